This is an optimization exercise on Yosys and OpenROAD, whose aim is small area and a short achievable clock period, not a production implementation.
RTL that was checked went through simulation tests only; none was proved equivalent to the original.
Runs are listed by start time; runs that overlapped did not see each other's results, and the first one shown may already differ from the original design.
The series may have gaps, and a smaller design here may also do less where the tests do not look.
The RTL of runs 6 to 15, 19, 22 to 25, 28, 29, 35 to 37, 39 and 59 was laid out without a check of its function.
In runs 47 to 62 the design's own scripts or RTL, not TritonCTS, make the clock network.
No driver is modelled on the clock port, so clock power and skew are understated where the tree is cut down; a real chip needs a root buffer or a tree.
Power figures rest on the tool's default switching activity, not on a simulated workload.

### design.v
module cordic (
    input clk,
    input rst_n,
    input start,
    input [15:0] angle,
    output reg [15:0] cos,
    output reg [15:0] sin
);
    reg [16:0] r;
    reg [3:0] cnt;
    wire d = ~r[16];
    wire idle = cnt[3] & cnt[2] & cnt[1];
    reg [14:0] e;
    always @(*) begin
        case (cnt)
            4'd0:  e = 15'h6487;
            4'd1:  e = 15'h3B58;
            4'd2:  e = 15'h1F5B;
            4'd3:  e = 15'h0FEA;
            4'd4:  e = 15'h07FD;
            4'd5:  e = 15'h03FF;
            4'd6:  e = 15'h01FF;
            4'd7:  e = 15'h00FF;
            4'd8:  e = 15'h007F;
            4'd9:  e = 15'h003F;
            4'd10: e = 15'h001F;
            4'd11: e = 15'h000F;
            4'd12: e = 15'h0007;
            4'd13: e = 15'h0003;
            default: e = 15'h0000;
        endcase
    end
    wire [15:0] tc_sh = sin >> cnt;
    wire [15:0] ts_sh = cos >> cnt;
    wire [15:0] tc = {tc_sh[15:2], tc_sh[1:0] & {2{~idle}}};
    wire [15:0] ts = {ts_sh[15:2], ts_sh[1:0] & {2{~idle}}};
    wire [15:0] new_cos = cos + (tc ^ {16{d}}) + {15'd0, d};
    wire [15:0] new_sin = sin + (ts ^ {16{~d}}) + {15'd0, ~d};
    wire [16:0] new_r = r + ({2'b00, e} ^ {17{d}}) + {16'd0, d};
    wire lo = (cnt == 4'd0) && (r[15:0] < 16'd2516);
    always @(posedge clk) begin
        if (start) begin
            cos <= 16'h4DBA;
            sin <= 16'h0000;
            r <= {1'b0, angle};
        end else begin
            cos <= new_cos;
            sin <= new_sin;
            r <= {new_r[16], new_r[15] & ~lo, new_r[14:0]};
        end
    end
    always @(posedge clk or negedge rst_n) begin
        if (!rst_n)
            cnt <= 4'hF;
        else if (start)
            cnt <= 4'h0;
        else if (cnt != 4'hF)
            cnt <= cnt + 4'h1;
    end
endmodule
### config.mk
export PLATFORM = sky130hd
export DESIGN_NAME = cordic
export DESIGN_NICKNAME = cordic
export VERILOG_FILES = /design/flow/design.v
export SDC_FILE = /design/flow/constraint.sdc
export NUM_CORES = 4
export LEC_CHECK = 0
export CAP_MARGIN = 20
export CORE_MARGIN = 2
export CORE_UTILIZATION = 40
export SLEW_MARGIN = 20
### run.sh
#!/bin/bash
# synth_recipe.tcl (not shown) runs the flow's synth.tcl, then flattens the netlist and writes it again
# the make line also repeats each setting of config.mk as NAME=value (left out here)
make -C /OpenROAD-flow-scripts/flow DESIGN_CONFIG=/design/flow/config.mk WORK_HOME=/design/flow/orfs CLKGATE_MAP_FILE= SYNTH_SCRIPT=/design/flow/synth_recipe.tcl finish
### constraint.sdc
create_clock -name core_clock -period 16.0 [get_ports {clk}]
set_input_delay 3.2000 -clock core_clock [delete_from_list [all_inputs] [get_ports {clk}]]
set_output_delay 3.2000 -clock core_clock [all_outputs]
set_load 0.01 [all_outputs]
==> results.cfg, run 1 <==
[cts]
cts_tree = built
cts-htree-levels = 2
clkTransAtPathRegs_ps = 80
insertion_delay_ps = 310
post_cts_resized = 0
cts_hold_buffers = 0
cts_setup_buffers = 0
cts-root-buf = clkbuf_16
cts_max_path_buffers = 2
clock_sinks = 53
numCtsBuffers = 5

[sta]
finalCriticalPeriod_ps = 5870
hold_viol = 0
relSlewSlack = 0.443
worst_clock_skew_ps = 9.63
finalCritPeriodShare = 0.367
maxSlewViolCount = 0
whs_ps = 577
rsz0062_at_grt = no
tightest_slew_ps = 835
finalSetupViolCount = 0
fmax_mhz = 170
setup_tns_ps = 0

[floorplanning]
dieArea_um2 = 14600
io_pins = 51
die_x_um = 121
die_h_um = 121
row_count = 42
initial_utilization = 0.410
design.core.area_um2 = 13300

[cells_and_area]
stdcell_area_um2 = 6180
drive_gt1_frac = 0.0830
syn2layout_area_growth_pct = 13.5
layout.nets = 757
diodes = 0

[route]
wire_per_inst_um = 16.9
dr.pass1.iters = 5
drcViolationCount = 0
initialDrtViolationCount = 315
vias = 4872
ant_nets = 0
wirelength_um = 14600
viasPerCell = 5.65

[yosys]
synthArstFlopShare = 0.0755
ys.flop_type = dfxtp_1
yosysSeqAreaShare = 0.199
netlist_instances = 663
yosysWarnings = 1
synthesis.area_um2 = 5450
synth_edf_count = 0
syn_nets = 734
ys_ff_latch = 53
syn_avg_cell_area_um2 = 8.22
ys_types = 62

[min_path]
whs_endpoint = r[0]
hold_class = flip-flop to flip-flop
min_path_cells = 2
hold_start = r[0]

[job]
maxCapViolCount = 0

[grt]
first_global_vias = 4782
grt_overflow = 0
grt_start_max_net_pins = 72
grtUsageTotal = 0.207
antenna_found_initial = 0
grt_first_pass_wirelength_um = 24400

[critical_path]
end_kind = flip-flop
startpoint_type = flip-flop
reg2reg_depth = 19
worstPathMaxFanout = 40
r2r_start = cnt[1]
cp.arrival_ps = 6070
worst-endpoint-required_ps = 16190
r2r_slack_ps = 10130
critical_path_class = flip-flop to flip-flop
r2r-end = cos[14]

[placed_design]
dp_hpwl_um = 10900
place_area_um2 = 6020
port_buffers = 50
gp_congestion = 0.943

[outcome]
status = timing/DRC/antenna clean
==> cells in the mapped netlist, types with 3 or more instances <==
library cell,n,area (um2)
or3_1,4,25.0
o21ai_0,39,195
nand3_1,12,60.1
dfxtp_1,49,981
mux2i_1,31,310
fa_1,3,60.1
nor3_1,13,65.1
mux4_2,12,270
dfstp_2,4,105
and3_1,4,25.0
buf_2,3,15.0
a221oi_1,3,26.3
or2_2,8,50.1
o21bai_1,4,30.0
a21o_1,11,82.6
xnor2_1,70,613
nand2b_1,14,87.6
a211oi_1,14,105
o2111ai_1,3,26.3
nor2b_1,15,93.8
and2_1,5,31.3
inv_1,22,82.6
ha_1,49,613
nand2_1,53,199
a31oi_1,5,31.3
a21oi_1,48,240
mux2_2,8,90.1
nor2_1,55,206
o22ai_1,9,56.3
a31o_2,4,35.0
buf_1,13,48.8
a22oi_1,4,30.0
clkbuf_1,19,71.3
o31ai_1,5,37.5
xor2_1,14,123
==> worst max-delay path by stage <==
| stage | depth (start not counted) | end | startpoint |
|---|---|---|---|
| 3_3_place_gp | 19 | cos[14] | cnt[1] |
| 6_report | 19 | cos[14] | cnt[1] |
| 5_1_grt | 19 | cos[14] | cnt[1] |
| 2_1_floorplan | 19 | sin[14] | cnt[0] |
| 3_5_place_dp | 19 | cos[14] | cnt[1] |
| 4_1_cts | 19 | cos[14] | cnt[1] |
==> placed cells by master (no fill, tap or decap), types with 3 or more instances in the layout <==
cell / n
a211oi_1: 14
a21o_1: 11
a21oi_1: 48
a221oi_1: 3
a22oi_1: 4
a31o_2: 4
a31oi_1: 5
and2_1: 5
and3_1: 4
buf_4: 3
clkbuf_16: 5
clkdlybuf4s50_1: 49
dfstp_2: 4
dfxtp_1: 49
fa_1: 3
ha_1: 49
inv_1: 22
mux2_2: 8
mux2i_1: 31
mux4_2: 12
nand2_1: 53
nand2b_1: 14
nand3_1: 12
nor2_1: 55
nor2b_1: 15
nor3_1: 13
o2111ai_1: 3
o21ai_0: 39
o21bai_1: 4
o22ai_1: 9
o31ai_1: 5
or2_2: 8
or3_1: 4
xnor2_1: 70
xor2_1: 14
==> cells by family after synthesis <==
logic type / Yosys count / synth area share
simple gates: 189 / 0.163
compound gates: 171 / 0.204
xor+xnor: 84 / 0.135
buf+inv: 61 / 0.0462
mux: 53 / 0.129
flops: 53 / 0.199
fa+ha+maj: 52 / 0.124
==> metrics by stage <==
step                 util  worst slack, ps  instances
floorplan               -            11290        663
global placement    0.453            10390        855
detailed placement  0.453            10250        855
CTS                 0.465            10210        863
global route        0.465             9730        863
finish              0.465            10130        863
==> worst max-delay path, cell delays in order (launching register included) <==
cell	delay, ps
dfstp_2	1010
clkinv_1	870
nor2_1	300
a21oi_1	100
mux2i_1	240
o32ai_1	170
a31o_2	260
a222oi_1	320
xnor2_1	180
fa_1	470
a21o_1	170
a21oi_1	220
o21ai_0	120
a21oi_1	220
nor2b_1	90
o2111ai_1	250
a311oi_1	180
a31oi_1	230
xnor2_1	80
or2_2	260
==> layer usage <==
metal | track usage | vias to the layer above | part of all wire
li1 | - | 2424 | -
met1 | 0.294 | 2324 | 0.50
met2 | 0.328 | 110 | 0.45
met3 | 0.0283 | 14 | 0.038
met4 | 0.0538 | 0 | 0.014
met5 | 0 | - | 0
==> final cells by class <==
class | count | area, um2
sequential | 53 | 1090
timing repair buffer | 53 | 518
tap | 176 | 220
inverter | 24 | 90.1
fill | 1315 | 7110
clock inverter | 1 | 5.00
multi-input combinational | 549 | 4110
clock buffer | 7 | 153
==> sequential cells by signal (all words and copies together), names as in the netlist <==
name  count
r        17
cos      16
cnt       4
sin      16
Power of run 1 is not shown: the default activity estimate is doubtful for this run.
==> run 2, diff against run 1 <==
==> flow/run.sh (new file) <==
#!/bin/bash
# Standard layout, with repair_timing aiming for extra setup slack so that the
# achieved period, not just the 16 ns clock, is optimised.
set -euo pipefail
bash standard.sh SETUP_SLACK_MARGIN=11.5 finish > standard_flow.log 2>&1
==> standard.sh (new file) <==
#!/bin/bash
# synth_recipe.tcl (not shown) runs the flow's synth.tcl, then flattens the netlist and writes it again
# the make line also repeats each setting of config.mk as NAME=value (left out here)
make -C /OpenROAD-flow-scripts/flow DESIGN_CONFIG=/design/flow/config.mk WORK_HOME=/design/flow/orfs CLKGATE_MAP_FILE= SYNTH_SCRIPT=/design/flow/synth_recipe.tcl "${@:-finish}"
removed: run.sh
==> results.cfg, run 2 <==
[critical_path]
r2r-end = cos[14]
cp_common_cell = a21oi_2
startpoint_type = flip-flop
end_kind = flip-flop
critPathSlowestCell = dfstp_2
reg2reg_depth = 20
critPathMaxStageDelay_ps = 560
critical_path_class = flip-flop to flip-flop
crit_chain = buf_12 -> mux2_4 -> nor2_4 -> a21oi_2 -> mux2i_2 -> o32ai_2 -> a31o_2 -> a222oi_1 -> xnor2_1 -> fa_2 -> a21o_1 -> a21oi_2 -> o21ai_2 -> a21oi_2 -> nor2b_2 -> o2111ai_2 -> a311oi_2 -> a31oi_1 -> xnor2_1 -> or2_4
r2r_slack_ps = 11510
cp.arrival_ps = 4680
r2r_start = cnt[0]
worstPathMaxFanout = 6
worst-endpoint-required_ps = 16200

[sta]
fmax_mhz = 223
finalCritPeriodShare = 0.280
hold_viol = 0
relSlewSlack = 0.539
setup_tns_ps = 0
finalSetupViolCount = 0
finalCriticalPeriod_ps = 4490
maxSlewViolCount = 0
rsz0062_at_grt = yes
worst_clock_skew_ps = 10.6
tightest_slew_ps = 692

[cells_and_area]
layout.cells.most_common = xnor2_1
num-fill-cells = 1269
largest_reg_flops = 17
layout_common_cells = xnor2_1, nor2_1, nand2_1, ha_1, clkdlybuf4s50_1
multi_input_area_um2 = 4240
drive_gt1_frac = 0.186
layout.nets = 776
diodes = 0
seq_area_um2 = 1140
syn2layout_area_growth_pct = 22.0
largest_registers = r x17, cos x16, sin x16
top_register = r

[floorplanning]
initial_utilization = 0.410
dieArea_um2 = 14600
io_pins = 51
design.core.area_um2 = 13300
die_x_um = 121
row_count = 42
die_h_um = 121

[grt]
grt_first_pass_wirelength_um = 25400
grtUsageTotal = 0.218
first_global_vias = 4771
grt_start_max_net_pins = 72
grt_overflow = 0
antenna_found_initial = 0

[yosys]
yosys.area.top_type = dfxtp_1
yosysWarnings = 1
synth_edf_count = 0
yosysSeqAreaShare = 0.199
synth_most_common_cell = xnor2_1
netlist_instances = 663
ys_ff_latch = 53
syn_nets = 734
ys_types = 62
synth_commonest_cells = xnor2_1, nor2_1, nand2_1
syn_avg_cell_area_um2 = 8.22
synthesis.area_um2 = 5450
synth_top_area_frac = 0.180
ys.flop_type = dfxtp_1
synthTopCellsByArea = dfxtp_1, ha_1, xnor2_1, mux2i_1, mux4_2
synthArstFlopShare = 0.0755

[placed_design]
dp_hpwl_um = 11100
port_buffers = 50
gp_congestion = 0.879

[min_path]
min_path_cells = 2
hold_class = flip-flop to flip-flop
whs_endpoint = sin[0]
hold_start = sin[0]

[route]
vias = 5084
drcViolationCount = 0
wirelength_um = 16100
dr.pass1.iters = 5
initialDrtViolationCount = 403
wire_per_inst_um = 18.3
ant_nets = 0
viasPerCell = 5.76

[cts]
clock_sinks = 53
cts_max_path_buffers = 2
numCtsBuffers = 5
cts_hold_buffers = 0
insertion_delay_ps = 310
cts_tree = built
cts-htree-levels = 2
cts-root-buf = clkbuf_16
clkTransAtPathRegs_ps = 80

[job]
maxCapViolCount = 0

[outcome]
status = timing/DRC/antenna clean
run 2: cell counts after synthesis:
No cell type changed its count.
run 2: metal layers:
layer	global-route usage	vias to the layer above	share of wire
li1	-	2467	-
met1	0.307	2464	0.47
met2	0.354	138	0.46
met3	0.0316	15	0.054
met4	0.0443	0	0.013
met5	0	-	0
run 2: worst max path at each step:
stage	startpoint	to	slack, ps	cells past startpoint
finish	cnt[0]	cos[14]	11510	20
global route	cnt[0]	cos[14]	11310	20
CTS	cnt[0]	cos[14]	11310	20
detailed placement	cnt[1]	cos[14]	10290	19
global placement	cnt[1]	cos[14]	10360	19
floorplan	cnt[0]	cos[14]	11540	21
run 2: cell type report:
type	instances	share of cell area
clock inverter	3	0.00697
inverter	24	0.0153
timing repair buffer	71	0.116
multi-input combinational	549	0.638
clock buffer	5	0.0188
timing repair inverter	1	0.000753
tap	176	0.0331
sequential	53	0.171
run 2: kinds of logic after synthesis:
logic type               after synthesis  share of synthesized area
adder cells (fa/ha/maj)               52                      0.124
multiplexers                          53                      0.129
flip-flops                            53                      0.199
buffers and inverters                 61                     0.0462
XOR/XNOR                              84                      0.135
AO/OA/AOI/OAI                        171                      0.204
AND/OR/NAND/NOR                      189                      0.163
run 2: timing repair:
action | in CTS | in global routing
cloned | 3 | 0
setup buffers | 6 | 10
gates resized for setup | 36 | 42
pin swaps | 6 | 24
setup endpoints to repair | 57 | 26
run 2: critical path: cells and delay by family (launching register included):
family | cells | cell delay (ps)
XOR/XNOR | 2 | 290
flip-flops | 1 | 560
buffers and inverters | 1 | 130
AO/OA/AOI/OAI | 11 | 1980
AND/OR/NAND/NOR | 3 | 400
adder cells (fa/ha/maj) | 1 | 430
multiplexers | 2 | 560
run 2: per-stage QoR:
step	cells	hold slack [ps]	utilization	setup slack [ps]	cell area (um2)
after global routing	882	594	0.500	11310	6640
after global placement	855	558	0.453	10360	6020
after detailed placement	855	572	0.453	10290	6020
after floorplan	663	521	-	11540	5460
final	882	559	0.500	11510	6640
after CTS	872	566	0.480	11310	6380
Power of run 2 is not shown: the default activity estimate is doubtful for this run.
==> run 3, diff against run 2 <==
--- a/config.mk
+++ b/config.mk
@@ -5,6 +5,7 @@
 export SDC_FILE = /design/flow/constraint.sdc
 export NUM_CORES = 4
 export LEC_CHECK = 0
+export ABC_AREA = 1
 export CAP_MARGIN = 20
 export CORE_MARGIN = 2
 export CORE_UTILIZATION = 40
==> results.cfg, run 3 <==
[outcome]
status = timing/DRC/antenna clean

[route]
initialDrtViolationCount = 460
drcViolationCount = 0
ant_nets = 0
vias = 5712
wire_per_inst_um = 14.4
viasPerCell = 5.27
dr.pass1.iters = 5
wirelength_um = 15600

[yosys]
yosysWarnings = 1
synth_top_family_by_area = simple AND/OR/NAND/NOR gates
ys_types = 40
synth_commonest_cells = nand2_1, nand3_1, a21oi_1
ys.flop_type = dfxtp_1
synth_top_area_frac = 0.181
synth_edf_count = 0
yosysSeqAreaShare = 0.201
synthArstFlopShare = 0.0755
synthesis.area_um2 = 5420
synth_adder_area_share = 0.124
syn_avg_cell_area_um2 = 6.22
synthSimpleGateAreaFrac = 0.333
muxShareOfSynthArea = 0.00739
synth_most_common_cell = nand2_1
netlist_instances = 871
syn_nets = 942
ys_ff_latch = 53
synthTopCellsByArea = dfxtp_1, nand2_1, ha_1, nand3_1, a21oi_1
synth_compound_area_frac = 0.182
yosys.area.top_type = dfxtp_1
yosys.area_share.xor_xnor = 0.0728

[sta]
rsz0062_at_grt = no
maxSlewViolCount = 0
relSlewSlack = 0.402
hold_viol = 0
fmax_mhz = 224
tightest_slew_ps = 893
finalCriticalPeriod_ps = 4460
worst_clock_skew_ps = 10.7
finalCritPeriodShare = 0.279
setup_tns_ps = 0
finalSetupViolCount = 0

[floorplanning]
row_count = 42
die_x_um = 120
io_pins = 51
die_h_um = 120
dieArea_um2 = 14500
initial_utilization = 0.409
design.core.area_um2 = 13200

[min_path]
whs_endpoint = r[0]
hold_start = r[0]
hold_class = flip-flop to flip-flop
min_path_cells = 2

[grt]
first_global_vias = 5333
grtUsageTotal = 0.219
antenna_found_initial = 0
grt_overflow = 0
grt_start_max_net_pins = 37
grt_first_pass_wirelength_um = 25600

[critical_path]
cp.arrival_ps = 1260
critPathMaxStageDelay_ps = 560
critical_path_class = flip-flop to primary output
startpoint = cos[3]
r2r-end = sin[12]
reg2reg_depth = 15
path_buf_inv = 1
r2r_slack_ps = 11800
worst-endpoint-required_ps = 12800
worstPathMaxFanout = 4
r2r_start = cnt[1]
end_kind = primary output
critPathSlowestCell = clkdlybuf4s50_1
startpoint_type = flip-flop
crit_chain = clkdlybuf4s50_1
cp_top_family = buffers and inverters

[cts]
numCtsBuffers = 5
cts-htree-levels = 2
cts_max_path_buffers = 2
cts_tree = built
cts_hold_buffers = 0
insertion_delay_ps = 310
clock_sinks = 53
cts-root-buf = clkbuf_16
clkTransAtPathRegs_ps = 70

[cells_and_area]
layout_common_cells = nand2_1, nand3_1, a21oi_1, inv_1, nor2_1
top_register = r
diodes = 0
multi_input_area_um2 = 3890
largest_reg_flops = 17
seq_area_um2 = 1120
largest_registers = r x17, cos x16, sin x16
layout.nets = 978
layout.cells.most_common = nand2_1
num-fill-cells = 1463
drive_gt1_frac = 0.0705
syn2layout_area_growth_pct = 15.6

[placed_design]
dp_hpwl_um = 11700
port_buffers = 50
gp_congestion = 0.964

[job]
maxCapViolCount = 0
-- run 3: routing by layer --
layer / track usage / routed length [um] / up-vias
met5: 0 / 0 / -
met4: 0.0574 / 222 / 0
met3: 0.0335 / 752 / 13
met2: 0.386 / 7510 / 137
met1: 0.279 / 7090 / 2580
li1: - / - / 2982
-- run 3: logic make-up (layout without fill, tap and decap cells) --
group | after synthesis | count (layout)
buffers and inverters | 109 | 146
AOI/OAI and AO/OA | 180 | 180
muxes | 4 | 4
and+or+nand+nor | 428 | 428
xor gates and xnor gates | 45 | 45
DFF | 53 | 53
adders and majority gates | 52 | 52
-- run 3: timing repair --
action | in CTS | in global routing
gates resized for setup | 8 | 25
pin swaps | 0 | 0
buffers inserted | 0 | 3
cloned | 0 | 1
endpoints found under the setup margin | 9 | 41
-- run 3: area by class of cell --
type                       instances  area share
timing repair buffer              57      0.0923
multi-input combinational        709       0.622
clock buffer                       6      0.0206
timing repair inverter             1    0.000799
inverter                          80      0.0490
sequential                        53       0.179
tap                              176      0.0352
clock inverter                     2     0.00160
-- run 3: metrics by stage --
step,hold slack (ps),cells,worst slack (ps),cell area [um2],utilization
global placement,463,1072,11180,6030,0.455
global route,497,1084,11500,6260,0.473
floorplan,442,871,11910,5420,-
detailed placement,464,1072,11170,6030,0.455
finish,472,1084,11540,6260,0.473
CTS,476,1080,11470,6180,0.467
-- run 3: worst max-delay path by stage --
stage | endpoint | slack, ps | depth (start not counted)
floorplan | r[10] | 11910 | 5
global placement | cnt[1] | 11180 | 6
detailed placement | cnt[1] | 11170 | 6
CTS | cos[12] | 11470 | 20
global route | cos[3] | 11500 | 1
finish | cos[3] | 11540 | 1
Power of run 3 is not shown: the default activity estimate is doubtful for this run.
==> run 4, diff against run 3 <==
==> flow/run.sh (replaced) <==
#!/bin/bash
# Standard layout, with repair_timing aiming for extra setup slack so that the
# achieved period, not just the 16 ns clock, is optimised.
set -euo pipefail
bash standard.sh SETUP_SLACK_MARGIN=12.0 finish > standard_flow.log 2>&1
==> results.cfg, run 4 <==
[route]
maxUsedRoutingLayer = met4
dr_wl_met3_um = 810
dr.pass1.iters = 5
wl_met1_um = 7450
viasPerCell = 5.22
wirelength_um = 16600
wire_per_inst_um = 14.8
drcViolationCount = 0
ant_nets = 0
vias = 5886
initialDrtViolationCount = 485
route.met2.wl_um = 8020

[grt]
grt_first_pass_wirelength_um = 27000
grtUsageTotal = 0.233
antenna_found_initial = 0
first_global_vias = 5626
grt_start_max_net_pins = 37
grt_overflow = 0

[sta]
finalCriticalPeriod_ps = 3980
tightest_slew_ps = 533
worst_clock_skew_ps = 5.01
maxSlewViolCount = 0
finalSetupViolCount = 0
finalWorstSetupSlack_ps = 12020
setup_tns_ps = 0
relSlewSlack = 0.641
rsz0062_at_grt = no
fmax_mhz = 251
finalCritPeriodShare = 0.249
hold_viol = 0

[yosys]
ys.flop_type = dfxtp_1
synth_commonest_cells = nand2_1, nand3_1, a21oi_1
synthesis.area_um2 = 5420
syn_nets = 942
ys_ff_latch = 53
synth_most_common_cell = nand2_1
yosysWarnings = 1
netlist_instances = 871
synth_edf_count = 0
yosys.area.top_type = dfxtp_1
synthArstFlopShare = 0.0755
ys_types = 40
synthTopCellsByArea = dfxtp_1, nand2_1, ha_1, nand3_1, a21oi_1
yosysSeqAreaShare = 0.201
syn_avg_cell_area_um2 = 6.22
synth_top_area_frac = 0.181

[critical_path]
cp.arrival_ps = 780
critPathSlowestCell = dfxtp_4
startpoint_type = flip-flop
cp_top_family = flip-flops
end_kind = primary output
path_buf_inv = 1
critical_path_class = flip-flop to primary output
crit_cells = 1
critPathMaxStageDelay_ps = 360
reg2reg_depth = 17
worst-endpoint-required_ps = 12800
worstPathMaxFanout = 2
crit_chain = buf_6

[cts]
cts_max_path_buffers = 2
clock_sinks = 53
cts_tree = built
insertion_delay_ps = 310
cts-htree-levels = 2
cts-root-buf = clkbuf_16
numCtsBuffers = 5
cts_hold_buffers = 0
clkTransAtPathRegs_ps = 70

[floorplanning]
dieArea_um2 = 14500
row_count = 42
design.core.area_um2 = 13200
io_pins = 51
initial_utilization = 0.409
die_h_um = 120
die_x_um = 120

[outcome]
status = timing/DRC/antenna clean

[cells_and_area]
syn2layout_area_growth_pct = 22.1
drive_gt1_frac = 0.164
layout.cells.most_common = nand2_1
finalNonFillerCells = 1128
diodes = 0
seq_area_um2 = 1170
top_register = r
layout_common_cells = nand2_1, nand3_1, a21oi_1, inv_1, nor2_1
layout.nets = 1022
multi_input_area_um2 = 3910
num-fill-cells = 1432
largest_registers = r x17, cos x16, sin x16
fin_util = 0.499
largest_reg_flops = 17

[min_path]
hold_class = flip-flop to flip-flop
min_path_cells = 2

[placed_design]
pre_cts_ws_ps = 10770
dp_hpwl_um = 11800
numPlacedInstances = 1071
port_buffers = 50
gp_congestion = 0.968

[job]
maxCapViolCount = 0
-- run 4: cell count changes in the layout (fill, tap and decap cells not counted), moves of 2 or more --
cell	delta
buf_4	+43
clkdlybuf4s50_1	-29
buf_2	+22
dfxtp_4	+15
buf_6	+10
dfxtp_1	-10
dfxtp_2	-5
o21ai_0	-5
o21ai_1	+5
dlymetal6s2s_1	-4
clkinvlp_4	+2
nor2_1	-2
nor2_2	+2
-- run 4: final cells by class --
cell class	count	area share
flip-flops and latches	53	0.177
well taps	176	0.0333
clock buffers	6	0.0195
inverters	80	0.0509
multi-input cells	709	0.591
repair buffers	101	0.125
clock inverters	2	0.00151
repair inverters	1	0.00114
-- run 4: through the flow --
| stage | instance area (um2) | hold slack, ps |
|---|---|---|
| floorplan | 5420 | 442 |
| global placement | 6020 | 462 |
| detailed placement | 6020 | 463 |
| CTS | 6470 | 474 |
| global route | 6610 | 498 |
| finish | 6610 | 468 |
-- run 4: cell families after synthesis --
logic type | Yosys count | synth area share
muxes | 4 | 0.00739
and+or+nand+nor | 428 | 0.333
buffers and inverters | 109 | 0.0806
AOI/OAI and AO/OA | 180 | 0.182
adders and majority gates | 52 | 0.124
xor gates and xnor gates | 45 | 0.0728
DFF | 53 | 0.201
-- run 4: path summary, 6_finish.rpt --
kind / slack [ps] / endpoint / start
max: 12020 / sin[11] / sin[11]
min: 470 / r[0] / r[0]
max reg2reg: 12250 / sin[12] / cnt[0]
min reg2reg: 470 / r[0] / r[0]
max in group asynchronous: 12660 / cnt[3] / rst_n
min in group asynchronous: 3320 / cnt[2] / rst_n
-- run 4: per-layer routing --
metal  vias to the layer above  global-route usage
met1                      2634               0.298
met4                         0              0.0705
li1                       3064                   -
met5                         -                   0
met2                       159               0.405
met3                        29              0.0349
-- run 4: timing repair --
action,CTS,global route
endpoints found under the setup margin,76,18
gates resized for setup,189,18
gates cloned,2,0
setup buffers,39,8
Power of run 4 is not shown: the default activity estimate is doubtful for this run.
==> run 5, diff against run 4 <==
==> flow/run.sh (replaced) <==
#!/bin/bash
# Standard layout, with repair_timing aiming for extra setup slack so that the
# achieved period, not just the 16 ns clock, is optimised.
set -euo pipefail
bash standard.sh SETUP_SLACK_MARGIN=12.5 finish > standard_flow.log 2>&1
==> results.cfg, run 5 <==
[outcome]
status = timing/DRC/antenna clean

[grt]
first_global_vias = 5569
antenna_found_initial = 0
grt_first_pass_wirelength_um = 27500
grtUsageTotal = 0.237
grt_start_max_net_pins = 36
grt_overflow = 0

[yosys]
yosysWarnings = 1
yosysSeqAreaShare = 0.201
synth_most_common_cell = nand2_1
synth_top_area_frac = 0.181
synth_edf_count = 0
syn_nets = 942
ys_types = 40
ys_ff_latch = 53
yosys.area.top_type = dfxtp_1
syn_avg_cell_area_um2 = 6.22
synthesis.area_um2 = 5420
synthArstFlopShare = 0.0755
ys.flop_type = dfxtp_1
synthTopCellsByArea = dfxtp_1, nand2_1, ha_1, nand3_1, a21oi_1
synth_commonest_cells = nand2_1, nand3_1, a21oi_1
netlist_instances = 871

[critical_path]
worstPathMaxFanout = 2
critical_path_class = flip-flop to primary output
r2r_start = cnt[0]
cp_top_family = flip-flops
startpoint_type = flip-flop
reg2reg_depth = 21
crit_cells = 1
r2r-end = cos[12]
worst-endpoint-required_ps = 12800
critical_path.endpoint = cos[1]
critPathMaxStageDelay_ps = 350
path_buf_inv = 1
critPathSlowestCell = dfxtp_4
crit_chain = buf_6
startpoint = cos[1]
end_kind = primary output
r2r_slack_ps = 12560
cp.arrival_ps = 780

[cts]
cts-root-buf = clkbuf_16
clock_sinks = 53
cts_max_path_buffers = 2
cts-htree-levels = 2
clkTransAtPathRegs_ps = 80
insertion_delay_ps = 310
numCtsBuffers = 5
cts_tree = built
cts_hold_buffers = 0

[route]
vias = 6150
viasPerCell = 5.32
drcViolationCount = 0
dr_wl_met3_um = 927
wirelength_um = 17600
initialDrtViolationCount = 488
dr.pass1.iters = 5
wl_met1_um = 8590
route.met2.wl_um = 7720
maxUsedRoutingLayer = met4
wire_per_inst_um = 15.2
ant_nets = 0

[sta]
worst_clock_skew_ps = 4.65
finalCriticalPeriod_ps = 3980
finalCritPeriodShare = 0.249
hold_viol = 0
tightest_slew_ps = 483
rsz0062_at_grt = yes
relSlewSlack = 0.678
setup_tns_ps = 0
finalSetupViolCount = 0
fmax_mhz = 251
maxSlewViolCount = 0

[cells_and_area]
layout.nets = 1049
layout.cells.most_common = nand2_1
drive_gt1_frac = 0.240
top_register = r
largest_reg_flops = 17
syn2layout_area_growth_pct = 34.8
layout_common_cells = nand2_1, inv_1, nand3_1, a21oi_1, buf_4
diodes = 0
num-fill-cells = 1363
largest_registers = r x17, cos x16, sin x16

[floorplanning]
die_x_um = 120
initial_utilization = 0.409
io_pins = 51
dieArea_um2 = 14500
row_count = 42
design.core.area_um2 = 13200
die_h_um = 120

[min_path]
hold_class = flip-flop to flip-flop
min_path_cells = 2

[placed_design]
gp_congestion = 0.995
port_buffers = 50
dp_hpwl_um = 11900

[job]
maxCapViolCount = 0
[run 5: cell types whose count changed in the layout (fill, tap and decap cells not counted), sizes merged]
cell           change
dlymetal6s2s       +9
clkinv             +2
clkdlybuf4s50     -16
inv                +2
buf               +25
dlygate4sd2        +6
clkbuf             -1
[run 5: tightest hold or removal path: stages, from the launching register on]
cell and delay, ps:
dfxtp_1 320, nand2_1 60, a31oi_1 70
[run 5: worst min-delay path by stage]
| stage | start | to |
|---|---|---|
| 2_1_floorplan | r[0] | r[0] |
| 3_3_place_gp | r[0] | r[0] |
| 3_5_place_dp | r[0] | r[0] |
| 4_1_cts | r[0] | r[0] |
| 5_1_grt | r[0] | r[0] |
| 6_report | r[0] | r[0] |
[run 5: timing repair]
item                                    4_1_cts  5_1_grt
endpoints found under the setup margin       85       59
cloned                                        3        2
resized for setup                           212       62
buffers inserted                             45       27
pin swaps                                     2       28
[run 5: metal layers]
metal	track usage	up-vias
met2	0.374	189
met4	0.0676	0
li1	-	3135
met3	0.0368	31
met5	0	-
met1	0.334	2795
[run 5: cells by family after synthesis]
group           synth area share
xor+xnor                  0.0728
fa+ha+maj                  0.124
simple gates               0.333
buf+inv                   0.0806
mux                      0.00739
flops                      0.201
compound gates             0.182
[run 5: per-stage QoR]
step | setup slack, ps | area, um2 | instances | hold WS (ps) | util
final | 12020 | 7300 | 1155 | 498 | 0.551
after global routing | 12000 | 7300 | 1155 | 530 | 0.551
after CTS | 12010 | 6820 | 1126 | 494 | 0.515
after detailed placement | 11270 | 6110 | 1070 | 482 | 0.462
after global placement | 11310 | 6110 | 1070 | 471 | 0.462
after floorplan | 12230 | 5580 | 871 | 453 | -
[run 5: layout make-up]
class | instances | area, um2 | share of cell area
multi-input cells | 709 | 4160 | 0.569
flip-flops and latches | 53 | 1170 | 0.160
inverters | 80 | 347 | 0.0475
well taps | 176 | 220 | 0.0302
repair inverters | 4 | 41.3 | 0.00566
clock buffers | 5 | 125 | 0.0171
clock inverters | 3 | 22.5 | 0.00309
repair buffers | 125 | 1220 | 0.167
Power of run 5 is not shown: the default activity estimate is doubtful for this run.
==> run 6, diff against run 5 <==
--- a/design.v
+++ b/design.v
@@ -1,3 +1,44 @@
+module add_bk #(parameter N = 16) (
+    input  [N-1:0] a,
+    input  [N-1:0] b,
+    input          ci,
+    output [N-1:0] s
+);
+    localparam L = $clog2(N);
+    wire [N-1:0] p0 = a ^ b;
+    wire [N-1:0] g0 = a & b;
+    wire [N*2*L-1:0] G;
+    wire [N*2*L-1:0] P;
+    assign G[N-1:0] = {g0[N-1:1], g0[0] | (p0[0] & ci)};
+    assign P[N-1:0] = p0;
+    genvar l, i;
+    generate
+        for (l = 0; l < L; l = l + 1) begin : up
+            for (i = 0; i < N; i = i + 1) begin : bt
+                if (((i + 1) % (2 << l)) == 0) begin : node
+                    assign G[(l+1)*N+i] = G[l*N+i] | (P[l*N+i] & G[l*N+i-(1<<l)]);
+                    assign P[(l+1)*N+i] = P[l*N+i] & P[l*N+i-(1<<l)];
+                end else begin : pass
+                    assign G[(l+1)*N+i] = G[l*N+i];
+                    assign P[(l+1)*N+i] = P[l*N+i];
+                end
+            end
+        end
+        for (l = L - 2; l >= 0; l = l - 1) begin : down
+            for (i = 0; i < N; i = i + 1) begin : bt
+                if (((i + 1) % (2 << l)) == (1 << l) && i >= (2 << l)) begin : node
+                    assign G[(2*L-1-l)*N+i] = G[(2*L-2-l)*N+i] | (P[(2*L-2-l)*N+i] & G[(2*L-2-l)*N+i-(1<<l)]);
+                    assign P[(2*L-1-l)*N+i] = P[(2*L-2-l)*N+i] & P[(2*L-2-l)*N+i-(1<<l)];
+                end else begin : pass
+                    assign G[(2*L-1-l)*N+i] = G[(2*L-2-l)*N+i];
+                    assign P[(2*L-1-l)*N+i] = P[(2*L-2-l)*N+i];
+                end
+            end
+        end
+    endgenerate
+    wire [N-1:0] gf = G[(2*L-1)*N +: N];
+    assign s = p0 ^ {gf[N-2:0], ci};
+endmodule
 module cordic (
     input clk,
     input rst_n,
@@ -34,9 +75,12 @@
     wire [15:0] ts_sh = cos >> cnt;
     wire [15:0] tc = {tc_sh[15:2], tc_sh[1:0] & {2{~idle}}};
     wire [15:0] ts = {ts_sh[15:2], ts_sh[1:0] & {2{~idle}}};
-    wire [15:0] new_cos = cos + (tc ^ {16{d}}) + {15'd0, d};
-    wire [15:0] new_sin = sin + (ts ^ {16{~d}}) + {15'd0, ~d};
-    wire [16:0] new_r = r + ({2'b00, e} ^ {17{d}}) + {16'd0, d};
+    wire [15:0] new_cos;
+    wire [15:0] new_sin;
+    wire [16:0] new_r;
+    add_bk #(16) i_add_c (.a(cos), .b(tc ^ {16{d}}), .ci(d), .s(new_cos));
+    add_bk #(16) i_add_s (.a(sin), .b(ts ^ {16{~d}}), .ci(~d), .s(new_sin));
+    assign new_r = r + ({2'b00, e} ^ {17{d}}) + {16'd0, d};
     wire lo = (cnt == 4'd0) && (r[15:0] < 16'd2516);
     always @(posedge clk) begin
         if (start) begin
==> flow/run.sh (replaced) <==
#!/bin/bash
# Standard layout, with repair_timing aiming for extra setup slack so that the
# achieved period, not just the 16 ns clock, is optimised.
set -euo pipefail
bash standard.sh SETUP_SLACK_MARGIN=12.0 finish > standard_flow.log 2>&1
==> results.cfg, run 6 <==
[grt]
grt_first_pass_wirelength_um = 26400
grtUsageTotal = 0.230
antenna_found_initial = 0
grt_overflow = 0
first_global_vias = 5355
grt_start_max_net_pins = 48

[yosys]
synthesis.area_um2 = 5390
yosys.area.top_type = dfxtp_1
yosysWarnings = 1
synth_top_area_frac = 0.182
ys_types = 51
ys_ff_latch = 53
yosysSeqAreaShare = 0.201
synth_commonest_cells = nand2_1, inv_1, o21ai_0
syn_nets = 852
synth_most_common_cell = nand2_1
netlist_instances = 772
syn_avg_cell_area_um2 = 6.98
synthArstFlopShare = 0.0755
ys.flop_type = dfxtp_1
synth_edf_count = 0
synthTopCellsByArea = dfxtp_1, nand2_1, ha_1, xor2_1, fa_1

[sta]
finalCriticalPeriod_ps = 3980
rsz0062_at_grt = yes
finalCritPeriodShare = 0.249
tightest_slew_ps = 705
relSlewSlack = 0.529
maxSlewViolCount = 0
worst_clock_skew_ps = 7.99
hold_viol = 0
finalSetupViolCount = 0
setup_tns_ps = 0
fmax_mhz = 251

[floorplanning]
design.core.area_um2 = 13200
die_h_um = 120
die_x_um = 120
io_pins = 51
dieArea_um2 = 14400
row_count = 42
initial_utilization = 0.409

[cells_and_area]
largest_registers = r x17, cos x16, sin x16
layout_common_cells = nand2_1, inv_1, buf_4, nand3_1, nor2_1
syn2layout_area_growth_pct = 22.7
layout.cells.most_common = nand2_1
layout.nets = 935
largest_reg_flops = 17
top_register = r
finalNonFillerCells = 1032
num-fill-cells = 1337
drive_gt1_frac = 0.230
diodes = 0

[critical_path]
crit_chain = buf_2
critPathMaxStageDelay_ps = 350
path_buf_inv = 1
cp_top_family = flip-flops
worstPathMaxFanout = 2
cp.arrival_ps = 780
startpoint_type = flip-flop
end_kind = primary output
critPathSlowestCell = dfxtp_4
critical_path_class = flip-flop to primary output
worst-endpoint-required_ps = 12800

[route]
viasPerCell = 5.17
initialDrtViolationCount = 246
vias = 5340
wire_per_inst_um = 15.6
ant_nets = 0
drcViolationCount = 0
dr.pass1.iters = 5
wirelength_um = 16100

[cts]
insertion_delay_ps = 310
cts_tree = built
cts-htree-levels = 2
cts-root-buf = clkbuf_16
clock_sinks = 53
clkTransAtPathRegs_ps = 70
cts_max_path_buffers = 2
numCtsBuffers = 5

[placed_design]
numPlacedInstances = 969
dp_hpwl_um = 11200
gp_congestion = 0.910
port_buffers = 50

[min_path]
hold_class = flip-flop to flip-flop

[job]
maxCapViolCount = 0

[outcome]
status = timing/DRC/antenna clean
## run 6: final cells by class
type                    instances  area (um2)  share of cell area
repair buffers                105         851               0.129
well taps                     176         220              0.0333
multi-input cells             605        3870               0.585
clock buffers                   8         146              0.0221
inverters                      83         334              0.0505
flip-flops and latches         53        1180               0.178
repair inverters                2        12.5             0.00189
## run 6: logic make-up after synthesis
kind of cell	Yosys count	share of synthesized area
compound gates	152	0.167
xor+xnor	55	0.0907
fa+ha+maj	61	0.165
buf+inv	114	0.0993
flops	53	0.201
mux	4	0.00975
simple gates	333	0.266
## run 6: timing repair
item	in CTS	in global routing
endpoints found under the hold margin	0	0
gates resized for setup	192	45
hold buffers	0	0
cloned	2	1
pin swaps	0	3
buffers inserted	42	10
endpoints found under the setup margin	72	13
## run 6: metal layers
layer,share of wire,GRT usage,up-vias
met5,0,0,-
met4,0.023,0.0809,0
met3,0.048,0.0295,24
met2,0.50,0.408,143
met1,0.43,0.286,2489
li1,-,-,2684
## run 6: metrics by stage
stage	instance area [um2]	hold WS [ps]	worst slack, ps	utilization
2_1_floorplan	5390	447	12030	-
3_3_place_gp	5910	457	10860	0.448
3_5_place_dp	5910	476	10770	0.448
4_1_cts	6370	488	11890	0.483
5_1_grt	6620	518	11780	0.502
6_report	6620	488	12020	0.502
## run 6: worst paths after layout
check	slack, ps	end	start	depth (start not counted)
worst max-delay path	12020	cos[15]	cos[15]	1
worst min-delay path	490	r[0]	r[0]	2
worst max register to register	12040	cos[15]	cnt[0]	20
worst min register to register	490	r[0]	r[0]	2
max in group asynchronous	12660	cnt[2]	rst_n	1
min in group asynchronous	3320	cnt[0]	rst_n	1
Power of run 6 is not shown: the default activity estimate is doubtful for this run.
==> run 7, diff against run 6 <==
--- a/design.v
+++ b/design.v
@@ -38,6 +38,52 @@
     endgenerate
     wire [N-1:0] gf = G[(2*L-1)*N +: N];
     assign s = p0 ^ {gf[N-2:0], ci};
+endmodule
+module add_sk #(parameter N = 16) (
+    input  [N-1:0] a,
+    input  [N-1:0] b,
+    input          ci,
+    output [N-1:0] s
+);
+    localparam L = $clog2(N);
+    wire [N-1:0] p0 = a ^ b;
+    wire [N-1:0] g0 = a & b;
+    wire [N*(L+1)-1:0] G;
+    wire [N*(L+1)-1:0] P;
+    assign G[N-1:0] = {g0[N-1:1], g0[0] | (p0[0] & ci)};
+    assign P[N-1:0] = p0;
+    genvar l, i;
+    generate
+        for (l = 0; l < L; l = l + 1) begin : lv
+            for (i = 0; i < N; i = i + 1) begin : bt
+                if ((i >> l) % 2 == 1) begin : node
+                    assign G[(l+1)*N+i] = G[l*N+i] | (P[l*N+i] & G[l*N+((i>>l)<<l)-1]);
+                    assign P[(l+1)*N+i] = P[l*N+i] & P[l*N+((i>>l)<<l)-1];
+                end else begin : pass
+                    assign G[(l+1)*N+i] = G[l*N+i];
+                    assign P[(l+1)*N+i] = P[l*N+i];
+                end
+            end
+        end
+    endgenerate
+    wire [N-1:0] gf = G[L*N +: N];
+    assign s = p0 ^ {gf[N-2:0], ci};
+endmodule
+module add_rc #(parameter N = 16) (
+    input  [N-1:0] a,
+    input  [N-1:0] b,
+    input          ci,
+    output [N-1:0] s
+);
+    wire [N:0] c;
+    assign c[0] = ci;
+    genvar i;
+    generate
+        for (i = 0; i < N; i = i + 1) begin : bt
+            assign c[i+1] = (a[i] & b[i]) | (c[i] & (a[i] ^ b[i]));
+        end
+    endgenerate
+    assign s = a ^ b ^ c[N-1:0];
 endmodule
 module cordic (
     input clk,
@@ -80,7 +126,7 @@
     wire [16:0] new_r;
     add_bk #(16) i_add_c (.a(cos), .b(tc ^ {16{d}}), .ci(d), .s(new_cos));
     add_bk #(16) i_add_s (.a(sin), .b(ts ^ {16{~d}}), .ci(~d), .s(new_sin));
-    assign new_r = r + ({2'b00, e} ^ {17{d}}) + {16'd0, d};
+    add_bk #(17) i_add_r (.a(r), .b({2'b00, e} ^ {17{d}}), .ci(d), .s(new_r));
     wire lo = (cnt == 4'd0) && (r[15:0] < 16'd2516);
     always @(posedge clk) begin
         if (start) begin
==> flow/run.sh (replaced) <==
#!/bin/bash
# Standard layout, with repair_timing aiming for extra setup slack so that the
# achieved period, not just the 16 ns clock, is optimised, and plain buffers
# (instead of delay cells) on the ports.
set -euo pipefail
bash standard.sh SETUP_SLACK_MARGIN=12.0 'BUFFER_PORTS_ARGS=-buffer_cell sky130_fd_sc_hd__buf_2' finish > standard_flow.log 2>&1
==> results.cfg, run 7 <==
[grt]
grt_first_pass_wirelength_um = 24400
grt_overflow = 0
grtUsageTotal = 0.213
antenna_found_initial = 0
first_global_vias = 5137
grt_start_max_net_pins = 55

[yosys]
yosysWarnings = 1
ys_ff_latch = 53
syn_nets = 867
synth_top_area_frac = 0.186
ys.flop_type = dfxtp_1
ys_types = 38
yosys.area.top_type = dfxtp_1
netlist_instances = 781
synth_edf_count = 0
yosysSeqAreaShare = 0.206
synth_commonest_cells = nand2_1, nand3_1, inv_1
synthArstFlopShare = 0.0755
synth_most_common_cell = nand2_1
synthTopCellsByArea = dfxtp_1, nand2_1, ha_1, fa_1, nand3_1
syn_avg_cell_area_um2 = 6.74
synthesis.area_um2 = 5260

[power]
p_total_mw = 1.38
irDropWorstVdd_uv = 119
leakage_nw = 3.17
p_per_area_nw_per_um2 = 223

[sta]
rsz0062_at_grt = yes
maxSlewViolCount = 0
setup_tns_ps = 0
finalWorstSetupSlack_ps = 12010
hold_viol = 0
worst_clock_skew_ps = 2.81
finalCritPeriodShare = 0.249
relSlewSlack = 0.695
finalCriticalPeriod_ps = 3990
fmax_mhz = 251
tightest_slew_ps = 456
finalSetupViolCount = 0

[critical_path]
end_kind = primary output
path_buf_inv = 1
cp.arrival_ps = 790
cp_top_family = flip-flops
worstPathMaxFanout = 2
critical_path.endpoint = sin[14]
critical_path_class = flip-flop to primary output
startpoint_type = flip-flop
r2r-end = sin[15]
crit_cells = 1
crit_chain = buf_2
reg2reg_depth = 19
worst-endpoint-required_ps = 12800
critPathSlowestCell = dfxtp_4
startpoint = sin[14]
r2r_slack_ps = 12220
r2r_start = cnt[3]
critPathMaxStageDelay_ps = 350

[floorplanning]
dieArea_um2 = 14100
row_count = 41
io_pins = 51
die_x_um = 119
die_h_um = 119
initial_utilization = 0.414
design.core.area_um2 = 12700

[job]
maxCapViolCount = 0

[cells_and_area]
largest_reg_flops = 17
diodes = 0
layout.nets = 928
multi_input_area_um2 = 3670
finalNonFillerCells = 1015
layout.cells.most_common = nand2_1
seq_area_um2 = 1170
syn2layout_area_growth_pct = 17.1
largest_registers = r x17, cos x16, sin x16
drive_gt1_frac = 0.180
top_register = r
layout_common_cells = nand2_1, nand3_1, inv_1, nor2_1
num-fill-cells = 1332

[min_path]
hold_class = flip-flop to flip-flop

[cts]
numCtsBuffers = 5
clkTransAtPathRegs_ps = 70
cts_hold_buffers = 0
cts-htree-levels = 2
cts_max_path_buffers = 2
clock_sinks = 53
insertion_delay_ps = 310
cts_tree = built
cts-root-buf = clkbuf_16

[placed_design]
pre_cts_ws_ps = 11000
port_buffers = 50
numPlacedInstances = 971
gp_congestion = 0.902
dp_hpwl_um = 10600

[route]
drcViolationCount = 0
viasPerCell = 5.09
ant_nets = 0
vias = 5168
initialDrtViolationCount = 307
wirelength_um = 14600
dr.pass1.iters = 4
wire_per_inst_um = 14.4

[outcome]
status = timing/DRC/antenna clean
## run 7: layer usage
layer / wire length [um] / part of all wire / vias up / track usage
met5: 0 / 0 / - / 0
met4: 297 / 0.020 / 0 / 0.0714
met3: 616 / 0.042 / 24 / 0.0309
met2: 7060 / 0.48 / 120 / 0.372
met1: 6630 / 0.45 / 2404 / 0.268
li1: - / - / 2620 / -
## run 7: repair_timing
item,in CTS,in global routing
gates resized for setup,56,17
setup endpoints to repair,65,22
buffers inserted,24,12
pin swaps,0,1
## run 7: per-stage QoR
stage               utilization  hold WS, ps  instance area [um2]
global route              0.484          523                 6160
CTS                       0.471          492                 6000
global placement          0.434          465                 5530
floorplan                     -          454                 5270
finish                    0.484          489                 6160
detailed placement        0.434          480                 5530
## run 7: power breakdown
group / leakage, nW / total (mW) / switching (mW) / internal [mW]
Combinational: 2.62 / 1.00 / 0.575 / 0.426
Sequential: 0.463 / 0.243 / 0.0366 / 0.206
Clock: 0.0841 / 0.132 / 0.0535 / 0.0784
Total: 3.17 / 1.38 / 0.665 / 0.711
## run 7: final cells by class
| class | instances | share of cell area |
|---|---|---|
| multi-input cells | 606 | 0.595 |
| flip-flops and latches | 53 | 0.191 |
| repair buffers | 88 | 0.0952 |
| inverters | 88 | 0.0564 |
| well taps | 172 | 0.0349 |
| clock buffers | 7 | 0.0231 |
| clock inverters | 1 | 0.00487 |
## run 7: cells by family (layout without fill, tap and decap cells)
logic type,count (synthesis),after routing,synth area share
AO/OA/AOI/OAI,97,97,0.103
AND/OR/NAND/NOR,394,394,0.311
buffers and inverters,122,184,0.106
XOR/XNOR,48,48,0.0799
flip-flops,53,53,0.206
adder cells (fa/ha/maj),67,67,0.193
## run 7: worst min path at each step
stage                start     end  slack [ps]  cells after the start
floorplan             r[0]    r[0]         450                      2
global placement      r[0]    r[0]         470                      2
detailed placement    r[0]    r[0]         480                      2
CTS                   r[0]    r[0]         490                      2
global route        sin[0]  sin[0]         520                      2
finish                r[0]    r[0]         490                      2
==> run 8, diff against run 7 <==
==> flow/run.sh (replaced) <==
#!/bin/bash
# Standard layout, with repair_timing aiming for extra setup slack so that the
# achieved period, not just the 16 ns clock, is optimised, and plain buffers
# (instead of delay cells) on the ports.
set -euo pipefail
bash standard.sh SETUP_SLACK_MARGIN=11.8 'BUFFER_PORTS_ARGS=-buffer_cell sky130_fd_sc_hd__buf_2' finish > standard_flow.log 2>&1
==> results.cfg, run 8 <==
[outcome]
status = timing/DRC/antenna clean

[sta]
maxSlewViolCount = 0
rsz0062_at_grt = yes
finalWorstSetupSlack_ps = 11880
finalCritPeriodShare = 0.258
hold_viol = 0
relSlewSlack = 0.629
worst_clock_skew_ps = 8.38
finalCriticalPeriod_ps = 4120
setup_tns_ps = 0
fmax_mhz = 243
tightest_slew_ps = 556
finalSetupViolCount = 0

[cts]
cts_tree = built
clock_sinks = 53
numCtsBuffers = 5
cts_hold_buffers = 0
cts_max_path_buffers = 2
cts-root-buf = clkbuf_16
cts-htree-levels = 2
clkTransAtPathRegs_ps = 70
insertion_delay_ps = 310

[floorplanning]
die_h_um = 119
die_x_um = 119
design.core.area_um2 = 12700
row_count = 41
dieArea_um2 = 14100
io_pins = 51
initial_utilization = 0.414

[yosys]
yosys.area.top_type = dfxtp_1
synthesis.area_um2 = 5260
synthTopCellsByArea = dfxtp_1, nand2_1, ha_1, fa_1, nand3_1
ys_ff_latch = 53
ys.flop_type = dfxtp_1
synth_most_common_cell = nand2_1
ys_types = 38
netlist_instances = 781
yosysWarnings = 1
syn_avg_cell_area_um2 = 6.74
syn_nets = 867
synthArstFlopShare = 0.0755
synth_edf_count = 0
synth_commonest_cells = nand2_1, nand3_1, inv_1
synth_top_area_frac = 0.186
yosysSeqAreaShare = 0.206

[cells_and_area]
drive_gt1_frac = 0.106
seq_area_um2 = 1100
syn2layout_area_growth_pct = 9.15
finalNonFillerCells = 983
layout.nets = 896
largest_reg_flops = 17
top_register = r
multi_input_area_um2 = 3630
num-fill-cells = 1399
diodes = 0
layout_common_cells = nand2_1, nand3_1, inv_1, buf_2, nor2_1
layout.cells.most_common = nand2_1
largest_registers = r x17, cos x16, sin x16
fin_util = 0.452

[job]
maxCapViolCount = 0

[grt]
first_global_vias = 4967
use_met2 = 0.369
grt_first_pass_wirelength_um = 24000
top_usage_layer = met2
antenna_found_initial = 0
grt_start_max_net_pins = 55
grtUsageTotal = 0.211
grt_overflow = 0
grt_use_met1 = 0.270
gr-usage-met3 = 0.0275

[placed_design]
port_buffers = 50
numPlacedInstances = 971
dp_hpwl_um = 10700
pre_cts_ws_ps = 10690
gp_congestion = 0.907

[route]
drcViolationCount = 0
vias = 5046
initialDrtViolationCount = 229
viasPerCell = 5.13
dr.pass1.iters = 5
wirelength_um = 14500
ant_nets = 0
wire_per_inst_um = 14.8

[critical_path]
cp.arrival_ps = 920
critical_path_class = flip-flop to primary output
critPathSlowestCell = dfxtp_1
crit_cells = 1
worst-endpoint-required_ps = 12800
reg2reg_depth = 19
r2r-end = cos[15]
critPathMaxStageDelay_ps = 440
startpoint_type = flip-flop
cp_top_family = flip-flops
crit_chain = buf_2
path_buf_inv = 1
r2r_start = cnt[3]
r2r_slack_ps = 12090
end_kind = primary output
worstPathMaxFanout = 5

[min_path]
whs_endpoint = r[0]
hold_start = r[0]
min_path_cells = 2
hold_class = flip-flop to flip-flop
[run 8: changes by cell type in the layout (fill, tap and decap cells not counted), moves of 6 or more]
cell     change
buf_2        +6
buf_4       -32
buf_6        -6
dfxtp_1     +29
dfxtp_2     -15
dfxtp_4     -14
[run 8: through the flow]
| step | hold slack, ps | instance area (um2) |
|---|---|---|
| after floorplan | 454 | 5260 |
| after global placement | 465 | 5520 |
| after detailed placement | 482 | 5520 |
| after CTS | 498 | 5680 |
| after global routing | 530 | 5750 |
| final | 498 | 5750 |
[run 8: layer usage]
metal,part of all wire,vias up
met3,0.045,24
met1,0.44,2345
met5,0,-
li1,-,2559
met2,0.49,118
met4,0.020,0
[run 8: kinds of logic (layout without fill, tap and decap cells)]
logic type	count (synthesis)	count (layout)	synth area share
xor gates and xnor gates	48	48	0.0799
DFF	53	53	0.206
adders and majority gates	67	67	0.193
AOI/OAI and AO/OA	97	97	0.103
buffers and inverters	122	152	0.106
and+or+nand+nor	394	394	0.311
[run 8: worst max-delay path by stage]
stage	endpoint	from
after floorplan	r[10]	start
after global placement	cnt[3]	start
after detailed placement	cnt[3]	start
after CTS	cos[8]	cos[8]
after global routing	cos[15]	cnt[3]
final	sin[8]	sin[8]
[run 8: area by class of cell]
class | count | area share
tap | 172 | 0.0375
clock inverter | 2 | 0.00174
multi-input combinational | 606 | 0.632
inverter | 88 | 0.0603
sequential | 53 | 0.192
clock buffer | 6 | 0.0224
timing repair buffer | 56 | 0.0538
[run 8: repair_timing]
| item | CTS | global route |
|---|---|---|
| gates resized for setup | 5 | 14 |
| setup buffers | 0 | 4 |
| endpoints found under the setup margin | 23 | 18 |
Power of run 8 is not shown: the default activity estimate is doubtful for this run.
==> run 9, diff against run 8 <==
==> flow/run.sh (replaced) <==
#!/bin/bash
# Standard layout, with repair_timing aiming for extra setup slack so that the
# achieved period, not just the 16 ns clock, is optimised, and plain buffers
# (instead of delay cells) on the ports.
set -euo pipefail
bash standard.sh SETUP_SLACK_MARGIN=11.6 'BUFFER_PORTS_ARGS=-buffer_cell sky130_fd_sc_hd__buf_2' finish > standard_flow.log 2>&1
==> results.cfg, run 9 <==
[outcome]
status = timing/DRC/antenna clean

[cts]
cts_max_path_buffers = 2
insertion_delay_ps = 310
cts_tree = built
cts-htree-levels = 2
clkTransAtPathRegs_ps = 70
cts-root-buf = clkbuf_16
clock_sinks = 53
numCtsBuffers = 5

[grt]
grt_first_pass_wirelength_um = 24100
gr-usage-met3 = 0.0270
grt_overflow = 0
antenna_found_initial = 0
grtUsageTotal = 0.211
grt_start_max_net_pins = 55
top_usage_layer = met2
use_met2 = 0.369
first_global_vias = 4974
grt_use_met1 = 0.271

[sta]
setup_tns_ps = 0
worst_clock_skew_ps = 8.32
finalSetupViolCount = 0
fmax_mhz = 239
hold_viol = 0
maxSlewViolCount = 0
finalCritPeriodShare = 0.262
tightest_slew_ps = 551
rsz0062_at_grt = yes
relSlewSlack = 0.632
finalCriticalPeriod_ps = 4190

[cells_and_area]
seq_area_um2 = 1100
largest_registers = r x17, cos x16, sin x16
layout.cells.most_common = nand2_1
largest_reg_flops = 17
drive_gt1_frac = 0.0991
layout_common_cells = nand2_1, nand3_1, inv_1, dfxtp_1, buf_2
top_register = r
syn2layout_area_growth_pct = 8.15
layout.nets = 892
multi_input_area_um2 = 3630
diodes = 0
num-fill-cells = 1405

[route]
viasPerCell = 5.13
wire_per_inst_um = 14.5
drcViolationCount = 0
wirelength_um = 14200
vias = 5018
initialDrtViolationCount = 248
ant_nets = 0
dr.pass1.iters = 5

[yosys]
syn_nets = 867
synthesis.area_um2 = 5260
ys.flop_type = dfxtp_1
syn_avg_cell_area_um2 = 6.74
yosys.area.top_type = dfxtp_1
synthArstFlopShare = 0.0755
synth_edf_count = 0
synth_top_area_frac = 0.186
synthTopCellsByArea = dfxtp_1, nand2_1, ha_1, fa_1, nand3_1
synth_most_common_cell = nand2_1
netlist_instances = 781
yosysWarnings = 1
synth_commonest_cells = nand2_1, nand3_1, inv_1
ys_ff_latch = 53
yosysSeqAreaShare = 0.206
ys_types = 38

[critical_path]
critical_path.endpoint = cos[8]
crit_chain = buf_2
cp.arrival_ps = 990
crit_cells = 1
path_buf_inv = 1
critPathMaxStageDelay_ps = 480
critPathSlowestCell = dfxtp_1
r2r_start = cnt[0]
worstPathMaxFanout = 5
r2r-end = cos[15]
critical_path_class = flip-flop to primary output
worst-endpoint-required_ps = 12800
r2r_slack_ps = 11960
end_kind = primary output
startpoint = cos[8]
reg2reg_depth = 23
startpoint_type = flip-flop
cp_top_family = flip-flops

[job]
maxCapViolCount = 0

[floorplanning]
io_pins = 51
die_h_um = 119
dieArea_um2 = 14100
initial_utilization = 0.414
die_x_um = 119
row_count = 41
design.core.area_um2 = 12700

[min_path]
hold_class = flip-flop to flip-flop

[placed_design]
port_buffers = 50
gp_congestion = 0.907
dp_hpwl_um = 10700
[run 9: cell counts after synthesis]
Identical to the previous run, type by type.
[run 9: kinds of logic (layout without fill, tap and decap cells)]
family          Yosys count  count (layout)  share of synthesized area
compound gates           97              97                      0.103
xor+xnor                 48              48                     0.0799
fa+ha+maj                67              67                      0.193
buf+inv                 122             148                      0.106
flops                    53              53                      0.206
simple gates            394             394                      0.311
[run 9: final cells by class]
class,instances,area share
multi-input cells,606,0.638
flip-flops and latches,53,0.193
inverters,88,0.0600
repair buffers,52,0.0470
well taps,172,0.0378
clock buffers,6,0.0226
clock inverters,2,0.00176
[run 9: worst min path at each step]
stage / startpoint / end / slack, ps / cells past startpoint
after detailed placement: r[0] / r[0] / 480 / 2
final: sin[0] / sin[0] / 500 / 2
after floorplan: r[0] / r[0] / 450 / 2
after global placement: r[0] / r[0] / 470 / 2
after CTS: r[0] / r[0] / 500 / 2
after global routing: sin[0] / sin[0] / 530 / 2
[run 9: metal layers]
layer | up-vias | part of all wire
met5 | - | 0
met4 | 0 | 0.019
met3 | 22 | 0.042
met2 | 116 | 0.49
met1 | 2332 | 0.45
li1 | 2548 | -
[run 9: timing repair]
item	in CTS	in global routing
hold buffers	0	0
endpoints found under the setup margin	16	5
buffers inserted	0	0
resized for setup	3	7
[run 9: per-stage QoR]
| step | hold slack (ps) | area [um2] | worst slack, ps | utilization | cells |
|---|---|---|---|---|---|
| 2_1_floorplan | 454 | 5260 | 11920 | - | 781 |
| 3_3_place_gp | 465 | 5520 | 10800 | 0.434 | 971 |
| 3_5_place_dp | 482 | 5520 | 10690 | 0.434 | 971 |
| 4_1_cts | 498 | 5670 | 11740 | 0.446 | 979 |
| 5_1_grt | 530 | 5690 | 11530 | 0.447 | 979 |
| 6_report | 498 | 5690 | 11810 | 0.447 | 979 |
Power of run 9 is not shown: the default activity estimate is doubtful for this run.
==> run 10, diff against run 9 <==
==> flow/run.sh (replaced) <==
#!/bin/bash
# Standard layout, with repair_timing aiming for extra setup slack so that the
# achieved period, not just the 16 ns clock, is optimised, and plain buffers
# (instead of delay cells) on the ports.
set -euo pipefail
bash standard.sh SETUP_SLACK_MARGIN=11.4 'BUFFER_PORTS_ARGS=-buffer_cell sky130_fd_sc_hd__buf_2' finish > standard_flow.log 2>&1
==> results.cfg, run 10 <==
[outcome]
status = timing/DRC/antenna clean

[yosys]
synth_top_area_frac = 0.186
yosysSeqAreaShare = 0.206
synth_edf_count = 0
synthTopCellsByArea = dfxtp_1, nand2_1, ha_1, fa_1, nand3_1
ys.flop_type = dfxtp_1
ys_types = 38
synth_commonest_cells = nand2_1, nand3_1, inv_1
yosys.area.top_type = dfxtp_1
synth_most_common_cell = nand2_1
ys_ff_latch = 53
syn_nets = 867
synthesis.area_um2 = 5260
synthArstFlopShare = 0.0755
yosysWarnings = 1
netlist_instances = 781
syn_avg_cell_area_um2 = 6.74

[cells_and_area]
layout_common_cells = nand2_1, nand3_1, inv_1, nor2_1
largest_registers = r x17, cos x16, sin x16
seq_area_um2 = 1090
largest_reg_flops = 17
top_register = r
diodes = 0
layout.cells.most_common = nand2_1
finalNonFillerCells = 979
multi_input_area_um2 = 3620
num-fill-cells = 1409
drive_gt1_frac = 0.0954
syn2layout_area_growth_pct = 7.87
layout.nets = 892

[cts]
cts_hold_buffers = 0
cts_setup_buffers = 0
cts-root-buf = clkbuf_16
numCtsBuffers = 5
cts_max_path_buffers = 2
clock_sinks = 53
cts_tree = built
clkTransAtPathRegs_ps = 70
insertion_delay_ps = 310
cts-htree-levels = 2

[floorplanning]
design.core.area_um2 = 12700
row_count = 41
dieArea_um2 = 14100
die_x_um = 119
die_h_um = 119
initial_utilization = 0.414
io_pins = 51

[sta]
finalCritPeriodShare = 0.262
maxSlewViolCount = 0
setup_tns_ps = 0
finalCriticalPeriod_ps = 4200
rsz0062_at_grt = no
tightest_slew_ps = 909
fmax_mhz = 238
finalSetupViolCount = 0
whs_ps = 498
worst_clock_skew_ps = 7.42
hold_viol = 0
finalWorstSetupSlack_ps = 11800
relSlewSlack = 0.392

[grt]
first_global_vias = 4974
grt_first_pass_wirelength_um = 24100
antenna_found_initial = 0
grtUsageTotal = 0.211
grt_start_max_net_pins = 55
grt_overflow = 0

[placed_design]
port_buffers = 50
numPlacedInstances = 971
pre_cts_ws_ps = 10690
dp_hpwl_um = 10700
gp_congestion = 0.907

[critical_path]
critPathSlowestCell = dfxtp_1
startpoint_type = flip-flop
path_buf_inv = 1
cp.arrival_ps = 1000
worst-endpoint-required_ps = 12800
reg2reg_depth = 19
r2r_start = cnt[3]
critPathMaxStageDelay_ps = 490
end_kind = primary output
r2r_slack_ps = 11840
worstPathMaxFanout = 5
critical_path_class = flip-flop to primary output
crit_chain = buf_2
r2r-end = cos[15]
cp_top_family = flip-flops

[route]
drcViolationCount = 0
dr.pass1.iters = 5
vias = 4987
ant_nets = 0
wire_per_inst_um = 14.6
wirelength_um = 14300
initialDrtViolationCount = 252
viasPerCell = 5.09

[job]
maxCapViolCount = 0

[min_path]
hold_class = flip-flop to flip-flop
whs_endpoint = sin[0]
min_path_cells = 2
hold_start = sin[0]
[run 10: cell count changes in the layout (fill, tap and decap cells not counted)]
cell / delta
nor2_2: -3
dfstp_2: +2
nor2_1: +3
dfstp_4: -2
[run 10: worst max-delay path by stage]
stage / from / to / slack [ps] / cells past startpoint
final: cos[8] / cos[8] / 11800 / 1
after floorplan: start / r[10] / 11920 / 5
after global routing: cnt[3] / cos[15] / 11450 / 18
after CTS: cnt[2] / cos[15] / 11480 / 21
after detailed placement: start / cnt[3] / 10690 / 4
after global placement: start / cnt[3] / 10800 / 4
[run 10: per-layer routing]
metal | share of wire | wire length [um] | track usage | up-vias
met3 | 0.039 | 551 | 0.0270 | 23
met2 | 0.49 | 6970 | 0.369 | 107
li1 | - | - | - | 2548
met1 | 0.45 | 6460 | 0.271 | 2309
met4 | 0.020 | 281 | 0.0625 | 0
met5 | 0 | 0 | 0 | -
[run 10: repair_timing]
action                     CTS  global route
setup endpoints to repair   16             5
pin swaps                    0             0
gates resized for setup      2             3
[run 10: through the flow]
step | area [um2] | utilization
after floorplan | 5260 | -
after global routing | 5680 | 0.446
after global placement | 5520 | 0.434
after CTS | 5670 | 0.445
after detailed placement | 5520 | 0.434
final | 5680 | 0.446
[run 10: cells by family after synthesis]
family | after synthesis | share of synthesized area
AOI/OAI and AO/OA | 97 | 0.103
xor gates and xnor gates | 48 | 0.0799
buffers and inverters | 122 | 0.106
adders and majority gates | 67 | 0.193
DFF | 53 | 0.206
and+or+nand+nor | 394 | 0.311
[run 10: final cells by class]
| class | instances | share of cell area |
|---|---|---|
| clock inverter | 2 | 0.00176 |
| clock buffer | 6 | 0.0227 |
| tap | 172 | 0.0379 |
| timing repair buffer | 52 | 0.0472 |
| inverter | 88 | 0.0602 |
| multi-input combinational | 606 | 0.638 |
| sequential | 53 | 0.192 |
Power of run 10 is not shown: the default activity estimate is doubtful for this run.
==> run 11, diff against run 10 <==
--- a/design.v
+++ b/design.v
@@ -124,8 +124,8 @@
     wire [15:0] new_cos;
     wire [15:0] new_sin;
     wire [16:0] new_r;
-    add_bk #(16) i_add_c (.a(cos), .b(tc ^ {16{d}}), .ci(d), .s(new_cos));
-    add_bk #(16) i_add_s (.a(sin), .b(ts ^ {16{~d}}), .ci(~d), .s(new_sin));
+    add_sk #(16) i_add_c (.a(cos), .b(tc ^ {16{d}}), .ci(d), .s(new_cos));
+    add_sk #(16) i_add_s (.a(sin), .b(ts ^ {16{~d}}), .ci(~d), .s(new_sin));
     add_bk #(17) i_add_r (.a(r), .b({2'b00, e} ^ {17{d}}), .ci(d), .s(new_r));
     wire lo = (cnt == 4'd0) && (r[15:0] < 16'd2516);
     always @(posedge clk) begin
==> flow/run.sh (replaced) <==
#!/bin/bash
# Standard layout, with repair_timing aiming for extra setup slack so that the
# achieved period, not just the 16 ns clock, is optimised, and plain buffers
# (instead of delay cells) on the ports.
set -euo pipefail
bash standard.sh SETUP_SLACK_MARGIN=11.8 'BUFFER_PORTS_ARGS=-buffer_cell sky130_fd_sc_hd__buf_2' finish > standard_flow.log 2>&1
==> results.cfg, run 11 <==
[critical_path]
critical_path_class = flip-flop to primary output
crit_chain = buf_2
worst-endpoint-required_ps = 12800
cp_top_family = flip-flops
path_buf_inv = 1
crit_cells = 1
cp.arrival_ps = 950
startpoint_type = flip-flop
reg2reg_depth = 19
critPathMaxStageDelay_ps = 460
critPathSlowestCell = dfxtp_1
end_kind = primary output
worstPathMaxFanout = 4

[yosys]
synth_top_area_frac = 0.199
syn_avg_cell_area_um2 = 6.38
syn_nets = 939
ys.flop_type = dfxtp_1
netlist_instances = 859
yosysWarnings = 1
synth_most_common_cell = nand2_1
synthesis.area_um2 = 5480
synthArstFlopShare = 0.0755
ys_types = 44
synthTopCellsByArea = nand2_1, dfxtp_1, ha_1, nand3_1, fa_1
yosysSeqAreaShare = 0.198
synth_edf_count = 0
yosys.area.top_type = nand2_1
synth_commonest_cells = nand2_1, nand3_1, inv_1
ys_ff_latch = 53

[cts]
cts_tree = built
cts-root-buf = clkbuf_16
clkTransAtPathRegs_ps = 70
clock_sinks = 53
cts_max_path_buffers = 2
insertion_delay_ps = 310
cts_hold_buffers = 0
cts-htree-levels = 2
numCtsBuffers = 5

[route]
wirelength_um = 15000
wire_per_inst_um = 14.0
dr.pass1.iters = 5
initialDrtViolationCount = 328
ant_nets = 0
viasPerCell = 5.05
drcViolationCount = 0
vias = 5388

[floorplanning]
row_count = 42
die_x_um = 121
io_pins = 51
die_h_um = 121
dieArea_um2 = 14700
initial_utilization = 0.412
design.core.area_um2 = 13300

[sta]
maxSlewViolCount = 0
finalCriticalPeriod_ps = 4150
tightest_slew_ps = 651
finalWorstSetupSlack_ps = 11850
hold_viol = 0
setup_tns_ps = 0
relSlewSlack = 0.565
rsz0062_at_grt = no
finalCritPeriodShare = 0.259
finalSetupViolCount = 0
worst_clock_skew_ps = 9.07
whs_ps = 484
fmax_mhz = 241

[job]
maxCapViolCount = 0

[cells_and_area]
fin_util = 0.449
drive_gt1_frac = 0.114
layout_common_cells = nand2_1, nand3_1, inv_1, nor2_1, buf_2
largest_reg_flops = 17
layout.nets = 970
syn2layout_area_growth_pct = 8.92
layout.cells.most_common = nand2_1
top_register = r
largest_registers = r x17, cos x16, sin x16
diodes = 0

[min_path]
min_path_cells = 2
hold_class = flip-flop to flip-flop

[placed_design]
port_buffers = 50
pre_cts_ws_ps = 11260
dp_hpwl_um = 11300
gp_congestion = 0.897

[grt]
antenna_found_initial = 0
first_global_vias = 4978
grt_overflow = 0
grt_start_max_net_pins = 42
grtUsageTotal = 0.209
grt_first_pass_wirelength_um = 24500

[outcome]
status = timing/DRC/antenna clean
## run 11: cell count changes after synthesis, sizes merged, moves of 5 or more
cell	previous run	this run
nand2	233	298
nor2	53	66
fa	24	16
a21oi	28	33
buf	24	29
## run 11: layer usage
metal	global-route usage	share of wire
met1	0.284	0.47
met2	0.341	0.45
met3	0.0324	0.057
met4	0.0647	0.020
met5	0	0
## run 11: timing repair
action | in CTS | in global routing
setup endpoints to repair | 18 | 7
setup buffers | 1 | 4
resized for setup | 3 | 4
pin swaps | 0 | 1
## run 11: path summary, 6_finish.rpt
check,startpoint,to,slack (ps)
hold reg to reg,r[0],r[0],480
setup reg to reg,cnt[0],sin[9],12090
max in group asynchronous,rst_n,cnt[3],13110
min in group asynchronous,rst_n,cnt[0],2870
hold / removal,r[0],r[0],480
setup / recovery,sin[7],sin[7],11850
## run 11: area by class of cell
type,count,area [um2]
fillers,1483,7320
multi-input cells,683,3840
flip-flops and latches,53,1100
repair buffers,59,337
inverters,88,337
well taps,176,220
clock buffers,6,129
clock inverters,2,10.0
## run 11: per-stage QoR
step / instances / area (um2)
2_1_floorplan: 859 / 5480
5_1_grt: 1067 / 5970
3_5_place_dp: 1054 / 5760
3_3_place_gp: 1053 / 5740
6_report: 1067 / 5970
4_1_cts: 1063 / 5920
## run 11: worst reg2reg max path, stage by stage (launching register included)
cell and delay, ps:
dfstp_2 540, buf_4 380, or2_1 190, o21ai_0 110
nand2_1 130, nand2_1 70, nand2_1 130, nand3_1 160
nand3_1 100, nand2_1 100, fa_1 490, inv_1 80
nand3_1 60, nand2_1 130, nand2_1 60, nand2_1 270
inv_1 130, fa_1 450, xor2_1 170, nor2_1 50
## run 11: logic make-up (layout without fill, tap and decap cells)
kind of cell / after synthesis / after routing / synth area share
flops: 53 / 53 / 0.198
simple gates: 482 / 482 / 0.371
fa+ha+maj: 61 / 61 / 0.161
compound gates: 100 / 100 / 0.103
xor+xnor: 40 / 40 / 0.0639
buf+inv: 123 / 155 / 0.103
Power of run 11 is not shown: the default activity estimate is doubtful for this run.
==> run 12, diff against run 11 <==
--- a/design.v
+++ b/design.v
@@ -124,9 +124,9 @@
     wire [15:0] new_cos;
     wire [15:0] new_sin;
     wire [16:0] new_r;
-    add_sk #(16) i_add_c (.a(cos), .b(tc ^ {16{d}}), .ci(d), .s(new_cos));
-    add_sk #(16) i_add_s (.a(sin), .b(ts ^ {16{~d}}), .ci(~d), .s(new_sin));
-    add_bk #(17) i_add_r (.a(r), .b({2'b00, e} ^ {17{d}}), .ci(d), .s(new_r));
+    add_bk #(16) i_add_c (.a(cos), .b(tc ^ {16{d}}), .ci(d), .s(new_cos));
+    add_bk #(16) i_add_s (.a(sin), .b(ts ^ {16{~d}}), .ci(~d), .s(new_sin));
+    add_rc #(17) i_add_r (.a(r), .b({2'b00, e} ^ {17{d}}), .ci(d), .s(new_r));
     wire lo = (cnt == 4'd0) && (r[15:0] < 16'd2516);
     always @(posedge clk) begin
         if (start) begin
==> results.cfg, run 12 <==
[outcome]
status = timing/DRC/antenna clean

[cells_and_area]
top_register = r
diodes = 0
layout.nets = 882
fin_util = 0.481
largest_reg_flops = 17
largest_registers = r x17, cos x16, sin x16
layout.cells.most_common = nand2_1
syn2layout_area_growth_pct = 17.6
drive_gt1_frac = 0.210
stdcell_area_um2 = 6070
finalNonFillerCells = 976
layout_common_cells = nand2_1, nand3_1, inv_1, buf_2, dfxtp_1

[critical_path]
worst-endpoint-required_ps = 16210
cp_top_family = adder cells
r2r_slack_ps = 9140
cp.arrival_ps = 7070
critPathSlowestCell = dfstp_2
startpoint_type = flip-flop
critical_path_class = flip-flop to flip-flop
worstPathMaxFanout = 4
cp_common_cell = fa_2
critPathMaxStageDelay_ps = 570
end_kind = flip-flop
path_buf_inv = 3

[floorplanning]
design.core.area_um2 = 12600
initial_utilization = 0.409
dieArea_um2 = 13800
die_x_um = 118
io_pins = 51
row_count = 41
die_h_um = 118

[yosys]
synth_edf_count = 0
yosysWarnings = 1
syn_avg_cell_area_um2 = 6.91
synthArstFlopShare = 0.0755
synthTopCellsByArea = dfxtp_1, nand2_1, fa_1, nand3_1, ha_1
netlist_instances = 746
synthesis.area_um2 = 5160
synth_commonest_cells = nand2_1, nand3_1, inv_1
yosysSeqAreaShare = 0.211
yosys.area.top_type = dfxtp_1
ys_ff_latch = 53
ys.flop_type = dfxtp_1
syn_nets = 825
ys_types = 44
synth_most_common_cell = nand2_1
synth_top_area_frac = 0.190

[power]
irDropWorstVdd_uv = 89.9
leakage_nw = 3.02
p_total_mw = 1.23
p_per_area_nw_per_um2 = 203

[placed_design]
pre_cts_ws_ps = 8430
numPlacedInstances = 938
port_buffers = 50
place_area_um2 = 5470
gp_congestion = 0.891
dp_hpwl_um = 11700

[cts]
cts_tree = built
cts_max_path_buffers = 2
clkTransAtPathRegs_ps = 80
cts-htree-levels = 2
insertion_delay_ps = 320
cts_hold_buffers = 0
cts-root-buf = clkbuf_16
clock_sinks = 53
numCtsBuffers = 5

[sta]
fmax_mhz = 146
worst_clock_skew_ps = 13.4
whs_ps = 505
finalCriticalPeriod_ps = 6860
relSlewSlack = 0.634
finalCritPeriodShare = 0.429
rsz0062_at_grt = yes
maxSlewViolCount = 0
hold_viol = 0
setup_tns_ps = 0
tightest_slew_ps = 547
finalSetupViolCount = 0
finalWorstSetupSlack_ps = 9140

[min_path]
hold_class = flip-flop to flip-flop

[route]
viasPerCell = 5.20
wirelength_um = 16600
maxUsedRoutingLayer = met4
initialDrtViolationCount = 322
route.met2.wl_um = 7980
drcViolationCount = 0
vias = 5072
dr.pass1.iters = 5
ant_nets = 0
wl_met1_um = 7510
dr_wl_met3_um = 824
wire_per_inst_um = 17.0

[grt]
grtUsageTotal = 0.245
grt_first_pass_wirelength_um = 26500
grt_overflow = 0
grt_start_max_net_pins = 56
antenna_found_initial = 0
first_global_vias = 5019

[job]
maxCapViolCount = 0
==> run 12: layout make-up <==
| type | instances | area (um2) |
|---|---|---|
| inverters | 88 | 375 |
| repair inverters | 2 | 17.5 |
| repair buffers | 82 | 564 |
| clock buffers | 5 | 125 |
| multi-input cells | 571 | 3620 |
| fillers | 1348 | 6550 |
| flip-flops and latches | 53 | 1100 |
| well taps | 172 | 215 |
| clock inverters | 3 | 46.3 |
==> run 12: cells by family (layout without fill, tap and decap cells) <==
family,after synthesis,in the layout,share of synthesized area
adder cells (fa/ha/maj),60,60,0.191
buffers and inverters,122,180,0.111
flip-flops,53,53,0.211
AND/OR/NAND/NOR,378,378,0.318
XOR/XNOR,36,36,0.0641
AO/OA/AOI/OAI,97,97,0.105
==> run 12: layer usage <==
layer  global-route usage  vias to the layer above
li1                     -                     2488
met5                    0                        -
met3               0.0368                       18
met1                0.328                     2434
met2                0.417                      132
met4               0.0550                        0
==> run 12: worst min-delay path, delay by kind of cell, from the launching register on <==
| family | cells | cell delay [ps] |
|---|---|---|
| AOI/OAI and AO/OA | 1 | 80 |
| DFF | 1 | 310 |
| and+or+nand+nor | 1 | 60 |
==> run 12: where the power goes <==
group	internal, mW	total, mW	switching (mW)
registers	0.195	0.253	0.0581
logic	0.344	0.850	0.506
clock network	0.0743	0.131	0.0571
==> run 12: path summary, 6_finish.rpt <==
path                       startpoint  endpoint  cells past startpoint
max                            cnt[0]     r[15]                     26
min                              r[0]      r[0]                      2
max reg2reg                    cnt[0]     r[15]                     26
min reg2reg                      r[0]      r[0]                      2
max in group asynchronous       rst_n    cnt[2]                      1
min in group asynchronous       rst_n    cnt[0]                      1
==> run 12: timing repair <==
| item | CTS | global route |
|---|---|---|
| endpoints found under the setup margin | 20 | 12 |
| pin swaps | 2 | 2 |
| setup buffers | 25 | 1 |
| gates cloned | 4 | 0 |
| resized for setup | 35 | 7 |
==> run 13, diff against run 12 <==
--- a/design.v
+++ b/design.v
@@ -126,7 +126,7 @@
     wire [16:0] new_r;
     add_bk #(16) i_add_c (.a(cos), .b(tc ^ {16{d}}), .ci(d), .s(new_cos));
     add_bk #(16) i_add_s (.a(sin), .b(ts ^ {16{~d}}), .ci(~d), .s(new_sin));
-    add_rc #(17) i_add_r (.a(r), .b({2'b00, e} ^ {17{d}}), .ci(d), .s(new_r));
+    add_bk #(17) i_add_r (.a(r), .b({2'b00, e} ^ {17{d}}), .ci(d), .s(new_r));
     wire lo = (cnt == 4'd0) && (r[15:0] < 16'd2516);
     always @(posedge clk) begin
         if (start) begin
==> flow/run.sh (replaced) <==
#!/bin/bash
# The standard layout with three changes:
#  - Yosys's ABC step maps with an area-oriented script (flow/abc_area.script)
#    instead of ORFS's; everything else in the synthesis, including the
#    flip-flop mapping, is the standard synthesis script unchanged;
#  - repair_timing aims for extra setup slack (SETUP_SLACK_MARGIN) so that
#    the achieved period, not just the 16 ns clock, is optimised;
#  - the ports get plain buffers (buf_2) instead of delay cells.
set -euo pipefail
here=$(pwd)
{
  head -n 1 synth_recipe.tcl
  cat <<EOT
proc abc {args} {
  set i [lsearch -exact \$args -script]
  if {\$i >= 0} { set args [lreplace \$args [expr {\$i + 1}] [expr {\$i + 1}] $here/flow/abc_area.script] }
  yosys abc {*}\$args
}
EOT
  tail -n +2 synth_recipe.tcl
} > synth_area.tcl
bash standard.sh SYNTH_SCRIPT="$here/synth_area.tcl" SETUP_SLACK_MARGIN=11.8 \
  'BUFFER_PORTS_ARGS=-buffer_cell sky130_fd_sc_hd__buf_2' finish > standard_flow.log 2>&1
==> flow/abc_area.script (new file) <==
strash
ifraig
dc2
strash
&get -n
&dch -f
&nf -a
&put
==> results.cfg, run 13 <==
[route]
dr.pass1.iters = 6
dr_wl_met3_um = 595
ant_nets = 0
viasPerCell = 5.48
route.met2.wl_um = 6260
wl_met1_um = 6440
initialDrtViolationCount = 295
vias = 4294
wire_per_inst_um = 17.5
wirelength_um = 13700
drcViolationCount = 0
maxUsedRoutingLayer = met4

[sta]
finalSetupViolCount = 0
tightest_slew_ps = 706
worst_clock_skew_ps = 4.22
finalCritPeriodShare = 0.295
setup_tns_ps = 0
fmax_mhz = 212
maxSlewViolCount = 0
finalCriticalPeriod_ps = 4720
rsz0062_at_grt = yes
relSlewSlack = 0.529
hold_viol = 0

[yosys]
synth_most_common_cell = nor2_1
ys_types = 36
synthTopCellsByArea = dfxtp_1, ha_1, fa_1, xnor2_1, nor2_1
synthSimpleGateAreaFrac = 0.130
synthesis.area_um2 = 4590
synth_commonest_cells = nor2_1, nand2_1, xnor2_1
ys_ff_latch = 53
synth_top_family_by_area = adder cells
synth_adder_area_share = 0.222
synth_edf_count = 0
synth_top_area_frac = 0.214
ys.flop_type = dfxtp_1
netlist_instances = 540
syn_nets = 626
yosysWarnings = 1
synth_compound_area_frac = 0.194
synthArstFlopShare = 0.0755
yosys.area.top_type = dfxtp_1
yosysSeqAreaShare = 0.237
syn_avg_cell_area_um2 = 8.49
yosys.area_share.xor_xnor = 0.115
muxShareOfSynthArea = 0.0723

[placed_design]
numPlacedInstances = 734
gp_congestion = 0.907
dp_hpwl_um = 9250
port_buffers = 50

[cells_and_area]
syn2layout_area_growth_pct = 27.9
finalNonFillerCells = 784
drive_gt1_frac = 0.246
largest_registers = r x17, cos x16, sin x16
num-fill-cells = 1074
layout.cells.most_common = nor2_1
layout_common_cells = nor2_1, nand2_1, xnor2_1, buf_2, dfxtp_1
layout.nets = 726
largest_reg_flops = 17
diodes = 0
top_register = r

[cts]
cts-root-buf = clkbuf_16
cts-htree-levels = 2
clock_sinks = 53
cts_tree = built
numCtsBuffers = 5
insertion_delay_ps = 300
clkTransAtPathRegs_ps = 70
cts_hold_buffers = 0
cts_max_path_buffers = 2

[floorplanning]
io_pins = 51
row_count = 39
initial_utilization = 0.405
die_x_um = 111
dieArea_um2 = 12300
design.core.area_um2 = 11300
die_h_um = 111

[critical_path]
worst-endpoint-required_ps = 16200
r2r_slack_ps = 11280
cp.arrival_ps = 4920
worstPathMaxFanout = 8
critical_path_class = flip-flop to flip-flop
end_kind = flip-flop
startpoint_type = flip-flop

[grt]
use_met2 = 0.358
grt_overflow = 0
grt_use_met1 = 0.312
grt_first_pass_wirelength_um = 22600
gr-usage-met3 = 0.0273
grtUsageTotal = 0.225
top_usage_layer = met2
antenna_found_initial = 0
first_global_vias = 4336
grt_start_max_net_pins = 66

[outcome]
status = timing/DRC/antenna clean

[job]
maxCapViolCount = 0

[min_path]
hold_class = flip-flop to flip-flop
run 13: layout make-up:
| class | count | area [um2] | area share |
|---|---|---|---|
| multi-input combinational | 450 | 3610 | 0.615 |
| sequential | 53 | 1110 | 0.189 |
| timing repair buffer | 93 | 637 | 0.109 |
| tap | 143 | 179 | 0.0305 |
| inverter | 37 | 173 | 0.0294 |
| clock buffer | 7 | 153 | 0.0260 |
| clock inverter | 1 | 5.00 | 0.000854 |
run 13: metrics by stage:
stage | instance area [um2] | worst slack (ps) | hold WS (ps) | util
floorplan | 4640 | 11500 | 525 | -
global placement | 5080 | 10560 | 546 | 0.449
detailed placement | 5080 | 10470 | 563 | 0.449
CTS | 5710 | 11270 | 577 | 0.504
global route | 5860 | 11030 | 588 | 0.518
finish | 5860 | 11280 | 571 | 0.518
run 13: final timing paths:
kind / from / to / depth (start not counted)
setup / recovery: cnt[0] / cos[15] / 26
hold / removal: r[0] / r[0] / 2
setup reg to reg: cnt[0] / cos[15] / 26
hold reg to reg: r[0] / r[0] / 2
max in group asynchronous: rst_n / cnt[1] / 1
min in group asynchronous: rst_n / cnt[3] / 1
run 13: worst max-delay path, cell delays in order, from the launching register on:
cell,delay (ps)
dfstp_4,720
mux2_4,340
nand2_4,70
o21ai_4,60
nand2_1,80
o21ai_2,90
a22oi_2,190
nor2_1,50
a21oi_1,140
o31ai_2,110
mux2i_1,150
fa_2,380
nor2b_1,120
o21a_1,150
o21a_1,130
o21ai_2,50
nand2b_1,120
a21o_1,140
a21o_1,180
a31oi_4,110
o21bai_1,180
a21oi_2,90
o21a_1,200
fa_2,360
xnor2_2,180
a21oi_1,90
o21a_1,130
run 13: what timing repair did:
action	in CTS	in global routing
pin swaps	19	17
gates cloned	1	0
resized for setup	55	17
buffers inserted	30	11
endpoints found under the setup margin	29	26
Power of run 13 is not shown: the default activity estimate is doubtful for this run.
==> run 14, diff against run 13 <==
==> flow/abc_area.script (replaced) <==
&get -n
&st
&dch
&nf
&put
==> results.cfg, run 14 <==
[grt]
first_global_vias = 3989
grtUsageTotal = 0.194
grt_first_pass_wirelength_um = 20100
grt_start_max_net_pins = 66
antenna_found_initial = 0
grt_overflow = 0

[critical_path]
crit_chain = buf_2
worstPathMaxFanout = 6
worst-endpoint-required_ps = 12800
critPathSlowestCell = dfxtp_1
critPathMaxStageDelay_ps = 510
startpoint_type = flip-flop
path_buf_inv = 1
cp.arrival_ps = 1000
end_kind = primary output
cp_top_family = flip-flops
critical_path_class = flip-flop to primary output

[yosys]
ys_ff_latch = 53
yosysSeqAreaShare = 0.230
synth_commonest_cells = xnor2_1, nand2_1, dfxtp_1
synthesis.area_um2 = 4730
syn_nets = 599
synth_edf_count = 0
yosys.area.top_type = dfxtp_1
ys_types = 39
synth_top_area_frac = 0.207
syn_avg_cell_area_um2 = 9.22
yosysWarnings = 1
synthTopCellsByArea = dfxtp_1, ha_1, xnor2_1, fa_1, mux2i_1
netlist_instances = 513
ys.flop_type = dfxtp_1
synth_most_common_cell = xnor2_1
synthArstFlopShare = 0.0755

[floorplanning]
row_count = 39
initial_utilization = 0.413
die_x_um = 113
design.core.area_um2 = 11500
dieArea_um2 = 12700
io_pins = 51
die_h_um = 113

[cts]
insertion_delay_ps = 300
cts_max_path_buffers = 2
clock_sinks = 53
cts-htree-levels = 2
cts-root-buf = clkbuf_16
clkTransAtPathRegs_ps = 70
numCtsBuffers = 5
cts_tree = built

[sta]
fmax_mhz = 238
maxSlewViolCount = 0
worst_clock_skew_ps = 7.05
hold_viol = 0
finalCritPeriodShare = 0.262
setup_tns_ps = 0
tightest_slew_ps = 814
relSlewSlack = 0.458
finalCriticalPeriod_ps = 4200
finalSetupViolCount = 0
finalWorstSetupSlack_ps = 11800
rsz0062_at_grt = yes

[cells_and_area]
seq_area_um2 = 1100
largest_registers = r x17, cos x16, sin x16
fin_util = 0.500
stdcell_area_um2 = 5730
diodes = 0
layout_common_cells = xnor2_1, nand2_1, buf_2, dfxtp_1, ha_1
drive_gt1_frac = 0.214
multi_input_area_um2 = 3700
layout.cells.most_common = xnor2_1
num-fill-cells = 1070
syn2layout_area_growth_pct = 21.2
top_register = r
layout.nets = 679
largest_reg_flops = 17

[placed_design]
gp_congestion = 0.870
dp_hpwl_um = 8630
pre_cts_ws_ps = 10920
place_area_um2 = 5190
port_buffers = 50

[job]
maxCapViolCount = 0

[route]
initialDrtViolationCount = 264
dr.pass1.iters = 5
viasPerCell = 5.58
drcViolationCount = 0
wire_per_inst_um = 16.9
ant_nets = 0
vias = 4109
wirelength_um = 12500

[min_path]
hold_class = flip-flop to flip-flop

[outcome]
status = timing/DRC/antenna clean
## run 14: cell families after synthesis
kind of cell    after synthesis  share of synthesized area
simple gates                116                      0.104
xor+xnor                     65                      0.120
mux                          55                      0.146
flops                        53                      0.230
compound gates              122                      0.157
buf+inv                      35                     0.0278
fa+ha+maj                    67                      0.215
## run 14: area by class of cell
cell class | count | area share
clock buffer | 6 | 0.0225
clock inverter | 2 | 0.00611
inverter | 35 | 0.0238
multi-input combinational | 425 | 0.645
sequential | 53 | 0.192
tap | 143 | 0.0312
timing repair buffer | 73 | 0.0794
## run 14: final timing paths
kind | startpoint | endpoint | slack, ps | cells past startpoint
worst max-delay path | cos[8] | cos[8] | 11800 | 1
max in group asynchronous | rst_n | cnt[3] | 13100 | 1
worst min register to register | cos[0] | cos[0] | 570 | 2
worst max register to register | cnt[0] | sin[15] | 11880 | 15
min in group asynchronous | rst_n | cnt[3] | 2880 | 1
worst min-delay path | cos[0] | cos[0] | 570 | 2
## run 14: worst reg2reg max path, cell delays in order (launching register included)
cell,delay [ps]
dfstp_4,700
buf_4,200
mux4_2,550
nand2_1,90
o21ai_0,90
a21oi_1,310
xnor2_1,190
ha_1,320
nand2_1,100
o31ai_4,350
a21oi_2,110
o21a_1,210
fa_1,400
xnor2_1,190
xnor2_1,130
nor2_1,50
## run 14: metal layers
layer,GRT usage,vias up,routed length [um]
li1,-,1997,-
met1,0.276,1990,5930
met2,0.305,107,5740
met3,0.0343,15,606
met4,0.0561,0,199
met5,0,-,0
## run 14: timing repair
| action | in CTS | in global routing |
|---|---|---|
| resized for setup | 23 | 28 |
| hold buffers | 0 | 0 |
| buffers inserted | 10 | 11 |
| pin swaps | 4 | 18 |
| setup endpoints to repair | 33 | 11 |
| cloned | 0 | 0 |
## run 14: per-stage QoR
| step | cells | hold WS [ps] |
|---|---|---|
| final | 737 | 565 |
| after CTS | 726 | 570 |
| after floorplan | 513 | 525 |
| after global routing | 737 | 592 |
| after global placement | 708 | 553 |
| after detailed placement | 708 | 561 |
Power of run 14 is not shown: the default activity estimate is doubtful for this run.
==> run 15, diff against run 14 <==
==> flow/abc_area.script (replaced) <==
strash
dch
map -B 0.9
topo
==> results.cfg, run 15 <==
[route]
wirelength_um = 14800
ant_nets = 0
dr.pass1.iters = 5
viasPerCell = 5.22
wire_per_inst_um = 15.0
vias = 5137
initialDrtViolationCount = 262
drcViolationCount = 0

[cells_and_area]
layout.nets = 902
layout_common_cells = nand2_1, nand3_1, clkinv_1, buf_2, nor2_1
layout.cells.most_common = nand2_1
diodes = 0
top_register = r
drive_gt1_frac = 0.125
largest_reg_flops = 17
syn2layout_area_growth_pct = 16.7
largest_registers = r x17, cos x16, sin x16

[floorplanning]
die_x_um = 116
die_h_um = 116
initial_utilization = 0.414
io_pins = 51
design.core.area_um2 = 12200
row_count = 40
dieArea_um2 = 13500

[grt]
grt_overflow = 0
grt_first_pass_wirelength_um = 24200
first_global_vias = 5077
grt_start_max_net_pins = 55
antenna_found_initial = 0
grtUsageTotal = 0.229

[sta]
worst_clock_skew_ps = 7.73
setup_tns_ps = 0
finalSetupViolCount = 0
relSlewSlack = 0.698
finalCritPeriodShare = 0.258
maxSlewViolCount = 0
fmax_mhz = 242
rsz0062_at_grt = yes
tightest_slew_ps = 448
hold_viol = 0
finalCriticalPeriod_ps = 4130

[critical_path]
critPathSlowestCell = dfxtp_1
crit_chain = buf_2
critPathMaxStageDelay_ps = 440
reg2reg_depth = 23
critical_path_class = flip-flop to primary output
startpoint = cos[7]
worst-endpoint-required_ps = 12800
end_kind = primary output
worstPathMaxFanout = 4
path_buf_inv = 1
critical_path.endpoint = cos[7]
r2r_slack_ps = 12120
crit_cells = 1
r2r_start = cnt[0]
cp.arrival_ps = 930
r2r-end = cos[15]
startpoint_type = flip-flop
cp_top_family = flip-flops

[yosys]
synthTopCellsByArea = dfxtp_1, nand2_1, ha_1, fa_1, nand3_1
yosysSeqAreaShare = 0.216
synth_top_family_by_area = simple AND/OR/NAND/NOR gates
yosys.area_share.xor_xnor = 0.0835
ys.flop_type = dfxtp_1
yosys.area.top_type = dfxtp_1
netlist_instances = 747
synthSimpleGateAreaFrac = 0.324
synth_compound_area_frac = 0.109
syn_avg_cell_area_um2 = 6.74
synth_most_common_cell = nand2_1
syn_nets = 833
yosysWarnings = 1
ys_types = 28
synth_adder_area_share = 0.202
synth_top_area_frac = 0.195
synth_edf_count = 0
synthArstFlopShare = 0.0755
ys_ff_latch = 53
synth_commonest_cells = nand2_1, nand3_1, clkinv_1
synthesis.area_um2 = 5030
muxShareOfSynthArea = 0

[cts]
numCtsBuffers = 5
cts_hold_buffers = 0
insertion_delay_ps = 310
clkTransAtPathRegs_ps = 80
cts_max_path_buffers = 2
cts_tree = built
clock_sinks = 53
cts-root-buf = clkbuf_16
cts-htree-levels = 2

[placed_design]
dp_hpwl_um = 11200
port_buffers = 50
gp_congestion = 0.999

[job]
maxCapViolCount = 0

[outcome]
status = timing/DRC/antenna clean

[min_path]
hold_class = flip-flop to flip-flop
-- run 15: area by class of cell --
class | count | area [um2]
Fill cell | 1287 | 6290
Clock inverter | 2 | 38.8
Multi-Input combinational cell | 606 | 3670
Sequential cell | 53 | 1100
Clock buffer | 6 | 129
Inverter | 88 | 362
Timing Repair Buffer | 62 | 359
Tap cell | 168 | 210
-- run 15: kinds of logic after synthesis --
logic type,after synthesis
AND/OR/NAND/NOR,394
AO/OA/AOI/OAI,97
buffers and inverters,88
adder cells (fa/ha/maj),67
flip-flops,53
XOR/XNOR,48
-- run 15: per-stage QoR --
stage | instance area, um2 | cells | hold WS [ps] | utilization | worst slack (ps)
3_3_place_gp | 5530 | 970 | 470 | 0.455 | 10970
5_1_grt | 5870 | 985 | 496 | 0.483 | 11780
4_1_cts | 5760 | 979 | 486 | 0.474 | 11820
3_5_place_dp | 5530 | 970 | 470 | 0.455 | 10920
2_1_floorplan | 5030 | 747 | 455 | - | 11810
6_report | 5870 | 985 | 482 | 0.483 | 11870
-- run 15: what timing repair did --
item                                    in CTS  in global routing
buffers inserted                             1                  6
resized for setup                           16                 20
hold endpoints to repair                     0                  0
endpoints found under the setup margin      44                 21
pin swaps                                    0                  1
-- run 15: tightest hold or removal path, stage by stage (launching register included) --
cell	delay [ps]
dfxtp_1	310
nand2_1	60
a31oi_1	70
-- run 15: metal layers --
metal,track usage,vias up,share of wire
met5,0,-,0
li1,-,2569,-
met2,0.409,126,0.50
met1,0.287,2422,0.44
met3,0.0311,20,0.042
met4,0.0706,0,0.019
-- run 15: how the worst min path moves through the flow --
stage / from / end / cells past startpoint / slack [ps]
after floorplan: r[0] / r[0] / 2 / 460
after global placement: r[0] / r[0] / 2 / 470
after detailed placement: r[0] / r[0] / 2 / 470
after CTS: r[0] / r[0] / 2 / 490
after global routing: r[0] / r[0] / 2 / 500
final: r[0] / r[0] / 2 / 480
Power of run 15 is not shown: the default activity estimate is doubtful for this run.
==> run 16, diff against run 15 <==
--- a/design.v
+++ b/design.v
@@ -4,7 +4,7 @@
     input          ci,
     output [N-1:0] s
 );
-    localparam L = $clog2(N);
+    localparam L = (N <= 2) ? 1 : (N <= 4) ? 2 : (N <= 8) ? 3 : (N <= 16) ? 4 : (N <= 32) ? 5 : 6;
     wire [N-1:0] p0 = a ^ b;
     wire [N-1:0] g0 = a & b;
     wire [N*2*L-1:0] G;
@@ -45,7 +45,7 @@
     input          ci,
     output [N-1:0] s
 );
-    localparam L = $clog2(N);
+    localparam L = (N <= 2) ? 1 : (N <= 4) ? 2 : (N <= 8) ? 3 : (N <= 16) ? 4 : (N <= 32) ? 5 : 6;
     wire [N-1:0] p0 = a ^ b;
     wire [N-1:0] g0 = a & b;
     wire [N*(L+1)-1:0] G;
==> flow/run.sh (replaced) <==
#!/bin/bash
# Standard layout, with repair_timing aiming for extra setup slack so that the
# achieved period, not just the 16 ns clock, is optimised, and plain buffers
# (instead of delay cells) on the ports.
set -euo pipefail
bash standard.sh SETUP_SLACK_MARGIN=11.8 'BUFFER_PORTS_ARGS=-buffer_cell sky130_fd_sc_hd__buf_2' finish > standard_flow.log 2>&1
removed: flow/abc_area.script
==> results.cfg, run 16 <==
[outcome]
status = timing/DRC/antenna clean

[sta]
maxSlewViolCount = 0
worst_clock_skew_ps = 8.38
hold_viol = 0
relSlewSlack = 0.629
tightest_slew_ps = 556
rsz0062_at_grt = yes
finalCritPeriodShare = 0.258
fmax_mhz = 243
finalCriticalPeriod_ps = 4120
setup_tns_ps = 0
finalWorstSetupSlack_ps = 11880
finalSetupViolCount = 0

[cells_and_area]
num-fill-cells = 1399
drive_gt1_frac = 0.106
diodes = 0
layout.nets = 896
top_register = r
largest_reg_flops = 17
layout.cells.most_common = nand2_1
layout_common_cells = nand2_1, nand3_1, inv_1, buf_2, nor2_1
largest_registers = r x17, cos x16, sin x16
syn2layout_area_growth_pct = 9.15

[cts]
cts-htree-levels = 2
clock_sinks = 53
cts_max_path_buffers = 2
cts_hold_buffers = 0
numCtsBuffers = 5
cts-root-buf = clkbuf_16
insertion_delay_ps = 310
clkTransAtPathRegs_ps = 70
cts_tree = built

[grt]
grt_overflow = 0
antenna_found_initial = 0
grtUsageTotal = 0.211
grt_start_max_net_pins = 55
first_global_vias = 4967
grt_first_pass_wirelength_um = 24000

[job]
maxCapViolCount = 0

[route]
wirelength_um = 14500
vias = 5046
dr.pass1.iters = 5
initialDrtViolationCount = 229
viasPerCell = 5.13
wire_per_inst_um = 14.8
ant_nets = 0
drcViolationCount = 0

[placed_design]
gp_congestion = 0.907
port_buffers = 50
dp_hpwl_um = 10700
pre_cts_ws_ps = 10690

[critical_path]
cp_top_family = flip-flops
worst-endpoint-required_ps = 12800
reg2reg_depth = 19
crit_chain = buf_2
end_kind = primary output
crit_cells = 1
critical_path_class = flip-flop to primary output
critPathMaxStageDelay_ps = 440
path_buf_inv = 1
worstPathMaxFanout = 5
cp.arrival_ps = 920
critPathSlowestCell = dfxtp_1
startpoint_type = flip-flop

[floorplanning]
row_count = 41
die_h_um = 119
dieArea_um2 = 14100
io_pins = 51
die_x_um = 119
initial_utilization = 0.414
design.core.area_um2 = 12700

[yosys]
ys_types = 38
synthTopCellsByArea = dfxtp_1, nand2_1, ha_1, fa_1, nand3_1
synth_commonest_cells = nand2_1, nand3_1, inv_1
synth_most_common_cell = nand2_1
syn_avg_cell_area_um2 = 6.74
synthArstFlopShare = 0.0755
netlist_instances = 781
ys_ff_latch = 53
syn_nets = 867
synthesis.area_um2 = 5260
yosysWarnings = 1
ys.flop_type = dfxtp_1
synth_top_area_frac = 0.186
synth_edf_count = 0
yosysSeqAreaShare = 0.206
yosys.area.top_type = dfxtp_1

[min_path]
hold_class = flip-flop to flip-flop
min_path_cells = 2
## run 16: changes by cell type in the layout (fill, tap and decap cells not counted), sizes merged
cell / before / now
bufinv: 1 / 0
clkinvlp: 1 / 0
clkinv: 88 / 3
inv: 0 / 87
buf: 62 / 56
## run 16: cell families after synthesis
family / count (synthesis) / share of synthesized area
buf+inv: 122 / 0.106
xor+xnor: 48 / 0.0799
fa+ha+maj: 67 / 0.193
compound gates: 97 / 0.103
simple gates: 394 / 0.311
flops: 53 / 0.206
## run 16: final cells by class
| cell class | count | area, um2 | area share |
|---|---|---|---|
| clock buffer | 6 | 129 | 0.0224 |
| clock inverter | 2 | 10.0 | 0.00174 |
| inverter | 88 | 347 | 0.0603 |
| multi-input combinational | 606 | 3630 | 0.632 |
| sequential | 53 | 1100 | 0.192 |
| tap | 172 | 215 | 0.0375 |
| timing repair buffer | 56 | 309 | 0.0538 |
## run 16: what timing repair did
action | in CTS | in global routing
setup buffers | 0 | 4
setup endpoints to repair | 23 | 18
gates resized for setup | 5 | 14
## run 16: metal layers
layer	part of all wire	GRT usage	vias up
li1	-	-	2559
met1	0.44	0.270	2345
met2	0.49	0.369	118
met3	0.045	0.0275	24
met4	0.020	0.0632	0
met5	0	0	-
## run 16: stage by stage
stage,utilization,instances,hold WS [ps],area [um2]
final,0.452,983,498,5750
after global routing,0.452,983,530,5750
after CTS,0.446,979,498,5680
after detailed placement,0.434,971,482,5520
after global placement,0.434,971,465,5520
after floorplan,-,781,454,5260
## run 16: final timing paths
check,start,to,slack (ps)
setup / recovery,sin[8],sin[8],11880
hold / removal,r[0],r[0],500
setup reg to reg,cnt[3],cos[15],12090
hold reg to reg,r[0],r[0],500
max in group asynchronous,rst_n,cnt[3],13110
min in group asynchronous,rst_n,cnt[0],2870
Power of run 16 is not shown: the default activity estimate is doubtful for this run.
==> run 17, diff against run 16 <==
--- a/config.mk
+++ b/config.mk
@@ -8,5 +8,5 @@
 export ABC_AREA = 1
 export CAP_MARGIN = 20
 export CORE_MARGIN = 2
-export CORE_UTILIZATION = 40
+export CORE_UTILIZATION = 60
 export SLEW_MARGIN = 20
==> results.cfg, run 17 <==
[cts]
cts-root-buf = clkbuf_8
cts_hold_buffers = 0
clock_sinks = 53
numCtsBuffers = 5
insertion_delay_ps = 330
cts_max_path_buffers = 2
cts_tree = built
clkTransAtPathRegs_ps = 110
cts-htree-levels = 2

[grt]
grt_start_max_net_pins = 55
first_global_vias = 5150
grt_first_pass_wirelength_um = 23500
antenna_found_initial = 0
grtUsageTotal = 0.300
grt_overflow = 0

[yosys]
synthesis.area_um2 = 5260
synth_edf_count = 0
synth_compound_area_frac = 0.103
synthSimpleGateAreaFrac = 0.311
synth_adder_area_share = 0.193
ys_types = 38
netlist_instances = 781
synthArstFlopShare = 0.0755
syn_nets = 867
synthTopCellsByArea = dfxtp_1, nand2_1, ha_1, fa_1, nand3_1
syn_avg_cell_area_um2 = 6.74
synth_commonest_cells = nand2_1, nand3_1, inv_1
yosys.area.top_type = dfxtp_1
synth_top_area_frac = 0.186
synth_most_common_cell = nand2_1
yosysWarnings = 1
ys.flop_type = dfxtp_1
yosysSeqAreaShare = 0.206
yosys.area_share.xor_xnor = 0.0799
synth_top_family_by_area = simple AND/OR/NAND/NOR gates
ys_ff_latch = 53
muxShareOfSynthArea = 0

[floorplanning]
design.core.area_um2 = 8590
row_count = 34
io_pins = 51
die_x_um = 97.7
die_h_um = 97.7
dieArea_um2 = 9540
initial_utilization = 0.613

[cells_and_area]
stdcell_area_um2 = 5650
finalNonFillerCells = 924
drive_gt1_frac = 0.113
layout.nets = 901
layout_common_cells = nand2_1, nand3_1, inv_1, buf_2, nor2_1
syn2layout_area_growth_pct = 7.32
largest_registers = r x17, cos x16, sin x16
layout.cells.most_common = nand2_1
largest_reg_flops = 17
num-fill-cells = 839
top_register = r
diodes = 0

[critical_path]
r2r-end = sin[15]
startpoint_type = flip-flop
worst-endpoint-required_ps = 12800
reg2reg_depth = 24
path_buf_inv = 1
r2r_start = cnt[0]
critPathSlowestCell = dfxtp_1
cp.arrival_ps = 930
end_kind = primary output
critPathMaxStageDelay_ps = 440
critical_path_class = flip-flop to primary output
cp_top_family = flip-flops
r2r_slack_ps = 12040
worstPathMaxFanout = 4
crit_chain = buf_2

[sta]
finalSetupViolCount = 0
hold_viol = 0
worst_clock_skew_ps = 12.5
tightest_slew_ps = 595
relSlewSlack = 0.603
setup_tns_ps = 0
finalCritPeriodShare = 0.258
maxSlewViolCount = 0
fmax_mhz = 242
finalCriticalPeriod_ps = 4130
whs_ps = 502
rsz0062_at_grt = yes

[route]
vias = 5196
dr.pass1.iters = 6
drcViolationCount = 0
wire_per_inst_um = 15.3
ant_nets = 0
viasPerCell = 5.62
initialDrtViolationCount = 312
wirelength_um = 14200

[placed_design]
gp_congestion = 0.925
place_area_um2 = 5440
port_buffers = 50
numPlacedInstances = 907
dp_hpwl_um = 10400

[min_path]
hold_start = r[0]
hold_class = flip-flop to flip-flop
whs_endpoint = r[0]
min_path_cells = 2

[job]
maxCapViolCount = 0

[outcome]
status = timing/DRC/antenna clean
run 17: cell types whose count changed in the layout (fill, tap and decap cells not counted), sizes merged:
cell | previous run | this run
buf | 56 | 61
clkinv | 3 | 1
clkinvlp | 0 | 2
run 17: worst max-delay path by stage:
stage                 start      end  cells past startpoint
finish              cos[11]  cos[11]                      1
global route         cnt[1]    r[14]                     19
CTS                  cos[8]   cos[8]                      1
detailed placement    start   cnt[3]                      4
global placement      start   cnt[3]                      4
floorplan             start    r[10]                      5
run 17: stage by stage:
step           worst slack [ps]   util
3_5_place_dp              10720  0.634
2_1_floorplan             11920      -
5_1_grt                   11740  0.657
6_report                  11870  0.657
4_1_cts                   11810  0.646
3_3_place_gp              10800  0.634
run 17: metal layers:
metal  vias up  global-route usage  wire length [um]
li1       2566                   -                 -
met1      2399               0.366              5790
met2       190               0.541              7110
met3        41              0.0273               725
met4         0               0.119               551
met5         -                   0                 0
run 17: kinds of logic (layout without fill, tap and decap cells):
logic type,count (synthesis),after routing
fa+ha+maj,67,67
simple gates,394,394
buf+inv,122,157
xor+xnor,48,48
flops,53,53
compound gates,97,97
run 17: layout make-up:
type / instances / area (um2) / area share
Inverter: 88 / 342 / 0.0605
Clock inverter: 2 / 15.0 / 0.00266
Timing Repair Buffer: 61 / 348 / 0.0616
Sequential cell: 53 / 1100 / 0.196
Clock buffer: 6 / 72.6 / 0.0128
Tap cell: 108 / 135 / 0.0239
Multi-Input combinational cell: 606 / 3630 / 0.643
run 17: repair_timing:
item                                    4_1_cts  5_1_grt
buffers inserted                              0        9
resized for setup                             6        9
endpoints found under the setup margin       21       18
endpoints found under the hold margin         0        0
Power of run 17 is not shown: the default activity estimate is doubtful for this run.
==> run 18, diff against run 17 <==
--- a/config.mk
+++ b/config.mk
@@ -8,5 +8,7 @@
 export ABC_AREA = 1
 export CAP_MARGIN = 20
 export CORE_MARGIN = 2
-export CORE_UTILIZATION = 60
+export CORE_UTILIZATION = 40
+export CTS_CLUSTER_DIAMETER = 300
+export CTS_CLUSTER_SIZE = 60
 export SLEW_MARGIN = 20
==> results.cfg, run 18 <==
[cts]
cts_tree = built
cts_hold_buffers = 0
cts-root-buf = clkbuf_16
numCtsBuffers = 5
clkTransAtPathRegs_ps = 70
cts_max_path_buffers = 2
cts-htree-levels = 2
clock_sinks = 53
insertion_delay_ps = 310

[cells_and_area]
diodes = 0
num-fill-cells = 1399
multi_input_comb_cells = 606
top_register = r
layout_common_cells = nand2_1, nand3_1, inv_1, buf_2, nor2_1
multi_input_area_um2 = 3630
seq_cells = 53
syn2layout_area_growth_pct = 9.15
layout.cells.most_common = nand2_1
bufAreaShareNonClock = 0.0538
sh_seq_area = 0.192
largest_class = multi-input combinational cells
clock_area_frac = 0.0242
drive_gt1_frac = 0.106
layout.nets = 896
nNonClkBuffers = 56
largest_registers = r x17, cos x16, sin x16
n_clock_buffer = 6
multi_input_area_share = 0.632
seq_area_um2 = 1100
inv_count = 88
largest_reg_flops = 17

[critical_path]
end_kind = primary output
r2r-end = cos[15]
r2r_slack_ps = 12090
startpoint_type = flip-flop
startpoint = sin[8]
r2r_start = cnt[3]
crit_cells = 1
critPathSlowestCell = dfxtp_1
critical_path.endpoint = sin[8]
cp_top_family = flip-flops
path_buf_inv = 1
reg2reg_depth = 19
critPathMaxStageDelay_ps = 440
crit_chain = buf_2
worst-endpoint-required_ps = 12800
critical_path_class = flip-flop to primary output
cp.arrival_ps = 920
worstPathMaxFanout = 5

[floorplanning]
design.core.area_um2 = 12700
row_count = 41
initial_utilization = 0.414
io_pins = 51
die_x_um = 119
taps = 172
die_h_um = 119
dieArea_um2 = 14100

[grt]
grt_start_max_net_pins = 55
grt_overflow = 0
first_global_vias = 4967
grtUsageTotal = 0.211
antenna_found_initial = 0
grt_first_pass_wirelength_um = 24000

[yosys]
synth_edf_count = 0
ys_types = 38
ys.flop_type = dfxtp_1
synth_commonest_cells = nand2_1, nand3_1, inv_1
ys_ff_latch = 53
synthArstFlopShare = 0.0755
synthTopCellsByArea = dfxtp_1, nand2_1, ha_1, fa_1, nand3_1
yosysSeqAreaShare = 0.206
netlist_instances = 781
syn_avg_cell_area_um2 = 6.74
synth_most_common_cell = nand2_1
synthesis.area_um2 = 5260
syn_nets = 867
synth_top_area_frac = 0.186
yosys.area.top_type = dfxtp_1
yosysWarnings = 1

[route]
drcViolationCount = 0
vias = 5046
initialDrtViolationCount = 229
wirelength_um = 14500
viasPerCell = 5.13
dr.pass1.iters = 5
wire_per_inst_um = 14.8
ant_nets = 0

[sta]
rsz0062_at_grt = yes
finalSetupViolCount = 0
setup_tns_ps = 0
fmax_mhz = 243
relSlewSlack = 0.629
hold_viol = 0
whs_ps = 498
finalCritPeriodShare = 0.258
finalCriticalPeriod_ps = 4120
maxSlewViolCount = 0
tightest_slew_ps = 556
worst_clock_skew_ps = 8.38

[job]
maxCapViolCount = 0

[placed_design]
gp_congestion = 0.907
port_buffers = 50
dp_hpwl_um = 10700

[min_path]
hold_class = flip-flop to flip-flop

[outcome]
status = timing/DRC/antenna clean
-- run 18: cell counts after synthesis --
Identical to the previous run, type by type.
-- run 18: per-layer routing --
layer	track usage	routed length [um]	vias up
li1	-	-	2559
met2	0.369	7120	118
met5	0	0	-
met4	0.0632	296	0
met3	0.0275	657	24
met1	0.270	6470	2345
-- run 18: cells by family (layout without fill, tap and decap cells) --
logic type / after synthesis / after routing / share of synthesized area
buffers and inverters: 122 / 152 / 0.106
DFF: 53 / 53 / 0.206
adders and majority gates: 67 / 67 / 0.193
AOI/OAI and AO/OA: 97 / 97 / 0.103
and+or+nand+nor: 394 / 394 / 0.311
xor gates and xnor gates: 48 / 48 / 0.0799
-- run 18: how the worst min path moves through the flow --
| stage | start | end | slack [ps] | depth (start not counted) |
|---|---|---|---|---|
| 5_1_grt | sin[0] | sin[0] | 530 | 2 |
| 2_1_floorplan | r[0] | r[0] | 450 | 2 |
| 3_3_place_gp | r[0] | r[0] | 470 | 2 |
| 4_1_cts | r[0] | r[0] | 500 | 2 |
| 6_report | r[0] | r[0] | 500 | 2 |
| 3_5_place_dp | r[0] | r[0] | 480 | 2 |
-- run 18: what timing repair did --
action	4_1_cts	5_1_grt
hold endpoints to repair	0	0
endpoints found under the setup margin	23	18
gates resized for setup	5	14
buffers inserted	0	4
-- run 18: metrics by stage --
step	cell area, um2	util	cells	setup slack (ps)
after global routing	5750	0.452	983	11760
after floorplan	5260	-	781	11920
final	5750	0.452	983	11880
after global placement	5520	0.434	971	10800
after CTS	5680	0.446	979	11800
after detailed placement	5520	0.434	971	10690
-- run 18: worst reg2reg max path: stages, from the launching register on --
cell,delay (ps)
dfstp_4,770
inv_2,230
nor2_2,340
nand3_1,210
nand3_1,130
nand2_1,80
fa_1,400
inv_1,110
nand3_1,80
o211ai_1,130
nand2_1,90
nand2_1,180
nand2_1,80
nand2_1,90
a21boi_0,130
fa_1,390
xor2_1,180
nand2_1,90
nand2_1,60
nor2_1,40
Power of run 18 is not shown: the default activity estimate is doubtful for this run.
==> run 19, diff against run 18 <==
--- a/design.v
+++ b/design.v
@@ -97,6 +97,7 @@
     reg [3:0] cnt;
     wire d = ~r[16];
     wire idle = cnt[3] & cnt[2] & cnt[1];
+    wire first = (cnt == 4'd0);
     reg [14:0] e;
     always @(*) begin
         case (cnt)
@@ -127,17 +128,21 @@
     add_bk #(16) i_add_c (.a(cos), .b(tc ^ {16{d}}), .ci(d), .s(new_cos));
     add_bk #(16) i_add_s (.a(sin), .b(ts ^ {16{~d}}), .ci(~d), .s(new_sin));
     add_bk #(17) i_add_r (.a(r), .b({2'b00, e} ^ {17{d}}), .ci(d), .s(new_r));
-    wire lo = (cnt == 4'd0) && (r[15:0] < 16'd2516);
+    wire lo = first && (r[15:0] < 16'd2516);
     always @(posedge clk) begin
-        if (start) begin
+        if (first) begin
             cos <= 16'h4DBA;
-            sin <= 16'h0000;
-            r <= {1'b0, angle};
+            sin <= 16'h4DBA;
         end else begin
             cos <= new_cos;
             sin <= new_sin;
+        end
+    end
+    always @(posedge clk) begin
+        if (start)
+            r <= {1'b0, angle};
+        else
             r <= {new_r[16], new_r[15] & ~lo, new_r[14:0]};
-        end
     end
     always @(posedge clk or negedge rst_n) begin
         if (!rst_n)
--- a/config.mk
+++ b/config.mk
@@ -9,6 +9,4 @@
 export CAP_MARGIN = 20
 export CORE_MARGIN = 2
 export CORE_UTILIZATION = 40
-export CTS_CLUSTER_DIAMETER = 300
-export CTS_CLUSTER_SIZE = 60
 export SLEW_MARGIN = 20
==> results.cfg, run 19 <==
[outcome]
status = timing/DRC/antenna clean

[yosys]
synthTopCellsByArea = dfxtp_1, nand2_1, ha_1, fa_1, nand3_1
yosysSeqAreaShare = 0.196
ys.flop_type = dfxtp_1
netlist_instances = 773
synth_most_common_cell = nand2_1
yosys.area.top_type = dfxtp_1
synth_edf_count = 0
ys_ff_latch = 53
yosysWarnings = 1
ys_types = 47
synth_commonest_cells = nand2_1, nand3_1, inv_1
synth_top_area_frac = 0.177
syn_avg_cell_area_um2 = 7.17
syn_nets = 859
synthesis.area_um2 = 5540
synthArstFlopShare = 0.0755

[cells_and_area]
finalNonFillerCells = 985
layout.nets = 894
diodes = 0
drive_gt1_frac = 0.182
layout_common_cells = nand2_1, nand3_1, inv_1, buf_2, dfxtp_1
top_register = r
seq_area_um2 = 1110
largest_registers = r x17, cos x16, sin x16
layout.cells.most_common = nand2_1
largest_reg_flops = 17
syn2layout_area_growth_pct = 8.52
multi_input_area_um2 = 3870
fin_util = 0.449
num-fill-cells = 1432

[job]
maxCapViolCount = 0

[sta]
rsz0062_at_grt = no
finalCritPeriodShare = 0.259
hold_viol = 0
finalCriticalPeriod_ps = 4150
whs_ps = 484
setup_tns_ps = 0
relSlewSlack = 0.550
tightest_slew_ps = 675
finalSetupViolCount = 0
fmax_mhz = 241
worst_clock_skew_ps = 7.77
maxSlewViolCount = 0

[grt]
grtUsageTotal = 0.197
grt_first_pass_wirelength_um = 23000
grt_overflow = 0
first_global_vias = 4584
grt_start_max_net_pins = 38
antenna_found_initial = 0

[cts]
cts-htree-levels = 2
numCtsBuffers = 5
cts_max_path_buffers = 2
insertion_delay_ps = 310
cts_tree = built
clkTransAtPathRegs_ps = 70
cts-root-buf = clkbuf_16
clock_sinks = 53

[floorplanning]
die_x_um = 122
die_h_um = 122
dieArea_um2 = 14800
io_pins = 51
design.core.area_um2 = 13400
row_count = 42
initial_utilization = 0.413

[route]
drcViolationCount = 0
dr.pass1.iters = 5
wire_per_inst_um = 14.0
viasPerCell = 5.00
wirelength_um = 13800
vias = 4927
initialDrtViolationCount = 284
ant_nets = 0

[critical_path]
r2r-end = sin[15]
cp_top_family = flip-flops
critPathMaxStageDelay_ps = 460
worst-endpoint-required_ps = 12800
reg2reg_depth = 21
startpoint_type = flip-flop
cp.arrival_ps = 950
r2r_slack_ps = 12150
end_kind = primary output
r2r_start = cnt[2]
worstPathMaxFanout = 5
critical_path_class = flip-flop to primary output
crit_cells = 1
critPathSlowestCell = dfxtp_1
critical_path.endpoint = cos[6]
startpoint = cos[6]
path_buf_inv = 1
crit_chain = buf_2

[min_path]
hold_class = flip-flop to flip-flop

[placed_design]
gp_congestion = 0.934
dp_hpwl_um = 10500
numPlacedInstances = 969
port_buffers = 50
==> run 19: cell types whose count changed after synthesis, moves of 10 or more <==
cell,before,now
nand2_1,233,218
nand3_1,94,84
o21ai_0,39,23
nand2_2,0,20
inv_1,80,68
==> run 19: final cells by class <==
class,instances,share of cell area
clock buffer,6,0.0231
multi-input combinational,606,0.644
timing repair buffer,59,0.0541
inverter,83,0.0554
sequential,53,0.184
tap,176,0.0366
clock inverter,2,0.00291
==> run 19: worst min path at each step <==
stage                     start   end  cells past startpoint
after floorplan            r[0]  r[0]                      2
after global placement     r[0]  r[0]                      2
after detailed placement   r[0]  r[0]                      2
after CTS                  r[0]  r[0]                      2
after global routing       r[0]  r[0]                      2
final                      r[0]  r[0]                      2
==> run 19: kinds of logic (layout without fill, tap and decap cells) <==
family,after synthesis,count (layout),share of synthesized area
and+or+nand+nor,399,399,0.331
buffers and inverters,114,150,0.106
AOI/OAI and AO/OA,88,88,0.0960
adders and majority gates,67,67,0.184
DFF,53,53,0.196
xor gates and xnor gates,52,52,0.0876
==> run 19: stage by stage <==
| stage | instance area, um2 | worst slack [ps] |
|---|---|---|
| floorplan | 5540 | 12050 |
| global placement | 5760 | 11620 |
| detailed placement | 5760 | 11610 |
| CTS | 5920 | 11810 |
| global route | 6010 | 11790 |
| finish | 6010 | 11850 |
==> run 19: layer usage <==
metal / track usage / part of all wire
met1: 0.268 / 0.48
met2: 0.322 / 0.46
met3: 0.0257 / 0.041
met4: 0.0647 / 0.022
met5: 0 / 0
==> run 19: what timing repair did <==
item                       CTS  global route
hold buffers                 0             0
pin swaps                    0             1
setup buffers                0             8
gates resized for setup      3            10
setup endpoints to repair    7            17
Power of run 19 is not shown: the default activity estimate is doubtful for this run.
==> run 20, diff against run 19 <==
--- a/design.v
+++ b/design.v
@@ -97,7 +97,6 @@
     reg [3:0] cnt;
     wire d = ~r[16];
     wire idle = cnt[3] & cnt[2] & cnt[1];
-    wire first = (cnt == 4'd0);
     reg [14:0] e;
     always @(*) begin
         case (cnt)
@@ -128,21 +127,17 @@
     add_bk #(16) i_add_c (.a(cos), .b(tc ^ {16{d}}), .ci(d), .s(new_cos));
     add_bk #(16) i_add_s (.a(sin), .b(ts ^ {16{~d}}), .ci(~d), .s(new_sin));
     add_bk #(17) i_add_r (.a(r), .b({2'b00, e} ^ {17{d}}), .ci(d), .s(new_r));
-    wire lo = first && (r[15:0] < 16'd2516);
+    wire lo = (cnt == 4'd0) && (r[15:0] < 16'd2516);
     always @(posedge clk) begin
-        if (first) begin
+        if (start) begin
             cos <= 16'h4DBA;
-            sin <= 16'h4DBA;
+            sin <= 16'h0000;
+            r <= {1'b0, angle};
         end else begin
             cos <= new_cos;
             sin <= new_sin;
+            r <= {new_r[16], new_r[15] & ~lo, new_r[14:0]};
         end
-    end
-    always @(posedge clk) begin
-        if (start)
-            r <= {1'b0, angle};
-        else
-            r <= {new_r[16], new_r[15] & ~lo, new_r[14:0]};
     end
     always @(posedge clk or negedge rst_n) begin
         if (!rst_n)
==> flow/run.sh (replaced) <==
#!/bin/bash
# Standard layout, with repair_timing aiming for extra setup slack so that the
# achieved period, not just the 16 ns clock, is optimised, and plain buffers
# (instead of delay cells) on the ports.
set -euo pipefail
bash standard.sh SETUP_SLACK_MARGIN=11.9 'BUFFER_PORTS_ARGS=-buffer_cell sky130_fd_sc_hd__buf_2' finish > standard_flow.log 2>&1
==> results.cfg, run 20 <==
[sta]
finalSetupViolCount = 0
finalCriticalPeriod_ps = 4080
tightest_slew_ps = 472
fmax_mhz = 245
worst_clock_skew_ps = 8.58
finalCritPeriodShare = 0.255
setup_tns_ps = 0
maxSlewViolCount = 0
relSlewSlack = 0.682
hold_viol = 0
rsz0062_at_grt = yes

[critical_path]
path_buf_inv = 1
critical_path_class = flip-flop to primary output
worstPathMaxFanout = 5
cp_top_family = flip-flops
critPathMaxStageDelay_ps = 410
worst-endpoint-required_ps = 12800
critPathSlowestCell = dfxtp_2
cp.arrival_ps = 880
crit_chain = buf_2
end_kind = primary output
startpoint_type = flip-flop

[placed_design]
port_buffers = 50
gp_congestion = 0.907
dp_hpwl_um = 10700

[cells_and_area]
top_register = r
layout_common_cells = nand2_1, nand3_1, inv_1, buf_2, nor2_1
diodes = 0
layout.nets = 900
largest_reg_flops = 17
multi_input_area_um2 = 3660
layout.cells.most_common = nand2_1
largest_registers = r x17, cos x16, sin x16
syn2layout_area_growth_pct = 10.5
drive_gt1_frac = 0.133
seq_area_um2 = 1120
num-fill-cells = 1393

[floorplanning]
die_x_um = 119
io_pins = 51
dieArea_um2 = 14100
row_count = 41
die_h_um = 119
design.core.area_um2 = 12700
initial_utilization = 0.414

[cts]
cts-root-buf = clkbuf_16
clock_sinks = 53
numCtsBuffers = 5
clkTransAtPathRegs_ps = 70
cts_max_path_buffers = 2
cts_tree = built
cts_hold_buffers = 0
cts-htree-levels = 2
insertion_delay_ps = 310

[yosys]
syn_avg_cell_area_um2 = 6.74
synth_compound_area_frac = 0.103
yosysSeqAreaShare = 0.206
synth_edf_count = 0
synthTopCellsByArea = dfxtp_1, nand2_1, ha_1, fa_1, nand3_1
synth_commonest_cells = nand2_1, nand3_1, inv_1
synthArstFlopShare = 0.0755
muxShareOfSynthArea = 0
yosys.area.top_type = dfxtp_1
synth_top_family_by_area = simple AND/OR/NAND/NOR gates
synthesis.area_um2 = 5260
synthSimpleGateAreaFrac = 0.311
synth_adder_area_share = 0.193
ys_types = 38
syn_nets = 867
ys_ff_latch = 53
netlist_instances = 781
synth_top_area_frac = 0.186
ys.flop_type = dfxtp_1
yosys.area_share.xor_xnor = 0.0799
yosysWarnings = 1
synth_most_common_cell = nand2_1

[grt]
grt_first_pass_wirelength_um = 24100
grtUsageTotal = 0.211
first_global_vias = 4968
grt_overflow = 0
antenna_found_initial = 0
grt_start_max_net_pins = 55

[route]
wire_per_inst_um = 14.7
initialDrtViolationCount = 315
ant_nets = 0
wirelength_um = 14500
dr.pass1.iters = 5
drcViolationCount = 0
vias = 5069
viasPerCell = 5.14

[outcome]
status = timing/DRC/antenna clean

[job]
maxCapViolCount = 0

[min_path]
hold_class = flip-flop to flip-flop
[run 20: changes by cell type after synthesis, sizes merged, moves of 3 or more]
cell,delta
buf,-4
xor2,-3
a21oi,+5
nand3,+5
or2,-3
nand2,-9
clkbuf,+7
nor2,+3
inv,+5
o21ai,+3
[run 20: final cells by class]
cell class                      count  share of cell area
Multi-Input combinational cell    606               0.628
Inverter                           88              0.0596
Timing Repair Buffer               60              0.0583
Tap cell                          172              0.0370
Sequential cell                    53               0.193
Clock buffer                        6              0.0222
Clock inverter                      2             0.00172
[run 20: per-stage QoR]
step | cells | hold WS (ps) | setup slack [ps] | util | instance area, um2
finish | 987 | 498 | 11920 | 0.457 | 5820
CTS | 979 | 498 | 11900 | 0.448 | 5700
floorplan | 781 | 454 | 11920 | - | 5260
global placement | 971 | 465 | 10800 | 0.434 | 5520
detailed placement | 971 | 482 | 10690 | 0.434 | 5520
global route | 987 | 530 | 11840 | 0.457 | 5820
[run 20: metal layers]
| layer | vias to the layer above | share of wire | global-route usage |
|---|---|---|---|
| li1 | 2567 | - | - |
| met1 | 2364 | 0.45 | 0.270 |
| met2 | 116 | 0.49 | 0.369 |
| met3 | 22 | 0.039 | 0.0275 |
| met4 | 0 | 0.020 | 0.0632 |
| met5 | - | 0 | 0 |
[run 20: final timing paths]
kind / cells past startpoint / end / slack (ps) / startpoint
worst min-delay path: 2 / sin[0] / 500 / sin[0]
min in group asynchronous: 1 / cnt[0] / 2870 / rst_n
worst min register to register: 2 / sin[0] / 500 / sin[0]
worst max-delay path: 1 / cos[8] / 11920 / cos[8]
worst max register to register: 22 / cos[15] / 12180 / cnt[0]
max in group asynchronous: 1 / cnt[3] / 13110 / rst_n
[run 20: what timing repair did]
item,CTS,global route
hold endpoints to repair,0,0
gates resized for setup,20,20
setup buffers,0,8
cloned,0,0
pin swaps,0,0
setup endpoints to repair,38,18
Power of run 20 is not shown: the default activity estimate is doubtful for this run.
==> run 21, diff against run 20 <==
==> flow/run.sh (replaced) <==
#!/bin/bash
# Standard layout, with repair_timing aiming for extra setup slack so that the
# achieved period, not just the 16 ns clock, is optimised, and plain buffers
# (instead of delay cells) on the ports.
set -euo pipefail
bash standard.sh SETUP_SLACK_MARGIN=11.7 'BUFFER_PORTS_ARGS=-buffer_cell sky130_fd_sc_hd__buf_2' finish > standard_flow.log 2>&1
==> results.cfg, run 21 <==
[route]
viasPerCell = 5.12
initialDrtViolationCount = 238
drcViolationCount = 0
wire_per_inst_um = 14.6
wirelength_um = 14300
vias = 5021
dr.pass1.iters = 5
ant_nets = 0

[critical_path]
crit_chain = buf_2
startpoint_type = flip-flop
path_buf_inv = 1
worst-endpoint-required_ps = 12800
cp.arrival_ps = 990
critPathMaxStageDelay_ps = 480
critical_path_class = flip-flop to primary output
cp_top_family = flip-flops
end_kind = primary output
critPathSlowestCell = dfxtp_1
worstPathMaxFanout = 5

[yosys]
ys_ff_latch = 53
synthArstFlopShare = 0.0755
synth_commonest_cells = nand2_1, nand3_1, inv_1
yosysSeqAreaShare = 0.206
synthTopCellsByArea = dfxtp_1, nand2_1, ha_1, fa_1, nand3_1
netlist_instances = 781
synth_top_area_frac = 0.186
synth_most_common_cell = nand2_1
synthesis.area_um2 = 5260
yosysWarnings = 1
yosys.area.top_type = dfxtp_1
syn_nets = 867
synth_edf_count = 0
ys_types = 38
syn_avg_cell_area_um2 = 6.74
ys.flop_type = dfxtp_1

[cts]
clkTransAtPathRegs_ps = 70
cts-htree-levels = 2
cts_tree = built
numCtsBuffers = 5
insertion_delay_ps = 310
cts-root-buf = clkbuf_16
cts_max_path_buffers = 2
clock_sinks = 53

[cells_and_area]
largest_registers = r x17, cos x16, sin x16
layout_common_cells = nand2_1, nand3_1, inv_1, dfxtp_1, buf_2
seq_area_um2 = 1100
diodes = 0
layout.nets = 893
num-fill-cells = 1399
top_register = r
largest_reg_flops = 17
drive_gt1_frac = 0.100
multi_input_area_um2 = 3630
layout.cells.most_common = nand2_1
syn2layout_area_growth_pct = 8.56

[placed_design]
dp_hpwl_um = 10700
gp_congestion = 0.907
port_buffers = 50

[floorplanning]
row_count = 41
design.core.area_um2 = 12700
initial_utilization = 0.414
die_x_um = 119
io_pins = 51
die_h_um = 119
dieArea_um2 = 14100

[sta]
maxSlewViolCount = 0
worst_clock_skew_ps = 8.39
relSlewSlack = 0.622
tightest_slew_ps = 566
finalCritPeriodShare = 0.262
finalSetupViolCount = 0
setup_tns_ps = 0
rsz0062_at_grt = no
hold_viol = 0
fmax_mhz = 239
finalCriticalPeriod_ps = 4190

[grt]
grt_overflow = 0
grtUsageTotal = 0.211
grt_first_pass_wirelength_um = 24100
grt_start_max_net_pins = 55
antenna_found_initial = 0
first_global_vias = 4974

[job]
maxCapViolCount = 0

[min_path]
hold_class = flip-flop to flip-flop

[outcome]
status = timing/DRC/antenna clean
==> run 21: cell counts after synthesis <==
Identical to the previous run, type by type.
==> run 21: kinds of logic (layout without fill, tap and decap cells) <==
| family | count (synthesis) | count (layout) | share of synthesized area |
|---|---|---|---|
| fa+ha+maj | 67 | 67 | 0.193 |
| flops | 53 | 53 | 0.206 |
| compound gates | 97 | 97 | 0.103 |
| xor+xnor | 48 | 48 | 0.0799 |
| simple gates | 394 | 394 | 0.311 |
| buf+inv | 122 | 149 | 0.106 |
==> run 21: path summary, 6_finish.rpt <==
path | start | end | slack, ps | depth (start not counted)
max | cos[8] | cos[8] | 11810 | 1
min | r[0] | r[0] | 490 | 2
max reg2reg | cnt[0] | cos[15] | 12080 | 23
min reg2reg | r[0] | r[0] | 490 | 2
max in group asynchronous | rst_n | cnt[3] | 13110 | 1
min in group asynchronous | rst_n | cnt[0] | 2870 | 1
==> run 21: tightest hold or removal path, delay by kind of cell (launching register included) <==
family,cells,cell delay (ps)
DFF,1,310
and+or+nand+nor,1,60
AOI/OAI and AO/OA,1,80
==> run 21: area by class of cell <==
type	instances	area share
Clock buffer	6	0.0226
Clock inverter	2	0.00175
Inverter	88	0.0602
Multi-Input combinational cell	606	0.636
Sequential cell	53	0.193
Tap cell	172	0.0377
Timing Repair Buffer	53	0.0495
==> run 21: routing by layer <==
layer / wire length [um] / global-route usage / vias up
met3: 589 / 0.0270 / 22
met4: 272 / 0.0625 / 0
met2: 7050 / 0.369 / 116
met5: 0 / 0 / -
li1: - / - / 2548
met1: 6420 / 0.271 / 2335
==> run 21: per-stage QoR <==
stage	util	cells	hold WS (ps)	instance area [um2]	setup WS, ps
after CTS	0.446	979	498	5670	11740
after floorplan	-	781	454	5260	11920
final	0.449	980	494	5710	11810
after detailed placement	0.434	971	482	5520	10690
after global placement	0.434	971	465	5520	10800
after global routing	0.449	980	530	5710	11710
==> run 21: repair_timing <==
action	in CTS	in global routing
hold buffers	0	0
buffers inserted	0	1
setup endpoints to repair	17	12
resized for setup	3	12
Power of run 21 is not shown: the default activity estimate is doubtful for this run.
==> run 22, diff against run 21 <==
--- a/design.v
+++ b/design.v
@@ -126,7 +126,7 @@
     wire [16:0] new_r;
     add_bk #(16) i_add_c (.a(cos), .b(tc ^ {16{d}}), .ci(d), .s(new_cos));
     add_bk #(16) i_add_s (.a(sin), .b(ts ^ {16{~d}}), .ci(~d), .s(new_sin));
-    add_bk #(17) i_add_r (.a(r), .b({2'b00, e} ^ {17{d}}), .ci(d), .s(new_r));
+    add_sk #(17) i_add_r (.a(r), .b({2'b00, e} ^ {17{d}}), .ci(d), .s(new_r));
     wire lo = (cnt == 4'd0) && (r[15:0] < 16'd2516);
     always @(posedge clk) begin
         if (start) begin
==> flow/run.sh (replaced) <==
#!/bin/bash
# Standard layout, with repair_timing aiming for extra setup slack so that the
# achieved period, not just the 16 ns clock, is optimised, and plain buffers
# (instead of delay cells) on the ports.
set -euo pipefail
bash standard.sh SETUP_SLACK_MARGIN=11.8 'BUFFER_PORTS_ARGS=-buffer_cell sky130_fd_sc_hd__buf_2' finish > standard_flow.log 2>&1
==> results.cfg, run 22 <==
[critical_path]
critical_path_class = flip-flop to primary output
cp_top_family = flip-flops
startpoint_type = flip-flop
critPathMaxStageDelay_ps = 450
r2r-end = cos[15]
worst-endpoint-required_ps = 12800
path_buf_inv = 1
critPathSlowestCell = dfxtp_1
crit_chain = buf_2
r2r_start = cnt[2]
reg2reg_depth = 21
r2r_slack_ps = 12110
end_kind = primary output
cp.arrival_ps = 940
worstPathMaxFanout = 4

[sta]
finalCritPeriodShare = 0.259
hold_viol = 0
maxSlewViolCount = 0
finalCriticalPeriod_ps = 4140
whs_ps = 481
finalWorstSetupSlack_ps = 11860
tightest_slew_ps = 625
fmax_mhz = 242
relSlewSlack = 0.583
finalSetupViolCount = 0
worst_clock_skew_ps = 8.82
setup_tns_ps = 0
rsz0062_at_grt = no

[grt]
grt_first_pass_wirelength_um = 23400
grt_start_max_net_pins = 53
use_met2 = 0.322
antenna_found_initial = 0
grtUsageTotal = 0.203
grt_use_met1 = 0.291
first_global_vias = 4665
grt_overflow = 0
top_usage_layer = met2
gr-usage-met3 = 0.0347

[route]
initialDrtViolationCount = 317
dr.pass1.iters = 5
wirelength_um = 14500
viasPerCell = 5.03
wire_per_inst_um = 14.2
drcViolationCount = 0
vias = 5120
ant_nets = 0

[min_path]
min_path_cells = 2
hold_class = flip-flop to flip-flop
whs_endpoint = r[0]
hold_start = r[0]

[floorplanning]
design.core.area_um2 = 13200
dieArea_um2 = 14400
io_pins = 51
die_x_um = 120
initial_utilization = 0.407
row_count = 42
die_h_um = 120

[cells_and_area]
layout.nets = 923
top_register = r
diodes = 0
layout.cells.most_common = nand2_1
stdcell_area_um2 = 5990
syn2layout_area_growth_pct = 11.5
fin_util = 0.454
largest_registers = r x17, cos x16, sin x16
drive_gt1_frac = 0.152
num-fill-cells = 1419
finalNonFillerCells = 1018
layout_common_cells = nand2_1, nand3_1, inv_1, buf_2, nor2_1
largest_reg_flops = 17

[placed_design]
dp_hpwl_um = 10200
pre_cts_ws_ps = 11260
numPlacedInstances = 995
port_buffers = 50
place_area_um2 = 5650
gp_congestion = 0.914

[yosys]
yosys.area.top_type = dfxtp_1
synth_most_common_cell = nand2_1
ys_types = 52
syn_avg_cell_area_um2 = 6.71
yosysWarnings = 1
syn_nets = 882
ys.flop_type = dfxtp_1
yosysSeqAreaShare = 0.202
netlist_instances = 800
synthArstFlopShare = 0.0755
synth_commonest_cells = nand2_1, inv_1, nand3_1
synth_edf_count = 0
synthTopCellsByArea = dfxtp_1, nand2_1, ha_1, nand3_1, fa_1
synthesis.area_um2 = 5370
synth_top_area_frac = 0.183
ys_ff_latch = 53

[outcome]
status = timing/DRC/antenna clean

[job]
maxCapViolCount = 0

[power]
p_per_area_nw_per_um2 = 220
leakage_nw = 3.11
p_total_mw = 1.32
irDropWorstVdd_uv = 86.6

[cts]
cts-root-buf = clkbuf_16
insertion_delay_ps = 310
clkTransAtPathRegs_ps = 80
cts-htree-levels = 2
cts_max_path_buffers = 2
numCtsBuffers = 5
cts_tree = built
clock_sinks = 53
==> run 22: logic make-up after synthesis <==
| kind of cell | share of synthesized area |
|---|---|
| buf+inv | 0.107 |
| mux | 0.00186 |
| xor+xnor | 0.0795 |
| compound gates | 0.107 |
| fa+ha+maj | 0.175 |
| flops | 0.202 |
| simple gates | 0.328 |
==> run 22: what timing repair did <==
action,4_1_cts,5_1_grt
resized for setup,7,12
cloned,1,0
hold buffers,0,0
buffers inserted,0,14
pin swaps,0,1
endpoints found under the setup margin,20,12
==> run 22: how the worst max path moves through the flow <==
stage	from	slack (ps)	depth (start not counted)	end
2_1_floorplan	start	11890	4	sin[11]
3_3_place_gp	start	11280	5	cnt[1]
3_5_place_dp	start	11260	5	cnt[1]
4_1_cts	cos[15]	11820	1	cos[15]
5_1_grt	cos[4]	11810	1	cos[4]
6_report	cos[14]	11860	1	cos[14]
==> run 22: area by class of cell <==
| type | instances | area (um2) | area share |
|---|---|---|---|
| Tap cell | 176 | 220 | 0.0368 |
| Clock buffer | 5 | 125 | 0.0209 |
| Sequential cell | 53 | 1110 | 0.185 |
| Clock inverter | 3 | 25.0 | 0.00418 |
| Multi-Input combinational cell | 618 | 3720 | 0.621 |
| Timing Repair inverter | 1 | 7.51 | 0.00125 |
| Timing Repair Buffer | 66 | 400 | 0.0669 |
| Inverter | 96 | 380 | 0.0635 |
==> run 22: power by group <==
group,leakage (nW),total [mW],internal (mW),switching (mW)
Sequential,0.455,0.257,0.196,0.0604
Combinational,2.58,0.944,0.387,0.557
Clock,0.0704,0.116,0.0591,0.0567
==> run 22: per-layer routing <==
metal	routed length, um	share of wire
met3	870	0.060
met4	264	0.018
met5	0	0
met1	6990	0.48
met2	6330	0.44
==> run 23, diff against run 22 <==
--- a/design.v
+++ b/design.v
@@ -117,8 +117,14 @@
             default: e = 15'h0000;
         endcase
     end
-    wire [15:0] tc_sh = sin >> cnt;
-    wire [15:0] ts_sh = cos >> cnt;
+    wire [15:0] tc_8 = cnt[3] ? {8'd0, sin[15:8]} : sin;
+    wire [15:0] ts_8 = cnt[3] ? {8'd0, cos[15:8]} : cos;
+    wire [15:0] tc_4 = cnt[2] ? {4'd0, tc_8[15:4]} : tc_8;
+    wire [15:0] ts_4 = cnt[2] ? {4'd0, ts_8[15:4]} : ts_8;
+    wire [15:0] tc_2 = cnt[1] ? {2'd0, tc_4[15:2]} : tc_4;
+    wire [15:0] ts_2 = cnt[1] ? {2'd0, ts_4[15:2]} : ts_4;
+    wire [15:0] tc_sh = cnt[0] ? {1'd0, tc_2[15:1]} : tc_2;
+    wire [15:0] ts_sh = cnt[0] ? {1'd0, ts_2[15:1]} : ts_2;
     wire [15:0] tc = {tc_sh[15:2], tc_sh[1:0] & {2{~idle}}};
     wire [15:0] ts = {ts_sh[15:2], ts_sh[1:0] & {2{~idle}}};
     wire [15:0] new_cos;
@@ -126,7 +132,7 @@
     wire [16:0] new_r;
     add_bk #(16) i_add_c (.a(cos), .b(tc ^ {16{d}}), .ci(d), .s(new_cos));
     add_bk #(16) i_add_s (.a(sin), .b(ts ^ {16{~d}}), .ci(~d), .s(new_sin));
-    add_sk #(17) i_add_r (.a(r), .b({2'b00, e} ^ {17{d}}), .ci(d), .s(new_r));
+    add_bk #(17) i_add_r (.a(r), .b({2'b00, e} ^ {17{d}}), .ci(d), .s(new_r));
     wire lo = (cnt == 4'd0) && (r[15:0] < 16'd2516);
     always @(posedge clk) begin
         if (start) begin
==> results.cfg, run 23 <==
[critical_path]
worstPathMaxFanout = 4
end_kind = primary output
critical_path_class = flip-flop to primary output
cp_top_family = flip-flops
r2r_slack_ps = 11970
crit_chain = buf_2
path_buf_inv = 1
cp.arrival_ps = 970
startpoint_type = flip-flop
worst-endpoint-required_ps = 12800
critPathMaxStageDelay_ps = 460
critPathSlowestCell = dfxtp_1

[cts]
cts_hold_buffers = 0
cts_tree = built
numCtsBuffers = 5
insertion_delay_ps = 310
clock_sinks = 53
cts_max_path_buffers = 2
cts-htree-levels = 2
clkTransAtPathRegs_ps = 70
cts-root-buf = clkbuf_16

[yosys]
netlist_instances = 784
synth_top_area_frac = 0.177
syn_nets = 870
synth_commonest_cells = nand2_1, nand3_1, inv_1
synthTopCellsByArea = dfxtp_1, nand2_1, ha_1, fa_1, nand3_1
yosysWarnings = 1
synth_top_family_by_area = simple AND/OR/NAND/NOR gates
synth_most_common_cell = nand2_1
ys_types = 46
yosys.area_share.xor_xnor = 0.0726
yosysSeqAreaShare = 0.196
synthSimpleGateAreaFrac = 0.324
ys.flop_type = dfxtp_1
synth_adder_area_share = 0.184
synth_compound_area_frac = 0.120
yosys.area.top_type = dfxtp_1
synthArstFlopShare = 0.0755
synth_edf_count = 0
syn_avg_cell_area_um2 = 7.05
synthesis.area_um2 = 5530
muxShareOfSynthArea = 0.00362
ys_ff_latch = 53

[placed_design]
port_buffers = 50
dp_hpwl_um = 10600
gp_congestion = 0.919

[sta]
rsz0062_at_grt = yes
relSlewSlack = 0.445
finalCriticalPeriod_ps = 4170
worst_clock_skew_ps = 7.16
finalSetupViolCount = 0
maxSlewViolCount = 0
fmax_mhz = 240
hold_viol = 0
finalCritPeriodShare = 0.260
tightest_slew_ps = 832
setup_tns_ps = 0

[floorplanning]
die_h_um = 122
io_pins = 51
die_x_um = 122
row_count = 42
dieArea_um2 = 14800
design.core.area_um2 = 13300
initial_utilization = 0.414

[grt]
first_global_vias = 4564
grt_overflow = 0
grt_start_max_net_pins = 55
grtUsageTotal = 0.205
grt_first_pass_wirelength_um = 23800
antenna_found_initial = 0

[cells_and_area]
syn2layout_area_growth_pct = 11.3
largest_registers = r x17, cos x16, sin x16
drive_gt1_frac = 0.175
top_register = r
layout_common_cells = nand2_1, nand3_1, inv_1, buf_2, nor2_1
num-fill-cells = 1416
diodes = 0
layout.cells.most_common = nand2_1
multi_input_area_um2 = 3910
fin_util = 0.461
seq_area_um2 = 1110
layout.nets = 908
largest_reg_flops = 17

[min_path]
hold_class = flip-flop to flip-flop

[route]
viasPerCell = 5.10
wirelength_um = 14900
ant_nets = 0
wire_per_inst_um = 14.9
drcViolationCount = 0
dr.pass1.iters = 5
initialDrtViolationCount = 393
vias = 5096

[power]
irDropWorstVdd_uv = 92.9
p_total_mw = 1.32
p_per_area_nw_per_um2 = 215
leakage_nw = 3.07

[job]
maxCapViolCount = 0

[outcome]
status = timing/DRC/antenna clean
[run 23: cell count changes in the layout (fill, tap and decap cells not counted), moves of 9 or more]
| cell | change |
|---|---|
| nand2_4 | +9 |
| o21ai_0 | +9 |
| nand2_1 | -24 |
| inv_1 | -17 |
| o211ai_1 | +13 |
[run 23: final timing paths]
kind	to	depth (start not counted)	startpoint
min in group asynchronous	cnt[0]	1	rst_n
max in group asynchronous	cnt[3]	1	rst_n
worst max-delay path	sin[15]	1	sin[15]
worst min-delay path	r[0]	2	r[0]
worst min register to register	r[0]	2	r[0]
worst max register to register	sin[15]	23	cnt[3]
[run 23: area by class of cell]
cell class,count,area share
inverters,77,0.0518
repair buffers,68,0.0681
well taps,176,0.0358
clock buffers,6,0.0209
repair inverters,1,0.00122
multi-input cells,616,0.636
clock inverters,2,0.00630
flip-flops and latches,53,0.180
[run 23: per-stage QoR]
stage               std cells  hold slack (ps)  worst slack (ps)  instance area, um2
floorplan                 784              453             11920                5530
global placement          974              466             10490                5760
detailed placement        974              468             10410                5760
CTS                       987              482             11800                6000
global route              999              507             11610                6160
finish                    999              486             11830                6160
[run 23: cell families (layout without fill, tap and decap cells)]
kind of cell / count (synthesis) / count (layout)
multiplexers: 2 / 2
buffers and inverters: 115 / 154
adder cells (fa/ha/maj): 67 / 67
AO/OA/AOI/OAI: 107 / 107
AND/OR/NAND/NOR: 395 / 395
flip-flops: 53 / 53
XOR/XNOR: 45 / 45
[run 23: repair_timing]
| item | CTS | global route |
|---|---|---|
| setup buffers | 4 | 12 |
| gates resized for setup | 14 | 12 |
| cloned | 1 | 0 |
| endpoints found under the setup margin | 29 | 10 |
[run 23: routing by layer]
layer  track usage  vias up  share of wire
li1              -     2611              -
met3        0.0431       19          0.068
met5             0        -              0
met1         0.294     2289           0.47
met2         0.317      177           0.45
met4        0.0445        0          0.019
[run 23: power breakdown]
part,internal [mW],switching (mW),total (mW)
sequential,0.196,0.0641,0.260
combinational,0.390,0.542,0.932
clock,0.0744,0.0551,0.130
total,0.661,0.661,1.32
==> run 24, diff against run 23 <==
--- a/design.v
+++ b/design.v
@@ -3,6 +3,16 @@
     input  [N-1:0] b,
     input          ci,
     output [N-1:0] s
+);
+    wire [N-1:0] c;
+    bk_carry #(N) i_carry (.a(a), .b(b), .ci(ci), .c(c));
+    assign s = a ^ b ^ c;
+endmodule
+module bk_carry #(parameter N = 16) (
+    input  [N-1:0] a,
+    input  [N-1:0] b,
+    input          ci,
+    output [N-1:0] c
 );
     localparam L = (N <= 2) ? 1 : (N <= 4) ? 2 : (N <= 8) ? 3 : (N <= 16) ? 4 : (N <= 32) ? 5 : 6;
     wire [N-1:0] p0 = a ^ b;
@@ -37,53 +47,7 @@
         end
     endgenerate
     wire [N-1:0] gf = G[(2*L-1)*N +: N];
-    assign s = p0 ^ {gf[N-2:0], ci};
-endmodule
-module add_sk #(parameter N = 16) (
-    input  [N-1:0] a,
-    input  [N-1:0] b,
-    input          ci,
-    output [N-1:0] s
-);
-    localparam L = (N <= 2) ? 1 : (N <= 4) ? 2 : (N <= 8) ? 3 : (N <= 16) ? 4 : (N <= 32) ? 5 : 6;
-    wire [N-1:0] p0 = a ^ b;
-    wire [N-1:0] g0 = a & b;
-    wire [N*(L+1)-1:0] G;
-    wire [N*(L+1)-1:0] P;
-    assign G[N-1:0] = {g0[N-1:1], g0[0] | (p0[0] & ci)};
-    assign P[N-1:0] = p0;
-    genvar l, i;
-    generate
-        for (l = 0; l < L; l = l + 1) begin : lv
-            for (i = 0; i < N; i = i + 1) begin : bt
-                if ((i >> l) % 2 == 1) begin : node
-                    assign G[(l+1)*N+i] = G[l*N+i] | (P[l*N+i] & G[l*N+((i>>l)<<l)-1]);
-                    assign P[(l+1)*N+i] = P[l*N+i] & P[l*N+((i>>l)<<l)-1];
-                end else begin : pass
-                    assign G[(l+1)*N+i] = G[l*N+i];
-                    assign P[(l+1)*N+i] = P[l*N+i];
-                end
-            end
-        end
-    endgenerate
-    wire [N-1:0] gf = G[L*N +: N];
-    assign s = p0 ^ {gf[N-2:0], ci};
-endmodule
-module add_rc #(parameter N = 16) (
-    input  [N-1:0] a,
-    input  [N-1:0] b,
-    input          ci,
-    output [N-1:0] s
-);
-    wire [N:0] c;
-    assign c[0] = ci;
-    genvar i;
-    generate
-        for (i = 0; i < N; i = i + 1) begin : bt
-            assign c[i+1] = (a[i] & b[i]) | (c[i] & (a[i] ^ b[i]));
-        end
-    endgenerate
-    assign s = a ^ b ^ c[N-1:0];
+    assign c = {gf[N-2:0], ci};
 endmodule
 module cordic (
     input clk,
@@ -117,21 +81,19 @@
             default: e = 15'h0000;
         endcase
     end
-    wire [15:0] tc_8 = cnt[3] ? {8'd0, sin[15:8]} : sin;
-    wire [15:0] ts_8 = cnt[3] ? {8'd0, cos[15:8]} : cos;
-    wire [15:0] tc_4 = cnt[2] ? {4'd0, tc_8[15:4]} : tc_8;
-    wire [15:0] ts_4 = cnt[2] ? {4'd0, ts_8[15:4]} : ts_8;
-    wire [15:0] tc_2 = cnt[1] ? {2'd0, tc_4[15:2]} : tc_4;
-    wire [15:0] ts_2 = cnt[1] ? {2'd0, ts_4[15:2]} : ts_4;
-    wire [15:0] tc_sh = cnt[0] ? {1'd0, tc_2[15:1]} : tc_2;
-    wire [15:0] ts_sh = cnt[0] ? {1'd0, ts_2[15:1]} : ts_2;
+    wire [15:0] tc_sh = sin >> cnt;
+    wire [15:0] ts_sh = cos >> cnt;
     wire [15:0] tc = {tc_sh[15:2], tc_sh[1:0] & {2{~idle}}};
     wire [15:0] ts = {ts_sh[15:2], ts_sh[1:0] & {2{~idle}}};
     wire [15:0] new_cos;
     wire [15:0] new_sin;
     wire [16:0] new_r;
-    add_bk #(16) i_add_c (.a(cos), .b(tc ^ {16{d}}), .ci(d), .s(new_cos));
-    add_bk #(16) i_add_s (.a(sin), .b(ts ^ {16{~d}}), .ci(~d), .s(new_sin));
+    wire [15:0] cy_c;
+    wire [15:0] cy_s;
+    bk_carry #(16) i_cy_c (.a(cos ^ {16{d}}), .b(tc), .ci(1'b0), .c(cy_c));
+    bk_carry #(16) i_cy_s (.a(sin ^ {16{~d}}), .b(ts), .ci(1'b0), .c(cy_s));
+    assign new_cos = cos ^ tc ^ cy_c;
+    assign new_sin = sin ^ ts ^ cy_s;
     add_bk #(17) i_add_r (.a(r), .b({2'b00, e} ^ {17{d}}), .ci(d), .s(new_r));
     wire lo = (cnt == 4'd0) && (r[15:0] < 16'd2516);
     always @(posedge clk) begin
==> results.cfg, run 24 <==
[cts]
insertion_delay_ps = 310
clock_sinks = 53
numCtsBuffers = 5
cts_setup_buffers = 11
cts_hold_buffers = 0
post_cts_resized = 10
cts-root-buf = clkbuf_16
cts_tree = built
clkTransAtPathRegs_ps = 70
cts_max_path_buffers = 2
cts-htree-levels = 2

[cells_and_area]
stdcell_area_um2 = 5980
largest_reg_flops = 17
syn2layout_area_growth_pct = 13.4
layout_common_cells = nand2_1, inv_1, xor2_1, a21oi_1, o21ai_0
drive_gt1_frac = 0.169
diodes = 0
top_register = r
layout.cells.most_common = nand2_1
largest_registers = r x17, cos x16, sin x16
finalNonFillerCells = 985
fin_util = 0.468
layout.nets = 886

[yosys]
yosysSeqAreaShare = 0.206
yosysWarnings = 1
synth_edf_count = 0
ys_ff_latch = 53
ys_types = 45
synth_most_common_cell = nand2_1
synth_commonest_cells = nand2_1, inv_1, xor2_1
synthArstFlopShare = 0.0755
synth_top_area_frac = 0.186
ys.flop_type = dfxtp_1
syn_nets = 835
synthTopCellsByArea = dfxtp_1, nand2_1, ha_1, xor2_1, a21oi_1
syn_avg_cell_area_um2 = 6.93
synthesis.area_um2 = 5280
netlist_instances = 761
yosys.area.top_type = dfxtp_1

[critical_path]
worst-endpoint-required_ps = 12800
reg2reg_depth = 20
cp.arrival_ps = 960
critPathSlowestCell = dfxtp_1
crit_cells = 1
critical_path_class = flip-flop to primary output
crit_chain = buf_2
path_buf_inv = 1
cp_top_family = flip-flops
end_kind = primary output
startpoint_type = flip-flop
worstPathMaxFanout = 5
critPathMaxStageDelay_ps = 470

[sta]
maxSlewViolCount = 0
relSlewSlack = 0.560
finalCritPeriodShare = 0.260
tightest_slew_ps = 660
finalWorstSetupSlack_ps = 11840
worst_clock_skew_ps = 8.27
whs_ps = 503
setup_tns_ps = 0
finalSetupViolCount = 0
fmax_mhz = 240
hold_viol = 0
finalCriticalPeriod_ps = 4160
rsz0062_at_grt = yes

[floorplanning]
io_pins = 51
initial_utilization = 0.413
design.core.area_um2 = 12800
die_x_um = 119
row_count = 41
dieArea_um2 = 14100
die_h_um = 119

[route]
vias = 5222
viasPerCell = 5.30
wirelength_um = 14900
dr.pass1.iters = 5
initialDrtViolationCount = 420
ant_nets = 0
wire_per_inst_um = 15.1
drcViolationCount = 0

[placed_design]
numPlacedInstances = 957
place_area_um2 = 5600
port_buffers = 50
dp_hpwl_um = 10700
gp_congestion = 1.01
pre_cts_ws_ps = 10730

[min_path]
hold_class = flip-flop to flip-flop
min_path_cells = 2

[grt]
grtUsageTotal = 0.212
first_global_vias = 4833
antenna_found_initial = 0
grt_start_max_net_pins = 40
grt_overflow = 0
grt_first_pass_wirelength_um = 24200

[job]
maxCapViolCount = 0

[power]
p_per_area_nw_per_um2 = 219
leakage_nw = 2.97
p_total_mw = 1.31
p_sw_uw = 673
combPwrFrac = 0.713
power_switching_share = 0.514
irDropWorstVdd_uv = 80.6
p_int_uw = 635
power.share.clock = 0.087
power_frac_seq = 0.200

[outcome]
status = timing/DRC/antenna clean
run 24: area by class of cell:
cell class	count	area, um2
Fill cell	1296	6790
Multi-Input combinational cell	610	3810
Sequential cell	53	1110
Timing Repair Buffer	70	410
Inverter	71	285
Tap cell	172	215
Clock buffer	6	129
Clock inverter	2	15.0
Timing Repair inverter	1	7.51
run 24: power by group through the flow:
| stage | registers [mW] | logic, mW | clock network, mW |
|---|---|---|---|
| detailed placement | 0.266 | 0.902 | 0 |
| finish | 0.261 | 0.933 | 0.114 |
| global placement | 0.264 | 0.867 | 0 |
| floorplan | 0.260 | 0.705 | 0 |
| CTS | 0.262 | 0.919 | 0.117 |
| global route | 0.272 | 1.06 | 0.122 |
run 24: worst paths after layout:
check	start	slack, ps	to
worst max-delay path	sin[6]	11840	sin[6]
worst min-delay path	r[0]	500	r[0]
worst max register to register	cnt[0]	12050	r[15]
worst min register to register	r[0]	500	r[0]
max in group asynchronous	rst_n	13100	cnt[1]
min in group asynchronous	rst_n	2880	cnt[2]
run 24: logic make-up (layout without fill, tap and decap cells):
| kind of cell | count (synthesis) | count (layout) | share of synthesized area |
|---|---|---|---|
| multiplexers | 6 | 6 | 0.0114 |
| AO/OA/AOI/OAI | 154 | 154 | 0.164 |
| flip-flops | 53 | 53 | 0.206 |
| AND/OR/NAND/NOR | 314 | 314 | 0.264 |
| adder cells (fa/ha/maj) | 55 | 55 | 0.142 |
| buffers and inverters | 98 | 150 | 0.0790 |
| XOR/XNOR | 81 | 81 | 0.134 |
run 24: per-layer routing:
| metal | global-route usage | part of all wire | vias to the layer above |
|---|---|---|---|
| met3 | 0.0378 | 0.058 | 28 |
| met5 | 0 | 0 | - |
| met2 | 0.347 | 0.46 | 161 |
| met4 | 0.0536 | 0.020 | 0 |
| met1 | 0.289 | 0.46 | 2427 |
| li1 | - | - | 2606 |
==> run 25, diff against run 24 <==
--- a/design.v
+++ b/design.v
@@ -94,7 +94,9 @@
     bk_carry #(16) i_cy_s (.a(sin ^ {16{~d}}), .b(ts), .ci(1'b0), .c(cy_s));
     assign new_cos = cos ^ tc ^ cy_c;
     assign new_sin = sin ^ ts ^ cy_s;
-    add_bk #(17) i_add_r (.a(r), .b({2'b00, e} ^ {17{d}}), .ci(d), .s(new_r));
+    wire [16:0] cy_r;
+    bk_carry #(17) i_cy_r (.a(r ^ {17{d}}), .b({2'b00, e}), .ci(1'b0), .c(cy_r));
+    assign new_r = r ^ {2'b00, e} ^ cy_r;
     wire lo = (cnt == 4'd0) && (r[15:0] < 16'd2516);
     always @(posedge clk) begin
         if (start) begin
==> results.cfg, run 25 <==
[outcome]
status = timing/DRC/antenna clean

[critical_path]
crit_cells = 1
critical_path.endpoint = cos[10]
startpoint = cos[10]
crit_chain = buf_2
end_kind = primary output
r2r_start = cnt[1]
critPathMaxStageDelay_ps = 470
critical_path_class = flip-flop to primary output
r2r_slack_ps = 12240
path_buf_inv = 1
startpoint_type = flip-flop
cp_top_family = flip-flops
worstPathMaxFanout = 5
critPathSlowestCell = dfxtp_1
worst-endpoint-required_ps = 12800
cp.arrival_ps = 960
reg2reg_depth = 19
r2r-end = cos[15]

[placed_design]
port_buffers = 50
pre_cts_ws_ps = 11310
gp_congestion = 0.928
dp_hpwl_um = 10600

[floorplanning]
die_h_um = 120
dieArea_um2 = 14500
row_count = 42
initial_utilization = 0.408
die_x_um = 120
design.core.area_um2 = 13200
io_pins = 51

[power]
power_frac_seq = 0.211
powerSeq_uw = 271
p_per_area_nw_per_um2 = 217
power_switching_share = 0.508
p_int_uw = 633
p_comb_uw = 882
power.share.clock = 0.103
power_leader = combinational logic
clock_net_power_uw = 132
irDropWorstVdd_uv = 75.9
combPwrFrac = 0.686
leakage_nw = 2.97
p_sw_uw = 653

[cells_and_area]
top_register = r
multi_input_area_um2 = 3850
layout.nets = 912
largest_reg_flops = 17
drive_gt1_frac = 0.130
layout.cells.most_common = nand2_1
syn2layout_area_growth_pct = 9.81
largest_registers = r x17, cos x16, sin x16
fin_util = 0.448
seq_area_um2 = 1090
diodes = 0
layout_common_cells = nand2_1, inv_1, a21oi_1, o21ai_0, xor2_1
num-fill-cells = 1491

[route]
maxUsedRoutingLayer = met4
drcViolationCount = 0
vias = 5178
dr_wl_met3_um = 613
wl_met1_um = 7080
dr.pass1.iters = 5
ant_nets = 0
viasPerCell = 5.06
wire_per_inst_um = 13.9
initialDrtViolationCount = 318
route.met2.wl_um = 6350
wirelength_um = 14200

[sta]
finalSetupViolCount = 0
finalWorstSetupSlack_ps = 11840
rsz0062_at_grt = no
maxSlewViolCount = 0
fmax_mhz = 240
finalCriticalPeriod_ps = 4160
relSlewSlack = 0.619
hold_viol = 0
tightest_slew_ps = 572
setup_tns_ps = 0
worst_clock_skew_ps = 7.06
finalCritPeriodShare = 0.260

[grt]
grt_overflow = 0
grtUsageTotal = 0.203
antenna_found_initial = 0
top_usage_layer = met2
grt_start_max_net_pins = 43
first_global_vias = 4922
grt_use_met1 = 0.279
grt_first_pass_wirelength_um = 23800
gr-usage-met3 = 0.0288
use_met2 = 0.336

[cts]
insertion_delay_ps = 310
clkTransAtPathRegs_ps = 80
cts_tree = built
cts-htree-levels = 2
cts_max_path_buffers = 2
clock_sinks = 53
cts-root-buf = clkbuf_16
numCtsBuffers = 5
cts_hold_buffers = 0

[yosys]
yosysWarnings = 1
synthesis.area_um2 = 5410
syn_avg_cell_area_um2 = 6.63
yosys.area.top_type = dfxtp_1
syn_nets = 882
synth_edf_count = 0
synthTopCellsByArea = dfxtp_1, nand2_1, ha_1, xor2_1, xnor2_1
synth_commonest_cells = nand2_1, inv_1, a21oi_1
synth_most_common_cell = nand2_1
yosysSeqAreaShare = 0.201
synth_top_area_frac = 0.181
ys_ff_latch = 53
netlist_instances = 816
synthArstFlopShare = 0.0755
ys.flop_type = dfxtp_1
ys_types = 45

[min_path]
hold_class = flip-flop to flip-flop

[job]
maxCapViolCount = 0
## run 25: cell count changes in the layout (fill, tap and decap cells not counted), sizes merged, moves of 4 or more
| cell | before | now |
|---|---|---|
| buf | 70 | 53 |
| xnor2 | 25 | 42 |
| a21oi | 54 | 69 |
| inv | 70 | 84 |
| nand2 | 199 | 211 |
| nand3 | 44 | 53 |
| fa | 8 | 0 |
| o21ai | 63 | 69 |
| o211ai | 11 | 6 |
| nor2 | 51 | 47 |
## run 25: worst min-delay path by stage
stage | startpoint | end | slack (ps) | depth (start not counted)
2_1_floorplan | r[15] | r[16] | 510 | 3
3_5_place_dp | r[15] | r[16] | 540 | 3
4_1_cts | r[15] | r[16] | 560 | 3
6_report | r[15] | r[16] | 570 | 3
5_1_grt | r[15] | r[16] | 610 | 3
3_3_place_gp | r[15] | r[16] | 550 | 3
## run 25: cells by family after synthesis
| logic type | after synthesis | share of synthesized area |
|---|---|---|
| simple gates | 328 | 0.262 |
| compound gates | 172 | 0.178 |
| buf+inv | 116 | 0.0875 |
| xor+xnor | 96 | 0.155 |
| flops | 53 | 0.201 |
| fa+ha+maj | 47 | 0.109 |
| mux | 4 | 0.00740 |
## run 25: area by class of cell
cell class,instances,area share
clock buffer,6,0.0217
clock inverter,2,0.00653
inverter,85,0.0544
multi-input combinational,647,0.649
sequential,53,0.184
tap,176,0.0371
timing repair buffer,53,0.0470
timing repair inverter,1,0.000843
## run 25: metrics by stage
step	area (um2)	instances	power [mW]	hold slack (ps)
6_report	5940	1023	1.29	565
2_1_floorplan	5410	816	0.966	508
4_1_cts	5920	1022	1.29	562
5_1_grt	5940	1023	1.45	615
3_3_place_gp	5750	1014	1.14	547
3_5_place_dp	5750	1014	1.15	537
## run 25: what timing repair did
action	in CTS	in global routing
setup endpoints to repair	6	15
cloned	0	1
buffers inserted	0	0
resized for setup	1	5
## run 25: tightest hold or removal path: cells and delay by family (launching register included)
family / cells / cell delay, ps
flip-flops: 1 / 370
AND/OR/NAND/NOR: 2 / 130
AO/OA/AOI/OAI: 1 / 40
==> run 26, diff against run 25 <==
==> design.v: back to that of run 16 <==
--- a/config.mk
+++ b/config.mk
@@ -5,7 +5,7 @@
 export SDC_FILE = /design/flow/constraint.sdc
 export NUM_CORES = 4
 export LEC_CHECK = 0
-export ABC_AREA = 1
+export ABC_AREA = 0
 export CAP_MARGIN = 20
 export CORE_MARGIN = 2
 export CORE_UTILIZATION = 40
==> results.cfg, run 26 <==
[yosys]
muxShareOfSynthArea = 0.150
yosys.area.top_type = dfxtp_1
ys.flop_type = dfxtp_1
synth_edf_count = 0
ys_types = 53
synth_commonest_cells = xnor2_1, nand2_1, nor2_1
synthSimpleGateAreaFrac = 0.148
syn_avg_cell_area_um2 = 8.78
yosysWarnings = 1
synth_adder_area_share = 0.186
netlist_instances = 624
synthArstFlopShare = 0.0755
synthTopCellsByArea = dfxtp_1, xnor2_1, ha_1, fa_1, mux2i_1
synth_compound_area_frac = 0.132
synth_top_family_by_area = adder cells
yosysSeqAreaShare = 0.198
ys_ff_latch = 53
synth_most_common_cell = xnor2_1
syn_nets = 710
synth_top_area_frac = 0.179
yosys.area_share.xor_xnor = 0.121
synthesis.area_um2 = 5480

[route]
viasPerCell = 5.71
dr.pass1.iters = 5
initialDrtViolationCount = 472
wire_per_inst_um = 18.9
ant_nets = 0
drcViolationCount = 0
wirelength_um = 16100
vias = 4850

[cts]
insertion_delay_ps = 310
clock_sinks = 53
numCtsBuffers = 5
cts_max_path_buffers = 2
cts_tree = built
cts-root-buf = clkbuf_16
clkTransAtPathRegs_ps = 80
cts-htree-levels = 2

[critical_path]
cp_common_cell = xnor2_1
startpoint_type = flip-flop
critical_path_class = flip-flop to flip-flop
critPathSlowestCell = dfstp_2
end_kind = flip-flop
r2r_slack_ps = 11710
worst-endpoint-required_ps = 16180
critPathMaxStageDelay_ps = 620
crit_chain = bufbuf_16 -> mux2_2 -> mux2i_2 -> a2bb2oi_2 -> a21oi_1 -> xnor2_2 -> ha_1 -> nor2b_2 -> o211ai_1 -> a31o_2 -> nor3_4 -> o41ai_2 -> fa_1 -> xnor2_1 -> xnor2_1 -> xnor2_1 -> nor2_1
cp_top_family = compound AO/OA/AOI/OAI gates
cp.arrival_ps = 4470
startpoint = cnt[0]
path_buf_inv = 1
worstPathMaxFanout = 6
r2r-end = sin[15]
r2r_start = cnt[0]
reg2reg_depth = 17

[sta]
worst_clock_skew_ps = 8.93
tightest_slew_ps = 758
finalSetupViolCount = 0
finalCriticalPeriod_ps = 4290
maxSlewViolCount = 0
finalCritPeriodShare = 0.268
hold_viol = 0
rsz0062_at_grt = yes
setup_tns_ps = 0
relSlewSlack = 0.494
fmax_mhz = 233

[cells_and_area]
largest_registers = r x17, cos x16, sin x16
syn2layout_area_growth_pct = 17.6
stdcell_area_um2 = 6440
drive_gt1_frac = 0.245
finalNonFillerCells = 849
largest_reg_flops = 17
num-fill-cells = 1282
fin_util = 0.485
diodes = 0
top_register = r
layout_common_cells = xnor2_1, nand2_1, nor2_1, buf_2, ha_1
layout.nets = 758

[placed_design]
numPlacedInstances = 817
place_area_um2 = 5760
gp_congestion = 0.954
dp_hpwl_um = 10800
port_buffers = 50

[min_path]
min_path_cells = 2
whs_endpoint = r[15]
hold_start = r[11]
hold_class = flip-flop to flip-flop

[floorplanning]
io_pins = 51
initial_utilization = 0.412
die_h_um = 121
die_x_um = 121
design.core.area_um2 = 13300
dieArea_um2 = 14700
row_count = 42

[grt]
grtUsageTotal = 0.225
grt_start_max_net_pins = 67
grt_first_pass_wirelength_um = 25800
grt_overflow = 0
first_global_vias = 4796
antenna_found_initial = 0

[outcome]
status = timing/DRC/antenna clean

[job]
maxCapViolCount = 0
[run 26: repair_timing]
| item | CTS | global route |
|---|---|---|
| gates resized for setup | 39 | 30 |
| hold buffers | 0 | 0 |
| pin swaps | 5 | 16 |
| setup endpoints to repair | 42 | 18 |
| cloned | 3 | 0 |
| endpoints found under the hold margin | 0 | 0 |
| setup buffers | 13 | 8 |
[run 26: through the flow]
step | hold WS [ps] | worst slack, ps
floorplan | 447 | 11960
finish | 512 | 11710
detailed placement | 486 | 10970
global placement | 485 | 11130
global route | 532 | 11550
CTS | 501 | 11720
[run 26: layout make-up]
class,instances,area [um2],share of cell area
repair buffers,77,573,0.0889
flip-flops and latches,53,1110,0.173
well taps,176,220,0.0342
multi-input cells,499,4230,0.656
inverters,36,140,0.0217
clock buffers,7,143,0.0221
clock inverters,1,30.0,0.00466
[run 26: how the worst max path moves through the flow]
stage / endpoint / slack, ps / cells past startpoint
finish: sin[15] / 11710 / 17
global route: sin[15] / 11550 / 17
CTS: sin[15] / 11720 / 15
detailed placement: sin[15] / 10970 / 16
global placement: r[15] / 11130 / 16
floorplan: sin[15] / 11960 / 15
[run 26: metal layers]
| metal | vias to the layer above | part of all wire | global-route usage |
|---|---|---|---|
| met3 | 31 | 0.066 | 0.0338 |
| li1 | 2267 | - | - |
| met5 | - | 0 | 0 |
| met4 | 0 | 0.020 | 0.0632 |
| met1 | 2333 | 0.45 | 0.308 |
| met2 | 219 | 0.47 | 0.367 |
[run 26: worst register-to-register path: stages, from the launching register on]
cell	delay (ps)
dfstp_2	620
bufbuf_16	310
mux2_2	370
mux2i_2	200
a2bb2oi_2	230
a21oi_1	140
xnor2_2	180
ha_1	310
nor2b_2	160
o211ai_1	250
a31o_2	260
nor3_4	50
o41ai_2	350
fa_1	250
xnor2_1	130
xnor2_1	150
xnor2_1	130
nor2_1	50
Power of run 26 is not shown: the default activity estimate is doubtful for this run.
==> run 27, diff against run 26 <==
--- a/config.mk
+++ b/config.mk
@@ -5,8 +5,9 @@
 export SDC_FILE = /design/flow/constraint.sdc
 export NUM_CORES = 4
 export LEC_CHECK = 0
-export ABC_AREA = 0
+export ABC_AREA = 1
 export CAP_MARGIN = 20
 export CORE_MARGIN = 2
 export CORE_UTILIZATION = 40
+export GPL_TIMING_DRIVEN = 1
 export SLEW_MARGIN = 20
==> results.cfg, run 27 <==
[floorplanning]
design.core.area_um2 = 12700
die_h_um = 119
initial_utilization = 0.414
dieArea_um2 = 14100
io_pins = 51
die_x_um = 119
row_count = 41

[yosys]
syn_avg_cell_area_um2 = 6.74
synth_edf_count = 0
synthTopCellsByArea = dfxtp_1, nand2_1, ha_1, fa_1, nand3_1
synthesis.area_um2 = 5260
yosys.area.top_type = dfxtp_1
synth_commonest_cells = nand2_1, nand3_1, inv_1
yosysSeqAreaShare = 0.206
ys.flop_type = dfxtp_1
ys_types = 38
syn_nets = 867
yosysWarnings = 1
synth_most_common_cell = nand2_1
netlist_instances = 781
synth_top_area_frac = 0.186
synthArstFlopShare = 0.0755
ys_ff_latch = 53

[critical_path]
worst-endpoint-required_ps = 12800
startpoint_type = flip-flop
path_buf_inv = 1
cp_top_family = flip-flops
critPathSlowestCell = dfxtp_1
critPathMaxStageDelay_ps = 440
end_kind = primary output
worstPathMaxFanout = 5
crit_chain = buf_2
crit_cells = 1
critical_path_class = flip-flop to primary output
reg2reg_depth = 19
cp.arrival_ps = 920

[grt]
antenna_found_initial = 0
grt_first_pass_wirelength_um = 24000
grt_overflow = 0
grt_start_max_net_pins = 55
grtUsageTotal = 0.211
first_global_vias = 4967

[route]
drcViolationCount = 0
vias = 5046
viasPerCell = 5.13
wirelength_um = 14500
initialDrtViolationCount = 229
wire_per_inst_um = 14.8
dr.pass1.iters = 5
ant_nets = 0

[job]
maxCapViolCount = 0

[cts]
cts-root-buf = clkbuf_16
insertion_delay_ps = 310
cts_hold_buffers = 0
cts_max_path_buffers = 2
clock_sinks = 53
clkTransAtPathRegs_ps = 70
cts-htree-levels = 2
cts_tree = built
numCtsBuffers = 5

[sta]
worst_clock_skew_ps = 8.38
finalCritPeriodShare = 0.258
finalSetupViolCount = 0
tightest_slew_ps = 556
relSlewSlack = 0.629
rsz0062_at_grt = yes
finalCriticalPeriod_ps = 4120
setup_tns_ps = 0
hold_viol = 0
fmax_mhz = 243
maxSlewViolCount = 0

[cells_and_area]
top_register = r
diodes = 0
layout_common_cells = nand2_1, nand3_1, inv_1, buf_2, nor2_1
largest_reg_flops = 17
layout.nets = 896
syn2layout_area_growth_pct = 9.15
drive_gt1_frac = 0.106
largest_registers = r x17, cos x16, sin x16
layout.cells.most_common = nand2_1

[placed_design]
gp_congestion = 0.907
dp_hpwl_um = 10700
port_buffers = 50

[outcome]
status = timing/DRC/antenna clean

[min_path]
hold_class = flip-flop to flip-flop
min_path_cells = 2
-- run 27: through the flow --
stage | std cells | utilization | hold slack, ps | area (um2) | setup WS (ps)
after floorplan | 781 | - | 454 | 5260 | 11920
after global placement | 971 | 0.434 | 465 | 5520 | 10800
after detailed placement | 971 | 0.434 | 482 | 5520 | 10690
after CTS | 979 | 0.446 | 498 | 5680 | 11800
after global routing | 983 | 0.452 | 530 | 5750 | 11760
final | 983 | 0.452 | 498 | 5750 | 11880
-- run 27: kinds of logic after synthesis --
kind of cell / synth area share
XOR/XNOR: 0.0799
buffers and inverters: 0.106
AND/OR/NAND/NOR: 0.311
AO/OA/AOI/OAI: 0.103
flip-flops: 0.206
adder cells (fa/ha/maj): 0.193
-- run 27: per-layer routing --
metal	vias to the layer above	global-route usage	wire length [um]	share of wire
li1	2559	-	-	-
met4	0	0.0632	296	0.020
met3	24	0.0275	657	0.045
met2	118	0.369	7120	0.49
met1	2345	0.270	6470	0.44
met5	-	0	0	0
-- run 27: timing repair --
item	CTS	global route
endpoints found under the hold margin	0	0
setup endpoints to repair	23	18
gates resized for setup	5	14
buffers inserted	0	4
-- run 27: layout make-up --
cell class | count | area [um2]
multi-input cells | 606 | 3630
fillers | 1399 | 6980
inverters | 88 | 347
flip-flops and latches | 53 | 1100
clock buffers | 6 | 129
well taps | 172 | 215
clock inverters | 2 | 10.0
repair buffers | 56 | 309
-- run 27: path summary, 6_finish.rpt --
| kind | start | endpoint | slack, ps |
|---|---|---|---|
| max in group asynchronous | rst_n | cnt[3] | 13110 |
| hold / removal | r[0] | r[0] | 500 |
| setup reg to reg | cnt[3] | cos[15] | 12090 |
| min in group asynchronous | rst_n | cnt[0] | 2870 |
| hold reg to reg | r[0] | r[0] | 500 |
| setup / recovery | sin[8] | sin[8] | 11880 |
Power of run 27 is not shown: the default activity estimate is doubtful for this run.
==> run 28, diff against run 27 <==
--- a/design.v
+++ b/design.v
@@ -126,7 +126,7 @@
     wire [16:0] new_r;
     add_bk #(16) i_add_c (.a(cos), .b(tc ^ {16{d}}), .ci(d), .s(new_cos));
     add_bk #(16) i_add_s (.a(sin), .b(ts ^ {16{~d}}), .ci(~d), .s(new_sin));
-    add_bk #(17) i_add_r (.a(r), .b({2'b00, e} ^ {17{d}}), .ci(d), .s(new_r));
+    assign new_r = r + ({2'b00, e} ^ {17{d}}) + {16'd0, d};
     wire lo = (cnt == 4'd0) && (r[15:0] < 16'd2516);
     always @(posedge clk) begin
         if (start) begin
--- a/config.mk
+++ b/config.mk
@@ -9,5 +9,4 @@
 export CAP_MARGIN = 20
 export CORE_MARGIN = 2
 export CORE_UTILIZATION = 40
-export GPL_TIMING_DRIVEN = 1
 export SLEW_MARGIN = 20
==> results.cfg, run 28 <==
[sta]
finalCriticalPeriod_ps = 4140
finalSetupViolCount = 0
setup_tns_ps = 0
hold_viol = 0
relSlewSlack = 0.649
rsz0062_at_grt = yes
finalCritPeriodShare = 0.258
maxSlewViolCount = 0
tightest_slew_ps = 524
fmax_mhz = 242
whs_ps = 480
worst_clock_skew_ps = 4.49

[placed_design]
gp_congestion = 0.892
dp_hpwl_um = 10800
numPlacedInstances = 969
port_buffers = 50

[critical_path]
startpoint_type = flip-flop
worst-endpoint-required_ps = 12800
cp.arrival_ps = 940
end_kind = primary output
cp_top_family = flip-flops
path_buf_inv = 1
critPathSlowestCell = dfxtp_1
crit_chain = buf_2
critPathMaxStageDelay_ps = 460
critical_path_class = flip-flop to primary output
worstPathMaxFanout = 5

[route]
initialDrtViolationCount = 342
wirelength_um = 14800
vias = 5137
dr.pass1.iters = 5
viasPerCell = 5.15
wire_per_inst_um = 14.9
ant_nets = 0
drcViolationCount = 0

[yosys]
syn_nets = 852
synth_edf_count = 0
synthTopCellsByArea = dfxtp_1, nand2_1, ha_1, xor2_1, fa_1
ys.flop_type = dfxtp_1
ys_types = 51
synthesis.area_um2 = 5390
yosys.area.top_type = dfxtp_1
synth_most_common_cell = nand2_1
netlist_instances = 772
synthArstFlopShare = 0.0755
ys_ff_latch = 53
yosysSeqAreaShare = 0.201
synth_top_area_frac = 0.182
syn_avg_cell_area_um2 = 6.98
yosysWarnings = 1
synth_commonest_cells = nand2_1, inv_1, o21ai_0

[cells_and_area]
fin_util = 0.465
layout.cells.most_common = nand2_1
num-fill-cells = 1414
diodes = 0
largest_registers = r x17, cos x16, sin x16
top_register = r
largest_reg_flops = 17
finalNonFillerCells = 997
layout_common_cells = nand2_1, inv_1, o21ai_0, buf_2
syn2layout_area_growth_pct = 13.9
layout.nets = 900
drive_gt1_frac = 0.175

[floorplanning]
initial_utilization = 0.409
die_x_um = 120
design.core.area_um2 = 13200
dieArea_um2 = 14400
io_pins = 51
row_count = 42
die_h_um = 120

[cts]
clkTransAtPathRegs_ps = 70
clock_sinks = 53
numCtsBuffers = 5
cts-root-buf = clkbuf_16
cts_max_path_buffers = 2
cts_hold_buffers = 0
insertion_delay_ps = 300
cts_tree = built
cts-htree-levels = 2

[grt]
grt_overflow = 0
antenna_found_initial = 0
first_global_vias = 4762
grt_first_pass_wirelength_um = 23800
grt_start_max_net_pins = 48
grtUsageTotal = 0.207

[job]
maxCapViolCount = 0

[min_path]
hold_class = flip-flop to flip-flop

[outcome]
status = timing/DRC/antenna clean
-- run 28: cell count changes in the layout (fill, tap and decap cells not counted), moves of 6 or more --
cell,delta
a21oi_1,+8
buf_4,+11
fa_1,-10
nand2_1,-35
nand2_2,+6
nand3_1,-46
o21ai_0,+12
o21ai_1,+7
o21ai_2,+9
xor2_1,+7
-- run 28: timing repair --
item	4_1_cts	5_1_grt
pin swaps	0	2
setup buffers	4	13
gates cloned	2	1
endpoints found under the setup margin	36	4
resized for setup	12	36
-- run 28: cells by family (layout without fill, tap and decap cells) --
| logic type | after synthesis | in the layout | synth area share |
|---|---|---|---|
| muxes | 4 | 4 | 0.00975 |
| and+or+nand+nor | 333 | 333 | 0.266 |
| buffers and inverters | 114 | 163 | 0.0993 |
| AOI/OAI and AO/OA | 152 | 152 | 0.167 |
| adders and majority gates | 61 | 61 | 0.165 |
| xor gates and xnor gates | 55 | 55 | 0.0907 |
| DFF | 53 | 53 | 0.201 |
-- run 28: layout make-up --
type / count / area, um2 / share of cell area
inverter: 83 / 334 / 0.0544
multi-input combinational: 605 / 3850 / 0.627
clock buffer: 7 / 153 / 0.0249
clock inverter: 1 / 5.00 / 0.000815
tap: 176 / 220 / 0.0359
timing repair buffer: 70 / 460 / 0.0750
sequential: 53 / 1100 / 0.180
timing repair inverter: 2 / 12.5 / 0.00204
-- run 28: path summary, 6_finish.rpt --
path	slack, ps	startpoint	cells past startpoint	endpoint
worst max-delay path	11860	sin[15]	1	sin[15]
worst min-delay path	480	r[0]	2	r[0]
worst max register to register	11970	cnt[0]	24	cos[15]
worst min register to register	480	r[0]	2	r[0]
max in group asynchronous	13100	rst_n	1	cnt[3]
min in group asynchronous	2880	rst_n	1	cnt[0]
-- run 28: routing by layer --
metal,GRT usage,wire (um)
met5,0,0
met1,0.269,6730
met2,0.353,7120
met3,0.0238,571
met4,0.0743,419
-- run 28: metrics by stage --
stage,area [um2],setup WS (ps)
floorplan,5390,11960
global placement,5660,10810
detailed placement,5660,10780
CTS,5900,11780
global route,6140,11770
finish,6140,11860
Power of run 28 is not shown: the default activity estimate is doubtful for this run.
==> run 29, diff against run 28 <==
--- a/design.v
+++ b/design.v
@@ -124,9 +124,9 @@
     wire [15:0] new_cos;
     wire [15:0] new_sin;
     wire [16:0] new_r;
-    add_bk #(16) i_add_c (.a(cos), .b(tc ^ {16{d}}), .ci(d), .s(new_cos));
-    add_bk #(16) i_add_s (.a(sin), .b(ts ^ {16{~d}}), .ci(~d), .s(new_sin));
-    assign new_r = r + ({2'b00, e} ^ {17{d}}) + {16'd0, d};
+    assign new_cos = cos + (tc ^ {16{d}}) + {15'd0, d};
+    assign new_sin = sin + (ts ^ {16{~d}}) + {15'd0, ~d};
+    add_bk #(17) i_add_r (.a(r), .b({2'b00, e} ^ {17{d}}), .ci(d), .s(new_r));
     wire lo = (cnt == 4'd0) && (r[15:0] < 16'd2516);
     always @(posedge clk) begin
         if (start) begin
==> results.cfg, run 29 <==
[outcome]
status = timing/DRC/antenna clean

[route]
initialDrtViolationCount = 277
viasPerCell = 5.07
ant_nets = 0
drcViolationCount = 0
wirelength_um = 14100
dr.pass1.iters = 5
vias = 5253
wire_per_inst_um = 13.7

[sta]
finalCritPeriodShare = 0.255
rsz0062_at_grt = no
relSlewSlack = 0.517
fmax_mhz = 246
hold_viol = 0
worst_clock_skew_ps = 4.39
setup_tns_ps = 0
maxSlewViolCount = 0
finalSetupViolCount = 0
finalCriticalPeriod_ps = 4070
tightest_slew_ps = 723
whs_ps = 490

[yosys]
yosysSeqAreaShare = 0.205
synth_edf_count = 0
synth_commonest_cells = nand2_1, inv_1, nand3_1
synthTopCellsByArea = dfxtp_1, nand2_1, ha_1, xor2_1, nand3_1
synth_top_area_frac = 0.185
synthArstFlopShare = 0.0755
synth_adder_area_share = 0.149
synth_most_common_cell = nand2_1
yosysWarnings = 1
ys_ff_latch = 53
synthSimpleGateAreaFrac = 0.300
synth_compound_area_frac = 0.178
syn_avg_cell_area_um2 = 6.41
muxShareOfSynthArea = 0.00189
netlist_instances = 827
ys_types = 44
synthesis.area_um2 = 5300
yosys.area.top_type = dfxtp_1
synth_top_family_by_area = simple AND/OR/NAND/NOR gates
ys.flop_type = dfxtp_1
yosys.area_share.xor_xnor = 0.0842
syn_nets = 903

[floorplanning]
design.core.area_um2 = 13100
dieArea_um2 = 14200
row_count = 42
die_h_um = 119
initial_utilization = 0.405
die_x_um = 119
io_pins = 51

[critical_path]
crit_chain = buf_2
worst-endpoint-required_ps = 12800
cp.arrival_ps = 870
worstPathMaxFanout = 4
end_kind = primary output
critPathSlowestCell = dfxtp_1
cp_top_family = flip-flops
startpoint_type = flip-flop
path_buf_inv = 1
critPathMaxStageDelay_ps = 410
critical_path_class = flip-flop to primary output

[grt]
grt_start_max_net_pins = 40
grtUsageTotal = 0.203
grt_first_pass_wirelength_um = 23300
antenna_found_initial = 0
first_global_vias = 4829
grt_overflow = 0

[cells_and_area]
layout.nets = 935
drive_gt1_frac = 0.103
syn2layout_area_growth_pct = 11.3
layout.cells.most_common = nand2_1
largest_reg_flops = 17
top_register = r
largest_registers = r x17, cos x16, sin x16
diodes = 0
layout_common_cells = nand2_1, inv_1, nand3_1, a21oi_1, o21ai_0

[cts]
cts-root-buf = clkbuf_16
cts-htree-levels = 2
clkTransAtPathRegs_ps = 70
insertion_delay_ps = 300
numCtsBuffers = 5
clock_sinks = 53
cts_tree = built
cts_max_path_buffers = 2
cts_hold_buffers = 0

[placed_design]
port_buffers = 50
gp_congestion = 0.869
dp_hpwl_um = 10600

[min_path]
hold_class = flip-flop to flip-flop

[job]
maxCapViolCount = 0
-- run 29: worst paths after layout --
| check | start | depth (start not counted) | endpoint | slack [ps] |
|---|---|---|---|---|
| worst max-delay path | cos[15] | 1 | cos[15] | 11930 |
| worst min register to register | r[0] | 2 | r[0] | 490 |
| worst min-delay path | r[0] | 2 | r[0] | 490 |
| max in group asynchronous | rst_n | 1 | cnt[0] | 13100 |
| worst max register to register | cnt[2] | 18 | r[14] | 12080 |
| min in group asynchronous | rst_n | 1 | cnt[2] | 2880 |
-- run 29: cell type report --
cell class | count | area (um2)
inverter | 80 | 313
sequential | 53 | 1090
multi-input combinational | 664 | 3780
clock inverter | 3 | 65.1
timing repair buffer | 55 | 307
fill | 1413 | 7180
clock buffer | 5 | 125
tap | 176 | 220
-- run 29: cells by family after synthesis --
family	count (synthesis)
XOR/XNOR	51
multiplexers	1
adder cells (fa/ha/maj)	57
flip-flops	53
AO/OA/AOI/OAI	171
AND/OR/NAND/NOR	384
buffers and inverters	110
-- run 29: stage by stage --
stage / util / setup WS (ps) / cells / area, um2
after floorplan: - / 12070 / 827 / 5300
after global placement: 0.433 / 10950 / 1027 / 5670
after detailed placement: 0.433 / 11400 / 1027 / 5670
after CTS: 0.448 / 11760 / 1035 / 5870
after global routing: 0.451 / 11800 / 1036 / 5900
final: 0.451 / 11930 / 1036 / 5900
-- run 29: layer usage --
metal | vias up | track usage | part of all wire
met5 | - | 0 | 0
li1 | 2791 | - | -
met4 | 0 | 0.0446 | 0.013
met2 | 88 | 0.348 | 0.47
met1 | 2362 | 0.268 | 0.48
met3 | 12 | 0.0326 | 0.033
-- run 29: what timing repair did --
action,in CTS,in global routing
gates resized for setup,3,12
endpoints found under the setup margin,6,9
buffers inserted,0,1
Power of run 29 is not shown: the default activity estimate is doubtful for this run.
==> run 30, diff against run 29 <==
--- a/design.v
+++ b/design.v
@@ -124,8 +124,8 @@
     wire [15:0] new_cos;
     wire [15:0] new_sin;
     wire [16:0] new_r;
-    assign new_cos = cos + (tc ^ {16{d}}) + {15'd0, d};
-    assign new_sin = sin + (ts ^ {16{~d}}) + {15'd0, ~d};
+    add_bk #(16) i_add_c (.a(cos), .b(tc ^ {16{d}}), .ci(d), .s(new_cos));
+    add_bk #(16) i_add_s (.a(sin), .b(ts ^ {16{~d}}), .ci(~d), .s(new_sin));
     add_bk #(17) i_add_r (.a(r), .b({2'b00, e} ^ {17{d}}), .ci(d), .s(new_r));
     wire lo = (cnt == 4'd0) && (r[15:0] < 16'd2516);
     always @(posedge clk) begin
==> flow/run.sh (replaced) <==
#!/bin/bash
# The standard layout with these changes:
#  - synthesis: no full/half-adder cell extraction (ADDER_MAP_FILE empty), so
#    ABC sees whole register-to-register paths, and ABC maps with a
#    delay-constrained area-recovering script (flow/abc_map.script) instead
#    of ORFS's; the rest of the standard synthesis script, including the
#    flip-flop mapping, flattening and renaming, is unchanged;
#  - repair_timing aims for extra setup slack (SETUP_SLACK_MARGIN) so that
#    the achieved period, not just the 16 ns clock, is optimised;
#  - the ports get plain buffers (buf_2) instead of delay cells.
set -euo pipefail
here=$(pwd)
{
  head -n 1 synth_recipe.tcl
  cat <<EOT
proc abc {args} {
  set i [lsearch -exact \$args -script]
  if {\$i >= 0} { set args [lreplace \$args [expr {\$i + 1}] [expr {\$i + 1}] $here/flow/abc_map.script] }
  yosys abc {*}\$args
}
EOT
  tail -n +2 synth_recipe.tcl
} > synth_map.tcl
bash standard.sh SYNTH_SCRIPT="$here/synth_map.tcl" ADDER_MAP_FILE= SETUP_SLACK_MARGIN=11.8 \
  'BUFFER_PORTS_ARGS=-buffer_cell sky130_fd_sc_hd__buf_2' finish > standard_flow.log 2>&1
==> flow/abc_map.script (new file) <==
strash
dch
map -D 2000
topo
stime -c
buffer -c
upsize -c
dnsize -c
==> results.cfg, run 30 <==
[critical_path]
cp.arrival_ps = 910
end_kind = primary output
critPathMaxStageDelay_ps = 430
worst-endpoint-required_ps = 12800
worstPathMaxFanout = 5
reg2reg_depth = 16
critical_path_class = flip-flop to primary output
path_buf_inv = 1
crit_chain = buf_2
startpoint_type = flip-flop
r2r-end = cos[15]
cp_top_family = flip-flops
r2r_start = cnt[3]
critPathSlowestCell = dfxtp_1
r2r_slack_ps = 12130

[route]
initialDrtViolationCount = 284
wire_per_inst_um = 13.4
vias = 5219
drcViolationCount = 0
wirelength_um = 13900
ant_nets = 0
viasPerCell = 5.05
dr.pass1.iters = 7

[yosys]
synth_most_common_cell = nand2_1
netlist_instances = 834
synthArstFlopShare = 0.0755
ys_types = 57
synthesis.area_um2 = 5050
ys_ff_latch = 53
yosysWarnings = 1
synthTopCellsByArea = dfxtp_1, nand2_1, xor2_1, nor2_1, o21ai_0
synth_edf_count = 0
yosysSeqAreaShare = 0.215
synth_commonest_cells = nand2_1, nor2_1, inv_1
synth_top_area_frac = 0.194
syn_nets = 853
ys.flop_type = dfxtp_1
yosys.area.top_type = dfxtp_1
syn_avg_cell_area_um2 = 6.05

[cells_and_area]
largest_reg_flops = 17
num-fill-cells = 1368
diodes = 0
layout_common_cells = nand2_1, nor2_1, inv_1, o21ai_0, xor2_1
syn2layout_area_growth_pct = 10.0
top_register = r
largest_registers = r x17, cos x16, sin x16
layout.nets = 880
stdcell_area_um2 = 5560
drive_gt1_frac = 0.122
layout.cells.most_common = nand2_1
finalNonFillerCells = 1034
fin_util = 0.446

[sta]
whs_ps = 467
fmax_mhz = 243
rsz0062_at_grt = no
setup_tns_ps = 0
finalWorstSetupSlack_ps = 11890
relSlewSlack = 0.370
finalCriticalPeriod_ps = 4110
worst_clock_skew_ps = 8.23
finalCritPeriodShare = 0.257
maxSlewViolCount = 0
tightest_slew_ps = 944
finalSetupViolCount = 0
hold_viol = 0

[cts]
cts-htree-levels = 2
cts-root-buf = clkbuf_16
insertion_delay_ps = 310
cts_max_path_buffers = 2
clock_sinks = 53
cts_hold_buffers = 0
cts_tree = built
numCtsBuffers = 5
clkTransAtPathRegs_ps = 80

[grt]
grt_first_pass_wirelength_um = 22600
grtUsageTotal = 0.209
grt_start_max_net_pins = 59
first_global_vias = 4625
grt_overflow = 0
antenna_found_initial = 0

[floorplanning]
design.core.area_um2 = 12500
io_pins = 51
dieArea_um2 = 13500
row_count = 41
initial_utilization = 0.405
die_h_um = 116
die_x_um = 116

[min_path]
whs_endpoint = r[0]
hold_class = flip-flop to flip-flop
hold_start = r[0]
min_path_cells = 2

[outcome]
status = timing/DRC/antenna clean

[placed_design]
dp_hpwl_um = 10200
numPlacedInstances = 1025
pre_cts_ws_ps = 11170
gp_congestion = 0.926
place_area_um2 = 5340
port_buffers = 50

[job]
maxCapViolCount = 0
==> run 30: cell types whose count changed after synthesis, sizes merged, moves of 5 or more <==
cell    previous run  this run
a21oi             69        49
a22oi              0         8
a31oi              4        14
and2               2         8
fa                10         0
ha                47         0
inv               80        96
nand2            240       205
nand3             71        20
nor2              57       125
o211ai             2         7
o21ai             70        94
or2                5        10
xor2              44        53
==> run 30: kinds of logic (layout without fill, tap and decap cells) <==
logic type | after synthesis | in the layout | share of synthesized area
fa+ha+maj | 1 | 1 | 0.00223
flops | 53 | 53 | 0.215
buf+inv | 130 | 158 | 0.110
compound gates | 207 | 207 | 0.258
mux | 2 | 2 | 0.00397
simple gates | 382 | 382 | 0.309
xor+xnor | 59 | 59 | 0.102
==> run 30: final cells by class <==
type / count / area, um2 / area share
clock inverters: 2 / 37.5 / 0.00676
inverters: 97 / 364 / 0.0655
repair buffers: 53 / 295 / 0.0532
well taps: 172 / 215 / 0.0387
flip-flops and latches: 53 / 1090 / 0.197
clock buffers: 6 / 139 / 0.0250
multi-input cells: 651 / 3410 / 0.614
==> run 30: what timing repair did <==
action / CTS / global route
resized for setup: 2 / 4
setup buffers: 0 / 1
setup endpoints to repair: 27 / 21
cloned: 0 / 0
==> run 30: tightest hold or removal path, stage by stage, from the launching register on <==
cell and delay [ps]:
dfxtp_1 310, nand2_1 60, a21oi_1 50
==> run 30: metal layers <==
layer / track usage / share of wire
met1: 0.303 / 0.51
met5: 0 / 0
met3: 0.0285 / 0.047
met2: 0.329 / 0.43
met4: 0.0460 / 0.012
==> run 30: worst max-delay path by stage <==
stage                         end   start  depth (start not counted)
final                      cos[2]  cos[2]                          1
after floorplan             r[15]   start                          5
after global placement      r[15]   start                          6
after CTS                 sin[15]  cnt[0]                         15
after detailed placement    r[15]   start                          6
after global routing        r[15]   start                          6
Power of run 30 is not shown: the default activity estimate is doubtful for this run.
==> run 31, diff against run 30 <==
==> flow/abc_map.script (replaced) <==
strash
dch
map -D 1750
topo
==> results.cfg, run 31 <==
[critical_path]
crit_cells = 1
cp.arrival_ps = 940
path_buf_inv = 1
r2r_slack_ps = 12120
crit_chain = buf_2
cp_top_family = flip-flops
critPathSlowestCell = dfxtp_1
worstPathMaxFanout = 6
startpoint_type = flip-flop
end_kind = primary output
critical_path_class = flip-flop to primary output
reg2reg_depth = 15
r2r-end = sin[11]
worst-endpoint-required_ps = 12800
critPathMaxStageDelay_ps = 450
r2r_start = cnt[0]

[placed_design]
numPlacedInstances = 1074
dp_hpwl_um = 10800
port_buffers = 50
gp_congestion = 0.924

[power]
p_total_mw = 1.23
irDropWorstVdd_uv = 82.4
p_per_area_nw_per_um2 = 218
leakage_nw = 2.45

[cts]
cts_setup_buffers = 0
clkTransAtPathRegs_ps = 80
cts_tree = built
insertion_delay_ps = 320
clock_sinks = 53
numCtsBuffers = 5
cts-root-buf = clkbuf_16
cts-htree-levels = 2
cts_max_path_buffers = 2

[grt]
first_global_vias = 4963
grt_first_pass_wirelength_um = 24600
grt_start_max_net_pins = 41
grtUsageTotal = 0.232
grt_overflow = 0
antenna_found_initial = 0

[min_path]
whs_endpoint = r[0]
hold_class = flip-flop to flip-flop
min_path_cells = 2
hold_start = r[0]

[cells_and_area]
top_register = r
syn2layout_area_growth_pct = 13.6
num-fill-cells = 1319
finalNonFillerCells = 1082
largest_reg_flops = 17
diodes = 0
fin_util = 0.467
layout.cells.most_common = nand2_1
seq_area_um2 = 1090
largest_registers = r x17, cos x16, sin x16
layout.nets = 932
layout_common_cells = nand2_1, o21ai_0, nor2_1, clkinv_1, a21oi_1
drive_gt1_frac = 0.0996
multi_input_area_um2 = 3540

[sta]
fmax_mhz = 242
finalCritPeriodShare = 0.259
worst_clock_skew_ps = 10.8
setup_tns_ps = 0
tightest_slew_ps = 687
finalSetupViolCount = 0
hold_viol = 0
maxSlewViolCount = 0
finalCriticalPeriod_ps = 4140
relSlewSlack = 0.530
rsz0062_at_grt = yes

[route]
viasPerCell = 5.24
dr.pass1.iters = 5
drcViolationCount = 0
wire_per_inst_um = 13.7
ant_nets = 0
wirelength_um = 14800
initialDrtViolationCount = 477
vias = 5670

[floorplanning]
die_h_um = 115
io_pins = 51
design.core.area_um2 = 12100
dieArea_um2 = 13300
row_count = 40
initial_utilization = 0.411
die_x_um = 115

[yosys]
ys.flop_type = dfxtp_1
syn_nets = 872
syn_avg_cell_area_um2 = 5.82
synthesis.area_um2 = 4960
ys_ff_latch = 53
netlist_instances = 853
synth_commonest_cells = nand2_1, o21ai_0, nor2_1
yosysSeqAreaShare = 0.219
yosys.area.top_type = dfxtp_1
ys_types = 32
synth_top_area_frac = 0.198
synth_edf_count = 0
yosysWarnings = 1
synthArstFlopShare = 0.0755
synth_most_common_cell = nand2_1
synthTopCellsByArea = dfxtp_1, nand2_1, o21ai_0, xor2_1, nor2_1

[job]
maxCapViolCount = 0

[outcome]
status = timing/DRC/antenna clean
==> run 31: changes by cell type after synthesis, moves of 25 or more <==
cell	delta
inv_1	-91
clkinv_1	+93
nand2_1	+44
nand3_1	+25
o21ai_0	+32
==> run 31: through the flow <==
step | hold slack, ps | setup slack (ps) | instance area (um2)
6_report | 480 | 11860 | 5640
3_3_place_gp | 460 | 10420 | 5450
3_5_place_dp | 461 | 10390 | 5450
2_1_floorplan | 444 | 11960 | 4960
4_1_cts | 476 | 11810 | 5610
5_1_grt | 493 | 11800 | 5640
==> run 31: cell type report <==
type                       instances  area share
clock buffer                       5      0.0222
multi-input combinational        706       0.629
sequential                        53       0.193
timing repair buffer              53      0.0495
inverter                          94      0.0650
tap                              168      0.0373
clock inverter                     3     0.00400
==> run 31: timing repair <==
action,CTS,global route
setup endpoints to repair,37,15
pin swaps,0,0
hold buffers,0,0
gates resized for setup,7,10
==> run 31: cells by family (layout without fill, tap and decap cells) <==
family                    after synthesis  count (layout)  synth area share
AOI/OAI and AO/OA                     226             226             0.264
xor gates and xnor gates               50              50            0.0883
buffers and inverters                  94             155            0.0711
DFF                                    53              53             0.219
and+or+nand+nor                       430             430             0.358
==> run 31: worst max-delay path by stage <==
stage / to / startpoint / slack, ps
6_report: sin[4] / sin[4] / 11860
2_1_floorplan: cnt[0] / start / 11960
3_5_place_dp: cnt[0] / start / 10390
4_1_cts: cos[15] / cnt[1] / 11810
5_1_grt: r[14] / cnt[3] / 11800
3_3_place_gp: cnt[0] / start / 10420
==> run 31: routing by layer <==
metal / up-vias / track usage / part of all wire
met3: 15 / 0.0506 / 0.063
met5: - / 0 / 0
met1: 2454 / 0.341 / 0.52
met2: 190 / 0.340 / 0.40
met4: 0 / 0.0618 / 0.015
li1: 3011 / - / -
==> run 31: power breakdown <==
part	leakage, nW	switching [mW]	internal (mW)
clock	0.0738	0.0582	0.0586
combinational	1.92	0.549	0.315
sequential	0.452	0.0539	0.192
==> run 32, diff against run 31 <==
==> flow/abc_map.script (replaced) <==
strash
dch
map -D 2500
topo
==> results.cfg, run 32 <==
[route]
wl_met1_um = 7030
initialDrtViolationCount = 364
ant_nets = 0
dr_wl_met3_um = 711
dr.pass1.iters = 5
drcViolationCount = 0
route.met2.wl_um = 6350
vias = 5198
maxUsedRoutingLayer = met4
wire_per_inst_um = 14.3
wirelength_um = 14300
viasPerCell = 5.22

[sta]
finalCriticalPeriod_ps = 4120
finalSetupViolCount = 0
relSlewSlack = 0.580
fmax_mhz = 243
worst_clock_skew_ps = 7.41
tightest_slew_ps = 615
whs_ps = 483
setup_tns_ps = 0
rsz0062_at_grt = yes
hold_viol = 0
finalCritPeriodShare = 0.258
maxSlewViolCount = 0

[cts]
cts_tree = built
cts_max_path_buffers = 2
cts-root-buf = clkbuf_16
clock_sinks = 53
cts-htree-levels = 2
numCtsBuffers = 5
insertion_delay_ps = 310
clkTransAtPathRegs_ps = 70

[outcome]
status = timing/DRC/antenna clean

[yosys]
ys.flop_type = dfxtp_1
synthTopCellsByArea = dfxtp_1, nand2_1, xor2_1, o21ai_0, nor2_1
synth_compound_area_frac = 0.230
yosys.area.top_type = dfxtp_1
syn_nets = 793
synth_top_area_frac = 0.213
synthSimpleGateAreaFrac = 0.311
yosysSeqAreaShare = 0.236
syn_avg_cell_area_um2 = 5.94
synth_edf_count = 0
ys_types = 31
synthesis.area_um2 = 4600
yosysWarnings = 1
ys_ff_latch = 53
synth_adder_area_share = 0.00435
synth_top_family_by_area = simple AND/OR/NAND/NOR gates
synthArstFlopShare = 0.0755
muxShareOfSynthArea = 0.00653
synth_most_common_cell = nand2_1
netlist_instances = 774
yosys.area_share.xor_xnor = 0.129
synth_commonest_cells = nand2_1, nor2_1, clkinv_1

[floorplanning]
io_pins = 51
dieArea_um2 = 12400
die_h_um = 111
initial_utilization = 0.406
die_x_um = 111
row_count = 39
design.core.area_um2 = 11300

[cells_and_area]
largest_reg_flops = 17
drive_gt1_frac = 0.143
syn2layout_area_growth_pct = 19.4
num-fill-cells = 1220
layout.cells.most_common = nand2_1
layout_common_cells = nand2_1, nor2_1, clkinv_1, o21ai_0, xor2_1
largest_registers = r x17, cos x16, sin x16
layout.nets = 870
diodes = 0
top_register = r
finalNonFillerCells = 995

[critical_path]
critPathSlowestCell = dfxtp_1
worst-endpoint-required_ps = 12800
crit_chain = buf_2
critical_path_class = flip-flop to primary output
critical_path.endpoint = cos[6]
path_buf_inv = 1
startpoint = cos[6]
startpoint_type = flip-flop
reg2reg_depth = 18
critPathMaxStageDelay_ps = 440
r2r_start = cnt[3]
cp_top_family = flip-flops
worstPathMaxFanout = 5
r2r-end = sin[15]
cp.arrival_ps = 920
r2r_slack_ps = 12000
end_kind = primary output
crit_cells = 1

[placed_design]
numPlacedInstances = 969
dp_hpwl_um = 10000
gp_congestion = 0.939
port_buffers = 50

[grt]
antenna_found_initial = 0
grt_first_pass_wirelength_um = 22900
grtUsageTotal = 0.224
first_global_vias = 4633
grt_start_max_net_pins = 37
grt_overflow = 0

[min_path]
hold_class = flip-flop to flip-flop

[job]
maxCapViolCount = 0
[run 32: cell count changes after synthesis, sizes merged, moves of 12 or more]
cell	delta
nand3	-28
o211ai	-21
nor2	+24
nand4	-12
nand2	-53
xor2	+15
[run 32: worst min path at each step]
stage,startpoint,to,slack [ps],depth (start not counted)
floorplan,r[0],r[0],450,2
finish,r[0],r[0],480,2
detailed placement,r[0],r[0],470,2
global route,r[0],r[0],540,2
global placement,r[0],r[0],460,2
CTS,r[0],r[0],490,2
[run 32: area by class of cell]
cell class	instances	area, um2	share of cell area
repair buffers	70	432	0.0786
clock inverters	2	38.8	0.00706
well taps	143	179	0.0326
inverters	101	402	0.0731
clock buffers	6	129	0.0235
flip-flops and latches	53	1100	0.200
multi-input cells	620	3210	0.585
[run 32: stage by stage]
stage	area [um2]	utilization	setup WS, ps
2_1_floorplan	4600	-	11910
3_3_place_gp	5050	0.446	10740
3_5_place_dp	5050	0.446	10680
4_1_cts	5290	0.467	11820
5_1_grt	5490	0.485	11750
6_report	5490	0.485	11880
[run 32: logic make-up after synthesis]
group                      after synthesis
and+or+nand+nor                        359
AOI/OAI and AO/OA                      188
buffers and inverters                  101
xor gates and xnor gates                68
DFF                                     53
muxes                                    3
adders and majority gates                2
[run 32: timing repair]
item | in CTS | in global routing
pin swaps | 1 | 7
buffers inserted | 3 | 15
resized for setup | 16 | 33
setup endpoints to repair | 39 | 16
hold buffers | 0 | 0
gates cloned | 0 | 0
[run 32: metal layers]
layer	vias up	GRT usage
met1	2334	0.320
met3	13	0.0383
met5	-	0
li1	2706	-
met4	0	0.0527
met2	145	0.352
Power of run 32 is not shown: the default activity estimate is doubtful for this run.
==> run 33, diff against run 32 <==
==> flow/abc_map.script (replaced) <==
strash
dch
map -D 2000
topo
==> results.cfg, run 33 <==
[outcome]
status = timing/DRC/antenna clean

[floorplanning]
die_x_um = 113
row_count = 39
dieArea_um2 = 12700
initial_utilization = 0.413
design.core.area_um2 = 11500
die_h_um = 113
io_pins = 51

[cts]
clock_sinks = 53
numCtsBuffers = 5
cts_max_path_buffers = 2
clkTransAtPathRegs_ps = 80
cts-root-buf = clkbuf_16
cts_tree = built
cts_hold_buffers = 0
cts_setup_buffers = 0
insertion_delay_ps = 310
cts-htree-levels = 2
post_cts_resized = 17

[yosys]
synth_edf_count = 0
yosysSeqAreaShare = 0.229
synthesis.area_um2 = 4730
yosys.area_share.xor_xnor = 0.109
synth_most_common_cell = nand2_1
synth_top_area_frac = 0.207
yosysWarnings = 1
netlist_instances = 801
syn_avg_cell_area_um2 = 5.91
synthSimpleGateAreaFrac = 0.326
ys_ff_latch = 53
muxShareOfSynthArea = 0.00423
synthArstFlopShare = 0.0755
ys.flop_type = dfxtp_1
syn_nets = 820
yosys.area.top_type = dfxtp_1
ys_types = 33
synth_compound_area_frac = 0.253
synth_adder_area_share = 0.00211
synth_commonest_cells = nand2_1, nor2_1, clkinv_1
synth_top_family_by_area = simple AND/OR/NAND/NOR gates
synthTopCellsByArea = dfxtp_1, nand2_1, o21ai_0, nor2_1, xor2_1

[job]
maxCapViolCount = 0

[route]
dr.pass1.iters = 5
initialDrtViolationCount = 458
drcViolationCount = 0
ant_nets = 0
viasPerCell = 5.34
wirelength_um = 14700
wire_per_inst_um = 14.6
vias = 5367

[sta]
hold_viol = 0
finalCriticalPeriod_ps = 4140
worst_clock_skew_ps = 8.09
whs_ps = 481
relSlewSlack = 0.617
finalSetupViolCount = 0
tightest_slew_ps = 560
setup_tns_ps = 0
maxSlewViolCount = 0
rsz0062_at_grt = yes
fmax_mhz = 242
finalCritPeriodShare = 0.259

[critical_path]
worstPathMaxFanout = 6
worst-endpoint-required_ps = 12800
critical_path_class = flip-flop to primary output
crit_chain = buf_2
critPathMaxStageDelay_ps = 450
cp.arrival_ps = 940
critPathSlowestCell = dfxtp_1
end_kind = primary output
path_buf_inv = 1
cp_top_family = flip-flops
startpoint_type = flip-flop

[cells_and_area]
syn2layout_area_growth_pct = 14.8
finalNonFillerCells = 1005
largest_registers = r x17, cos x16, sin x16
layout.nets = 880
drive_gt1_frac = 0.119
largest_reg_flops = 17
layout_common_cells = nand2_1, nor2_1, clkinv_1, o21ai_0, xor2_1
diodes = 0
top_register = r
num-fill-cells = 1222
layout.cells.most_common = nand2_1

[grt]
grt_overflow = 0
grtUsageTotal = 0.233
grt_use_met1 = 0.338
use_met2 = 0.357
antenna_found_initial = 0
top_usage_layer = met2
grt_start_max_net_pins = 59
grt_first_pass_wirelength_um = 24200
gr-usage-met3 = 0.0300
first_global_vias = 4896

[min_path]
hold_class = flip-flop to flip-flop

[placed_design]
gp_congestion = 0.966
dp_hpwl_um = 10800
numPlacedInstances = 997
port_buffers = 50
==> run 33: cell types whose count changed in the layout (fill, tap and decap cells not counted), sizes merged, moves of 5 or more <==
cell    before  now
buf         68   53
nand2      195  205
xor2        61   53
a31oi        7   14
o211ai       1    7
o21ai      100   94
nor2       120  125
==> run 33: final cells by class <==
class | instances | area (um2) | share of cell area
clock buffer | 6 | 129 | 0.0237
timing repair buffer | 53 | 292 | 0.0536
tap | 143 | 179 | 0.0329
inverter | 97 | 399 | 0.0734
sequential | 53 | 1100 | 0.202
multi-input combinational | 651 | 3320 | 0.611
clock inverter | 2 | 15.0 | 0.00276
==> run 33: final timing paths <==
path / depth (start not counted) / slack [ps] / to / start
max: 1 / 11860 / sin[8] / sin[8]
min in group asynchronous: 1 / 2870 / cnt[0] / rst_n
min reg2reg: 2 / 480 / r[0] / r[0]
max in group asynchronous: 1 / 13110 / cnt[0] / rst_n
min: 2 / 480 / r[0] / r[0]
max reg2reg: 18 / 12030 / r[15] / cnt[2]
==> run 33: cell families (layout without fill, tap and decap cells) <==
| group | Yosys count | count (layout) |
|---|---|---|
| adder cells (fa/ha/maj) | 1 | 1 |
| multiplexers | 2 | 2 |
| AND/OR/NAND/NOR | 382 | 382 |
| XOR/XNOR | 59 | 59 |
| buffers and inverters | 97 | 158 |
| AO/OA/AOI/OAI | 207 | 207 |
| flip-flops | 53 | 53 |
==> run 33: metal layers <==
| layer | vias up | routed length, um |
|---|---|---|
| li1 | 2779 | - |
| met1 | 2422 | 7360 |
| met2 | 146 | 6310 |
| met3 | 20 | 695 |
| met4 | 0 | 293 |
| met5 | - | 0 |
==> run 33: through the flow <==
stage / setup WS (ps) / util / instance area (um2)
final: 11860 / 0.474 / 5440
after global routing: 11770 / 0.474 / 5440
after CTS: 11800 / 0.469 / 5380
after detailed placement: 10770 / 0.452 / 5190
after global placement: 10830 / 0.452 / 5190
after floorplan: 11940 / - / 4740
Power of run 33 is not shown: the default activity estimate is doubtful for this run.
==> run 34, diff against run 33 <==
--- a/flow/run.sh
+++ b/flow/run.sh
@@ -21,5 +21,5 @@
 EOT
   tail -n +2 synth_recipe.tcl
 } > synth_map.tcl
-bash standard.sh SYNTH_SCRIPT="$here/synth_map.tcl" ADDER_MAP_FILE= SETUP_SLACK_MARGIN=11.8 \
+bash standard.sh SYNTH_SCRIPT="$here/synth_map.tcl" ADDER_MAP_FILE= SETUP_SLACK_MARGIN=12.0 \
   'BUFFER_PORTS_ARGS=-buffer_cell sky130_fd_sc_hd__buf_2' finish > standard_flow.log 2>&1
==> results.cfg, run 34 <==
[outcome]
status = timing/DRC/antenna clean

[route]
initialDrtViolationCount = 412
wirelength_um = 15300
ant_nets = 0
maxUsedRoutingLayer = met4
dr.pass1.iters = 5
wl_met1_um = 7350
dr_wl_met3_um = 962
drcViolationCount = 0
route.met2.wl_um = 6740
viasPerCell = 5.38
vias = 5549
wire_per_inst_um = 14.8

[cts]
cts-root-buf = clkbuf_16
clock_sinks = 53
clkTransAtPathRegs_ps = 80
cts_max_path_buffers = 2
cts_hold_buffers = 0
cts-htree-levels = 2
cts_tree = built
numCtsBuffers = 5
insertion_delay_ps = 310

[floorplanning]
row_count = 39
initial_utilization = 0.413
die_x_um = 113
design.core.area_um2 = 11500
dieArea_um2 = 12700
io_pins = 51
die_h_um = 113

[cells_and_area]
layout.cells.most_common = nand2_1
layout.nets = 907
top_register = r
syn2layout_area_growth_pct = 22.8
stdcell_area_um2 = 5810
largest_reg_flops = 17
layout_common_cells = nand2_1, nor2_1, clkinv_1, o21ai_0, xor2_1
num-fill-cells = 1239
diodes = 0
largest_registers = r x17, cos x16, sin x16
finalNonFillerCells = 1032
drive_gt1_frac = 0.189

[yosys]
yosysSeqAreaShare = 0.229
synth_top_area_frac = 0.207
synthArstFlopShare = 0.0755
netlist_instances = 801
synth_commonest_cells = nand2_1, nor2_1, clkinv_1
synthTopCellsByArea = dfxtp_1, nand2_1, o21ai_0, nor2_1, xor2_1
synth_edf_count = 0
ys_ff_latch = 53
yosys.area.top_type = dfxtp_1
yosysWarnings = 1
synth_most_common_cell = nand2_1
synthesis.area_um2 = 4730
syn_nets = 820
ys_types = 33
syn_avg_cell_area_um2 = 5.91
ys.flop_type = dfxtp_1

[critical_path]
startpoint = sin[3]
critical_path_class = flip-flop to primary output
reg2reg_depth = 18
startpoint_type = flip-flop
r2r-end = sin[15]
path_buf_inv = 1
crit_chain = buf_6
crit_cells = 1
r2r_slack_ps = 12270
r2r_start = cnt[0]
cp_top_family = flip-flops
end_kind = primary output
worst-endpoint-required_ps = 12800
worstPathMaxFanout = 2
critPathSlowestCell = dfxtp_4
cp.arrival_ps = 780
critPathMaxStageDelay_ps = 360

[grt]
grt_overflow = 0
antenna_found_initial = 0
grt_first_pass_wirelength_um = 25400
first_global_vias = 5268
grtUsageTotal = 0.243
grt_start_max_net_pins = 59

[sta]
setup_tns_ps = 0
relSlewSlack = 0.590
finalCriticalPeriod_ps = 3980
hold_viol = 0
finalSetupViolCount = 0
fmax_mhz = 251
maxSlewViolCount = 0
tightest_slew_ps = 600
worst_clock_skew_ps = 8.78
rsz0062_at_grt = no
finalWorstSetupSlack_ps = 12020
finalCritPeriodShare = 0.249

[min_path]
whs_endpoint = r[0]
hold_start = r[0]
min_path_cells = 2
hold_class = flip-flop to flip-flop

[job]
maxCapViolCount = 0

[placed_design]
gp_congestion = 0.960
dp_hpwl_um = 11000
place_area_um2 = 5190
numPlacedInstances = 997
port_buffers = 50
pre_cts_ws_ps = 10770
-- run 34: what timing repair did --
action,CTS,global route
gates cloned,0,0
buffers inserted,15,12
pin swaps,0,2
gates resized for setup,60,41
setup endpoints to repair,70,39
-- run 34: cells by family after synthesis --
| logic type | share of synthesized area |
|---|---|
| mux | 0.00423 |
| fa+ha+maj | 0.00211 |
| xor+xnor | 0.109 |
| buf+inv | 0.0769 |
| compound gates | 0.253 |
| simple gates | 0.326 |
| flops | 0.229 |
-- run 34: tightest hold or removal path: stages (launching register included) --
cell and delay, ps:
dfxtp_1 320, nand2_1 60, a21oi_1 60
-- run 34: area by class of cell --
cell class | instances | area (um2) | share of cell area
multi-input combinational | 651 | 3360 | 0.578
sequential | 53 | 1150 | 0.198
timing repair buffer | 80 | 548 | 0.0943
inverter | 97 | 403 | 0.0693
tap | 143 | 179 | 0.0308
clock buffer | 6 | 129 | 0.0222
clock inverter | 2 | 38.8 | 0.00667
-- run 34: routing by layer --
layer / GRT usage / up-vias
met5: 0 / -
met4: 0.0642 / 0
met3: 0.0466 / 17
met2: 0.388 / 167
met1: 0.337 / 2522
li1: - / 2843
-- run 34: per-stage QoR --
| stage | hold WS [ps] | util |
|---|---|---|
| finish | 479 | 0.507 |
| global route | 506 | 0.507 |
| floorplan | 444 | - |
| CTS | 475 | 0.489 |
| global placement | 453 | 0.452 |
| detailed placement | 464 | 0.452 |
-- run 34: worst max path at each step --
stage	endpoint	slack, ps
floorplan	r[15]	12000
global placement	r[15]	10840
detailed placement	r[15]	10770
CTS	r[15]	11990
global route	sin[3]	12000
finish	sin[3]	12020
Power of run 34 is not shown: the default activity estimate is doubtful for this run.
==> run 35, diff against run 34 <==
--- a/design.v
+++ b/design.v
@@ -124,8 +124,8 @@
     wire [15:0] new_cos;
     wire [15:0] new_sin;
     wire [16:0] new_r;
-    add_bk #(16) i_add_c (.a(cos), .b(tc ^ {16{d}}), .ci(d), .s(new_cos));
-    add_bk #(16) i_add_s (.a(sin), .b(ts ^ {16{~d}}), .ci(~d), .s(new_sin));
+    add_sk #(16) i_add_c (.a(cos), .b(tc ^ {16{d}}), .ci(d), .s(new_cos));
+    add_sk #(16) i_add_s (.a(sin), .b(ts ^ {16{~d}}), .ci(~d), .s(new_sin));
     add_bk #(17) i_add_r (.a(r), .b({2'b00, e} ^ {17{d}}), .ci(d), .s(new_r));
     wire lo = (cnt == 4'd0) && (r[15:0] < 16'd2516);
     always @(posedge clk) begin
--- a/flow/run.sh
+++ b/flow/run.sh
@@ -21,5 +21,5 @@
 EOT
   tail -n +2 synth_recipe.tcl
 } > synth_map.tcl
-bash standard.sh SYNTH_SCRIPT="$here/synth_map.tcl" ADDER_MAP_FILE= SETUP_SLACK_MARGIN=12.0 \
+bash standard.sh SYNTH_SCRIPT="$here/synth_map.tcl" ADDER_MAP_FILE= SETUP_SLACK_MARGIN=11.8 \
   'BUFFER_PORTS_ARGS=-buffer_cell sky130_fd_sc_hd__buf_2' finish > standard_flow.log 2>&1
==> results.cfg, run 35 <==
[yosys]
yosysSeqAreaShare = 0.228
netlist_instances = 814
syn_nets = 833
synthArstFlopShare = 0.0755
ys.flop_type = dfxtp_1
synthTopCellsByArea = dfxtp_1, nand2_1, o21ai_0, xor2_1, nor2_1
ys_ff_latch = 53
yosysWarnings = 1
syn_avg_cell_area_um2 = 5.85
ys_types = 35
synth_commonest_cells = nand2_1, nor2_1, clkinv_1
synth_most_common_cell = nand2_1
synth_top_area_frac = 0.206
yosys.area.top_type = dfxtp_1
synth_edf_count = 0
synthesis.area_um2 = 4760

[sta]
tightest_slew_ps = 791
whs_ps = 475
finalCriticalPeriod_ps = 4150
relSlewSlack = 0.467
finalSetupViolCount = 0
rsz0062_at_grt = yes
finalCritPeriodShare = 0.259
worst_clock_skew_ps = 13.3
setup_tns_ps = 0
maxSlewViolCount = 0
hold_viol = 0
fmax_mhz = 241

[critical_path]
critical_path.endpoint = sin[15]
worst-endpoint-required_ps = 12800
reg2reg_depth = 17
startpoint_type = flip-flop
worstPathMaxFanout = 5
r2r_slack_ps = 12160
cp_top_family = flip-flops
r2r_start = cnt[1]
crit_cells = 1
cp.arrival_ps = 950
critical_path_class = flip-flop to primary output
crit_chain = buf_2
r2r-end = r[15]
end_kind = primary output
critPathSlowestCell = dfxtp_1
critPathMaxStageDelay_ps = 460
startpoint = sin[15]
path_buf_inv = 1

[cts]
clkTransAtPathRegs_ps = 80
cts_hold_buffers = 0
cts-htree-levels = 2
clock_sinks = 53
cts-root-buf = clkbuf_16
cts_max_path_buffers = 2
cts_tree = built
insertion_delay_ps = 320
numCtsBuffers = 5

[cells_and_area]
diodes = 0
drive_gt1_frac = 0.114
syn2layout_area_growth_pct = 14.1
layout_common_cells = nand2_1, nor2_1, clkinv_1, o21ai_0, a21oi_1
fin_util = 0.472
largest_registers = r x17, cos x16, sin x16
layout.nets = 896
num-fill-cells = 1230
largest_reg_flops = 17
top_register = r
layout.cells.most_common = nand2_1
stdcell_area_um2 = 5430

[grt]
antenna_found_initial = 0
grtUsageTotal = 0.243
grt_start_max_net_pins = 58
first_global_vias = 5068
grt_overflow = 0
grt_first_pass_wirelength_um = 25100

[floorplanning]
die_h_um = 113
design.core.area_um2 = 11500
initial_utilization = 0.414
row_count = 39
die_x_um = 113
dieArea_um2 = 12800
io_pins = 51

[route]
initialDrtViolationCount = 428
drcViolationCount = 0
viasPerCell = 5.39
wire_per_inst_um = 14.7
ant_nets = 0
vias = 5506
wirelength_um = 15000
dr.pass1.iters = 15

[min_path]
min_path_cells = 2
hold_class = flip-flop to flip-flop

[placed_design]
gp_congestion = 1.01
place_area_um2 = 5240
port_buffers = 50
dp_hpwl_um = 11200

[outcome]
status = timing/DRC/antenna clean

[job]
maxCapViolCount = 0
run 35: worst min-delay path by stage:
stage / start / endpoint / slack, ps
after CTS: r[0] / r[0] / 470
after global placement: r[0] / r[0] / 450
after floorplan: r[0] / r[0] / 440
after global routing: r[0] / r[0] / 500
final: r[0] / r[0] / 470
after detailed placement: r[0] / r[0] / 460
run 35: timing repair:
| action | CTS | global route |
|---|---|---|
| buffers inserted | 0 | 0 |
| gates resized for setup | 6 | 13 |
| endpoints found under the setup margin | 21 | 30 |
run 35: layer usage:
layer,share of wire,global-route usage
met1,0.48,0.338
met3,0.058,0.0380
met4,0.018,0.0789
met2,0.44,0.384
met5,0,0
run 35: cell families (layout without fill, tap and decap cells):
family | count (synthesis) | in the layout | share of synthesized area
and+or+nand+nor | 384 | 384 | 0.325
AOI/OAI and AO/OA | 220 | 220 | 0.264
buffers and inverters | 101 | 165 | 0.0796
xor gates and xnor gates | 55 | 55 | 0.101
DFF | 53 | 53 | 0.228
muxes | 1 | 1 | 0.00210
run 35: metrics by stage:
step                setup WS (ps)  cells
CTS                         11800   1021
detailed placement          11410   1013
global route                11780   1021
floorplan                   11830    814
global placement            11520   1013
finish                      11850   1021
run 35: area by class of cell:
cell class,instances,area (um2),area share
multi-input cells,660,3320,0.611
flip-flops and latches,53,1090,0.201
inverters,101,392,0.0721
repair buffers,56,303,0.0557
well taps,143,179,0.0329
clock buffers,5,125,0.0230
clock inverters,3,21.3,0.00392
Power of run 35 is not shown: the default activity estimate is doubtful for this run.
==> run 36, diff against run 35 <==
==> design.v: back to that of run 24 <==
==> results.cfg, run 36 <==
[outcome]
status = timing/DRC/antenna clean

[sta]
finalSetupViolCount = 0
maxSlewViolCount = 0
tightest_slew_ps = 602
finalWorstSetupSlack_ps = 11830
hold_viol = 0
finalCritPeriodShare = 0.261
fmax_mhz = 240
whs_ps = 488
relSlewSlack = 0.594
worst_clock_skew_ps = 13.4
rsz0062_at_grt = yes
setup_tns_ps = 0
finalCriticalPeriod_ps = 4170

[yosys]
syn_avg_cell_area_um2 = 6.09
synth_edf_count = 0
yosysSeqAreaShare = 0.223
ys.flop_type = dfxtp_1
syn_nets = 817
synthArstFlopShare = 0.0755
synth_top_area_frac = 0.202
ys_types = 37
synthTopCellsByArea = dfxtp_1, nand2_1, xor2_1, o21ai_0, nor2_1
ys_ff_latch = 53
netlist_instances = 798
synthesis.area_um2 = 4860
yosys.area.top_type = dfxtp_1
synth_commonest_cells = nand2_1, nor2_1, clkinv_1
synth_most_common_cell = nand2_1
yosysWarnings = 1

[route]
dr.pass1.iters = 5
route.met2.wl_um = 5710
viasPerCell = 5.12
dr_wl_met3_um = 840
wirelength_um = 13600
initialDrtViolationCount = 335
drcViolationCount = 0
maxUsedRoutingLayer = met4
wl_met1_um = 6870
wire_per_inst_um = 13.5
ant_nets = 0
vias = 5172

[critical_path]
end_kind = primary output
r2r_start = cnt[0]
crit_chain = buf_2
crit_cells = 1
r2r-end = cos[15]
worstPathMaxFanout = 5
r2r_slack_ps = 12080
reg2reg_depth = 16
worst-endpoint-required_ps = 12800
startpoint = cos[9]
critical_path_class = flip-flop to primary output
cp_top_family = flip-flops
critPathMaxStageDelay_ps = 470
critical_path.endpoint = cos[9]
cp.arrival_ps = 970
critPathSlowestCell = dfxtp_1
path_buf_inv = 1
startpoint_type = flip-flop

[min_path]
min_path_cells = 2
hold_class = flip-flop to flip-flop
whs_endpoint = r[0]
hold_start = r[0]

[power]
power_switching_share = 0.515
power.share.clock = 0.108
irDropWorstVdd_uv = 70.0
power_frac_seq = 0.222
combPwrFrac = 0.670
p_sw_uw = 617
p_total_mw = 1.20
p_per_area_nw_per_um2 = 215
leakage_nw = 2.40
p_int_uw = 580

[cells_and_area]
fin_util = 0.467
seq_area_um2 = 1100
layout.nets = 881
layout.cells.most_common = nand2_1
largest_reg_flops = 17
finalNonFillerCells = 1010
diodes = 0
layout_common_cells = nand2_1, nor2_1, clkinv_1, o21ai_0, xor2_1
drive_gt1_frac = 0.116
largest_registers = r x17, cos x16, sin x16
multi_input_area_um2 = 3430
syn2layout_area_growth_pct = 14.5
stdcell_area_um2 = 5570
top_register = r
num-fill-cells = 1285

[placed_design]
port_buffers = 50
place_area_um2 = 5330
dp_hpwl_um = 10400
numPlacedInstances = 999
gp_congestion = 0.926
pre_cts_ws_ps = 10720

[job]
maxCapViolCount = 0

[grt]
grt_start_max_net_pins = 52
grt_overflow = 0
grtUsageTotal = 0.217
antenna_found_initial = 0
top_usage_layer = met2
grt_use_met1 = 0.309
first_global_vias = 4583
use_met2 = 0.335
gr-usage-met3 = 0.0445
grt_first_pass_wirelength_um = 22700

[cts]
cts_max_path_buffers = 2
cts_tree = built
cts-root-buf = clkbuf_16
insertion_delay_ps = 310
cts-htree-levels = 2
clock_sinks = 53
numCtsBuffers = 5
clkTransAtPathRegs_ps = 70
cts_hold_buffers = 0

[floorplanning]
initial_utilization = 0.408
die_h_um = 114
dieArea_um2 = 13000
die_x_um = 114
row_count = 40
design.core.area_um2 = 11900
io_pins = 51
run 36: changes by cell type in the layout (fill, tap and decap cells not counted), moves of 5 or more:
| cell | before | now |
|---|---|---|
| a21oi_1 | 60 | 48 |
| a31oi_1 | 11 | 6 |
| clkinv_1 | 97 | 89 |
| nand2_1 | 215 | 197 |
| nand3_1 | 25 | 30 |
| nor2_1 | 113 | 100 |
| o21ai_0 | 97 | 86 |
| o221ai_1 | 9 | 2 |
| o22ai_1 | 4 | 12 |
| xnor2_1 | 3 | 22 |
| xor2_1 | 52 | 71 |
run 36: repair_timing:
action | CTS | global route
buffers inserted | 0 | 3
setup endpoints to repair | 34 | 30
resized for setup | 8 | 18
endpoints found under the hold margin | 0 | 0
run 36: final cells by class:
| cell class | instances | area share |
|---|---|---|
| repair buffers | 57 | 0.0558 |
| clock buffers | 6 | 0.0232 |
| inverters | 94 | 0.0663 |
| clock inverters | 2 | 0.00697 |
| flip-flops and latches | 53 | 0.198 |
| multi-input cells | 651 | 0.617 |
| well taps | 147 | 0.0330 |
run 36: tightest hold or removal path: stages (launching register included):
cell and delay, ps:
dfxtp_1 320, nand2_1 60, a31oi_1 70
run 36: cells by family (layout without fill, tap and decap cells):
group | after synthesis | count (layout) | share of synthesized area
xor+xnor | 93 | 93 | 0.168
flops | 53 | 53 | 0.223
simple gates | 362 | 362 | 0.305
compound gates | 194 | 194 | 0.227
buf+inv | 94 | 159 | 0.0726
mux | 2 | 2 | 0.00412
run 36: power groups by stage:
| stage | logic [mW] | registers, mW | clock network [mW] |
|---|---|---|---|
| 6_report | 0.802 | 0.265 | 0.129 |
| 5_1_grt | 0.922 | 0.275 | 0.136 |
| 4_1_cts | 0.799 | 0.265 | 0.131 |
| 3_5_place_dp | 0.792 | 0.267 | 0 |
| 3_3_place_gp | 0.790 | 0.268 | 0 |
| 2_1_floorplan | 0.614 | 0.272 | 0 |
==> run 37, diff against run 36 <==
==> design.v: back to that of run 19 <==
==> results.cfg, run 37 <==
[outcome]
status = timing/DRC/antenna clean

[route]
viasPerCell = 5.37
vias = 5337
wirelength_um = 14200
dr.pass1.iters = 17
wire_per_inst_um = 14.3
initialDrtViolationCount = 553
ant_nets = 0
drcViolationCount = 0

[yosys]
ys.flop_type = dfxtp_1
yosys.area.top_type = dfxtp_1
yosys.area_share.xor_xnor = 0.140
synth_adder_area_share = 0.00632
yosysSeqAreaShare = 0.229
synthTopCellsByArea = dfxtp_1, nand2_1, xor2_1, o21ai_0, nor2_1
ys_ff_latch = 53
muxShareOfSynthArea = 0.00632
synth_most_common_cell = nand2_1
synthSimpleGateAreaFrac = 0.317
ys_types = 31
synth_edf_count = 0
syn_avg_cell_area_um2 = 6.05
yosysWarnings = 1
synthesis.area_um2 = 4750
synth_top_area_frac = 0.206
synthArstFlopShare = 0.0755
netlist_instances = 786
synth_top_family_by_area = simple AND/OR/NAND/NOR gates
synth_commonest_cells = nand2_1, nor2_1, o21ai_0
syn_nets = 805
synth_compound_area_frac = 0.231

[placed_design]
port_buffers = 50
gp_congestion = 0.965
dp_hpwl_um = 10500

[sta]
relSlewSlack = 0.591
tightest_slew_ps = 609
worst_clock_skew_ps = 8.07
setup_tns_ps = 0
rsz0062_at_grt = no
finalCritPeriodShare = 0.258
hold_viol = 0
fmax_mhz = 243
finalCriticalPeriod_ps = 4120
maxSlewViolCount = 0
finalSetupViolCount = 0

[cts]
cts_tree = built
clkTransAtPathRegs_ps = 70
clock_sinks = 53
cts_max_path_buffers = 2
cts-htree-levels = 2
insertion_delay_ps = 310
numCtsBuffers = 5
cts-root-buf = clkbuf_16

[cells_and_area]
largest_registers = r x17, cos x16, sin x16
layout.nets = 870
diodes = 0
num-fill-cells = 1257
top_register = r
drive_gt1_frac = 0.129
seq_area_um2 = 1100
fin_util = 0.477
layout.cells.most_common = nand2_1
largest_reg_flops = 17
layout_common_cells = nand2_1, nor2_1, o21ai_0, clkinv_1, xor2_1
syn2layout_area_growth_pct = 15.5
multi_input_area_um2 = 3370

[critical_path]
cp_top_family = flip-flops
path_buf_inv = 1
end_kind = primary output
worst-endpoint-required_ps = 12800
worstPathMaxFanout = 4
critPathMaxStageDelay_ps = 440
reg2reg_depth = 17
critical_path_class = flip-flop to primary output
startpoint_type = flip-flop
critPathSlowestCell = dfxtp_1
cp.arrival_ps = 920
crit_cells = 1
crit_chain = buf_2

[floorplanning]
die_x_um = 113
io_pins = 51
design.core.area_um2 = 11500
row_count = 39
initial_utilization = 0.413
die_h_um = 113
dieArea_um2 = 12800

[grt]
antenna_found_initial = 0
first_global_vias = 4736
grtUsageTotal = 0.226
grt_start_max_net_pins = 31
grt_first_pass_wirelength_um = 23400
grt_overflow = 0

[min_path]
hold_class = flip-flop to flip-flop
min_path_cells = 2

[job]
maxCapViolCount = 0
## run 37: through the flow
stage	hold WS, ps	setup WS [ps]	cells	instance area (um2)
floorplan	454	12090	786	4750
global placement	464	11270	982	5200
detailed placement	470	11100	982	5200
CTS	484	11750	990	5410
global route	522	11840	994	5490
finish	485	11880	994	5490
## run 37: worst paths after layout
kind	from	to	slack, ps
setup / recovery	sin[13]	sin[13]	11880
setup reg to reg	cnt[0]	sin[15]	12190
hold reg to reg	r[0]	r[0]	490
max in group asynchronous	rst_n	cnt[2]	13110
hold / removal	r[0]	r[0]	490
min in group asynchronous	rst_n	cnt[3]	2870
## run 37: logic make-up after synthesis
logic type	after synthesis
XOR/XNOR	76
AND/OR/NAND/NOR	372
AO/OA/AOI/OAI	189
buffers and inverters	90
multiplexers	3
flip-flops	53
adder cells (fa/ha/maj)	3
## run 37: repair_timing
action,4_1_cts,5_1_grt
gates resized for setup,9,16
setup buffers,1,4
pin swaps,0,1
hold buffers,0,0
setup endpoints to repair,28,17
## run 37: final cells by class
class	instances	share of cell area
Clock inverter	2	0.00638
Timing Repair Buffer	58	0.0609
Tap cell	143	0.0326
Clock buffer	5	0.0228
Multi-Input combinational cell	643	0.614
Inverter	90	0.0638
Sequential cell	53	0.200
## run 37: per-layer routing
layer / part of all wire / GRT usage
met2: 0.44 / 0.351
met5: 0 / 0
met3: 0.067 / 0.0418
met4: 0.011 / 0.0512
met1: 0.48 / 0.327
Power of run 37 is not shown: the default activity estimate is doubtful for this run.
==> run 38, diff against run 37 <==
--- a/design.v
+++ b/design.v
@@ -97,7 +97,6 @@
     reg [3:0] cnt;
     wire d = ~r[16];
     wire idle = cnt[3] & cnt[2] & cnt[1];
-    wire first = (cnt == 4'd0);
     reg [14:0] e;
     always @(*) begin
         case (cnt)
@@ -128,21 +127,17 @@
     add_bk #(16) i_add_c (.a(cos), .b(tc ^ {16{d}}), .ci(d), .s(new_cos));
     add_bk #(16) i_add_s (.a(sin), .b(ts ^ {16{~d}}), .ci(~d), .s(new_sin));
     add_bk #(17) i_add_r (.a(r), .b({2'b00, e} ^ {17{d}}), .ci(d), .s(new_r));
-    wire lo = first && (r[15:0] < 16'd2516);
+    wire lo = (cnt == 4'd0) && (r[15:0] < 16'd2516);
     always @(posedge clk) begin
-        if (first) begin
+        if (start) begin
             cos <= 16'h4DBA;
-            sin <= 16'h4DBA;
+            sin <= 16'h0000;
+            r <= {1'b0, angle};
         end else begin
             cos <= new_cos;
             sin <= new_sin;
+            r <= {new_r[16], new_r[15] & ~lo, new_r[14:0]};
         end
-    end
-    always @(posedge clk) begin
-        if (start)
-            r <= {1'b0, angle};
-        else
-            r <= {new_r[16], new_r[15] & ~lo, new_r[14:0]};
     end
     always @(posedge clk or negedge rst_n) begin
         if (!rst_n)
--- a/config.mk
+++ b/config.mk
@@ -9,4 +9,5 @@
 export CAP_MARGIN = 20
 export CORE_MARGIN = 2
 export CORE_UTILIZATION = 40
+export CTS_BUF_LIST = sky130_fd_sc_hd__clkbuf_4 sky130_fd_sc_hd__clkbuf_8
 export SLEW_MARGIN = 20
==> results.cfg, run 38 <==
[yosys]
syn_avg_cell_area_um2 = 5.91
yosysSeqAreaShare = 0.229
yosys.area.top_type = dfxtp_1
ys_types = 33
ys.flop_type = dfxtp_1
synth_top_area_frac = 0.207
syn_nets = 820
synth_commonest_cells = nand2_1, nor2_1, clkinv_1
yosysWarnings = 1
synthTopCellsByArea = dfxtp_1, nand2_1, o21ai_0, nor2_1, xor2_1
synth_most_common_cell = nand2_1
synth_edf_count = 0
ys_ff_latch = 53
netlist_instances = 801
synthesis.area_um2 = 4730
synthArstFlopShare = 0.0755

[route]
dr.pass1.iters = 5
ant_nets = 0
vias = 5381
viasPerCell = 5.34
initialDrtViolationCount = 451
drcViolationCount = 0
wirelength_um = 14800
wire_per_inst_um = 14.7

[cells_and_area]
num-fill-cells = 1227
largest_registers = r x17, cos x16, sin x16
finalNonFillerCells = 1007
fin_util = 0.471
diodes = 0
syn2layout_area_growth_pct = 14.1
layout.nets = 882
top_register = r
stdcell_area_um2 = 5400
layout_common_cells = nand2_1, nor2_1, clkinv_1, o21ai_0, xor2_1
drive_gt1_frac = 0.127
layout.cells.most_common = nand2_1
largest_reg_flops = 17

[cts]
numCtsBuffers = 5
cts_hold_buffers = 0
cts-htree-levels = 2
cts-root-buf = clkbuf_8
cts_tree = built
clock_sinks = 53
cts_max_path_buffers = 2
clkTransAtPathRegs_ps = 110
insertion_delay_ps = 340

[sta]
relSlewSlack = 0.630
finalSetupViolCount = 0
finalCriticalPeriod_ps = 4130
setup_tns_ps = 0
rsz0062_at_grt = no
worst_clock_skew_ps = 11.0
fmax_mhz = 242
finalWorstSetupSlack_ps = 11870
finalCritPeriodShare = 0.258
hold_viol = 0
maxSlewViolCount = 0
tightest_slew_ps = 541
whs_ps = 486

[grt]
antenna_found_initial = 0
grt_start_max_net_pins = 59
grt_first_pass_wirelength_um = 24200
grtUsageTotal = 0.234
grt_overflow = 0
first_global_vias = 4918

[critical_path]
cp.arrival_ps = 930
path_buf_inv = 1
worst-endpoint-required_ps = 12800
critical_path_class = flip-flop to primary output
r2r_slack_ps = 12030
critPathMaxStageDelay_ps = 430
startpoint_type = flip-flop
cp_top_family = flip-flops
end_kind = primary output
worstPathMaxFanout = 5
crit_chain = buf_2
critPathSlowestCell = dfxtp_1

[min_path]
hold_class = flip-flop to flip-flop

[outcome]
status = timing/DRC/antenna clean

[placed_design]
port_buffers = 50
numPlacedInstances = 997
gp_congestion = 0.966
place_area_um2 = 5190
dp_hpwl_um = 10800
pre_cts_ws_ps = 10770

[floorplanning]
dieArea_um2 = 12700
die_h_um = 113
die_x_um = 113
row_count = 39
design.core.area_um2 = 11500
io_pins = 51
initial_utilization = 0.413

[job]
maxCapViolCount = 0
## run 38: cells by family (layout without fill, tap and decap cells)
group / Yosys count / after routing / synth area share
AND/OR/NAND/NOR: 382 / 382 / 0.326
AO/OA/AOI/OAI: 207 / 207 / 0.253
buffers and inverters: 97 / 160 / 0.0769
XOR/XNOR: 59 / 59 / 0.109
flip-flops: 53 / 53 / 0.229
multiplexers: 2 / 2 / 0.00423
adder cells (fa/ha/maj): 1 / 1 / 0.00211
## run 38: what timing repair did
item | 4_1_cts | 5_1_grt
pin swaps | 0 | 1
buffers inserted | 0 | 2
setup endpoints to repair | 42 | 25
gates resized for setup | 19 | 25
## run 38: routing by layer
| metal | vias to the layer above | wire, um | track usage |
|---|---|---|---|
| met4 | 0 | 294 | 0.0797 |
| met3 | 19 | 715 | 0.0321 |
| met2 | 147 | 6410 | 0.358 |
| met1 | 2430 | 7350 | 0.337 |
| li1 | 2785 | - | - |
| met5 | - | 0 | 0 |
## run 38: worst paths after layout
kind / startpoint / endpoint / cells past startpoint
min in group asynchronous: rst_n / cnt[0] / 1
max in group asynchronous: rst_n / cnt[0] / 1
hold / removal: r[0] / r[0] / 2
setup reg to reg: cnt[2] / r[15] / 18
hold reg to reg: r[0] / r[0] / 2
setup / recovery: cos[8] / cos[8] / 1
## run 38: final cells by class
| cell class | instances | area (um2) | share of cell area |
|---|---|---|---|
| Clock inverter | 2 | 15.0 | 0.00278 |
| Tap cell | 143 | 179 | 0.0331 |
| Inverter | 97 | 398 | 0.0736 |
| Multi-Input combinational cell | 651 | 3330 | 0.616 |
| Clock buffer | 6 | 76.3 | 0.0141 |
| Sequential cell | 53 | 1100 | 0.204 |
| Timing Repair Buffer | 55 | 303 | 0.0560 |
Power of run 38 is not shown: the default activity estimate is doubtful for this run.
==> run 39, diff against run 38 <==
==> design.v (replaced) <==
module add_bk #(parameter N = 16) (
    input  [N-1:0] a,
    input  [N-1:0] b,
    input          ci,
    output [N-1:0] s
);
    localparam L = (N <= 2) ? 1 : (N <= 4) ? 2 : (N <= 8) ? 3 : (N <= 16) ? 4 : (N <= 32) ? 5 : 6;
    wire [N-1:0] p0 = a ^ b;
    wire [N-1:0] g0 = a & b;
    wire [N*2*L-1:0] G;
    wire [N*2*L-1:0] P;
    assign G[N-1:0] = {g0[N-1:1], g0[0] | (p0[0] & ci)};
    assign P[N-1:0] = p0;
    genvar l, i;
    generate
        for (l = 0; l < L; l = l + 1) begin : up
            for (i = 0; i < N; i = i + 1) begin : bt
                if (((i + 1) % (2 << l)) == 0) begin : node
                    assign G[(l+1)*N+i] = G[l*N+i] | (P[l*N+i] & G[l*N+i-(1<<l)]);
                    assign P[(l+1)*N+i] = P[l*N+i] & P[l*N+i-(1<<l)];
                end else begin : pass
                    assign G[(l+1)*N+i] = G[l*N+i];
                    assign P[(l+1)*N+i] = P[l*N+i];
                end
            end
        end
        for (l = L - 2; l >= 0; l = l - 1) begin : down
            for (i = 0; i < N; i = i + 1) begin : bt
                if (((i + 1) % (2 << l)) == (1 << l) && i >= (2 << l)) begin : node
                    assign G[(2*L-1-l)*N+i] = G[(2*L-2-l)*N+i] | (P[(2*L-2-l)*N+i] & G[(2*L-2-l)*N+i-(1<<l)]);
                    assign P[(2*L-1-l)*N+i] = P[(2*L-2-l)*N+i] & P[(2*L-2-l)*N+i-(1<<l)];
                end else begin : pass
                    assign G[(2*L-1-l)*N+i] = G[(2*L-2-l)*N+i];
                    assign P[(2*L-1-l)*N+i] = P[(2*L-2-l)*N+i];
                end
            end
        end
    endgenerate
    wire [N-1:0] gf = G[(2*L-1)*N +: N];
    assign s = p0 ^ {gf[N-2:0], ci};
endmodule
module cordic (
    input clk,
    input rst_n,
    input start,
    input [15:0] angle,
    output reg [15:0] cos,
    output reg [15:0] sin
);
    reg [16:0] r;
    reg [3:0] q;
    wire d = ~r[16];
    wire first = (q == 4'd15);
    wire idle = (q == 4'd13) || (q == 4'd14);
    reg [14:0] e;
    always @(*) begin
        case (q)
            4'd15: e = 15'h6487;
            4'd0:  e = 15'h3B58;
            4'd1:  e = 15'h1F5B;
            4'd2:  e = 15'h0FEA;
            4'd3:  e = 15'h07FD;
            4'd4:  e = 15'h03FF;
            4'd5:  e = 15'h01FF;
            4'd6:  e = 15'h00FF;
            4'd7:  e = 15'h007F;
            4'd8:  e = 15'h003F;
            4'd9:  e = 15'h001F;
            4'd10: e = 15'h000F;
            4'd11: e = 15'h0007;
            4'd12: e = 15'h0003;
            default: e = 15'h0000;
        endcase
    end
    wire [14:0] tc_sh = sin[15:1] >> q;
    wire [14:0] ts_sh = cos[15:1] >> q;
    wire [15:0] tc = {1'b0, tc_sh[14:2], tc_sh[1:0] & {2{~idle}}};
    wire [15:0] ts = {1'b0, ts_sh[14:2], ts_sh[1:0] & {2{~idle}}};
    wire [15:0] new_cos;
    wire [15:0] new_sin;
    wire [16:0] new_r;
    add_bk #(16) i_add_c (.a(cos), .b(tc ^ {16{d}}), .ci(d), .s(new_cos));
    add_bk #(16) i_add_s (.a(sin), .b(ts ^ {16{~d}}), .ci(~d), .s(new_sin));
    add_bk #(17) i_add_r (.a(r), .b({2'b00, e} ^ {17{d}}), .ci(d), .s(new_r));
    wire lo = first && (r[15:0] < 16'd2516);
    always @(posedge clk) begin
        if (first) begin
            cos <= 16'h4DBA;
            sin <= 16'h4DBA;
        end else begin
            cos <= new_cos;
            sin <= new_sin;
        end
    end
    always @(posedge clk) begin
        if (start)
            r <= {1'b0, angle};
        else
            r <= {new_r[16], new_r[15] & ~lo, new_r[14:0]};
    end
    always @(posedge clk or negedge rst_n) begin
        if (!rst_n)
            q <= 4'd14;
        else if (start)
            q <= 4'd15;
        else if (q != 4'd14)
            q <= q + 4'd1;
    end
endmodule
==> results.cfg, run 39 <==
[critical_path]
end_kind = primary output
worst-endpoint-required_ps = 12800
crit_chain = buf_2
critPathMaxStageDelay_ps = 450
startpoint_type = flip-flop
critPathSlowestCell = dfxtp_1
crit_cells = 1
critical_path_class = flip-flop to primary output
cp_top_family = flip-flops
worstPathMaxFanout = 5
r2r_start = q[1]
path_buf_inv = 1
cp.arrival_ps = 950
reg2reg_depth = 15
startpoint = sin[4]

[route]
wirelength_um = 13800
initialDrtViolationCount = 330
dr.pass1.iters = 6
drcViolationCount = 0
ant_nets = 0
vias = 5142
viasPerCell = 5.24
wire_per_inst_um = 14.1

[cells_and_area]
num-fill-cells = 1202
layout.nets = 860
largest_registers = r x17, cos x16, sin x16
drive_gt1_frac = 0.126
layout.cells.most_common = nand2_1
stdcell_area_um2 = 5210
top_register = r
diodes = 0
largest_reg_flops = 17
syn2layout_area_growth_pct = 14.5
layout_common_cells = nand2_1, nor2_1, o21ai_0, clkinv_1, buf_2

[grt]
grt_start_max_net_pins = 51
grt_first_pass_wirelength_um = 23100
grt_overflow = 0
first_global_vias = 4589
grtUsageTotal = 0.228
antenna_found_initial = 0

[sta]
rsz0062_at_grt = no
fmax_mhz = 241
finalCritPeriodShare = 0.259
finalWorstSetupSlack_ps = 11850
setup_tns_ps = 0
relSlewSlack = 0.542
worst_clock_skew_ps = 13.4
hold_viol = 0
maxSlewViolCount = 0
finalSetupViolCount = 0
finalCriticalPeriod_ps = 4150
tightest_slew_ps = 670

[yosys]
synth_most_common_cell = nand2_1
synthesis.area_um2 = 4550
syn_avg_cell_area_um2 = 5.86
netlist_instances = 776
yosysWarnings = 1
synth_edf_count = 0
ys_ff_latch = 53
syn_nets = 795
synth_top_area_frac = 0.216
yosys.area.top_type = dfxtp_1
yosysSeqAreaShare = 0.239
synthTopCellsByArea = dfxtp_1, nand2_1, o21ai_0, nor2_1, xor2_1
ys.flop_type = dfxtp_1
synth_commonest_cells = nand2_1, o21ai_0, nor2_1
synthArstFlopShare = 0.0755
ys_types = 33

[min_path]
hold_class = flip-flop to flip-flop
hold_start = r[0]
min_path_cells = 2

[cts]
clock_sinks = 53
cts_tree = built
cts_max_path_buffers = 2
clkTransAtPathRegs_ps = 110
insertion_delay_ps = 340
cts-htree-levels = 2
cts-root-buf = clkbuf_8
numCtsBuffers = 5

[floorplanning]
initial_utilization = 0.414
io_pins = 51
dieArea_um2 = 12200
die_h_um = 111
design.core.area_um2 = 11000
row_count = 38
die_x_um = 111

[placed_design]
place_area_um2 = 4990
port_buffers = 50
pre_cts_ws_ps = 11000
dp_hpwl_um = 10700
gp_congestion = 0.923

[outcome]
status = timing/DRC/antenna clean

[job]
maxCapViolCount = 0
## run 39: cell types whose count changed in the layout (fill, tap and decap cells not counted), moves of 6 or more
cell,previous run,this run
a31oi_1,14,4
nand2_1,204,212
nand3_1,20,7
nor2_1,122,112
o21a_1,6,0
o21ai_0,89,112
## run 39: worst paths after layout
path                       slack, ps       to
hold / removal                   470     r[0]
max in group asynchronous      13150     q[2]
hold reg to reg                  470     r[0]
min in group asynchronous       2640     q[0]
setup reg to reg               12180  cos[15]
setup / recovery               11850   sin[4]
## run 39: per-layer routing
layer  vias up  wire [um]  global-route usage
met1      2326       6940               0.325
met2       117       6100               0.362
met5         -          0                   0
li1       2686          -                   -
met4         0        143              0.0442
met3        13        635              0.0406
## run 39: area by class of cell
cell class / instances / area (um2) / share of cell area
Inverter: 92 / 367 / 0.0704
Sequential cell: 53 / 1100 / 0.211
Multi-Input combinational cell: 631 / 3160 / 0.607
Tap cell: 140 / 175 / 0.0336
Timing Repair Buffer: 58 / 314 / 0.0603
Clock buffer: 6 / 76.3 / 0.0147
Clock inverter: 2 / 15.0 / 0.00288
## run 39: repair_timing
action,4_1_cts,5_1_grt
hold buffers,0,0
endpoints found under the setup margin,21,21
resized for setup,13,19
buffers inserted,0,5
cloned,0,0
## run 39: logic make-up after synthesis
logic type                 after synthesis  synth area share
buffers and inverters                   92            0.0759
xor gates and xnor gates                52             0.100
muxes                                    2           0.00440
AOI/OAI and AO/OA                      212             0.258
DFF                                     53             0.239
and+or+nand+nor                        364             0.321
adders and majority gates                1           0.00220
## run 39: through the flow
stage	hold slack (ps)	cells	utilization
3_3_place_gp	452	969	0.455
6_report	473	982	0.474
5_1_grt	501	982	0.474
2_1_floorplan	443	776	-
4_1_cts	477	977	0.464
3_5_place_dp	461	969	0.455
Power of run 39 is not shown: the default activity estimate is doubtful for this run.
==> run 40, diff against run 39 <==
--- a/design.v
+++ b/design.v
@@ -81,8 +81,8 @@
     wire [16:0] new_r;
     add_bk #(16) i_add_c (.a(cos), .b(tc ^ {16{d}}), .ci(d), .s(new_cos));
     add_bk #(16) i_add_s (.a(sin), .b(ts ^ {16{~d}}), .ci(~d), .s(new_sin));
-    add_bk #(17) i_add_r (.a(r), .b({2'b00, e} ^ {17{d}}), .ci(d), .s(new_r));
     wire lo = first && (r[15:0] < 16'd2516);
+    add_bk #(17) i_add_r (.a(r), .b({d, d & ~lo, e ^ {15{d}}}), .ci(d), .s(new_r));
     always @(posedge clk) begin
         if (first) begin
             cos <= 16'h4DBA;
@@ -96,7 +96,7 @@
         if (start)
             r <= {1'b0, angle};
         else
-            r <= {new_r[16], new_r[15] & ~lo, new_r[14:0]};
+            r <= new_r;
     end
     always @(posedge clk or negedge rst_n) begin
         if (!rst_n)
==> results.cfg, run 40 <==
[yosys]
syn_avg_cell_area_um2 = 5.88
netlist_instances = 770
synth_top_area_frac = 0.217
ys.flop_type = dfxtp_1
synth_edf_count = 0
synth_most_common_cell = nand2_1
yosysSeqAreaShare = 0.240
yosysWarnings = 1
ys_types = 33
synthArstFlopShare = 0.0755
synth_commonest_cells = nand2_1, o21ai_0, nor2_1
syn_nets = 789
yosys.area.top_type = dfxtp_1
synthTopCellsByArea = dfxtp_1, nand2_1, o21ai_0, nor2_1, xor2_1
ys_ff_latch = 53
synthesis.area_um2 = 4530

[critical_path]
end_kind = primary output
crit_chain = buf_2
cp_top_family = flip-flops
path_buf_inv = 1
startpoint_type = flip-flop
cp.arrival_ps = 950
worstPathMaxFanout = 4
critPathMaxStageDelay_ps = 440
critPathSlowestCell = dfxtp_1
critical_path_class = flip-flop to primary output
worst-endpoint-required_ps = 12800

[sta]
worst_clock_skew_ps = 11.9
finalCritPeriodShare = 0.259
hold_viol = 0
finalSetupViolCount = 0
finalCriticalPeriod_ps = 4150
maxSlewViolCount = 0
relSlewSlack = 0.452
rsz0062_at_grt = no
setup_tns_ps = 0
tightest_slew_ps = 816
fmax_mhz = 241

[route]
drcViolationCount = 0
dr_wl_met3_um = 678
vias = 5088
viasPerCell = 5.23
wire_per_inst_um = 14.2
wirelength_um = 13800
ant_nets = 0
initialDrtViolationCount = 371
dr.pass1.iters = 5
maxUsedRoutingLayer = met4
wl_met1_um = 6650
route.met2.wl_um = 6110

[grt]
gr-usage-met3 = 0.0382
antenna_found_initial = 0
first_global_vias = 4488
use_met2 = 0.373
grt_first_pass_wirelength_um = 22300
top_usage_layer = met2
grt_overflow = 0
grt_start_max_net_pins = 35
grtUsageTotal = 0.235
grt_use_met1 = 0.320

[placed_design]
port_buffers = 50
gp_congestion = 1.00
dp_hpwl_um = 10300

[floorplanning]
design.core.area_um2 = 10900
initial_utilization = 0.414
io_pins = 51
row_count = 38
dieArea_um2 = 12200
die_h_um = 110
die_x_um = 110

[cells_and_area]
top_register = r
layout.cells.most_common = nand2_1
diodes = 0
layout.nets = 851
largest_reg_flops = 17
drive_gt1_frac = 0.125
largest_registers = r x17, cos x16, sin x16
syn2layout_area_growth_pct = 13.4
layout_common_cells = nand2_1, o21ai_0, nor2_1, clkinv_1, buf_2

[cts]
cts-root-buf = clkbuf_8
cts-htree-levels = 2
clock_sinks = 53
numCtsBuffers = 5
cts_tree = built
insertion_delay_ps = 340
cts_max_path_buffers = 2
clkTransAtPathRegs_ps = 110

[min_path]
hold_class = flip-flop to flip-flop

[job]
maxCapViolCount = 0

[outcome]
status = timing/DRC/antenna clean
==> run 40: changes by cell type in the layout (fill, tap and decap cells not counted), moves of 4 or more <==
cell	previous run	this run
o21a_1	0	7
nand3_1	7	13
nor3_1	5	11
xnor2_1	4	10
nor2_1	112	107
clkinv_1	86	82
clkinvlp_4	6	2
o21ai_0	112	108
o221ai_1	5	1
xor2_1	48	44
==> run 40: logic make-up after synthesis <==
| family | count (synthesis) | synth area share |
|---|---|---|
| compound gates | 201 | 0.245 |
| mux | 1 | 0.00221 |
| xor+xnor | 54 | 0.104 |
| simple gates | 375 | 0.337 |
| buf+inv | 86 | 0.0713 |
| flops | 53 | 0.240 |
==> run 40: what timing repair did <==
action / 4_1_cts / 5_1_grt
gates resized for setup: 5 / 20
hold buffers: 0 / 0
gates cloned: 0 / 0
endpoints found under the setup margin: 15 / 23
hold endpoints to repair: 0 / 0
setup buffers: 0 / 3
==> run 40: cell type report <==
cell class	instances	area [um2]
clock buffer	5	68.8
multi-input combinational	631	3140
tap	140	175
fill	1186	5800
clock inverter	3	22.5
sequential	53	1100
inverter	86	334
timing repair buffer	55	292
==> run 40: metrics by stage <==
step / area, um2 / util / hold slack [ps] / std cells / worst slack, ps
after floorplan: 4530 / - / 443 / 770 / 12010
after global placement: 4970 / 0.454 / 452 / 962 / 11600
after detailed placement: 4970 / 0.454 / 461 / 962 / 11510
after CTS: 5070 / 0.463 / 477 / 970 / 11810
after global routing: 5130 / 0.469 / 525 / 973 / 11810
final: 5130 / 0.469 / 475 / 973 / 11850
==> run 40: worst paths after layout <==
kind	startpoint	to	slack, ps	cells past startpoint
min reg2reg	r[0]	r[0]	480	2
min in group asynchronous	rst_n	q[0]	2650	1
max	cos[1]	cos[1]	11850	1
max reg2reg	q[2]	cos[15]	12160	16
min	r[0]	r[0]	480	2
max in group asynchronous	rst_n	q[3]	13140	1
Power of run 40 is not shown: the default activity estimate is doubtful for this run.
==> run 41, diff against run 40 <==
==> flow/abc_map.script (replaced) <==
strash
dch
map -D 2500
topo
==> results.cfg, run 41 <==
[outcome]
status = timing/DRC/antenna clean

[route]
wire_per_inst_um = 14.7
ant_nets = 0
wl_met1_um = 6400
initialDrtViolationCount = 376
viasPerCell = 5.23
route.met2.wl_um = 6700
drcViolationCount = 0
dr_wl_met3_um = 589
dr.pass1.iters = 5
wirelength_um = 14100
maxUsedRoutingLayer = met4
vias = 5007

[yosys]
synthArstFlopShare = 0.0755
yosys.area.top_type = dfxtp_1
syn_avg_cell_area_um2 = 5.95
synth_commonest_cells = nand2_1, nor2_1, o21ai_0
synthesis.area_um2 = 4450
synth_top_area_frac = 0.221
ys_ff_latch = 53
yosysWarnings = 1
syn_nets = 766
netlist_instances = 747
yosysSeqAreaShare = 0.244
synth_edf_count = 0
synth_most_common_cell = nand2_1
synthTopCellsByArea = dfxtp_1, nand2_1, o21ai_0, nor2_1, xor2_1
ys.flop_type = dfxtp_1
ys_types = 37

[critical_path]
critical_path_class = flip-flop to primary output
startpoint = sin[3]
worstPathMaxFanout = 6
r2r_start = q[0]
startpoint_type = flip-flop
critPathSlowestCell = dfxtp_1
path_buf_inv = 1
cp.arrival_ps = 960
crit_chain = buf_2
end_kind = primary output
cp_top_family = flip-flops
worst-endpoint-required_ps = 12800
critPathMaxStageDelay_ps = 450

[grt]
grt_start_max_net_pins = 29
grtUsageTotal = 0.242
grt_first_pass_wirelength_um = 22500
grt_overflow = 0
first_global_vias = 4582
antenna_found_initial = 0

[sta]
finalCriticalPeriod_ps = 4160
finalCritPeriodShare = 0.260
rsz0062_at_grt = yes
finalSetupViolCount = 0
fmax_mhz = 240
maxSlewViolCount = 0
finalWorstSetupSlack_ps = 11840
worst_clock_skew_ps = 5.11
hold_viol = 0
setup_tns_ps = 0
relSlewSlack = 0.624
tightest_slew_ps = 564

[cells_and_area]
top_register = r
layout.cells.most_common = nand2_1
largest_registers = r x17, cos x16, sin x16
diodes = 0
seq_area_um2 = 1100
layout_common_cells = nand2_1, nor2_1, o21ai_0, clkinv_1, buf_2
num-fill-cells = 1154
multi_input_area_um2 = 3110
largest_reg_flops = 17
drive_gt1_frac = 0.149
syn2layout_area_growth_pct = 18.0
layout.nets = 836

[floorplanning]
die_h_um = 109
dieArea_um2 = 12000
row_count = 38
initial_utilization = 0.410
io_pins = 51
design.core.area_um2 = 10800
die_x_um = 109

[placed_design]
dp_hpwl_um = 10300
pre_cts_ws_ps = 10460
gp_congestion = 0.909
port_buffers = 50

[min_path]
hold_start = r[0]
hold_class = flip-flop to flip-flop

[cts]
clkTransAtPathRegs_ps = 100
numCtsBuffers = 5
cts-htree-levels = 2
clock_sinks = 53
cts_tree = built
cts_max_path_buffers = 2
cts-root-buf = clkbuf_8
insertion_delay_ps = 340

[job]
maxCapViolCount = 0
run 41: path summary, 6_finish.rpt:
kind                       endpoint  slack, ps  depth (start not counted)
min                            r[0]        470                          2
max                          sin[3]      11840                          1
min reg2reg                    r[0]        470                          2
max in group asynchronous      q[3]      13140                          1
max reg2reg                 cos[15]      12090                         24
min in group asynchronous      q[0]       2650                          1
run 41: what timing repair did:
action	4_1_cts	5_1_grt
hold buffers	0	0
setup buffers	2	10
gates resized for setup	19	26
endpoints found under the setup margin	25	15
pin swaps	1	1
gates cloned	0	0
run 41: final cells by class:
class,count,area share
multi-input combinational,602,0.593
sequential,53,0.211
inverter,92,0.0711
timing repair buffer,63,0.0689
tap,140,0.0334
clock buffer,7,0.0172
clock inverter,1,0.00572
run 41: cell families after synthesis:
family	count (synthesis)	synth area share
adder cells (fa/ha/maj)	2	0.00450
buffers and inverters	92	0.0776
XOR/XNOR	50	0.0985
AO/OA/AOI/OAI	202	0.259
multiplexers	2	0.00450
flip-flops	53	0.244
AND/OR/NAND/NOR	346	0.312
run 41: routing by layer:
layer	up-vias	track usage
met4	0	0.0823
met1	2254	0.308
met5	-	0
li1	2614	-
met3	26	0.0379
met2	113	0.415
run 41: stage by stage:
| stage | std cells | utilization | hold WS [ps] | cell area [um2] |
|---|---|---|---|---|
| final | 958 | 0.484 | 471 | 5250 |
| after global routing | 958 | 0.484 | 522 | 5250 |
| after CTS | 948 | 0.470 | 473 | 5100 |
| after detailed placement | 938 | 0.451 | 458 | 4890 |
| after global placement | 938 | 0.451 | 451 | 4890 |
| after floorplan | 747 | - | 443 | 4460 |
Power of run 41 is not shown: the default activity estimate is doubtful for this run.
==> run 42, diff against run 41 <==
--- a/flow/run.sh
+++ b/flow/run.sh
@@ -21,5 +21,5 @@
 EOT
   tail -n +2 synth_recipe.tcl
 } > synth_map.tcl
-bash standard.sh SYNTH_SCRIPT="$here/synth_map.tcl" ADDER_MAP_FILE= SETUP_SLACK_MARGIN=11.8 \
+bash standard.sh SYNTH_SCRIPT="$here/synth_map.tcl" ADDER_MAP_FILE= SETUP_SLACK_MARGIN=12.0 \
   'BUFFER_PORTS_ARGS=-buffer_cell sky130_fd_sc_hd__buf_2' finish > standard_flow.log 2>&1
==> flow/abc_map.script (replaced) <==
strash
dch
map -D 2000
topo
==> results.cfg, run 42 <==
[cts]
clock_sinks = 53
cts_max_path_buffers = 2
insertion_delay_ps = 340
cts-htree-levels = 2
numCtsBuffers = 5
cts_hold_buffers = 0
cts-root-buf = clkbuf_8
clkTransAtPathRegs_ps = 120
cts_tree = built

[cells_and_area]
layout_common_cells = nand2_1, nor2_1, o21ai_0, clkinv_1, a21oi_1
largest_registers = r x17, cos x16, sin x16
layout.nets = 885
layout.cells.most_common = nand2_1
syn2layout_area_growth_pct = 25.0
multi_input_area_um2 = 3150
seq_area_um2 = 1150
top_register = r
largest_reg_flops = 17
drive_gt1_frac = 0.194
diodes = 0
num-fill-cells = 1144

[floorplanning]
row_count = 38
io_pins = 51
die_x_um = 110
dieArea_um2 = 12200
initial_utilization = 0.414
design.core.area_um2 = 10900
die_h_um = 110

[route]
dr.pass1.iters = 5
wirelength_um = 14100
initialDrtViolationCount = 335
vias = 5196
dr_wl_met3_um = 599
wire_per_inst_um = 14.0
maxUsedRoutingLayer = met4
ant_nets = 0
viasPerCell = 5.16
route.met2.wl_um = 6350
drcViolationCount = 0
wl_met1_um = 6800

[sta]
tightest_slew_ps = 824
whs_ps = 474
relSlewSlack = 0.447
hold_viol = 0
finalCriticalPeriod_ps = 4010
maxSlewViolCount = 0
rsz0062_at_grt = yes
setup_tns_ps = 0
finalWorstSetupSlack_ps = 11990
fmax_mhz = 249
finalSetupViolCount = 0
worst_clock_skew_ps = 12.2
finalCritPeriodShare = 0.251

[critical_path]
path_buf_inv = 1
reg2reg_depth = 16
end_kind = primary output
worst-endpoint-required_ps = 12800
worstPathMaxFanout = 2
startpoint = cos[0]
r2r-end = sin[13]
critPathSlowestCell = dfxtp_2
crit_chain = buf_6
crit_cells = 1
cp_top_family = flip-flops
r2r_start = q[0]
r2r_slack_ps = 12360
startpoint_type = flip-flop
cp.arrival_ps = 810
critical_path.endpoint = cos[0]
critPathMaxStageDelay_ps = 370
critical_path_class = flip-flop to primary output

[yosys]
synthesis.area_um2 = 4530
synth_most_common_cell = nand2_1
syn_avg_cell_area_um2 = 5.88
netlist_instances = 770
synth_top_area_frac = 0.217
yosysWarnings = 1
synthTopCellsByArea = dfxtp_1, nand2_1, o21ai_0, nor2_1, xor2_1
ys.flop_type = dfxtp_1
yosysSeqAreaShare = 0.240
yosys.area.top_type = dfxtp_1
ys_types = 33
synthArstFlopShare = 0.0755
synth_commonest_cells = nand2_1, o21ai_0, nor2_1
syn_nets = 789
synth_edf_count = 0
ys_ff_latch = 53

[placed_design]
pre_cts_ws_ps = 11510
gp_congestion = 1.00
dp_hpwl_um = 10300
port_buffers = 50

[grt]
antenna_found_initial = 0
grtUsageTotal = 0.242
first_global_vias = 4709
grt_first_pass_wirelength_um = 23000
grt_overflow = 0
grt_start_max_net_pins = 35

[min_path]
hold_class = flip-flop to flip-flop

[outcome]
status = timing/DRC/antenna clean

[job]
maxCapViolCount = 0
[run 42: cell count changes in the layout (fill, tap and decap cells not counted), sizes merged, moves of 3 or more]
cell	change
a221oi	-3
and2	+7
buf	+27
clkbuf	-3
nand2	+33
nand3	+4
nor2	-14
o21ai	+10
[run 42: cell families after synthesis]
| family | after synthesis | share of synthesized area |
|---|---|---|
| flops | 53 | 0.240 |
| xor+xnor | 54 | 0.104 |
| compound gates | 201 | 0.245 |
| simple gates | 375 | 0.337 |
| mux | 1 | 0.00221 |
| buf+inv | 86 | 0.0713 |
[run 42: repair_timing]
item | in CTS | in global routing
gates resized for setup | 76 | 24
endpoints found under the setup margin | 58 | 56
setup buffers | 32 | 5
[run 42: worst min-delay path by stage]
stage / start / to / slack (ps) / cells past startpoint
after floorplan: r[0] / r[0] / 440 / 2
after global placement: r[0] / r[0] / 450 / 2
after detailed placement: r[0] / r[0] / 460 / 2
after CTS: r[0] / r[0] / 480 / 2
after global routing: r[0] / r[0] / 530 / 2
final: r[0] / r[0] / 470 / 2
[run 42: layer usage]
metal	vias up	track usage
met5	-	0
met4	0	0.0893
met3	26	0.0376
met2	124	0.390
met1	2331	0.327
li1	2715	-
[run 42: cell type report]
type                    count  share of cell area
inverters                  86              0.0591
flip-flops and latches     53               0.204
clock inverters             3             0.00398
repair buffers             89               0.132
clock buffers               5              0.0122
well taps                 140              0.0310
multi-input cells         631               0.558
[run 42: metrics by stage]
stage,area (um2),cells,util
after floorplan,4530,770,-
after global placement,4970,962,0.454
after detailed placement,4970,962,0.454
after CTS,5540,1002,0.507
after global routing,5660,1007,0.517
final,5660,1007,0.517
Power of run 42 is not shown: the default activity estimate is doubtful for this run.
==> run 43, diff against run 42 <==
--- a/flow/run.sh
+++ b/flow/run.sh
@@ -21,5 +21,5 @@
 EOT
   tail -n +2 synth_recipe.tcl
 } > synth_map.tcl
-bash standard.sh SYNTH_SCRIPT="$here/synth_map.tcl" ADDER_MAP_FILE= SETUP_SLACK_MARGIN=12.0 \
+bash standard.sh SYNTH_SCRIPT="$here/synth_map.tcl" ADDER_MAP_FILE= SETUP_SLACK_MARGIN=12.0 SETUP_MOVE_SEQUENCE=sizeup,swap \
   'BUFFER_PORTS_ARGS=-buffer_cell sky130_fd_sc_hd__buf_2' finish > standard_flow.log 2>&1
==> results.cfg, run 43 <==
[yosys]
synth_edf_count = 0
netlist_instances = 770
syn_avg_cell_area_um2 = 5.88
synthesis.area_um2 = 4530
synthArstFlopShare = 0.0755
synth_top_area_frac = 0.217
yosysWarnings = 1
syn_nets = 789
ys_ff_latch = 53
synthTopCellsByArea = dfxtp_1, nand2_1, o21ai_0, nor2_1, xor2_1
ys.flop_type = dfxtp_1
yosys.area.top_type = dfxtp_1
synth_commonest_cells = nand2_1, o21ai_0, nor2_1
synth_most_common_cell = nand2_1
yosysSeqAreaShare = 0.240
ys_types = 33

[placed_design]
port_buffers = 50
gp_congestion = 1.00
numPlacedInstances = 962
dp_hpwl_um = 10300

[grt]
grt_start_max_net_pins = 35
first_global_vias = 4572
grtUsageTotal = 0.239
grt_first_pass_wirelength_um = 22600
antenna_found_initial = 0
grt_overflow = 0

[critical_path]
worst-endpoint-required_ps = 12800
startpoint_type = flip-flop
cp_top_family = flip-flops
cp.arrival_ps = 850
worstPathMaxFanout = 5
critPathSlowestCell = dfxtp_4
path_buf_inv = 1
crit_chain = buf_6
end_kind = primary output
critPathMaxStageDelay_ps = 400
critical_path_class = flip-flop to primary output

[sta]
finalCritPeriodShare = 0.253
setup_tns_ps = 0
finalCriticalPeriod_ps = 4050
finalSetupViolCount = 0
worst_clock_skew_ps = 9.71
tightest_slew_ps = 818
hold_viol = 0
relSlewSlack = 0.452
rsz0062_at_grt = yes
fmax_mhz = 247
maxSlewViolCount = 0

[floorplanning]
row_count = 38
die_h_um = 110
dieArea_um2 = 12200
die_x_um = 110
initial_utilization = 0.414
design.core.area_um2 = 10900
io_pins = 51

[cts]
numCtsBuffers = 5
insertion_delay_ps = 340
cts_hold_buffers = 0
post_cts_resized = 88
clock_sinks = 53
clkTransAtPathRegs_ps = 100
cts_setup_buffers = 0
cts-root-buf = clkbuf_8
cts_tree = built
cts_max_path_buffers = 2
cts-htree-levels = 2

[route]
viasPerCell = 5.22
vias = 5062
wire_per_inst_um = 14.4
dr.pass1.iters = 4
drcViolationCount = 0
wirelength_um = 13900
initialDrtViolationCount = 299
ant_nets = 0

[cells_and_area]
top_register = r
drive_gt1_frac = 0.161
largest_registers = r x17, cos x16, sin x16
diodes = 0
num-fill-cells = 1146
largest_reg_flops = 17
finalNonFillerCells = 970
syn2layout_area_growth_pct = 19.8
layout.cells.most_common = nand2_1
layout.nets = 848
layout_common_cells = nand2_1, nor2_1, o21ai_0, clkinv_1, a21oi_1

[outcome]
status = timing/DRC/antenna clean

[min_path]
hold_class = flip-flop to flip-flop

[job]
maxCapViolCount = 0
-- run 43: cell count changes in the layout (fill, tap and decap cells not counted), sizes merged --
| cell | delta |
|---|---|
| buf | -37 |
-- run 43: layout make-up --
| class | instances | area, um2 | area share |
|---|---|---|---|
| Multi-Input combinational cell | 631 | 3170 | 0.585 |
| Sequential cell | 53 | 1180 | 0.218 |
| Inverter | 86 | 334 | 0.0616 |
| Timing Repair Buffer | 52 | 469 | 0.0865 |
| Clock inverter | 3 | 22.5 | 0.00415 |
| Clock buffer | 5 | 68.8 | 0.0127 |
| Tap cell | 140 | 175 | 0.0323 |
-- run 43: worst paths after layout --
path	from	to	slack (ps)	depth (start not counted)
worst max register to register	q[0]	cos[15]	12280	17
worst min-delay path	r[0]	r[0]	470	2
worst min register to register	r[0]	r[0]	470	2
worst max-delay path	cos[3]	cos[3]	11950	1
max in group asynchronous	rst_n	q[3]	13140	1
min in group asynchronous	rst_n	q[0]	2650	1
-- run 43: stage by stage --
| stage | setup slack, ps | cell area, um2 | util | hold slack, ps |
|---|---|---|---|---|
| 6_report | 11950 | 5420 | 0.496 | 473 |
| 5_1_grt | 11920 | 5420 | 0.496 | 516 |
| 4_1_cts | 11940 | 5350 | 0.489 | 477 |
| 3_5_place_dp | 11510 | 4970 | 0.454 | 461 |
| 3_3_place_gp | 11600 | 4970 | 0.454 | 452 |
| 2_1_floorplan | 12010 | 4530 | - | 443 |
-- run 43: cell families (layout without fill, tap and decap cells) --
kind of cell    Yosys count  after routing  share of synthesized area
flops                    53             53                      0.240
simple gates            375            375                      0.337
mux                       1              1                    0.00221
compound gates          201            201                      0.245
xor+xnor                 54             54                      0.104
buf+inv                  86            146                     0.0713
-- run 43: metal layers --
metal | wire, um | vias up | global-route usage
li1 | - | 2654 | -
met1 | 6720 | 2271 | 0.325
met2 | 6230 | 111 | 0.379
met3 | 607 | 26 | 0.0376
met4 | 381 | 0 | 0.0893
met5 | 0 | - | 0
Power of run 43 is not shown: the default activity estimate is doubtful for this run.
==> run 44, diff against run 43 <==
--- a/flow/run.sh
+++ b/flow/run.sh
@@ -21,5 +21,5 @@
 EOT
   tail -n +2 synth_recipe.tcl
 } > synth_map.tcl
-bash standard.sh SYNTH_SCRIPT="$here/synth_map.tcl" ADDER_MAP_FILE= SETUP_SLACK_MARGIN=12.0 SETUP_MOVE_SEQUENCE=sizeup,swap \
+bash standard.sh SYNTH_SCRIPT="$here/synth_map.tcl" ADDER_MAP_FILE= SETUP_SLACK_MARGIN=11.9 SETUP_MOVE_SEQUENCE=sizeup,swap \
   'BUFFER_PORTS_ARGS=-buffer_cell sky130_fd_sc_hd__buf_2' finish > standard_flow.log 2>&1
==> results.cfg, run 44 <==
[yosys]
synth_edf_count = 0
synthesis.area_um2 = 4530
netlist_instances = 770
synthArstFlopShare = 0.0755
ys_types = 33
yosysSeqAreaShare = 0.240
yosys.area.top_type = dfxtp_1
synth_top_area_frac = 0.217
syn_nets = 789
ys_ff_latch = 53
synth_commonest_cells = nand2_1, o21ai_0, nor2_1
yosysWarnings = 1
synth_most_common_cell = nand2_1
syn_avg_cell_area_um2 = 5.88
synthTopCellsByArea = dfxtp_1, nand2_1, o21ai_0, nor2_1, xor2_1
ys.flop_type = dfxtp_1

[sta]
finalWorstSetupSlack_ps = 11930
whs_ps = 474
finalCriticalPeriod_ps = 4070
setup_tns_ps = 0
finalCritPeriodShare = 0.254
rsz0062_at_grt = yes
finalSetupViolCount = 0
hold_viol = 0
tightest_slew_ps = 824
fmax_mhz = 246
relSlewSlack = 0.448
worst_clock_skew_ps = 10.9
maxSlewViolCount = 0

[placed_design]
numPlacedInstances = 962
dp_hpwl_um = 10300
place_area_um2 = 4970
port_buffers = 50
pre_cts_ws_ps = 11510
gp_congestion = 1.00

[critical_path]
startpoint_type = flip-flop
worstPathMaxFanout = 5
crit_cells = 1
reg2reg_depth = 17
startpoint = cos[5]
r2r-end = cos[15]
r2r_start = q[0]
cp_top_family = flip-flops
cp.arrival_ps = 870
crit_chain = buf_2
worst-endpoint-required_ps = 12800
r2r_slack_ps = 12270
path_buf_inv = 1
end_kind = primary output
critPathSlowestCell = dfxtp_1
critPathMaxStageDelay_ps = 390
critical_path_class = flip-flop to primary output

[route]
viasPerCell = 5.21
initialDrtViolationCount = 353
dr.pass1.iters = 5
drcViolationCount = 0
wirelength_um = 13700
vias = 5050
ant_nets = 0
wire_per_inst_um = 14.1

[floorplanning]
die_x_um = 110
initial_utilization = 0.414
dieArea_um2 = 12200
die_h_um = 110
io_pins = 51
row_count = 38
design.core.area_um2 = 10900

[cells_and_area]
largest_reg_flops = 17
layout.cells.most_common = nand2_1
top_register = r
diodes = 0
num-fill-cells = 1176
seq_area_um2 = 1140
stdcell_area_um2 = 5180
largest_registers = r x17, cos x16, sin x16
syn2layout_area_growth_pct = 14.4
multi_input_area_um2 = 3160
drive_gt1_frac = 0.147
layout_common_cells = nand2_1, o21ai_0, nor2_1, clkinv_1, buf_2
layout.nets = 848
fin_util = 0.473
finalNonFillerCells = 970

[grt]
gr-usage-met3 = 0.0382
grt_start_max_net_pins = 35
antenna_found_initial = 0
grt_use_met1 = 0.321
use_met2 = 0.376
first_global_vias = 4509
grt_first_pass_wirelength_um = 22300
grt_overflow = 0
grtUsageTotal = 0.236
top_usage_layer = met2

[min_path]
whs_endpoint = r[0]
hold_start = r[0]
hold_class = flip-flop to flip-flop
min_path_cells = 2

[job]
maxCapViolCount = 0

[cts]
cts_hold_buffers = 0
numCtsBuffers = 5
clock_sinks = 53
cts-htree-levels = 2
cts_max_path_buffers = 2
cts_tree = built
clkTransAtPathRegs_ps = 110
cts-root-buf = clkbuf_8
insertion_delay_ps = 340

[outcome]
status = timing/DRC/antenna clean
-- run 44: changes by cell type in the layout (fill, tap and decap cells not counted) --
| cell | delta |
|---|---|
| dfxtp_2 | -1 |
| buf_2 | +31 |
| o21ai_1 | -5 |
| dfxtp_4 | -11 |
| buf_6 | -31 |
| o21ai_0 | +5 |
| a31oi_2 | +1 |
| nor2_4 | -1 |
| clkinvlp_4 | +2 |
| nor2_2 | +1 |
| clkinv_2 | -2 |
| dfxtp_1 | +12 |
| a31oi_4 | -1 |
-- run 44: cell type report --
type	instances	area share
sequential	53	0.220
clock inverter	3	0.00435
multi-input combinational	631	0.610
clock buffer	5	0.0133
tap	140	0.0338
inverter	86	0.0655
timing repair buffer	52	0.0532
-- run 44: kinds of logic (layout without fill, tap and decap cells) --
| family | count (synthesis) | after routing | synth area share |
|---|---|---|---|
| flops | 53 | 53 | 0.240 |
| buf+inv | 86 | 146 | 0.0713 |
| mux | 1 | 1 | 0.00221 |
| simple gates | 375 | 375 | 0.337 |
| xor+xnor | 54 | 54 | 0.104 |
| compound gates | 201 | 201 | 0.245 |
-- run 44: worst max-delay path by stage --
stage | slack [ps] | endpoint
finish | 11930 | cos[5]
global route | 11900 | sin[15]
CTS | 11830 | r[15]
detailed placement | 11510 | r[15]
global placement | 11600 | r[15]
floorplan | 12010 | r[15]
-- run 44: worst min-delay path, cell delays in order (launching register included) --
cell and delay (ps):
dfxtp_1 320, nand2_1 60, a21oi_1 60
-- run 44: timing repair --
item,in CTS,in global routing
pin swaps,0,0
setup buffers,0,0
gates resized for setup,20,37
endpoints found under the setup margin,32,40
-- run 44: routing by layer --
| metal | vias to the layer above | routed length (um) |
|---|---|---|
| li1 | 2650 | - |
| met1 | 2263 | 6650 |
| met2 | 115 | 6150 |
| met3 | 22 | 583 |
| met4 | 0 | 326 |
| met5 | - | 0 |
Power of run 44 is not shown: the default activity estimate is doubtful for this run.
==> run 45, diff against run 44 <==
--- a/flow/run.sh
+++ b/flow/run.sh
@@ -21,5 +21,5 @@
 EOT
   tail -n +2 synth_recipe.tcl
 } > synth_map.tcl
-bash standard.sh SYNTH_SCRIPT="$here/synth_map.tcl" ADDER_MAP_FILE= SETUP_SLACK_MARGIN=11.9 SETUP_MOVE_SEQUENCE=sizeup,swap \
+bash standard.sh SYNTH_SCRIPT="$here/synth_map.tcl" ADDER_MAP_FILE= SETUP_SLACK_MARGIN=11.95 SETUP_MOVE_SEQUENCE=sizeup,swap \
   'BUFFER_PORTS_ARGS=-buffer_cell sky130_fd_sc_hd__buf_2' finish > standard_flow.log 2>&1
==> results.cfg, run 45 <==
[placed_design]
gp_congestion = 1.00
dp_hpwl_um = 10300
numPlacedInstances = 962
port_buffers = 50

[critical_path]
crit_cells = 1
path_buf_inv = 1
worst-endpoint-required_ps = 12800
reg2reg_depth = 17
startpoint_type = flip-flop
worstPathMaxFanout = 5
critPathSlowestCell = dfxtp_4
end_kind = primary output
cp.arrival_ps = 850
r2r_start = q[0]
cp_top_family = flip-flops
r2r_slack_ps = 12250
startpoint = cos[3]
r2r-end = cos[15]
critical_path.endpoint = cos[3]
crit_chain = buf_6
critPathMaxStageDelay_ps = 400
critical_path_class = flip-flop to primary output

[route]
ant_nets = 0
wire_per_inst_um = 14.3
dr.pass1.iters = 4
initialDrtViolationCount = 369
viasPerCell = 5.22
drcViolationCount = 0
wirelength_um = 13900
vias = 5066

[cells_and_area]
syn2layout_area_growth_pct = 18.2
layout_common_cells = nand2_1, o21ai_0, nor2_1, clkinv_1, a21oi_1
top_register = r
diodes = 0
finalNonFillerCells = 970
largest_registers = r x17, cos x16, sin x16
largest_reg_flops = 17
layout.cells.most_common = nand2_1
layout.nets = 848
fin_util = 0.489
drive_gt1_frac = 0.160

[job]
maxCapViolCount = 0

[yosys]
synth_commonest_cells = nand2_1, o21ai_0, nor2_1
syn_avg_cell_area_um2 = 5.88
ys_ff_latch = 53
synth_most_common_cell = nand2_1
synthesis.area_um2 = 4530
yosys.area.top_type = dfxtp_1
netlist_instances = 770
synthTopCellsByArea = dfxtp_1, nand2_1, o21ai_0, nor2_1, xor2_1
yosysSeqAreaShare = 0.240
synth_top_area_frac = 0.217
ys_types = 33
syn_nets = 789
ys.flop_type = dfxtp_1
synth_edf_count = 0
yosysWarnings = 1
synthArstFlopShare = 0.0755

[cts]
numCtsBuffers = 5
cts_max_path_buffers = 2
clkTransAtPathRegs_ps = 100
cts_tree = built
cts-root-buf = clkbuf_8
clock_sinks = 53
cts-htree-levels = 2
insertion_delay_ps = 340

[floorplanning]
die_x_um = 110
row_count = 38
die_h_um = 110
design.core.area_um2 = 10900
io_pins = 51
dieArea_um2 = 12200
initial_utilization = 0.414

[outcome]
status = timing/DRC/antenna clean

[sta]
maxSlewViolCount = 0
setup_tns_ps = 0
finalSetupViolCount = 0
fmax_mhz = 247
finalCritPeriodShare = 0.253
rsz0062_at_grt = yes
hold_viol = 0
worst_clock_skew_ps = 10.4
relSlewSlack = 0.447
finalCriticalPeriod_ps = 4050
tightest_slew_ps = 824

[grt]
grt_start_max_net_pins = 35
first_global_vias = 4543
grtUsageTotal = 0.238
gr-usage-met3 = 0.0376
antenna_found_initial = 0
grt_use_met1 = 0.324
grt_overflow = 0
use_met2 = 0.377
grt_first_pass_wirelength_um = 22500
top_usage_layer = met2

[min_path]
hold_class = flip-flop to flip-flop
run 45: cell counts after synthesis:
No cell type changed its count.
run 45: metrics by stage:
step / cell area, um2 / worst slack (ps) / hold WS, ps
3_5_place_dp: 4970 / 11510 / 461
4_1_cts: 5220 / 11910 / 477
6_report: 5350 / 11960 / 473
2_1_floorplan: 4530 / 12010 / 443
5_1_grt: 5350 / 11900 / 508
3_3_place_gp: 4970 / 11600 / 452
run 45: area by class of cell:
cell class / instances / area, um2
Clock inverter: 3 / 22.5
Fill cell: 1155 / 5580
Clock buffer: 5 / 68.8
Sequential cell: 53 / 1160
Multi-Input combinational cell: 631 / 3160
Timing Repair Buffer: 52 / 425
Tap cell: 140 / 175
Inverter: 86 / 337
run 45: how the worst min path moves through the flow:
stage / start / to / slack, ps / cells after the start
2_1_floorplan: r[0] / r[0] / 440 / 2
3_3_place_gp: r[0] / r[0] / 450 / 2
3_5_place_dp: r[0] / r[0] / 460 / 2
4_1_cts: r[0] / r[0] / 480 / 2
5_1_grt: sin[0] / sin[0] / 510 / 2
6_report: r[0] / r[0] / 470 / 2
run 45: timing repair:
item	4_1_cts	5_1_grt
hold buffers	0	0
setup endpoints to repair	50	52
buffers inserted	0	0
resized for setup	60	37
run 45: tightest hold or removal path, delay by kind of cell, from the launching register on:
family / cells / cell delay (ps)
simple gates: 1 / 60
flops: 1 / 320
compound gates: 1 / 60
run 45: layer usage:
layer / part of all wire / vias up
met5: 0 / -
met4: 0.026 / 0
met3: 0.039 / 24
met2: 0.45 / 126
met1: 0.49 / 2264
li1: - / 2652
run 45: cells by family after synthesis:
family / Yosys count / share of synthesized area
AOI/OAI and AO/OA: 201 / 0.245
xor gates and xnor gates: 54 / 0.104
buffers and inverters: 86 / 0.0713
DFF: 53 / 0.240
muxes: 1 / 0.00221
and+or+nand+nor: 375 / 0.337
Power of run 45 is not shown: the default activity estimate is doubtful for this run.
==> run 46, diff against run 45 <==
--- a/flow/run.sh
+++ b/flow/run.sh
@@ -21,5 +21,5 @@
 EOT
   tail -n +2 synth_recipe.tcl
 } > synth_map.tcl
-bash standard.sh SYNTH_SCRIPT="$here/synth_map.tcl" ADDER_MAP_FILE= SETUP_SLACK_MARGIN=11.95 SETUP_MOVE_SEQUENCE=sizeup,swap \
+bash standard.sh SYNTH_SCRIPT="$here/synth_map.tcl" ADDER_MAP_FILE= SETUP_SLACK_MARGIN=11.85 SETUP_MOVE_SEQUENCE=sizeup,swap \
   'BUFFER_PORTS_ARGS=-buffer_cell sky130_fd_sc_hd__buf_2' finish > standard_flow.log 2>&1
==> results.cfg, run 46 <==
[cells_and_area]
largest_registers = r x17, cos x16, sin x16
layout_common_cells = nand2_1, o21ai_0, nor2_1, clkinv_1, buf_2
largest_reg_flops = 17
top_register = r
multi_input_area_um2 = 3150
drive_gt1_frac = 0.131
syn2layout_area_growth_pct = 13.3
diodes = 0
num-fill-cells = 1181
stdcell_area_um2 = 5130
layout.cells.most_common = nand2_1
seq_area_um2 = 1110
layout.nets = 848

[critical_path]
r2r_slack_ps = 12180
cp.arrival_ps = 900
path_buf_inv = 1
cp_top_family = flip-flops
critPathSlowestCell = dfxtp_1
worstPathMaxFanout = 5
critPathMaxStageDelay_ps = 420
startpoint_type = flip-flop
end_kind = primary output
critical_path_class = flip-flop to primary output
crit_chain = buf_2
worst-endpoint-required_ps = 12800

[cts]
numCtsBuffers = 5
cts-htree-levels = 2
cts_hold_buffers = 0
insertion_delay_ps = 340
clock_sinks = 53
cts-root-buf = clkbuf_8
clkTransAtPathRegs_ps = 100
cts_tree = built
cts_max_path_buffers = 2
cts_setup_buffers = 0

[grt]
antenna_found_initial = 0
grt_start_max_net_pins = 35
grt_overflow = 0
grtUsageTotal = 0.235
first_global_vias = 4491
grt_first_pass_wirelength_um = 22300

[yosys]
synth_edf_count = 0
synthesis.area_um2 = 4530
yosys.area.top_type = dfxtp_1
ys.flop_type = dfxtp_1
synth_commonest_cells = nand2_1, o21ai_0, nor2_1
netlist_instances = 770
yosysWarnings = 1
synthArstFlopShare = 0.0755
yosysSeqAreaShare = 0.240
syn_avg_cell_area_um2 = 5.88
ys_types = 33
syn_nets = 789
synthTopCellsByArea = dfxtp_1, nand2_1, o21ai_0, nor2_1, xor2_1
ys_ff_latch = 53
synth_most_common_cell = nand2_1
synth_top_area_frac = 0.217

[floorplanning]
io_pins = 51
initial_utilization = 0.414
die_h_um = 110
dieArea_um2 = 12200
die_x_um = 110
design.core.area_um2 = 10900
row_count = 38

[sta]
worst_clock_skew_ps = 10.1
finalSetupViolCount = 0
tightest_slew_ps = 817
maxSlewViolCount = 0
finalCriticalPeriod_ps = 4100
finalCritPeriodShare = 0.257
hold_viol = 0
setup_tns_ps = 0
relSlewSlack = 0.452
rsz0062_at_grt = yes
fmax_mhz = 244

[placed_design]
port_buffers = 50
dp_hpwl_um = 10300
gp_congestion = 1.00
place_area_um2 = 4970

[route]
ant_nets = 0
viasPerCell = 5.22
drcViolationCount = 0
wirelength_um = 13700
wire_per_inst_um = 14.2
vias = 5067
dr.pass1.iters = 5
initialDrtViolationCount = 314

[min_path]
hold_class = flip-flop to flip-flop

[job]
maxCapViolCount = 0

[outcome]
status = timing/DRC/antenna clean
[run 46: cell counts after synthesis]
No cell type changed its count.
[run 46: per-layer routing]
layer,routed length (um),part of all wire,vias to the layer above,track usage
met5,0,0,-,0
met4,359,0.026,0,0.0866
met3,565,0.041,25,0.0382
met2,6140,0.45,121,0.373
met1,6680,0.49,2266,0.321
li1,-,-,2655,-
[run 46: area by class of cell]
class,instances,share of cell area
multi-input cells,631,0.614
flip-flops and latches,53,0.216
clock buffers,5,0.0134
repair buffers,52,0.0524
clock inverters,3,0.00439
inverters,86,0.0659
well taps,140,0.0341
[run 46: kinds of logic (layout without fill, tap and decap cells)]
kind of cell / Yosys count / after routing / synth area share
compound gates: 201 / 201 / 0.245
mux: 1 / 1 / 0.00221
simple gates: 375 / 375 / 0.337
xor+xnor: 54 / 54 / 0.104
buf+inv: 86 / 146 / 0.0713
flops: 53 / 53 / 0.240
[run 46: final timing paths]
check                           startpoint  cells after the start      end
worst max-delay path               sin[10]                      1  sin[10]
worst min-delay path                  r[0]                      2     r[0]
worst max register to register        q[2]                     16  cos[15]
worst min register to register        r[0]                      2     r[0]
max in group asynchronous            rst_n                      1     q[3]
min in group asynchronous            rst_n                      1     q[0]
[run 46: through the flow]
| step | cells | util | setup WS, ps | hold WS, ps |
|---|---|---|---|---|
| floorplan | 770 | - | 12010 | 443 |
| global route | 970 | 0.469 | 11820 | 525 |
| finish | 970 | 0.469 | 11900 | 475 |
| global placement | 962 | 0.454 | 11600 | 452 |
| detailed placement | 962 | 0.454 | 11510 | 461 |
| CTS | 970 | 0.464 | 11810 | 477 |
[run 46: timing repair]
item	4_1_cts	5_1_grt
endpoints found under the setup margin	21	29
gates resized for setup	9	25
hold endpoints to repair	0	0
pin swaps	0	0
Power of run 46 is not shown: the default activity estimate is doubtful for this run.
==> run 47, diff against run 46 <==
--- a/flow/run.sh
+++ b/flow/run.sh
@@ -7,7 +7,11 @@
 #    flip-flop mapping, flattening and renaming, is unchanged;
 #  - repair_timing aims for extra setup slack (SETUP_SLACK_MARGIN) so that
 #    the achieved period, not just the 16 ns clock, is optimised;
-#  - the ports get plain buffers (buf_2) instead of delay cells.
+#  - repair_timing only resizes cells and swaps pins (SETUP_MOVE_SEQUENCE);
+#  - the ports get plain buffers (buf_2) instead of delay cells;
+#  - the clock tree is one level: the clock port drives four clkbuf_16, each
+#    placed at the centre of a cluster of flip-flops (flow/cts_flat.tcl),
+#    instead of TritonCTS's two-level tree.
 set -euo pipefail
 here=$(pwd)
 {
@@ -21,5 +25,6 @@
 EOT
   tail -n +2 synth_recipe.tcl
 } > synth_map.tcl
-bash standard.sh SYNTH_SCRIPT="$here/synth_map.tcl" ADDER_MAP_FILE= SETUP_SLACK_MARGIN=11.85 SETUP_MOVE_SEQUENCE=sizeup,swap \
+bash standard.sh SYNTH_SCRIPT="$here/synth_map.tcl" ADDER_MAP_FILE= SETUP_SLACK_MARGIN=11.9 SETUP_MOVE_SEQUENCE=sizeup,swap \
+  PRE_CTS_TCL="$here/flow/cts_flat.tcl" \
   'BUFFER_PORTS_ARGS=-buffer_cell sky130_fd_sc_hd__buf_2' finish > standard_flow.log 2>&1
==> flow/cts_flat.tcl (new file) <==
# Clock tree of one level: the clock port drives NBUF buffers directly, each
# buffer drives the flip-flops of one cluster (k-means on their locations).
proc my_flat_clock_tree { nbuf bufname } {
  set block [ord::get_db_block]
  set clknet [$block findNet clk]
  set master [[ord::get_db] findMaster $bufname]
  set sinks {}
  foreach it [$clknet getITerms] { lappend sinks $it }
  # sink locations
  set pts {}
  foreach it $sinks {
    set bb [[$it getInst] getBBox]
    lappend pts [list [expr {([$bb xMin] + [$bb xMax]) / 2}] [expr {([$bb yMin] + [$bb yMax]) / 2}]]
  }
  # k-means, seeded along x-sorted order
  set n [llength $pts]
  set order [lsort -integer -indices [lmap p $pts {expr {[lindex $p 0] * 100000 + [lindex $p 1]}}]]
  set cent {}
  for {set k 0} {$k < $nbuf} {incr k} {
    lappend cent [lindex $pts [lindex $order [expr {($k * $n + $n / 2) / $nbuf}]]]
  }
  for {set iter 0} {$iter < 50} {incr iter} {
    set asg {}
    foreach p $pts {
      set best 0; set bd 1e30
      for {set k 0} {$k < $nbuf} {incr k} {
        set c [lindex $cent $k]
        set dd [expr {abs([lindex $p 0] - [lindex $c 0]) + abs([lindex $p 1] - [lindex $c 1])}]
        if {$dd < $bd} { set bd $dd; set best $k }
      }
      lappend asg $best
    }
    set newc {}
    for {set k 0} {$k < $nbuf} {incr k} {
      set sx 0; set sy 0; set m 0
      foreach p $pts a $asg { if {$a == $k} { incr sx [lindex $p 0]; incr sy [lindex $p 1]; incr m } }
      if {$m > 0} { lappend newc [list [expr {$sx / $m}] [expr {$sy / $m}]] } else { lappend newc [lindex $cent $k] }
    }
    set cent $newc
  }
  for {set k 0} {$k < $nbuf} {incr k} {
    set inst [odb::dbInst_create $block $master "clkbuf_flat_$k"]
    set net [odb::dbNet_create $block "clknet_flat_$k"]
    $net setSigType CLOCK
    [$inst findITerm A] connect $clknet
    [$inst findITerm X] connect $net
    set c [lindex $cent $k]
    $inst setLocation [lindex $c 0] [lindex $c 1]
    $inst setPlacementStatus PLACED
    foreach it $sinks a $asg { if {$a == $k} { $it disconnect; $it connect $net } }
  }
  $clknet setSigType CLOCK
}

# Used by ORFS's cts.tcl (sourced as PRE_CTS_TCL) in place of TritonCTS: four
# clkbuf_16 straight from the clock port, one per cluster of flip-flops.
proc clock_tree_synthesis { args } {
  my_flat_clock_tree 4 sky130_fd_sc_hd__clkbuf_16
  set_propagated_clock [all_clocks]
}
--- a/config.mk
+++ b/config.mk
@@ -9,5 +9,4 @@
 export CAP_MARGIN = 20
 export CORE_MARGIN = 2
 export CORE_UTILIZATION = 40
-export CTS_BUF_LIST = sky130_fd_sc_hd__clkbuf_4 sky130_fd_sc_hd__clkbuf_8
 export SLEW_MARGIN = 20
==> results.cfg, run 47 <==
[outcome]
status = timing/DRC/antenna clean

[critical_path]
crit_cells = 1
critPathSlowestCell = dfxtp_1
path_buf_inv = 1
startpoint_type = flip-flop
startpoint = cos[3]
cp_top_family = flip-flops
reg2reg_depth = 17
critical_path.endpoint = cos[3]
r2r_slack_ps = 12210
critical_path_class = flip-flop to primary output
cp.arrival_ps = 800
worstPathMaxFanout = 5
r2r_start = q[0]
critPathMaxStageDelay_ps = 470
crit_chain = buf_2
r2r-end = cos[15]
worst-endpoint-required_ps = 12800
end_kind = primary output

[sta]
finalCritPeriodShare = 0.250
hold_viol = 0
finalCriticalPeriod_ps = 4000
maxSlewViolCount = 0
worst_clock_skew_ps = 13.6
tightest_slew_ps = 806
rsz0062_at_grt = no
finalSetupViolCount = 0
relSlewSlack = 0.460
setup_tns_ps = 0
fmax_mhz = 250

[grt]
grt_first_pass_wirelength_um = 22200
grt_start_max_net_pins = 35
antenna_found_initial = 0
first_global_vias = 4453
grtUsageTotal = 0.226
grt_overflow = 0

[placed_design]
gp_congestion = 1.00
port_buffers = 50
dp_hpwl_um = 10300

[yosys]
syn_nets = 789
synth_edf_count = 0
ys.flop_type = dfxtp_1
synthArstFlopShare = 0.0755
synthTopCellsByArea = dfxtp_1, nand2_1, o21ai_0, nor2_1, xor2_1
synth_most_common_cell = nand2_1
yosys.area.top_type = dfxtp_1
ys_types = 33
synth_commonest_cells = nand2_1, o21ai_0, nor2_1
syn_avg_cell_area_um2 = 5.88
netlist_instances = 770
synthesis.area_um2 = 4530
ys_ff_latch = 53
yosysWarnings = 1
yosysSeqAreaShare = 0.240
synth_top_area_frac = 0.217

[cells_and_area]
layout_common_cells = nand2_1, o21ai_0, nor2_1, clkinv_1
syn2layout_area_growth_pct = 13.1
layout.cells.most_common = nand2_1
largest_reg_flops = 17
diodes = 0
top_register = r
drive_gt1_frac = 0.117
layout.nets = 847
largest_registers = r x17, cos x16, sin x16

[floorplanning]
design.core.area_um2 = 10900
row_count = 38
dieArea_um2 = 12200
initial_utilization = 0.414
die_x_um = 110
io_pins = 51
die_h_um = 110

[route]
drcViolationCount = 0
wire_per_inst_um = 14.1
wirelength_um = 13600
vias = 5018
dr.pass1.iters = 4
viasPerCell = 5.19
ant_nets = 0
initialDrtViolationCount = 358

[cts]
clkTransAtPathRegs_ps = 70
cts_hold_buffers = 0
insertion_delay_ps = 140

[job]
maxCapViolCount = 0

[min_path]
hold_class = flip-flop to flip-flop
hold_start = r[0]
==> run 47: cell types whose count changed in the layout (fill, tap and decap cells not counted), sizes merged <==
cell and change:
clkbuf -1, clkinv -2, clkinvlp -2, inv +1
==> run 47: kinds of logic (layout without fill, tap and decap cells) <==
group | Yosys count | after routing | share of synthesized area
AOI/OAI and AO/OA | 201 | 201 | 0.245
xor gates and xnor gates | 54 | 54 | 0.104
buffers and inverters | 86 | 142 | 0.0713
DFF | 53 | 53 | 0.240
muxes | 1 | 1 | 0.00221
and+or+nand+nor | 375 | 375 | 0.337
==> run 47: worst min-delay path, delay by kind of cell, from the launching register on <==
family | cells | cell delay [ps]
flip-flops | 1 | 310
AND/OR/NAND/NOR | 1 | 60
AO/OA/AOI/OAI | 1 | 60
==> run 47: metal layers <==
layer,global-route usage,part of all wire,vias to the layer above
met3,0.0223,0.047,18
met2,0.371,0.45,113
li1,-,-,2644
met1,0.321,0.49,2243
met4,0.0446,0.020,0
met5,0,0,-
==> run 47: worst min path at each step <==
stage              to  slack, ps  cells after the start
6_report         r[0]        470                      2
3_5_place_dp     r[0]        460                      2
5_1_grt        sin[0]        520                      2
3_3_place_gp     r[0]        450                      2
4_1_cts          r[0]        470                      2
2_1_floorplan    r[0]        440                      2
==> run 47: cell type report <==
class | count | area, um2
Buffer | 4 | 100
Fill cell | 1180 | 5810
Inverter | 86 | 334
Multi-Input combinational cell | 631 | 3150
Sequential cell | 53 | 1090
Tap cell | 140 | 175
Timing Repair Buffer | 52 | 272
==> run 47: per-stage QoR <==
step | util | setup slack, ps | instances | hold WS [ps] | area (um2)
finish | 0.468 | 12000 | 966 | 470 | 5120
global route | 0.468 | 11900 | 966 | 519 | 5120
CTS | 0.465 | 11910 | 966 | 472 | 5090
detailed placement | 0.454 | 11510 | 962 | 461 | 4970
global placement | 0.454 | 11600 | 962 | 452 | 4970
floorplan | - | 12010 | 770 | 443 | 4530
==> run 47: repair_timing <==
item,4_1_cts,5_1_grt
resized for setup,9,18
setup buffers,0,0
endpoints found under the setup margin,26,24
Power of run 47 is not shown: the default activity estimate is doubtful for this run.
==> run 48, diff against run 47 <==
--- a/flow/run.sh
+++ b/flow/run.sh
@@ -25,6 +25,6 @@
 EOT
   tail -n +2 synth_recipe.tcl
 } > synth_map.tcl
-bash standard.sh SYNTH_SCRIPT="$here/synth_map.tcl" ADDER_MAP_FILE= SETUP_SLACK_MARGIN=11.9 SETUP_MOVE_SEQUENCE=sizeup,swap \
+bash standard.sh SYNTH_SCRIPT="$here/synth_map.tcl" ADDER_MAP_FILE= SETUP_SLACK_MARGIN=12.0 SETUP_MOVE_SEQUENCE=sizeup,swap \
   PRE_CTS_TCL="$here/flow/cts_flat.tcl" \
   'BUFFER_PORTS_ARGS=-buffer_cell sky130_fd_sc_hd__buf_2' finish > standard_flow.log 2>&1
==> results.cfg, run 48 <==
[outcome]
status = timing/DRC/antenna clean

[yosys]
synth_commonest_cells = nand2_1, o21ai_0, nor2_1
yosysSeqAreaShare = 0.240
yosys.area.top_type = dfxtp_1
synthTopCellsByArea = dfxtp_1, nand2_1, o21ai_0, nor2_1, xor2_1
syn_nets = 789
ys_types = 33
synth_most_common_cell = nand2_1
synthesis.area_um2 = 4530
synthArstFlopShare = 0.0755
synth_edf_count = 0
synth_top_area_frac = 0.217
yosysWarnings = 1
syn_avg_cell_area_um2 = 5.88
ys_ff_latch = 53
ys.flop_type = dfxtp_1
netlist_instances = 770

[floorplanning]
taps = 140
dieArea_um2 = 12200
row_count = 38
die_h_um = 110
io_pins = 51
die_x_um = 110
initial_utilization = 0.414
design.core.area_um2 = 10900

[grt]
grt_start_max_net_pins = 35
grtUsageTotal = 0.226
antenna_found_initial = 0
grt_overflow = 0
grt_first_pass_wirelength_um = 22200
first_global_vias = 4453

[cells_and_area]
diodes = 0
layout.cells.most_common = nand2_1
drive_gt1_frac = 0.120
seq_cells = 53
layout.nets = 847
inv_count = 86
largest_class = multi-input combinational cells
multi_input_area_share = 0.616
largest_registers = r x17, cos x16, sin x16
multi_input_comb_cells = 631
largest_reg_flops = 17
num-fill-cells = 1183
sh_seq_area = 0.213
seq_area_um2 = 1090
syn2layout_area_growth_pct = 13.7
layout_common_cells = nand2_1, nor2_1, o21ai_0, clkinv_1, buf_2
top_register = r
multi_input_area_um2 = 3170

[sta]
worst_clock_skew_ps = 13.6
maxSlewViolCount = 0
finalSetupViolCount = 0
finalCriticalPeriod_ps = 3970
relSlewSlack = 0.444
rsz0062_at_grt = yes
hold_viol = 0
tightest_slew_ps = 829
finalCritPeriodShare = 0.248
fmax_mhz = 252
setup_tns_ps = 0

[cts]
clkTransAtPathRegs_ps = 70
insertion_delay_ps = 140
cts_setup_buffers = 0

[critical_path]
critPathSlowestCell = dfxtp_1
critPathMaxStageDelay_ps = 450
critical_path_class = flip-flop to primary output
worst-endpoint-required_ps = 12800
crit_chain = buf_2
startpoint_type = flip-flop
worstPathMaxFanout = 4
path_buf_inv = 1
end_kind = primary output
cp.arrival_ps = 770
cp_top_family = flip-flops

[route]
vias = 5037
ant_nets = 0
wirelength_um = 13700
drcViolationCount = 0
viasPerCell = 5.21
dr.pass1.iters = 7
initialDrtViolationCount = 332
wire_per_inst_um = 14.2

[placed_design]
dp_hpwl_um = 10300
gp_congestion = 1.00
port_buffers = 50

[job]
maxCapViolCount = 0

[min_path]
hold_class = flip-flop to flip-flop
==> run 48: cell counts after synthesis <==
Identical to the previous run, type by type.
==> run 48: what timing repair did <==
action,CTS,global route
resized for setup,10,25
endpoints found under the setup margin,30,23
pin swaps,0,0
hold buffers,0,0
hold endpoints to repair,0,0
==> run 48: metal layers <==
layer | GRT usage | wire (um)
met1 | 0.321 | 6650
met2 | 0.371 | 6150
met3 | 0.0223 | 600
met4 | 0.0446 | 277
met5 | 0 | 0
==> run 48: worst paths after layout <==
check	from	to	slack (ps)	cells after the start
setup / recovery	cos[15]	cos[15]	12030	1
hold / removal	r[0]	r[0]	470	2
setup reg to reg	q[0]	cos[15]	12240	17
hold reg to reg	r[0]	r[0]	470	2
max in group asynchronous	rst_n	q[2]	12930	1
min in group asynchronous	rst_n	q[0]	2860	1
==> run 48: worst min-delay path: cells and delay by family, from the launching register on <==
| kind | cells | cell delay [ps] |
|---|---|---|
| flops | 1 | 310 |
| compound gates | 1 | 60 |
| simple gates | 1 | 60 |
==> run 48: logic make-up (layout without fill, tap and decap cells) <==
family | Yosys count | after routing | synth area share
flip-flops | 53 | 53 | 0.240
buffers and inverters | 86 | 142 | 0.0713
XOR/XNOR | 54 | 54 | 0.104
AO/OA/AOI/OAI | 201 | 201 | 0.245
AND/OR/NAND/NOR | 375 | 375 | 0.337
multiplexers | 1 | 1 | 0.00221
==> run 48: metrics by stage <==
| stage | hold WS (ps) | worst slack (ps) | utilization | instance area, um2 | std cells |
|---|---|---|---|---|---|
| floorplan | 443 | 12010 | - | 4530 | 770 |
| global placement | 452 | 11600 | 0.454 | 4970 | 962 |
| detailed placement | 461 | 11510 | 0.454 | 4970 | 962 |
| CTS | 472 | 11940 | 0.465 | 5090 | 966 |
| global route | 519 | 11960 | 0.471 | 5150 | 966 |
| finish | 470 | 12030 | 0.471 | 5150 | 966 |
Power of run 48 is not shown: the default activity estimate is doubtful for this run.
==> run 49, diff against run 48 <==
--- a/flow/run.sh
+++ b/flow/run.sh
@@ -25,6 +25,6 @@
 EOT
   tail -n +2 synth_recipe.tcl
 } > synth_map.tcl
-bash standard.sh SYNTH_SCRIPT="$here/synth_map.tcl" ADDER_MAP_FILE= SETUP_SLACK_MARGIN=12.0 SETUP_MOVE_SEQUENCE=sizeup,swap \
+bash standard.sh SYNTH_SCRIPT="$here/synth_map.tcl" ADDER_MAP_FILE= SETUP_SLACK_MARGIN=12.25 SETUP_MOVE_SEQUENCE=sizeup,swap \
   PRE_CTS_TCL="$here/flow/cts_flat.tcl" \
   'BUFFER_PORTS_ARGS=-buffer_cell sky130_fd_sc_hd__buf_2' finish > standard_flow.log 2>&1
==> results.cfg, run 49 <==
[outcome]
status = timing/DRC/antenna clean

[cells_and_area]
largest_registers = r x17, cos x16, sin x16
drive_gt1_frac = 0.178
finalNonFillerCells = 965
diodes = 0
syn2layout_area_growth_pct = 22.1
layout_common_cells = nand2_1, nor2_1, o21ai_0, clkinv_1, a21oi_1
layout.cells.most_common = nand2_1
fin_util = 0.505
largest_reg_flops = 17
num-fill-cells = 1131
top_register = r
layout.nets = 846

[grt]
grtUsageTotal = 0.224
grt_overflow = 0
grt_start_max_net_pins = 51
grt_first_pass_wirelength_um = 22000
antenna_found_initial = 0
first_global_vias = 4514

[sta]
finalCritPeriodShare = 0.240
maxSlewViolCount = 0
rsz0062_at_grt = yes
tightest_slew_ps = 591
hold_viol = 0
finalSetupViolCount = 0
worst_clock_skew_ps = 7.55
finalCriticalPeriod_ps = 3840
fmax_mhz = 261
setup_tns_ps = 0
relSlewSlack = 0.604

[placed_design]
dp_hpwl_um = 10300
port_buffers = 50
gp_congestion = 0.935
numPlacedInstances = 961

[yosys]
synthesis.area_um2 = 4530
synth_most_common_cell = nand2_1
yosys.area.top_type = dfxtp_1
synth_commonest_cells = nand2_1, o21ai_0, nor2_1
synth_top_area_frac = 0.217
synthTopCellsByArea = dfxtp_1, nand2_1, o21ai_0, nor2_1, xor2_1
ys_ff_latch = 53
syn_nets = 789
netlist_instances = 770
ys.flop_type = dfxtp_1
ys_types = 33
syn_avg_cell_area_um2 = 5.88
synth_edf_count = 0
synthArstFlopShare = 0.0755
yosysWarnings = 1
yosysSeqAreaShare = 0.240

[critical_path]
startpoint_type = flip-flop
end_kind = primary output
worstPathMaxFanout = 5
crit_cells = 1
crit_chain = buf_6
worst-endpoint-required_ps = 12800
reg2reg_depth = 19
path_buf_inv = 1
critical_path_class = flip-flop to primary output
r2r_start = q[1]
critPathSlowestCell = dfxtp_4
r2r_slack_ps = 12520
startpoint = cos[3]
r2r-end = r[15]
critical_path.endpoint = cos[3]
cp_top_family = flip-flops
critPathMaxStageDelay_ps = 390
cp.arrival_ps = 640

[route]
dr.pass1.iters = 4
ant_nets = 0
drcViolationCount = 0
viasPerCell = 5.23
wire_per_inst_um = 14.2
initialDrtViolationCount = 343
wirelength_um = 13700
vias = 5047

[job]
maxCapViolCount = 0

[floorplanning]
initial_utilization = 0.414
die_h_um = 110
dieArea_um2 = 12200
die_x_um = 110
design.core.area_um2 = 10900
row_count = 38
io_pins = 51

[min_path]
hold_class = flip-flop to flip-flop

[cts]
cts_setup_buffers = 0
clkTransAtPathRegs_ps = 70
insertion_delay_ps = 140
-- run 49: routing by layer --
layer  wire (um)  GRT usage  up-vias
li1            -          -     2649
met1        6430      0.314     2249
met2        6310      0.380      131
met3         730     0.0223       18
met4         214     0.0313        0
met5           0          0        -
-- run 49: worst min-delay path by stage --
stage,end,depth (start not counted),slack (ps),start
6_report,r[0],2,470,r[0]
5_1_grt,r[0],2,500,r[0]
4_1_cts,r[0],2,470,r[0]
3_5_place_dp,r[0],2,460,r[0]
3_3_place_gp,r[0],2,450,r[0]
2_1_floorplan,r[0],2,440,r[0]
-- run 49: area by class of cell --
cell class | count | area, um2 | area share
plain buffers | 4 | 100 | 0.0181
well taps | 140 | 175 | 0.0317
repair buffers | 51 | 468 | 0.0847
multi-input cells | 631 | 3260 | 0.589
flip-flops and latches | 53 | 1180 | 0.214
inverters | 86 | 345 | 0.0625
-- run 49: stage by stage --
step                      hold WS [ps]  setup slack, ps  instance area (um2)
after floorplan                    443            12330                 4530
after global placement             452            11600                 4960
after detailed placement           463            11570                 4960
after CTS                          474            12150                 5400
after global routing               496            12140                 5530
final                              473            12160                 5530
-- run 49: logic make-up after synthesis --
logic type	synth area share
AOI/OAI and AO/OA	0.245
xor gates and xnor gates	0.104
buffers and inverters	0.0713
DFF	0.240
muxes	0.00221
and+or+nand+nor	0.337
-- run 49: repair_timing --
item                                    CTS  global route
hold buffers                              0             0
gates resized for setup                 102            63
pin swaps                                 0             9
endpoints found under the setup margin   66            57
Power of run 49 is not shown: the default activity estimate is doubtful for this run.
==> run 50, diff against run 49 <==
--- a/flow/run.sh
+++ b/flow/run.sh
@@ -25,6 +25,6 @@
 EOT
   tail -n +2 synth_recipe.tcl
 } > synth_map.tcl
-bash standard.sh SYNTH_SCRIPT="$here/synth_map.tcl" ADDER_MAP_FILE= SETUP_SLACK_MARGIN=12.25 SETUP_MOVE_SEQUENCE=sizeup,swap \
+bash standard.sh SYNTH_SCRIPT="$here/synth_map.tcl" ADDER_MAP_FILE= SETUP_SLACK_MARGIN=12.4 SETUP_MOVE_SEQUENCE=sizeup,swap \
   PRE_CTS_TCL="$here/flow/cts_flat.tcl" \
   'BUFFER_PORTS_ARGS=-buffer_cell sky130_fd_sc_hd__buf_2' finish > standard_flow.log 2>&1
==> results.cfg, run 50 <==
[outcome]
status = timing/DRC/antenna clean

[sta]
finalCriticalPeriod_ps = 3850
tightest_slew_ps = 646
relSlewSlack = 0.567
finalSetupViolCount = 0
worst_clock_skew_ps = 19.9
rsz0062_at_grt = yes
finalCritPeriodShare = 0.241
fmax_mhz = 259
setup_tns_ps = 0
hold_viol = 0
maxSlewViolCount = 0

[critical_path]
r2r_slack_ps = 12590
crit_cells = 1
critPathSlowestCell = dfxtp_4
reg2reg_depth = 19
worst-endpoint-required_ps = 12800
cp_top_family = flip-flops
critPathMaxStageDelay_ps = 400
path_buf_inv = 1
crit_chain = buf_6
critical_path_class = flip-flop to primary output
cp.arrival_ps = 650
startpoint_type = flip-flop
end_kind = primary output
worstPathMaxFanout = 5

[yosys]
synth_top_family_by_area = simple AND/OR/NAND/NOR gates
ys.flop_type = dfxtp_1
muxShareOfSynthArea = 0.00221
synth_commonest_cells = nand2_1, o21ai_0, nor2_1
yosysWarnings = 1
synthSimpleGateAreaFrac = 0.337
synth_most_common_cell = nand2_1
ys_ff_latch = 53
yosys.area_share.xor_xnor = 0.104
synth_top_area_frac = 0.217
synthesis.area_um2 = 4530
syn_nets = 789
ys_types = 33
syn_avg_cell_area_um2 = 5.88
synth_edf_count = 0
synth_adder_area_share = 0
synthTopCellsByArea = dfxtp_1, nand2_1, o21ai_0, nor2_1, xor2_1
synth_compound_area_frac = 0.245
netlist_instances = 770
synthArstFlopShare = 0.0755
yosys.area.top_type = dfxtp_1
yosysSeqAreaShare = 0.240

[cts]
cts_setup_buffers = 0
insertion_delay_ps = 140
clkTransAtPathRegs_ps = 80
cts_hold_buffers = 0

[grt]
grt_overflow = 0
grtUsageTotal = 0.230
grt_first_pass_wirelength_um = 22800
antenna_found_initial = 0
first_global_vias = 4713
grt_start_max_net_pins = 51

[floorplanning]
design.core.area_um2 = 10900
die_h_um = 110
row_count = 38
initial_utilization = 0.414
dieArea_um2 = 12200
io_pins = 51
die_x_um = 110

[cells_and_area]
largest_reg_flops = 17
drive_gt1_frac = 0.218
layout.nets = 845
layout.cells.most_common = nand2_1
syn2layout_area_growth_pct = 26.0
largest_registers = r x17, cos x16, sin x16
top_register = r
diodes = 0
layout_common_cells = nand2_1, nor2_1, clkinv_1, o21ai_0, a21oi_1

[route]
drcViolationCount = 0
dr.pass1.iters = 5
wirelength_um = 13900
ant_nets = 0
wire_per_inst_um = 14.4
viasPerCell = 5.30
initialDrtViolationCount = 309
vias = 5110

[placed_design]
dp_hpwl_um = 10400
gp_congestion = 0.939
port_buffers = 50

[min_path]
min_path_cells = 2
hold_class = flip-flop to flip-flop

[job]
maxCapViolCount = 0
-- run 50: cells by family after synthesis --
logic type / count (synthesis)
xor+xnor: 54
simple gates: 375
buf+inv: 86
flops: 53
compound gates: 201
mux: 1
-- run 50: timing repair --
action,4_1_cts,5_1_grt
gates resized for setup,125,103
setup endpoints to repair,74,60
pin swaps,1,14
-- run 50: path summary, 6_finish.rpt --
kind	from	endpoint
max	cos[3]	cos[3]
min	sin[0]	sin[0]
max reg2reg	q[1]	r[15]
min reg2reg	sin[0]	sin[0]
max in group asynchronous	rst_n	q[1]
min in group asynchronous	rst_n	q[0]
-- run 50: stage by stage --
stage	hold WS, ps	instances	utilization	instance area, um2	setup slack (ps)
4_1_cts	485	964	0.497	5440	12150
3_5_place_dp	471	960	0.453	4960	11550
5_1_grt	511	964	0.522	5700	12140
3_3_place_gp	454	960	0.453	4960	11690
6_report	484	964	0.522	5700	12150
2_1_floorplan	443	770	-	4530	12400
-- run 50: layer usage --
| layer | vias up | wire [um] | global-route usage | share of wire |
|---|---|---|---|---|
| met3 | 22 | 533 | 0.0153 | 0.038 |
| met5 | - | 0 | 0 | 0 |
| met1 | 2308 | 6640 | 0.319 | 0.48 |
| met4 | 0 | 249 | 0.0411 | 0.018 |
| met2 | 123 | 6430 | 0.397 | 0.46 |
| li1 | 2657 | - | - | - |
-- run 50: cell type report --
class | count | area (um2)
plain buffers | 4 | 100
flip-flops and latches | 53 | 1190
inverters | 86 | 368
repair buffers | 50 | 473
multi-input cells | 631 | 3400
well taps | 140 | 175
fillers | 1147 | 5230
Power of run 50 is not shown: the default activity estimate is doubtful for this run.
==> run 51, diff against run 50 <==
--- a/flow/run.sh
+++ b/flow/run.sh
@@ -25,6 +25,6 @@
 EOT
   tail -n +2 synth_recipe.tcl
 } > synth_map.tcl
-bash standard.sh SYNTH_SCRIPT="$here/synth_map.tcl" ADDER_MAP_FILE= SETUP_SLACK_MARGIN=12.4 SETUP_MOVE_SEQUENCE=sizeup,swap \
+bash standard.sh SYNTH_SCRIPT="$here/synth_map.tcl" ADDER_MAP_FILE= SETUP_SLACK_MARGIN=12.1 SETUP_MOVE_SEQUENCE=sizeup,swap \
   PRE_CTS_TCL="$here/flow/cts_flat.tcl" \
   'BUFFER_PORTS_ARGS=-buffer_cell sky130_fd_sc_hd__buf_2' finish > standard_flow.log 2>&1
==> results.cfg, run 51 <==
[yosys]
yosysWarnings = 1
synthArstFlopShare = 0.0755
synth_most_common_cell = nand2_1
ys_types = 33
syn_nets = 789
synth_edf_count = 0
syn_avg_cell_area_um2 = 5.88
synth_commonest_cells = nand2_1, o21ai_0, nor2_1
synth_top_area_frac = 0.217
ys_ff_latch = 53
synthesis.area_um2 = 4530
netlist_instances = 770
ys.flop_type = dfxtp_1
yosys.area.top_type = dfxtp_1
yosysSeqAreaShare = 0.240
synthTopCellsByArea = dfxtp_1, nand2_1, o21ai_0, nor2_1, xor2_1

[cts]
cts_hold_buffers = 0
insertion_delay_ps = 140
clkTransAtPathRegs_ps = 70
cts_setup_buffers = 0

[sta]
finalCriticalPeriod_ps = 3870
rsz0062_at_grt = no
finalSetupViolCount = 0
relSlewSlack = 0.553
maxSlewViolCount = 0
finalCritPeriodShare = 0.242
worst_clock_skew_ps = 8.56
setup_tns_ps = 0
hold_viol = 0
fmax_mhz = 258
tightest_slew_ps = 666

[placed_design]
port_buffers = 50
gp_congestion = 0.964
numPlacedInstances = 962
dp_hpwl_um = 10600

[floorplanning]
die_x_um = 110
initial_utilization = 0.414
die_h_um = 110
design.core.area_um2 = 10900
row_count = 38
dieArea_um2 = 12200
io_pins = 51

[cells_and_area]
layout.cells.most_common = nand2_1
num-fill-cells = 1198
seq_area_um2 = 1120
layout.nets = 847
largest_registers = r x17, cos x16, sin x16
multi_input_area_um2 = 3180
diodes = 0
largest_reg_flops = 17
layout_common_cells = nand2_1, nor2_1, o21ai_0, clkinv_1, buf_2
top_register = r
syn2layout_area_growth_pct = 14.7
drive_gt1_frac = 0.140
finalNonFillerCells = 966

[grt]
antenna_found_initial = 0
grtUsageTotal = 0.232
grt_start_max_net_pins = 35
grt_overflow = 0
grt_first_pass_wirelength_um = 22800
first_global_vias = 4648

[critical_path]
startpoint_type = flip-flop
worst-endpoint-required_ps = 12800
startpoint = cos[3]
crit_chain = buf_2
critPathMaxStageDelay_ps = 390
critPathSlowestCell = dfxtp_4
cp.arrival_ps = 670
worstPathMaxFanout = 5
critical_path_class = flip-flop to primary output
path_buf_inv = 1
r2r_start = q[1]
end_kind = primary output
cp_top_family = flip-flops

[route]
dr.pass1.iters = 5
wire_per_inst_um = 14.3
viasPerCell = 5.25
initialDrtViolationCount = 335
drcViolationCount = 0
vias = 5073
ant_nets = 0
wirelength_um = 13900

[min_path]
hold_start = r[0]
hold_class = flip-flop to flip-flop

[job]
maxCapViolCount = 0

[outcome]
status = timing/DRC/antenna clean
-- run 51: cell counts after synthesis --
No cell type changed its count.
-- run 51: area by class of cell --
| class | count | area share |
|---|---|---|
| multi-input cells | 631 | 0.613 |
| well taps | 140 | 0.0337 |
| plain buffers | 4 | 0.0193 |
| repair buffers | 52 | 0.0530 |
| flip-flops and latches | 53 | 0.216 |
| inverters | 86 | 0.0658 |
-- run 51: repair_timing --
action	in CTS	in global routing
pin swaps	0	0
gates resized for setup	23	45
setup endpoints to repair	39	36
-- run 51: through the flow --
stage / setup WS [ps] / hold WS, ps / instance area, um2 / util
2_1_floorplan: 12230 / 443 / 4530 / -
3_3_place_gp: 11600 / 453 / 4970 / 0.454
3_5_place_dp: 11560 / 464 / 4970 / 0.454
4_1_cts: 12100 / 475 / 5110 / 0.468
5_1_grt: 12110 / 491 / 5190 / 0.475
6_report: 12130 / 474 / 5190 / 0.475
-- run 51: cells by family (layout without fill, tap and decap cells) --
kind of cell	Yosys count	after routing	share of synthesized area
buf+inv	86	142	0.0713
flops	53	53	0.240
compound gates	201	201	0.245
xor+xnor	54	54	0.104
simple gates	375	375	0.337
mux	1	1	0.00221
-- run 51: path summary, 6_finish.rpt --
path,endpoint,slack (ps),cells past startpoint
min,r[0],470,2
min reg2reg,r[0],470,2
max,cos[3],12130,1
max reg2reg,r[15],12400,19
min in group asynchronous,q[0],2860,1
max in group asynchronous,q[2],12930,1
-- run 51: metal layers --
layer | track usage | up-vias | share of wire
li1 | - | 2646 | -
met1 | 0.323 | 2273 | 0.48
met2 | 0.401 | 141 | 0.46
met3 | 0.0112 | 13 | 0.042
met4 | 0.0393 | 0 | 0.015
met5 | 0 | - | 0
Power of run 51 is not shown: the default activity estimate is doubtful for this run.
==> run 52, diff against run 51 <==
==> flow/abc_map.script (replaced) <==
strash
dch
map -D 1750
topo
==> results.cfg, run 52 <==
[outcome]
status = timing/DRC/antenna clean

[critical_path]
critPathMaxStageDelay_ps = 390
end_kind = primary output
r2r_start = q[1]
cp.arrival_ps = 680
worstPathMaxFanout = 4
critical_path_class = flip-flop to primary output
reg2reg_depth = 15
worst-endpoint-required_ps = 12800
r2r_slack_ps = 12480
r2r-end = r[15]
crit_chain = buf_2
startpoint_type = flip-flop
path_buf_inv = 1
critPathSlowestCell = dfxtp_2
cp_top_family = flip-flops

[yosys]
yosysWarnings = 1
ys.flop_type = dfxtp_1
synth_top_area_frac = 0.198
syn_nets = 853
yosysSeqAreaShare = 0.219
yosys.area.top_type = dfxtp_1
synth_commonest_cells = nand2_1, o21ai_0, clkinv_1
synth_most_common_cell = nand2_1
synthesis.area_um2 = 4960
synth_edf_count = 0
ys_ff_latch = 53
syn_avg_cell_area_um2 = 5.94
synthArstFlopShare = 0.0755
netlist_instances = 834
ys_types = 35
synthTopCellsByArea = dfxtp_1, nand2_1, o21ai_0, clkinv_1, nor2_1

[sta]
tightest_slew_ps = 710
finalSetupViolCount = 0
rsz0062_at_grt = no
finalCriticalPeriod_ps = 3880
finalCritPeriodShare = 0.243
worst_clock_skew_ps = 24.9
maxSlewViolCount = 0
fmax_mhz = 258
relSlewSlack = 0.525
whs_ps = 478
hold_viol = 0
setup_tns_ps = 0

[floorplanning]
initial_utilization = 0.411
die_h_um = 115
design.core.area_um2 = 12100
row_count = 40
dieArea_um2 = 13300
io_pins = 51
die_x_um = 115

[cells_and_area]
num-fill-cells = 1324
layout.cells.most_common = nand2_1
multi_input_area_um2 = 3600
seq_area_um2 = 1120
largest_reg_flops = 17
layout.nets = 913
drive_gt1_frac = 0.136
syn2layout_area_growth_pct = 14.3
top_register = r
layout_common_cells = nand2_1, o21ai_0, nor2_1, clkinv_1
largest_registers = r x17, cos x16, sin x16
diodes = 0

[route]
drcViolationCount = 0
dr.pass1.iters = 5
vias = 5724
viasPerCell = 5.40
wire_per_inst_um = 14.3
ant_nets = 0
initialDrtViolationCount = 439
wirelength_um = 15200

[placed_design]
gp_congestion = 0.943
dp_hpwl_um = 11500
port_buffers = 50

[job]
maxCapViolCount = 0

[grt]
first_global_vias = 4952
grt_start_max_net_pins = 57
grtUsageTotal = 0.227
grt_overflow = 0
grt_use_met1 = 0.350
use_met2 = 0.356
grt_first_pass_wirelength_um = 24900
gr-usage-met3 = 0.0158
top_usage_layer = met2
antenna_found_initial = 0

[cts]
cts_hold_buffers = 0
clkTransAtPathRegs_ps = 70
insertion_delay_ps = 150
cts_setup_buffers = 0

[min_path]
hold_class = flip-flop to flip-flop
whs_endpoint = r[0]
hold_start = r[0]
min_path_cells = 2
[run 52: changes by cell type in the layout (fill, tap and decap cells not counted), moves of 8 or more]
cell,previous run,this run
nor2_1,106,78
nand3_1,13,50
o21ai_1,19,3
nand2_1,212,245
nand4_1,3,11
a31oi_1,5,13
and2_2,14,6
o211ai_1,4,14
xor2_1,44,32
[run 52: cell type report]
cell class,count,share of cell area
plain buffers,4,0.0177
inverters,84,0.0592
well taps,168,0.0371
multi-input cells,697,0.636
repair buffers,54,0.0521
flip-flops and latches,53,0.198
[run 52: cell families after synthesis]
kind of cell | share of synthesized area
flops | 0.219
compound gates | 0.268
xor+xnor | 0.0866
buf+inv | 0.0636
simple gates | 0.361
mux | 0.00202
[run 52: what timing repair did]
item	4_1_cts	5_1_grt
hold endpoints to repair	0	0
endpoints found under the setup margin	43	26
pin swaps	0	2
gates resized for setup	22	30
[run 52: worst max path at each step]
stage                  from      end  slack (ps)  cells past startpoint
finish              cos[15]  cos[15]       12120                      1
global route         cos[3]   cos[3]       12100                      1
CTS                    q[2]    r[15]       12080                     16
detailed placement     q[1]    r[15]       11340                     15
global placement       q[1]    r[15]       11480                     15
floorplan              q[0]    r[15]       12130                     15
[run 52: metal layers]
| layer | wire length, um | up-vias |
|---|---|---|
| li1 | - | 2961 |
| met4 | 210 | 0 |
| met1 | 7470 | 2569 |
| met3 | 963 | 16 |
| met5 | 0 | - |
| met2 | 6540 | 178 |
[run 52: worst reg2reg max path: cells and delay by family (launching register included)]
family / cells / cell delay (ps)
flops: 1 / 810
compound gates: 7 / 1270
xor+xnor: 1 / 220
simple gates: 6 / 1020
buf+inv: 1 / 130
[run 52: metrics by stage]
stage               instances  cell area [um2]  setup slack [ps]  utilization
global placement         1056             5450             11480        0.452
detailed placement       1056             5450             11340        0.452
finish                   1060             5670             12120        0.470
global route             1060             5670             12100        0.470
CTS                      1060             5600             12080        0.464
floorplan                 834             4960             12130            -
Power of run 52 is not shown: the default activity estimate is doubtful for this run.
==> run 53, diff against run 52 <==
--- a/flow/run.sh
+++ b/flow/run.sh
@@ -8,7 +8,8 @@
 #  - repair_timing aims for extra setup slack (SETUP_SLACK_MARGIN) so that
 #    the achieved period, not just the 16 ns clock, is optimised;
 #  - repair_timing only resizes cells and swaps pins (SETUP_MOVE_SEQUENCE);
-#  - the ports get plain buffers (buf_2) instead of delay cells;
+#  - the ports get plain buffers (buf_1, which repair_timing may upsize)
+#    instead of delay cells;
 #  - the clock tree is one level: the clock port drives four clkbuf_16, each
 #    placed at the centre of a cluster of flip-flops (flow/cts_flat.tcl),
 #    instead of TritonCTS's two-level tree.
@@ -27,4 +28,4 @@
 } > synth_map.tcl
 bash standard.sh SYNTH_SCRIPT="$here/synth_map.tcl" ADDER_MAP_FILE= SETUP_SLACK_MARGIN=12.1 SETUP_MOVE_SEQUENCE=sizeup,swap \
   PRE_CTS_TCL="$here/flow/cts_flat.tcl" \
-  'BUFFER_PORTS_ARGS=-buffer_cell sky130_fd_sc_hd__buf_2' finish > standard_flow.log 2>&1
+  'BUFFER_PORTS_ARGS=-buffer_cell sky130_fd_sc_hd__buf_1' finish > standard_flow.log 2>&1
==> flow/abc_map.script (replaced) <==
strash
dch
map -D 2250
topo
==> results.cfg, run 53 <==
[cells_and_area]
layout.nets = 852
layout.cells.most_common = nand2_1
diodes = 0
top_register = r
syn2layout_area_growth_pct = 18.4
num-fill-cells = 1202
largest_registers = r x17, cos x16, sin x16
drive_gt1_frac = 0.150
seq_area_um2 = 1130
multi_input_area_um2 = 3300
layout_common_cells = nand2_1, nor2_1, clkinv_1, o21ai_0, xor2_1
largest_reg_flops = 17

[route]
wire_per_inst_um = 13.7
wirelength_um = 13300
drcViolationCount = 0
vias = 5067
ant_nets = 0
viasPerCell = 5.22
initialDrtViolationCount = 343
dr.pass1.iters = 6

[sta]
rsz0062_at_grt = yes
fmax_mhz = 257
finalCritPeriodShare = 0.243
tightest_slew_ps = 595
relSlewSlack = 0.593
finalSetupViolCount = 0
maxSlewViolCount = 0
setup_tns_ps = 0
finalCriticalPeriod_ps = 3890
whs_ps = 486
hold_viol = 0
worst_clock_skew_ps = 17.9

[critical_path]
end_kind = primary output
critPathSlowestCell = dfxtp_1
crit_chain = clkbuf_2
critPathMaxStageDelay_ps = 390
cp_top_family = flip-flops
critical_path_class = flip-flop to primary output
worst-endpoint-required_ps = 12800
worstPathMaxFanout = 3
startpoint = cos[8]
cp.arrival_ps = 690
r2r_start = q[2]
startpoint_type = flip-flop
path_buf_inv = 1

[min_path]
hold_start = r[0]
hold_class = flip-flop to flip-flop

[grt]
grt_start_max_net_pins = 53
antenna_found_initial = 0
grtUsageTotal = 0.216
grt_first_pass_wirelength_um = 21400
grt_overflow = 0
first_global_vias = 4431

[yosys]
synth_most_common_cell = nand2_1
ys_types = 34
yosys.area.top_type = dfxtp_1
netlist_instances = 774
syn_avg_cell_area_um2 = 5.85
yosysWarnings = 1
ys_ff_latch = 53
synth_commonest_cells = nand2_1, nor2_1, o21ai_0
synth_edf_count = 0
yosysSeqAreaShare = 0.240
ys.flop_type = dfxtp_1
synthesis.area_um2 = 4530
synthTopCellsByArea = dfxtp_1, nand2_1, o21ai_0, nor2_1, clkinv_1
syn_nets = 793
synthArstFlopShare = 0.0755
synth_top_area_frac = 0.217

[floorplanning]
row_count = 38
design.core.area_um2 = 10900
dieArea_um2 = 12200
die_x_um = 110
io_pins = 51
initial_utilization = 0.414
die_h_um = 110

[cts]
clkTransAtPathRegs_ps = 70
cts_setup_buffers = 0
cts_hold_buffers = 0
insertion_delay_ps = 140

[placed_design]
dp_hpwl_um = 10100
port_buffers = 50
gp_congestion = 0.966

[job]
maxCapViolCount = 0

[outcome]
status = timing/DRC/antenna clean
-- run 53: metal layers --
metal	vias to the layer above	GRT usage	part of all wire
li1	2657	-	-
met1	2268	0.325	0.49
met2	134	0.348	0.44
met3	8	0.0159	0.063
met4	0	0.0241	0.010
met5	-	0	0
-- run 53: cell families after synthesis --
kind of cell / after synthesis / synth area share
xor gates and xnor gates: 48 / 0.0929
buffers and inverters: 100 / 0.0829
DFF: 53 / 0.240
and+or+nand+nor: 377 / 0.337
adders and majority gates: 1 / 0.00221
muxes: 1 / 0.00221
AOI/OAI and AO/OA: 194 / 0.243
-- run 53: stage by stage --
stage,setup WS [ps],instance area [um2],std cells,utilization
4_1_cts,12100,5100,971,0.467
2_1_floorplan,12170,4530,774,-
6_report,12110,5360,971,0.490
5_1_grt,12070,5360,971,0.490
3_5_place_dp,11360,4920,967,0.450
3_3_place_gp,11440,4920,967,0.450
-- run 53: layout make-up --
class,count,share of cell area
Buffer,4,0.0187
Inverter,100,0.0794
Multi-Input combinational cell,621,0.615
Sequential cell,53,0.210
Tap cell,140,0.0327
Timing Repair Buffer,53,0.0439
-- run 53: timing repair --
action,in CTS,in global routing
gates resized for setup,42,106
pin swaps,0,23
setup endpoints to repair,49,40
-- run 53: final timing paths --
kind | endpoint | cells past startpoint | slack [ps]
worst max-delay path | cos[8] | 1 | 12110
worst min-delay path | r[0] | 2 | 490
worst max register to register | cos[15] | 17 | 12320
worst min register to register | r[0] | 2 | 490
max in group asynchronous | q[1] | 1 | 12850
min in group asynchronous | q[0] | 1 | 2890
Power of run 53 is not shown: the default activity estimate is doubtful for this run.
==> run 54, diff against run 53 <==
--- a/flow/run.sh
+++ b/flow/run.sh
@@ -26,6 +26,6 @@
 EOT
   tail -n +2 synth_recipe.tcl
 } > synth_map.tcl
-bash standard.sh SYNTH_SCRIPT="$here/synth_map.tcl" ADDER_MAP_FILE= SETUP_SLACK_MARGIN=12.1 SETUP_MOVE_SEQUENCE=sizeup,swap \
+bash standard.sh SYNTH_SCRIPT="$here/synth_map.tcl" ADDER_MAP_FILE= SETUP_SLACK_MARGIN=12.15 SETUP_MOVE_SEQUENCE=sizeup,swap \
   PRE_CTS_TCL="$here/flow/cts_flat.tcl" \
   'BUFFER_PORTS_ARGS=-buffer_cell sky130_fd_sc_hd__buf_1' finish > standard_flow.log 2>&1
==> flow/abc_map.script (replaced) <==
strash
dch
map -D 2000
topo
==> results.cfg, run 54 <==
[yosys]
syn_nets = 789
synth_most_common_cell = nand2_1
yosys.area_share.xor_xnor = 0.104
synth_adder_area_share = 0
synth_top_area_frac = 0.217
synth_top_family_by_area = simple AND/OR/NAND/NOR gates
ys.flop_type = dfxtp_1
yosysSeqAreaShare = 0.240
syn_avg_cell_area_um2 = 5.88
ys_ff_latch = 53
synthSimpleGateAreaFrac = 0.337
synthesis.area_um2 = 4530
synth_commonest_cells = nand2_1, o21ai_0, nor2_1
synth_compound_area_frac = 0.245
yosysWarnings = 1
synth_edf_count = 0
ys_types = 33
netlist_instances = 770
synthTopCellsByArea = dfxtp_1, nand2_1, o21ai_0, nor2_1, xor2_1
synthArstFlopShare = 0.0755
muxShareOfSynthArea = 0.00221
yosys.area.top_type = dfxtp_1

[floorplanning]
die_x_um = 110
dieArea_um2 = 12200
io_pins = 51
die_h_um = 110
design.core.area_um2 = 10900
initial_utilization = 0.414
row_count = 38

[grt]
antenna_found_initial = 0
grtUsageTotal = 0.227
grt_use_met1 = 0.316
gr-usage-met3 = 0.0182
grt_overflow = 0
first_global_vias = 4684
use_met2 = 0.388
grt_start_max_net_pins = 36
top_usage_layer = met2
grt_first_pass_wirelength_um = 22400

[sta]
rsz0062_at_grt = yes
finalCritPeriodShare = 0.240
finalSetupViolCount = 0
maxSlewViolCount = 0
setup_tns_ps = 0
hold_viol = 0
worst_clock_skew_ps = 33.1
relSlewSlack = 0.596
fmax_mhz = 260
tightest_slew_ps = 602
finalCriticalPeriod_ps = 3840

[critical_path]
crit_chain = buf_6
critical_path_class = flip-flop to primary output
end_kind = primary output
cp_top_family = flip-flops
startpoint_type = flip-flop
path_buf_inv = 1
cp.arrival_ps = 640
critPathMaxStageDelay_ps = 380
worstPathMaxFanout = 3
critPathSlowestCell = dfxtp_2
worst-endpoint-required_ps = 12800

[min_path]
hold_class = flip-flop to flip-flop

[cells_and_area]
top_register = r
syn2layout_area_growth_pct = 16.0
layout.cells.most_common = nand2_1
largest_registers = r x17, cos x16, sin x16
diodes = 0
drive_gt1_frac = 0.139
layout_common_cells = nand2_1, nor2_1, o21ai_0, clkinv_1, a21oi_1
largest_reg_flops = 17
num-fill-cells = 1212
layout.nets = 848

[placed_design]
gp_congestion = 0.981
dp_hpwl_um = 10400
port_buffers = 50

[route]
initialDrtViolationCount = 327
drcViolationCount = 0
wire_per_inst_um = 14.1
ant_nets = 0
viasPerCell = 5.22
dr.pass1.iters = 5
vias = 5047
wirelength_um = 13600

[cts]
clkTransAtPathRegs_ps = 90
cts_setup_buffers = 0
cts_hold_buffers = 0
insertion_delay_ps = 160

[outcome]
status = timing/DRC/antenna clean

[job]
maxCapViolCount = 0
[run 54: changes by cell type after synthesis, moves of 3 or more]
cell	delta
nand2_1	+19
a221oi_1	-3
nand3_1	+3
o21ai_0	+10
nor2_1	-26
a21oi_1	+7
clkinv_1	-14
or2_2	-3
xnor2_1	+4
a31oi_1	-5
[run 54: what timing repair did]
| action | CTS | global route |
|---|---|---|
| setup endpoints to repair | 65 | 55 |
| gates resized for setup | 67 | 65 |
| cloned | 0 | 0 |
| pin swaps | 0 | 3 |
[run 54: final timing paths]
kind	start	endpoint	slack, ps	depth (start not counted)
worst max-delay path	sin[5]	sin[5]	12160	1
worst min-delay path	r[0]	r[0]	470	2
worst max register to register	q[1]	sin[13]	12420	18
worst min register to register	r[0]	r[0]	470	2
max in group asynchronous	rst_n	q[1]	12890	1
min in group asynchronous	rst_n	q[0]	2860	1
[run 54: area by class of cell]
class,count,area [um2],share of cell area
Buffer,4,100,0.0191
Multi-Input combinational cell,631,3180,0.606
Inverter,86,337,0.0641
Timing Repair Buffer,53,304,0.0579
Tap cell,140,175,0.0333
Sequential cell,53,1150,0.219
[run 54: per-layer routing]
layer  vias up  share of wire
li1       2659              -
met1      2264           0.49
met2       106           0.46
met3        18          0.039
met4         0          0.019
met5         -              0
[run 54: logic make-up (layout without fill, tap and decap cells)]
kind of cell	Yosys count	count (layout)
AOI/OAI and AO/OA	201	201
xor gates and xnor gates	54	54
buffers and inverters	86	143
DFF	53	53
muxes	1	1
and+or+nand+nor	375	375
[run 54: through the flow]
| step | std cells | area [um2] | utilization | hold slack [ps] | setup slack, ps |
|---|---|---|---|---|---|
| after floorplan | 770 | 4530 | - | 443 | 12230 |
| after global placement | 963 | 4910 | 0.449 | 452 | 11170 |
| after detailed placement | 963 | 4910 | 0.449 | 466 | 11090 |
| after CTS | 967 | 5120 | 0.469 | 474 | 12110 |
| after global routing | 967 | 5250 | 0.480 | 498 | 12100 |
| final | 967 | 5250 | 0.480 | 475 | 12160 |
Power of run 54 is not shown: the default activity estimate is doubtful for this run.
==> run 55, diff against run 54 <==
--- a/flow/run.sh
+++ b/flow/run.sh
@@ -26,6 +26,6 @@
 EOT
   tail -n +2 synth_recipe.tcl
 } > synth_map.tcl
-bash standard.sh SYNTH_SCRIPT="$here/synth_map.tcl" ADDER_MAP_FILE= SETUP_SLACK_MARGIN=12.15 SETUP_MOVE_SEQUENCE=sizeup,swap \
+bash standard.sh SYNTH_SCRIPT="$here/synth_map.tcl" ADDER_MAP_FILE= SETUP_SLACK_MARGIN=12.1 SETUP_MOVE_SEQUENCE=sizeup,swap \
   PRE_CTS_TCL="$here/flow/cts_flat.tcl" \
   'BUFFER_PORTS_ARGS=-buffer_cell sky130_fd_sc_hd__buf_1' finish > standard_flow.log 2>&1
--- a/config.mk
+++ b/config.mk
@@ -8,5 +8,5 @@
 export ABC_AREA = 1
 export CAP_MARGIN = 20
 export CORE_MARGIN = 2
-export CORE_UTILIZATION = 40
+export CORE_UTILIZATION = 55
 export SLEW_MARGIN = 20
==> results.cfg, run 55 <==
[outcome]
status = timing/DRC/antenna clean

[yosys]
synth_top_family_by_area = simple AND/OR/NAND/NOR gates
synth_adder_area_share = 0
synthSimpleGateAreaFrac = 0.337
synthArstFlopShare = 0.0755
synthesis.area_um2 = 4530
ys_ff_latch = 53
synth_top_area_frac = 0.217
synth_edf_count = 0
syn_avg_cell_area_um2 = 5.88
ys.flop_type = dfxtp_1
yosys.area_share.xor_xnor = 0.104
ys_types = 33
synth_commonest_cells = nand2_1, o21ai_0, nor2_1
yosysSeqAreaShare = 0.240
syn_nets = 789
synthTopCellsByArea = dfxtp_1, nand2_1, o21ai_0, nor2_1, xor2_1
netlist_instances = 770
synth_compound_area_frac = 0.245
muxShareOfSynthArea = 0.00221
synth_most_common_cell = nand2_1
yosysWarnings = 1
yosys.area.top_type = dfxtp_1

[sta]
fmax_mhz = 257
finalSetupViolCount = 0
hold_viol = 0
maxSlewViolCount = 0
worst_clock_skew_ps = 16.2
rsz0062_at_grt = yes
finalCriticalPeriod_ps = 3890
setup_tns_ps = 0
tightest_slew_ps = 597
finalWorstSetupSlack_ps = 12110
relSlewSlack = 0.600
finalCritPeriodShare = 0.243

[critical_path]
worstPathMaxFanout = 5
end_kind = primary output
reg2reg_depth = 16
critPathMaxStageDelay_ps = 400
r2r_slack_ps = 12400
cp.arrival_ps = 690
critPathSlowestCell = dfxtp_2
r2r-end = sin[15]
startpoint_type = flip-flop
worst-endpoint-required_ps = 12800
path_buf_inv = 1
cp_top_family = flip-flops
r2r_start = q[1]
critical_path_class = flip-flop to primary output
crit_chain = clkbuf_2

[placed_design]
numPlacedInstances = 928
port_buffers = 50
dp_hpwl_um = 10100
gp_congestion = 1.01
pre_cts_ws_ps = 11620

[grt]
antenna_found_initial = 0
first_global_vias = 4533
grtUsageTotal = 0.292
grt_overflow = 0
grt_start_max_net_pins = 31
grt_first_pass_wirelength_um = 21400

[route]
vias = 5099
dr.pass1.iters = 5
drcViolationCount = 0
initialDrtViolationCount = 350
wire_per_inst_um = 14.2
wirelength_um = 13300
viasPerCell = 5.47
ant_nets = 0

[cts]
cts_setup_buffers = 0
insertion_delay_ps = 140
clkTransAtPathRegs_ps = 70

[min_path]
min_path_cells = 2
hold_class = flip-flop to flip-flop
hold_start = r[0]
whs_endpoint = r[0]

[cells_and_area]
num-fill-cells = 814
diodes = 0
largest_reg_flops = 17
largest_registers = r x17, cos x16, sin x16
finalNonFillerCells = 932
drive_gt1_frac = 0.103
fin_util = 0.631
layout.nets = 848
layout.cells.most_common = nand2_1
top_register = r
seq_area_um2 = 1120
multi_input_area_um2 = 3180
syn2layout_area_growth_pct = 12.8
layout_common_cells = nand2_1, nor2_1, o21ai_0, clkinv_1, a21oi_1

[floorplanning]
dieArea_um2 = 8970
row_count = 33
initial_utilization = 0.559
die_h_um = 94.7
design.core.area_um2 = 8090
io_pins = 51
die_x_um = 94.7

[job]
maxCapViolCount = 0
==> run 55: cell counts after synthesis <==
Identical to the previous run, type by type.
==> run 55: per-stage QoR <==
stage	hold WS, ps	area [um2]
2_1_floorplan	443	4530
3_3_place_gp	454	4870
3_5_place_dp	464	4870
4_1_cts	474	5020
5_1_grt	506	5100
6_report	484	5100
==> run 55: logic make-up after synthesis <==
kind of cell	count (synthesis)
buffers and inverters	86
xor gates and xnor gates	54
muxes	1
and+or+nand+nor	375
AOI/OAI and AO/OA	201
DFF	53
==> run 55: cell type report <==
type | count | share of cell area
Multi-Input combinational cell | 631 | 0.622
Tap cell | 105 | 0.0257
Buffer | 4 | 0.0196
Timing Repair Buffer | 53 | 0.0453
Inverter | 86 | 0.0672
Sequential cell | 53 | 0.220
==> run 55: timing repair <==
item | 4_1_cts | 5_1_grt
endpoints found under the setup margin | 37 | 42
gates resized for setup | 26 | 54
hold buffers | 0 | 0
==> run 55: worst max path at each step <==
stage / endpoint / from / depth (start not counted) / slack (ps)
after floorplan: sin[13] / q[0] / 20 / 12230
after global placement: r[15] / q[0] / 22 / 11750
after detailed placement: r[15] / q[0] / 20 / 11620
after CTS: r[15] / q[2] / 19 / 12060
after global routing: r[15] / q[3] / 18 / 12060
final: cos[3] / cos[3] / 1 / 12110
==> run 55: layer usage <==
layer / vias up / part of all wire / GRT usage
met2: 142 / 0.47 / 0.501
met5: - / 0 / 0
met1: 2265 / 0.46 / 0.396
met3: 26 / 0.043 / 0.0176
li1: 2666 / - / -
met4: 0 / 0.024 / 0.0857
Power of run 55 is not shown: the default activity estimate is doubtful for this run.
==> run 56, diff against run 55 <==
--- a/config.mk
+++ b/config.mk
@@ -8,5 +8,5 @@
 export ABC_AREA = 1
 export CAP_MARGIN = 20
 export CORE_MARGIN = 2
-export CORE_UTILIZATION = 55
+export CORE_UTILIZATION = 40
 export SLEW_MARGIN = 20
==> results.cfg, run 56 <==
[yosys]
synth_edf_count = 0
ys_types = 33
ys.flop_type = dfxtp_1
synth_most_common_cell = nand2_1
yosysSeqAreaShare = 0.240
netlist_instances = 770
synthesis.area_um2 = 4530
ys_ff_latch = 53
synthTopCellsByArea = dfxtp_1, nand2_1, o21ai_0, nor2_1, xor2_1
synthArstFlopShare = 0.0755
syn_avg_cell_area_um2 = 5.88
syn_nets = 789
synth_top_area_frac = 0.217
yosysWarnings = 1
synth_commonest_cells = nand2_1, o21ai_0, nor2_1
yosys.area.top_type = dfxtp_1

[floorplanning]
row_count = 38
initial_utilization = 0.414
dieArea_um2 = 12200
die_x_um = 110
die_h_um = 110
design.core.area_um2 = 10900
io_pins = 51

[placed_design]
dp_hpwl_um = 10400
gp_congestion = 0.981
place_area_um2 = 4910
port_buffers = 50

[cts]
insertion_delay_ps = 160
clkTransAtPathRegs_ps = 60
cts_hold_buffers = 0

[critical_path]
worst-endpoint-required_ps = 12800
startpoint_type = flip-flop
cp_top_family = flip-flops
path_buf_inv = 1
worstPathMaxFanout = 5
critPathMaxStageDelay_ps = 400
critPathSlowestCell = dfxtp_2
end_kind = primary output
critical_path_class = flip-flop to primary output
crit_chain = clkbuf_2
cp.arrival_ps = 680

[grt]
grt_start_max_net_pins = 36
grt_first_pass_wirelength_um = 22200
grt_overflow = 0
antenna_found_initial = 0
first_global_vias = 4670
grtUsageTotal = 0.225

[cells_and_area]
layout_common_cells = nand2_1, nor2_1, o21ai_0, clkinv_1, a21oi_1
largest_reg_flops = 17
diodes = 0
fin_util = 0.472
layout.cells.most_common = nand2_1
drive_gt1_frac = 0.105
top_register = r
syn2layout_area_growth_pct = 14.0
largest_registers = r x17, cos x16, sin x16
layout.nets = 848
stdcell_area_um2 = 5160

[sta]
finalCritPeriodShare = 0.242
tightest_slew_ps = 603
rsz0062_at_grt = yes
maxSlewViolCount = 0
hold_viol = 0
fmax_mhz = 258
finalCriticalPeriod_ps = 3880
worst_clock_skew_ps = 34.1
relSlewSlack = 0.596
finalSetupViolCount = 0
setup_tns_ps = 0
whs_ps = 475

[outcome]
status = timing/DRC/antenna clean

[route]
wire_per_inst_um = 14.1
drcViolationCount = 0
vias = 5098
initialDrtViolationCount = 306
dr.pass1.iters = 5
viasPerCell = 5.27
ant_nets = 0
wirelength_um = 13600

[min_path]
hold_class = flip-flop to flip-flop

[job]
maxCapViolCount = 0
[run 56: changes by cell type in the layout (fill, tap and decap cells not counted), sizes merged]
cell and change:
clkinvlp -3, clkinv +2, buf -1, clkbuf +1, inv +1
[run 56: final timing paths]
kind | to | start | slack [ps] | depth (start not counted)
worst max register to register | sin[13] | q[0] | 12410 | 15
max in group asynchronous | q[1] | rst_n | 12890 | 1
worst min-delay path | r[0] | r[0] | 470 | 2
min in group asynchronous | q[0] | rst_n | 2860 | 1
worst max-delay path | cos[3] | cos[3] | 12120 | 1
worst min register to register | r[0] | r[0] | 470 | 2
[run 56: routing by layer]
layer	track usage	vias to the layer above	share of wire
li1	-	2665	-
met1	0.316	2291	0.48
met2	0.383	125	0.46
met3	0.0188	17	0.046
met4	0.0375	0	0.018
met5	0	-	0
[run 56: worst register-to-register path, cell delays in order, from the launching register on]
cell and delay, ps:
dfrtp_2 530, o21ai_0 460, o21ai_0 230, and2_2 230
o21ai_0 360, xor2_1 190, nand2_1 80, and2_2 210
nand3_1 80, nand2_1 130, a21oi_2 280, o21ai_1 150
and2_2 200, nor2_1 120, a21oi_1 80, o21a_1 120
[run 56: kinds of logic after synthesis]
family          Yosys count  share of synthesized area
mux                       1                    0.00221
compound gates          201                      0.245
flops                    53                      0.240
buf+inv                  86                     0.0713
xor+xnor                 54                      0.104
simple gates            375                      0.337
[run 56: timing repair]
action / CTS / global route
setup endpoints to repair: 48 / 41
resized for setup: 28 / 56
pin swaps: 0 / 2
setup buffers: 0 / 0
[run 56: layout make-up]
class	count	area (um2)
Buffer	4	100
Fill cell	1218	5770
Inverter	86	338
Multi-Input combinational cell	631	3190
Sequential cell	53	1120
Tap cell	140	175
Timing Repair Buffer	53	240
[run 56: per-stage QoR]
stage	cells	setup slack (ps)
after global placement	963	11170
after detailed placement	963	11090
final	967	12120
after floorplan	770	12230
after global routing	967	12030
after CTS	967	12080
Power of run 56 is not shown: the default activity estimate is doubtful for this run.
==> run 57, diff against run 56 <==
--- a/flow/run.sh
+++ b/flow/run.sh
@@ -26,6 +26,6 @@
 EOT
   tail -n +2 synth_recipe.tcl
 } > synth_map.tcl
-bash standard.sh SYNTH_SCRIPT="$here/synth_map.tcl" ADDER_MAP_FILE= SETUP_SLACK_MARGIN=12.1 SETUP_MOVE_SEQUENCE=sizeup,swap \
+bash standard.sh SYNTH_SCRIPT="$here/synth_map.tcl" ADDER_MAP_FILE= SETUP_SLACK_MARGIN=12.1 SETUP_MOVE_SEQUENCE=unbuffer,sizeup,swap \
   PRE_CTS_TCL="$here/flow/cts_flat.tcl" \
   'BUFFER_PORTS_ARGS=-buffer_cell sky130_fd_sc_hd__buf_1' finish > standard_flow.log 2>&1
==> results.cfg, run 57 <==
[cells_and_area]
largest_registers = r x17, cos x16, sin x16
layout.cells.most_common = nand2_1
top_register = r
num-fill-cells = 1218
layout_common_cells = nand2_1, nor2_1, o21ai_0, clkinv_1, a21oi_1
syn2layout_area_growth_pct = 14.0
largest_reg_flops = 17
drive_gt1_frac = 0.105
layout.nets = 848
diodes = 0

[sta]
worst_clock_skew_ps = 34.1
rsz0062_at_grt = yes
finalCritPeriodShare = 0.242
maxSlewViolCount = 0
relSlewSlack = 0.596
fmax_mhz = 258
hold_viol = 0
finalCriticalPeriod_ps = 3880
finalSetupViolCount = 0
tightest_slew_ps = 603
setup_tns_ps = 0

[route]
ant_nets = 0
vias = 5098
wl_met1_um = 6510
maxUsedRoutingLayer = met4
wire_per_inst_um = 14.1
drcViolationCount = 0
dr.pass1.iters = 5
initialDrtViolationCount = 306
viasPerCell = 5.27
route.met2.wl_um = 6280
dr_wl_met3_um = 621
wirelength_um = 13600

[floorplanning]
die_h_um = 110
dieArea_um2 = 12200
io_pins = 51
design.core.area_um2 = 10900
die_x_um = 110
initial_utilization = 0.414
row_count = 38

[critical_path]
critPathSlowestCell = dfxtp_2
worstPathMaxFanout = 5
critical_path_class = flip-flop to primary output
critPathMaxStageDelay_ps = 400
cp.arrival_ps = 680
worst-endpoint-required_ps = 12800
startpoint_type = flip-flop
cp_top_family = flip-flops
crit_chain = clkbuf_2
path_buf_inv = 1
end_kind = primary output

[yosys]
yosys.area.top_type = dfxtp_1
syn_nets = 789
yosysWarnings = 1
synth_top_area_frac = 0.217
ys_ff_latch = 53
synth_most_common_cell = nand2_1
synthTopCellsByArea = dfxtp_1, nand2_1, o21ai_0, nor2_1, xor2_1
yosysSeqAreaShare = 0.240
syn_avg_cell_area_um2 = 5.88
synth_commonest_cells = nand2_1, o21ai_0, nor2_1
netlist_instances = 770
synthesis.area_um2 = 4530
synth_edf_count = 0
ys_types = 33
ys.flop_type = dfxtp_1
synthArstFlopShare = 0.0755

[placed_design]
port_buffers = 50
gp_congestion = 0.981
dp_hpwl_um = 10400

[job]
maxCapViolCount = 0

[grt]
grt_first_pass_wirelength_um = 22200
grt_start_max_net_pins = 36
grt_overflow = 0
antenna_found_initial = 0
grtUsageTotal = 0.225
first_global_vias = 4670

[cts]
clkTransAtPathRegs_ps = 60
insertion_delay_ps = 160
cts_setup_buffers = 0

[outcome]
status = timing/DRC/antenna clean

[min_path]
hold_class = flip-flop to flip-flop
==> run 57: cell counts after synthesis <==
Identical to the previous run, type by type.
==> run 57: final timing paths <==
path                         from  endpoint  slack [ps]  cells after the start
min                          r[0]      r[0]         470                      2
min in group asynchronous   rst_n      q[0]        2860                      1
max in group asynchronous   rst_n      q[1]       12890                      1
max                        cos[3]    cos[3]       12120                      1
min reg2reg                  r[0]      r[0]         470                      2
max reg2reg                  q[0]   sin[13]       12410                     15
==> run 57: kinds of logic after synthesis <==
| logic type | Yosys count | synth area share |
|---|---|---|
| simple gates | 375 | 0.337 |
| mux | 1 | 0.00221 |
| flops | 53 | 0.240 |
| buf+inv | 86 | 0.0713 |
| compound gates | 201 | 0.245 |
| xor+xnor | 54 | 0.104 |
==> run 57: metrics by stage <==
| stage | hold WS (ps) | setup slack (ps) | util | std cells | instance area (um2) |
|---|---|---|---|---|---|
| after CTS | 474 | 12080 | 0.462 | 967 | 5050 |
| after floorplan | 443 | 12230 | - | 770 | 4530 |
| final | 475 | 12120 | 0.472 | 967 | 5160 |
| after global routing | 498 | 12030 | 0.472 | 967 | 5160 |
| after global placement | 452 | 11170 | 0.449 | 963 | 4910 |
| after detailed placement | 466 | 11090 | 0.449 | 963 | 4910 |
==> run 57: repair_timing <==
action / in CTS / in global routing
pin swaps: 0 / 2
setup endpoints to repair: 48 / 41
resized for setup: 28 / 56
hold buffers: 0 / 0
endpoints found under the hold margin: 0 / 0
==> run 57: area by class of cell <==
cell class,count,area [um2],share of cell area
Multi-Input combinational cell,631,3190,0.618
Timing Repair Buffer,53,240,0.0465
Buffer,4,100,0.0194
Inverter,86,338,0.0655
Tap cell,140,175,0.0339
Sequential cell,53,1120,0.216
==> run 57: metal layers <==
metal / GRT usage / up-vias
met2: 0.383 / 125
met3: 0.0188 / 17
met4: 0.0375 / 0
met1: 0.316 / 2291
met5: 0 / -
li1: - / 2665
Power of run 57 is not shown: the default activity estimate is doubtful for this run.
==> run 58, diff against run 57 <==
--- a/flow/run.sh
+++ b/flow/run.sh
@@ -26,6 +26,6 @@
 EOT
   tail -n +2 synth_recipe.tcl
 } > synth_map.tcl
-bash standard.sh SYNTH_SCRIPT="$here/synth_map.tcl" ADDER_MAP_FILE= SETUP_SLACK_MARGIN=12.1 SETUP_MOVE_SEQUENCE=unbuffer,sizeup,swap \
+bash standard.sh SYNTH_SCRIPT="$here/synth_map.tcl" ADDER_MAP_FILE= SETUP_SLACK_MARGIN=12.1 SETUP_MOVE_SEQUENCE=sizeup,swap \
   PRE_CTS_TCL="$here/flow/cts_flat.tcl" \
   'BUFFER_PORTS_ARGS=-buffer_cell sky130_fd_sc_hd__buf_1' finish > standard_flow.log 2>&1
==> flow/abc_map.script (replaced) <==
strash
dch -f
map -D 2000
topo
==> results.cfg, run 58 <==
[critical_path]
startpoint = sin[3]
end_kind = primary output
path_buf_inv = 1
critPathMaxStageDelay_ps = 390
critPathSlowestCell = dfxtp_2
r2r_start = q[0]
startpoint_type = flip-flop
crit_chain = buf_2
worst-endpoint-required_ps = 12800
worstPathMaxFanout = 3
critical_path_class = flip-flop to primary output
cp_top_family = flip-flops
cp.arrival_ps = 680

[floorplanning]
row_count = 39
dieArea_um2 = 12300
io_pins = 51
die_h_um = 111
die_x_um = 111
design.core.area_um2 = 11300
initial_utilization = 0.405

[cells_and_area]
fin_util = 0.465
largest_registers = r x17, cos x16, sin x16
diodes = 0
top_register = r
layout_common_cells = nand2_1, nor2_1, clkinv_1, o21ai_0, a21oi_1
drive_gt1_frac = 0.103
layout.nets = 856
num-fill-cells = 1232
layout.cells.most_common = nand2_1
largest_reg_flops = 17
syn2layout_area_growth_pct = 14.7

[sta]
setup_tns_ps = 0
maxSlewViolCount = 0
rsz0062_at_grt = yes
hold_viol = 0
tightest_slew_ps = 720
finalSetupViolCount = 0
finalCriticalPeriod_ps = 3880
fmax_mhz = 258
relSlewSlack = 0.517
worst_clock_skew_ps = 22.1
finalCritPeriodShare = 0.243

[route]
ant_nets = 0
drcViolationCount = 0
wirelength_um = 13500
vias = 5111
wire_per_inst_um = 13.8
initialDrtViolationCount = 351
dr.pass1.iters = 5
viasPerCell = 5.23

[grt]
grtUsageTotal = 0.212
grt_overflow = 0
grt_start_max_net_pins = 56
antenna_found_initial = 0
grt_first_pass_wirelength_um = 22200
first_global_vias = 4687

[yosys]
ys_ff_latch = 53
syn_nets = 798
ys.flop_type = dfxtp_1
ys_types = 32
yosysSeqAreaShare = 0.238
synth_commonest_cells = nand2_1, nor2_1, clkinv_1
synthArstFlopShare = 0.0755
synthesis.area_um2 = 4570
yosys.area.top_type = dfxtp_1
synthTopCellsByArea = dfxtp_1, nand2_1, nor2_1, o21ai_0, xor2_1
synth_top_area_frac = 0.215
synth_most_common_cell = nand2_1
synth_edf_count = 0
yosysWarnings = 1
netlist_instances = 779
syn_avg_cell_area_um2 = 5.86

[outcome]
status = timing/DRC/antenna clean

[cts]
insertion_delay_ps = 150
cts_hold_buffers = 0
clkTransAtPathRegs_ps = 80
cts_setup_buffers = 0

[placed_design]
dp_hpwl_um = 10200
gp_congestion = 0.953
port_buffers = 50

[min_path]
hold_class = flip-flop to flip-flop
hold_start = r[0]

[job]
maxCapViolCount = 0
[run 58: through the flow]
stage / hold WS [ps] / setup slack, ps / instance area (um2) / cells
6_report: 470 / 12120 / 5240 / 978
5_1_grt: 495 / 12040 / 5240 / 978
4_1_cts: 474 / 12100 / 5140 / 978
3_5_place_dp: 461 / 11050 / 4950 / 974
3_3_place_gp: 453 / 11130 / 4950 / 974
2_1_floorplan: 444 / 12190 / 4570 / 779
[run 58: tightest hold or removal path, cell delays in order (launching register included)]
cell	delay, ps
dfxtp_1	320
nand2_1	60
a21oi_1	50
[run 58: path summary, 6_finish.rpt]
kind                            endpoint  slack, ps  cells after the start
worst min-delay path                r[0]        470                      2
min in group asynchronous           q[0]       2870                      1
worst max register to register   cos[14]      12350                     13
worst min register to register      r[0]        470                      2
max in group asynchronous           q[2]      12880                      1
worst max-delay path              sin[3]      12120                      1
[run 58: cells by family after synthesis]
family	after synthesis	synth area share
compound gates	196	0.244
xor+xnor	51	0.0978
fa+ha+maj	2	0.00438
buf+inv	87	0.0715
simple gates	390	0.344
flops	53	0.238
[run 58: layout make-up]
class | instances | area [um2] | area share
repair buffers | 52 | 219 | 0.0418
multi-input cells | 639 | 3260 | 0.622
plain buffers | 4 | 100 | 0.0191
well taps | 143 | 179 | 0.0342
flip-flops and latches | 53 | 1130 | 0.215
inverters | 87 | 352 | 0.0671
[run 58: layer usage]
metal,routed length (um),vias to the layer above,global-route usage
met5,0,-,0
li1,-,2696,-
met3,633,18,0.0148
met2,6410,113,0.372
met1,6180,2284,0.286
met4,250,0,0.0442
[run 58: timing repair]
action | 4_1_cts | 5_1_grt
pin swaps | 2 | 4
setup endpoints to repair | 51 | 34
gates resized for setup | 42 | 45
Power of run 58 is not shown: the default activity estimate is doubtful for this run.
==> run 59, diff against run 58 <==
--- a/design.v
+++ b/design.v
@@ -50,12 +50,11 @@
     reg [16:0] r;
     reg [3:0] q;
     wire d = ~r[16];
-    wire first = (q == 4'd15);
-    wire idle = (q == 4'd13) || (q == 4'd14);
+    wire first = (q == 4'd13);
     reg [14:0] e;
     always @(*) begin
         case (q)
-            4'd15: e = 15'h6487;
+            4'd13: e = 15'h6487;
             4'd0:  e = 15'h3B58;
             4'd1:  e = 15'h1F5B;
             4'd2:  e = 15'h0FEA;
@@ -74,8 +73,8 @@
     end
     wire [14:0] tc_sh = sin[15:1] >> q;
     wire [14:0] ts_sh = cos[15:1] >> q;
-    wire [15:0] tc = {1'b0, tc_sh[14:2], tc_sh[1:0] & {2{~idle}}};
-    wire [15:0] ts = {1'b0, ts_sh[14:2], ts_sh[1:0] & {2{~idle}}};
+    wire [15:0] tc = {1'b0, tc_sh};
+    wire [15:0] ts = {1'b0, ts_sh};
     wire [15:0] new_cos;
     wire [15:0] new_sin;
     wire [16:0] new_r;
@@ -100,10 +99,14 @@
     end
     always @(posedge clk or negedge rst_n) begin
         if (!rst_n)
-            q <= 4'd14;
+            q <= 4'd15;
         else if (start)
+            q <= 4'd13;
+        else if (first)
+            q <= 4'd0;
+        else if (q == 4'd12)
             q <= 4'd15;
-        else if (q != 4'd14)
+        else if (q != 4'd15)
             q <= q + 4'd1;
     end
 endmodule
==> flow/abc_map.script (replaced) <==
strash
dch
map -D 2000
topo
==> results.cfg, run 59 <==
[yosys]
yosysWarnings = 1
ys_types = 33
synth_edf_count = 0
synth_top_area_frac = 0.216
yosys.area_share.xor_xnor = 0.114
synth_adder_area_share = 0.00221
muxShareOfSynthArea = 0.00662
synth_compound_area_frac = 0.238
ys_ff_latch = 53
ys.flop_type = dfxtp_1
synthTopCellsByArea = dfxtp_1, nand2_1, o21ai_0, xor2_1, nor2_1
synthSimpleGateAreaFrac = 0.331
synthArstFlopShare = 0.0755
synth_top_family_by_area = simple AND/OR/NAND/NOR gates
syn_avg_cell_area_um2 = 5.96
synth_most_common_cell = nand2_1
synth_commonest_cells = nand2_1, nor2_1, o21ai_0
syn_nets = 781
netlist_instances = 762
yosysSeqAreaShare = 0.239
yosys.area.top_type = dfxtp_1
synthesis.area_um2 = 4540

[critical_path]
cp.arrival_ps = 690
cp_top_family = flip-flops
path_buf_inv = 1
startpoint = sin[15]
r2r-end = cos[15]
worst-endpoint-required_ps = 12800
crit_chain = buf_2
worstPathMaxFanout = 4
r2r_start = q[0]
critPathSlowestCell = dfxtp_2
startpoint_type = flip-flop
critical_path_class = flip-flop to primary output
r2r_slack_ps = 12380
critPathMaxStageDelay_ps = 400
end_kind = primary output
reg2reg_depth = 16

[min_path]
hold_start = r[0]
hold_class = flip-flop to flip-flop
whs_endpoint = r[0]
min_path_cells = 2

[grt]
grt_overflow = 0
grt_start_max_net_pins = 53
antenna_found_initial = 0
grtUsageTotal = 0.225
gr-usage-met3 = 0.0126
top_usage_layer = met2
grt_first_pass_wirelength_um = 23200
use_met2 = 0.354
grt_use_met1 = 0.344
first_global_vias = 4436

[cells_and_area]
num-fill-cells = 1183
fin_util = 0.484
layout.cells.most_common = nand2_1
diodes = 0
drive_gt1_frac = 0.127
layout_common_cells = nand2_1, nor2_1, o21ai_0, clkinv_1, xor2_1
top_register = r
syn2layout_area_growth_pct = 16.6
layout.nets = 840
largest_reg_flops = 17
largest_registers = r x17, cos x16, sin x16

[route]
wirelength_um = 14500
vias = 5030
ant_nets = 0
dr.pass1.iters = 5
initialDrtViolationCount = 386
viasPerCell = 5.25
wire_per_inst_um = 15.1
drcViolationCount = 0

[outcome]
status = timing/DRC/antenna clean

[cts]
insertion_delay_ps = 140
cts_setup_buffers = 0
clkTransAtPathRegs_ps = 70

[sta]
worst_clock_skew_ps = 17.3
tightest_slew_ps = 627
finalWorstSetupSlack_ps = 12110
relSlewSlack = 0.571
fmax_mhz = 257
rsz0062_at_grt = yes
finalSetupViolCount = 0
hold_viol = 0
maxSlewViolCount = 0
finalCriticalPeriod_ps = 3890
finalCritPeriodShare = 0.243
setup_tns_ps = 0

[placed_design]
pre_cts_ws_ps = 11310
dp_hpwl_um = 10800
port_buffers = 50
gp_congestion = 0.926

[job]
maxCapViolCount = 0

[floorplanning]
row_count = 38
io_pins = 51
die_x_um = 111
design.core.area_um2 = 10900
dieArea_um2 = 12200
die_h_um = 111
initial_utilization = 0.415
[run 59: area by class of cell]
type                    instances  area, um2  area share
plain buffers                   4        100      0.0189
inverters                      84        337      0.0636
multi-input cells             625       3330       0.629
flip-flops and latches         53       1120       0.211
well taps                     140        175      0.0331
repair buffers                 53        235      0.0444
[run 59: how the worst max path moves through the flow]
| stage | cells after the start | slack [ps] | end |
|---|---|---|---|
| global route | 15 | 12060 | cos[15] |
| detailed placement | 20 | 11310 | r[15] |
| floorplan | 18 | 12190 | r[15] |
| CTS | 19 | 12070 | r[15] |
| finish | 1 | 12110 | sin[15] |
| global placement | 19 | 11270 | r[15] |
[run 59: stage by stage]
stage,instances,hold WS [ps],area [um2]
2_1_floorplan,762,455,4540
3_3_place_gp,955,464,4920
3_5_place_dp,955,480,4920
4_1_cts,959,488,5090
5_1_grt,959,510,5290
6_report,959,484,5290
[run 59: cells by family (layout without fill, tap and decap cells)]
kind of cell	Yosys count	after routing
AO/OA/AOI/OAI	191	191
XOR/XNOR	59	59
flip-flops	53	53
multiplexers	3	3
buffers and inverters	84	141
adder cells (fa/ha/maj)	1	1
AND/OR/NAND/NOR	371	371
[run 59: per-layer routing]
| layer | vias up | wire, um |
|---|---|---|
| li1 | 2642 | - |
| met1 | 2271 | 7370 |
| met2 | 106 | 6280 |
| met3 | 11 | 627 |
| met4 | 0 | 197 |
| met5 | - | 0 |
[run 59: what timing repair did]
action | CTS | global route
gates resized for setup | 37 | 73
endpoints found under the setup margin | 46 | 39
hold buffers | 0 | 0
pin swaps | 0 | 9
Power of run 59 is not shown: default switching activity piles up to over one toggle a cycle in this logic, so the estimate is an artifact.
==> run 60, diff against run 59 <==
--- a/design.v
+++ b/design.v
@@ -50,11 +50,12 @@
     reg [16:0] r;
     reg [3:0] q;
     wire d = ~r[16];
-    wire first = (q == 4'd13);
+    wire first = (q == 4'd15);
+    wire idle = (q == 4'd13) || (q == 4'd14);
     reg [14:0] e;
     always @(*) begin
         case (q)
-            4'd13: e = 15'h6487;
+            4'd15: e = 15'h6487;
             4'd0:  e = 15'h3B58;
             4'd1:  e = 15'h1F5B;
             4'd2:  e = 15'h0FEA;
@@ -73,8 +74,8 @@
     end
     wire [14:0] tc_sh = sin[15:1] >> q;
     wire [14:0] ts_sh = cos[15:1] >> q;
-    wire [15:0] tc = {1'b0, tc_sh};
-    wire [15:0] ts = {1'b0, ts_sh};
+    wire [15:0] tc = {1'b0, tc_sh[14:2], tc_sh[1:0] & {2{~idle}}};
+    wire [15:0] ts = {1'b0, ts_sh[14:2], ts_sh[1:0] & {2{~idle}}};
     wire [15:0] new_cos;
     wire [15:0] new_sin;
     wire [16:0] new_r;
@@ -99,14 +100,10 @@
     end
     always @(posedge clk or negedge rst_n) begin
         if (!rst_n)
+            q <= 4'd14;
+        else if (start)
             q <= 4'd15;
-        else if (start)
-            q <= 4'd13;
-        else if (first)
-            q <= 4'd0;
-        else if (q == 4'd12)
-            q <= 4'd15;
-        else if (q != 4'd15)
+        else if (q != 4'd14)
             q <= q + 4'd1;
     end
 endmodule
--- a/flow/run.sh
+++ b/flow/run.sh
@@ -10,7 +10,7 @@
 #  - repair_timing only resizes cells and swaps pins (SETUP_MOVE_SEQUENCE);
 #  - the ports get plain buffers (buf_1, which repair_timing may upsize)
 #    instead of delay cells;
-#  - the clock tree is one level: the clock port drives four clkbuf_16, each
+#  - the clock tree is one level: the clock port drives three clkbuf_16, each
 #    placed at the centre of a cluster of flip-flops (flow/cts_flat.tcl),
 #    instead of TritonCTS's two-level tree.
 set -euo pipefail
--- a/flow/cts_flat.tcl
+++ b/flow/cts_flat.tcl
@@ -55,6 +55,6 @@
 # Used by ORFS's cts.tcl (sourced as PRE_CTS_TCL) in place of TritonCTS: four
 # clkbuf_16 straight from the clock port, one per cluster of flip-flops.
 proc clock_tree_synthesis { args } {
-  my_flat_clock_tree 4 sky130_fd_sc_hd__clkbuf_16
+  my_flat_clock_tree 3 sky130_fd_sc_hd__clkbuf_16
   set_propagated_clock [all_clocks]
 }
==> results.cfg, run 60 <==
[outcome]
status = timing/DRC/antenna clean

[sta]
rsz0062_at_grt = yes
finalWorstSetupSlack_ps = 12110
finalCritPeriodShare = 0.243
finalCriticalPeriod_ps = 3890
worst_clock_skew_ps = 27.8
fmax_mhz = 257
whs_ps = 481
relSlewSlack = 0.588
tightest_slew_ps = 614
hold_viol = 0
finalSetupViolCount = 0
setup_tns_ps = 0
maxSlewViolCount = 0

[floorplanning]
design.core.area_um2 = 10900
die_h_um = 110
initial_utilization = 0.414
row_count = 38
io_pins = 51
die_x_um = 110
dieArea_um2 = 12200

[grt]
grt_overflow = 0
grt_first_pass_wirelength_um = 22200
antenna_found_initial = 0
grt_start_max_net_pins = 36
first_global_vias = 4671
grtUsageTotal = 0.225

[job]
maxCapViolCount = 0

[critical_path]
critPathSlowestCell = dfxtp_2
reg2reg_depth = 18
r2r_slack_ps = 12340
startpoint_type = flip-flop
cp_top_family = flip-flops
path_buf_inv = 1
end_kind = primary output
crit_chain = buf_2
worst-endpoint-required_ps = 12800
critical_path.endpoint = cos[3]
crit_cells = 1
cp.arrival_ps = 690
r2r_start = q[1]
startpoint = cos[3]
critical_path_class = flip-flop to primary output
r2r-end = sin[13]
worstPathMaxFanout = 5
critPathMaxStageDelay_ps = 400

[yosys]
ys_ff_latch = 53
ys_types = 33
yosysWarnings = 1
yosysSeqAreaShare = 0.240
synth_most_common_cell = nand2_1
synthesis.area_um2 = 4530
synth_edf_count = 0
synth_commonest_cells = nand2_1, o21ai_0, nor2_1
synth_top_area_frac = 0.217
synthTopCellsByArea = dfxtp_1, nand2_1, o21ai_0, nor2_1, xor2_1
yosys.area.top_type = dfxtp_1
syn_nets = 789
syn_avg_cell_area_um2 = 5.88
synthArstFlopShare = 0.0755
netlist_instances = 770
ys.flop_type = dfxtp_1

[placed_design]
place_area_um2 = 4910
gp_congestion = 0.981
numPlacedInstances = 963
dp_hpwl_um = 10400
port_buffers = 50
pre_cts_ws_ps = 11090

[route]
vias = 5072
wirelength_um = 13600
ant_nets = 0
wire_per_inst_um = 14.1
drcViolationCount = 0
viasPerCell = 5.25
initialDrtViolationCount = 322
dr.pass1.iters = 5

[cells_and_area]
num-fill-cells = 1211
largest_registers = r x17, cos x16, sin x16
diodes = 0
largest_reg_flops = 17
seq_area_um2 = 1130
stdcell_area_um2 = 5130
finalNonFillerCells = 966
layout_common_cells = nand2_1, nor2_1, o21ai_0, clkinv_1, a21oi_1
layout.nets = 847
drive_gt1_frac = 0.110
multi_input_area_um2 = 3170
layout.cells.most_common = nand2_1
top_register = r
fin_util = 0.469
syn2layout_area_growth_pct = 13.2

[cts]
cts_setup_buffers = 0
clkTransAtPathRegs_ps = 100
insertion_delay_ps = 160

[min_path]
min_path_cells = 2
hold_class = flip-flop to flip-flop
run 60: cell types whose count changed in the layout (fill, tap and decap cells not counted), moves of 5 or more:
| cell | before | now |
|---|---|---|
| a21oi_1 | 38 | 45 |
| and2_2 | 4 | 14 |
| clkbuf_2 | 9 | 16 |
| dfxtp_1 | 34 | 27 |
| dfxtp_2 | 14 | 20 |
| nand3_1 | 19 | 13 |
| nor2_1 | 96 | 106 |
| nor3_1 | 4 | 11 |
| o21ai_0 | 83 | 99 |
| o21ai_2 | 7 | 2 |
| or2_2 | 14 | 9 |
run 60: logic make-up (layout without fill, tap and decap cells):
family          after synthesis  after routing  synth area share
buf+inv                      86            142            0.0713
mux                           1              1           0.00221
simple gates                375            375             0.337
flops                        53             53             0.240
xor+xnor                     54             54             0.104
compound gates              201            201             0.245
run 60: worst min-delay path, stage by stage (launching register included):
cell and delay, ps:
dfxtp_2 340, nand2_1 60, a21oi_1 50
run 60: timing repair:
action                     4_1_cts  5_1_grt
setup endpoints to repair       55       41
resized for setup               36       51
pin swaps                        0        3
hold buffers                     0        0
run 60: worst min path at each step:
stage,start,to
floorplan,r[0],r[0]
global placement,r[0],r[0]
detailed placement,r[0],r[0]
CTS,r[0],r[0]
global route,sin[0],sin[0]
finish,sin[0],sin[0]
run 60: final cells by class:
| type | count | share of cell area |
|---|---|---|
| well taps | 140 | 0.0342 |
| flip-flops and latches | 53 | 0.220 |
| plain buffers | 3 | 0.0146 |
| inverters | 86 | 0.0654 |
| multi-input cells | 631 | 0.618 |
| repair buffers | 53 | 0.0474 |
run 60: metal layers:
metal / GRT usage / vias to the layer above / wire, um
met5: 0 / - / 0
met4: 0.0295 / 0 / 149
met3: 0.0194 / 12 / 669
met2: 0.387 / 113 / 6320
met1: 0.316 / 2291 / 6500
li1: - / 2656 / -
Power of run 60 is not shown: the default activity estimate is doubtful for this run.
==> run 61, diff against run 60 <==
--- a/flow/cts_flat.tcl
+++ b/flow/cts_flat.tcl
@@ -52,7 +52,7 @@
   $clknet setSigType CLOCK
 }
 
-# Used by ORFS's cts.tcl (sourced as PRE_CTS_TCL) in place of TritonCTS: four
+# Used by ORFS's cts.tcl (sourced as PRE_CTS_TCL) in place of TritonCTS: three
 # clkbuf_16 straight from the clock port, one per cluster of flip-flops.
 proc clock_tree_synthesis { args } {
   my_flat_clock_tree 3 sky130_fd_sc_hd__clkbuf_16
==> results.cfg, run 61 <==
[yosys]
ys_types = 33
synthSimpleGateAreaFrac = 0.337
ys.flop_type = dfxtp_1
netlist_instances = 770
synth_adder_area_share = 0
synth_commonest_cells = nand2_1, o21ai_0, nor2_1
synth_edf_count = 0
yosysWarnings = 1
synth_most_common_cell = nand2_1
muxShareOfSynthArea = 0.00221
synthArstFlopShare = 0.0755
syn_avg_cell_area_um2 = 5.88
yosysSeqAreaShare = 0.240
synth_compound_area_frac = 0.245
ys_ff_latch = 53
synth_top_area_frac = 0.217
synthesis.area_um2 = 4530
yosys.area.top_type = dfxtp_1
synth_top_family_by_area = simple AND/OR/NAND/NOR gates
yosys.area_share.xor_xnor = 0.104
synthTopCellsByArea = dfxtp_1, nand2_1, o21ai_0, nor2_1, xor2_1
syn_nets = 789

[sta]
finalSetupViolCount = 0
setup_tns_ps = 0
worst_clock_skew_ps = 27.8
relSlewSlack = 0.588
rsz0062_at_grt = yes
whs_ps = 481
finalCriticalPeriod_ps = 3890
maxSlewViolCount = 0
tightest_slew_ps = 614
fmax_mhz = 257
finalWorstSetupSlack_ps = 12110
finalCritPeriodShare = 0.243
hold_viol = 0

[route]
vias = 5072
viasPerCell = 5.25
ant_nets = 0
wirelength_um = 13600
drcViolationCount = 0
initialDrtViolationCount = 322
dr.pass1.iters = 5
wire_per_inst_um = 14.1

[grt]
first_global_vias = 4671
grt_start_max_net_pins = 36
grt_overflow = 0
grt_first_pass_wirelength_um = 22200
use_met2 = 0.387
top_usage_layer = met2
grtUsageTotal = 0.225
grt_use_met1 = 0.316
antenna_found_initial = 0
gr-usage-met3 = 0.0194

[cells_and_area]
finalNonFillerCells = 966
syn2layout_area_growth_pct = 13.2
seq_area_um2 = 1130
drive_gt1_frac = 0.110
layout.cells.most_common = nand2_1
largest_registers = r x17, cos x16, sin x16
top_register = r
multi_input_area_um2 = 3170
largest_reg_flops = 17
diodes = 0
num-fill-cells = 1211
layout.nets = 847
layout_common_cells = nand2_1, nor2_1, o21ai_0, clkinv_1, a21oi_1

[min_path]
hold_class = flip-flop to flip-flop

[placed_design]
port_buffers = 50
numPlacedInstances = 963
gp_congestion = 0.981
pre_cts_ws_ps = 11090
dp_hpwl_um = 10400

[critical_path]
worstPathMaxFanout = 5
cp.arrival_ps = 690
end_kind = primary output
r2r_slack_ps = 12340
critPathMaxStageDelay_ps = 400
critPathSlowestCell = dfxtp_2
startpoint_type = flip-flop
critical_path_class = flip-flop to primary output
crit_chain = buf_2
cp_top_family = flip-flops
worst-endpoint-required_ps = 12800
path_buf_inv = 1

[job]
maxCapViolCount = 0

[floorplanning]
die_h_um = 110
row_count = 38
die_x_um = 110
dieArea_um2 = 12200
io_pins = 51
initial_utilization = 0.414
design.core.area_um2 = 10900

[cts]
clkTransAtPathRegs_ps = 100
cts_hold_buffers = 0
insertion_delay_ps = 160

[outcome]
status = timing/DRC/antenna clean
run 61: area by class of cell:
cell class                      instances  area share
Sequential cell                        53       0.220
Tap cell                              140      0.0342
Buffer                                  3      0.0146
Inverter                               86      0.0654
Multi-Input combinational cell        631       0.618
Timing Repair Buffer                   53      0.0474
run 61: stage by stage:
step | util | instance area, um2
2_1_floorplan | - | 4530
3_3_place_gp | 0.449 | 4910
3_5_place_dp | 0.449 | 4910
4_1_cts | 0.461 | 5040
5_1_grt | 0.469 | 5130
6_report | 0.469 | 5130
run 61: per-layer routing:
| layer | routed length, um | share of wire | up-vias |
|---|---|---|---|
| li1 | - | - | 2656 |
| met1 | 6500 | 0.48 | 2291 |
| met2 | 6320 | 0.46 | 113 |
| met3 | 669 | 0.049 | 12 |
| met4 | 149 | 0.011 | 0 |
| met5 | 0 | 0 | - |
run 61: logic make-up after synthesis:
logic type / count (synthesis)
AND/OR/NAND/NOR: 375
buffers and inverters: 86
XOR/XNOR: 54
AO/OA/AOI/OAI: 201
multiplexers: 1
flip-flops: 53
run 61: path summary, 6_finish.rpt:
path                             start  endpoint  cells after the start
worst max-delay path            cos[3]    cos[3]                      1
worst min-delay path            sin[0]    sin[0]                      2
worst max register to register    q[1]   sin[13]                     18
worst min register to register  sin[0]    sin[0]                      2
max in group asynchronous        rst_n      q[1]                      1
min in group asynchronous        rst_n      q[0]                      1
run 61: what timing repair did:
item	CTS	global route
buffers inserted	0	0
pin swaps	0	3
gates resized for setup	36	51
hold endpoints to repair	0	0
setup endpoints to repair	55	41
run 61: worst reg2reg max path, cell delays in order (launching register included):
cell      delay [ps]
dfstp_4          800
clkinv_4         230
nor2_1           150
nor2_1            80
o21ai_0          340
nand2_1           90
nand2_1           80
nand2_1           90
or2_2            300
nand2_1          100
o21ai_1          110
nand3_1           90
nand2_1          130
a21oi_2          290
o21ai_1          140
and2_2           190
nor2_1           120
a21oi_1           80
o21a_1           120
Power of run 61 is not shown: the default activity estimate is doubtful for this run.
==> run 62, diff against run 61 <==
--- a/flow/run.sh
+++ b/flow/run.sh
@@ -26,6 +26,6 @@
 EOT
   tail -n +2 synth_recipe.tcl
 } > synth_map.tcl
-bash standard.sh SYNTH_SCRIPT="$here/synth_map.tcl" ADDER_MAP_FILE= SETUP_SLACK_MARGIN=12.1 SETUP_MOVE_SEQUENCE=sizeup,swap \
+bash standard.sh SYNTH_SCRIPT="$here/synth_map.tcl" ADDER_MAP_FILE= SETUP_SLACK_MARGIN=12.05 SETUP_MOVE_SEQUENCE=sizeup,swap \
   PRE_CTS_TCL="$here/flow/cts_flat.tcl" \
   'BUFFER_PORTS_ARGS=-buffer_cell sky130_fd_sc_hd__buf_1' finish > standard_flow.log 2>&1
==> results.cfg, run 62 <==
[yosys]
syn_nets = 789
synth_most_common_cell = nand2_1
synth_edf_count = 0
ys_ff_latch = 53
synthArstFlopShare = 0.0755
synthTopCellsByArea = dfxtp_1, nand2_1, o21ai_0, nor2_1, xor2_1
syn_avg_cell_area_um2 = 5.88
netlist_instances = 770
ys.flop_type = dfxtp_1
yosysWarnings = 1
synth_top_area_frac = 0.217
synth_commonest_cells = nand2_1, o21ai_0, nor2_1
synthesis.area_um2 = 4530
yosysSeqAreaShare = 0.240
yosys.area.top_type = dfxtp_1
ys_types = 33

[placed_design]
numPlacedInstances = 963
port_buffers = 50
pre_cts_ws_ps = 11090
gp_congestion = 0.981
dp_hpwl_um = 10400

[critical_path]
path_buf_inv = 1
cp.arrival_ps = 720
critPathMaxStageDelay_ps = 410
cp_top_family = flip-flops
end_kind = primary output
crit_chain = buf_1
startpoint_type = flip-flop
critPathSlowestCell = dfxtp_1
worstPathMaxFanout = 4
worst-endpoint-required_ps = 12800
critical_path_class = flip-flop to primary output

[sta]
tightest_slew_ps = 611
finalCriticalPeriod_ps = 3920
hold_viol = 0
rsz0062_at_grt = yes
finalSetupViolCount = 0
setup_tns_ps = 0
relSlewSlack = 0.590
fmax_mhz = 255
worst_clock_skew_ps = 26.6
maxSlewViolCount = 0
finalWorstSetupSlack_ps = 12080
whs_ps = 482
finalCritPeriodShare = 0.245

[cts]
cts_setup_buffers = 0
clkTransAtPathRegs_ps = 100
insertion_delay_ps = 160

[route]
initialDrtViolationCount = 326
ant_nets = 0
viasPerCell = 5.24
wirelength_um = 13500
drcViolationCount = 0
wire_per_inst_um = 14.0
dr.pass1.iters = 5
vias = 5066

[grt]
grt_first_pass_wirelength_um = 22200
first_global_vias = 4659
antenna_found_initial = 0
grtUsageTotal = 0.225
grt_start_max_net_pins = 36
grt_overflow = 0

[floorplanning]
die_x_um = 110
dieArea_um2 = 12200
die_h_um = 110
design.core.area_um2 = 10900
io_pins = 51
initial_utilization = 0.414
row_count = 38

[cells_and_area]
top_register = r
layout.cells.most_common = nand2_1
largest_registers = r x17, cos x16, sin x16
drive_gt1_frac = 0.0751
layout.nets = 847
layout_common_cells = nand2_1, nor2_1, o21ai_0, clkinv_1, buf_1
diodes = 0
syn2layout_area_growth_pct = 12.3
largest_reg_flops = 17
num-fill-cells = 1218
finalNonFillerCells = 966

[min_path]
hold_class = flip-flop to flip-flop

[outcome]
status = timing/DRC/antenna clean

[job]
maxCapViolCount = 0
[run 62: cell count changes in the layout (fill, tap and decap cells not counted)]
cell	previous run	this run
dfxtp_1	27	39
a21boi_1	0	1
buf_1	32	48
a21boi_2	1	0
dfxtp_4	2	0
o21ai_1	12	10
o21ai_0	99	101
dfxtp_2	20	10
clkbuf_2	16	1
buf_2	1	0
[run 62: cells by family (layout without fill, tap and decap cells)]
logic type,after synthesis,in the layout,synth area share
flops,53,53,0.240
xor+xnor,54,54,0.104
compound gates,201,201,0.245
buf+inv,86,142,0.0713
mux,1,1,0.00221
simple gates,375,375,0.337
[run 62: worst paths after layout]
kind,start,slack (ps),cells past startpoint,end
max in group asynchronous,rst_n,12900,1,q[1]
max reg2reg,q[1],12350,18,sin[13]
min reg2reg,r[0],480,2,r[0]
min in group asynchronous,rst_n,2850,1,q[0]
max,cos[2],12080,1,cos[2]
min,r[0],480,2,r[0]
[run 62: cell type report]
class,count,area [um2],share of cell area
Multi-Input combinational cell,631,3160,0.623
Buffer,3,75.1,0.0148
Tap cell,140,175,0.0345
Inverter,86,335,0.0660
Timing Repair Buffer,53,223,0.0438
Sequential cell,53,1110,0.218
[run 62: per-layer routing]
metal,global-route usage,vias to the layer above,wire length [um]
li1,-,2652,-
met1,0.316,2281,6510
met2,0.387,121,6220
met3,0.0200,12,661
met4,0.0295,0,159
met5,0,-,0
[run 62: what timing repair did]
item / 4_1_cts / 5_1_grt
gates resized for setup: 21 / 33
hold buffers: 0 / 0
pin swaps: 0 / 0
hold endpoints to repair: 0 / 0
setup endpoints to repair: 41 / 31
gates cloned: 0 / 0
[run 62: metrics by stage]
stage / cell area, um2 / util
after floorplan: 4530 / -
after global placement: 4910 / 0.449
after CTS: 5020 / 0.459
after detailed placement: 4910 / 0.449
after global routing: 5080 / 0.465
final: 5080 / 0.465
Power of run 62 is not shown: the default activity estimate is doubtful for this run.

## afterwards: timing with drivers on the ports
How much do the figures lean on ideal ports? The routed layouts below were timed once more, with nothing changed but the port constraints.
Step 1, drivers: a clkbuf_16 drives clk and a buf_2 each remaining input, both assumed.
Step 2 moves the port delays by t, midway between the first and last clock arrival at a register: inputs arrive t later, outputs are due t later. That takes back most of the time a late clock gives input paths.
Slacks: no drivers / after step 1 / after step 2; pairs: no drivers / after step 1.
| run | t (ns) | setup slack, ns | worst setup path at the end | worst register clock-pin slew, ns |
|---|---|---|---|---|
| run 1 | 0.342 | 10.126 / 10.126 / 10.126 | register to register | 0.08 / 0.08 |
| run 2 | 0.351 | 11.514 / 11.476 / 11.514 | register to register | 0.08 / 0.08 |
| run 3 | 0.346 | 11.539 / 11.496 / 11.339 | input to register | 0.07 / 0.07 |
| run 4 | 0.345 | 12.020 / 11.980 / 11.772 | input to register | 0.07 / 0.07 |
| run 5 | 0.357 | 12.019 / 11.973 / 12.085 | input to register | 0.08 / 0.08 |
| run 6 | 0.345 | 12.018 / 11.979 / 11.777 | input to register | 0.07 / 0.07 |
| run 7 | 0.345 | 12.014 / 11.976 / 11.811 | input to register | 0.07 / 0.07 |
| run 8 | 0.346 | 11.879 / 11.839 / 11.671 | input to register | 0.07 / 0.07 |
| run 9 | 0.347 | 11.813 / 11.773 / 11.499 | input to register | 0.07 / 0.07 |
| run 10 | 0.348 | 11.802 / 11.763 / 11.501 | input to register | 0.07 / 0.07 |
| run 11 | 0.345 | 11.852 / 11.810 / 11.736 | input to register | 0.07 / 0.07 |
| run 12 | 0.353 | 9.140 / 9.140 / 9.140 | register to register | 0.08 / 0.08 |
| run 13 | 0.333 | 11.279 / 11.279 / 11.279 | register to register | 0.07 / 0.07 |
| run 14 | 0.335 | 11.802 / 11.763 / 11.703 | input to register | 0.07 / 0.07 |
| run 15 | 0.348 | 11.870 / 11.829 / 11.682 | input to register | 0.08 / 0.08 |
| run 16 | 0.346 | 11.879 / 11.839 / 11.671 | input to register | 0.07 / 0.07 |
| run 17 | 0.354 | 11.866 / 11.832 / 11.671 | input to register | 0.11 / 0.11 |
| run 18 | 0.346 | 11.879 / 11.839 / 11.671 | input to register | 0.07 / 0.07 |
| run 19 | 0.348 | 11.851 / 11.810 / 11.673 | input to register | 0.07 / 0.07 |
| run 20 | 0.348 | 11.916 / 11.877 / 11.668 | input to register | 0.08 / 0.08 |
| run 21 | 0.347 | 11.814 / 11.775 / 11.675 | input to register | 0.07 / 0.07 |
| run 22 | 0.348 | 11.863 / 11.823 / 11.685 | input to register | 0.08 / 0.08 |
| run 23 | 0.344 | 11.832 / 11.794 / 11.739 | input to register | 0.07 / 0.07 |
| run 24 | 0.351 | 11.839 / 11.796 / 11.613 | input to register | 0.07 / 0.07 |
| run 25 | 0.355 | 11.836 / 11.791 / 11.597 | input to register | 0.08 / 0.08 |
| run 26 | 0.342 | 11.711 / 11.711 / 11.601 | input to register | 0.08 / 0.08 |
| run 27 | 0.346 | 11.879 / 11.839 / 11.671 | input to register | 0.07 / 0.07 |
| run 28 | 0.341 | 11.864 / 11.823 / 11.763 | input to register | 0.07 / 0.07 |
| run 29 | 0.339 | 11.927 / 11.889 / 11.654 | input to register | 0.07 / 0.07 |
| run 30 | 0.343 | 11.890 / 11.848 / 11.582 | input to register | 0.08 / 0.08 |
| run 31 | 0.349 | 11.862 / 11.824 / 11.636 | input to register | 0.08 / 0.08 |
| run 32 | 0.353 | 11.876 / 11.833 / 11.760 | input to register | 0.07 / 0.07 |
| run 33 | 0.348 | 11.860 / 11.819 / 11.645 | input to register | 0.08 / 0.08 |
| run 34 | 0.347 | 12.020 / 11.980 / 11.812 | input to register | 0.08 / 0.08 |
| run 35 | 0.350 | 11.849 / 11.810 / 11.636 | input to register | 0.08 / 0.08 |
| run 36 | 0.350 | 11.828 / 11.786 / 11.625 | input to register | 0.08 / 0.08 |
| run 37 | 0.344 | 11.877 / 11.839 / 11.628 | input to register | 0.07 / 0.07 |
| run 38 | 0.372 | 11.868 / 11.833 / 11.525 | input to register | 0.11 / 0.11 |
| run 39 | 0.366 | 11.851 / 11.817 / 11.680 | input to register | 0.11 / 0.11 |
| run 40 | 0.369 | 11.852 / 11.817 / 11.573 | input to register | 0.12 / 0.12 |
| run 41 | 0.369 | 11.836 / 11.802 / 11.673 | input to register | 0.10 / 0.10 |
| run 42 | 0.371 | 11.986 / 11.950 / 11.772 | input to register | 0.12 / 0.12 |
| run 43 | 0.370 | 11.952 / 11.918 / 11.781 | input to register | 0.11 / 0.11 |
| run 44 | 0.371 | 11.931 / 11.896 / 11.690 | input to register | 0.11 / 0.11 |
| run 45 | 0.368 | 11.955 / 11.921 / 11.673 | input to register | 0.11 / 0.11 |
| run 46 | 0.371 | 11.895 / 11.859 / 11.675 | input to register | 0.11 / 0.11 |
| run 47 | 0.226 | 12.002 / 11.909 / 11.947 | input to register | 0.07 / 0.07 |
| run 48 | 0.223 | 12.033 / 11.942 / 11.955 | input to register | 0.07 / 0.07 |
| run 49 | 0.222 | 12.162 / 12.073 / 12.144 | input to register | 0.07 / 0.07 |
| run 50 | 0.223 | 12.146 / 12.056 / 12.211 | input to register | 0.08 / 0.08 |
| run 51 | 0.225 | 12.131 / 12.040 / 12.111 | input to register | 0.07 / 0.07 |
| run 52 | 0.230 | 12.118 / 12.024 / 12.104 | input to register | 0.08 / 0.08 |
| run 53 | 0.222 | 12.111 / 12.018 / 12.094 | input to register | 0.07 / 0.07 |
| run 54 | 0.228 | 12.157 / 12.068 / 12.151 | input to register | 0.09 / 0.09 |
| run 55 | 0.224 | 12.111 / 12.024 / 12.066 | input to register | 0.08 / 0.08 |
| run 56 | 0.228 | 12.121 / 12.032 / 12.026 | input to register | 0.09 / 0.09 |
| run 57 | 0.228 | 12.121 / 12.032 / 12.026 | input to register | 0.09 / 0.09 |
| run 58 | 0.225 | 12.119 / 12.028 / 12.072 | input to register | 0.08 / 0.08 |
| run 59 | 0.228 | 12.111 / 12.014 / 12.049 | input to register | 0.07 / 0.07 |
| run 60 | 0.221 | 12.107 / 12.033 / 12.030 | input to register | 0.10 / 0.10 |
| run 61 | 0.221 | 12.107 / 12.033 / 12.030 | input to register | 0.10 / 0.10 |
| run 62 | 0.221 | 12.078 / 12.005 / 12.030 | input to register | 0.10 / 0.10 |
After both steps every run listed still meets setup and hold. For run 38, which loses most, drivers alone change the setup slack by -0.035 ns; drivers and shift together by -0.343 ns.
